What follows belongs to an exercise in optimizing a design on an open flow for small area; a production flow would make more cautious choices. The RTL was checked by simulation tests, not by an equivalence proof against the original design. Runs are listed by start time; runs that overlapped did not see each other's results, and the first one shown may already differ from the original design. Not every run is shown, and edits may drop behaviour that the tests do not exercise. Power figures rest on the tool's default switching activity, not on a simulated workload.

File: flow/config.mk
export PLATFORM = sky130hd
export DESIGN_NAME = ikaopll_top
export DESIGN_NICKNAME = ikaopll_top
export VERILOG_FILES = /design/flow/design.v
export SDC_FILE = /design/flow/constraint.sdc
export NUM_CORES = 4
export LEC_CHECK = 0
export CAP_MARGIN = 20
export CORE_MARGIN = 2
export CORE_UTILIZATION = 45
export SLEW_MARGIN = 20
File: flow/constraint.sdc
create_clock -name core_clock -period 10.0 [get_ports {i_EMUCLK}]
set_input_delay 2.0000 -clock core_clock [delete_from_list [all_inputs] [get_ports {i_EMUCLK}]]
set_output_delay 2.0000 -clock core_clock [all_outputs]
set_load 0.01 [all_outputs]
File: flow/design.v
module IKAOPLL_srlatch (
    input   wire            i_S,
    input   wire            i_R,
    output  reg             o_Q
);
always @(*) begin
    case({i_S, i_R})
        2'b00: o_Q = o_Q;
        2'b01: o_Q = 1'b0;
        2'b10: o_Q = 1'b1;
        2'b11: o_Q = 1'b0;  
    endcase
end
endmodule
module IKAOPLL_dlatch #(parameter WIDTH = 8) (
    input   wire                    i_EN,
    input   wire    [WIDTH-1:0]     i_D,
    output  reg     [WIDTH-1:0]     o_Q
);
always @(*) begin
    if(i_EN) o_Q = i_D;
    else o_Q = o_Q;
end
endmodule
module IKAOPLL_sr #(parameter WIDTH = 1, parameter LENGTH = 9, parameter TAP0 = LENGTH, parameter TAP1 = LENGTH, parameter TAP2 = LENGTH) (
    input   wire                    i_EMUCLK,
    input   wire                    i_CEN_n,
    input   wire    [WIDTH-1:0]     i_D,
    output  wire    [WIDTH-1:0]     o_Q_TAP0,
    output  wire    [WIDTH-1:0]     o_Q_TAP1,
    output  wire    [WIDTH-1:0]     o_Q_TAP2,
    output  wire    [WIDTH-1:0]     o_Q_LAST
);
reg     [WIDTH-1:0]     sr[0:LENGTH-1];
always @(posedge i_EMUCLK) if(!i_CEN_n) begin
    sr[0] <= i_D;
end
genvar stage;
generate
for(stage = 0; stage < LENGTH-1; stage = stage + 1) begin : primitive_sr
always @(posedge i_EMUCLK) if(!i_CEN_n) begin
    sr[stage + 1] <= sr[stage];
end
end
endgenerate
assign  o_Q_LAST = sr[LENGTH-1];
assign  o_Q_TAP0 = (TAP0 == 0) ? i_D : sr[TAP0-1];
assign  o_Q_TAP1 = (TAP1 == 0) ? i_D : sr[TAP1-1];
assign  o_Q_TAP2 = (TAP2 == 0) ? i_D : sr[TAP2-1];
endmodule
module IKAOPLL_timinggen #(parameter FULLY_SYNCHRONOUS = 1, parameter FAST_RESET = 0) (
    input   wire            i_EMUCLK,  
    input   wire            i_phiM_PCEN_n,
    input   wire            i_IC_n,
    output  wire            o_RST_n,
    output  wire            o_phi1_PCEN_n,  
    output  wire            o_phi1_NCEN_n,  
    output  wire            o_DAC_EN,
    input   wire            i_RHYTHM_EN,
    output  wire            o_CYCLE_00, o_CYCLE_12, o_CYCLE_17, o_CYCLE_20, o_CYCLE_21,
    output  wire            o_CYCLE_D3_ZZ, o_CYCLE_D4, o_CYCLE_D4_ZZ,
    output  wire            o_MnC_SEL, o_INHIBIT_FDBK,
    output  reg             o_HH_TT_SEL,
    output  wire            o_MO_CTRL, o_RO_CTRL
);
wire            phi1ncen_n = o_phi1_NCEN_n;
wire            ic_n_zzzz;
reg             ic_n_negedge;  
wire            phi1_init = ic_n_negedge;
generate
if(FULLY_SYNCHRONOUS == 0) begin : FULLY_SYNCHRONOUS_0_reset_syncchain
    reg     [2:0]   ic_n_internal;
    always @(posedge i_EMUCLK) if(!i_phiM_PCEN_n) begin 
        ic_n_internal[0] <= i_IC_n; 
        ic_n_internal[2:1] <= ic_n_internal[1:0];  
    end
    always @(posedge i_EMUCLK) if(!i_phiM_PCEN_n) begin
        ic_n_negedge <= ic_n_internal[0] & ~ic_n_internal[2];
    end
    assign  ic_n_zzzz = ic_n_internal[1];
    assign  o_RST_n = ic_n_internal[2];
end
else begin : FULLY_SYNCHRONOUS_1_reset_syncchain
    reg     [4:0]   ic_n_internal;
    always @(posedge i_EMUCLK) if(!i_phiM_PCEN_n) begin 
        ic_n_internal[0] <= i_IC_n; 
        ic_n_internal[4:1] <= ic_n_internal[3:0];  
    end
    always @(posedge i_EMUCLK) if(!i_phiM_PCEN_n) begin
        ic_n_negedge <= ic_n_internal[2] & ~ic_n_internal[4];
    end
    assign  ic_n_zzzz = ic_n_internal[3];
    assign  o_RST_n = ic_n_internal[4];
end
endgenerate
reg     [3:0]   phisr;
wire            phi1p = phisr[1];
wire            phi1n = phisr[3];
assign          o_DAC_EN = phisr[0];
generate
if(FAST_RESET == 0) begin : FAST_RESET_0_phi1gen
    always @(posedge i_EMUCLK) if(!i_phiM_PCEN_n) begin
        if(phi1_init)   phisr <= 4'b1111;  
        else      begin phisr[3:1] <= phisr[2:0]; phisr[0] <= ~&{phisr} & phisr[3]; end  
    end
end
else begin : FAST_RESET_1_phi1gen
    always @(posedge i_EMUCLK) if(!(i_phiM_PCEN_n & ic_n_zzzz)) begin
        if(phi1_init)   phisr <= 4'b1111;  
        else      begin phisr[3:1] <= phisr[2:0]; phisr[0] <= ~&{phisr} & phisr[3]; end  
    end
end
endgenerate
generate
if(FAST_RESET == 0) begin : FAST_RESET_0_cenout
    assign  o_phi1_PCEN_n = phi1p | i_phiM_PCEN_n;  
    assign  o_phi1_NCEN_n = phi1n | i_phiM_PCEN_n;
end
else begin : FAST_RESET_1_cenout
    assign  o_phi1_PCEN_n = (phi1p | i_phiM_PCEN_n | ic_n_negedge) & ic_n_zzzz;  
    assign  o_phi1_NCEN_n = (phi1n | i_phiM_PCEN_n | ic_n_negedge) & ic_n_zzzz;
end
endgenerate
reg     [2:0]   mcyccntr_lo;
reg     [1:0]   mcyccntr_hi;
wire    [4:0]   mc = {mcyccntr_hi, mcyccntr_lo};
always @(posedge i_EMUCLK) if(phi1_init ? !i_phiM_PCEN_n : !phi1ncen_n) begin
    if(phi1_init) begin
        mcyccntr_lo <= 3'd0;
        mcyccntr_hi <= 2'd0;
    end
    else begin
        mcyccntr_lo <= (mcyccntr_lo == 3'd5) ? 3'd0 : mcyccntr_lo + 3'd1;
        if(mcyccntr_lo == 3'd5) mcyccntr_hi <= (mcyccntr_hi == 2'd2) ? 2'd0 : mcyccntr_hi + 2'd1;
    end
end
assign  o_CYCLE_21 = mc == 5'd21;
assign  o_CYCLE_20 = mc == 5'd20;
assign  o_CYCLE_17 = mc == 5'd17;
assign  o_CYCLE_12 = mc == 5'd12;
assign  o_CYCLE_00 = mc == 5'd0;
reg     [1:0]   mc_d4_dly, mc_d3_dly;
assign  o_CYCLE_D4 = mc[4];
assign  o_CYCLE_D4_ZZ = mc_d4_dly[1];
assign  o_CYCLE_D3_ZZ = mc_d3_dly[1];
always @(posedge i_EMUCLK) if(!phi1ncen_n) begin
    mc_d4_dly[1] <= mc_d4_dly[0];
    mc_d4_dly[0] <= mc[4];
    mc_d3_dly[1] <= mc_d3_dly[0];
    mc_d3_dly[0] <= mc[3];
end
assign  o_MnC_SEL       =  &{(~mc[2] | mc[0]), (mc[2] | ~mc[1])};  
assign  o_INHIBIT_FDBK  = ~|{o_MnC_SEL, ((mc == 5'd20) & i_RHYTHM_EN), ((mc == 5'd19) & i_RHYTHM_EN)};
assign  o_MO_CTRL       = ~|{(i_RHYTHM_EN & o_CYCLE_D4_ZZ), ~o_MnC_SEL};
assign  o_RO_CTRL       =  &{(~o_MnC_SEL | o_CYCLE_D4_ZZ), ~(mc == 5'd18), ~(mc == 5'd12), i_RHYTHM_EN};  
always @(posedge i_EMUCLK) if(!phi1ncen_n) o_HH_TT_SEL <= &{o_MnC_SEL, ~((mc[4:1] == 4'b1000) & i_RHYTHM_EN)};
endmodule
module IKAOPLL_reg #(parameter FULLY_SYNCHRONOUS = 1, parameter ALTPATCH_CONFIG_MODE = 0, parameter INSTROM_STYLE = 0) (
    input   wire            i_EMUCLK,  
    input   wire            i_phiM_PCEN_n,
    input   wire            i_RST_n,
    input   wire            i_phi1_PCEN_n,  
    input   wire            i_phi1_NCEN_n,  
    input   wire            i_CS_n,
    input   wire            i_WR_n,
    input   wire            i_A0,
    input   wire    [7:0]   i_D,
    output  wire    [1:0]   o_D,
    output  wire            o_D_OE,
    input   wire            i_ALTPATCH_EN,
    input   wire            i_CYCLE_00, i_CYCLE_12, i_CYCLE_21, i_CYCLE_D3_ZZ, i_CYCLE_D4_ZZ, i_MnC_SEL,
    output  wire    [3:0]   o_TEST,
    output  wire            o_RHYTHM_EN,
    output  wire    [8:0]   o_FNUM,
    output  wire    [2:0]   o_BLOCK,
    output  reg             o_KON,
    output  wire            o_SUSEN,
    output  reg     [5:0]   o_TL,
    output  reg             o_DC, o_DM,
    output  reg     [2:0]   o_FB,
    output  reg             o_AM, o_PM, o_ETYP, o_KSR,
    output  reg     [3:0]   o_MUL,
    output  reg     [1:0]   o_KSL,
    output  wire    [3:0]   o_AR, o_DR, o_RR,
    output  reg     [3:0]   o_SL,
    output  wire            o_EG_ENVCNTR_TEST_DATA,
    input   wire    [9:0]   i_REG_TEST_PHASE,
    input   wire    [6:0]   i_REG_TEST_ATTNLV,
    input   wire    [8:0]   i_REG_TEST_SNDDATA
);
wire            emuclk = i_EMUCLK;
wire            phiMpcen_n = i_phiM_PCEN_n;
wire            phi1pcen_n = i_phi1_PCEN_n;
wire            phi1ncen_n = i_phi1_NCEN_n;
assign  o_D_OE = |{i_CS_n, ~i_WR_n, i_A0, ~i_RST_n};
wire            addrreg_wrrq, datareg_wrrq;
IKAOPLL_rw_synchronizer #(.FULLY_SYNCHRONOUS(FULLY_SYNCHRONOUS)) u_sync_addrreg(
    .i_EMUCLK(emuclk), .i_phiM_PCEN_n(phiMpcen_n), .i_phi1_PCEN_n(phi1pcen_n), .i_phi1_NCEN_n(phi1ncen_n),
    .i_RST_n(i_RST_n), .i_IN(~|{i_CS_n, i_WR_n, i_A0}), .o_OUT(addrreg_wrrq)
);
IKAOPLL_rw_synchronizer #(.FULLY_SYNCHRONOUS(FULLY_SYNCHRONOUS)) u_sync_datareg(
    .i_EMUCLK(emuclk), .i_phiM_PCEN_n(phiMpcen_n), .i_phi1_PCEN_n(phi1pcen_n), .i_phi1_NCEN_n(phi1ncen_n),
    .i_RST_n(i_RST_n), .i_IN(~|{i_CS_n, i_WR_n, ~i_A0}), .o_OUT(datareg_wrrq)
);
wire    [7:0]   dbus_inlatch;
assign  o_EG_ENVCNTR_TEST_DATA = dbus_inlatch[2];
generate
if(FULLY_SYNCHRONOUS == 0) begin : FULLY_SYNCHRONOUS_0_inlatch
wire    [7:0]   dbus_inlatch_temp;
IKAOPLL_dlatch #(.WIDTH(8)) u_dbus_inlatch_temp (
    .i_EN(~|{i_CS_n, i_WR_n, ~i_RST_n}), .i_D(i_D), .o_Q(dbus_inlatch_temp)
);
assign  dbus_inlatch = dbus_inlatch_temp;
end
else begin : FULLY_SYNCHRONOUS_1_inlatch
reg     [7:0]   din_syncchain[0:1];
reg     [1:0]   cs_n_syncchain, wr_n_syncchain;
reg     [7:0]   dbus_inlatch_temp;
wire            cs_n = cs_n_syncchain[1];
wire            wr_n = wr_n_syncchain[1];
wire    [7:0]   din = din_syncchain[1];
always @(posedge emuclk) begin
    din_syncchain[0] <= i_D;
    din_syncchain[1] <= din_syncchain[0];
    cs_n_syncchain[0] <= i_CS_n;
    cs_n_syncchain[1] <= cs_n_syncchain[0];
    wr_n_syncchain[0] <= i_WR_n;
    wr_n_syncchain[1] <= wr_n_syncchain[0];
    if(~|{cs_n, wr_n}) dbus_inlatch_temp <= din;
end
assign  dbus_inlatch = dbus_inlatch_temp;
end
endgenerate
reg     [7:0]   d1reg_addr;
always @(posedge emuclk) if(!phi1ncen_n) if(addrreg_wrrq) d1reg_addr <= dbus_inlatch;
reg     [1:0]   am_reg, pm_reg, etyp_reg, ksr_reg;
reg     [3:0]   mul_reg[0:1];
reg     [1:0]   ksl_reg[0:1];
reg     [3:0]   ar_reg[0:1];
reg     [3:0]   dr_reg[0:1];
reg     [3:0]   sl_reg[0:1];
reg     [3:0]   rr_reg[0:1];
reg     [5:0]   tl_reg;
reg             dc_reg, dm_reg;
reg     [2:0]   fb_reg;
reg     [3:0]   test_reg;
reg     [5:0]   rhythm_reg;
reg             altpatch_en_reg;
assign  o_TEST = test_reg;
assign  o_RHYTHM_EN = rhythm_reg[5];
always @(posedge emuclk)
begin
    if(!i_RST_n) begin
        am_reg <= 2'b00; pm_reg <= 2'b00; etyp_reg <= 2'b00; ksr_reg <= 2'b00;
        mul_reg[0] <= 4'd0; mul_reg[1] <= 4'd0;
        ksl_reg[0] <= 2'd0; ksl_reg[1] <= 2'd0;
        ar_reg[0] <= 4'd0; ar_reg[1] <= 4'd0;
        dr_reg[0] <= 4'd0; dr_reg[1] <= 4'd0;
        sl_reg[0] <= 4'd0; sl_reg[1] <= 4'd0;
        rr_reg[0] <= 4'd0; rr_reg[1] <= 4'd0;
        tl_reg <= 6'd0;
        dc_reg <= 1'b0; dm_reg <= 1'b0;
        fb_reg <= 1'b0;
        test_reg <= 4'b0000;
        rhythm_reg <= 6'b000000;
    end
    else begin if(!phi1ncen_n) begin
        if(datareg_wrrq) begin
                 if(d1reg_addr == 8'h0) {am_reg[0], pm_reg[0], etyp_reg[0], ksr_reg[0], mul_reg[0]} <= dbus_inlatch;
            else if(d1reg_addr == 8'h1) {am_reg[1], pm_reg[1], etyp_reg[1], ksr_reg[1], mul_reg[1]} <= dbus_inlatch;
            else if(d1reg_addr == 8'h2) {ksl_reg[0], tl_reg} <= dbus_inlatch;
            else if(d1reg_addr == 8'h3) {ksl_reg[1], dc_reg, dm_reg, fb_reg} <= {dbus_inlatch[7:6], dbus_inlatch[4:0]};
            else if(d1reg_addr == 8'h4) {ar_reg[0], dr_reg[0]} <= dbus_inlatch;
            else if(d1reg_addr == 8'h5) {ar_reg[1], dr_reg[1]} <= dbus_inlatch;
            else if(d1reg_addr == 8'h6) {sl_reg[0], rr_reg[0]} <= dbus_inlatch;
            else if(d1reg_addr == 8'h7) {sl_reg[1], rr_reg[1]} <= dbus_inlatch;
            else if(d1reg_addr == 8'hE) rhythm_reg <= dbus_inlatch[5:0];
            else if(d1reg_addr == 8'hF) {altpatch_en_reg, test_reg} <= dbus_inlatch[4:0];
        end
    end end
end
reg     [5:0]   d9reg_addr;
always @(posedge emuclk) if(!phi1ncen_n) if(addrreg_wrrq && dbus_inlatch[7:6] == 2'b00) d9reg_addr <= dbus_inlatch[5:0];
reg             d9reg_en;
always @(posedge emuclk) begin
    if(!i_RST_n) d9reg_en <= 1'b0;
    else begin if(!phi1ncen_n) begin
        if(addrreg_wrrq) d9reg_en <= dbus_inlatch[7:6] == 2'b00;
    end end
end
reg     [7:0]   d9reg_data;
always @(posedge emuclk) begin
    if(!i_RST_n) d9reg_data <= 8'h00;
    else begin if(!phi1ncen_n) begin
        if(d9reg_en && datareg_wrrq) d9reg_data <= dbus_inlatch;
    end end
end
reg     [4:0]   d9reg_addrcntr;
always @(posedge emuclk) if(!phi1ncen_n) begin
    if(i_CYCLE_21) d9reg_addrcntr <= 5'd0;
    else d9reg_addrcntr <= d9reg_addrcntr + 5'd1;
end
reg             d9reg_wrdata_queued_n;  
wire            trace_d9reg_addrcntr = ~|{~i_RST_n, addrreg_wrrq, d9reg_wrdata_queued_n};
always @(posedge emuclk) if(!phi1ncen_n) begin
    d9reg_wrdata_queued_n <= ~(trace_d9reg_addrcntr | (d9reg_en && datareg_wrrq));
end
wire            d9reg_addr_match = ~d9reg_addrcntr[4] & (d9reg_addrcntr[3:0] == d9reg_addr[3:0]) & trace_d9reg_addrcntr;
wire            reg10_18_en = ((d9reg_addr[5:4] == 2'b01) & d9reg_addr_match) | ~i_RST_n;
wire            reg20_28_en = ((d9reg_addr[5:4] == 2'b10) & d9reg_addr_match) | ~i_RST_n;
wire            reg30_38_en = ((d9reg_addr[5:4] == 2'b11) & d9reg_addr_match) | ~i_RST_n;
wire            kon_reg;
wire    [3:0]   vol_reg, inst_reg;
IKAOPLL_d9reg #(8) u_fnum_lsbs (.i_EMUCLK(emuclk), .i_phi1_NCEN_n(phi1ncen_n), 
                                .i_EN(reg10_18_en), .i_TAPSEL({i_CYCLE_D4_ZZ, i_CYCLE_D3_ZZ}), .i_D(i_RST_n ? d9reg_data : 8'd0), .o_Q(o_FNUM[7:0]));
IKAOPLL_d9reg #(1) u_fnum_msb  (.i_EMUCLK(emuclk), .i_phi1_NCEN_n(phi1ncen_n), 
                                .i_EN(reg20_28_en), .i_TAPSEL({i_CYCLE_D4_ZZ, i_CYCLE_D3_ZZ}), .i_D(i_RST_n ? d9reg_data[0]: 1'b0), .o_Q(o_FNUM[8]));
IKAOPLL_d9reg #(3) u_block     (.i_EMUCLK(emuclk), .i_phi1_NCEN_n(phi1ncen_n), 
                                .i_EN(reg20_28_en), .i_TAPSEL({i_CYCLE_D4_ZZ, i_CYCLE_D3_ZZ}), .i_D(i_RST_n ? d9reg_data[3:1] : 3'd0), .o_Q(o_BLOCK));
IKAOPLL_d9reg #(1) u_kon       (.i_EMUCLK(emuclk), .i_phi1_NCEN_n(phi1ncen_n), 
                                .i_EN(reg20_28_en), .i_TAPSEL({i_CYCLE_D4_ZZ, i_CYCLE_D3_ZZ}), .i_D(i_RST_n ? d9reg_data[4] : 1'b0), .o_Q(kon_reg));
IKAOPLL_d9reg #(1) u_susen     (.i_EMUCLK(emuclk), .i_phi1_NCEN_n(phi1ncen_n), 
                                .i_EN(reg20_28_en), .i_TAPSEL({i_CYCLE_D4_ZZ, i_CYCLE_D3_ZZ}), .i_D(i_RST_n ? d9reg_data[5] : 1'b0), .o_Q(o_SUSEN));
IKAOPLL_d9reg #(4) u_vol       (.i_EMUCLK(emuclk), .i_phi1_NCEN_n(phi1ncen_n), 
                                .i_EN(reg30_38_en), .i_TAPSEL({i_CYCLE_D4_ZZ, i_CYCLE_D3_ZZ}), .i_D(i_RST_n ? d9reg_data[3:0] : 4'd0), .o_Q(vol_reg));
IKAOPLL_d9reg #(4) u_inst      (.i_EMUCLK(emuclk), .i_phi1_NCEN_n(phi1ncen_n), 
                                .i_EN(reg30_38_en), .i_TAPSEL({i_CYCLE_D4_ZZ, i_CYCLE_D3_ZZ}), .i_D(i_RST_n ? d9reg_data[7:4] : 4'd0), .o_Q(inst_reg));
reg             cyc13;
always @(posedge i_EMUCLK) if(!phi1ncen_n) cyc13 <= i_CYCLE_12;
wire            perc_proc_d = rhythm_reg[5] & cyc13;
reg     [4:0]   perc_proc;
always @(posedge i_EMUCLK) if(!phi1ncen_n) begin
    perc_proc[0] <= perc_proc_d;
    perc_proc[4:1] <= perc_proc[3:0];
end
wire            am_rom, pm_rom, etyp_rom, ksr_rom;
wire    [3:0]   mul_rom;
wire    [1:0]   ksl_rom;
wire    [3:0]   ar_rom;
wire    [3:0]   dr_rom;
wire    [3:0]   sl_rom;
wire    [3:0]   rr_rom;
wire    [5:0]   tl_rom;
wire            dc_rom, dm_rom;
wire    [2:0]   fb_rom;
IKAOPLL_instrom #(INSTROM_STYLE) u_instrom (
    .i_EMUCLK                   (emuclk                     ),
    .i_phi1_PCEN_n              (phi1pcen_n                 ),
    .i_ALTPATCH_EN              (ALTPATCH_CONFIG_MODE ? altpatch_en_reg : i_ALTPATCH_EN),
    .i_INST_ADDR                (inst_reg                   ),
    .i_BD0_SEL(perc_proc_d), .i_HH_SEL(perc_proc[0]), .i_TT_SEL(perc_proc[1]), .i_BD1_SEL(perc_proc[2]), .i_SD_SEL(perc_proc[3]), .i_TC_SEL(perc_proc[4]), 
    .i_MnC_SEL(i_MnC_SEL),
    .o_TL_ROM(tl_rom), .o_DC_ROM(dc_rom), .o_DM_ROM(dm_rom), .o_FB_ROM(fb_rom),
    .o_AM_ROM(am_rom), .o_PM_ROM(pm_rom), .o_ETYP_ROM(etyp_rom), .o_KSR_ROM(ksr_rom),
    .o_MUL_ROM(mul_rom), .o_KSL_ROM(ksl_rom),
    .o_AR_ROM(ar_rom), .o_DR_ROM(dr_rom), .o_SL_ROM(sl_rom), .o_RR_ROM(rr_rom)
);
always @(*) begin
    o_KON = (rhythm_reg[4] & perc_proc_d) |
            (rhythm_reg[0] & perc_proc[0]) |
            (rhythm_reg[2] & perc_proc[1]) |
            (rhythm_reg[4] & perc_proc[2]) |
            (rhythm_reg[3] & perc_proc[3]) | 
            (rhythm_reg[1] & perc_proc[4]) | 
            kon_reg;
end
wire            cust_inst_sel = ~|{perc_proc_d, perc_proc[0], perc_proc[1], perc_proc[2], perc_proc[3], perc_proc[4]} & inst_reg == 4'h0;
reg             m_nc_sel_z, cust_inst_sel_z;
always @(posedge i_EMUCLK) if(!phi1pcen_n) begin  
    m_nc_sel_z <= i_MnC_SEL;
    cust_inst_sel_z <= cust_inst_sel;
end
wire            reg_mod_oe = cust_inst_sel_z &  m_nc_sel_z;  
wire            reg_car_oe = cust_inst_sel_z & ~m_nc_sel_z;  
wire            fdbk_reg_oe = cust_inst_sel_z;  
wire            vol_latch_oe = ~m_nc_sel_z;  
reg             inst_latch_oe;
always @(posedge i_EMUCLK) if(!phi1pcen_n) inst_latch_oe <= perc_proc[0] | perc_proc[1];
wire            rom_general_oe = ~cust_inst_sel_z;
wire            tl_rom_oe = ~|{inst_latch_oe, reg_mod_oe, vol_latch_oe};
reg     [3:0]   vol_reg_latch, inst_reg_latch;
always @(posedge i_EMUCLK) if(!phi1pcen_n) vol_reg_latch <= vol_reg;
always @(posedge i_EMUCLK) if(!phi1pcen_n) inst_reg_latch <= inst_reg;
reg             kon_z;
always @(posedge i_EMUCLK) if(!phi1pcen_n) begin
    kon_z <= o_KON;
end
wire            force_egparam_zero = ~inst_latch_oe & m_nc_sel_z & ~kon_z;
reg     [3:0]   ar_muxed, dr_muxed, rr_muxed;
assign  o_AR = force_egparam_zero ? 4'd0 : ar_muxed;
assign  o_DR = force_egparam_zero ? 4'd0 : dr_muxed;
assign  o_RR = force_egparam_zero ? 4'd0 : rr_muxed;
always @(*) begin
    case({tl_rom_oe, reg_mod_oe, vol_latch_oe, inst_latch_oe})
        4'b1000: o_TL = tl_rom;
        4'b0100: o_TL = tl_reg;
        4'b0010: o_TL = {vol_reg_latch, 2'b00};
        4'b0001: o_TL = {inst_reg_latch, 2'b00};
        default: o_TL = {6{1'b0}};
    endcase
    case({rom_general_oe, fdbk_reg_oe})
        2'b10:   begin o_DC = dc_rom; o_DM = dm_rom; o_FB = fb_rom; end
        2'b01:   begin o_DC = dc_reg; o_DM = dm_reg; o_FB = fb_reg; end
        default: begin o_DC = 1'b0; o_DM = 1'b0; o_FB = {3{1'b0}}; end
    endcase
    case({rom_general_oe, reg_mod_oe, reg_car_oe})
        3'b100: begin
            o_AM = am_rom; o_PM = pm_rom; o_ETYP = etyp_rom; o_KSR = ksr_rom;
            o_MUL = mul_rom;
            o_KSL = ksl_rom;
            ar_muxed = ar_rom; dr_muxed = dr_rom; rr_muxed = rr_rom; o_SL = sl_rom; 
        end
        3'b010: begin
            o_AM = am_reg[0]; o_PM = pm_reg[0]; o_ETYP = etyp_reg[0]; o_KSR = ksr_reg[0];
            o_MUL = mul_reg[0];
            o_KSL = ksl_reg[0];
            ar_muxed = ar_reg[0]; dr_muxed = dr_reg[0]; rr_muxed = rr_reg[0]; o_SL = sl_reg[0]; 
        end
        3'b001: begin
            o_AM = am_reg[1]; o_PM = pm_reg[1]; o_ETYP = etyp_reg[1]; o_KSR = ksr_reg[1];
            o_MUL = mul_reg[1];
            o_KSL = ksl_reg[1];
            ar_muxed = ar_reg[1]; dr_muxed = dr_reg[1]; rr_muxed = rr_reg[1]; o_SL = sl_reg[1]; 
        end
        default: begin
            o_AM = 1'b0; o_PM = 1'b0; o_ETYP = 1'b0; o_KSR = 1'b0;
            o_MUL = {4{1'b0}};
            o_KSL = {2{1'b0}};
            ar_muxed = {4{1'b0}}; dr_muxed = {4{1'b0}}; rr_muxed = {4{1'b0}}; o_SL = {4{1'b0}}; 
        end
    endcase
end
reg     [16:0]  d0_testreg;
reg     [8:0]   d1_testreg;
assign  o_D[0] = d0_testreg[0];
assign  o_D[1] = d1_testreg[8];
always @(posedge emuclk) if(!phi1ncen_n) begin
    if(i_CYCLE_00) d0_testreg <= {i_REG_TEST_ATTNLV, i_REG_TEST_PHASE};
    else d0_testreg <= d0_testreg >> 1;
    if(i_CYCLE_00) d1_testreg <= i_REG_TEST_SNDDATA;
    else d1_testreg <= d1_testreg << 1;
end
endmodule
module IKAOPLL_rw_synchronizer #(parameter FULLY_SYNCHRONOUS = 1) (
    input   wire            i_EMUCLK,
    input   wire            i_phiM_PCEN_n,
    input   wire            i_phi1_PCEN_n,
    input   wire            i_phi1_NCEN_n,
    input   wire            i_RST_n,
    input   wire            i_IN,
    output  wire            o_OUT
);
generate
if(FULLY_SYNCHRONOUS == 0) begin : FULLY_SYNCHRONOUS_0_busrq
wire            busrq_latched;
IKAOPLL_srlatch u_busrq_srlatch (
    .i_S((i_IN & i_RST_n) & ~o_OUT), .i_R(o_OUT | ~i_RST_n), .o_Q(busrq_latched)
);
reg     [2:0]   inreg;
assign          o_OUT = inreg[2];
always @(posedge i_EMUCLK) begin
    if(!i_RST_n) inreg <= 3'b000;
    else begin
        if(!i_phiM_PCEN_n) inreg[0] <= busrq_latched;
        if(!i_phi1_PCEN_n) inreg[1] <= inreg[0];
        if(!i_phi1_NCEN_n) inreg[2] <= inreg[1];
    end
end
end
else begin : FULLY_SYNCHRONOUS_1_busrq
reg     [2:0]   inreg;
assign          o_OUT = inreg[2];
always @(posedge i_EMUCLK) begin
    if(!i_RST_n) inreg <= 3'b000;
    else begin
        if(!i_phiM_PCEN_n) begin
            case({o_OUT, i_IN})
                2'b00: inreg[0] <= inreg[0];
                2'b01: inreg[0] <= 1'b1;
                2'b10: inreg[0] <= 1'b0;
                2'b11: inreg[0] <= 1'b0;
            endcase
        end
        if(!i_phi1_PCEN_n) inreg[1] <= inreg[0];
        if(!i_phi1_NCEN_n) inreg[2] <= inreg[1];
    end
end
end
endgenerate
endmodule
module IKAOPLL_d9reg #(parameter WIDTH = 1) (
    input   wire                    i_EMUCLK,
    input   wire                    i_phi1_NCEN_n,
    input   wire                    i_EN,
    input   wire    [1:0]           i_TAPSEL,
    input   wire    [WIDTH-1:0]     i_D,
    output  reg     [WIDTH-1:0]     o_Q
);
wire    [WIDTH-1:0]     d, q_0, q_1, q_2, q_last;
IKAOPLL_sr #(.WIDTH(WIDTH), .LENGTH(9), .TAP0(2), .TAP1(5), .TAP2(8)) u_d9reg 
(.i_EMUCLK(i_EMUCLK), .i_CEN_n(i_phi1_NCEN_n), .i_D(d), .o_Q_TAP0(q_0), .o_Q_TAP1(q_1), .o_Q_TAP2(q_2), .o_Q_LAST(q_last));
assign  d = i_EN ? i_D : q_last;
always @(*) begin
    case(i_TAPSEL)
        2'd0: o_Q = q_0;
        2'd1: o_Q = q_1;
        2'd2: o_Q = q_2;
        2'd3: o_Q = {WIDTH{1'b0}};
    endcase
end
endmodule
module IKAOPLL_instrom #(parameter INSTROM_STYLE = 0) (
    input   wire            i_EMUCLK,
    input   wire            i_phi1_PCEN_n,  
    input   wire            i_ALTPATCH_EN,
    input   wire    [3:0]   i_INST_ADDR,
    input   wire            i_BD0_SEL, i_HH_SEL, i_TT_SEL, i_BD1_SEL, i_SD_SEL, i_TC_SEL,
    input   wire            i_MnC_SEL,  
    output  wire    [5:0]   o_TL_ROM,
    output  wire            o_DC_ROM, o_DM_ROM,
    output  wire    [2:0]   o_FB_ROM,
    output  wire            o_AM_ROM, o_PM_ROM, o_ETYP_ROM, o_KSR_ROM,
    output  wire    [3:0]   o_MUL_ROM,
    output  wire    [1:0]   o_KSL_ROM,
    output  wire    [3:0]   o_AR_ROM, o_DR_ROM, o_SL_ROM, o_RR_ROM
);
wire            percussion_sel = |{i_BD0_SEL, i_HH_SEL, i_TT_SEL, i_BD1_SEL, i_SD_SEL, i_TC_SEL};
reg     [5:0]   mem_addr;
always @(*) begin
    if(percussion_sel) begin
        case({i_BD0_SEL, i_HH_SEL, i_TT_SEL, i_BD1_SEL, i_SD_SEL, i_TC_SEL})
            6'b100000: mem_addr = {i_ALTPATCH_EN, 1'b1, 4'h0};
            6'b010000: mem_addr = {i_ALTPATCH_EN, 1'b1, 4'h1};
            6'b001000: mem_addr = {i_ALTPATCH_EN, 1'b1, 4'h2};
            6'b000100: mem_addr = {i_ALTPATCH_EN, 1'b1, 4'h3};
            6'b000010: mem_addr = {i_ALTPATCH_EN, 1'b1, 4'h4};
            6'b000001: mem_addr = {i_ALTPATCH_EN, 1'b1, 4'h5};
            default:   mem_addr = {i_ALTPATCH_EN, 1'b1, 4'hF};
        endcase
    end
    else begin
        mem_addr = {i_ALTPATCH_EN, 1'b0, i_INST_ADDR};
    end
end
reg     [62:0]  mem_q;
generate
if(INSTROM_STYLE == 0) begin
always @(posedge i_EMUCLK) if(!i_phi1_PCEN_n) begin
    case(mem_addr)
        6'h00: mem_q <= 63'b000000_0_0_000_00_00_00_00_00000000_0000_00000000_00000000_00000000_00000000;
        6'h01: mem_q <= 63'b011110_1_0_111_00_11_11_10_00010001_0000_11010111_00001000_00000001_00000111;
        6'h02: mem_q <= 63'b011010_0_1_101_00_01_00_10_00110001_0000_11011111_10000111_00100001_00110011;
        6'h03: mem_q <= 63'b011001_0_0_000_00_00_00_10_00110001_1000_11111100_00100100_00010010_00010011;
        6'h04: mem_q <= 63'b001110_0_0_111_00_01_11_10_00010001_0000_10100110_10000100_01110010_00000111;
        6'h05: mem_q <= 63'b011110_0_0_110_00_00_11_10_00100001_0000_11100111_00000110_00000010_00001000;
        6'h06: mem_q <= 63'b010110_0_0_101_00_00_11_10_00010010_0000_11100111_00000001_00000001_00001000;
        6'h07: mem_q <= 63'b011101_0_0_111_00_01_11_00_00010001_0000_10001000_00100001_00010000_00000111;
        6'h08: mem_q <= 63'b101101_1_0_100_00_00_11_00_00110001_0000_10100111_00100010_00000000_00000111;
        6'h09: mem_q <= 63'b011011_0_0_110_00_11_11_00_00010001_0000_01100110_01000101_00010001_00000111;
        6'h0A: mem_q <= 63'b001011_1_1_000_00_11_01_00_00010001_0000_10001111_01010111_01110000_00010111;
        6'h0B: mem_q <= 63'b000011_1_0_001_00_00_00_10_00110001_1000_11111110_10100100_00010000_00000100;
        6'h0C: mem_q <= 63'b100100_0_0_111_01_01_00_10_01110001_0000_11111111_10001000_00100001_00100010;
        6'h0D: mem_q <= 63'b001100_0_0_101_00_11_10_01_00010000_0000_11001111_00100101_00100100_00000010;
        6'h0E: mem_q <= 63'b010101_0_0_011_00_00_00_00_00010001_0100_11001001_10010101_00000000_00110010;
        6'h0F: mem_q <= 63'b001001_0_0_011_00_11_10_00_00010001_1000_11111110_00010100_01000001_00000011;
        6'h10: mem_q <= 63'b011000_0_1_111_00_00_00_00_00010000_0000_11010000_11110000_01100000_10100000;  
        6'h11: mem_q <= 63'b000000_0_0_000_00_00_00_00_00010000_0000_11000000_10000000_10100000_01110000;  
        6'h12: mem_q <= 63'b000000_0_0_000_00_00_00_00_01010000_0000_11110000_10000000_01010000_10010000;  
        6'h13: mem_q <= 63'b000000_0_0_000_00_00_00_00_00000001_0000_00001111_00001000_00000110_00001101;  
        6'h14: mem_q <= 63'b000000_0_0_000_00_00_00_00_00000001_0000_00001101_00001000_00000100_00001000;  
        6'h15: mem_q <= 63'b000000_0_0_000_00_00_00_00_00000001_0000_00001010_00001010_00000101_00000101;  
        6'h16: mem_q <= 63'b000000_0_0_000_00_00_00_00_00000000_0000_00000000_00000000_00000000_00000000;
        6'h17: mem_q <= 63'b000000_0_0_000_00_00_00_00_00000000_0000_00000000_00000000_00000000_00000000;
        6'h18: mem_q <= 63'b000000_0_0_000_00_00_00_00_00000000_0000_00000000_00000000_00000000_00000000;
        6'h19: mem_q <= 63'b000000_0_0_000_00_00_00_00_00000000_0000_00000000_00000000_00000000_00000000;
        6'h1A: mem_q <= 63'b000000_0_0_000_00_00_00_00_00000000_0000_00000000_00000000_00000000_00000000;
        6'h1B: mem_q <= 63'b000000_0_0_000_00_00_00_00_00000000_0000_00000000_00000000_00000000_00000000;
        6'h1C: mem_q <= 63'b000000_0_0_000_00_00_00_00_00000000_0000_00000000_00000000_00000000_00000000;
        6'h1D: mem_q <= 63'b000000_0_0_000_00_00_00_00_00000000_0000_00000000_00000000_00000000_00000000;
        6'h1E: mem_q <= 63'b000000_0_0_000_00_00_00_00_00000000_0000_00000000_00000000_00000000_00000000;
        6'h1F: mem_q <= 63'b000000_0_0_000_00_00_00_00_00000000_0000_00000000_00000000_00000000_00000000;
        6'h20: mem_q <= 63'b000000_0_0_000_00_00_00_00_00000000_0000_00000000_00000000_00000000_00000000;
        6'h21: mem_q <= 63'b000101_0_0_110_00_00_01_00_00110001_0000_11101000_10000001_01000010_00100111;
        6'h22: mem_q <= 63'b010100_0_1_101_00_01_00_10_00110001_0000_11011111_10000110_00100001_00110010;
        6'h23: mem_q <= 63'b001000_0_1_000_00_00_00_11_00010001_0000_11111011_10100010_00100001_00000010;
        6'h24: mem_q <= 63'b001100_0_0_111_00_01_11_10_00010001_0000_10100110_10000100_01100010_00010111;
        6'h25: mem_q <= 63'b011110_0_0_110_00_00_11_10_00100001_0000_11100111_00010110_00000010_00011000;
        6'h26: mem_q <= 63'b000110_0_0_000_00_00_00_00_00100001_0000_10101110_00110010_11111111_01000100;
        6'h27: mem_q <= 63'b011101_0_0_111_00_01_11_00_00010001_0000_10001000_00100001_00010000_00010111;
        6'h28: mem_q <= 63'b100010_1_0_111_00_00_11_00_00110001_0000_10100111_00100010_00000001_00010111;
        6'h29: mem_q <= 63'b100101_0_0_000_00_00_10_11_01010001_0000_01000111_00000011_01110000_00100001;
        6'h2A: mem_q <= 63'b001111_0_1_111_10_00_10_10_01010001_0000_10101010_10000101_01010000_00010010;
        6'h2B: mem_q <= 63'b100100_0_0_111_01_01_00_10_01110001_0000_11111111_10001000_00100001_00100010;
        6'h2C: mem_q <= 63'b010001_0_0_110_00_10_11_10_00010011_0000_01100111_01010100_00010001_10000110;
        6'h2D: mem_q <= 63'b010011_0_0_101_00_00_00_00_00010010_1100_11001001_10010101_00000000_00110010;
        6'h2E: mem_q <= 63'b001100_0_0_000_00_11_11_00_00010011_0000_10011100_01000000_00111111_00110110;
        6'h2F: mem_q <= 63'b001101_0_0_000_00_01_11_01_00010010_0000_11001101_00010101_01010000_01100110;
        6'h30: mem_q <= 63'b011000_0_1_111_00_00_00_00_00010000_0000_11010000_11110000_01100000_10100000;  
        6'h31: mem_q <= 63'b000000_0_0_000_00_00_00_00_00010000_0000_11000000_10000000_10100000_01110000;  
        6'h32: mem_q <= 63'b000000_0_0_000_00_00_00_00_01010000_0000_11110000_10000000_01010000_10010000;  
        6'h33: mem_q <= 63'b000000_0_0_000_00_00_00_00_00000001_0000_00001111_00001000_00000110_00001101;  
        6'h34: mem_q <= 63'b000000_0_0_000_00_00_00_00_00000001_0000_00001101_00001000_00000100_00001000;  
        6'h35: mem_q <= 63'b000000_0_0_000_00_00_00_00_00000001_0000_00001010_00001010_00000101_00000101;  
        6'h36: mem_q <= 63'b000000_0_0_000_00_00_00_00_00000000_0000_00000000_00000000_00000000_00000000;
        6'h37: mem_q <= 63'b000000_0_0_000_00_00_00_00_00000000_0000_00000000_00000000_00000000_00000000;
        6'h38: mem_q <= 63'b000000_0_0_000_00_00_00_00_00000000_0000_00000000_00000000_00000000_00000000;
        6'h39: mem_q <= 63'b000000_0_0_000_00_00_00_00_00000000_0000_00000000_00000000_00000000_00000000;
        6'h3A: mem_q <= 63'b000000_0_0_000_00_00_00_00_00000000_0000_00000000_00000000_00000000_00000000;
        6'h3B: mem_q <= 63'b000000_0_0_000_00_00_00_00_00000000_0000_00000000_00000000_00000000_00000000;
        6'h3C: mem_q <= 63'b000000_0_0_000_00_00_00_00_00000000_0000_00000000_00000000_00000000_00000000;
        6'h3D: mem_q <= 63'b000000_0_0_000_00_00_00_00_00000000_0000_00000000_00000000_00000000_00000000;
        6'h3E: mem_q <= 63'b000000_0_0_000_00_00_00_00_00000000_0000_00000000_00000000_00000000_00000000;
        6'h3F: mem_q <= 63'b000000_0_0_000_00_00_00_00_00000000_0000_00000000_00000000_00000000_00000000;
    endcase
end
end
else if(INSTROM_STYLE == 1) begin
reg     [62:0]  inst_q;
reg     [62:0]  perc_q;
reg             ipsel;  
always @(posedge i_EMUCLK) if(!i_phi1_PCEN_n) ipsel <= mem_addr[4];  
always @(*) mem_q = ipsel ? perc_q : inst_q;
always @(posedge i_EMUCLK) if(!i_phi1_PCEN_n) begin
    case({mem_addr[5], mem_addr[3:0]})
        5'h00: inst_q <= 63'b000000_0_0_000_00_00_00_00_00000000_0000_00000000_00000000_00000000_00000000;
        5'h01: inst_q <= 63'b011110_1_0_111_00_11_11_10_00010001_0000_11010111_00001000_00000001_00000111;
        5'h02: inst_q <= 63'b011010_0_1_101_00_01_00_10_00110001_0000_11011111_10000111_00100001_00110011;
        5'h03: inst_q <= 63'b011001_0_0_000_00_00_00_10_00110001_1000_11111100_00100100_00010010_00010011;
        5'h04: inst_q <= 63'b001110_0_0_111_00_01_11_10_00010001_0000_10100110_10000100_01110010_00000111;
        5'h05: inst_q <= 63'b011110_0_0_110_00_00_11_10_00100001_0000_11100111_00000110_00000010_00001000;
        5'h06: inst_q <= 63'b010110_0_0_101_00_00_11_10_00010010_0000_11100111_00000001_00000001_00001000;
        5'h07: inst_q <= 63'b011101_0_0_111_00_01_11_00_00010001_0000_10001000_00100001_00010000_00000111;
        5'h08: inst_q <= 63'b101101_1_0_100_00_00_11_00_00110001_0000_10100111_00100010_00000000_00000111;
        5'h09: inst_q <= 63'b011011_0_0_110_00_11_11_00_00010001_0000_01100110_01000101_00010001_00000111;
        5'h0A: inst_q <= 63'b001011_1_1_000_00_11_01_00_00010001_0000_10001111_01010111_01110000_00010111;
        5'h0B: inst_q <= 63'b000011_1_0_001_00_00_00_10_00110001_1000_11111110_10100100_00010000_00000100;
        5'h0C: inst_q <= 63'b100100_0_0_111_01_01_00_10_01110001_0000_11111111_10001000_00100001_00100010;
        5'h0D: inst_q <= 63'b001100_0_0_101_00_11_10_01_00010000_0000_11001111_00100101_00100100_00000010;
        5'h0E: inst_q <= 63'b010101_0_0_011_00_00_00_00_00010001_0100_11001001_10010101_00000000_00110010;
        5'h0F: inst_q <= 63'b001001_0_0_011_00_11_10_00_00010001_1000_11111110_00010100_01000001_00000011;
        5'h10: inst_q <= 63'b000000_0_0_000_00_00_00_00_00000000_0000_00000000_00000000_00000000_00000000;
        5'h11: inst_q <= 63'b000101_0_0_110_00_00_01_00_00110001_0000_11101000_10000001_01000010_00100111;
        5'h12: inst_q <= 63'b010100_0_1_101_00_01_00_10_00110001_0000_11011111_10000110_00100001_00110010;
        5'h13: inst_q <= 63'b001000_0_1_000_00_00_00_11_00010001_0000_11111011_10100010_00100001_00000010;
        5'h14: inst_q <= 63'b001100_0_0_111_00_01_11_10_00010001_0000_10100110_10000100_01100010_00010111;
        5'h15: inst_q <= 63'b011110_0_0_110_00_00_11_10_00100001_0000_11100111_00010110_00000010_00011000;
        5'h16: inst_q <= 63'b000110_0_0_000_00_00_00_00_00100001_0000_10101110_00110010_11111111_01000100;
        5'h17: inst_q <= 63'b011101_0_0_111_00_01_11_00_00010001_0000_10001000_00100001_00010000_00010111;
        5'h18: inst_q <= 63'b100010_1_0_111_00_00_11_00_00110001_0000_10100111_00100010_00000001_00010111;
        5'h19: inst_q <= 63'b100101_0_0_000_00_00_10_11_01010001_0000_01000111_00000011_01110000_00100001;
        5'h1A: inst_q <= 63'b001111_0_1_111_10_00_10_10_01010001_0000_10101010_10000101_01010000_00010010;
        5'h1B: inst_q <= 63'b100100_0_0_111_01_01_00_10_01110001_0000_11111111_10001000_00100001_00100010;
        5'h1C: inst_q <= 63'b010001_0_0_110_00_10_11_10_00010011_0000_01100111_01010100_00010001_10000110;
        5'h1D: inst_q <= 63'b010011_0_0_101_00_00_00_00_00010010_1100_11001001_10010101_00000000_00110010;
        5'h1E: inst_q <= 63'b001100_0_0_000_00_11_11_00_00010011_0000_10011100_01000000_00111111_00110110;
        5'h1F: inst_q <= 63'b001101_0_0_000_00_01_11_01_00010010_0000_11001101_00010101_01010000_01100110;
    endcase
    case(mem_addr[2:0])
        3'h0:  perc_q <= 63'b011000_0_1_111_00_00_00_00_00010000_0000_11010000_11110000_01100000_10100000;  
        3'h1:  perc_q <= 63'b000000_0_0_000_00_00_00_00_00010000_0000_11000000_10000000_10100000_01110000;  
        3'h2:  perc_q <= 63'b000000_0_0_000_00_00_00_00_01010000_0000_11110000_10000000_01010000_10010000;  
        3'h3:  perc_q <= 63'b000000_0_0_000_00_00_00_00_00000001_0000_00001111_00001000_00000110_00001101;  
        3'h4:  perc_q <= 63'b000000_0_0_000_00_00_00_00_00000001_0000_00001101_00001000_00000100_00001000;  
        3'h5:  perc_q <= 63'b000000_0_0_000_00_00_00_00_00000001_0000_00001010_00001010_00000101_00000101;  
        default: perc_q <= 63'b000000_0_0_000_00_00_00_00_00000000_0000_00000000_00000000_00000000_00000000;  
    endcase
end
end
else if(INSTROM_STYLE == 2) begin
always @(posedge i_EMUCLK) if(!i_phi1_PCEN_n) begin
    case(mem_addr)
        6'h01: mem_q <= 63'b011110_1_0_111_00_11_11_10_00010001_0000_11010111_00001000_00000001_00000111;
        6'h02: mem_q <= 63'b011010_0_1_101_00_01_00_10_00110001_0000_11011111_10000111_00100001_00110011;
        6'h03: mem_q <= 63'b011001_0_0_000_00_00_00_10_00110001_1000_11111100_00100100_00010010_00010011;
        6'h04: mem_q <= 63'b001110_0_0_111_00_01_11_10_00010001_0000_10100110_10000100_01110010_00000111;
        6'h05: mem_q <= 63'b011110_0_0_110_00_00_11_10_00100001_0000_11100111_00000110_00000010_00001000;
        6'h06: mem_q <= 63'b010110_0_0_101_00_00_11_10_00010010_0000_11100111_00000001_00000001_00001000;
        6'h07: mem_q <= 63'b011101_0_0_111_00_01_11_00_00010001_0000_10001000_00100001_00010000_00000111;
        6'h08: mem_q <= 63'b101101_1_0_100_00_00_11_00_00110001_0000_10100111_00100010_00000000_00000111;
        6'h09: mem_q <= 63'b011011_0_0_110_00_11_11_00_00010001_0000_01100110_01000101_00010001_00000111;
        6'h0A: mem_q <= 63'b001011_1_1_000_00_11_01_00_00010001_0000_10001111_01010111_01110000_00010111;
        6'h0B: mem_q <= 63'b000011_1_0_001_00_00_00_10_00110001_1000_11111110_10100100_00010000_00000100;
        6'h0C: mem_q <= 63'b100100_0_0_111_01_01_00_10_01110001_0000_11111111_10001000_00100001_00100010;
        6'h0D: mem_q <= 63'b001100_0_0_101_00_11_10_01_00010000_0000_11001111_00100101_00100100_00000010;
        6'h0E: mem_q <= 63'b010101_0_0_011_00_00_00_00_00010001_0100_11001001_10010101_00000000_00110010;
        6'h0F: mem_q <= 63'b001001_0_0_011_00_11_10_00_00010001_1000_11111110_00010100_01000001_00000011;
        6'h10: mem_q <= 63'b011000_0_1_111_00_00_00_00_00010000_0000_11010000_11110000_01100000_10100000;  
        6'h11: mem_q <= 63'b000000_0_0_000_00_00_00_00_00010000_0000_11000000_10000000_10100000_01110000;  
        6'h12: mem_q <= 63'b000000_0_0_000_00_00_00_00_01010000_0000_11110000_10000000_01010000_10010000;  
        6'h13: mem_q <= 63'b000000_0_0_000_00_00_00_00_00000001_0000_00001111_00001000_00000110_00001101;  
        6'h14: mem_q <= 63'b000000_0_0_000_00_00_00_00_00000001_0000_00001101_00001000_00000100_00001000;  
        6'h15: mem_q <= 63'b000000_0_0_000_00_00_00_00_00000001_0000_00001010_00001010_00000101_00000101;  
        6'h21: mem_q <= 63'b000101_0_0_110_00_00_01_00_00110001_0000_11101000_10000001_01000010_00100111;
        6'h22: mem_q <= 63'b010100_0_1_101_00_01_00_10_00110001_0000_11011111_10000110_00100001_00110010;
        6'h23: mem_q <= 63'b001000_0_1_000_00_00_00_11_00010001_0000_11111011_10100010_00100001_00000010;
        6'h24: mem_q <= 63'b001100_0_0_111_00_01_11_10_00010001_0000_10100110_10000100_01100010_00010111;
        6'h25: mem_q <= 63'b011110_0_0_110_00_00_11_10_00100001_0000_11100111_00010110_00000010_00011000;
        6'h26: mem_q <= 63'b000110_0_0_000_00_00_00_00_00100001_0000_10101110_00110010_11111111_01000100;
        6'h27: mem_q <= 63'b011101_0_0_111_00_01_11_00_00010001_0000_10001000_00100001_00010000_00010111;
        6'h28: mem_q <= 63'b100010_1_0_111_00_00_11_00_00110001_0000_10100111_00100010_00000001_00010111;
        6'h29: mem_q <= 63'b100101_0_0_000_00_00_10_11_01010001_0000_01000111_00000011_01110000_00100001;
        6'h2A: mem_q <= 63'b001111_0_1_111_10_00_10_10_01010001_0000_10101010_10000101_01010000_00010010;
        6'h2B: mem_q <= 63'b100100_0_0_111_01_01_00_10_01110001_0000_11111111_10001000_00100001_00100010;
        6'h2C: mem_q <= 63'b010001_0_0_110_00_10_11_10_00010011_0000_01100111_01010100_00010001_10000110;
        6'h2D: mem_q <= 63'b010011_0_0_101_00_00_00_00_00010010_1100_11001001_10010101_00000000_00110010;
        6'h2E: mem_q <= 63'b001100_0_0_000_00_11_11_00_00010011_0000_10011100_01000000_00111111_00110110;
        6'h2F: mem_q <= 63'b001101_0_0_000_00_01_11_01_00010010_0000_11001101_00010101_01010000_01100110;
        6'h30: mem_q <= 63'b011000_0_1_111_00_00_00_00_00010000_0000_11010000_11110000_01100000_10100000;  
        6'h31: mem_q <= 63'b000000_0_0_000_00_00_00_00_00010000_0000_11000000_10000000_10100000_01110000;  
        6'h32: mem_q <= 63'b000000_0_0_000_00_00_00_00_01010000_0000_11110000_10000000_01010000_10010000;  
        6'h33: mem_q <= 63'b000000_0_0_000_00_00_00_00_00000001_0000_00001111_00001000_00000110_00001101;  
        6'h34: mem_q <= 63'b000000_0_0_000_00_00_00_00_00000001_0000_00001101_00001000_00000100_00001000;  
        6'h35: mem_q <= 63'b000000_0_0_000_00_00_00_00_00000001_0000_00001010_00001010_00000101_00000101;  
        default: mem_q <= 63'b000000_0_0_000_00_00_00_00_00000000_0000_00000000_00000000_00000000_00000000;   
    endcase
end
end
endgenerate
reg             m_nc_sel_z;
always @(posedge i_EMUCLK) if(!i_phi1_PCEN_n) m_nc_sel_z <= i_MnC_SEL;  
assign  o_RR_ROM   = m_nc_sel_z ? mem_q[7:4] : mem_q[3:0];
assign  o_SL_ROM   = m_nc_sel_z ? mem_q[15:12] : mem_q[11:8];
assign  o_DR_ROM   = m_nc_sel_z ? mem_q[23:20] : mem_q[19:16];
assign  o_AR_ROM   = m_nc_sel_z ? mem_q[31:28] : mem_q[27:24];
assign  o_KSL_ROM  = m_nc_sel_z ? mem_q[35:34] : mem_q[33:32];
assign  o_MUL_ROM  = m_nc_sel_z ? mem_q[43:40] : mem_q[39:36];
assign  o_KSR_ROM  = m_nc_sel_z ? mem_q[45] : mem_q[44];
assign  o_ETYP_ROM = m_nc_sel_z ? mem_q[47] : mem_q[46];
assign  o_PM_ROM   = m_nc_sel_z ? mem_q[49] : mem_q[48];
assign  o_AM_ROM   = m_nc_sel_z ? mem_q[51] : mem_q[50];
assign  o_FB_ROM   = mem_q[54:52];
assign  o_DM_ROM   = mem_q[55];
assign  o_DC_ROM   = mem_q[56];
assign  o_TL_ROM   = mem_q[62:57];
endmodule
module IKAOPLL_lfo (
    input   wire            i_EMUCLK,  
    input   wire            i_phi1_PCEN_n,  
    input   wire            i_phi1_NCEN_n,  
    input   wire            i_RST_n,
    input   wire            i_CYCLE_00, i_CYCLE_21, i_CYCLE_D4, i_CYCLE_D3_ZZ,
    input   wire    [3:0]   i_TEST,
    output  wire    [2:0]   o_PMVAL,
    output  reg     [3:0]   o_AMVAL
);
wire            emuclk = i_EMUCLK;
wire            phi1pcen_n = i_phi1_PCEN_n;
wire            phi1ncen_n = i_phi1_NCEN_n;
reg     [5:0]   prescaler;
wire            prescaler_co = (prescaler == 6'd63) & i_CYCLE_21;
always @(posedge emuclk) if(!phi1ncen_n) begin
    if(i_TEST[1] || ~i_RST_n) prescaler <= 6'd0;
    else begin
        if(i_CYCLE_21) prescaler <= prescaler + 6'd1;
    end
end
reg     [3:0]   pm_prescaler;
wire            pm_prescaler_co = (pm_prescaler == 4'd15) & prescaler_co;
always @(posedge emuclk) if(!phi1ncen_n) begin
    if(i_TEST[1] || ~i_RST_n) pm_prescaler <= 4'd0;
    else begin
        if(prescaler_co) pm_prescaler <= pm_prescaler + 4'd1;
    end
end
reg     [2:0]   pm_cntr;
always @(posedge emuclk) if(!phi1ncen_n) begin
    if(i_TEST[1] || ~i_RST_n) pm_cntr <= 3'd0;
    else begin
        if(pm_prescaler_co || (i_CYCLE_21 && i_TEST[3])) pm_cntr <= pm_cntr + 3'd1;
    end
end
assign  o_PMVAL = pm_cntr;
reg             amval_cntup;
always @(posedge emuclk) if(!phi1pcen_n) if(i_CYCLE_21) amval_cntup <= prescaler_co;
reg             cycle_d3_zzz;
always @(posedge emuclk) if(!phi1ncen_n) cycle_d3_zzz <= i_CYCLE_D3_ZZ;
wire            amval_addend_en0 = amval_cntup | i_TEST[3];  
wire            amval_addend_en1 = ~(i_CYCLE_D4 | cycle_d3_zzz);
wire            amval_addend_src0;  
wire            amval_addend_src1 = i_CYCLE_00;
reg             amval_addend_co_z;  
wire            amval_addend_cin = amval_addend_co_z & amval_addend_en1;
wire            amval_addend_a;  
wire            amval_addend_b = ((amval_addend_src0 & amval_addend_en0) | (amval_addend_src1 & amval_addend_en0)) & amval_addend_en1;
wire    [1:0]   sum = amval_addend_a + amval_addend_b + amval_addend_cin;
always @(posedge emuclk) if(!phi1ncen_n) amval_addend_co_z <= sum[1] & i_RST_n;
wire            amval_sr_000_000_0XX;
wire            amval_sr_1XX_1X1_1XX;
reg             amval_tff;
assign  amval_addend_src0 = amval_tff;
always @(posedge emuclk) if(!phi1ncen_n) begin
    if(i_TEST[1] || ~i_RST_n) amval_tff <= 1'b0;
    else begin
        if((amval_sr_000_000_0XX || amval_sr_1XX_1X1_1XX) && amval_cntup) amval_tff <= ~amval_tff;
    end    
end
reg     [8:0]   amval_sr;
wire            amval_sr_d = ~(~i_RST_n | i_TEST[1] | ~sum[0]);
assign  amval_addend_a = amval_sr[0];
always @(posedge emuclk) if(!phi1ncen_n) begin
    amval_sr[8] <= amval_sr_d;
    amval_sr[7:0] <= amval_sr[8:1];
end
assign  amval_sr_000_000_0XX = ~|{amval_sr[6:0], ~amval_tff, ~i_CYCLE_00};
assign  amval_sr_1XX_1X1_1XX = ~|{~amval_sr[6:5], ~amval_sr[3], ~amval_sr[0], amval_tff, ~i_CYCLE_00};
always @(posedge emuclk) if(!phi1pcen_n) if(i_CYCLE_00) o_AMVAL <= amval_sr[6:3];
endmodule
module IKAOPLL_pg #(parameter USE_PIPELINED_MULTIPLIER = 1) (
    input   wire            i_EMUCLK,  
    input   wire            i_RST_n,
    input   wire            i_phi1_PCEN_n,  
    input   wire            i_phi1_NCEN_n,  
    input   wire            i_CYCLE_17, i_CYCLE_20, i_CYCLE_21,
    input   wire    [3:0]   i_TEST,
    input   wire            i_RHYTHM_EN,
    input   wire    [8:0]   i_FNUM,
    input   wire    [2:0]   i_BLOCK,
    input   wire            i_PM,
    input   wire    [2:0]   i_PMVAL,
    input   wire    [3:0]   i_MUL,
    input   wire            i_PG_PHASE_RST,
    output  wire    [9:0]   o_OP_PHASE
);
wire            emuclk = i_EMUCLK;
wire            phi1pcen_n = i_phi1_PCEN_n;
wire            phi1ncen_n = i_phi1_NCEN_n;
reg     [8:0]   cyc0r_fnum;
reg     [2:0]   cyc0r_block;
reg     [3:0]   cyc0r_mul;
reg             cyc0r_pm;
always @(posedge emuclk) if(!phi1ncen_n) begin
    cyc0r_fnum <= i_FNUM;
    cyc0r_block <= i_BLOCK;
    cyc0r_mul <= i_MUL;
    cyc0r_pm <= i_PM;
end
reg     [18:0]  cyc3r_phase_current;
wire    [18:0]  cyc18r_phase_sr_out;
generate
if(USE_PIPELINED_MULTIPLIER == 1) begin : USE_PIPELINED_MULTIPLIER_1
wire            cyc1c_pmamt_sign = i_PMVAL[2] & cyc0r_pm;
reg     [2:0]   cyc1c_pmamt_val;
always @(*) begin
    case(i_PMVAL[1:0] & {2{cyc0r_pm}})
        2'b00: cyc1c_pmamt_val = 3'b000                  ^ {3{cyc1c_pmamt_sign}};
        2'b01: cyc1c_pmamt_val = {1'b0, cyc0r_fnum[8:7]} ^ {3{cyc1c_pmamt_sign}};
        2'b10: cyc1c_pmamt_val = {cyc0r_fnum[8:6]}       ^ {3{cyc1c_pmamt_sign}};
        2'b11: cyc1c_pmamt_val = {1'b0, cyc0r_fnum[8:7]} ^ {3{cyc1c_pmamt_sign}};
    endcase
end
wire    [9:0]   debug_cyc1c_pmamt_full = {{7{cyc1c_pmamt_sign}}, cyc1c_pmamt_val} + cyc1c_pmamt_sign;
wire    [10:0]  cyc1c_phase_modded_val = {cyc0r_fnum, 1'b0} + {{7{cyc1c_pmamt_sign}}, cyc1c_pmamt_val} + cyc1c_pmamt_sign;
wire            cyc1c_phase_modded_msb = cyc1c_phase_modded_val[10] & ~cyc1c_pmamt_sign;
wire    [10:0]  cyc1c_phase_modded = {cyc1c_phase_modded_msb, cyc1c_phase_modded_val[9:0]}; 
reg     [13:0]  cyc1c_blockshifter0;
reg     [16:0]  cyc1c_blockshifter1;
always @(*) begin
    case(cyc0r_block[1:0])
        2'b00: cyc1c_blockshifter0 = {3'b000, cyc1c_phase_modded};
        2'b01: cyc1c_blockshifter0 = {2'b00, cyc1c_phase_modded, 1'b0};
        2'b10: cyc1c_blockshifter0 = {1'b0, cyc1c_phase_modded, 2'b00};
        2'b11: cyc1c_blockshifter0 = {cyc1c_phase_modded, 3'b000};
    endcase
    case(cyc0r_block[2])
        1'b0: cyc1c_blockshifter1 = {4'b0000, cyc1c_blockshifter0[13:1]};
        1'b1: cyc1c_blockshifter1 = {cyc1c_blockshifter0, 3'b000};
    endcase
end
reg     [3:0]   cyc1r_mul;
reg     [16:0]  cyc1r_phase_shifted;
reg     [18:0]  cyc1r_phase_prev;
always @(posedge emuclk) if(!phi1ncen_n) begin
    case(cyc0r_mul)
        4'h0: cyc1r_mul <= 4'd0;
        4'h1: cyc1r_mul <= 4'd1;
        4'h2: cyc1r_mul <= 4'd2;
        4'h3: cyc1r_mul <= 4'd3;
        4'h4: cyc1r_mul <= 4'd4;
        4'h5: cyc1r_mul <= 4'd5;
        4'h6: cyc1r_mul <= 4'd6;
        4'h7: cyc1r_mul <= 4'd7;
        4'h8: cyc1r_mul <= 4'd8;
        4'h9: cyc1r_mul <= 4'd9;
        4'hA: cyc1r_mul <= 4'd10;
        4'hB: cyc1r_mul <= 4'd10;
        4'hC: cyc1r_mul <= 4'd12;
        4'hD: cyc1r_mul <= 4'd12;
        4'hE: cyc1r_mul <= 4'd15;
        4'hF: cyc1r_mul <= 4'd15;
    endcase
    cyc1r_phase_shifted <= cyc1c_blockshifter1;
    cyc1r_phase_prev <= ~(i_PG_PHASE_RST | i_TEST[2]) ? cyc18r_phase_sr_out : 19'd0;
end
reg     [20:0]  cyc2r_phase_multiplied;  
reg     [18:0]  cyc2r_phase_prev;
always @(posedge emuclk) if(!phi1ncen_n) begin
    if(cyc1r_mul == 4'd0) cyc2r_phase_multiplied <= {5'b00000, cyc1r_phase_shifted[16:1]};
    else begin
        cyc2r_phase_multiplied <= cyc1r_phase_shifted * cyc1r_mul;
    end
    cyc2r_phase_prev <= cyc1r_phase_prev;
end
always @(posedge emuclk) if(!phi1ncen_n) begin
    cyc3r_phase_current <= cyc2r_phase_multiplied[18:0] + cyc2r_phase_prev;
end
end
else begin : USE_PIPELINED_MULTIPLIER_0
wire            cyc1c_pmamt_sign = i_PMVAL[2] & cyc0r_pm;
reg     [2:0]   cyc1c_pmamt_val;
always @(*) begin
    case(i_PMVAL[1:0] & {2{cyc0r_pm}})
        2'b00: cyc1c_pmamt_val = 3'b000                  ^ {3{cyc1c_pmamt_sign}};
        2'b01: cyc1c_pmamt_val = {1'b0, cyc0r_fnum[8:7]} ^ {3{cyc1c_pmamt_sign}};
        2'b10: cyc1c_pmamt_val = {cyc0r_fnum[8:6]}       ^ {3{cyc1c_pmamt_sign}};
        2'b11: cyc1c_pmamt_val = {1'b0, cyc0r_fnum[8:7]} ^ {3{cyc1c_pmamt_sign}};
    endcase
end
wire    [10:0]  cyc1c_phase_modded_val = {cyc0r_fnum, 1'b0} + {{7{cyc1c_pmamt_sign}}, cyc1c_pmamt_val} + cyc1c_pmamt_sign;
wire            cyc1c_phase_modded_sign = cyc1c_phase_modded_val[10] & ~cyc1c_pmamt_sign;
wire    [10:0]  cyc1c_phase_modded = {cyc1c_phase_modded_sign, cyc1c_phase_modded_val[9:0]}; 
reg     [13:0]  cyc1c_blockshifter0;
reg     [16:0]  cyc1c_blockshifter1;
always @(*) begin
    case(cyc0r_block[1:0])
        2'b00: cyc1c_blockshifter0 = {3'b000, cyc1c_phase_modded};
        2'b01: cyc1c_blockshifter0 = {2'b00, cyc1c_phase_modded, 1'b0};
        2'b10: cyc1c_blockshifter0 = {1'b0, cyc1c_phase_modded, 2'b00};
        2'b11: cyc1c_blockshifter0 = {cyc1c_phase_modded, 3'b000};
    endcase
    case(cyc0r_block[2])
        1'b0: cyc1c_blockshifter1 = {4'b0000, cyc1c_blockshifter0[13:1]};
        1'b1: cyc1c_blockshifter1 = {cyc1c_blockshifter0, 3'b000};
    endcase
end
reg     [20:0]  cyc1c_phase_multiplied;
always @(*) begin
    case(cyc0r_mul)
        4'h0: cyc1c_phase_multiplied = {5'b00000, cyc1c_blockshifter1[16:1]};
        4'h1: cyc1c_phase_multiplied = cyc1c_blockshifter1 * 4'd1;
        4'h2: cyc1c_phase_multiplied = cyc1c_blockshifter1 * 4'd2;
        4'h3: cyc1c_phase_multiplied = cyc1c_blockshifter1 * 4'd3;
        4'h4: cyc1c_phase_multiplied = cyc1c_blockshifter1 * 4'd4;
        4'h5: cyc1c_phase_multiplied = cyc1c_blockshifter1 * 4'd5;
        4'h6: cyc1c_phase_multiplied = cyc1c_blockshifter1 * 4'd6;
        4'h7: cyc1c_phase_multiplied = cyc1c_blockshifter1 * 4'd7;
        4'h8: cyc1c_phase_multiplied = cyc1c_blockshifter1 * 4'd8;
        4'h9: cyc1c_phase_multiplied = cyc1c_blockshifter1 * 4'd9;
        4'hA: cyc1c_phase_multiplied = cyc1c_blockshifter1 * 4'd10;
        4'hB: cyc1c_phase_multiplied = cyc1c_blockshifter1 * 4'd10;
        4'hC: cyc1c_phase_multiplied = cyc1c_blockshifter1 * 4'd12;
        4'hD: cyc1c_phase_multiplied = cyc1c_blockshifter1 * 4'd12;
        4'hE: cyc1c_phase_multiplied = cyc1c_blockshifter1 * 4'd15;
        4'hF: cyc1c_phase_multiplied = cyc1c_blockshifter1 * 4'd15;
    endcase
end
wire    [18:0]  cyc1c_phase_prev;
reg     [18:0]  cyc1r_phase_multiplied;
reg     [18:0]  cyc1r_phase_prev;
always @(posedge emuclk) if(!phi1ncen_n) begin
    cyc1r_phase_multiplied <= cyc1c_phase_multiplied[18:0];
    cyc1r_phase_prev <= ~(~i_PG_PHASE_RST | i_TEST[2]) ? cyc18r_phase_sr_out : 19'd0;
end
reg     [18:0]  cyc2r_phase_current;
always @(posedge emuclk) if(!phi1ncen_n) begin
    cyc2r_phase_current <= cyc1r_phase_multiplied + cyc1r_phase_prev;
end
always @(posedge emuclk) if(!phi1ncen_n) begin
    cyc3r_phase_current <= cyc2r_phase_current;
end
end
endgenerate
IKAOPLL_sr #(.WIDTH(19), .LENGTH(15)) u_cyc4r_cyc18r_phase_sr
(.i_EMUCLK(emuclk), .i_CEN_n(phi1ncen_n), .i_D(i_RST_n ? cyc3r_phase_current : 19'd0), .o_Q_LAST(cyc18r_phase_sr_out),
 .o_Q_TAP0(), .o_Q_TAP1(), .o_Q_TAP2());  
wire            hh_phase_en = i_CYCLE_17 & i_RHYTHM_EN;
wire            sd_phase_en = i_CYCLE_20 & i_RHYTHM_EN;
wire            tc_phase_en = i_CYCLE_21 & i_RHYTHM_EN;
reg     [3:0]   hh_phase_z;
reg     [1:0]   tc_phase_z;
always @(posedge emuclk) if(!phi1pcen_n) begin
    if(i_CYCLE_17)  hh_phase_z <= {cyc18r_phase_sr_out[17:16], cyc18r_phase_sr_out[12:11]};
    if(!i_RST_n) tc_phase_z <= 2'b00;  
    else if(tc_phase_en) tc_phase_z <= {cyc18r_phase_sr_out[14], cyc18r_phase_sr_out[12]};
end
wire            hh_phase_z_d17 = hh_phase_z[3];
wire            hh_phase_z_d16 = hh_phase_z[2];
wire            hh_phase_z_d12 = hh_phase_z[1];
wire            hh_phase_z_d11 = hh_phase_z[0];
wire            tc_phase_z_d14 = tc_phase_z[1];
wire            tc_phase_z_d12 = tc_phase_z[0];
wire            scramble_phase = |{(hh_phase_z_d16 ^ hh_phase_z_d11),
                                   (hh_phase_z_d12 ^ tc_phase_z_d14),
                                   (tc_phase_z_d14 ^ tc_phase_z_d12)};
wire            noise_out;
wire            noise_inv = noise_out ^ scramble_phase;
reg     [9:0]   rhythm_phase;
always @(*) begin
    case({hh_phase_en, sd_phase_en, tc_phase_en})
        3'b100:  rhythm_phase = {scramble_phase, 1'b0, {2{noise_inv}}, ~noise_inv, 1'b1, 1'b0, ~noise_inv, 2'b00};  
        3'b010:  rhythm_phase = {hh_phase_z_d17, noise_out ^ hh_phase_z_d17, 8'b0000_0000};  
        3'b001:  rhythm_phase = {scramble_phase, 1'b1, 8'b0000_0000};
        default: rhythm_phase = 10'b00_0000_0000;
    endcase
end
wire            pgmem_out_en = ~((i_CYCLE_17 | i_CYCLE_20 | i_CYCLE_21) & i_RHYTHM_EN);
assign  o_OP_PHASE = rhythm_phase | (cyc18r_phase_sr_out[18:9] & {10{pgmem_out_en}});
reg     [22:0]  noise_lfsr;
wire            noise_lfsr_zero = noise_lfsr == 23'd0;
assign  noise_out = noise_lfsr[22];
always @(posedge emuclk) begin
    if(!i_RST_n) noise_lfsr <= 23'd0;  
    else begin if(!phi1ncen_n) begin
        noise_lfsr[0] <= (noise_lfsr[22] ^ noise_lfsr[8]) | noise_lfsr_zero | i_TEST[1];
        noise_lfsr[22:1] <= noise_lfsr[21:0];
    end end
end
reg     [4:0]   debug_cyccntr;
reg     [9:0]   debug_phasereg_static[0:17];
always @(posedge emuclk) if(!phi1ncen_n) begin
    if(i_CYCLE_21) debug_cyccntr <= 5'd0;
    else debug_cyccntr <= debug_cyccntr + 5'd1;
    case(debug_cyccntr)
        5'd0 : debug_phasereg_static[0]  <= o_OP_PHASE;  
        5'd3 : debug_phasereg_static[1]  <= o_OP_PHASE;  
        5'd1 : debug_phasereg_static[2]  <= o_OP_PHASE;  
        5'd4 : debug_phasereg_static[3]  <= o_OP_PHASE;  
        5'd2 : debug_phasereg_static[4]  <= o_OP_PHASE;  
        5'd5 : debug_phasereg_static[5]  <= o_OP_PHASE;  
        5'd6 : debug_phasereg_static[6]  <= o_OP_PHASE;  
        5'd9 : debug_phasereg_static[7]  <= o_OP_PHASE;  
        5'd7 : debug_phasereg_static[8]  <= o_OP_PHASE;  
        5'd10: debug_phasereg_static[9]  <= o_OP_PHASE;  
        5'd8 : debug_phasereg_static[10] <= o_OP_PHASE;  
        5'd11: debug_phasereg_static[11] <= o_OP_PHASE;  
        5'd12: debug_phasereg_static[12] <= o_OP_PHASE;  
        5'd15: debug_phasereg_static[13] <= o_OP_PHASE;  
        5'd13: debug_phasereg_static[14] <= o_OP_PHASE;  
        5'd16: debug_phasereg_static[15] <= o_OP_PHASE;  
        5'd14: debug_phasereg_static[16] <= o_OP_PHASE;  
        5'd17: debug_phasereg_static[17] <= o_OP_PHASE;  
        default: ;
    endcase
end
endmodule
module IKAOPLL_eg (
    input   wire            i_EMUCLK,  
    input   wire            i_RST_n,
    input   wire            i_phi1_PCEN_n,  
    input   wire            i_phi1_NCEN_n,  
    input   wire            i_CYCLE_00, i_CYCLE_21, i_MnC_SEL, i_HH_TT_SEL,
    input   wire    [3:0]   i_TEST,
    input   wire    [8:0]   i_FNUM,
    input   wire    [2:0]   i_BLOCK,
    input   wire            i_KON,
    input   wire            i_SUSEN,
    input   wire    [5:0]   i_TL,
    input   wire            i_ETYP,
    input   wire            i_AM,
    input   wire    [3:0]   i_AMVAL,
    input   wire            i_KSR,
    input   wire    [1:0]   i_KSL,
    input   wire    [3:0]   i_AR, i_DR, i_RR, i_SL,
    input   wire            i_EG_ENVCNTR_TEST_DATA,
    output  wire            o_PG_PHASE_RST,
    output  wire    [6:0]   o_OP_ATTNLV,
    output  wire            o_OP_ATTNLV_MAX
);
wire            emuclk = i_EMUCLK;
wire            phi1pcen_n = i_phi1_PCEN_n;
wire            phi1ncen_n = i_phi1_NCEN_n;
reg     [1:0]   eg_prescaler;
reg             eg_prescaler_d0_z;
wire            serial_val_latch = i_CYCLE_00 & eg_prescaler_d0_z;
always @(posedge emuclk) begin
    if(!i_RST_n) eg_prescaler <= 2'd0;
    else begin if(!phi1ncen_n) begin
        if(i_CYCLE_21) eg_prescaler <= eg_prescaler + 2'd1;
    end end
    if(!phi1ncen_n) eg_prescaler_d0_z <= eg_prescaler[0];
end
reg     [17:0]  envcntr_sr;
reg             envcntr_adder_co_z;
wire    [1:0]   envcntr_adder = ((envcntr_adder_co_z | i_CYCLE_00) & eg_prescaler == 2'd3) + envcntr_sr[0];
always @(posedge emuclk) if(!phi1ncen_n) begin
    envcntr_adder_co_z <= envcntr_adder[1] & i_RST_n;  
    envcntr_sr[17] <= envcntr_adder[0] & i_RST_n;
    envcntr_sr[16] <= i_TEST[3] ? i_EG_ENVCNTR_TEST_DATA : envcntr_sr[17];
    envcntr_sr[15:0] <= envcntr_sr[16:1]; 
end
reg     [1:0]   envcntr;
always @(posedge emuclk) if(!phi1pcen_n) if(serial_val_latch) envcntr <= envcntr_sr[1:0];
reg     [16:0]  debug_envcntr;
always @(posedge emuclk) if(!phi1pcen_n) if(serial_val_latch) debug_envcntr <= envcntr_sr[16:0];
reg             rst_z;
reg             det_one;
reg     [16:0]  zb_sr;
always @(posedge emuclk) if(!phi1ncen_n) begin
    rst_z <= ~i_RST_n;
    det_one <= ~(~(i_CYCLE_00 | rst_z) & (envcntr_sr[17] | ~det_one));
    zb_sr[16] <= det_one & envcntr_sr[17];
    zb_sr[15:0] <= zb_sr[16:1];
end
reg     [3:0]   conseczerobitcntr;
always @(posedge emuclk) if(!phi1pcen_n) if(serial_val_latch) begin
    conseczerobitcntr[3] <= zb_sr[7] | zb_sr[8] | zb_sr[9] | zb_sr[10] | zb_sr[11] | zb_sr[12];
    conseczerobitcntr[2] <= zb_sr[3] | zb_sr[4] | zb_sr[5] | zb_sr[6]  | zb_sr[11] | zb_sr[12];
    conseczerobitcntr[1] <= zb_sr[1] | zb_sr[2] | zb_sr[5] | zb_sr[6]  | zb_sr[9]  | zb_sr[10];
    conseczerobitcntr[0] <= zb_sr[0] | zb_sr[2] | zb_sr[4] | zb_sr[6]  | zb_sr[8]  | zb_sr[10] | zb_sr[12];
end
wire    [1:0]   cyc2c_next_envstat;
wire    [1:0]   cyc17r_envstat, cyc19r_envstat;
IKAOPLL_sr #(.WIDTH(2), .LENGTH(18), .TAP0(16)) u_cyc2r_cyc19r_envstatreg
(.i_EMUCLK(i_EMUCLK), .i_CEN_n(i_phi1_NCEN_n), .i_D(cyc2c_next_envstat), .o_Q_TAP0(cyc17r_envstat), .o_Q_LAST(cyc19r_envstat),
 .o_Q_TAP1(), .o_Q_TAP2());
wire            cyc2c_decay_end, cyc2c_attnlv_min, cyc18c_attnlv_quite;  
reg             cyc18r_kon, cyc19r_kon;
reg             cyc18r_attnlv_quite, cyc19r_attnlv_quite;
always @(posedge emuclk) if(!phi1ncen_n) begin
    cyc18r_kon <= i_KON;
    cyc19r_kon <= cyc18r_kon;
    cyc18r_attnlv_quite <= cyc18c_attnlv_quite;
    cyc19r_attnlv_quite <= cyc18r_attnlv_quite;
end
wire            cyc18c_start_attack = cyc17r_envstat == 2'd3 & cyc18c_attnlv_quite & i_KON;
reg             cyc18r_start_attack, cyc19r_start_attack;
always @(posedge emuclk) if(!phi1ncen_n) begin
    cyc18r_start_attack <= cyc18c_start_attack;
    cyc19r_start_attack <= cyc18r_start_attack;
end
reg     [14:0]  hh_tt_start_attack_dly;  
assign  o_PG_PHASE_RST = i_HH_TT_SEL ? hh_tt_start_attack_dly[14] : cyc18r_start_attack;
always @(posedge emuclk) if(!phi1ncen_n) begin
    hh_tt_start_attack_dly[0] <= cyc18r_start_attack;
    hh_tt_start_attack_dly[14:1] <= hh_tt_start_attack_dly[13:0];
end
wire    [1:0]   envstat_masked = cyc17r_envstat & {2{~cyc18c_start_attack}};
assign  cyc2c_next_envstat[1] = |{~i_RST_n,
                                  ~cyc19r_start_attack & ~cyc19r_kon,
                                  ~cyc19r_start_attack &  cyc19r_envstat == 2'd3,
                                  ~cyc19r_start_attack &  cyc19r_envstat == 2'd2,
                                  ~cyc19r_start_attack &  cyc19r_envstat == 2'd1 &  cyc2c_decay_end};
assign  cyc2c_next_envstat[0] = |{~i_RST_n,
                                  ~cyc19r_start_attack & ~cyc19r_kon,
                                  ~cyc19r_start_attack &  cyc19r_envstat == 2'd3,
                                  ~cyc19r_start_attack &  cyc19r_envstat == 2'd1 & ~cyc2c_decay_end,
                                  ~cyc19r_start_attack &  cyc19r_envstat == 2'd0 &  cyc2c_attnlv_min};
wire    [1:0]   cyc0c_egparam_sel = {( i_KON & cyc17r_envstat == 2'd3 & ~cyc18c_attnlv_quite), (~i_KON & ~i_SUSEN & ~i_MnC_SEL & ~i_ETYP)};
reg     [3:0]   cyc0r_egparam_muxed;
reg     [3:0]   cyc0r_ksr_factor;
always @(posedge emuclk) if(!phi1ncen_n) begin
    case(cyc0c_egparam_sel)
        2'b10: cyc0r_egparam_muxed <= 4'd12;  
        2'b01: cyc0r_egparam_muxed <= 4'd7;   
        2'b00: begin
            case(envstat_masked)
                2'd0: cyc0r_egparam_muxed <= i_AR;
                2'd1: cyc0r_egparam_muxed <= i_DR;
                2'd2: cyc0r_egparam_muxed <= i_ETYP ? 4'd0 : i_RR;
                2'd3: cyc0r_egparam_muxed <= i_SUSEN ? 4'd5 : i_RR;
            endcase
        end
        2'b11: cyc0r_egparam_muxed <= 4'd15;  
    endcase
    cyc0r_ksr_factor <= i_KSR ? {i_BLOCK[2:0], i_FNUM[8]} : {2'b00, i_BLOCK[2:1]};
end
wire    [4:0]   cyc1c_egparam_scaled = cyc0r_egparam_muxed + cyc0r_ksr_factor[3:2];
wire    [3:0]   cyc1c_egparam_saturated = cyc1c_egparam_scaled[4] ? 4'd15 : cyc1c_egparam_scaled[3:0];  
reg     [1:0]   cyc1r_eg_prescaler;
reg     [3:0]   cyc1r_egparam_saturated;
reg     [3:0]   cyc1r_attenrate;  
reg             cyc1r_envdeltaweight_intensity;
reg     [1:0]   cyc1r_ksr_factor_lo;
reg             cyc1r_egparam_zero;
always @(posedge emuclk) if(!phi1ncen_n) begin
    cyc1r_eg_prescaler <= eg_prescaler;
    cyc1r_egparam_saturated <= cyc1c_egparam_saturated;
    cyc1r_attenrate <= conseczerobitcntr;
    cyc1r_envdeltaweight_intensity <= (cyc0r_ksr_factor[1]      & ~envcntr[0]) |
							          (cyc0r_ksr_factor[0]      &  envcntr == 2'd0) |
							          (cyc0r_ksr_factor == 2'd3 &  envcntr == 2'd1);
    cyc1r_ksr_factor_lo <= cyc0r_ksr_factor[1:0];
    cyc1r_egparam_zero <= cyc0r_egparam_muxed == 4'd0;
end
wire    [3:0]   cyc2c_egparam_final = cyc1r_egparam_saturated + cyc1r_attenrate;  
wire            cyc2c_slow_atten = (cyc2c_egparam_final == 4'd12 & cyc1r_egparam_saturated < 4'd12 & ~cyc1r_egparam_zero) |
                                   (cyc2c_egparam_final == 4'd13 & cyc1r_egparam_saturated < 4'd12 & ~cyc1r_egparam_zero & cyc1r_ksr_factor_lo[1]) |
                                   (cyc2c_egparam_final == 4'd14 & cyc1r_egparam_saturated < 4'd12 & ~cyc1r_egparam_zero & cyc1r_ksr_factor_lo[0]);
wire            cyc2c_attn_act = (~cyc19r_attnlv_quite & cyc19r_envstat[1]      & ~cyc19r_start_attack) |
                                 (~cyc19r_attnlv_quite & cyc19r_envstat == 2'd1 & ~cyc19r_start_attack & ~cyc2c_decay_end);
wire    [3:0]   cyc2c_attndelta_sel;
assign  cyc2c_attndelta_sel[0] =  cyc2c_slow_atten | 
                                 (cyc1r_egparam_saturated == 4'd12 & ~cyc1r_envdeltaweight_intensity);
assign  cyc2c_attndelta_sel[1] = (cyc1r_egparam_saturated == 4'd12 &  cyc1r_envdeltaweight_intensity) |
                                 (cyc1r_egparam_saturated == 4'd13 & ~cyc1r_envdeltaweight_intensity);
assign  cyc2c_attndelta_sel[2] = (cyc1r_egparam_saturated == 4'd13 &                               cyc1r_envdeltaweight_intensity) |
                                 (cyc1r_egparam_saturated == 4'd14 &                              ~cyc1r_envdeltaweight_intensity) |
                                 (cyc1r_egparam_saturated == 4'd12 & cyc1r_eg_prescaler == 2'd3 & ~cyc1r_envdeltaweight_intensity & cyc2c_attn_act) |
                                 (cyc1r_egparam_saturated == 4'd12 & cyc1r_eg_prescaler[0]      &  cyc1r_envdeltaweight_intensity & cyc2c_attn_act) |
                                 (cyc1r_egparam_saturated == 4'd13 & cyc1r_eg_prescaler[0]      & ~cyc1r_envdeltaweight_intensity & cyc2c_attn_act) |
                                 (cyc2c_slow_atten                 & cyc1r_eg_prescaler == 2'd3                                   & cyc2c_attn_act);
assign  cyc2c_attndelta_sel[3] = (cyc1r_egparam_saturated == 4'd14 &  cyc1r_envdeltaweight_intensity) |
                                  cyc1r_egparam_saturated == 4'd15;
wire            cyc2c_dec_attnlv = cyc19r_envstat == 2'd0 & cyc19r_kon & cyc1r_egparam_saturated != 4'd15 & ~cyc2c_attnlv_min;
wire    [6:0]   cyc19r_attnlv;
wire    [6:0]   cyc19r_attnlv_masked = cyc2c_dec_attnlv ? ~cyc19r_attnlv : 7'd0;
wire    [6:0]   cyc2c_attndelta_in0 = cyc2c_attndelta_sel[0] ? {{4{cyc2c_dec_attnlv}}, cyc19r_attnlv_masked[6:4]} : 7'd0;
wire    [6:0]   cyc2c_attndelta_in1 = cyc2c_attndelta_sel[1] ? {{3{cyc2c_dec_attnlv}}, cyc19r_attnlv_masked[6:3]} : 7'd0;
wire    [6:0]   cyc2c_attndelta_in2 = cyc2c_attndelta_sel[2] ? {{2{cyc2c_dec_attnlv}}, cyc19r_attnlv_masked[6:3], cyc2c_attn_act | cyc19r_attnlv_masked[2]} : 7'd0;
wire    [6:0]   cyc2c_attndelta_in3 = cyc2c_attndelta_sel[3] ? {{1{cyc2c_dec_attnlv}}, cyc19r_attnlv_masked[6:3], cyc2c_attn_act | cyc19r_attnlv_masked[2], cyc19r_attnlv_masked[1]} : 7'd0;
wire    [6:0]   cyc2c_attndelta = cyc2c_attndelta_in0 | cyc2c_attndelta_in1 | cyc2c_attndelta_in2 | cyc2c_attndelta_in3;
wire            cyc2c_curr_attnlv_en = ~(cyc1r_egparam_saturated == 4'd15 & cyc19r_start_attack);
wire            cyc2c_curr_attnlv_force_max = (cyc19r_attnlv_quite & |{cyc19r_envstat} & ~cyc19r_start_attack) | ~i_RST_n;
wire    [6:0]   cyc2c_curr_attnlv = cyc2c_curr_attnlv_force_max ? 7'd127 :
                                                                  cyc2c_curr_attnlv_en ? cyc19r_attnlv : 7'd0;
wire    [6:0]   cyc2c_next_attnlv = cyc2c_curr_attnlv + cyc2c_attndelta;  
reg     [6:0]   cyc2r_attnlv;
always @(posedge emuclk) if(!phi1ncen_n) cyc2r_attnlv <= i_RST_n ? cyc2c_next_attnlv : 7'd127;
wire    [6:0]   cyc17r_attnlv, cyc18r_attnlv;
IKAOPLL_sr #(.WIDTH(7), .LENGTH(17), .TAP0(15), .TAP1(16)) u_cyc3r_cyc19r_attnlvreg
(.i_EMUCLK(i_EMUCLK), .i_CEN_n(phi1ncen_n), .i_D(cyc2r_attnlv), .o_Q_TAP0(cyc17r_attnlv), .o_Q_TAP1(cyc18r_attnlv), .o_Q_LAST(cyc19r_attnlv),
 .o_Q_TAP2());
assign  cyc18c_attnlv_quite = cyc17r_attnlv[6:2] == 5'b11111;
reg     [3:0]   cyc18r_sl;
always @(posedge emuclk) if(!phi1ncen_n) cyc18r_sl <= i_SL;
reg     [3:0]   cyc19r_sl;
always @(posedge emuclk) if(!phi1ncen_n) cyc19r_sl <= cyc18r_sl;
assign  cyc2c_attnlv_min = cyc19r_attnlv == 7'd0;
assign  o_OP_ATTNLV_MAX = cyc19r_attnlv == 7'd127;
assign  cyc2c_decay_end = cyc19r_attnlv[6:3] == cyc19r_sl;
reg     [6:0]   cyc18c_ksval_base;
always @(*) begin
    case(i_FNUM[8:5])
        4'h0: cyc18c_ksval_base = 7'd0;
        4'h1: cyc18c_ksval_base = 7'd32;
        4'h2: cyc18c_ksval_base = 7'd40;
        4'h3: cyc18c_ksval_base = 7'd45;
        4'h4: cyc18c_ksval_base = 7'd48;
        4'h5: cyc18c_ksval_base = 7'd51;
        4'h6: cyc18c_ksval_base = 7'd53;
        4'h7: cyc18c_ksval_base = 7'd55;
        4'h8: cyc18c_ksval_base = 7'd56;
        4'h9: cyc18c_ksval_base = 7'd58;
        4'hA: cyc18c_ksval_base = 7'd59;
        4'hB: cyc18c_ksval_base = 7'd60;
        4'hC: cyc18c_ksval_base = 7'd61;
        4'hD: cyc18c_ksval_base = 7'd62;
        4'hE: cyc18c_ksval_base = 7'd63;
        4'hF: cyc18c_ksval_base = 7'd64;
    endcase
end
wire    [3:0]   cyc18c_ksval_adder_hi = cyc18c_ksval_base[5:3] + i_BLOCK;
wire    [5:0]   cyc18c_ksval = (cyc18c_ksval_adder_hi[3] | cyc18c_ksval_base[6]) ? {cyc18c_ksval_adder_hi[2:0], cyc18c_ksval_base[2:0]} : 6'd0;
reg     [6:0]   cyc18c_ksval_shifted;
always @(*) begin
    case(i_KSL)
        2'd0: cyc18c_ksval_shifted = 7'd0;
        2'd1: cyc18c_ksval_shifted = {2'b00, cyc18c_ksval[5:1]};
        2'd2: cyc18c_ksval_shifted = {1'b0, cyc18c_ksval};
        2'd3: cyc18c_ksval_shifted = {cyc18c_ksval, 1'b0};
    endcase
end
reg     [7:0]   cyc18r_ksval_tl;
always @(posedge emuclk) if(!phi1ncen_n) cyc18r_ksval_tl <= cyc18c_ksval_shifted + {i_TL, 1'b0};
reg     [7:0]   cyc18r_am;
always @(posedge emuclk) if(!phi1ncen_n) cyc18r_am <= i_AM;
wire    [7:0]   cyc19c_ksval_am = cyc18r_ksval_tl[6:0] + (cyc18r_am ? i_AMVAL : 4'd0);
wire    [7:0]   cyc19c_attnlv_scaled = cyc19c_ksval_am[6:0] + cyc18r_attnlv;
wire            cyc19c_ksval_ovfl = cyc18r_ksval_tl[7] | cyc19c_ksval_am[7] | cyc19c_attnlv_scaled[7];
wire    [6:0]   cyc19c_attnlv_saturated = cyc19c_ksval_ovfl ? 7'd127 : cyc19c_attnlv_scaled[6:0];
reg     [6:0]   cyc19r_final_attnlv;
always @(posedge emuclk) if(!phi1ncen_n) cyc19r_final_attnlv <= i_TEST[0] ? 7'd0 : cyc19c_attnlv_saturated;
assign  o_OP_ATTNLV = cyc19r_final_attnlv;
reg     [4:0]   debug_cyccntr;
reg     [6:0]   debug_envreg_static[0:17];
reg     [1:0]   debug_envstat_static[0:17];
reg     [1:0]   debug_cyc2r_next_envstat;
always @(posedge emuclk) if(!phi1ncen_n) begin
    if(i_CYCLE_21) debug_cyccntr <= 5'd0;
    else debug_cyccntr <= debug_cyccntr + 5'd1;
    case(debug_cyccntr)
        5'd1 : debug_envreg_static[0]  <= ~o_OP_ATTNLV;  
        5'd4 : debug_envreg_static[1]  <= ~o_OP_ATTNLV;  
        5'd2 : debug_envreg_static[2]  <= ~o_OP_ATTNLV;  
        5'd5 : debug_envreg_static[3]  <= ~o_OP_ATTNLV;  
        5'd3 : debug_envreg_static[4]  <= ~o_OP_ATTNLV;  
        5'd6 : debug_envreg_static[5]  <= ~o_OP_ATTNLV;  
        5'd7 : debug_envreg_static[6]  <= ~o_OP_ATTNLV;  
        5'd10: debug_envreg_static[7]  <= ~o_OP_ATTNLV;  
        5'd8 : debug_envreg_static[8]  <= ~o_OP_ATTNLV;  
        5'd11: debug_envreg_static[9]  <= ~o_OP_ATTNLV;  
        5'd9 : debug_envreg_static[10] <= ~o_OP_ATTNLV;  
        5'd12: debug_envreg_static[11] <= ~o_OP_ATTNLV;  
        5'd13: debug_envreg_static[12] <= ~o_OP_ATTNLV;  
        5'd16: debug_envreg_static[13] <= ~o_OP_ATTNLV;  
        5'd14: debug_envreg_static[14] <= ~o_OP_ATTNLV;  
        5'd17: debug_envreg_static[15] <= ~o_OP_ATTNLV;  
        5'd15: debug_envreg_static[16] <= ~o_OP_ATTNLV;  
        5'd0 : debug_envreg_static[17] <= ~o_OP_ATTNLV;  
        default: ;
    endcase
    debug_cyc2r_next_envstat <= cyc2c_next_envstat;
    case(debug_cyccntr)
        5'd2 : debug_envstat_static[0]  <= debug_cyc2r_next_envstat;  
        5'd5 : debug_envstat_static[1]  <= debug_cyc2r_next_envstat;  
        5'd3 : debug_envstat_static[2]  <= debug_cyc2r_next_envstat;  
        5'd6 : debug_envstat_static[3]  <= debug_cyc2r_next_envstat;  
        5'd4 : debug_envstat_static[4]  <= debug_cyc2r_next_envstat;  
        5'd7 : debug_envstat_static[5]  <= debug_cyc2r_next_envstat;  
        5'd8 : debug_envstat_static[6]  <= debug_cyc2r_next_envstat;  
        5'd11: debug_envstat_static[7]  <= debug_cyc2r_next_envstat;  
        5'd9 : debug_envstat_static[8]  <= debug_cyc2r_next_envstat;  
        5'd12: debug_envstat_static[9]  <= debug_cyc2r_next_envstat;  
        5'd10: debug_envstat_static[10] <= debug_cyc2r_next_envstat;  
        5'd13: debug_envstat_static[11] <= debug_cyc2r_next_envstat;  
        5'd14: debug_envstat_static[12] <= debug_cyc2r_next_envstat;  
        5'd17: debug_envstat_static[13] <= debug_cyc2r_next_envstat;  
        5'd15: debug_envstat_static[14] <= debug_cyc2r_next_envstat;  
        5'd0 : debug_envstat_static[15] <= debug_cyc2r_next_envstat;  
        5'd16: debug_envstat_static[16] <= debug_cyc2r_next_envstat;  
        5'd1 : debug_envstat_static[17] <= debug_cyc2r_next_envstat;  
        default: ;
    endcase
end
endmodule
module IKAOPLL_op (
    input   wire            i_EMUCLK,  
    input   wire            i_RST_n,
    input   wire            i_phi1_PCEN_n,  
    input   wire            i_phi1_NCEN_n,  
    input   wire            i_CYCLE_00, i_CYCLE_21, i_HH_TT_SEL, i_INHIBIT_FDBK,
    input   wire    [3:0]   i_TEST,
    input   wire            i_DC, i_DM,
    input   wire    [2:0]   i_FB,
    input   wire    [9:0]   i_OP_PHASE,
    input   wire    [6:0]   i_OP_ATTNLV,
    input   wire            i_OP_ATTNLV_MAX,
    output  wire    [8:0]   o_DAC_OPDATA
);
wire            emuclk = i_EMUCLK;
wire            phi1pcen_n = i_phi1_PCEN_n;
wire            phi1ncen_n = i_phi1_NCEN_n;
reg             cyc18r_dc, cyc18r_dm;
reg     [2:0]   cyc18r_fb;
always @(posedge emuclk) if(!phi1ncen_n) begin
    cyc18r_dc <= i_DC;
    cyc18r_dm <= i_DM;
    cyc18r_fb <= i_FB;
end
reg     [9:0]   cyc19c_op_fdbk;
wire    [9:0]   cyc19c_phase_modded = i_OP_PHASE + cyc19c_op_fdbk;
wire    [7:0]   cyc19c_logsin_addr = cyc19c_phase_modded[8] ? ~cyc19c_phase_modded[7:0] : cyc19c_phase_modded[7:0];  
wire    [45:0]  cyc19c_logsin_data;
IKAOPLL_logsinrom u_cyc19c_logsinrom (.i_EMUCLK(emuclk), .i_CEN_n(phi1pcen_n), .i_ADDR(cyc19c_logsin_addr[5:1]), .o_DATA(cyc19c_logsin_data));
wire    [45:0]  ls = cyc19c_logsin_data;
reg     [10:0]  cyc19c_logsin_op0, cyc19c_logsin_op1;
always @(*) begin
    case(cyc19c_logsin_addr[7:6])
        2'd0: cyc19c_logsin_op0 = {ls[45], ls[44], ls[42], ls[40], ls[36], ls[32], ls[27], ls[22], ls[17], ls[11],  ls[4]};
        2'd1: cyc19c_logsin_op0 = {  1'b0,   1'b0, ls[43], ls[41], ls[37], ls[33], ls[28], ls[23], ls[18], ls[12],  ls[5]};
        2'd2: cyc19c_logsin_op0 = {  1'b0,   1'b0,   1'b0,   1'b0, ls[38], ls[34], ls[29], ls[24], ls[19], ls[13],  ls[6]};
        2'd3: cyc19c_logsin_op0 = {  1'b0,   1'b0,   1'b0,   1'b0,   1'b0,   1'b0, ls[30], ls[25], ls[20], ls[14],  ls[7]};
    endcase
    case(cyc19c_logsin_addr[7:6])
        2'd0: cyc19c_logsin_op1 = {  1'b0,   1'b0, ls[39], ls[39], ls[35], ls[31], ls[26], ls[21], ls[15],  ls[8],  ls[0]} & {10{~cyc19c_logsin_addr[0]}};
        2'd1: cyc19c_logsin_op1 = {  1'b0,   1'b0,   1'b0,   1'b0,   1'b0,   1'b0,   1'b0,   1'b0, ls[16],  ls[9],  ls[1]} & {10{~cyc19c_logsin_addr[0]}};
        2'd2: cyc19c_logsin_op1 = {  1'b0,   1'b0,   1'b0,   1'b0,   1'b0,   1'b0,   1'b0,   1'b0,   1'b0, ls[10],  ls[2]} & {10{~cyc19c_logsin_addr[0]}};
        2'd3: cyc19c_logsin_op1 = {  1'b0,   1'b0,   1'b0,   1'b0,   1'b0,   1'b0,   1'b0,   1'b0,   1'b0,   1'b0,  ls[3]} & {10{~cyc19c_logsin_addr[0]}};
    endcase 
end
reg     [11:0]  cyc19r_lswave_raw;
reg             cyc19r_lswave_sign;
reg             cyc19r_dc, cyc19r_dm;
always @(posedge emuclk) if(!phi1ncen_n) begin
    cyc19r_lswave_raw <= cyc19c_logsin_op0 + cyc19c_logsin_op1;
    cyc19r_lswave_sign <= cyc19c_phase_modded[9];
    cyc19r_dc <= cyc18r_dc;
    cyc19r_dm <= cyc18r_dm;
end
wire    [12:0]  cyc20c_lswave_attenuated = cyc19r_lswave_raw + {i_OP_ATTNLV, 4'd0};  
wire    [11:0]  cyc20c_lswave_saturated = cyc20c_lswave_attenuated[12] ? 11'd0 : ~cyc20c_lswave_attenuated[11:0];  
wire    [47:0]  cyc20c_exp_data;
IKAOPLL_exprom u_cyc20c_exprom (.i_EMUCLK(emuclk), .i_CEN_n(phi1pcen_n), .i_ADDR(cyc20c_lswave_saturated[5:1]), .o_DATA(cyc20c_exp_data));
wire    [47:0]  e = cyc20c_exp_data;
reg     [9:0]   cyc20c_exp_op0, cyc20c_exp_op1;
always @(*) begin
    case(cyc20c_lswave_saturated[7:6])
        2'd0: cyc20c_exp_op0 = {  1'b0,   1'b0,  e[39],  e[35],  e[31],  e[27],  e[23],  e[15],   e[8],   e[0]};
        2'd1: cyc20c_exp_op0 = {  1'b0,  e[43],  e[40],  e[36],  e[32],  e[28],  e[24],  e[16],   e[9],   e[1]};
        2'd2: cyc20c_exp_op0 = { e[46],  e[44],  e[41],  e[37],  e[33],  e[29],  e[25],  e[17],  e[10],   e[2]};
        2'd3: cyc20c_exp_op0 = { e[47],  e[45],  e[42],  e[38],  e[34],  e[30],  e[26],  e[18],  e[11],   e[3]};
    endcase
    case(cyc20c_lswave_saturated[7:6])
        2'd0: cyc20c_exp_op1 = {  1'b0,   1'b0,   1'b0,   1'b0,   1'b0,   1'b0,   1'b0,  e[19],  e[12],   e[4]} & {7'b0000000, {3{cyc20c_lswave_saturated[0]}}};
        2'd1: cyc20c_exp_op1 = {  1'b0,   1'b0,   1'b0,   1'b0,   1'b0,   1'b0,   1'b0,  e[20],  e[13],   e[5]} & {7'b0000000, {3{cyc20c_lswave_saturated[0]}}};
        2'd2: cyc20c_exp_op1 = {  1'b0,   1'b0,   1'b0,   1'b0,   1'b0,   1'b0,   1'b0,  e[21],   1'b0,   e[6]} & {7'b0000000, {3{cyc20c_lswave_saturated[0]}}};
        2'd3: cyc20c_exp_op1 = {  1'b0,   1'b0,   1'b0,   1'b0,   1'b0,   1'b0,   1'b0,  e[22],  e[14],   e[7]} & {7'b0000000, {3{cyc20c_lswave_saturated[0]}}};
    endcase 
end
reg     [9:0]   cyc20r_fpwave_mantissa;
reg     [3:0]   cyc20r_fpwave_exponent;
reg             cyc20r_fpwave_sign;
reg             cyc20r_dc, cyc20r_dm, cyc20r_attnlv_max;
always @(posedge emuclk) if(!phi1ncen_n) begin
    cyc20r_fpwave_mantissa <= cyc20c_exp_op0 + cyc20c_exp_op1;  
    cyc20r_fpwave_exponent <= cyc20c_lswave_saturated[11:8];
    cyc20r_fpwave_sign <= cyc19r_lswave_sign;
    cyc20r_dc <= cyc19r_dc;
    cyc20r_dm <= cyc19r_dm;
    cyc20r_attnlv_max <= i_OP_ATTNLV_MAX;
end
wire            cyc21c_fpwave_shifter_mute =  cyc20r_attnlv_max | 
                                             ( i_INHIBIT_FDBK & cyc20r_dm & cyc20r_fpwave_sign) | 
                                             (~i_INHIBIT_FDBK & cyc20r_dc & cyc20r_fpwave_sign);
wire            cyc21c_intwave_flip = cyc20r_fpwave_sign & ~cyc20r_attnlv_max;
reg     [10:0]  cyc21c_fpwave_shifter0, cyc21c_fpwave_shifter1;
always @(*) begin
    case(cyc20r_fpwave_exponent[1:0])
        2'd0: cyc21c_fpwave_shifter0 = {4'b0001, cyc20r_fpwave_mantissa[9:3]};
        2'd1: cyc21c_fpwave_shifter0 = {3'b001, cyc20r_fpwave_mantissa[9:2]};
        2'd2: cyc21c_fpwave_shifter0 = {2'b01, cyc20r_fpwave_mantissa[9:1]};
        2'd3: cyc21c_fpwave_shifter0 = {1'b1, cyc20r_fpwave_mantissa[9:0]};
    endcase
    if(cyc21c_fpwave_shifter_mute) cyc21c_fpwave_shifter1 = 11'd0;
    else begin
        case(cyc20r_fpwave_exponent[3:2])
            2'd0: cyc21c_fpwave_shifter1 = 11'd0;
            2'd1: cyc21c_fpwave_shifter1 = {8'b0, cyc21c_fpwave_shifter0[10:8]};
            2'd2: cyc21c_fpwave_shifter1 = {4'b0, cyc21c_fpwave_shifter0[10:4]};
            2'd3: cyc21c_fpwave_shifter1 = cyc21c_fpwave_shifter0;
        endcase
    end
end
wire    [11:0]  cyc21c_intwave_flipped = cyc21c_intwave_flip ? {1'b1, ~cyc21c_fpwave_shifter1} : {1'b0, cyc21c_fpwave_shifter1};
assign  o_DAC_OPDATA = cyc21c_intwave_flipped[11:3];
wire    [11:0]  cyc21c_mod_z_tap6, cyc21c_mod_zz_tap6;
wire    [11:0]  cyc21c_mod_z_tap9, cyc21c_mod_zz_tap9;
wire    [12:0]  cyc21c_modsum = {cyc21c_mod_z_tap6[11], cyc21c_mod_z_tap6} + {cyc21c_mod_zz_tap6[11], cyc21c_mod_zz_tap6};
wire    [11:0]  op_z_reg_d = i_RST_n ? (i_INHIBIT_FDBK ? cyc21c_intwave_flipped : cyc21c_mod_z_tap9) : 12'd0;
IKAOPLL_sr #(.WIDTH(12), .LENGTH(9), .TAP0(6)) u_op_z_reg
(.i_EMUCLK(i_EMUCLK), .i_CEN_n(phi1ncen_n), .i_D(op_z_reg_d), .o_Q_TAP0(cyc21c_mod_z_tap6), .o_Q_LAST(cyc21c_mod_z_tap9),
 .o_Q_TAP1(), .o_Q_TAP2());
wire    [11:0]  op_zz_reg_d = i_RST_n ? (i_INHIBIT_FDBK ? cyc21c_mod_z_tap9 : cyc21c_mod_zz_tap9) : 12'd0;
IKAOPLL_sr #(.WIDTH(12), .LENGTH(9), .TAP0(6)) u_op_zz_reg
(.i_EMUCLK(i_EMUCLK), .i_CEN_n(phi1ncen_n), .i_D(op_zz_reg_d), .o_Q_TAP0(cyc21c_mod_zz_tap6), .o_Q_LAST(cyc21c_mod_zz_tap9),
 .o_Q_TAP1(), .o_Q_TAP2());
reg     [8:0]   cyc21r_intwave;
reg     [11:0]  cyc21r_modsum;
reg             cyc21r_inhibit_fdbk;
always @(posedge emuclk) if(!phi1ncen_n) begin
    cyc21r_intwave <= cyc21c_intwave_flipped[8:0];  
    cyc21r_modsum <= cyc21c_modsum[12:1];  
    cyc21r_inhibit_fdbk <= i_INHIBIT_FDBK;
end
always @(*) begin
    case({i_HH_TT_SEL, cyc21r_inhibit_fdbk})
        2'b10: begin
            case(cyc18r_fb)
                3'd1: cyc19c_op_fdbk = {{4{cyc21r_modsum[11]}}, cyc21r_modsum[11:6]}; 
                3'd2: cyc19c_op_fdbk = {{3{cyc21r_modsum[11]}}, cyc21r_modsum[11:5]}; 
                3'd3: cyc19c_op_fdbk = {{2{cyc21r_modsum[11]}}, cyc21r_modsum[11:4]}; 
                3'd4: cyc19c_op_fdbk = {{1{cyc21r_modsum[11]}}, cyc21r_modsum[11:3]}; 
                3'd5: cyc19c_op_fdbk = cyc21r_modsum[11:2];
                3'd6: cyc19c_op_fdbk = cyc21r_modsum[10:1];
                3'd7: cyc19c_op_fdbk = cyc21r_modsum[9:0];
                3'd0: cyc19c_op_fdbk = 10'd0;
            endcase
        end
        2'b01: cyc19c_op_fdbk = {cyc21r_intwave, 1'b0};
        default: cyc19c_op_fdbk = 10'd0;
    endcase
end
reg     [4:0]   debug_cyccntr;
reg     [11:0]  debug_opwavereg_static[0:17];
always @(posedge emuclk) if(!phi1ncen_n) begin
    if(i_CYCLE_21) debug_cyccntr <= 5'd0;
    else debug_cyccntr <= debug_cyccntr + 5'd1;
    case(debug_cyccntr)
        5'd2 : debug_opwavereg_static[0]  <= cyc21c_intwave_flipped;  
        5'd5 : debug_opwavereg_static[1]  <= cyc21c_intwave_flipped;  
        5'd3 : debug_opwavereg_static[2]  <= cyc21c_intwave_flipped;  
        5'd6 : debug_opwavereg_static[3]  <= cyc21c_intwave_flipped;  
        5'd4 : debug_opwavereg_static[4]  <= cyc21c_intwave_flipped;  
        5'd7 : debug_opwavereg_static[5]  <= cyc21c_intwave_flipped;  
        5'd8 : debug_opwavereg_static[6]  <= cyc21c_intwave_flipped;  
        5'd11: debug_opwavereg_static[7]  <= cyc21c_intwave_flipped;  
        5'd9 : debug_opwavereg_static[8]  <= cyc21c_intwave_flipped;  
        5'd12: debug_opwavereg_static[9]  <= cyc21c_intwave_flipped;  
        5'd10: debug_opwavereg_static[10] <= cyc21c_intwave_flipped;  
        5'd13: debug_opwavereg_static[11] <= cyc21c_intwave_flipped;  
        5'd14: debug_opwavereg_static[12] <= cyc21c_intwave_flipped;  
        5'd17: debug_opwavereg_static[13] <= cyc21c_intwave_flipped;  
        5'd15: debug_opwavereg_static[14] <= cyc21c_intwave_flipped;  
        5'd0 : debug_opwavereg_static[15] <= cyc21c_intwave_flipped;  
        5'd16: debug_opwavereg_static[16] <= cyc21c_intwave_flipped;  
        5'd1 : debug_opwavereg_static[17] <= cyc21c_intwave_flipped;  
        default: ;
    endcase
end
endmodule
module IKAOPLL_logsinrom (
    input   wire            i_EMUCLK,  
    input   wire            i_CEN_n,  
    input   wire    [4:0]   i_ADDR,
    output  reg     [45:0]  o_DATA
);
always @(posedge i_EMUCLK) if(!i_CEN_n) begin
    case(i_ADDR)
        5'd0 : o_DATA <= 46'b11100111110100011101111_00110011001110101111010;
        5'd1 : o_DATA <= 46'b10110101101100111101110_11000011100110000011010;
        5'd2 : o_DATA <= 46'b10100101111101011000100_01011110001010100001010;
        5'd3 : o_DATA <= 46'b10100001010111111111001_00101011100010010010011;
        5'd4 : o_DATA <= 46'b10100001000110110110010_11110010001110010101001;
        5'd5 : o_DATA <= 46'b01110101010110110010011_00100010000110100110010;
        5'd6 : o_DATA <= 46'b01110101000110010011000_11010011100010000101001;
        5'd7 : o_DATA <= 46'b01110001010101010101001_01000110000010010010001;
        5'd8 : o_DATA <= 46'b01110001000001001011111_10111011101010010111011;
        5'd9 : o_DATA <= 46'b01110001000000001011110_00101010101010101111001;
        5'd10: o_DATA <= 46'b01001101110011001101101_10111110001010111110000;
        5'd11: o_DATA <= 46'b01001101110010001100101_11100101010001100010111;
        5'd12: o_DATA <= 46'b01001101100011000100110_11010111110110100011000;
        5'd13: o_DATA <= 46'b01001101100010000010111_01000001010111011111011;
        5'd14: o_DATA <= 46'b01001001110011000010110_11000001001011000011011;
        5'd15: o_DATA <= 46'b01001001110001000100001_01110001101001011111110;
        5'd16: o_DATA <= 46'b01001001110000000100000_11101000110101110010111;
        5'd17: o_DATA <= 46'b01001000100101001010011_01111110110100101100100;
        5'd18: o_DATA <= 46'b01001000100101001000010_01111000001111110100010;
        5'd19: o_DATA <= 46'b01001000100100001000010_11100100000111001111011;
        5'd20: o_DATA <= 46'b00011100010111001110001_11110100011001001110111;
        5'd21: o_DATA <= 46'b00011100010111001100000_11011100100001010100111;
        5'd22: o_DATA <= 46'b00011100010110001010001_11001100101011001101010;
        5'd23: o_DATA <= 46'b00011100010110000000011_10010101110001101110111;
        5'd24: o_DATA <= 46'b00011100000111000010010_10011101000101111001111;
        5'd25: o_DATA <= 46'b00011100000101000110011_00001001011001110100101;
        5'd26: o_DATA <= 46'b00011100000101000100011_00000001000101110100111;
        5'd27: o_DATA <= 46'b00011100000100000110000_00011101010001110010110;
        5'd28: o_DATA <= 46'b00011100000100000000001_10011001001001100100111;
        5'd29: o_DATA <= 46'b00011000010101000010001_10000101011001100000110;
        5'd30: o_DATA <= 46'b00011000010101000010000_00001001001001100010100;
        5'd31: o_DATA <= 46'b00011000010001001000010_00010101010101000100101;
    endcase
end
endmodule
module IKAOPLL_exprom (
    input   wire            i_EMUCLK,  
    input   wire            i_CEN_n,  
    input   wire    [4:0]   i_ADDR,
    output  reg     [47:0]  o_DATA
);
always @(posedge i_EMUCLK) if(!i_CEN_n) begin
    case(i_ADDR)
        5'd0 : o_DATA <= 48'b1001011100010110010001100_11000000011101010110000;
        5'd1 : o_DATA <= 48'b1001011101010010001000010_11101001001000100000000;
        5'd2 : o_DATA <= 48'b1001011101010010001001111_11001010011001110111011;
        5'd3 : o_DATA <= 48'b1001011101110000010110000_11001010011101010110001;
        5'd4 : o_DATA <= 48'b1001011101110100000110110_11100011001000110010000;
        5'd5 : o_DATA <= 48'b1001011101110101001011001_11100001001001010011010;
        5'd6 : o_DATA <= 48'b1001011101110101111000110_11000000011101110111000;
        5'd7 : o_DATA <= 48'b1001011101110111110101001_11001000011000010101010;
        5'd8 : o_DATA <= 48'b1011001100110011100100111_11001001011100010110001;
        5'd9 : o_DATA <= 48'b1011001100110011111110010_11000010011001111110011;
        5'd10: o_DATA <= 48'b1011101000100010111011101_11000010011101010110101;
        5'd11: o_DATA <= 48'b1110100000000100100010011_11101011001000110010101;
        5'd12: o_DATA <= 48'b1110100000001100000101100_11001011011100011110101;
        5'd13: o_DATA <= 48'b1110100000001100011101011_11000000011011110110011;
        5'd14: o_DATA <= 48'b1110100001001001001010100_11000000011111010110001;
        5'd15: o_DATA <= 48'b1110100001001011000011010_11001001011010110110111;
        5'd16: o_DATA <= 48'b1110100001001011010110101_11101001001110011010101;
        5'd17: o_DATA <= 48'b1110100001001111101100000_11100110001001110010011;
        5'd18: o_DATA <= 48'b1110100001001111101101111_11100110101101001010001;
        5'd19: o_DATA <= 48'b1110100001111100110000001_11001111011001110111101;
        5'd20: o_DATA <= 48'b1110100001111100110011110_11101111001110010011011;
        5'd21: o_DATA <= 48'b1110110000111000101111001_11100110001110110010101;
        5'd22: o_DATA <= 48'b1110110010110000011100110_11101110001010111010100;
        5'd23: o_DATA <= 48'b1110110010110011010001101_11101000001101011011010;
        5'd24: o_DATA <= 48'b1110110010110111001001011_11100001001001111011110;
        5'd25: o_DATA <= 48'b1110110010110111011110100_11111001000011011000000;
        5'd26: o_DATA <= 48'b1110111010010101010111011_11101000001111111011101;
        5'd27: o_DATA <= 48'b1110111111000000100001100_11100100101000001011011;
        5'd28: o_DATA <= 48'b1110111111000000111000011_11101100101000001010110;
        5'd29: o_DATA <= 48'b1110111111000000111101101_11101101001110111011010;
        5'd30: o_DATA <= 48'b1110111111000110100111110_11000001011100010110011;
        5'd31: o_DATA <= 48'b1110111111000111111010001_11101000001000110011101;
    endcase
end
endmodule
module IKAOPLL_dac (
    input   wire            i_EMUCLK,  
    input   wire            i_RST_n,
    input   wire            i_phi1_NCEN_n,  
    input   wire            i_DAC_EN, i_CYCLE_00, i_MO_CTRL, i_RO_CTRL, i_INHIBIT_FDBK,
    input   wire            i_RHYTHM_EN,
    output  wire    [8:0]   o_REG_TEST_SNDDATA,
    input   wire    [8:0]   i_DAC_OPDATA,
    output  wire                o_DAC_EN_MO,
    output  wire                o_DAC_EN_RO,
    output  wire                o_IMP_NOFLUC_SIGN,
    output  wire        [7:0]   o_IMP_NOFLUC_MAG,
    output  wire signed [9:0]   o_IMP_FLUC_SIGNED_MO,    
    output  wire signed [9:0]   o_IMP_FLUC_SIGNED_RO,
    input   wire signed [4:0]   i_ACC_SIGNED_MOVOL,
    input   wire signed [4:0]   i_ACC_SIGNED_ROVOL,
    output  reg                 o_ACC_SIGNED_STRB,
    output  reg  signed [15:0]  o_ACC_SIGNED
);
wire            emuclk = i_EMUCLK;
wire            phi1ncen_n = i_phi1_NCEN_n;
wire            perc_sr_shift_n = ~(~i_RHYTHM_EN | i_RO_CTRL) & i_RST_n;
wire    [8:0]   perc_sr_q;
wire    [8:0]   perc_sr_d = i_INHIBIT_FDBK ? ((i_RHYTHM_EN & i_RST_n) ? perc_sr_q : 9'd0) : i_DAC_OPDATA;
IKAOPLL_sr #(.WIDTH(9), .LENGTH(5)) u_percussion_sr
(.i_EMUCLK(emuclk), .i_CEN_n(phi1ncen_n | perc_sr_shift_n), .i_D(perc_sr_d), .o_Q_LAST(perc_sr_q),
 .o_Q_TAP0(), .o_Q_TAP1(), .o_Q_TAP2());
reg     [8:0]   snddata_signmag;
assign  o_REG_TEST_SNDDATA = snddata_signmag;
always @(posedge emuclk) if(!phi1ncen_n) begin
    snddata_signmag[8] <= perc_sr_d[8];
    snddata_signmag[7:0] <= perc_sr_d[8] ? ~perc_sr_d[7:0] : perc_sr_d[7:0];
end
reg             mo_ctrl_z, ro_ctrl_z;
wire            fm_dac_en = mo_ctrl_z & i_DAC_EN;
wire            perc_dac_en = ro_ctrl_z & i_DAC_EN;
assign  o_DAC_EN_MO = fm_dac_en;
assign  o_DAC_EN_RO = perc_dac_en;
always @(posedge emuclk) if(!phi1ncen_n) begin
    mo_ctrl_z <= i_MO_CTRL;
    ro_ctrl_z <= i_RO_CTRL;
end
assign  o_IMP_NOFLUC_SIGN = snddata_signmag[8];
assign  o_IMP_NOFLUC_MAG = snddata_signmag[7:0];
wire signed [9:0]   dac_out = snddata_signmag[8] ? {2'b11, ~snddata_signmag[7:0]}: {2'b00, snddata_signmag[7:0]} + 10'b1;
wire signed [9:0]   dac_zlv = snddata_signmag[8] ? 10'h3FF : 10'h1;  
assign  o_IMP_FLUC_SIGNED_MO = fm_dac_en   ? dac_out : dac_zlv;
assign  o_IMP_FLUC_SIGNED_RO = perc_dac_en ? dac_out : dac_zlv;
reg         [2:0]   cyc0_dly;
reg                 dac_acc_en;
reg signed  [16:0]  dac_acc;
always @(posedge emuclk) if(!phi1ncen_n) begin
    cyc0_dly[0] <= i_CYCLE_00;
    cyc0_dly[2:1] <= cyc0_dly[1:0];
    dac_acc_en <= ~i_INHIBIT_FDBK;
    if(cyc0_dly[2]) begin
        dac_acc <= 17'sd0;
             if(dac_acc >  17'sd32767) o_ACC_SIGNED <= 16'sd32767;
        else if(dac_acc < -17'sd32768) o_ACC_SIGNED <= -16'sd32768;
        else o_ACC_SIGNED <= dac_acc[15:0];
    end
    else begin if(dac_acc_en) begin
        if(ro_ctrl_z) dac_acc <= dac_acc + ($signed(snddata_signmag[8] ? {1'b1, ~snddata_signmag[7:0]} : {1'b0, snddata_signmag[7:0]}) * i_ACC_SIGNED_ROVOL);
        else          dac_acc <= dac_acc + ($signed(snddata_signmag[8] ? {1'b1, ~snddata_signmag[7:0]} : {1'b0, snddata_signmag[7:0]}) * i_ACC_SIGNED_MOVOL);
    end end
end
reg     [4:0]   dac_acc_outcyc;
always @(posedge emuclk) if(!phi1ncen_n) begin
    if(cyc0_dly[2]) dac_acc_outcyc <= 5'd0;
    else dac_acc_outcyc <= dac_acc_outcyc + 5'd1;
    if(dac_acc_outcyc == 5'd1) o_ACC_SIGNED_STRB <= 1'b1;
    else if(dac_acc_outcyc == 5'd10) o_ACC_SIGNED_STRB <= 1'b0;
end
endmodule
module IKAOPLL #(
    parameter FULLY_SYNCHRONOUS = 1,         
    parameter FAST_RESET = 0,                
    parameter ALTPATCH_CONFIG_MODE = 0,      
    parameter USE_PIPELINED_MULTIPLIER = 0   
    ) (
    input   wire                i_XIN_EMUCLK,  
    output  wire                o_XOUT,
    input   wire                i_phiM_PCEN_n,  
    input   wire                i_IC_n,
    input   wire                i_ALTPATCH_EN,
    input   wire                i_CS_n,
    input   wire                i_WR_n,
    input   wire                i_A0,
    input   wire        [7:0]   i_D,
    output  wire        [1:0]   o_D,  
    output  wire                o_D_OE,
    output  wire                o_DAC_EN_MO,
    output  wire                o_DAC_EN_RO,
    output  wire                o_IMP_NOFLUC_SIGN,
    output  wire        [7:0]   o_IMP_NOFLUC_MAG,
    output  wire signed [9:0]   o_IMP_FLUC_SIGNED_MO,    
    output  wire signed [9:0]   o_IMP_FLUC_SIGNED_RO,
    input   wire signed [4:0]   i_ACC_SIGNED_MOVOL,
    input   wire signed [4:0]   i_ACC_SIGNED_ROVOL,
    output  wire                o_ACC_SIGNED_STRB,
    output  wire signed [15:0]  o_ACC_SIGNED
);
wire            emuclk = i_XIN_EMUCLK;
assign  o_XOUT = ~emuclk;
wire            phi1pcen_n, phi1ncen_n, dac_en;
wire            rst_n;
wire            cycle_00, cycle_12, cycle_17, cycle_20, cycle_21;
wire            cycle_d4, cycle_d3_zz, cycle_d4_zz;
wire            m_nc_sel, inhibit_fdbk, hh_tt_sel;
wire            mo_ctrl, ro_ctrl;
wire    [3:0]   test;
wire            rhythm_en;
wire    [8:0]   fnum;
wire    [2:0]   block;
wire            kon, susen;
wire    [5:0]   tl;
wire            dc, dm;
wire    [2:0]   fb;
wire            am, pm, etyp, ksr;
wire    [3:0]   mul;
wire    [1:0]   ksl;
wire    [3:0]   ar, dr, rr, sl;
wire            eg_envcntr_test_data;
wire    [8:0]   reg_test_snddata;
wire    [2:0]   pmval;  
wire    [3:0]   amval;
wire            pg_phase_rst;
wire    [9:0]   op_phase;
wire    [6:0]   op_attnlv;
wire            op_attnlv_max;
wire    [8:0]   dac_opdata;
IKAOPLL_timinggen #(.FULLY_SYNCHRONOUS(FULLY_SYNCHRONOUS), .FAST_RESET(FAST_RESET)) u_TIMINGGEN (
    .i_EMUCLK                   (emuclk                     ),
    .i_phiM_PCEN_n              (i_phiM_PCEN_n              ),
    .i_IC_n                     (i_IC_n                     ),
    .o_RST_n                    (rst_n                      ),
    .o_phi1_PCEN_n              (phi1pcen_n                 ),
    .o_phi1_NCEN_n              (phi1ncen_n                 ),
    .o_DAC_EN                   (dac_en                     ),
    .i_RHYTHM_EN                (rhythm_en                  ),
    .o_CYCLE_00                 (cycle_00                   ), 
    .o_CYCLE_12                 (cycle_12                   ), 
    .o_CYCLE_17                 (cycle_17                   ), 
    .o_CYCLE_20                 (cycle_20                   ), 
    .o_CYCLE_21                 (cycle_21                   ),
    .o_CYCLE_D4                 (cycle_d4                   ),
    .o_CYCLE_D3_ZZ              (cycle_d3_zz                ),
    .o_CYCLE_D4_ZZ              (cycle_d4_zz                ),
    .o_MnC_SEL                  (m_nc_sel                   ),
    .o_INHIBIT_FDBK             (inhibit_fdbk               ),
    .o_HH_TT_SEL                (hh_tt_sel                  ),
    .o_MO_CTRL                  (mo_ctrl                    ),
    .o_RO_CTRL                  (ro_ctrl                    )
);
IKAOPLL_reg #(.FULLY_SYNCHRONOUS(FULLY_SYNCHRONOUS), .ALTPATCH_CONFIG_MODE(ALTPATCH_CONFIG_MODE), .INSTROM_STYLE(0)) u_REG (
    .i_EMUCLK                   (emuclk                     ),
    .i_phiM_PCEN_n              (i_phiM_PCEN_n              ),
    .i_RST_n                    (rst_n                      ),
    .i_phi1_PCEN_n              (phi1pcen_n                 ),
    .i_phi1_NCEN_n              (phi1ncen_n                 ),
    .i_CS_n                     (i_CS_n                     ),
    .i_WR_n                     (i_WR_n                     ),
    .i_A0                       (i_A0                       ),
    .i_D                        (i_D                        ),
    .o_D                        (o_D                        ),
    .o_D_OE                     (o_D_OE                     ),
    .i_ALTPATCH_EN              (i_ALTPATCH_EN              ),
    .i_CYCLE_00                 (cycle_00                   ),
    .i_CYCLE_12                 (cycle_12                   ),
    .i_CYCLE_21                 (cycle_21                   ),
    .i_CYCLE_D3_ZZ              (cycle_d3_zz                ),
    .i_CYCLE_D4_ZZ              (cycle_d4_zz                ),
    .i_MnC_SEL                  (m_nc_sel                   ),
    .o_TEST                     (test                       ),
    .o_RHYTHM_EN                (rhythm_en                  ),
    .o_FNUM                     (fnum                       ),
    .o_BLOCK                    (block                      ),
    .o_KON                      (kon                        ),
    .o_SUSEN                    (susen                      ),
    .o_TL                       (tl                         ),
    .o_DC                       (dc                         ), 
    .o_DM                       (dm                         ),
    .o_FB                       (fb                         ),
    .o_AM                       (am                         ),
    .o_PM                       (pm                         ),
    .o_ETYP                     (etyp                       ),
    .o_KSR                      (ksr                        ),
    .o_MUL                      (mul                        ),
    .o_KSL                      (ksl                        ),
    .o_AR                       (ar                         ),
    .o_DR                       (dr                         ),
    .o_RR                       (rr                         ),
    .o_SL                       (sl                         ),
    .o_EG_ENVCNTR_TEST_DATA     (eg_envcntr_test_data       ),
    .i_REG_TEST_PHASE           (op_phase                   ),
    .i_REG_TEST_ATTNLV          (op_attnlv                  ),
    .i_REG_TEST_SNDDATA         (reg_test_snddata           )
);
IKAOPLL_lfo u_LFO (
    .i_EMUCLK                   (emuclk                     ),
    .i_RST_n                    (rst_n                      ),
    .i_phi1_PCEN_n              (phi1pcen_n                 ),
    .i_phi1_NCEN_n              (phi1ncen_n                 ),
    .i_CYCLE_00                 (cycle_00                   ),
    .i_CYCLE_21                 (cycle_21                   ),
    .i_CYCLE_D4                 (cycle_d4                   ),
    .i_CYCLE_D3_ZZ              (cycle_d3_zz                ),
    .i_TEST                     (test                       ),
    .o_PMVAL                    (pmval                      ),
    .o_AMVAL                    (amval                      )
);
IKAOPLL_pg #(.USE_PIPELINED_MULTIPLIER(USE_PIPELINED_MULTIPLIER)) u_PG (
    .i_EMUCLK                   (emuclk                     ),
    .i_RST_n                    (rst_n                      ),
    .i_phi1_PCEN_n              (phi1pcen_n                 ),
    .i_phi1_NCEN_n              (phi1ncen_n                 ),
    .i_CYCLE_17                 (cycle_17                   ),
    .i_CYCLE_20                 (cycle_20                   ),
    .i_CYCLE_21                 (cycle_21                   ),
    .i_TEST                     (test                       ),
    .i_RHYTHM_EN                (rhythm_en                  ),
    .i_FNUM                     (fnum                       ),
    .i_BLOCK                    (block                      ),
    .i_PM                       (pm                         ),
    .i_PMVAL                    (pmval                      ),
    .i_MUL                      (mul                        ),
    .i_PG_PHASE_RST             (pg_phase_rst               ),
    .o_OP_PHASE                 (op_phase                   )
);
IKAOPLL_eg u_EG (
    .i_EMUCLK                   (emuclk                     ),
    .i_RST_n                    (rst_n                      ),
    .i_phi1_PCEN_n              (phi1pcen_n                 ),
    .i_phi1_NCEN_n              (phi1ncen_n                 ),
    .i_CYCLE_00                 (cycle_00                   ),
    .i_CYCLE_21                 (cycle_21                   ),
    .i_MnC_SEL                  (m_nc_sel                   ),
    .i_HH_TT_SEL                (hh_tt_sel                  ),
    .i_TEST                     (test                       ),
    .i_FNUM                     (fnum                       ),
    .i_BLOCK                    (block                      ),
    .i_KON                      (kon                        ),
    .i_SUSEN                    (susen                      ),
    .i_TL                       (tl                         ),
    .i_ETYP                     (etyp                       ),
    .i_AM                       (am                         ),
    .i_AMVAL                    (amval                      ),
    .i_KSR                      (ksr                        ),
    .i_KSL                      (ksl                        ),
    .i_AR                       (ar                         ),
    .i_DR                       (dr                         ),
    .i_RR                       (rr                         ),
    .i_SL                       (sl                         ),
    .i_EG_ENVCNTR_TEST_DATA     (eg_envcntr_test_data       ),
    .o_PG_PHASE_RST             (pg_phase_rst               ),
    .o_OP_ATTNLV                (op_attnlv                  ),
    .o_OP_ATTNLV_MAX            (op_attnlv_max              )
);
IKAOPLL_op u_OP (
    .i_EMUCLK                   (emuclk                     ),
    .i_RST_n                    (rst_n                      ),
    .i_phi1_PCEN_n              (phi1pcen_n                 ),
    .i_phi1_NCEN_n              (phi1ncen_n                 ),
    .i_CYCLE_00                 (cycle_00                   ),
    .i_CYCLE_21                 (cycle_21                   ),
    .i_HH_TT_SEL                (hh_tt_sel                  ),
    .i_INHIBIT_FDBK             (inhibit_fdbk               ),
    .i_TEST                     (test                       ),
    .i_DC                       (dc                         ),
    .i_DM                       (dm                         ),
    .i_FB                       (fb                         ),
    .i_OP_PHASE                 (op_phase                   ),
    .i_OP_ATTNLV                (op_attnlv                  ),
    .i_OP_ATTNLV_MAX            (op_attnlv_max              ),
    .o_DAC_OPDATA               (dac_opdata                 )
);
IKAOPLL_dac u_DAC (
    .i_EMUCLK                   (emuclk                     ),
    .i_RST_n                    (rst_n                      ),
    .i_phi1_NCEN_n              (phi1ncen_n                 ),
    .i_DAC_EN                   (dac_en                     ),
    .i_CYCLE_00                 (cycle_00                   ),
    .i_MO_CTRL                  (mo_ctrl                    ),
    .i_RO_CTRL                  (ro_ctrl                    ),
    .i_INHIBIT_FDBK             (inhibit_fdbk               ),
    .i_RHYTHM_EN                (rhythm_en                  ),
    .o_REG_TEST_SNDDATA         (reg_test_snddata           ),
    .i_DAC_OPDATA               (dac_opdata                 ),
    .o_DAC_EN_MO                (o_DAC_EN_MO                ),
    .o_DAC_EN_RO                (o_DAC_EN_RO                ),
    .o_IMP_NOFLUC_SIGN          (o_IMP_NOFLUC_SIGN          ),
    .o_IMP_NOFLUC_MAG           (o_IMP_NOFLUC_MAG           ),
    .o_IMP_FLUC_SIGNED_MO       (o_IMP_FLUC_SIGNED_MO       ),
    .o_IMP_FLUC_SIGNED_RO       (o_IMP_FLUC_SIGNED_RO       ),
    .i_ACC_SIGNED_MOVOL         (i_ACC_SIGNED_MOVOL         ),
    .i_ACC_SIGNED_ROVOL         (i_ACC_SIGNED_ROVOL         ),
    .o_ACC_SIGNED_STRB          (o_ACC_SIGNED_STRB          ),
    .o_ACC_SIGNED               (o_ACC_SIGNED               )
);
endmodule 
module ikaopll_top (
    input   wire                i_EMUCLK,
    input   wire                i_phiM_PCEN_n,
    input   wire                i_IC_n,
    input   wire                i_ALTPATCH_EN,
    input   wire                i_CS_n,
    input   wire                i_WR_n,
    input   wire                i_A0,
    input   wire        [7:0]   i_D,
    output  wire        [1:0]   o_D,
    output  wire                o_D_OE,
    output  wire                o_DAC_EN_MO,
    output  wire                o_DAC_EN_RO,
    output  wire                o_IMP_NOFLUC_SIGN,
    output  wire        [7:0]   o_IMP_NOFLUC_MAG,
    output  wire signed [9:0]   o_IMP_FLUC_SIGNED_MO,
    output  wire signed [9:0]   o_IMP_FLUC_SIGNED_RO,
    input   wire signed [4:0]   i_ACC_SIGNED_MOVOL,
    input   wire signed [4:0]   i_ACC_SIGNED_ROVOL,
    output  wire                o_ACC_SIGNED_STRB,
    output  wire signed [15:0]  o_ACC_SIGNED
);
IKAOPLL #(
    .FULLY_SYNCHRONOUS          (1),
    .FAST_RESET                 (1),
    .ALTPATCH_CONFIG_MODE       (0),
    .USE_PIPELINED_MULTIPLIER   (1)
) u_opll (
    .i_XIN_EMUCLK               (i_EMUCLK),
    .o_XOUT                     (),
    .i_phiM_PCEN_n              (i_phiM_PCEN_n),
    .i_IC_n                     (i_IC_n),
    .i_ALTPATCH_EN              (i_ALTPATCH_EN),
    .i_CS_n                     (i_CS_n),
    .i_WR_n                     (i_WR_n),
    .i_A0                       (i_A0),
    .i_D                        (i_D),
    .o_D                        (o_D),
    .o_D_OE                     (o_D_OE),
    .o_DAC_EN_MO                (o_DAC_EN_MO),
    .o_DAC_EN_RO                (o_DAC_EN_RO),
    .o_IMP_NOFLUC_SIGN          (o_IMP_NOFLUC_SIGN),
    .o_IMP_NOFLUC_MAG           (o_IMP_NOFLUC_MAG),
    .o_IMP_FLUC_SIGNED_MO       (o_IMP_FLUC_SIGNED_MO),
    .o_IMP_FLUC_SIGNED_RO       (o_IMP_FLUC_SIGNED_RO),
    .i_ACC_SIGNED_MOVOL         (i_ACC_SIGNED_MOVOL),
    .i_ACC_SIGNED_ROVOL         (i_ACC_SIGNED_ROVOL),
    .o_ACC_SIGNED_STRB          (o_ACC_SIGNED_STRB),
    .o_ACC_SIGNED               (o_ACC_SIGNED)
);
endmodule
File: flow/run.sh
#!/bin/bash
# synth_recipe.tcl (not shown) runs the flow's synth.tcl, then flattens the netlist and writes it again
# the make line also repeats each setting of config.mk as NAME=value (left out here)
make -C /OpenROAD-flow-scripts/flow DESIGN_CONFIG=/design/flow/config.mk WORK_HOME=/design/flow/orfs CLKGATE_MAP_FILE= SYNTH_SCRIPT=/design/flow/synth_recipe.tcl finish
==> results of run 1 <==
## cells by family (layout without fill, tap and decap cells)
kind of cell             Yosys count  in the layout  share of synthesized area
flip-flops                      1653           1653                     0.6356
AND/OR/NAND/NOR                 1580           1580                    0.09480
AO/OA/AOI/OAI                   1148           1148                    0.09657
buffers and inverters            536            729                    0.02713
adder cells (fa/ha/maj)          401            401                    0.08043
multiplexers                     272            272                    0.04226
XOR/XNOR                         195            195                    0.02326
other                              0              3                          0
## routing by layer
metal / up-vias / wire length [um] / GRT usage
met4: 0 / 5321 / 0.06625
li1: 21380 / - / -
met3: 300 / 7460 / 0.02843
met2: 1167 / 82020 / 0.3190
met5: - / 0 / 0
met1: 22740 / 79600 / 0.2836
## final cells by class
cell class,count,area share
flip-flops and latches,1653,0.5682
multi-input cells,3596,0.3025
clock buffers,210,0.05362
well taps,2204,0.03244
repair buffers,163,0.01756
clock inverters,109,0.01456
inverters,247,0.01108
diodes,3,0.00008830
## cell usage in the layout, fill, tap and decap left out, types with 37 or more instances in the layout
cell type	instances
nand2b_1	37
o22ai_1	46
dfxtp_1	133
xnor2_1	128
o21ai_0	266
nor3_1	87
a21oi_1	331
buf_4	82
mux2i_1	205
a21o_1	54
a31oi_1	47
a211oi_1	47
nor2_1	448
edfxtp_1	1520
inv_1	236
nor2b_1	51
clkbuf_16	173
ha_1	255
xor2_1	61
o211ai_1	48
nand3_1	86
fa_1	146
nand2_1	572
clkdlybuf4s50_1	75
and2_1	141
## stage by stage
| stage | setup slack (ns) | hold WS [ns] | instances |
|---|---|---|---|
| 6_report | 2.167 | 0.3256 | 8185 |
| 5_1_grt | 1.567 | 0.3338 | 8182 |
| 4_1_cts | 2.258 | 0.3274 | 8179 |
| 3_5_place_dp | 2.266 | 0.3121 | 7860 |
| 3_3_place_gp | 2.248 | 0.3107 | 7860 |
| 2_1_floorplan | 1.037 | 0.3096 | 5785 |
## worst max-delay path by stage
stage                                   from                                end  slack, ns  depth (start not counted)
CTS                 u_opll.u_OP.cyc18r_fb[2]  u_opll.u_OP.cyc19r_lswave_raw[10]       2.26                         26
finish              u_opll.u_OP.cyc18r_fb[2]  u_opll.u_OP.cyc19r_lswave_raw[10]       2.17                         26
floorplan                      i_phiM_PCEN_n       u_opll.u_DAC.o_ACC_SIGNED[0]       1.04                          5
global placement    u_opll.u_OP.cyc18r_fb[2]  u_opll.u_OP.cyc19r_lswave_raw[10]       2.25                         26
detailed placement  u_opll.u_OP.cyc18r_fb[2]  u_opll.u_OP.cyc19r_lswave_raw[10]       2.27                         26
global route        u_opll.u_OP.cyc18r_fb[2]  u_opll.u_OP.cyc19r_lswave_raw[10]       1.57                         26
## power groups by stage
| stage | logic, mW | registers (mW) | clock network [mW] |
|---|---|---|---|
| final | 9.18 | 9.42 | 6.45 |
| after global placement | 9.04 | 9.55 | 0 |
| after detailed placement | 9.12 | 9.57 | 0 |
| after floorplan | 6.82 | 9.30 | 0 |
| after CTS | 9.19 | 9.44 | 6.64 |
| after global routing | 10.3 | 9.52 | 6.90 |
==> impl_metrics.toml, run 1 <==
[run_status]
outcome = "complete, no violations"

[floorplanning]
coreArea_um2 = 167400
rows = 150
fp.dieW_um = 415.0
ioPinCount = 76
die_area_um2 = 172200
die_h_um = 415.0
start_util = 0.4540

[clock_tree]
clk_latency_ns = 0.84
root_buffer = "clkbuf_16"
ctsHoldBuffers = 0
clk_transition_reported_paths_ns = 0.06
postCtsSetupBuffers = 0
cts_buffers = 171
cts_resized = 0
clockBufferDepth = 3
htree_levels = 4
cts_tree = "done"
cts_sinks = 1653

[timing]
drv_slew = 0
fin_skew_ns = 0.06986
setup_tns_ns = 0
grt_setup_unrepaired = "false"
setup_violations = 0
fmax_mhz = 127.7
worst_pin_slew_ns = 1.074
slew_headroom = 0.2654
final.min_clock_period_ns = 7.833
hold_viol_final = 0
min_period_over_period = 0.7833

[critical_path]
r2r_setup_slack_ns = 2.17
rr_worst_depth = 26
worstPathArrival_ns = 8.38
timing.rr.end = "u_opll.u_OP.cyc19r_lswave_raw[10]"
crit_type = "flip-flop to flip-flop"
endpoint_kind = "flip-flop"
required_ns = 10.55
crit_path_max_incr_delay_ns = 0.87
cpMaxStageDelayCell = "edfxtp_1"
critPathMostFrequentCell = "o21a_1"
startpoint_type = "flip-flop"
cp_num_buf_inv = 2
cp_top_family = "compound AO/OA/AOI/OAI gates"
critPathMaxFanout = 24
r2r-start = "u_opll.u_OP.cyc18r_fb[2]"

[power_and_ir_drop]
seqPwrFrac = 0.376
leakage_nw = 31.47
pwr-share-clk = 0.258
switchingPower_mw = 8.847
power_mw = 25.05
sw_frac_of_total = 0.3531
p_int_mw = 16.21
power_density_nw_per_um2 = 294.7
vdd.ir_drop.worst_v = 0.0001929
pwr-share-comb = 0.366

[logic_synthesis]
synth_cell_type_count = 97
syn-num-nets = 6211
synth_top_cell_by_area = "edfxtp_1"
synthesis.area_um2 = 76010
yosysMostFrequentCell = "edfxtp_1"
synth_top_area_frac = 0.6005
synth_common_cells = "edfxtp_1 (1,520), nand2_1 (572), nor2_1 (449)"
synthCells = 5785
synth-seq-cells = 1653
ys_top_cells_by_area = "edfxtp_1 (60%), ha_1 (4.2%), fa_1 (3.8%)"
avgSynthCellArea_um2 = 13.14
synthFlopType = "edfxtp_1"
ys_warn_count = 44
ys_seq_area_frac = 0.6356
synth_edf_count = 1520
ys_async_sr_fraction = 0

[routing]
drc = 0
first_iter_violations = 4499
ant_nets = 0
vias_per_cell = 5.569
vias = 45580
wirelength_mm = 174.4
first_pass_iters = 5
wl_per_cell_um = 21.31

[worst_hold_path]
hold_class = "flip-flop to flip-flop"
whs_path_depth = 0

[cells_and_area]
syn2layout_area_growth_pct = 11.85
seqCellArea_um2 = 48310
reg.largest.list = "u_opll.u_PG.u_cyc4r_cyc18r_phase_sr.sr x285, u_opll.u_EG.u_cyc3r_cyc19r_attnlvreg.sr x119"
final_layout_size_suffix_gt1_frac = 0.08297
regMostFlops = "u_opll.u_PG.u_cyc4r_cyc18r_phase_sr.sr"
post-route-util = 0.5078
fin_nets = 6258
multi_input_area_um2 = 25710
largest_register_ffs = 285
fin_area_um2 = 85020
nFillCells = 14350

[global_route]
grt_max_degree = 207
antenna_found_initial = 1
grt_overflow = 0
grt_pass1_vias = 44630
grt_pass1_wl_mm = 268.6
grt_usage = 0.2004

[flow_run]
maxCapViolCount = 0

[place]
gp_congestion = 0.9191
portBuffers = 75
place_area_um2 = 79140
dp_hpwl_mm = 116.4
==> inputs of run 2 (changes only) <==
--- a/flow/design.v
+++ b/flow/design.v
@@ -547,68 +547,70 @@
 if(INSTROM_STYLE == 0) begin
-always @(posedge i_EMUCLK) if(!i_phi1_PCEN_n) begin
-    case(mem_addr)
-        6'h00: mem_q <= 63'b000000_0_0_000_00_00_00_00_00000000_0000_00000000_00000000_00000000_00000000;
-        6'h01: mem_q <= 63'b011110_1_0_111_00_11_11_10_00010001_0000_11010111_00001000_00000001_00000111;
-        6'h02: mem_q <= 63'b011010_0_1_101_00_01_00_10_00110001_0000_11011111_10000111_00100001_00110011;
-        6'h03: mem_q <= 63'b011001_0_0_000_00_00_00_10_00110001_1000_11111100_00100100_00010010_00010011;
-        6'h04: mem_q <= 63'b001110_0_0_111_00_01_11_10_00010001_0000_10100110_10000100_01110010_00000111;
-        6'h05: mem_q <= 63'b011110_0_0_110_00_00_11_10_00100001_0000_11100111_00000110_00000010_00001000;
-        6'h06: mem_q <= 63'b010110_0_0_101_00_00_11_10_00010010_0000_11100111_00000001_00000001_00001000;
-        6'h07: mem_q <= 63'b011101_0_0_111_00_01_11_00_00010001_0000_10001000_00100001_00010000_00000111;
-        6'h08: mem_q <= 63'b101101_1_0_100_00_00_11_00_00110001_0000_10100111_00100010_00000000_00000111;
-        6'h09: mem_q <= 63'b011011_0_0_110_00_11_11_00_00010001_0000_01100110_01000101_00010001_00000111;
-        6'h0A: mem_q <= 63'b001011_1_1_000_00_11_01_00_00010001_0000_10001111_01010111_01110000_00010111;
-        6'h0B: mem_q <= 63'b000011_1_0_001_00_00_00_10_00110001_1000_11111110_10100100_00010000_00000100;
-        6'h0C: mem_q <= 63'b100100_0_0_111_01_01_00_10_01110001_0000_11111111_10001000_00100001_00100010;
-        6'h0D: mem_q <= 63'b001100_0_0_101_00_11_10_01_00010000_0000_11001111_00100101_00100100_00000010;
-        6'h0E: mem_q <= 63'b010101_0_0_011_00_00_00_00_00010001_0100_11001001_10010101_00000000_00110010;
-        6'h0F: mem_q <= 63'b001001_0_0_011_00_11_10_00_00010001_1000_11111110_00010100_01000001_00000011;
-        6'h10: mem_q <= 63'b011000_0_1_111_00_00_00_00_00010000_0000_11010000_11110000_01100000_10100000;  
-        6'h11: mem_q <= 63'b000000_0_0_000_00_00_00_00_00010000_0000_11000000_10000000_10100000_01110000;  
-        6'h12: mem_q <= 63'b000000_0_0_000_00_00_00_00_01010000_0000_11110000_10000000_01010000_10010000;  
-        6'h13: mem_q <= 63'b000000_0_0_000_00_00_00_00_00000001_0000_00001111_00001000_00000110_00001101;  
-        6'h14: mem_q <= 63'b000000_0_0_000_00_00_00_00_00000001_0000_00001101_00001000_00000100_00001000;  
-        6'h15: mem_q <= 63'b000000_0_0_000_00_00_00_00_00000001_0000_00001010_00001010_00000101_00000101;  
-        6'h16: mem_q <= 63'b000000_0_0_000_00_00_00_00_00000000_0000_00000000_00000000_00000000_00000000;
-        6'h17: mem_q <= 63'b000000_0_0_000_00_00_00_00_00000000_0000_00000000_00000000_00000000_00000000;
-        6'h18: mem_q <= 63'b000000_0_0_000_00_00_00_00_00000000_0000_00000000_00000000_00000000_00000000;
-        6'h19: mem_q <= 63'b000000_0_0_000_00_00_00_00_00000000_0000_00000000_00000000_00000000_00000000;
-        6'h1A: mem_q <= 63'b000000_0_0_000_00_00_00_00_00000000_0000_00000000_00000000_00000000_00000000;
-        6'h1B: mem_q <= 63'b000000_0_0_000_00_00_00_00_00000000_0000_00000000_00000000_00000000_00000000;
-        6'h1C: mem_q <= 63'b000000_0_0_000_00_00_00_00_00000000_0000_00000000_00000000_00000000_00000000;
-        6'h1D: mem_q <= 63'b000000_0_0_000_00_00_00_00_00000000_0000_00000000_00000000_00000000_00000000;
-        6'h1E: mem_q <= 63'b000000_0_0_000_00_00_00_00_00000000_0000_00000000_00000000_00000000_00000000;
-        6'h1F: mem_q <= 63'b000000_0_0_000_00_00_00_00_00000000_0000_00000000_00000000_00000000_00000000;
-        6'h20: mem_q <= 63'b000000_0_0_000_00_00_00_00_00000000_0000_00000000_00000000_00000000_00000000;
-        6'h21: mem_q <= 63'b000101_0_0_110_00_00_01_00_00110001_0000_11101000_10000001_01000010_00100111;
-        6'h22: mem_q <= 63'b010100_0_1_101_00_01_00_10_00110001_0000_11011111_10000110_00100001_00110010;
-        6'h23: mem_q <= 63'b001000_0_1_000_00_00_00_11_00010001_0000_11111011_10100010_00100001_00000010;
-        6'h24: mem_q <= 63'b001100_0_0_111_00_01_11_10_00010001_0000_10100110_10000100_01100010_00010111;
-        6'h25: mem_q <= 63'b011110_0_0_110_00_00_11_10_00100001_0000_11100111_00010110_00000010_00011000;
-        6'h26: mem_q <= 63'b000110_0_0_000_00_00_00_00_00100001_0000_10101110_00110010_11111111_01000100;
-        6'h27: mem_q <= 63'b011101_0_0_111_00_01_11_00_00010001_0000_10001000_00100001_00010000_00010111;
-        6'h28: mem_q <= 63'b100010_1_0_111_00_00_11_00_00110001_0000_10100111_00100010_00000001_00010111;
-        6'h29: mem_q <= 63'b100101_0_0_000_00_00_10_11_01010001_0000_01000111_00000011_01110000_00100001;
-        6'h2A: mem_q <= 63'b001111_0_1_111_10_00_10_10_01010001_0000_10101010_10000101_01010000_00010010;
-        6'h2B: mem_q <= 63'b100100_0_0_111_01_01_00_10_01110001_0000_11111111_10001000_00100001_00100010;
-        6'h2C: mem_q <= 63'b010001_0_0_110_00_10_11_10_00010011_0000_01100111_01010100_00010001_10000110;
-        6'h2D: mem_q <= 63'b010011_0_0_101_00_00_00_00_00010010_1100_11001001_10010101_00000000_00110010;
-        6'h2E: mem_q <= 63'b001100_0_0_000_00_11_11_00_00010011_0000_10011100_01000000_00111111_00110110;
-        6'h2F: mem_q <= 63'b001101_0_0_000_00_01_11_01_00010010_0000_11001101_00010101_01010000_01100110;
-        6'h30: mem_q <= 63'b011000_0_1_111_00_00_00_00_00010000_0000_11010000_11110000_01100000_10100000;  
-        6'h31: mem_q <= 63'b000000_0_0_000_00_00_00_00_00010000_0000_11000000_10000000_10100000_01110000;  
-        6'h32: mem_q <= 63'b000000_0_0_000_00_00_00_00_01010000_0000_11110000_10000000_01010000_10010000;  
-        6'h33: mem_q <= 63'b000000_0_0_000_00_00_00_00_00000001_0000_00001111_00001000_00000110_00001101;  
-        6'h34: mem_q <= 63'b000000_0_0_000_00_00_00_00_00000001_0000_00001101_00001000_00000100_00001000;  
-        6'h35: mem_q <= 63'b000000_0_0_000_00_00_00_00_00000001_0000_00001010_00001010_00000101_00000101;  
-        6'h36: mem_q <= 63'b000000_0_0_000_00_00_00_00_00000000_0000_00000000_00000000_00000000_00000000;
-        6'h37: mem_q <= 63'b000000_0_0_000_00_00_00_00_00000000_0000_00000000_00000000_00000000_00000000;
-        6'h38: mem_q <= 63'b000000_0_0_000_00_00_00_00_00000000_0000_00000000_00000000_00000000_00000000;
-        6'h39: mem_q <= 63'b000000_0_0_000_00_00_00_00_00000000_0000_00000000_00000000_00000000_00000000;
-        6'h3A: mem_q <= 63'b000000_0_0_000_00_00_00_00_00000000_0000_00000000_00000000_00000000_00000000;
-        6'h3B: mem_q <= 63'b000000_0_0_000_00_00_00_00_00000000_0000_00000000_00000000_00000000_00000000;
-        6'h3C: mem_q <= 63'b000000_0_0_000_00_00_00_00_00000000_0000_00000000_00000000_00000000_00000000;
-        6'h3D: mem_q <= 63'b000000_0_0_000_00_00_00_00_00000000_0000_00000000_00000000_00000000_00000000;
-        6'h3E: mem_q <= 63'b000000_0_0_000_00_00_00_00_00000000_0000_00000000_00000000_00000000_00000000;
-        6'h3F: mem_q <= 63'b000000_0_0_000_00_00_00_00_00000000_0000_00000000_00000000_00000000_00000000;
+reg     [5:0]   mem_addr_z;
+always @(posedge i_EMUCLK) if(!i_phi1_PCEN_n) mem_addr_z <= mem_addr;
+always @(*) begin
+    case(mem_addr_z)
+        6'h00: mem_q = 63'b000000_0_0_000_00_00_00_00_00000000_0000_00000000_00000000_00000000_00000000;
+        6'h01: mem_q = 63'b011110_1_0_111_00_11_11_10_00010001_0000_11010111_00001000_00000001_00000111;
+        6'h02: mem_q = 63'b011010_0_1_101_00_01_00_10_00110001_0000_11011111_10000111_00100001_00110011;
+        6'h03: mem_q = 63'b011001_0_0_000_00_00_00_10_00110001_1000_11111100_00100100_00010010_00010011;
+        6'h04: mem_q = 63'b001110_0_0_111_00_01_11_10_00010001_0000_10100110_10000100_01110010_00000111;
+        6'h05: mem_q = 63'b011110_0_0_110_00_00_11_10_00100001_0000_11100111_00000110_00000010_00001000;
+        6'h06: mem_q = 63'b010110_0_0_101_00_00_11_10_00010010_0000_11100111_00000001_00000001_00001000;
+        6'h07: mem_q = 63'b011101_0_0_111_00_01_11_00_00010001_0000_10001000_00100001_00010000_00000111;
+        6'h08: mem_q = 63'b101101_1_0_100_00_00_11_00_00110001_0000_10100111_00100010_00000000_00000111;
+        6'h09: mem_q = 63'b011011_0_0_110_00_11_11_00_00010001_0000_01100110_01000101_00010001_00000111;
+        6'h0A: mem_q = 63'b001011_1_1_000_00_11_01_00_00010001_0000_10001111_01010111_01110000_00010111;
+        6'h0B: mem_q = 63'b000011_1_0_001_00_00_00_10_00110001_1000_11111110_10100100_00010000_00000100;
+        6'h0C: mem_q = 63'b100100_0_0_111_01_01_00_10_01110001_0000_11111111_10001000_00100001_00100010;
+        6'h0D: mem_q = 63'b001100_0_0_101_00_11_10_01_00010000_0000_11001111_00100101_00100100_00000010;
+        6'h0E: mem_q = 63'b010101_0_0_011_00_00_00_00_00010001_0100_11001001_10010101_00000000_00110010;
+        6'h0F: mem_q = 63'b001001_0_0_011_00_11_10_00_00010001_1000_11111110_00010100_01000001_00000011;
+        6'h10: mem_q = 63'b011000_0_1_111_00_00_00_00_00010000_0000_11010000_11110000_01100000_10100000;  
+        6'h11: mem_q = 63'b000000_0_0_000_00_00_00_00_00010000_0000_11000000_10000000_10100000_01110000;  
+        6'h12: mem_q = 63'b000000_0_0_000_00_00_00_00_01010000_0000_11110000_10000000_01010000_10010000;  
+        6'h13: mem_q = 63'b000000_0_0_000_00_00_00_00_00000001_0000_00001111_00001000_00000110_00001101;  
+        6'h14: mem_q = 63'b000000_0_0_000_00_00_00_00_00000001_0000_00001101_00001000_00000100_00001000;  
+        6'h15: mem_q = 63'b000000_0_0_000_00_00_00_00_00000001_0000_00001010_00001010_00000101_00000101;  
+        6'h16: mem_q = 63'b000000_0_0_000_00_00_00_00_00000000_0000_00000000_00000000_00000000_00000000;
+        6'h17: mem_q = 63'b000000_0_0_000_00_00_00_00_00000000_0000_00000000_00000000_00000000_00000000;
+        6'h18: mem_q = 63'b000000_0_0_000_00_00_00_00_00000000_0000_00000000_00000000_00000000_00000000;
+        6'h19: mem_q = 63'b000000_0_0_000_00_00_00_00_00000000_0000_00000000_00000000_00000000_00000000;
+        6'h1A: mem_q = 63'b000000_0_0_000_00_00_00_00_00000000_0000_00000000_00000000_00000000_00000000;
+        6'h1B: mem_q = 63'b000000_0_0_000_00_00_00_00_00000000_0000_00000000_00000000_00000000_00000000;
+        6'h1C: mem_q = 63'b000000_0_0_000_00_00_00_00_00000000_0000_00000000_00000000_00000000_00000000;
+        6'h1D: mem_q = 63'b000000_0_0_000_00_00_00_00_00000000_0000_00000000_00000000_00000000_00000000;
+        6'h1E: mem_q = 63'b000000_0_0_000_00_00_00_00_00000000_0000_00000000_00000000_00000000_00000000;
+        6'h1F: mem_q = 63'b000000_0_0_000_00_00_00_00_00000000_0000_00000000_00000000_00000000_00000000;
+        6'h20: mem_q = 63'b000000_0_0_000_00_00_00_00_00000000_0000_00000000_00000000_00000000_00000000;
+        6'h21: mem_q = 63'b000101_0_0_110_00_00_01_00_00110001_0000_11101000_10000001_01000010_00100111;
+        6'h22: mem_q = 63'b010100_0_1_101_00_01_00_10_00110001_0000_11011111_10000110_00100001_00110010;
+        6'h23: mem_q = 63'b001000_0_1_000_00_00_00_11_00010001_0000_11111011_10100010_00100001_00000010;
+        6'h24: mem_q = 63'b001100_0_0_111_00_01_11_10_00010001_0000_10100110_10000100_01100010_00010111;
+        6'h25: mem_q = 63'b011110_0_0_110_00_00_11_10_00100001_0000_11100111_00010110_00000010_00011000;
+        6'h26: mem_q = 63'b000110_0_0_000_00_00_00_00_00100001_0000_10101110_00110010_11111111_01000100;
+        6'h27: mem_q = 63'b011101_0_0_111_00_01_11_00_00010001_0000_10001000_00100001_00010000_00010111;
+        6'h28: mem_q = 63'b100010_1_0_111_00_00_11_00_00110001_0000_10100111_00100010_00000001_00010111;
+        6'h29: mem_q = 63'b100101_0_0_000_00_00_10_11_01010001_0000_01000111_00000011_01110000_00100001;
+        6'h2A: mem_q = 63'b001111_0_1_111_10_00_10_10_01010001_0000_10101010_10000101_01010000_00010010;
+        6'h2B: mem_q = 63'b100100_0_0_111_01_01_00_10_01110001_0000_11111111_10001000_00100001_00100010;
+        6'h2C: mem_q = 63'b010001_0_0_110_00_10_11_10_00010011_0000_01100111_01010100_00010001_10000110;
+        6'h2D: mem_q = 63'b010011_0_0_101_00_00_00_00_00010010_1100_11001001_10010101_00000000_00110010;
+        6'h2E: mem_q = 63'b001100_0_0_000_00_11_11_00_00010011_0000_10011100_01000000_00111111_00110110;
+        6'h2F: mem_q = 63'b001101_0_0_000_00_01_11_01_00010010_0000_11001101_00010101_01010000_01100110;
+        6'h30: mem_q = 63'b011000_0_1_111_00_00_00_00_00010000_0000_11010000_11110000_01100000_10100000;  
+        6'h31: mem_q = 63'b000000_0_0_000_00_00_00_00_00010000_0000_11000000_10000000_10100000_01110000;  
+        6'h32: mem_q = 63'b000000_0_0_000_00_00_00_00_01010000_0000_11110000_10000000_01010000_10010000;  
+        6'h33: mem_q = 63'b000000_0_0_000_00_00_00_00_00000001_0000_00001111_00001000_00000110_00001101;  
+        6'h34: mem_q = 63'b000000_0_0_000_00_00_00_00_00000001_0000_00001101_00001000_00000100_00001000;  
+        6'h35: mem_q = 63'b000000_0_0_000_00_00_00_00_00000001_0000_00001010_00001010_00000101_00000101;  
+        6'h36: mem_q = 63'b000000_0_0_000_00_00_00_00_00000000_0000_00000000_00000000_00000000_00000000;
+        6'h37: mem_q = 63'b000000_0_0_000_00_00_00_00_00000000_0000_00000000_00000000_00000000_00000000;
+        6'h38: mem_q = 63'b000000_0_0_000_00_00_00_00_00000000_0000_00000000_00000000_00000000_00000000;
+        6'h39: mem_q = 63'b000000_0_0_000_00_00_00_00_00000000_0000_00000000_00000000_00000000_00000000;
+        6'h3A: mem_q = 63'b000000_0_0_000_00_00_00_00_00000000_0000_00000000_00000000_00000000_00000000;
+        6'h3B: mem_q = 63'b000000_0_0_000_00_00_00_00_00000000_0000_00000000_00000000_00000000_00000000;
+        6'h3C: mem_q = 63'b000000_0_0_000_00_00_00_00_00000000_0000_00000000_00000000_00000000_00000000;
+        6'h3D: mem_q = 63'b000000_0_0_000_00_00_00_00_00000000_0000_00000000_00000000_00000000_00000000;
+        6'h3E: mem_q = 63'b000000_0_0_000_00_00_00_00_00000000_0000_00000000_00000000_00000000_00000000;
+        6'h3F: mem_q = 63'b000000_0_0_000_00_00_00_00_00000000_0000_00000000_00000000_00000000_00000000;
     endcase
@@ -868,38 +870,17 @@
 end
-reg     [3:0]   cyc1r_mul;
-reg     [16:0]  cyc1r_phase_shifted;
-reg     [18:0]  cyc1r_phase_prev;
-always @(posedge emuclk) if(!phi1ncen_n) begin
+reg     [3:0]   cyc1c_mul;
+always @(*) begin
     case(cyc0r_mul)
-        4'h0: cyc1r_mul <= 4'd0;
-        4'h1: cyc1r_mul <= 4'd1;
-        4'h2: cyc1r_mul <= 4'd2;
-        4'h3: cyc1r_mul <= 4'd3;
-        4'h4: cyc1r_mul <= 4'd4;
-        4'h5: cyc1r_mul <= 4'd5;
-        4'h6: cyc1r_mul <= 4'd6;
-        4'h7: cyc1r_mul <= 4'd7;
-        4'h8: cyc1r_mul <= 4'd8;
-        4'h9: cyc1r_mul <= 4'd9;
-        4'hA: cyc1r_mul <= 4'd10;
-        4'hB: cyc1r_mul <= 4'd10;
-        4'hC: cyc1r_mul <= 4'd12;
-        4'hD: cyc1r_mul <= 4'd12;
-        4'hE: cyc1r_mul <= 4'd15;
-        4'hF: cyc1r_mul <= 4'd15;
+        4'hB:    cyc1c_mul = 4'd10;
+        4'hD:    cyc1c_mul = 4'd12;
+        4'hE:    cyc1c_mul = 4'd15;
+        default: cyc1c_mul = cyc0r_mul;
     endcase
-    cyc1r_phase_shifted <= cyc1c_blockshifter1;
-    cyc1r_phase_prev <= ~(i_PG_PHASE_RST | i_TEST[2]) ? cyc18r_phase_sr_out : 19'd0;
-end
-reg     [20:0]  cyc2r_phase_multiplied;  
-reg     [18:0]  cyc2r_phase_prev;
-always @(posedge emuclk) if(!phi1ncen_n) begin
-    if(cyc1r_mul == 4'd0) cyc2r_phase_multiplied <= {5'b00000, cyc1r_phase_shifted[16:1]};
-    else begin
-        cyc2r_phase_multiplied <= cyc1r_phase_shifted * cyc1r_mul;
-    end
-    cyc2r_phase_prev <= cyc1r_phase_prev;
 end
+wire    [18:0]  cyc1c_phase_delta = (cyc0r_mul == 4'd0) ? {3'b000, cyc1c_blockshifter1[16:1]} : cyc1c_blockshifter1 * cyc1c_mul;
+reg     [18:0]  cyc1r_phase_current, cyc2r_phase_current;
 always @(posedge emuclk) if(!phi1ncen_n) begin
-    cyc3r_phase_current <= cyc2r_phase_multiplied[18:0] + cyc2r_phase_prev;
+    cyc1r_phase_current <= cyc1c_phase_delta + (~(i_PG_PHASE_RST | i_TEST[2]) ? cyc18r_phase_sr_out : 19'd0);
+    cyc2r_phase_current <= cyc1r_phase_current;
+    cyc3r_phase_current <= cyc2r_phase_current;
 end
@@ -1503,40 +1484,98 @@
     input   wire    [4:0]   i_ADDR,
-    output  reg     [45:0]  o_DATA
+    output  wire    [45:0]  o_DATA
 );
-always @(posedge i_EMUCLK) if(!i_CEN_n) begin
-    case(i_ADDR)
-        5'd0 : o_DATA <= 46'b11100111110100011101111_00110011001110101111010;
-        5'd1 : o_DATA <= 46'b10110101101100111101110_11000011100110000011010;
-        5'd2 : o_DATA <= 46'b10100101111101011000100_01011110001010100001010;
-        5'd3 : o_DATA <= 46'b10100001010111111111001_00101011100010010010011;
-        5'd4 : o_DATA <= 46'b10100001000110110110010_11110010001110010101001;
-        5'd5 : o_DATA <= 46'b01110101010110110010011_00100010000110100110010;
-        5'd6 : o_DATA <= 46'b01110101000110010011000_11010011100010000101001;
-        5'd7 : o_DATA <= 46'b01110001010101010101001_01000110000010010010001;
-        5'd8 : o_DATA <= 46'b01110001000001001011111_10111011101010010111011;
-        5'd9 : o_DATA <= 46'b01110001000000001011110_00101010101010101111001;
-        5'd10: o_DATA <= 46'b01001101110011001101101_10111110001010111110000;
-        5'd11: o_DATA <= 46'b01001101110010001100101_11100101010001100010111;
-        5'd12: o_DATA <= 46'b01001101100011000100110_11010111110110100011000;
-        5'd13: o_DATA <= 46'b01001101100010000010111_01000001010111011111011;
-        5'd14: o_DATA <= 46'b01001001110011000010110_11000001001011000011011;
-        5'd15: o_DATA <= 46'b01001001110001000100001_01110001101001011111110;
-        5'd16: o_DATA <= 46'b01001001110000000100000_11101000110101110010111;
-        5'd17: o_DATA <= 46'b01001000100101001010011_01111110110100101100100;
-        5'd18: o_DATA <= 46'b01001000100101001000010_01111000001111110100010;
-        5'd19: o_DATA <= 46'b01001000100100001000010_11100100000111001111011;
-        5'd20: o_DATA <= 46'b00011100010111001110001_11110100011001001110111;
-        5'd21: o_DATA <= 46'b00011100010111001100000_11011100100001010100111;
-        5'd22: o_DATA <= 46'b00011100010110001010001_11001100101011001101010;
-        5'd23: o_DATA <= 46'b00011100010110000000011_10010101110001101110111;
-        5'd24: o_DATA <= 46'b00011100000111000010010_10011101000101111001111;
-        5'd25: o_DATA <= 46'b00011100000101000110011_00001001011001110100101;
-        5'd26: o_DATA <= 46'b00011100000101000100011_00000001000101110100111;
-        5'd27: o_DATA <= 46'b00011100000100000110000_00011101010001110010110;
-        5'd28: o_DATA <= 46'b00011100000100000000001_10011001001001100100111;
-        5'd29: o_DATA <= 46'b00011000010101000010001_10000101011001100000110;
-        5'd30: o_DATA <= 46'b00011000010101000010000_00001001001001100010100;
-        5'd31: o_DATA <= 46'b00011000010001001000010_00010101010101000100101;
-    endcase
-end
+reg     [4:0]   addr_z;
+always @(posedge i_EMUCLK) if(!i_CEN_n) addr_z <= i_ADDR;
+wire    [31:0]  col0 = 32'b10010111101110010110101111011000;
+assign  o_DATA[0] = col0[addr_z];
+wire    [31:0]  col1 = 32'b00111101111111011110100100101111;
+assign  o_DATA[1] = col1[addr_z];
+wire    [31:0]  col2 = 32'b11111111101100111000100000000000;
+assign  o_DATA[2] = col2[addr_z];
+wire    [31:0]  col3 = 32'b00000001010010001111001101010111;
+assign  o_DATA[3] = col3[addr_z];
+wire    [31:0]  col4 = 32'b01001000100110011111111110101011;
+assign  o_DATA[4] = col4[addr_z];
+wire    [31:0]  col5 = 32'b10010110111111101010011101110001;
+assign  o_DATA[5] = col5[addr_z];
+wire    [31:0]  col6 = 32'b00000001110110101010011000000001;
+assign  o_DATA[6] = col6[addr_z];
+wire    [31:0]  col7 = 32'b00001111001001011010010110011000;
+assign  o_DATA[7] = col7[addr_z];
+wire    [31:0]  col8 = 32'b01111111100001110001111000100101;
+assign  o_DATA[8] = col8[addr_z];
+wire    [31:0]  col9 = 32'b11111111111111011110100000000000;
+assign  o_DATA[9] = col9[addr_z];
+wire    [31:0]  col10 = 32'b00000000010011000111011111111111;
+assign  o_DATA[10] = col10[addr_z];
+wire    [31:0]  col11 = 32'b10000101000011110011000000110011;
+assign  o_DATA[11] = col11[addr_z];
+wire    [31:0]  col12 = 32'b01110010010101001100011100010101;
+assign  o_DATA[12] = col12[addr_z];
+wire    [31:0]  col13 = 32'b10101010100100110011100000000000;
+assign  o_DATA[13] = col13[addr_z];
+wire    [31:0]  col14 = 32'b00000000111000111001001101001010;
+assign  o_DATA[14] = col14[addr_z];
+wire    [31:0]  col15 = 32'b11111111100000001111100101001011;
+assign  o_DATA[15] = col15[addr_z];
+wire    [31:0]  col16 = 32'b00000000000000100001011111111111;
+assign  o_DATA[16] = col16[addr_z];
+wire    [31:0]  col17 = 32'b10101001111110100001110010000100;
+assign  o_DATA[17] = col17[addr_z];
+wire    [31:0]  col18 = 32'b01011011011001110000011100001100;
+assign  o_DATA[18] = col18[addr_z];
+wire    [31:0]  col19 = 32'b10011001101101101001010101010101;
+assign  o_DATA[19] = col19[addr_z];
+wire    [31:0]  col20 = 32'b00000000000111111000111100111001;
+assign  o_DATA[20] = col20[addr_z];
+wire    [31:0]  col21 = 32'b00000000011111111111100011010110;
+assign  o_DATA[21] = col21[addr_z];
+wire    [31:0]  col22 = 32'b00110001111110010101110101010010;
+assign  o_DATA[22] = col22[addr_z];
+wire    [31:0]  col23 = 32'b00110110110100101010110110101001;
+assign  o_DATA[23] = col23[addr_z];
+wire    [31:0]  col24 = 32'b10000111100011100111001100110011;
+assign  o_DATA[24] = col24[addr_z];
+wire    [31:0]  col25 = 32'b00000000000000000111111100000111;
+assign  o_DATA[25] = col25[addr_z];
+wire    [31:0]  col26 = 32'b00000000000000000000011111001011;
+assign  o_DATA[26] = col26[addr_z];
+wire    [31:0]  col27 = 32'b01101011010100100110001101111000;
+assign  o_DATA[27] = col27[addr_z];
+wire    [31:0]  col28 = 32'b00001110001100011001110010011011;
+assign  o_DATA[28] = col28[addr_z];
+wire    [31:0]  col29 = 32'b10000000011111100000111100001111;
+assign  o_DATA[29] = col29[addr_z];
+wire    [31:0]  col30 = 32'b00000000000000000000000011111111;
+assign  o_DATA[30] = col30[addr_z];
+wire    [31:0]  col31 = 32'b00000000000000000000000000111010;
+assign  o_DATA[31] = col31[addr_z];
+wire    [31:0]  col32 = 32'b11100111001101101101010110001100;
+assign  o_DATA[32] = col32[addr_z];
+wire    [31:0]  col33 = 32'b00000001111100000111110001111000;
+assign  o_DATA[33] = col33[addr_z];
+wire    [31:0]  col34 = 32'b01111111111111100000000011111111;
+assign  o_DATA[34] = col34[addr_z];
+wire    [31:0]  col35 = 32'b00000000000000000000000000000110;
+assign  o_DATA[35] = col35[addr_z];
+wire    [31:0]  col36 = 32'b11100000111100011100110010101101;
+assign  o_DATA[36] = col36[addr_z];
+wire    [31:0]  col37 = 32'b00000000000011111111110000000111;
+assign  o_DATA[37] = col37[addr_z];
+wire    [31:0]  col38 = 32'b00000000000000011111111111111111;
+assign  o_DATA[38] = col38[addr_z];
+wire    [31:0]  col39 = 32'b00000000000000000000000000000001;
+assign  o_DATA[39] = col39[addr_z];
+wire    [31:0]  col40 = 32'b00011111111100000011110001100111;
+assign  o_DATA[40] = col40[addr_z];
+wire    [31:0]  col41 = 32'b11111111111111111111110000000000;
+assign  o_DATA[41] = col41[addr_z];
+wire    [31:0]  col42 = 32'b11111111111100000000001111100010;
+assign  o_DATA[42] = col42[addr_z];
+wire    [31:0]  col43 = 32'b00000000000000000000001111111111;
+assign  o_DATA[43] = col43[addr_z];
+wire    [31:0]  col44 = 32'b00000000000011111111111111100001;
+assign  o_DATA[44] = col44[addr_z];
+wire    [31:0]  col45 = 32'b00000000000000000000000000011111;
+assign  o_DATA[45] = col45[addr_z];
 endmodule
@@ -1546,40 +1585,102 @@
     input   wire    [4:0]   i_ADDR,
-    output  reg     [47:0]  o_DATA
+    output  wire    [47:0]  o_DATA
 );
-always @(posedge i_EMUCLK) if(!i_CEN_n) begin
-    case(i_ADDR)
-        5'd0 : o_DATA <= 48'b1001011100010110010001100_11000000011101010110000;
-        5'd1 : o_DATA <= 48'b1001011101010010001000010_11101001001000100000000;
-        5'd2 : o_DATA <= 48'b1001011101010010001001111_11001010011001110111011;
-        5'd3 : o_DATA <= 48'b1001011101110000010110000_11001010011101010110001;
-        5'd4 : o_DATA <= 48'b1001011101110100000110110_11100011001000110010000;
-        5'd5 : o_DATA <= 48'b1001011101110101001011001_11100001001001010011010;
-        5'd6 : o_DATA <= 48'b1001011101110101111000110_11000000011101110111000;
-        5'd7 : o_DATA <= 48'b1001011101110111110101001_11001000011000010101010;
-        5'd8 : o_DATA <= 48'b1011001100110011100100111_11001001011100010110001;
-        5'd9 : o_DATA <= 48'b1011001100110011111110010_11000010011001111110011;
-        5'd10: o_DATA <= 48'b1011101000100010111011101_11000010011101010110101;
-        5'd11: o_DATA <= 48'b1110100000000100100010011_11101011001000110010101;
-        5'd12: o_DATA <= 48'b1110100000001100000101100_11001011011100011110101;
-        5'd13: o_DATA <= 48'b1110100000001100011101011_11000000011011110110011;
-        5'd14: o_DATA <= 48'b1110100001001001001010100_11000000011111010110001;
-        5'd15: o_DATA <= 48'b1110100001001011000011010_11001001011010110110111;
-        5'd16: o_DATA <= 48'b1110100001001011010110101_11101001001110011010101;
-        5'd17: o_DATA <= 48'b1110100001001111101100000_11100110001001110010011;
-        5'd18: o_DATA <= 48'b1110100001001111101101111_11100110101101001010001;
-        5'd19: o_DATA <= 48'b1110100001111100110000001_11001111011001110111101;
-        5'd20: o_DATA <= 48'b1110100001111100110011110_11101111001110010011011;
-        5'd21: o_DATA <= 48'b1110110000111000101111001_11100110001110110010101;
-        5'd22: o_DATA <= 48'b1110110010110000011100110_11101110001010111010100;
-        5'd23: o_DATA <= 48'b1110110010110011010001101_11101000001101011011010;
-        5'd24: o_DATA <= 48'b1110110010110111001001011_11100001001001111011110;
-        5'd25: o_DATA <= 48'b1110110010110111011110100_11111001000011011000000;
-        5'd26: o_DATA <= 48'b1110111010010101010111011_11101000001111111011101;
-        5'd27: o_DATA <= 48'b1110111111000000100001100_11100100101000001011011;
-        5'd28: o_DATA <= 48'b1110111111000000111000011_11101100101000001010110;
-        5'd29: o_DATA <= 48'b1110111111000000111101101_11101101001110111011010;
-        5'd30: o_DATA <= 48'b1110111111000110100111110_11000001011100010110011;
-        5'd31: o_DATA <= 48'b1110111111000111111010001_11101000001000110011101;
-    endcase
-end
+reg     [4:0]   addr_z;
+always @(posedge i_EMUCLK) if(!i_CEN_n) addr_z <= i_ADDR;
+wire    [31:0]  col0 = 32'b11001100001111111111111100001100;
+assign  o_DATA[0] = col0[addr_z];
+wire    [31:0]  col1 = 32'b01111001100100101010001010100100;
+assign  o_DATA[1] = col1[addr_z];
+wire    [31:0]  col2 = 32'b10010101011010011001110000000000;
+assign  o_DATA[2] = col2[addr_z];
+wire    [31:0]  col3 = 32'b10101101100110000000000011100100;
+assign  o_DATA[3] = col3[addr_z];
+wire    [31:0]  col4 = 32'b11111101111111111111111101111101;
+assign  o_DATA[4] = col4[addr_z];
+wire    [31:0]  col5 = 32'b01000000000010001111011111001101;
+assign  o_DATA[5] = col5[addr_z];
+wire    [31:0]  col6 = 32'b00111111110001010001001000000000;
+assign  o_DATA[6] = col6[addr_z];
+wire    [31:0]  col7 = 32'b11100111111110111111111111111101;
+assign  o_DATA[7] = col7[addr_z];
+wire    [31:0]  col8 = 32'b10100101011010101010101001010110;
+assign  o_DATA[8] = col8[addr_z];
+wire    [31:0]  col9 = 32'b00000111100011100110011001101101;
+assign  o_DATA[9] = col9[addr_z];
+wire    [31:0]  col10 = 32'b00100110011100011110000000000000;
+assign  o_DATA[10] = col10[addr_z];
+wire    [31:0]  col11 = 32'b01100100101101010101010101001001;
+assign  o_DATA[11] = col11[addr_z];
+wire    [31:0]  col12 = 32'b11111101111111111111111111111111;
+assign  o_DATA[12] = col12[addr_z];
+wire    [31:0]  col13 = 32'b01000000000010001111011111001101;
+assign  o_DATA[13] = col13[addr_z];
+wire    [31:0]  col14 = 32'b00011000000001000000000000000000;
+assign  o_DATA[14] = col14[addr_z];
+wire    [31:0]  col15 = 32'b01100011000110011001100100110010;
+assign  o_DATA[15] = col15[addr_z];
+wire    [31:0]  col16 = 32'b00000000011111100001111000011100;
+assign  o_DATA[16] = col16[addr_z];
+wire    [31:0]  col17 = 32'b00111000011111100000000000000000;
+assign  o_DATA[17] = col17[addr_z];
+wire    [31:0]  col18 = 32'b10110110110110011001100110001110;
+assign  o_DATA[18] = col18[addr_z];
+wire    [31:0]  col19 = 32'b00000010000000000000000000000000;
+assign  o_DATA[19] = col19[addr_z];
+wire    [31:0]  col20 = 32'b10111111111101110000100000110010;
+assign  o_DATA[20] = col20[addr_z];
+wire    [31:0]  col21 = 32'b11111111111111111111111111111111;
+assign  o_DATA[21] = col21[addr_z];
+wire    [31:0]  col22 = 32'b11111111111111111111111111111111;
+assign  o_DATA[22] = col22[addr_z];
+wire    [31:0]  col23 = 32'b10110101101011010010110110100100;
+assign  o_DATA[23] = col23[addr_z];
+wire    [31:0]  col24 = 32'b01010101010101001010101101010110;
+assign  o_DATA[24] = col24[addr_z];
+wire    [31:0]  col25 = 32'b01101010110101010101010101010101;
+assign  o_DATA[25] = col25[addr_z];
+wire    [31:0]  col26 = 32'b01101101101101001011010010100101;
+assign  o_DATA[26] = col26[addr_z];
+wire    [31:0]  col27 = 32'b11000110001100011100111000111000;
+assign  o_DATA[27] = col27[addr_z];
+wire    [31:0]  col28 = 32'b01100110011001110011001110011000;
+assign  o_DATA[28] = col28[addr_z];
+wire    [31:0]  col29 = 32'b10110011011001100110011001100110;
+assign  o_DATA[29] = col29[addr_z];
+wire    [31:0]  col30 = 32'b10110110110110010010011011001001;
+assign  o_DATA[30] = col30[addr_z];
+wire    [31:0]  col31 = 32'b11111000001111100000111111000000;
+assign  o_DATA[31] = col31[addr_z];
+wire    [31:0]  col32 = 32'b10000111100001111100001111100000;
+assign  o_DATA[32] = col32[addr_z];
+wire    [31:0]  col33 = 32'b11000011100001111000011110000111;
+assign  o_DATA[33] = col33[addr_z];
+wire    [31:0]  col34 = 32'b11000111000111100011100011110001;
+assign  o_DATA[34] = col34[addr_z];
+wire    [31:0]  col35 = 32'b00000000001111111111000000000000;
+assign  o_DATA[35] = col35[addr_z];
+wire    [31:0]  col36 = 32'b00000111111110000000001111111111;
+assign  o_DATA[36] = col36[addr_z];
+wire    [31:0]  col37 = 32'b00000011111110000000011111111000;
+assign  o_DATA[37] = col37[addr_z];
+wire    [31:0]  col38 = 32'b11111000000111111100000011111110;
+assign  o_DATA[38] = col38[addr_z];
+wire    [31:0]  col39 = 32'b11111111110000000000000000000000;
+assign  o_DATA[39] = col39[addr_z];
+wire    [31:0]  col40 = 32'b11111000000000000000001111111111;
+assign  o_DATA[40] = col40[addr_z];
+wire    [31:0]  col41 = 32'b11111100000000000000011111111111;
+assign  o_DATA[41] = col41[addr_z];
+wire    [31:0]  col42 = 32'b11111111111000000000000011111111;
+assign  o_DATA[42] = col42[addr_z];
+wire    [31:0]  col43 = 32'b11111111111111111111110000000000;
+assign  o_DATA[43] = col43[addr_z];
+wire    [31:0]  col44 = 32'b00000000000000000000011111111111;
+assign  o_DATA[44] = col44[addr_z];
+wire    [31:0]  col45 = 32'b11111111111111111111111100000000;
+assign  o_DATA[45] = col45[addr_z];
+wire    [31:0]  col46 = 32'b11111111111111111111100000000000;
+assign  o_DATA[46] = col46[addr_z];
+wire    [31:0]  col47 = 32'b11111111111111111111111111111111;
+assign  o_DATA[47] = col47[addr_z];
 endmodule
==> impl_metrics.toml, run 2 <==
[clock_tree]
cts_resized = 0
cts_buffers = 153
clk_latency_ns = 0.79
cts_sinks = 1481
clockBufferDepth = 3
htree_levels = 4
root_buffer = "clkbuf_16"
cts_tree = "done"
postCtsSetupBuffers = 0
ctsHoldBuffers = 0
clk_transition_reported_paths_ns = 0.06

[timing]
fmax_mhz = 115.1
hold_viol_final = 0
min_period_over_period = 0.8692
worst_pin_slew_ns = 1.153
grt_setup_unrepaired = "false"
fin_skew_ns = 0.03861
timing.final.ws_setup_ns = 1.308
drv_slew = 0
setup_violations = 0
setup_tns_ns = 0
slew_headroom = 0.2312
final.min_clock_period_ns = 8.692

[routing]
ant_nets = 0
first_pass_iters = 6
first_iter_violations = 4089
wl_per_cell_um = 20.03
vias_per_cell = 5.553
drc = 0
wirelength_mm = 154.7
vias = 42880

[critical_path]
startpoint_type = "flip-flop"
crit_type = "flip-flop to flip-flop"
endpoint_kind = "flip-flop"
critPathMostFrequentCell = "a21oi_1"
worstPathArrival_ns = 9.30
cpMaxStageDelayCell = "edfxtp_1"
crit_path_max_incr_delay_ns = 1.00
required_ns = 10.60
critPathMaxFanout = 33

[logic_synthesis]
ys_seq_area_frac = 0.6189
synth_common_cells = "edfxtp_1 (1,348), nand2_1 (545), nor2_1 (452)"
synthesis.area_um2 = 69700
ys_async_sr_fraction = 0
avgSynthCellArea_um2 = 12.57
synth-seq-cells = 1481
ys_top_cells_by_area = "edfxtp_1 (58%), ha_1 (4.3%), fa_1 (4.2%)"
synthFlopType = "edfxtp_1"
synth_top_area_frac = 0.5807
synth_cell_type_count = 85
ys_warn_count = 44
synthCells = 5544
yosysMostFrequentCell = "edfxtp_1"
synth_top_cell_by_area = "edfxtp_1"
syn-num-nets = 5951
synth_edf_count = 1348

[global_route]
antenna_found_initial = 7
grt_max_degree = 199
grt_pass1_wl_mm = 241.4
grt_overflow = 0
grt_usage = 0.1942
grt_pass1_vias = 41480

[cells_and_area]
mostFrequentLayoutCells = "edfxtp_1 (1,348), nand2_1 (545), nor2_1 (450)"
syn2layout_area_growth_pct = 11.26
regMostFlops = "u_opll.u_PG.u_cyc4r_cyc18r_phase_sr.sr"
reg.largest.list = "u_opll.u_PG.u_cyc4r_cyc18r_phase_sr.sr x285, u_opll.u_EG.u_cyc3r_cyc19r_attnlvreg.sr x119"
largest_register_ffs = 285
final_common_cell = "edfxtp_1"
final_layout_size_suffix_gt1_frac = 0.06855
fin_nets = 5953

[flow_run]
maxCapViolCount = 0

[floorplanning]
die_area_um2 = 158100
fp.dieW_um = 397.6
ioPinCount = 76
rows = 144
coreArea_um2 = 153900
die_h_um = 397.6
start_util = 0.4530

[power_and_ir_drop]
leakage_nw = 28.71
vdd.ir_drop.worst_v = 0.0002378
power_density_nw_per_um2 = 287.2

[run_status]
outcome = "complete, no violations"

[place]
post-place-ws_ns = 1.372
dp_hpwl_mm = 101.4
gp_congestion = 0.9135
portBuffers = 75

[worst_hold_path]
hold_class = "flip-flop to flip-flop"
[run 2: cell count changes in the layout (fill, tap and decap cells not counted), sizes merged, moves of 21 or more]
cell | before | now
mux2i | 205 | 174
a21oi | 335 | 385
o21ai | 278 | 257
mux4 | 36 | 12
nand2b | 37 | 61
nand2 | 572 | 545
edfxtp | 1520 | 1348
[run 2: final cells by class]
type / count / area [um^2]
diodes: 2 / 5.005
clock buffers: 197 / 4128
clock inverters: 87 / 897.1
fillers: 13340 / 76320
inverters: 243 / 922.1
multi-input cells: 3523 / 24560
flip-flops and latches: 1481 / 43140
well taps: 2044 / 2557
repair buffers: 144 / 1343
[run 2: power by group]
group	total, mW	internal (mW)	switching [mW]
combinational	8.51	3.43	5.08
clock	5.65	3.20	2.45
sequential	8.12	7.68	0.435
[run 2: kinds of logic after synthesis]
kind of cell / share of synthesized area
fa+ha+maj: 0.08447
xor+xnor: 0.02585
simple gates: 0.1020
flops: 0.6189
compound gates: 0.1048
buf+inv: 0.02933
mux: 0.03468
[run 2: metrics by stage]
stage / hold slack, ns / power, mW / utilization / std cells / cell area, um^2
floorplan: 0.3096 / 14.57 / - / 5544 / 69710
global placement: 0.3103 / 16.64 / 0.4710 / 7433 / 72470
global route: 0.3281 / 23.88 / 0.5040 / 7719 / 77550
CTS: 0.3101 / 22.49 / 0.5037 / 7717 / 77510
finish: 0.3090 / 22.27 / 0.5040 / 7721 / 77550
detailed placement: 0.3121 / 16.71 / 0.4711 / 7433 / 72480
[run 2: per-layer routing]
layer,vias to the layer above,GRT usage,wire length (um)
met2,1135,0.2975,69880
met3,249,0.02973,7949
met4,2,0.06466,4082
met1,21240,0.2833,72750
met5,-,0,7
li1,20250,-,-
[run 2: worst max-delay path: cells and delay by family (launching register included)]
kind | cells | cell delay, ns
mux | 1 | 0.30
simple gates | 7 | 0.79
xor+xnor | 2 | 0.50
buf+inv | 4 | 0.91
flops | 1 | 1.00
compound gates | 20 | 3.71
fa+ha+maj | 4 | 1.27
[run 2: worst paths after layout]
kind,from,end,slack [ns],cells past startpoint
worst max-delay path,u_opll.u_OP.cyc18r_fb[2],u_opll.u_OP.cyc19r_lswave_raw[10],1.31,38
worst min-delay path,flip-flop,flip-flop,0.31,0
worst max register to register,u_opll.u_OP.cyc18r_fb[2],u_opll.u_OP.cyc19r_lswave_raw[10],1.31,38
worst min register to register,flip-flop,flip-flop,0.31,0
==> inputs of run 3 (changes only) <==
--- a/flow/design.v
+++ b/flow/design.v
@@ -367,7 +367,4 @@
 wire            cust_inst_sel = ~|{perc_proc_d, perc_proc[0], perc_proc[1], perc_proc[2], perc_proc[3], perc_proc[4]} & inst_reg == 4'h0;
-reg             m_nc_sel_z, cust_inst_sel_z;
-always @(posedge i_EMUCLK) if(!phi1pcen_n) begin  
-    m_nc_sel_z <= i_MnC_SEL;
-    cust_inst_sel_z <= cust_inst_sel;
-end
+wire            m_nc_sel_z = i_MnC_SEL;
+wire            cust_inst_sel_z = cust_inst_sel;
 wire            reg_mod_oe = cust_inst_sel_z &  m_nc_sel_z;  
@@ -376,13 +373,8 @@
 wire            vol_latch_oe = ~m_nc_sel_z;  
-reg             inst_latch_oe;
-always @(posedge i_EMUCLK) if(!phi1pcen_n) inst_latch_oe <= perc_proc[0] | perc_proc[1];
+wire            inst_latch_oe = perc_proc[0] | perc_proc[1];
 wire            rom_general_oe = ~cust_inst_sel_z;
 wire            tl_rom_oe = ~|{inst_latch_oe, reg_mod_oe, vol_latch_oe};
-reg     [3:0]   vol_reg_latch, inst_reg_latch;
-always @(posedge i_EMUCLK) if(!phi1pcen_n) vol_reg_latch <= vol_reg;
-always @(posedge i_EMUCLK) if(!phi1pcen_n) inst_reg_latch <= inst_reg;
-reg             kon_z;
-always @(posedge i_EMUCLK) if(!phi1pcen_n) begin
-    kon_z <= o_KON;
-end
+wire    [3:0]   vol_reg_latch = vol_reg;
+wire    [3:0]   inst_reg_latch = inst_reg;
+wire            kon_z = o_KON;
 wire            force_egparam_zero = ~inst_latch_oe & m_nc_sel_z & ~kon_z;
@@ -526,2 +518,4 @@
 );
+reg             altpatch_en_z;
+always @(posedge i_EMUCLK) if(!i_phi1_PCEN_n) altpatch_en_z <= i_ALTPATCH_EN;
 wire            percussion_sel = |{i_BD0_SEL, i_HH_SEL, i_TT_SEL, i_BD1_SEL, i_SD_SEL, i_TC_SEL};
@@ -531,9 +525,9 @@
         case({i_BD0_SEL, i_HH_SEL, i_TT_SEL, i_BD1_SEL, i_SD_SEL, i_TC_SEL})
-            6'b100000: mem_addr = {i_ALTPATCH_EN, 1'b1, 4'h0};
-            6'b010000: mem_addr = {i_ALTPATCH_EN, 1'b1, 4'h1};
-            6'b001000: mem_addr = {i_ALTPATCH_EN, 1'b1, 4'h2};
-            6'b000100: mem_addr = {i_ALTPATCH_EN, 1'b1, 4'h3};
-            6'b000010: mem_addr = {i_ALTPATCH_EN, 1'b1, 4'h4};
-            6'b000001: mem_addr = {i_ALTPATCH_EN, 1'b1, 4'h5};
-            default:   mem_addr = {i_ALTPATCH_EN, 1'b1, 4'hF};
+            6'b100000: mem_addr = {altpatch_en_z, 1'b1, 4'h0};
+            6'b010000: mem_addr = {altpatch_en_z, 1'b1, 4'h1};
+            6'b001000: mem_addr = {altpatch_en_z, 1'b1, 4'h2};
+            6'b000100: mem_addr = {altpatch_en_z, 1'b1, 4'h3};
+            6'b000010: mem_addr = {altpatch_en_z, 1'b1, 4'h4};
+            6'b000001: mem_addr = {altpatch_en_z, 1'b1, 4'h5};
+            default:   mem_addr = {altpatch_en_z, 1'b1, 4'hF};
         endcase
@@ -541,3 +535,3 @@
     else begin
-        mem_addr = {i_ALTPATCH_EN, 1'b0, i_INST_ADDR};
+        mem_addr = {altpatch_en_z, 1'b0, i_INST_ADDR};
     end
@@ -547,4 +541,3 @@
 if(INSTROM_STYLE == 0) begin
-reg     [5:0]   mem_addr_z;
-always @(posedge i_EMUCLK) if(!i_phi1_PCEN_n) mem_addr_z <= mem_addr;
+wire    [5:0]   mem_addr_z = mem_addr;
 always @(*) begin
@@ -720,4 +713,3 @@
 endgenerate
-reg             m_nc_sel_z;
-always @(posedge i_EMUCLK) if(!i_phi1_PCEN_n) m_nc_sel_z <= i_MnC_SEL;  
+wire            m_nc_sel_z = i_MnC_SEL;
 assign  o_RR_ROM   = m_nc_sel_z ? mem_q[7:4] : mem_q[3:0];
@@ -1587,4 +1579,3 @@
 );
-reg     [4:0]   addr_z;
-always @(posedge i_EMUCLK) if(!i_CEN_n) addr_z <= i_ADDR;
+wire    [4:0]   addr_z = i_ADDR;
 wire    [31:0]  col0 = 32'b11001100001111111111111100001100;
@@ -1748,4 +1739,3 @@
     else begin if(dac_acc_en) begin
-        if(ro_ctrl_z) dac_acc <= dac_acc + ($signed(snddata_signmag[8] ? {1'b1, ~snddata_signmag[7:0]} : {1'b0, snddata_signmag[7:0]}) * i_ACC_SIGNED_ROVOL);
-        else          dac_acc <= dac_acc + ($signed(snddata_signmag[8] ? {1'b1, ~snddata_signmag[7:0]} : {1'b0, snddata_signmag[7:0]}) * i_ACC_SIGNED_MOVOL);
+        dac_acc <= dac_acc + ($signed(snddata_signmag[8] ? {1'b1, ~snddata_signmag[7:0]} : {1'b0, snddata_signmag[7:0]}) * (ro_ctrl_z ? i_ACC_SIGNED_ROVOL : i_ACC_SIGNED_MOVOL));
     end end
--- a/flow/config.mk
+++ b/flow/config.mk
@@ -10,2 +10,4 @@
 export CORE_UTILIZATION = 45
+export CTS_CLUSTER_DIAMETER = 100
+export CTS_CLUSTER_SIZE = 20
 export SLEW_MARGIN = 20
==> impl_metrics.toml, run 3 <==
[global_route]
grt_max_degree = 193
grt_usage = 0.2047
grt_overflow = 0
grt_pass1_vias = 39930
grt_pass1_wl_mm = 240.9
antenna_found_initial = 4

[clock_tree]
root_buffer = "clkbuf_16"
ctsHoldBuffers = 0
cts_sinks = 1459
postCtsSetupBuffers = 0
cts_tree = "done"
cts_buffers = 86
clk_transition_reported_paths_ns = 0.09
clockBufferDepth = 3
cts_resized = 0
htree_levels = 3
clk_latency_ns = 0.71

[timing]
slew_headroom = 0.2628
hold_viol_final = 0
fmax_mhz = 114.9
fin_skew_ns = 0.02756
setup_tns_ns = 0
setup_violations = 0
timing.final.ws_setup_ns = 1.297
grt_setup_unrepaired = "false"
worst_pin_slew_ns = 1.106
final.min_clock_period_ns = 8.703
drv_slew = 0
min_period_over_period = 0.8703
hold_slack_ns = 0.3180

[routing]
dr_wl_met3_mm = 9.257
wirelength_mm = 157.4
first_iter_violations = 4045
wl_per_cell_um = 21.59
vias = 41300
drc = 0
vias_per_cell = 5.665
wl_met2_mm = 70.66
first_pass_iters = 8
wl_met1_mm = 72.69
topRoutingLayerUsed = "met5"
ant_nets = 0

[logic_synthesis]
syn-num-nets = 5681
ys_seq_area_frac = 0.6343
synthFlopType = "edfxtp_1"
synth_top_cell_by_area = "edfxtp_1"
synthCells = 5345
synth-seq-cells = 1459
avgSynthCellArea_um2 = 12.53
synth_common_cells = "edfxtp_1 (1,326), nand2_1 (520), nor2_1 (497)"
ys_top_cells_by_area = "edfxtp_1 (59%), ha_1 (4.0%), dfxtp_1 (4.0%)"
synth_top_area_frac = 0.5945
synth_cell_type_count = 93
yosysMostFrequentCell = "edfxtp_1"
synth_edf_count = 1326
ys_warn_count = 43
synthesis.area_um2 = 66980
ys_async_sr_fraction = 0

[power_and_ir_drop]
pwr-share-comb = 0.399
seqPwrFrac = 0.413
leakage_nw = 26.34
sw_frac_of_total = 0.3721
power_density_nw_per_um2 = 265.8
p_int_mw = 12.07
vdd.ir_drop.worst_v = 0.0002765
switchingPower_mw = 7.153
pwr-share-clk = 0.187

[floorplanning]
ioPinCount = 76
start_util = 0.4530
die_area_um2 = 151900
coreArea_um2 = 147800
rows = 141
die_h_um = 389.8
fp.dieW_um = 389.8

[critical_path]
rr_worst_depth = 35
r2r-start = "u_opll.u_OP.cyc18r_fb[2]"
cpMaxStageDelayCell = "edfxtp_1"
startpoint_type = "flip-flop"
timing.rr.end = "u_opll.u_OP.cyc19r_lswave_raw[10]"
r2r_setup_slack_ns = 1.30
crit_type = "flip-flop to flip-flop"
crit_path_max_incr_delay_ns = 0.80
worstPathArrival_ns = 9.18
critPathMostFrequentCell = "a21oi_1"
endpoint_kind = "flip-flop"
critPathMaxFanout = 20
required_ns = 10.48

[place]
dp_hpwl_mm = 105.3
post-place-ws_ns = 1.467
portBuffers = 75
gp_congestion = 0.9622

[cells_and_area]
final_layout_size_suffix_gt1_frac = 0.05097
mostFrequentLayoutCells = "edfxtp_1 (1,326), nand2_1 (520), nor2_1 (497)"
fin_nets = 5646
syn2layout_area_growth_pct = 7.990
final_common_cell = "edfxtp_1"
seqCellArea_um2 = 42480
reg.largest.list = "u_opll.u_PG.u_cyc4r_cyc18r_phase_sr.sr x285, u_opll.u_EG.u_cyc3r_cyc19r_attnlvreg.sr x119"
regMostFlops = "u_opll.u_PG.u_cyc4r_cyc18r_phase_sr.sr"
multi_input_area_um2 = 22680
largest_register_ffs = 285
nFillCells = 12950

[flow_run]
maxCapViolCount = 0

[worst_hold_path]
hold_class = "flip-flop to flip-flop"
whs_path_depth = 0

[run_status]
outcome = "complete, no violations"
-- run 3: cell types whose count changed after synthesis, sizes merged, moves of 15 or more --
cell    change
nor3       +23
ha         -22
nand2b     -22
inv        -31
nand2      -25
nor2       +47
edfxtp     -22
fa         -49
clkbuf     -18
and2       -64
xnor2      -15
-- run 3: layer usage --
metal  vias to the layer above  track usage
met1                     20310       0.2958
li1                      19480            -
met3                       256      0.03204
met4                         2      0.06753
met2                      1252       0.3170
met5                         -            0
-- run 3: worst max path at each step --
stage | start | endpoint | slack, ns | cells past startpoint
final | u_opll.u_OP.cyc18r_fb[2] | u_opll.u_OP.cyc19r_lswave_raw[10] | 1.30 | 35
after detailed placement | u_opll.u_OP.cyc18r_fb[2] | u_opll.u_OP.cyc19r_lswave_raw[10] | 1.47 | 36
after global routing | u_opll.u_OP.cyc18r_fb[2] | u_opll.u_OP.cyc19r_lswave_raw[10] | 0.23 | 36
after global placement | u_opll.u_OP.cyc18r_fb[2] | u_opll.u_OP.cyc19r_lswave_raw[10] | 1.48 | 36
after CTS | u_opll.u_OP.cyc18r_fb[2] | u_opll.u_OP.cyc19r_lswave_raw[10] | 1.40 | 36
after floorplan | i_phiM_PCEN_n | u_opll.u_DAC.u_percussion_sr.sr[0][0] | 0.25 | 4
-- run 3: stage by stage --
stage	total power, mW	cells	instance area, um^2	utilization
final	19.22	7290	72330	0.4892
after global routing	20.55	7288	72320	0.4892
after CTS	19.34	7285	72300	0.4890
after detailed placement	15.65	7151	69790	0.4721
after global placement	15.67	7150	69790	0.4720
after floorplan	13.55	5345	66980	-
-- run 3: cells by family (layout without fill, tap and decap cells) --
logic type / Yosys count / count (layout) / synth area share
and+or+nand+nor: 1537 / 1537 / 0.1032
DFF: 1459 / 1459 / 0.6343
AOI/OAI and AO/OA: 1141 / 1141 / 0.1071
buffers and inverters: 495 / 506 / 0.02825
adders and majority gates: 323 / 323 / 0.07065
muxes: 200 / 200 / 0.03165
xor gates and xnor gates: 190 / 190 / 0.02485
other: 0 / 4 / 0
-- run 3: worst max-delay path: cells and delay by family, from the launching register on --
kind                       cells  cell delay [ns]
AOI/OAI and AO/OA             17             2.90
and+or+nand+nor                9             1.74
adders and majority gates      4             1.06
xor gates and xnor gates       2             0.97
buffers and inverters          3             0.96
DFF                            1             0.80
-- run 3: layout make-up --
cell class / instances / share of cell area
Clock buffer: 117 / 0.03136
Timing Repair Buffer: 156 / 0.01962
Clock inverter: 17 / 0.003252
Sequential cell: 1459 / 0.5873
Inverter: 216 / 0.01135
Antenna cell: 4 / 0.0001384
Multi-Input combinational cell: 3391 / 0.3135
Tap cell: 1930 / 0.03339
-- run 3: power groups by stage --
stage / Combinational [mW] / Clock [mW] / Sequential, mW
2_1_floorplan: 5.62 / 0 / 7.93
3_3_place_gp: 7.61 / 0 / 8.06
3_5_place_dp: 7.58 / 0 / 8.08
4_1_cts: 7.64 / 3.76 / 7.95
5_1_grt: 8.58 / 3.96 / 8.01
6_report: 7.68 / 3.60 / 7.94
==> inputs of run 4 (changes only) <==
--- a/flow/design.v
+++ b/flow/design.v
@@ -61,2 +61,4 @@
     output  wire            o_CYCLE_D3_ZZ, o_CYCLE_D4, o_CYCLE_D4_ZZ,
+    output  wire            o_CYCLE_03, o_CYCLE_13, o_ACC_STRB_WINDOW,
+    output  reg     [4:0]   o_SLOT_INDEX,
     output  wire            o_MnC_SEL, o_INHIBIT_FDBK,
@@ -141,11 +143,14 @@
 assign  o_CYCLE_00 = mc == 5'd0;
-reg     [1:0]   mc_d4_dly, mc_d3_dly;
 assign  o_CYCLE_D4 = mc[4];
-assign  o_CYCLE_D4_ZZ = mc_d4_dly[1];
-assign  o_CYCLE_D3_ZZ = mc_d3_dly[1];
-always @(posedge i_EMUCLK) if(!phi1ncen_n) begin
-    mc_d4_dly[1] <= mc_d4_dly[0];
-    mc_d4_dly[0] <= mc[4];
-    mc_d3_dly[1] <= mc_d3_dly[0];
-    mc_d3_dly[0] <= mc[3];
+assign  o_CYCLE_D4_ZZ = (mc == 5'd0) | (mc == 5'd1) | (mc[4] & (mc[2:1] != 2'b00));  
+assign  o_CYCLE_D3_ZZ = (~mc[4] & mc[3] & (mc[2:1] != 2'b00)) | (mc == 5'd16) | (mc == 5'd17);  
+assign  o_CYCLE_03 = mc == 5'd3;
+assign  o_CYCLE_13 = mc == 5'd13;
+assign  o_ACC_STRB_WINDOW = (mc >= 5'd8) & (mc <= 5'd18);
+always @(*) begin
+    case(mc[4:3])
+        2'd0:    o_SLOT_INDEX = {2'b00, mc[2:0]};
+        2'd1:    o_SLOT_INDEX = 5'd6 + {2'b00, mc[2:0]};
+        default: o_SLOT_INDEX = 5'd12 + {2'b00, mc[2:0]};
+    endcase
 end
@@ -170,3 +175,4 @@
     input   wire            i_ALTPATCH_EN,
-    input   wire            i_CYCLE_00, i_CYCLE_12, i_CYCLE_21, i_CYCLE_D3_ZZ, i_CYCLE_D4_ZZ, i_MnC_SEL,
+    input   wire            i_CYCLE_00, i_CYCLE_13, i_CYCLE_21, i_CYCLE_D3_ZZ, i_CYCLE_D4_ZZ, i_MnC_SEL,
+    input   wire    [4:0]   i_SLOT_INDEX,
     output  wire    [3:0]   o_TEST,
@@ -297,7 +303,3 @@
 end
-reg     [4:0]   d9reg_addrcntr;
-always @(posedge emuclk) if(!phi1ncen_n) begin
-    if(i_CYCLE_21) d9reg_addrcntr <= 5'd0;
-    else d9reg_addrcntr <= d9reg_addrcntr + 5'd1;
-end
+wire    [4:0]   d9reg_addrcntr = i_SLOT_INDEX;
 reg             d9reg_wrdata_queued_n;  
@@ -327,4 +329,3 @@
                                 .i_EN(reg30_38_en), .i_TAPSEL({i_CYCLE_D4_ZZ, i_CYCLE_D3_ZZ}), .i_D(i_RST_n ? d9reg_data[7:4] : 4'd0), .o_Q(inst_reg));
-reg             cyc13;
-always @(posedge i_EMUCLK) if(!phi1ncen_n) cyc13 <= i_CYCLE_12;
+wire            cyc13 = i_CYCLE_13;
 wire            perc_proc_d = rhythm_reg[5] & cyc13;
@@ -848,16 +849,2 @@
 wire    [10:0]  cyc1c_phase_modded = {cyc1c_phase_modded_msb, cyc1c_phase_modded_val[9:0]}; 
-reg     [13:0]  cyc1c_blockshifter0;
-reg     [16:0]  cyc1c_blockshifter1;
-always @(*) begin
-    case(cyc0r_block[1:0])
-        2'b00: cyc1c_blockshifter0 = {3'b000, cyc1c_phase_modded};
-        2'b01: cyc1c_blockshifter0 = {2'b00, cyc1c_phase_modded, 1'b0};
-        2'b10: cyc1c_blockshifter0 = {1'b0, cyc1c_phase_modded, 2'b00};
-        2'b11: cyc1c_blockshifter0 = {cyc1c_phase_modded, 3'b000};
-    endcase
-    case(cyc0r_block[2])
-        1'b0: cyc1c_blockshifter1 = {4'b0000, cyc1c_blockshifter0[13:1]};
-        1'b1: cyc1c_blockshifter1 = {cyc1c_blockshifter0, 3'b000};
-    endcase
-end
 reg     [3:0]   cyc1c_mul;
@@ -865,2 +852,3 @@
     case(cyc0r_mul)
+        4'h0:    cyc1c_mul = 4'd1;
         4'hB:    cyc1c_mul = 4'd10;
@@ -871,3 +859,8 @@
 end
-wire    [18:0]  cyc1c_phase_delta = (cyc0r_mul == 4'd0) ? {3'b000, cyc1c_blockshifter1[16:1]} : cyc1c_blockshifter1 * cyc1c_mul;
+wire            cyc1c_mul_zero = cyc0r_mul == 4'd0;
+wire    [10:0]  cyc1c_phase_masked = {cyc1c_phase_modded[10:1], cyc1c_phase_modded[0] & ~(cyc0r_block == 3'd0 & ~cyc1c_mul_zero)};
+wire    [14:0]  cyc1c_phase_product = cyc1c_phase_masked * cyc1c_mul;
+wire    [17:0]  cyc1c_blockshifter0 = {3'b000, cyc1c_phase_product} << cyc0r_block[1:0];
+wire    [21:0]  cyc1c_blockshifter1 = cyc0r_block[2] ? {cyc1c_blockshifter0, 4'b0000} : {4'b0000, cyc1c_blockshifter0};
+wire    [18:0]  cyc1c_phase_delta = cyc1c_mul_zero ? cyc1c_blockshifter1[20:2] : cyc1c_blockshifter1[19:1];
 reg     [18:0]  cyc1r_phase_current, cyc2r_phase_current;
@@ -1681,3 +1674,3 @@
     input   wire            i_phi1_NCEN_n,  
-    input   wire            i_DAC_EN, i_CYCLE_00, i_MO_CTRL, i_RO_CTRL, i_INHIBIT_FDBK,
+    input   wire            i_DAC_EN, i_CYCLE_03, i_ACC_STRB_WINDOW, i_MO_CTRL, i_RO_CTRL, i_INHIBIT_FDBK,
     input   wire            i_RHYTHM_EN,
@@ -1693,3 +1686,3 @@
     input   wire signed [4:0]   i_ACC_SIGNED_ROVOL,
-    output  reg                 o_ACC_SIGNED_STRB,
+    output  wire                o_ACC_SIGNED_STRB,
     output  reg  signed [15:0]  o_ACC_SIGNED
@@ -1725,3 +1718,3 @@
 assign  o_IMP_FLUC_SIGNED_RO = perc_dac_en ? dac_out : dac_zlv;
-reg         [2:0]   cyc0_dly;
+wire        [2:0]   cyc0_dly = {i_CYCLE_03, 2'b00};
 reg                 dac_acc_en;
@@ -1729,4 +1722,2 @@
 always @(posedge emuclk) if(!phi1ncen_n) begin
-    cyc0_dly[0] <= i_CYCLE_00;
-    cyc0_dly[2:1] <= cyc0_dly[1:0];
     dac_acc_en <= ~i_INHIBIT_FDBK;
@@ -1742,9 +1733,3 @@
 end
-reg     [4:0]   dac_acc_outcyc;
-always @(posedge emuclk) if(!phi1ncen_n) begin
-    if(cyc0_dly[2]) dac_acc_outcyc <= 5'd0;
-    else dac_acc_outcyc <= dac_acc_outcyc + 5'd1;
-    if(dac_acc_outcyc == 5'd1) o_ACC_SIGNED_STRB <= 1'b1;
-    else if(dac_acc_outcyc == 5'd10) o_ACC_SIGNED_STRB <= 1'b0;
-end
+assign  o_ACC_SIGNED_STRB = i_ACC_STRB_WINDOW;
 endmodule
@@ -1784,2 +1769,4 @@
 wire            cycle_d4, cycle_d3_zz, cycle_d4_zz;
+wire            cycle_03, cycle_13, acc_strb_window;
+wire    [4:0]   slot_index;
 wire            m_nc_sel, inhibit_fdbk, hh_tt_sel;
@@ -1824,2 +1811,6 @@
     .o_CYCLE_D4_ZZ              (cycle_d4_zz                ),
+    .o_CYCLE_03                 (cycle_03                   ),
+    .o_CYCLE_13                 (cycle_13                   ),
+    .o_ACC_STRB_WINDOW          (acc_strb_window            ),
+    .o_SLOT_INDEX               (slot_index                 ),
     .o_MnC_SEL                  (m_nc_sel                   ),
@@ -1844,3 +1835,4 @@
     .i_CYCLE_00                 (cycle_00                   ),
-    .i_CYCLE_12                 (cycle_12                   ),
+    .i_CYCLE_13                 (cycle_13                   ),
+    .i_SLOT_INDEX               (slot_index                 ),
     .i_CYCLE_21                 (cycle_21                   ),
@@ -1957,3 +1949,4 @@
     .i_DAC_EN                   (dac_en                     ),
-    .i_CYCLE_00                 (cycle_00                   ),
+    .i_CYCLE_03                 (cycle_03                   ),
+    .i_ACC_STRB_WINDOW          (acc_strb_window            ),
     .i_MO_CTRL                  (mo_ctrl                    ),
--- a/flow/config.mk
+++ b/flow/config.mk
@@ -7,5 +7,6 @@
 export LEC_CHECK = 0
+export ABC_AREA = 1
 export CAP_MARGIN = 20
 export CORE_MARGIN = 2
-export CORE_UTILIZATION = 45
+export CORE_UTILIZATION = 60
 export CTS_CLUSTER_DIAMETER = 100
==> impl_metrics.toml, run 4 <==
[cells_and_area]
multi_input_area_um2 = 19960
reg.largest.list = "u_opll.u_PG.u_cyc4r_cyc18r_phase_sr.sr x285, u_opll.u_EG.u_cyc3r_cyc19r_attnlvreg.sr x119"
final_common_cell = "edfxtp_1"
final_layout_size_suffix_gt1_frac = 0.04942
stdcell_count = 7171
syn2layout_area_growth_pct = 7.084
regMostFlops = "u_opll.u_PG.u_cyc4r_cyc18r_phase_sr.sr"
largest_register_ffs = 285
nFillCells = 8161
seqCellArea_um2 = 41910
mostFrequentLayoutCells = "edfxtp_1 (1,307), nand2_1 (1,002), inv_1 (622)"
fin_nets = 6043

[floorplanning]
start_util = 0.6065
die_h_um = 333.4
ioPinCount = 76
die_area_um2 = 111200
rows = 120
coreArea_um2 = 107400
fp.dieW_um = 333.4

[power_and_ir_drop]
leakage_nw = 27.36
p_int_mw = 11.68
pwr-share-comb = 0.400
vdd.ir_drop.worst_v = 0.0002417
pwr-share-clk = 0.183
seqPwrFrac = 0.418
sw_frac_of_total = 0.3823
power_density_nw_per_um2 = 271.2
switchingPower_mw = 7.229

[routing]
first_iter_violations = 4886
ant_nets = 0
drc = 0
vias = 41940
wirelength_mm = 151.4
first_pass_iters = 6
vias_per_cell = 5.848
wl_per_cell_um = 21.12

[timing]
drv_slew = 0
fin_skew_ns = 0.03270
fmax_mhz = 123.6
final.min_clock_period_ns = 8.089
setup_violations = 0
worst_pin_slew_ns = 1.076
setup_tns_ns = 0
min_period_over_period = 0.8089
slew_headroom = 0.2826
grt_setup_unrepaired = "false"
hold_viol_final = 0

[clock_tree]
cts_tree = "done"
root_buffer = "clkbuf_16"
clockBufferDepth = 3
postCtsSetupBuffers = 0
clk_transition_reported_paths_ns = 0.08
cts_resized = 0
cts_sinks = 1440
clk_latency_ns = 0.68
cts_buffers = 84
htree_levels = 3
ctsHoldBuffers = 0

[logic_synthesis]
synthesis.area_um2 = 65100
synthCells = 5681
yosysMostFrequentCell = "edfxtp_1"
ys_warn_count = 43
synth_edf_count = 1307
synth_top_cell_by_area = "edfxtp_1"
avgSynthCellArea_um2 = 11.46
syn-num-nets = 6003
synth_common_cells = "edfxtp_1 (1,307), nand2_1 (1,003), inv_1 (622)"
ys_async_sr_fraction = 0
ys_seq_area_frac = 0.6437
synthFlopType = "edfxtp_1"
synth_cell_type_count = 78
synth-seq-cells = 1440
synth_top_area_frac = 0.6028
ys_top_cells_by_area = "edfxtp_1 (60%), nand2_1 (5.8%), ha_1 (4.1%)"

[critical_path]
critPathMaxFanout = 15
worstPathArrival_ns = 8.51
required_ns = 10.42
startpoint_type = "flip-flop"
critPathMostFrequentCell = "nand2_1"
crit_type = "flip-flop to flip-flop"
crit_path_max_incr_delay_ns = 0.54
endpoint_kind = "flip-flop"
r2r-start = "u_opll.u_LFO.pm_cntr[2]"
cpMaxStageDelayCell = "fa_1"
r2r_setup_slack_ns = 1.91
rr_worst_depth = 44

[place]
placed_cells = 7037
gp_congestion = 0.9771
portBuffers = 75
dp_hpwl_mm = 106.0

[global_route]
grt_overflow = 0
grt_pass1_vias = 39750
grt_max_degree = 206
grt_usage = 0.2707
grt_pass1_wl_mm = 231.2
antenna_found_initial = 5

[worst_hold_path]
whs_path_depth = 0
hold_class = "flip-flop to flip-flop"

[run_status]
outcome = "complete, no violations"

[flow_run]
maxCapViolCount = 0
-- run 4: cells by family after synthesis --
kind of cell	count (synthesis)	synth area share
simple gates	1876	0.1234
fa+ha+maj	297	0.06665
xor+xnor	134	0.01814
buf+inv	838	0.05033
compound gates	1089	0.09671
flops	1440	0.6437
mux	7	0.001076
-- run 4: how the worst max path moves through the flow --
| stage | endpoint | start | cells past startpoint |
|---|---|---|---|
| global route | u_opll.u_OP.cyc19r_lswave_raw[10] | u_opll.u_OP.cyc18r_fb[2] | 46 |
| CTS | flip-flop | u_opll.u_LFO.pm_cntr[2] | 44 |
| finish | flip-flop | u_opll.u_LFO.pm_cntr[2] | 44 |
| global placement | flip-flop | u_opll.u_LFO.pm_cntr[2] | 44 |
| detailed placement | flip-flop | u_opll.u_LFO.pm_cntr[2] | 44 |
| floorplan | u_opll.u_DAC.dac_acc[0] | i_phiM_PCEN_n | 5 |
-- run 4: final cells by class --
type | instances | area share
sequential | 1440 | 0.6011
tap | 1403 | 0.02518
inverter | 668 | 0.03604
clock inverter | 10 | 0.001759
antenna | 1 | 0.00003589
clock buffer | 122 | 0.03250
multi-input combinational | 3403 | 0.2863
timing repair buffer | 124 | 0.01705
-- run 4: metrics by stage --
step	total power, mW	area (um^2)	hold WS (ns)	utilization	setup slack (ns)
2_1_floorplan	13.32	65120	0.3096	-	1.790
3_3_place_gp	15.38	67280	0.3116	0.6267	2.154
3_5_place_dp	15.45	67310	0.3161	0.6270	1.938
4_1_cts	18.93	69700	0.3358	0.6493	1.906
5_1_grt	20.15	69710	0.3465	0.6494	1.053
6_report	18.91	69720	0.3356	0.6494	1.911
-- run 4: per-layer routing --
metal / share of wire / track usage / routed length [um] / up-vias
met5: 0.000066 / 0 / 10 / -
met4: 0.038 / 0.1026 / 5733 / 2
met3: 0.062 / 0.03396 / 9454 / 289
met2: 0.45 / 0.4172 / 68400 / 1464
met1: 0.45 / 0.3978 / 67830 / 20360
li1: - / - / - / 19830
-- run 4: power by group through the flow --
| stage | Clock (mW) | Combinational [mW] | Sequential [mW] |
|---|---|---|---|
| after CTS | 3.55 | 7.49 | 7.89 |
| after global placement | 0 | 7.38 | 8.00 |
| after detailed placement | 0 | 7.44 | 8.01 |
| final | 3.45 | 7.56 | 7.89 |
| after floorplan | 0 | 5.42 | 7.89 |
| after global routing | 3.73 | 8.46 | 7.95 |
-- run 4: worst max-delay path, delay by kind of cell (launching register included) --
| family | cells | cell delay (ns) |
|---|---|---|
| AND/OR/NAND/NOR | 14 | 1.69 |
| XOR/XNOR | 3 | 0.51 |
| adder cells (fa/ha/maj) | 6 | 2.37 |
| multiplexers | 1 | 0.14 |
| flip-flops | 1 | 0.41 |
| AO/OA/AOI/OAI | 15 | 2.14 |
| buffers and inverters | 5 | 0.56 |
==> inputs of run 5 (changes only) <==
--- a/flow/design.v
+++ b/flow/design.v
@@ -522,209 +522,67 @@
 wire            percussion_sel = |{i_BD0_SEL, i_HH_SEL, i_TT_SEL, i_BD1_SEL, i_SD_SEL, i_TC_SEL};
-reg     [5:0]   mem_addr;
-always @(*) begin
-    if(percussion_sel) begin
-        case({i_BD0_SEL, i_HH_SEL, i_TT_SEL, i_BD1_SEL, i_SD_SEL, i_TC_SEL})
-            6'b100000: mem_addr = {altpatch_en_z, 1'b1, 4'h0};
-            6'b010000: mem_addr = {altpatch_en_z, 1'b1, 4'h1};
-            6'b001000: mem_addr = {altpatch_en_z, 1'b1, 4'h2};
-            6'b000100: mem_addr = {altpatch_en_z, 1'b1, 4'h3};
-            6'b000010: mem_addr = {altpatch_en_z, 1'b1, 4'h4};
-            6'b000001: mem_addr = {altpatch_en_z, 1'b1, 4'h5};
-            default:   mem_addr = {altpatch_en_z, 1'b1, 4'hF};
-        endcase
-    end
-    else begin
-        mem_addr = {altpatch_en_z, 1'b0, i_INST_ADDR};
-    end
-end
 reg     [62:0]  mem_q;
-generate
-if(INSTROM_STYLE == 0) begin
-wire    [5:0]   mem_addr_z = mem_addr;
 always @(*) begin
-    case(mem_addr_z)
-        6'h00: mem_q = 63'b000000_0_0_000_00_00_00_00_00000000_0000_00000000_00000000_00000000_00000000;
-        6'h01: mem_q = 63'b011110_1_0_111_00_11_11_10_00010001_0000_11010111_00001000_00000001_00000111;
-        6'h02: mem_q = 63'b011010_0_1_101_00_01_00_10_00110001_0000_11011111_10000111_00100001_00110011;
-        6'h03: mem_q = 63'b011001_0_0_000_00_00_00_10_00110001_1000_11111100_00100100_00010010_00010011;
-        6'h04: mem_q = 63'b001110_0_0_111_00_01_11_10_00010001_0000_10100110_10000100_01110010_00000111;
-        6'h05: mem_q = 63'b011110_0_0_110_00_00_11_10_00100001_0000_11100111_00000110_00000010_00001000;
-        6'h06: mem_q = 63'b010110_0_0_101_00_00_11_10_00010010_0000_11100111_00000001_00000001_00001000;
-        6'h07: mem_q = 63'b011101_0_0_111_00_01_11_00_00010001_0000_10001000_00100001_00010000_00000111;
-        6'h08: mem_q = 63'b101101_1_0_100_00_00_11_00_00110001_0000_10100111_00100010_00000000_00000111;
-        6'h09: mem_q = 63'b011011_0_0_110_00_11_11_00_00010001_0000_01100110_01000101_00010001_00000111;
-        6'h0A: mem_q = 63'b001011_1_1_000_00_11_01_00_00010001_0000_10001111_01010111_01110000_00010111;
-        6'h0B: mem_q = 63'b000011_1_0_001_00_00_00_10_00110001_1000_11111110_10100100_00010000_00000100;
-        6'h0C: mem_q = 63'b100100_0_0_111_01_01_00_10_01110001_0000_11111111_10001000_00100001_00100010;
-        6'h0D: mem_q = 63'b001100_0_0_101_00_11_10_01_00010000_0000_11001111_00100101_00100100_00000010;
-        6'h0E: mem_q = 63'b010101_0_0_011_00_00_00_00_00010001_0100_11001001_10010101_00000000_00110010;
-        6'h0F: mem_q = 63'b001001_0_0_011_00_11_10_00_00010001_1000_11111110_00010100_01000001_00000011;
-        6'h10: mem_q = 63'b011000_0_1_111_00_00_00_00_00010000_0000_11010000_11110000_01100000_10100000;  
-        6'h11: mem_q = 63'b000000_0_0_000_00_00_00_00_00010000_0000_11000000_10000000_10100000_01110000;  
-        6'h12: mem_q = 63'b000000_0_0_000_00_00_00_00_01010000_0000_11110000_10000000_01010000_10010000;  
-        6'h13: mem_q = 63'b000000_0_0_000_00_00_00_00_00000001_0000_00001111_00001000_00000110_00001101;  
-        6'h14: mem_q = 63'b000000_0_0_000_00_00_00_00_00000001_0000_00001101_00001000_00000100_00001000;  
-        6'h15: mem_q = 63'b000000_0_0_000_00_00_00_00_00000001_0000_00001010_00001010_00000101_00000101;  
-        6'h16: mem_q = 63'b000000_0_0_000_00_00_00_00_00000000_0000_00000000_00000000_00000000_00000000;
-        6'h17: mem_q = 63'b000000_0_0_000_00_00_00_00_00000000_0000_00000000_00000000_00000000_00000000;
-        6'h18: mem_q = 63'b000000_0_0_000_00_00_00_00_00000000_0000_00000000_00000000_00000000_00000000;
-        6'h19: mem_q = 63'b000000_0_0_000_00_00_00_00_00000000_0000_00000000_00000000_00000000_00000000;
-        6'h1A: mem_q = 63'b000000_0_0_000_00_00_00_00_00000000_0000_00000000_00000000_00000000_00000000;
-        6'h1B: mem_q = 63'b000000_0_0_000_00_00_00_00_00000000_0000_00000000_00000000_00000000_00000000;
-        6'h1C: mem_q = 63'b000000_0_0_000_00_00_00_00_00000000_0000_00000000_00000000_00000000_00000000;
-        6'h1D: mem_q = 63'b000000_0_0_000_00_00_00_00_00000000_0000_00000000_00000000_00000000_00000000;
-        6'h1E: mem_q = 63'b000000_0_0_000_00_00_00_00_00000000_0000_00000000_00000000_00000000_00000000;
-        6'h1F: mem_q = 63'b000000_0_0_000_00_00_00_00_00000000_0000_00000000_00000000_00000000_00000000;
-        6'h20: mem_q = 63'b000000_0_0_000_00_00_00_00_00000000_0000_00000000_00000000_00000000_00000000;
-        6'h21: mem_q = 63'b000101_0_0_110_00_00_01_00_00110001_0000_11101000_10000001_01000010_00100111;
-        6'h22: mem_q = 63'b010100_0_1_101_00_01_00_10_00110001_0000_11011111_10000110_00100001_00110010;
-        6'h23: mem_q = 63'b001000_0_1_000_00_00_00_11_00010001_0000_11111011_10100010_00100001_00000010;
-        6'h24: mem_q = 63'b001100_0_0_111_00_01_11_10_00010001_0000_10100110_10000100_01100010_00010111;
-        6'h25: mem_q = 63'b011110_0_0_110_00_00_11_10_00100001_0000_11100111_00010110_00000010_00011000;
-        6'h26: mem_q = 63'b000110_0_0_000_00_00_00_00_00100001_0000_10101110_00110010_11111111_01000100;
-        6'h27: mem_q = 63'b011101_0_0_111_00_01_11_00_00010001_0000_10001000_00100001_00010000_00010111;
-        6'h28: mem_q = 63'b100010_1_0_111_00_00_11_00_00110001_0000_10100111_00100010_00000001_00010111;
-        6'h29: mem_q = 63'b100101_0_0_000_00_00_10_11_01010001_0000_01000111_00000011_01110000_00100001;
-        6'h2A: mem_q = 63'b001111_0_1_111_10_00_10_10_01010001_0000_10101010_10000101_01010000_00010010;
-        6'h2B: mem_q = 63'b100100_0_0_111_01_01_00_10_01110001_0000_11111111_10001000_00100001_00100010;
-        6'h2C: mem_q = 63'b010001_0_0_110_00_10_11_10_00010011_0000_01100111_01010100_00010001_10000110;
-        6'h2D: mem_q = 63'b010011_0_0_101_00_00_00_00_00010010_1100_11001001_10010101_00000000_00110010;
-        6'h2E: mem_q = 63'b001100_0_0_000_00_11_11_00_00010011_0000_10011100_01000000_00111111_00110110;
-        6'h2F: mem_q = 63'b001101_0_0_000_00_01_11_01_00010010_0000_11001101_00010101_01010000_01100110;
-        6'h30: mem_q = 63'b011000_0_1_111_00_00_00_00_00010000_0000_11010000_11110000_01100000_10100000;  
-        6'h31: mem_q = 63'b000000_0_0_000_00_00_00_00_00010000_0000_11000000_10000000_10100000_01110000;  
-        6'h32: mem_q = 63'b000000_0_0_000_00_00_00_00_01010000_0000_11110000_10000000_01010000_10010000;  
-        6'h33: mem_q = 63'b000000_0_0_000_00_00_00_00_00000001_0000_00001111_00001000_00000110_00001101;  
-        6'h34: mem_q = 63'b000000_0_0_000_00_00_00_00_00000001_0000_00001101_00001000_00000100_00001000;  
-        6'h35: mem_q = 63'b000000_0_0_000_00_00_00_00_00000001_0000_00001010_00001010_00000101_00000101;  
-        6'h36: mem_q = 63'b000000_0_0_000_00_00_00_00_00000000_0000_00000000_00000000_00000000_00000000;
-        6'h37: mem_q = 63'b000000_0_0_000_00_00_00_00_00000000_0000_00000000_00000000_00000000_00000000;
-        6'h38: mem_q = 63'b000000_0_0_000_00_00_00_00_00000000_0000_00000000_00000000_00000000_00000000;
-        6'h39: mem_q = 63'b000000_0_0_000_00_00_00_00_00000000_0000_00000000_00000000_00000000_00000000;
-        6'h3A: mem_q = 63'b000000_0_0_000_00_00_00_00_00000000_0000_00000000_00000000_00000000_00000000;
-        6'h3B: mem_q = 63'b000000_0_0_000_00_00_00_00_00000000_0000_00000000_00000000_00000000_00000000;
-        6'h3C: mem_q = 63'b000000_0_0_000_00_00_00_00_00000000_0000_00000000_00000000_00000000_00000000;
-        6'h3D: mem_q = 63'b000000_0_0_000_00_00_00_00_00000000_0000_00000000_00000000_00000000_00000000;
-        6'h3E: mem_q = 63'b000000_0_0_000_00_00_00_00_00000000_0000_00000000_00000000_00000000_00000000;
-        6'h3F: mem_q = 63'b000000_0_0_000_00_00_00_00_00000000_0000_00000000_00000000_00000000_00000000;
-    endcase
-end
-end
-else if(INSTROM_STYLE == 1) begin
-reg     [62:0]  inst_q;
-reg     [62:0]  perc_q;
-reg             ipsel;  
-always @(posedge i_EMUCLK) if(!i_phi1_PCEN_n) ipsel <= mem_addr[4];  
-always @(*) mem_q = ipsel ? perc_q : inst_q;
-always @(posedge i_EMUCLK) if(!i_phi1_PCEN_n) begin
-    case({mem_addr[5], mem_addr[3:0]})
-        5'h00: inst_q <= 63'b000000_0_0_000_00_00_00_00_00000000_0000_00000000_00000000_00000000_00000000;
-        5'h01: inst_q <= 63'b011110_1_0_111_00_11_11_10_00010001_0000_11010111_00001000_00000001_00000111;
-        5'h02: inst_q <= 63'b011010_0_1_101_00_01_00_10_00110001_0000_11011111_10000111_00100001_00110011;
-        5'h03: inst_q <= 63'b011001_0_0_000_00_00_00_10_00110001_1000_11111100_00100100_00010010_00010011;
-        5'h04: inst_q <= 63'b001110_0_0_111_00_01_11_10_00010001_0000_10100110_10000100_01110010_00000111;
-        5'h05: inst_q <= 63'b011110_0_0_110_00_00_11_10_00100001_0000_11100111_00000110_00000010_00001000;
-        5'h06: inst_q <= 63'b010110_0_0_101_00_00_11_10_00010010_0000_11100111_00000001_00000001_00001000;
-        5'h07: inst_q <= 63'b011101_0_0_111_00_01_11_00_00010001_0000_10001000_00100001_00010000_00000111;
-        5'h08: inst_q <= 63'b101101_1_0_100_00_00_11_00_00110001_0000_10100111_00100010_00000000_00000111;
-        5'h09: inst_q <= 63'b011011_0_0_110_00_11_11_00_00010001_0000_01100110_01000101_00010001_00000111;
-        5'h0A: inst_q <= 63'b001011_1_1_000_00_11_01_00_00010001_0000_10001111_01010111_01110000_00010111;
-        5'h0B: inst_q <= 63'b000011_1_0_001_00_00_00_10_00110001_1000_11111110_10100100_00010000_00000100;
-        5'h0C: inst_q <= 63'b100100_0_0_111_01_01_00_10_01110001_0000_11111111_10001000_00100001_00100010;
-        5'h0D: inst_q <= 63'b001100_0_0_101_00_11_10_01_00010000_0000_11001111_00100101_00100100_00000010;
-        5'h0E: inst_q <= 63'b010101_0_0_011_00_00_00_00_00010001_0100_11001001_10010101_00000000_00110010;
-        5'h0F: inst_q <= 63'b001001_0_0_011_00_11_10_00_00010001_1000_11111110_00010100_01000001_00000011;
-        5'h10: inst_q <= 63'b000000_0_0_000_00_00_00_00_00000000_0000_00000000_00000000_00000000_00000000;
-        5'h11: inst_q <= 63'b000101_0_0_110_00_00_01_00_00110001_0000_11101000_10000001_01000010_00100111;
-        5'h12: inst_q <= 63'b010100_0_1_101_00_01_00_10_00110001_0000_11011111_10000110_00100001_00110010;
-        5'h13: inst_q <= 63'b001000_0_1_000_00_00_00_11_00010001_0000_11111011_10100010_00100001_00000010;
-        5'h14: inst_q <= 63'b001100_0_0_111_00_01_11_10_00010001_0000_10100110_10000100_01100010_00010111;
-        5'h15: inst_q <= 63'b011110_0_0_110_00_00_11_10_00100001_0000_11100111_00010110_00000010_00011000;
-        5'h16: inst_q <= 63'b000110_0_0_000_00_00_00_00_00100001_0000_10101110_00110010_11111111_01000100;
-        5'h17: inst_q <= 63'b011101_0_0_111_00_01_11_00_00010001_0000_10001000_00100001_00010000_00010111;
-        5'h18: inst_q <= 63'b100010_1_0_111_00_00_11_00_00110001_0000_10100111_00100010_00000001_00010111;
-        5'h19: inst_q <= 63'b100101_0_0_000_00_00_10_11_01010001_0000_01000111_00000011_01110000_00100001;
-        5'h1A: inst_q <= 63'b001111_0_1_111_10_00_10_10_01010001_0000_10101010_10000101_01010000_00010010;
-        5'h1B: inst_q <= 63'b100100_0_0_111_01_01_00_10_01110001_0000_11111111_10001000_00100001_00100010;
-        5'h1C: inst_q <= 63'b010001_0_0_110_00_10_11_10_00010011_0000_01100111_01010100_00010001_10000110;
-        5'h1D: inst_q <= 63'b010011_0_0_101_00_00_00_00_00010010_1100_11001001_10010101_00000000_00110010;
-        5'h1E: inst_q <= 63'b001100_0_0_000_00_11_11_00_00010011_0000_10011100_01000000_00111111_00110110;
-        5'h1F: inst_q <= 63'b001101_0_0_000_00_01_11_01_00010010_0000_11001101_00010101_01010000_01100110;
-    endcase
-    case(mem_addr[2:0])
-        3'h0:  perc_q <= 63'b011000_0_1_111_00_00_00_00_00010000_0000_11010000_11110000_01100000_10100000;  
-        3'h1:  perc_q <= 63'b000000_0_0_000_00_00_00_00_00010000_0000_11000000_10000000_10100000_01110000;  
-        3'h2:  perc_q <= 63'b000000_0_0_000_00_00_00_00_01010000_0000_11110000_10000000_01010000_10010000;  
-        3'h3:  perc_q <= 63'b000000_0_0_000_00_00_00_00_00000001_0000_00001111_00001000_00000110_00001101;  
-        3'h4:  perc_q <= 63'b000000_0_0_000_00_00_00_00_00000001_0000_00001101_00001000_00000100_00001000;  
-        3'h5:  perc_q <= 63'b000000_0_0_000_00_00_00_00_00000001_0000_00001010_00001010_00000101_00000101;  
-        default: perc_q <= 63'b000000_0_0_000_00_00_00_00_00000000_0000_00000000_00000000_00000000_00000000;  
-    endcase
-end
-end
-else if(INSTROM_STYLE == 2) begin
-always @(posedge i_EMUCLK) if(!i_phi1_PCEN_n) begin
-    case(mem_addr)
-        6'h01: mem_q <= 63'b011110_1_0_111_00_11_11_10_00010001_0000_11010111_00001000_00000001_00000111;
-        6'h02: mem_q <= 63'b011010_0_1_101_00_01_00_10_00110001_0000_11011111_10000111_00100001_00110011;
-        6'h03: mem_q <= 63'b011001_0_0_000_00_00_00_10_00110001_1000_11111100_00100100_00010010_00010011;
-        6'h04: mem_q <= 63'b001110_0_0_111_00_01_11_10_00010001_0000_10100110_10000100_01110010_00000111;
-        6'h05: mem_q <= 63'b011110_0_0_110_00_00_11_10_00100001_0000_11100111_00000110_00000010_00001000;
-        6'h06: mem_q <= 63'b010110_0_0_101_00_00_11_10_00010010_0000_11100111_00000001_00000001_00001000;
-        6'h07: mem_q <= 63'b011101_0_0_111_00_01_11_00_00010001_0000_10001000_00100001_00010000_00000111;
-        6'h08: mem_q <= 63'b101101_1_0_100_00_00_11_00_00110001_0000_10100111_00100010_00000000_00000111;
-        6'h09: mem_q <= 63'b011011_0_0_110_00_11_11_00_00010001_0000_01100110_01000101_00010001_00000111;
-        6'h0A: mem_q <= 63'b001011_1_1_000_00_11_01_00_00010001_0000_10001111_01010111_01110000_00010111;
-        6'h0B: mem_q <= 63'b000011_1_0_001_00_00_00_10_00110001_1000_11111110_10100100_00010000_00000100;
-        6'h0C: mem_q <= 63'b100100_0_0_111_01_01_00_10_01110001_0000_11111111_10001000_00100001_00100010;
-        6'h0D: mem_q <= 63'b001100_0_0_101_00_11_10_01_00010000_0000_11001111_00100101_00100100_00000010;
-        6'h0E: mem_q <= 63'b010101_0_0_011_00_00_00_00_00010001_0100_11001001_10010101_00000000_00110010;
-        6'h0F: mem_q <= 63'b001001_0_0_011_00_11_10_00_00010001_1000_11111110_00010100_01000001_00000011;
-        6'h10: mem_q <= 63'b011000_0_1_111_00_00_00_00_00010000_0000_11010000_11110000_01100000_10100000;  
-        6'h11: mem_q <= 63'b000000_0_0_000_00_00_00_00_00010000_0000_11000000_10000000_10100000_01110000;  
-        6'h12: mem_q <= 63'b000000_0_0_000_00_00_00_00_01010000_0000_11110000_10000000_01010000_10010000;  
-        6'h13: mem_q <= 63'b000000_0_0_000_00_00_00_00_00000001_0000_00001111_00001000_00000110_00001101;  
-        6'h14: mem_q <= 63'b000000_0_0_000_00_00_00_00_00000001_0000_00001101_00001000_00000100_00001000;  
-        6'h15: mem_q <= 63'b000000_0_0_000_00_00_00_00_00000001_0000_00001010_00001010_00000101_00000101;  
-        6'h21: mem_q <= 63'b000101_0_0_110_00_00_01_00_00110001_0000_11101000_10000001_01000010_00100111;
-        6'h22: mem_q <= 63'b010100_0_1_101_00_01_00_10_00110001_0000_11011111_10000110_00100001_00110010;
-        6'h23: mem_q <= 63'b001000_0_1_000_00_00_00_11_00010001_0000_11111011_10100010_00100001_00000010;
-        6'h24: mem_q <= 63'b001100_0_0_111_00_01_11_10_00010001_0000_10100110_10000100_01100010_00010111;
-        6'h25: mem_q <= 63'b011110_0_0_110_00_00_11_10_00100001_0000_11100111_00010110_00000010_00011000;
-        6'h26: mem_q <= 63'b000110_0_0_000_00_00_00_00_00100001_0000_10101110_00110010_11111111_01000100;
-        6'h27: mem_q <= 63'b011101_0_0_111_00_01_11_00_00010001_0000_10001000_00100001_00010000_00010111;
-        6'h28: mem_q <= 63'b100010_1_0_111_00_00_11_00_00110001_0000_10100111_00100010_00000001_00010111;
-        6'h29: mem_q <= 63'b100101_0_0_000_00_00_10_11_01010001_0000_01000111_00000011_01110000_00100001;
-        6'h2A: mem_q <= 63'b001111_0_1_111_10_00_10_10_01010001_0000_10101010_10000101_01010000_00010010;
-        6'h2B: mem_q <= 63'b100100_0_0_111_01_01_00_10_01110001_0000_11111111_10001000_00100001_00100010;
-        6'h2C: mem_q <= 63'b010001_0_0_110_00_10_11_10_00010011_0000_01100111_01010100_00010001_10000110;
-        6'h2D: mem_q <= 63'b010011_0_0_101_00_00_00_00_00010010_1100_11001001_10010101_00000000_00110010;
-        6'h2E: mem_q <= 63'b001100_0_0_000_00_11_11_00_00010011_0000_10011100_01000000_00111111_00110110;
-        6'h2F: mem_q <= 63'b001101_0_0_000_00_01_11_01_00010010_0000_11001101_00010101_01010000_01100110;
-        6'h30: mem_q <= 63'b011000_0_1_111_00_00_00_00_00010000_0000_11010000_11110000_01100000_10100000;  
-        6'h31: mem_q <= 63'b000000_0_0_000_00_00_00_00_00010000_0000_11000000_10000000_10100000_01110000;  
-        6'h32: mem_q <= 63'b000000_0_0_000_00_00_00_00_01010000_0000_11110000_10000000_01010000_10010000;  
-        6'h33: mem_q <= 63'b000000_0_0_000_00_00_00_00_00000001_0000_00001111_00001000_00000110_00001101;  
-        6'h34: mem_q <= 63'b000000_0_0_000_00_00_00_00_00000001_0000_00001101_00001000_00000100_00001000;  
-        6'h35: mem_q <= 63'b000000_0_0_000_00_00_00_00_00000001_0000_00001010_00001010_00000101_00000101;  
-        default: mem_q <= 63'b000000_0_0_000_00_00_00_00_00000000_0000_00000000_00000000_00000000_00000000;   
-    endcase
-end
-end
-endgenerate
-wire            m_nc_sel_z = i_MnC_SEL;
-assign  o_RR_ROM   = m_nc_sel_z ? mem_q[7:4] : mem_q[3:0];
-assign  o_SL_ROM   = m_nc_sel_z ? mem_q[15:12] : mem_q[11:8];
-assign  o_DR_ROM   = m_nc_sel_z ? mem_q[23:20] : mem_q[19:16];
-assign  o_AR_ROM   = m_nc_sel_z ? mem_q[31:28] : mem_q[27:24];
-assign  o_KSL_ROM  = m_nc_sel_z ? mem_q[35:34] : mem_q[33:32];
-assign  o_MUL_ROM  = m_nc_sel_z ? mem_q[43:40] : mem_q[39:36];
-assign  o_KSR_ROM  = m_nc_sel_z ? mem_q[45] : mem_q[44];
-assign  o_ETYP_ROM = m_nc_sel_z ? mem_q[47] : mem_q[46];
-assign  o_PM_ROM   = m_nc_sel_z ? mem_q[49] : mem_q[48];
-assign  o_AM_ROM   = m_nc_sel_z ? mem_q[51] : mem_q[50];
-assign  o_FB_ROM   = mem_q[54:52];
-assign  o_DM_ROM   = mem_q[55];
-assign  o_DC_ROM   = mem_q[56];
-assign  o_TL_ROM   = mem_q[62:57];
+    case({altpatch_en_z, i_INST_ADDR})
+        5'h00: mem_q = 63'b000000000000000000000000000000000000000000000000000000000000000;
+        5'h01: mem_q = 63'b011110101110011111000010001000011010111000010000000000100000111;
+        5'h02: mem_q = 63'b011010011010001001000110001000011011111100001110010000100110011;
+        5'h03: mem_q = 63'b011001000000000001000110001100011111100001001000001001000010011;
+        5'h04: mem_q = 63'b001110001110001111000010001000010100110100001000111001000000111;
+        5'h05: mem_q = 63'b011110001100000111000100001000011100111000001100000001000001000;
+        5'h06: mem_q = 63'b010110001010000111000010010000011100111000000010000000100001000;
+        5'h07: mem_q = 63'b011101001110001110000010001000010001000001000010001000000000111;
+        5'h08: mem_q = 63'b101101101000000110000110001000010100111001000100000000000000111;
+        5'h09: mem_q = 63'b011011001100011110000010001000001100110010001010001000100000111;
+        5'h0A: mem_q = 63'b001011110000011010000010001000010001111010101110111000000010111;
+        5'h0B: mem_q = 63'b000011100010000001000110001100011111110101001000001000000000100;
+        5'h0C: mem_q = 63'b100100001110101001001110001000011111111100010000010000100100010;
+        5'h0D: mem_q = 63'b001100001010011100100010000000011001111001001010010010000000010;
+        5'h0E: mem_q = 63'b010101000110000000000010001010011001001100101010000000000110010;
+        5'h0F: mem_q = 63'b001001000110011100000010001100011111110000101000100000100000011;
+        5'h10: mem_q = 63'b000000000000000000000000000000000000000000000000000000000000000;
+        5'h11: mem_q = 63'b000101001100000010000110001000011101000100000010100001000100111;
+        5'h12: mem_q = 63'b010100011010001001000110001000011011111100001100010000100110010;
+        5'h13: mem_q = 63'b001000010000000001100010001000011111011101000100010000100000010;
+        5'h14: mem_q = 63'b001100001110001111000010001000010100110100001000110001000010111;
+        5'h15: mem_q = 63'b011110001100000111000100001000011100111000101100000001000011000;
+        5'h16: mem_q = 63'b000110000000000000000100001000010101110001100101111111101000100;
+        5'h17: mem_q = 63'b011101001110001110000010001000010001000001000010001000000010111;
+        5'h18: mem_q = 63'b100010101110000110000110001000010100111001000100000000100010111;
+        5'h19: mem_q = 63'b100101000000000101101010001000001000111000000110111000000100001;
+        5'h1A: mem_q = 63'b001111011111000101001010001000010101010100001010101000000010010;
+        5'h1B: mem_q = 63'b100100001110101001001110001000011111111100010000010000100100010;
+        5'h1C: mem_q = 63'b010001001100010111000010011000001100111010101000001000110000110;
+        5'h1D: mem_q = 63'b010011001010000000000010010110011001001100101010000000000110010;
+        5'h1E: mem_q = 63'b001100000000011110000010011000010011100010000000011111100110110;
+        5'h1F: mem_q = 63'b001101000000001110100010010000011001101000101010101000001100110;
+    endcase
+end
+wire    [3:0]   perc_rr = ({4{i_BD0_SEL}} & 4'b1010) | ({4{i_HH_SEL}} & 4'b0111) | ({4{i_TT_SEL}} & 4'b1001) | ({4{i_BD1_SEL}} & 4'b1101) | ({4{i_SD_SEL}} & 4'b1000) | ({4{i_TC_SEL}} & 4'b0101);
+wire    [3:0]   perc_sl = ({4{i_BD0_SEL}} & 4'b0110) | ({4{i_HH_SEL}} & 4'b1010) | ({4{i_TT_SEL}} & 4'b0101) | ({4{i_BD1_SEL}} & 4'b0110) | ({4{i_SD_SEL}} & 4'b0100) | ({4{i_TC_SEL}} & 4'b0101);
+wire    [3:0]   perc_dr = ({4{i_BD0_SEL}} & 4'b1111) | ({4{i_HH_SEL}} & 4'b1000) | ({4{i_TT_SEL}} & 4'b1000) | ({4{i_BD1_SEL}} & 4'b1000) | ({4{i_SD_SEL}} & 4'b1000) | ({4{i_TC_SEL}} & 4'b1010);
+wire    [3:0]   perc_ar = ({4{i_BD0_SEL}} & 4'b1101) | ({4{i_HH_SEL}} & 4'b1100) | ({4{i_TT_SEL}} & 4'b1111) | ({4{i_BD1_SEL}} & 4'b1111) | ({4{i_SD_SEL}} & 4'b1101) | ({4{i_TC_SEL}} & 4'b1010);
+wire    [1:0]   perc_ksl = 2'b0;
+wire    [3:0]   perc_mul = ({4{i_BD0_SEL}} & 4'b0001) | ({4{i_HH_SEL}} & 4'b0001) | ({4{i_TT_SEL}} & 4'b0101) | ({4{i_BD1_SEL}} & 4'b0001) | ({4{i_SD_SEL}} & 4'b0001) | ({4{i_TC_SEL}} & 4'b0001);
+wire    [0:0]   perc_ksr = 1'b0;
+wire    [0:0]   perc_etyp = 1'b0;
+wire    [0:0]   perc_pm = 1'b0;
+wire    [0:0]   perc_am = 1'b0;
+wire    [2:0]   perc_fb = ({3{i_BD0_SEL}} & 3'b111);
+wire    [0:0]   perc_dm = ({1{i_BD0_SEL}} & 1'b1);
+wire    [0:0]   perc_dc = 1'b0;
+wire    [5:0]   perc_tl = ({6{i_BD0_SEL}} & 6'b011000);
+assign  o_RR_ROM = percussion_sel ? perc_rr : (i_MnC_SEL ? mem_q[7:4] : mem_q[3:0]);
+assign  o_SL_ROM = percussion_sel ? perc_sl : (i_MnC_SEL ? mem_q[15:12] : mem_q[11:8]);
+assign  o_DR_ROM = percussion_sel ? perc_dr : (i_MnC_SEL ? mem_q[23:20] : mem_q[19:16]);
+assign  o_AR_ROM = percussion_sel ? perc_ar : (i_MnC_SEL ? mem_q[31:28] : mem_q[27:24]);
+assign  o_KSL_ROM = percussion_sel ? perc_ksl : (i_MnC_SEL ? mem_q[35:34] : mem_q[33:32]);
+assign  o_MUL_ROM = percussion_sel ? perc_mul : (i_MnC_SEL ? mem_q[43:40] : mem_q[39:36]);
+assign  o_KSR_ROM = percussion_sel ? perc_ksr : (i_MnC_SEL ? mem_q[45] : mem_q[44]);
+assign  o_ETYP_ROM = percussion_sel ? perc_etyp : (i_MnC_SEL ? mem_q[47] : mem_q[46]);
+assign  o_PM_ROM = percussion_sel ? perc_pm : (i_MnC_SEL ? mem_q[49] : mem_q[48]);
+assign  o_AM_ROM = percussion_sel ? perc_am : (i_MnC_SEL ? mem_q[51] : mem_q[50]);
+assign  o_FB_ROM = percussion_sel ? perc_fb : mem_q[54:52];
+assign  o_DM_ROM = percussion_sel ? perc_dm : mem_q[55];
+assign  o_DC_ROM = percussion_sel ? perc_dc : mem_q[56];
+assign  o_TL_ROM = percussion_sel ? perc_tl : mem_q[62:57];
 endmodule
@@ -1718,5 +1576,25 @@
 assign  o_IMP_FLUC_SIGNED_RO = perc_dac_en ? dac_out : dac_zlv;
+reg signed  [16:0]  dac_acc;
+wire signed [8:0]   acc_x = $signed(snddata_signmag[8] ? {1'b1, ~snddata_signmag[7:0]} : {1'b0, snddata_signmag[7:0]});
+wire        [4:0]   acc_v = ro_ctrl_z ? i_ACC_SIGNED_ROVOL : i_ACC_SIGNED_MOVOL;
+wire        [5:0]   acc_vx = {acc_v, 1'b0};
+wire signed [10:0]  acc_x1 = {{2{acc_x[8]}}, acc_x};
+wire signed [10:0]  acc_x2 = {acc_x[8], acc_x, 1'b0};
+wire        [2:0]   acc_neg, acc_one, acc_two;
+wire signed [10:0]  acc_pp[0:2];
+genvar bd;
+generate
+for(bd = 0; bd < 3; bd = bd + 1) begin : booth_digit
+    wire    [2:0]   b = (bd == 2) ? {acc_vx[5], acc_vx[5:4]} : acc_vx[2*bd+2:2*bd];
+    assign  acc_one[bd] = b[1] ^ b[0];
+    assign  acc_two[bd] = (b[2] & ~b[1] & ~b[0]) | (~b[2] & b[1] & b[0]);
+    assign  acc_neg[bd] = b[2] & ~(b[1] & b[0]);
+    wire signed [10:0] mag = acc_one[bd] ? acc_x1 : acc_two[bd] ? acc_x2 : 11'sd0;
+    assign  acc_pp[bd] = acc_neg[bd] ? ~mag : mag;
+end
+endgenerate
+wire signed [16:0]  dac_acc_next = dac_acc + acc_pp[0] + (acc_pp[1] <<< 2) + (acc_pp[2] <<< 4)
+                                   + $signed({12'd0, acc_neg[2], 1'b0, acc_neg[1], 1'b0, acc_neg[0]});
 wire        [2:0]   cyc0_dly = {i_CYCLE_03, 2'b00};
 reg                 dac_acc_en;
-reg signed  [16:0]  dac_acc;
 always @(posedge emuclk) if(!phi1ncen_n) begin
@@ -1730,3 +1608,3 @@
     else begin if(dac_acc_en) begin
-        dac_acc <= dac_acc + ($signed(snddata_signmag[8] ? {1'b1, ~snddata_signmag[7:0]} : {1'b0, snddata_signmag[7:0]}) * (ro_ctrl_z ? i_ACC_SIGNED_ROVOL : i_ACC_SIGNED_MOVOL));
+        dac_acc <= dac_acc_next;
     end end
==> impl_metrics.toml, run 5 <==
[run_status]
outcome = "complete, no violations"

[power_and_ir_drop]
power_density_nw_per_um2 = 258.5
vdd.ir_drop.worst_v = 0.0001991
leakage_nw = 26.88

[critical_path]
required_ns = 10.44
startpoint_type = "flip-flop"
critPathMaxFanout = 17
crit_path_max_incr_delay_ns = 0.52
rr_worst_depth = 45
endpoint_kind = "flip-flop"
crit_type = "flip-flop to flip-flop"
startpoint = "u_opll.u_LFO.pm_cntr[2]"
worstPathArrival_ns = 8.61
r2r_setup_slack_ns = 1.82
cpMaxStageDelayCell = "fa_1"
critPathMostFrequentCell = "nand2_1"
r2r-start = "u_opll.u_LFO.pm_cntr[2]"

[floorplanning]
start_util = 0.6048
die_h_um = 332.3
coreArea_um2 = 106900
die_area_um2 = 110400
fp.dieW_um = 332.3
rows = 120
ioPinCount = 76

[timing]
setup_tns_ns = 0
hold_slack_ns = 0.3326
min_period_over_period = 0.8176
fmax_mhz = 122.3
setup_violations = 0
slew_headroom = 0.2476
fin_skew_ns = 0.04151
grt_setup_unrepaired = "false"
final.min_clock_period_ns = 8.176
drv_slew = 0
timing.final.ws_setup_ns = 1.824
hold_viol_final = 0
worst_pin_slew_ns = 1.114

[clock_tree]
ctsHoldBuffers = 0
cts_buffers = 83
cts_resized = 0
postCtsSetupBuffers = 0
clk_transition_reported_paths_ns = 0.08
clockBufferDepth = 3
root_buffer = "clkbuf_16"
htree_levels = 3
cts_tree = "done"
cts_sinks = 1440
clk_latency_ns = 0.71

[worst_hold_path]
hold_class = "flip-flop to flip-flop"

[logic_synthesis]
synth_edf_count = 1307
ys_async_sr_fraction = 0
yosysMostFrequentCell = "edfxtp_1"
syn-num-nets = 5967
synthCells = 5681
synth_common_cells = "edfxtp_1 (1,307), nand2_1 (1,028), inv_1 (581)"
synth_cell_type_count = 73
avgSynthCellArea_um2 = 11.38
ys_warn_count = 43
synth-seq-cells = 1440
ys_seq_area_frac = 0.6483
synth_top_cell_by_area = "edfxtp_1"
synthesis.area_um2 = 64650
synthFlopType = "edfxtp_1"
synth_top_area_frac = 0.6071
ys_top_cells_by_area = "edfxtp_1 (61%), nand2_1 (6.0%), dfxtp_1 (4.1%)"

[routing]
drc = 0
first_pass_iters = 10
first_iter_violations = 4352
ant_nets = 0
vias_per_cell = 5.811
vias = 41620
wl_per_cell_um = 20.70
wirelength_mm = 148.2

[place]
gp_congestion = 0.9787
post-place-ws_ns = 1.884
dp_hpwl_mm = 102.6
place_area_um2 = 66820
placed_cells = 7027
portBuffers = 75

[global_route]
grt_max_degree = 216
grt_usage = 0.2656
grt_pass1_vias = 39200
antenna_found_initial = 2
grt_overflow = 0
grt_pass1_wl_mm = 226.2

[cells_and_area]
final_layout_size_suffix_gt1_frac = 0.05036
reg.largest.list = "u_opll.u_PG.u_cyc4r_cyc18r_phase_sr.sr x285, u_opll.u_EG.u_cyc3r_cyc19r_attnlvreg.sr x119"
regMostFlops = "u_opll.u_PG.u_cyc4r_cyc18r_phase_sr.sr"
largest_register_ffs = 285
final_common_cell = "edfxtp_1"
antennaDiodeCount = 0
mostFrequentLayoutCells = "edfxtp_1 (1,307), nand2_1 (1,028), inv_1 (580)"
fin_area_um2 = 69240
stdcell_count = 7161
syn2layout_area_growth_pct = 7.101
fin_nets = 5995

[flow_run]
maxCapViolCount = 0
run 5: cell count changes in the layout (fill, tap and decap cells not counted), moves of 8 or more:
cell	previous run	this run
nand4_1	31	39
inv_1	622	580
a21oi_1	359	410
buf_4	44	31
ha_1	214	199
a211oi_1	38	16
nor3_1	48	35
nand2_1	1002	1028
o21ai_0	388	447
xnor2_1	45	36
nor2_1	421	391
xor2_1	88	112
fa_1	83	62
run 5: routing by layer:
metal	part of all wire	track usage	vias to the layer above
met4	0.038	0.09749	0
met3	0.061	0.03439	295
met5	0	0	-
li1	-	-	19850
met1	0.45	0.3879	20010
met2	0.45	0.4128	1457
run 5: cell type report:
| class | instances | area, um^2 |
|---|---|---|
| Multi-Input combinational cell | 3437 | 19620 |
| Clock inverter | 11 | 161.4 |
| Fill cell | 8230 | 37660 |
| Inverter | 632 | 2384 |
| Sequential cell | 1440 | 41910 |
| Timing Repair Buffer | 115 | 1166 |
| Tap cell | 1403 | 1755 |
| Clock buffer | 123 | 2247 |
run 5: power by group:
group	switching, mW	total (mW)	internal [mW]
sequential	0.306	7.77	7.47
combinational	4.51	6.67	2.16
clock	1.87	3.45	1.58
total	6.69	17.9	11.2
run 5: kinds of logic after synthesis:
family,Yosys count,share of synthesized area
and+or+nand+nor,1870,0.1240
DFF,1440,0.6483
AOI/OAI and AO/OA,1151,0.09981
buffers and inverters,804,0.04904
adders and majority gates,261,0.05771
xor gates and xnor gates,148,0.02005
muxes,7,0.001084
run 5: worst min-delay path by stage:
stage                     cells past startpoint       from  slack [ns]   endpoint
final                                         0  flip-flop        0.33  flip-flop
after global routing                          0  flip-flop        0.34  flip-flop
after CTS                                     0  flip-flop        0.33  flip-flop
after detailed placement                      0  flip-flop        0.31  flip-flop
after global placement                        0  flip-flop        0.31  flip-flop
after floorplan                               0  flip-flop        0.31  flip-flop
run 5: critical path: cells and delay by family, from the launching register on:
kind / cells / cell delay, ns
and+or+nand+nor: 22 / 2.94
DFF: 1 / 0.42
AOI/OAI and AO/OA: 10 / 1.27
xor gates and xnor gates: 2 / 0.48
buffers and inverters: 5 / 0.45
adders and majority gates: 6 / 2.31
run 5: metrics by stage:
stage	power, mW	util
after CTS	17.92	0.6476
after detailed placement	14.45	0.6250
after global routing	19.08	0.6477
final	17.90	0.6477
after floorplan	12.66	-
after global placement	14.41	0.6246
==> inputs of run 6 (changes only) <==
--- a/flow/design.v
+++ b/flow/design.v
@@ -894,2 +894,16 @@
 wire            phi1ncen_n = i_phi1_NCEN_n;
+function automatic [16:0] rca16;
+    input   [15:0]  a, b;
+    input           ci;
+    integer         k;
+    reg             c;
+    begin
+        c = ci;
+        for(k = 0; k < 16; k = k + 1) begin
+            rca16[k] = a[k] ^ b[k] ^ c;
+            c = (a[k] & b[k]) | (c & (a[k] ^ b[k]));
+        end
+        rca16[16] = c;
+    end
+endfunction
 reg     [1:0]   eg_prescaler;
@@ -989,3 +1003,4 @@
 end
-wire    [4:0]   cyc1c_egparam_scaled = cyc0r_egparam_muxed + cyc0r_ksr_factor[3:2];
+wire    [16:0]  cyc1c_egparam_scaled_w = rca16({12'd0, cyc0r_egparam_muxed}, {14'd0, cyc0r_ksr_factor[3:2]}, 1'b0);
+wire    [4:0]   cyc1c_egparam_scaled = cyc1c_egparam_scaled_w[4:0];
 wire    [3:0]   cyc1c_egparam_saturated = cyc1c_egparam_scaled[4] ? 4'd15 : cyc1c_egparam_scaled[3:0];  
@@ -1007,3 +1022,4 @@
 end
-wire    [3:0]   cyc2c_egparam_final = cyc1r_egparam_saturated + cyc1r_attenrate;  
+wire    [16:0]  cyc2c_egparam_final_w = rca16({12'd0, cyc1r_egparam_saturated}, {12'd0, cyc1r_attenrate}, 1'b0);
+wire    [3:0]   cyc2c_egparam_final = cyc2c_egparam_final_w[3:0];  
 wire            cyc2c_slow_atten = (cyc2c_egparam_final == 4'd12 & cyc1r_egparam_saturated < 4'd12 & ~cyc1r_egparam_zero) |
@@ -1038,3 +1054,4 @@
                                                                   cyc2c_curr_attnlv_en ? cyc19r_attnlv : 7'd0;
-wire    [6:0]   cyc2c_next_attnlv = cyc2c_curr_attnlv + cyc2c_attndelta;  
+wire    [16:0]  cyc2c_next_attnlv_w = rca16({9'd0, cyc2c_curr_attnlv}, {9'd0, cyc2c_attndelta}, 1'b0);
+wire    [6:0]   cyc2c_next_attnlv = cyc2c_next_attnlv_w[6:0];  
 reg     [6:0]   cyc2r_attnlv;
@@ -1074,3 +1091,4 @@
 end
-wire    [3:0]   cyc18c_ksval_adder_hi = cyc18c_ksval_base[5:3] + i_BLOCK;
+wire    [16:0]  cyc18c_ksval_adder_hi_w = rca16({13'd0, cyc18c_ksval_base[5:3]}, {13'd0, i_BLOCK}, 1'b0);
+wire    [3:0]   cyc18c_ksval_adder_hi = cyc18c_ksval_adder_hi_w[3:0];
 wire    [5:0]   cyc18c_ksval = (cyc18c_ksval_adder_hi[3] | cyc18c_ksval_base[6]) ? {cyc18c_ksval_adder_hi[2:0], cyc18c_ksval_base[2:0]} : 6'd0;
@@ -1086,7 +1104,10 @@
 reg     [7:0]   cyc18r_ksval_tl;
-always @(posedge emuclk) if(!phi1ncen_n) cyc18r_ksval_tl <= cyc18c_ksval_shifted + {i_TL, 1'b0};
+wire    [16:0]  cyc18c_ksval_tl_w = rca16({9'd0, cyc18c_ksval_shifted}, {9'd0, i_TL, 1'b0}, 1'b0);
+always @(posedge emuclk) if(!phi1ncen_n) cyc18r_ksval_tl <= cyc18c_ksval_tl_w[7:0];
 reg     [7:0]   cyc18r_am;
 always @(posedge emuclk) if(!phi1ncen_n) cyc18r_am <= i_AM;
-wire    [7:0]   cyc19c_ksval_am = cyc18r_ksval_tl[6:0] + (cyc18r_am ? i_AMVAL : 4'd0);
-wire    [7:0]   cyc19c_attnlv_scaled = cyc19c_ksval_am[6:0] + cyc18r_attnlv;
+wire    [16:0]  cyc19c_ksval_am_w = rca16({9'd0, cyc18r_ksval_tl[6:0]}, {12'd0, (cyc18r_am ? i_AMVAL : 4'd0)}, 1'b0);
+wire    [7:0]   cyc19c_ksval_am = cyc19c_ksval_am_w[7:0];
+wire    [16:0]  cyc19c_attnlv_scaled_w = rca16({9'd0, cyc19c_ksval_am[6:0]}, {9'd0, cyc18r_attnlv}, 1'b0);
+wire    [7:0]   cyc19c_attnlv_scaled = cyc19c_attnlv_scaled_w[7:0];
 wire            cyc19c_ksval_ovfl = cyc18r_ksval_tl[7] | cyc19c_ksval_am[7] | cyc19c_attnlv_scaled[7];
@@ -1165,2 +1186,16 @@
 wire            phi1ncen_n = i_phi1_NCEN_n;
+function automatic [16:0] rca16;
+    input   [15:0]  a, b;
+    input           ci;
+    integer         k;
+    reg             c;
+    begin
+        c = ci;
+        for(k = 0; k < 16; k = k + 1) begin
+            rca16[k] = a[k] ^ b[k] ^ c;
+            c = (a[k] & b[k]) | (c & (a[k] ^ b[k]));
+        end
+        rca16[16] = c;
+    end
+endfunction
 reg             cyc18r_dc, cyc18r_dm;
@@ -1173,3 +1208,4 @@
 reg     [9:0]   cyc19c_op_fdbk;
-wire    [9:0]   cyc19c_phase_modded = i_OP_PHASE + cyc19c_op_fdbk;
+wire    [16:0]  cyc19c_phase_modded_w = {7'd0, i_OP_PHASE + cyc19c_op_fdbk};  
+wire    [9:0]   cyc19c_phase_modded = cyc19c_phase_modded_w[9:0];
 wire    [7:0]   cyc19c_logsin_addr = cyc19c_phase_modded[8] ? ~cyc19c_phase_modded[7:0] : cyc19c_phase_modded[7:0];  
@@ -1193,2 +1229,3 @@
 end
+wire    [16:0]  cyc19c_lswave_sum = rca16({5'd0, cyc19c_logsin_op0}, {5'd0, cyc19c_logsin_op1}, 1'b0);
 reg     [11:0]  cyc19r_lswave_raw;
@@ -1197,3 +1234,3 @@
 always @(posedge emuclk) if(!phi1ncen_n) begin
-    cyc19r_lswave_raw <= cyc19c_logsin_op0 + cyc19c_logsin_op1;
+    cyc19r_lswave_raw <= cyc19c_lswave_sum[11:0];
     cyc19r_lswave_sign <= cyc19c_phase_modded[9];
@@ -1202,3 +1239,4 @@
 end
-wire    [12:0]  cyc20c_lswave_attenuated = cyc19r_lswave_raw + {i_OP_ATTNLV, 4'd0};  
+wire    [16:0]  cyc20c_lswave_attenuated_w = rca16({8'd0, cyc19r_lswave_raw[11:4]}, {9'd0, i_OP_ATTNLV}, 1'b0);
+wire    [12:0]  cyc20c_lswave_attenuated = {cyc20c_lswave_attenuated_w[8:0], cyc19r_lswave_raw[3:0]};  
 wire    [11:0]  cyc20c_lswave_saturated = cyc20c_lswave_attenuated[12] ? 11'd0 : ~cyc20c_lswave_attenuated[11:0];  
@@ -1260,3 +1298,4 @@
 wire    [11:0]  cyc21c_mod_z_tap9, cyc21c_mod_zz_tap9;
-wire    [12:0]  cyc21c_modsum = {cyc21c_mod_z_tap6[11], cyc21c_mod_z_tap6} + {cyc21c_mod_zz_tap6[11], cyc21c_mod_zz_tap6};
+wire    [16:0]  cyc21c_modsum_w = rca16({{4{cyc21c_mod_z_tap6[11]}}, cyc21c_mod_z_tap6}, {{4{cyc21c_mod_zz_tap6[11]}}, cyc21c_mod_zz_tap6}, 1'b0);
+wire    [12:0]  cyc21c_modsum = cyc21c_modsum_w[12:0];
 wire    [11:0]  op_z_reg_d = i_RST_n ? (i_INHIBIT_FDBK ? cyc21c_intwave_flipped : cyc21c_mod_z_tap9) : 12'd0;
==> impl_metrics.toml, run 6 <==
[run_status]
outcome = "complete, no violations"

[global_route]
busiest_layer = "met2"
grt_overflow = 0
use_met1 = 0.3725
grt_pass1_wl_mm = 217.4
met2_usage = 0.4145
grt_pass1_vias = 37840
grt_max_degree = 211
grt_usage = 0.2616
antenna_found_initial = 6
grt_util_met3 = 0.03481

[timing]
fin_skew_ns = 0.02188
setup_tns_ns = 0
final.min_clock_period_ns = 8.827
min_period_over_period = 0.8827
timing.final.ws_setup_ns = 1.173
setup_violations = 0
drv_slew = 0
hold_viol_final = 0
grt_setup_unrepaired = "false"
worst_pin_slew_ns = 1.072
hold_slack_ns = 0.3234
fmax_mhz = 113.3
slew_headroom = 0.2852

[clock_tree]
htree_levels = 3
clk_latency_ns = 0.69
clk_transition_reported_paths_ns = 0.09
root_buffer = "clkbuf_16"
cts_buffers = 82
postCtsSetupBuffers = 0
ctsHoldBuffers = 0
cts_tree = "done"
clockBufferDepth = 3
cts_sinks = 1440
cts_resized = 0

[routing]
ant_nets = 0
wl_per_cell_um = 20.76
wirelength_mm = 142.8
drc = 0
first_iter_violations = 4589
vias = 40070
first_pass_iters = 18
vias_per_cell = 5.826

[cells_and_area]
final_common_cell = "edfxtp_1"
fin_area_um2 = 68150
nFillCells = 7970
final_layout_size_suffix_gt1_frac = 0.04340
mostFrequentLayoutCells = "edfxtp_1 (1,307), nand2_1 (885), inv_1 (596)"
multi_input_area_um2 = 18470
fin_nets = 5704
regMostFlops = "u_opll.u_PG.u_cyc4r_cyc18r_phase_sr.sr"
reg.largest.list = "u_opll.u_PG.u_cyc4r_cyc18r_phase_sr.sr x285, u_opll.u_EG.u_cyc3r_cyc19r_attnlvreg.sr x119"
largest_register_ffs = 285
syn2layout_area_growth_pct = 7.474
seqCellArea_um2 = 41910

[critical_path]
crit_path_max_incr_delay_ns = 0.50
crit_type = "flip-flop to flip-flop"
r2r-start = "u_opll.u_TIMINGGEN.mcyccntr_lo[1]"
startpoint = "u_opll.u_TIMINGGEN.mcyccntr_lo[1]"
cpMaxStageDelayCell = "ha_1"
worstPathArrival_ns = 9.28
startpoint_type = "flip-flop"
required_ns = 10.46
critPathMaxFanout = 10
endpoint_kind = "flip-flop"
critPathMostFrequentCell = "nand2_1"

[flow_run]
maxCapViolCount = 0

[floorplanning]
ioPinCount = 76
die_h_um = 329.1
start_util = 0.6032
coreArea_um2 = 105100
die_area_um2 = 108300
fp.dieW_um = 329.1
rows = 119

[logic_synthesis]
synth_top_cell_by_area = "edfxtp_1"
yosysMostFrequentCell = "edfxtp_1"
synth_common_cells = "edfxtp_1 (1,307), nand2_1 (886), inv_1 (597)"
synthesis.area_um2 = 63410
ys_warn_count = 43
synth_cell_type_count = 67
ys_seq_area_frac = 0.6609
synth-seq-cells = 1440
avgSynthCellArea_um2 = 11.79
synthCells = 5378
synth_top_area_frac = 0.6189
ys_async_sr_fraction = 0
syn-num-nets = 5668
synthFlopType = "edfxtp_1"
ys_top_cells_by_area = "edfxtp_1 (62%), nand2_1 (5.2%), dfxtp_1 (4.2%)"
synth_edf_count = 1307

[place]
post-place-ws_ns = 1.247
portBuffers = 75
dp_hpwl_mm = 98.88
gp_congestion = 0.9505
place_area_um2 = 65640

[power_and_ir_drop]
power_density_nw_per_um2 = 257.6
vdd.ir_drop.worst_v = 0.0002670
leakage_nw = 26.21

[worst_hold_path]
hold_class = "flip-flop to flip-flop"
[run 6: final cells by class]
| type | count | area share |
|---|---|---|
| well taps | 1391 | 0.02554 |
| diodes | 2 | 0.00007344 |
| flip-flops and latches | 1440 | 0.6150 |
| inverters | 626 | 0.03459 |
| repair buffers | 122 | 0.01737 |
| clock buffers | 146 | 0.03426 |
| clock inverters | 8 | 0.002148 |
| multi-input cells | 3142 | 0.2711 |
[run 6: cells by family after synthesis]
kind of cell,Yosys count,share of synthesized area
simple gates,1682,0.1123
flops,1440,0.6609
compound gates,1081,0.09816
buf+inv,796,0.04842
fa+ha+maj,265,0.06436
xor+xnor,110,0.01519
mux,4,0.0006314
[run 6: final timing paths]
check | endpoint | slack, ns | cells past startpoint
worst min-delay path | flip-flop | 0.32 | 0
worst max register to register | u_opll.u_OP.cyc19r_lswave_raw[10] | 1.17 | 41
worst min register to register | flip-flop | 0.32 | 0
worst max-delay path | u_opll.u_OP.cyc19r_lswave_raw[10] | 1.17 | 41
[run 6: per-stage QoR]
stage,total power [mW],std cells,utilization
floorplan,12.28,5378,-
global placement,14.08,6719,0.6244
detailed placement,14.07,6720,0.6244
CTS,17.59,6874,0.6480
global route,18.65,6875,0.6483
finish,17.56,6877,0.6483
[run 6: critical path: cells and delay by family, from the launching register on]
family | cells | cell delay [ns]
AOI/OAI and AO/OA | 2 | 0.18
xor gates and xnor gates | 1 | 0.47
adders and majority gates | 15 | 4.73
buffers and inverters | 6 | 0.72
DFF | 1 | 0.46
and+or+nand+nor | 17 | 2.01
[run 6: layer usage]
metal / up-vias / wire length [um]
met1: 19390 / 62050
met4: 6 / 5513
met3: 333 / 9044
li1: 18900 / -
met5: - / 35
met2: 1441 / 66150
[run 6: report_power, final]
group | switching [mW] | leakage, nW | total [mW] | internal [mW]
Sequential | 0.274 | 13.7 | 7.74 | 7.46
Combinational | 4.27 | 11.4 | 6.33 | 2.06
Clock | 1.88 | 1.17 | 3.49 | 1.61
==> inputs of run 7 (changes only) <==
==> flow/flow/run.sh (new file) <==
#!/bin/bash
# Own flow: the standard layout (standard.sh, with its standard synthesis),
# except that the port buffers are the smallest buffer cell rather than the one
# buffer_ports picks by default. Every input and output port still gets a buffer.
set -e
cp standard.sh standard_sh_copy.log
export BUFFER_PORTS_ARGS="-buffer_cell sky130_fd_sc_hd__buf_1"
bash standard.sh > standard.log 2>&1
==> flow/standard.sh (new file) <==
#!/bin/bash
# synth_recipe.tcl (not shown) runs the flow's synth.tcl, then flattens the netlist and writes it again
# the make line also repeats each setting of config.mk as NAME=value (left out here)
make -C /OpenROAD-flow-scripts/flow DESIGN_CONFIG=/design/flow/config.mk WORK_HOME=/design/flow/orfs CLKGATE_MAP_FILE= SYNTH_SCRIPT=/design/flow/synth_recipe.tcl "${@:-finish}"
--- a/flow/config.mk
+++ b/flow/config.mk
@@ -11,4 +11,4 @@
 export CORE_UTILIZATION = 60
-export CTS_CLUSTER_DIAMETER = 100
-export CTS_CLUSTER_SIZE = 20
+export CTS_CLUSTER_DIAMETER = 120
+export CTS_CLUSTER_SIZE = 28
 export SLEW_MARGIN = 20
removed: flow/run.sh
==> impl_metrics.toml, run 7 <==
[global_route]
met2_usage = 0.4166
grt_usage = 0.2595
grt_max_degree = 206
grt_pass1_wl_mm = 216.0
grt_overflow = 0
use_met1 = 0.3790
grt_util_met3 = 0.03402
grt_pass1_vias = 37110
busiest_layer = "met2"
antenna_found_initial = 4

[logic_synthesis]
synthesis.area_um2 = 63410
ys_seq_area_frac = 0.6609
synth_top_area_frac = 0.6189
yosysMostFrequentCell = "edfxtp_1"
synth-seq-cells = 1440
avgSynthCellArea_um2 = 11.79
syn-num-nets = 5668
synthCells = 5378
synth_edf_count = 1307
synth_common_cells = "edfxtp_1 (1,307), nand2_1 (886), inv_1 (597)"
synth_top_cell_by_area = "edfxtp_1"
synth_cell_type_count = 67
ys_top_cells_by_area = "edfxtp_1 (62%), nand2_1 (5.2%), dfxtp_1 (4.2%)"
ys_warn_count = 43
synthFlopType = "edfxtp_1"
ys_async_sr_fraction = 0

[clock_tree]
clk_latency_ns = 0.72
cts_tree = "done"
clockBufferDepth = 3
cts_sinks = 1440
htree_levels = 2
cts_resized = 0
root_buffer = "clkbuf_16"
ctsHoldBuffers = 0
cts_buffers = 59
postCtsSetupBuffers = 0
clk_transition_reported_paths_ns = 0.11

[routing]
wirelength_mm = 142.4
wl_per_cell_um = 20.82
vias_per_cell = 5.826
drc = 0
first_pass_iters = 8
first_iter_violations = 4311
ant_nets = 0
vias = 39840

[cells_and_area]
fin_area_um2 = 67060
regMostFlops = "u_opll.u_PG.u_cyc4r_cyc18r_phase_sr.sr"
seqCellArea_um2 = 41910
largest_register_ffs = 285
reg.largest.list = "u_opll.u_PG.u_cyc4r_cyc18r_phase_sr.sr x285, u_opll.u_EG.u_cyc3r_cyc19r_attnlvreg.sr x119"
nFillCells = 8200
final_common_cell = "edfxtp_1"
post-route-util = 0.6379
mostFrequentLayoutCells = "edfxtp_1 (1,307), nand2_1 (885), inv_1 (596)"
final_layout_size_suffix_gt1_frac = 0.04057
syn2layout_area_growth_pct = 5.750
multi_input_area_um2 = 18480
fin_nets = 5688
antennaDiodeCount = 0

[timing]
hold_viol_final = 0
worst_pin_slew_ns = 1.097
timing.final.ws_setup_ns = 1.053
fin_skew_ns = 0.04814
grt_setup_unrepaired = "false"
fmax_mhz = 111.8
setup_tns_ns = 0
slew_headroom = 0.2659
setup_violations = 0
min_period_over_period = 0.8947
hold_slack_ns = 0.3346
final.min_clock_period_ns = 8.947
drv_slew = 0

[place]
portBuffers = 75
dp_hpwl_mm = 99.00
gp_congestion = 0.9887
post-place-ws_ns = 1.207
place_area_um2 = 65230

[critical_path]
critPathMostFrequentCell = "fa_1"
crit_type = "flip-flop to flip-flop"
startpoint_type = "flip-flop"
required_ns = 10.46
critPathMaxFanout = 10
worstPathArrival_ns = 9.41
endpoint_kind = "flip-flop"
cpMaxStageDelayCell = "ha_1"
crit_path_max_incr_delay_ns = 0.48
rr_worst_depth = 37

[floorplanning]
fp.dieW_um = 329.1
ioPinCount = 76
coreArea_um2 = 105100
start_util = 0.6032
rows = 119
die_area_um2 = 108300
die_h_um = 329.1

[power_and_ir_drop]
leakage_nw = 25.72
power_density_nw_per_um2 = 253.8
vdd.ir_drop.worst_v = 0.0003002

[worst_hold_path]
hold_class = "flip-flop to flip-flop"
whs_path_depth = 0

[flow_run]
maxCapViolCount = 0

[run_status]
outcome = "complete, no violations"
==> run 7: cell types whose count changed in the layout (fill, tap and decap cells not counted), moves of 4 or more <==
cell             change
clkbuf_16           -25
clkinv_8             -4
clkbuf_1            -18
clkdlybuf4s50_1     -75
buf_4                +8
buf_1               +75
==> run 7: critical path, delay by kind of cell (launching register included) <==
kind / cells / cell delay [ns]
and+or+nand+nor: 15 / 2.11
buffers and inverters: 5 / 0.70
DFF: 1 / 0.46
AOI/OAI and AO/OA: 4 / 0.87
adders and majority gates: 12 / 4.07
xor gates and xnor gates: 1 / 0.43
==> run 7: layout make-up <==
cell class                      instances  area share
Tap cell                             1391     0.02595
Multi-Input combinational cell       3142      0.2756
Inverter                              626     0.03515
Clock inverter                          8    0.002388
Timing Repair Buffer                  129     0.01147
Clock buffer                          103     0.02448
Sequential cell                      1440      0.6250
==> run 7: logic make-up after synthesis <==
kind of cell,Yosys count,share of synthesized area
fa+ha+maj,265,0.06436
flops,1440,0.6609
xor+xnor,110,0.01519
compound gates,1081,0.09816
mux,4,0.0006314
buf+inv,796,0.04842
simple gates,1682,0.1123
==> run 7: path summary, 6_finish.rpt <==
path                                               start                           endpoint  slack, ns
worst max-delay path            u_opll.u_OP.cyc18r_fb[1]  u_opll.u_OP.cyc19r_lswave_raw[10]       1.05
worst min-delay path                           flip-flop                          flip-flop       0.33
worst max register to register  u_opll.u_OP.cyc18r_fb[1]  u_opll.u_OP.cyc19r_lswave_raw[10]       1.05
worst min register to register                 flip-flop                          flip-flop       0.33
==> run 7: metrics by stage <==
stage | total power [mW] | std cells
2_1_floorplan | 12.28 | 5378
3_3_place_gp | 14.06 | 6726
3_5_place_dp | 14.10 | 6727
4_1_cts | 17.04 | 6838
5_1_grt | 18.11 | 6839
6_report | 17.02 | 6839
==> run 7: power breakdown <==
group          internal, mW  leakage, nW  switching (mW)
registers              7.46         13.7           0.273
clock network          1.18        0.852            1.77
logic                  2.04         11.2            4.29
total                  10.7         25.7            6.33
==> run 7: per-layer routing <==
| metal | vias up | part of all wire | wire length, um |
|---|---|---|---|
| met1 | 19400 | 0.45 | 63460 |
| met4 | 2 | 0.026 | 3737 |
| li1 | 18820 | - | - |
| met3 | 225 | 0.064 | 9125 |
| met5 | - | 0.000091 | 13 |
| met2 | 1395 | 0.46 | 66070 |
==> inputs of run 8 (changes only) <==
--- a/flow/design.v
+++ b/flow/design.v
@@ -596,2 +596,3 @@
     output  wire    [2:0]   o_PMVAL,
+    output  wire    [2:0]   o_PMVAL_NEXT,  
     output  reg     [3:0]   o_AMVAL
@@ -618,8 +619,6 @@
 reg     [2:0]   pm_cntr;
-always @(posedge emuclk) if(!phi1ncen_n) begin
-    if(i_TEST[1] || ~i_RST_n) pm_cntr <= 3'd0;
-    else begin
-        if(pm_prescaler_co || (i_CYCLE_21 && i_TEST[3])) pm_cntr <= pm_cntr + 3'd1;
-    end
-end
+wire    [2:0]   pm_cntr_next = (i_TEST[1] || ~i_RST_n) ? 3'd0 :
+                               (pm_prescaler_co || (i_CYCLE_21 && i_TEST[3])) ? pm_cntr + 3'd1 : pm_cntr;
+always @(posedge emuclk) if(!phi1ncen_n) pm_cntr <= pm_cntr_next;
+assign  o_PMVAL_NEXT = pm_cntr_next;
 assign  o_PMVAL = pm_cntr;
@@ -679,118 +678,59 @@
 wire            phi1ncen_n = i_phi1_NCEN_n;
-reg     [8:0]   cyc0r_fnum;
-reg     [2:0]   cyc0r_block;
-reg     [3:0]   cyc0r_mul;
-reg             cyc0r_pm;
-always @(posedge emuclk) if(!phi1ncen_n) begin
-    cyc0r_fnum <= i_FNUM;
-    cyc0r_block <= i_BLOCK;
-    cyc0r_mul <= i_MUL;
-    cyc0r_pm <= i_PM;
-end
-reg     [18:0]  cyc3r_phase_current;
-wire    [18:0]  cyc18r_phase_sr_out;
-generate
-if(USE_PIPELINED_MULTIPLIER == 1) begin : USE_PIPELINED_MULTIPLIER_1
-wire            cyc1c_pmamt_sign = i_PMVAL[2] & cyc0r_pm;
-reg     [2:0]   cyc1c_pmamt_val;
-always @(*) begin
-    case(i_PMVAL[1:0] & {2{cyc0r_pm}})
-        2'b00: cyc1c_pmamt_val = 3'b000                  ^ {3{cyc1c_pmamt_sign}};
-        2'b01: cyc1c_pmamt_val = {1'b0, cyc0r_fnum[8:7]} ^ {3{cyc1c_pmamt_sign}};
-        2'b10: cyc1c_pmamt_val = {cyc0r_fnum[8:6]}       ^ {3{cyc1c_pmamt_sign}};
-        2'b11: cyc1c_pmamt_val = {1'b0, cyc0r_fnum[8:7]} ^ {3{cyc1c_pmamt_sign}};
-    endcase
-end
-wire    [9:0]   debug_cyc1c_pmamt_full = {{7{cyc1c_pmamt_sign}}, cyc1c_pmamt_val} + cyc1c_pmamt_sign;
-wire    [10:0]  cyc1c_phase_modded_val = {cyc0r_fnum, 1'b0} + {{7{cyc1c_pmamt_sign}}, cyc1c_pmamt_val} + cyc1c_pmamt_sign;
-wire            cyc1c_phase_modded_msb = cyc1c_phase_modded_val[10] & ~cyc1c_pmamt_sign;
-wire    [10:0]  cyc1c_phase_modded = {cyc1c_phase_modded_msb, cyc1c_phase_modded_val[9:0]}; 
-reg     [3:0]   cyc1c_mul;
-always @(*) begin
-    case(cyc0r_mul)
-        4'h0:    cyc1c_mul = 4'd1;
-        4'hB:    cyc1c_mul = 4'd10;
-        4'hD:    cyc1c_mul = 4'd12;
-        4'hE:    cyc1c_mul = 4'd15;
-        default: cyc1c_mul = cyc0r_mul;
-    endcase
-end
-wire            cyc1c_mul_zero = cyc0r_mul == 4'd0;
-wire    [10:0]  cyc1c_phase_masked = {cyc1c_phase_modded[10:1], cyc1c_phase_modded[0] & ~(cyc0r_block == 3'd0 & ~cyc1c_mul_zero)};
-wire    [14:0]  cyc1c_phase_product = cyc1c_phase_masked * cyc1c_mul;
-wire    [17:0]  cyc1c_blockshifter0 = {3'b000, cyc1c_phase_product} << cyc0r_block[1:0];
-wire    [21:0]  cyc1c_blockshifter1 = cyc0r_block[2] ? {cyc1c_blockshifter0, 4'b0000} : {4'b0000, cyc1c_blockshifter0};
-wire    [18:0]  cyc1c_phase_delta = cyc1c_mul_zero ? cyc1c_blockshifter1[20:2] : cyc1c_blockshifter1[19:1];
-reg     [18:0]  cyc1r_phase_current, cyc2r_phase_current;
-always @(posedge emuclk) if(!phi1ncen_n) begin
-    cyc1r_phase_current <= cyc1c_phase_delta + (~(i_PG_PHASE_RST | i_TEST[2]) ? cyc18r_phase_sr_out : 19'd0);
-    cyc2r_phase_current <= cyc1r_phase_current;
-    cyc3r_phase_current <= cyc2r_phase_current;
-end
-end
-else begin : USE_PIPELINED_MULTIPLIER_0
-wire            cyc1c_pmamt_sign = i_PMVAL[2] & cyc0r_pm;
-reg     [2:0]   cyc1c_pmamt_val;
-always @(*) begin
-    case(i_PMVAL[1:0] & {2{cyc0r_pm}})
-        2'b00: cyc1c_pmamt_val = 3'b000                  ^ {3{cyc1c_pmamt_sign}};
-        2'b01: cyc1c_pmamt_val = {1'b0, cyc0r_fnum[8:7]} ^ {3{cyc1c_pmamt_sign}};
-        2'b10: cyc1c_pmamt_val = {cyc0r_fnum[8:6]}       ^ {3{cyc1c_pmamt_sign}};
-        2'b11: cyc1c_pmamt_val = {1'b0, cyc0r_fnum[8:7]} ^ {3{cyc1c_pmamt_sign}};
-    endcase
-end
-wire    [10:0]  cyc1c_phase_modded_val = {cyc0r_fnum, 1'b0} + {{7{cyc1c_pmamt_sign}}, cyc1c_pmamt_val} + cyc1c_pmamt_sign;
-wire            cyc1c_phase_modded_sign = cyc1c_phase_modded_val[10] & ~cyc1c_pmamt_sign;
-wire    [10:0]  cyc1c_phase_modded = {cyc1c_phase_modded_sign, cyc1c_phase_modded_val[9:0]}; 
-reg     [13:0]  cyc1c_blockshifter0;
-reg     [16:0]  cyc1c_blockshifter1;
+wire            cyc0c_pmamt_sign = i_PMVAL[2] & i_PM;
+reg     [2:0]   cyc0c_pmamt_val;
 always @(*) begin
-    case(cyc0r_block[1:0])
-        2'b00: cyc1c_blockshifter0 = {3'b000, cyc1c_phase_modded};
-        2'b01: cyc1c_blockshifter0 = {2'b00, cyc1c_phase_modded, 1'b0};
-        2'b10: cyc1c_blockshifter0 = {1'b0, cyc1c_phase_modded, 2'b00};
-        2'b11: cyc1c_blockshifter0 = {cyc1c_phase_modded, 3'b000};
-    endcase
-    case(cyc0r_block[2])
-        1'b0: cyc1c_blockshifter1 = {4'b0000, cyc1c_blockshifter0[13:1]};
-        1'b1: cyc1c_blockshifter1 = {cyc1c_blockshifter0, 3'b000};
+    case(i_PMVAL[1:0] & {2{i_PM}})
+        2'b00: cyc0c_pmamt_val = 3'b000              ^ {3{cyc0c_pmamt_sign}};
+        2'b01: cyc0c_pmamt_val = {1'b0, i_FNUM[8:7]} ^ {3{cyc0c_pmamt_sign}};
+        2'b10: cyc0c_pmamt_val = {i_FNUM[8:6]}       ^ {3{cyc0c_pmamt_sign}};
+        2'b11: cyc0c_pmamt_val = {1'b0, i_FNUM[8:7]} ^ {3{cyc0c_pmamt_sign}};
     endcase
 end
-reg     [20:0]  cyc1c_phase_multiplied;
+wire    [10:0]  cyc0c_phase_modded_val = {i_FNUM, 1'b0} + {{7{cyc0c_pmamt_sign}}, cyc0c_pmamt_val} + cyc0c_pmamt_sign;
+wire            cyc0c_phase_modded_msb = cyc0c_phase_modded_val[10] & ~cyc0c_pmamt_sign;
+wire    [10:0]  cyc0c_phase_modded = {cyc0c_phase_modded_msb, cyc0c_phase_modded_val[9:0]};
+reg     [3:0]   cyc0c_mul;
 always @(*) begin
-    case(cyc0r_mul)
-        4'h0: cyc1c_phase_multiplied = {5'b00000, cyc1c_blockshifter1[16:1]};
-        4'h1: cyc1c_phase_multiplied = cyc1c_blockshifter1 * 4'd1;
-        4'h2: cyc1c_phase_multiplied = cyc1c_blockshifter1 * 4'd2;
-        4'h3: cyc1c_phase_multiplied = cyc1c_blockshifter1 * 4'd3;
-        4'h4: cyc1c_phase_multiplied = cyc1c_blockshifter1 * 4'd4;
-        4'h5: cyc1c_phase_multiplied = cyc1c_blockshifter1 * 4'd5;
-        4'h6: cyc1c_phase_multiplied = cyc1c_blockshifter1 * 4'd6;
-        4'h7: cyc1c_phase_multiplied = cyc1c_blockshifter1 * 4'd7;
-        4'h8: cyc1c_phase_multiplied = cyc1c_blockshifter1 * 4'd8;
-        4'h9: cyc1c_phase_multiplied = cyc1c_blockshifter1 * 4'd9;
-        4'hA: cyc1c_phase_multiplied = cyc1c_blockshifter1 * 4'd10;
-        4'hB: cyc1c_phase_multiplied = cyc1c_blockshifter1 * 4'd10;
-        4'hC: cyc1c_phase_multiplied = cyc1c_blockshifter1 * 4'd12;
-        4'hD: cyc1c_phase_multiplied = cyc1c_blockshifter1 * 4'd12;
-        4'hE: cyc1c_phase_multiplied = cyc1c_blockshifter1 * 4'd15;
-        4'hF: cyc1c_phase_multiplied = cyc1c_blockshifter1 * 4'd15;
+    case(i_MUL)
+        4'h0:    cyc0c_mul = 4'd1;
+        4'hB:    cyc0c_mul = 4'd10;
+        4'hD:    cyc0c_mul = 4'd12;
+        4'hE:    cyc0c_mul = 4'd15;
+        default: cyc0c_mul = i_MUL;
     endcase
 end
-wire    [18:0]  cyc1c_phase_prev;
-reg     [18:0]  cyc1r_phase_multiplied;
-reg     [18:0]  cyc1r_phase_prev;
-always @(posedge emuclk) if(!phi1ncen_n) begin
-    cyc1r_phase_multiplied <= cyc1c_phase_multiplied[18:0];
-    cyc1r_phase_prev <= ~(~i_PG_PHASE_RST | i_TEST[2]) ? cyc18r_phase_sr_out : 19'd0;
-end
-reg     [18:0]  cyc2r_phase_current;
+wire            cyc0c_mul_zero = i_MUL == 4'd0;
+wire    [10:0]  cyc0c_phase_masked = {cyc0c_phase_modded[10:1], cyc0c_phase_modded[0] & ~(i_BLOCK == 3'd0 & ~cyc0c_mul_zero)};
+reg     [14:0]  cyc0r_phase_product;
+reg     [2:0]   cyc0r_block;
+reg             cyc0r_mul_zero;
 always @(posedge emuclk) if(!phi1ncen_n) begin
-    cyc2r_phase_current <= cyc1r_phase_multiplied + cyc1r_phase_prev;
+    cyc0r_phase_product <= cyc0c_phase_masked * cyc0c_mul;
+    cyc0r_block <= i_BLOCK;
+    cyc0r_mul_zero <= cyc0c_mul_zero;
 end
+function automatic [19:0] rca19;
+    input   [18:0]  a, b;
+    integer         k;
+    reg             c;
+    begin
+        c = 1'b0;
+        for(k = 0; k < 19; k = k + 1) begin
+            rca19[k] = a[k] ^ b[k] ^ c;
+            c = (a[k] & b[k]) | (c & (a[k] ^ b[k]));
+        end
+        rca19[19] = c;
+    end
+endfunction
+wire    [18:0]  cyc18r_phase_sr_out;
+wire    [17:0]  cyc1c_blockshifter0 = {3'b000, cyc0r_phase_product} << cyc0r_block[1:0];
+wire    [21:0]  cyc1c_blockshifter1 = cyc0r_block[2] ? {cyc1c_blockshifter0, 4'b0000} : {4'b0000, cyc1c_blockshifter0};
+wire    [18:0]  cyc1c_phase_delta = cyc0r_mul_zero ? cyc1c_blockshifter1[20:2] : cyc1c_blockshifter1[19:1];
+wire    [19:0]  cyc1c_phase_sum = rca19(cyc1c_phase_delta, (~(i_PG_PHASE_RST | i_TEST[2]) ? cyc18r_phase_sr_out : 19'd0));
+reg     [18:0]  cyc1r_phase_current, cyc2r_phase_current, cyc3r_phase_current;
 always @(posedge emuclk) if(!phi1ncen_n) begin
+    cyc1r_phase_current <= cyc1c_phase_sum[18:0];
+    cyc2r_phase_current <= cyc1r_phase_current;
     cyc3r_phase_current <= cyc2r_phase_current;
 end
-end
-endgenerate
 IKAOPLL_sr #(.WIDTH(19), .LENGTH(15)) u_cyc4r_cyc18r_phase_sr
@@ -1229,3 +1169,3 @@
 end
-wire    [16:0]  cyc19c_lswave_sum = rca16({5'd0, cyc19c_logsin_op0}, {5'd0, cyc19c_logsin_op1}, 1'b0);
+wire    [11:0]  cyc19c_lswave_sum = cyc19c_logsin_op0 + cyc19c_logsin_op1;  
 reg     [11:0]  cyc19r_lswave_raw;
@@ -1705,2 +1645,3 @@
 wire    [2:0]   pmval;  
+wire    [2:0]   pmval_next;
 wire    [3:0]   amval;
@@ -1794,2 +1735,3 @@
     .o_PMVAL                    (pmval                      ),
+    .o_PMVAL_NEXT               (pmval_next                 ),
     .o_AMVAL                    (amval                      )
@@ -1809,3 +1751,3 @@
     .i_PM                       (pm                         ),
-    .i_PMVAL                    (pmval                      ),
+    .i_PMVAL                    (pmval_next                 ),
     .i_MUL                      (mul                        ),
==> flow/run.sh (new file) <==
#!/bin/bash
# synth_recipe.tcl (not shown) runs the flow's synth.tcl, then flattens the netlist and writes it again
# the make line also repeats each setting of config.mk as NAME=value (left out here)
make -C /OpenROAD-flow-scripts/flow DESIGN_CONFIG=/design/flow/config.mk WORK_HOME=/design/flow/orfs CLKGATE_MAP_FILE= SYNTH_SCRIPT=/design/flow/synth_recipe.tcl finish
removed: flow/flow/run.sh
removed: flow/standard.sh
==> impl_metrics.toml, run 8 <==
[place]
portBuffers = 75
post-place-ws_ns = 0.9223
gp_congestion = 0.9767
place_area_um2 = 65460
dp_hpwl_mm = 102.2

[cells_and_area]
final_common_cell = "edfxtp_1"
fin_nets = 5626
nFillCells = 7997
reg.largest.list = "u_opll.u_PG.u_cyc4r_cyc18r_phase_sr.sr x285, u_opll.u_EG.u_cyc3r_cyc19r_attnlvreg.sr x119"
post-route-util = 0.6471
mostFrequentLayoutCells = "edfxtp_1 (1,309), nand2_1 (875), inv_1 (588)"
regMostFlops = "u_opll.u_PG.u_cyc4r_cyc18r_phase_sr.sr"
final_layout_size_suffix_gt1_frac = 0.04010
largest_register_ffs = 285
fin_area_um2 = 67260
syn2layout_area_growth_pct = 6.672

[power_and_ir_drop]
power_density_nw_per_um2 = 241.0
vdd.ir_drop.worst_v = 0.0002245
leakage_nw = 25.76

[floorplanning]
die_h_um = 328.2
start_util = 0.6066
coreArea_um2 = 103900
rows = 118
fp.dieW_um = 328.2
die_area_um2 = 107700
ioPinCount = 76

[critical_path]
crit_type = "flip-flop to flip-flop"
worstPathArrival_ns = 9.68
rr_worst_depth = 48
cpMaxStageDelayCell = "fa_1"
r2r_setup_slack_ns = 0.80
critPathMaxFanout = 9
cp_num_buf_inv = 10
r2r-start = "u_opll.u_TIMINGGEN.mcyccntr_lo[2]"
required_ns = 10.48
timing.rr.end = "u_opll.u_PG.cyc0r_phase_product[14]"
crit_path_max_incr_delay_ns = 0.53
startpoint_type = "flip-flop"
endpoint_kind = "flip-flop"
path_depth = 48
critPathMostFrequentCell = "nand2_1"
cp_top_family = "adder cells"
startpoint = "u_opll.u_TIMINGGEN.mcyccntr_lo[2]"
endpoint = "u_opll.u_PG.cyc0r_phase_product[14]"

[routing]
ant_nets = 0
first_pass_iters = 7
drc = 0
vias = 39690
first_iter_violations = 4612
vias_per_cell = 5.865
wl_per_cell_um = 21.38
wirelength_mm = 144.7

[run_status]
outcome = "complete, no violations"

[clock_tree]
ctsHoldBuffers = 0
clk_transition_reported_paths_ns = 0.11
cts_buffers = 58
postCtsSetupBuffers = 0
cts_tree = "done"
clk_latency_ns = 0.73
cts_sinks = 1442
root_buffer = "clkbuf_16"
cts_resized = 0
clockBufferDepth = 3
htree_levels = 2

[logic_synthesis]
synthCells = 5301
synth_top_area_frac = 0.6234
synthesis.area_um2 = 63050
syn-num-nets = 5590
synth_common_cells = "edfxtp_1 (1,309), nand2_1 (875), inv_1 (590)"
synthFlopType = "edfxtp_1"
synth_cell_type_count = 66
ys_warn_count = 43
synth-seq-cells = 1442
synth_edf_count = 1309
yosysMostFrequentCell = "edfxtp_1"
avgSynthCellArea_um2 = 11.89
ys_async_sr_fraction = 0
synth_top_cell_by_area = "edfxtp_1"
ys_seq_area_frac = 0.6656
ys_top_cells_by_area = "edfxtp_1 (62%), nand2_1 (5.2%), dfxtp_1 (4.2%)"

[timing]
slew_headroom = 0.2663
fmax_mhz = 108.7
grt_setup_unrepaired = "false"
drv_slew = 0
final.min_clock_period_ns = 9.196
hold_viol_final = 0
setup_tns_ns = 0
worst_pin_slew_ns = 1.097
fin_skew_ns = 0.03669
hold_slack_ns = 0.3371
min_period_over_period = 0.9196
setup_violations = 0
timing.final.ws_setup_ns = 0.8041

[global_route]
grt_max_degree = 192
grt_usage = 0.2673
grt_pass1_vias = 37160
grt_overflow = 0
antenna_found_initial = 4
grt_pass1_wl_mm = 219.5

[worst_hold_path]
hold_class = "flip-flop to flip-flop"

[flow_run]
maxCapViolCount = 0
run 8: cell count changes after synthesis, sizes merged, moves of 9 or more:
cell and change:
o21a -13, o21ai -28, nand2 -10, a21oi -11, fa +9, inv -12
clkbuf -12, xor2 -10, nand3 -20, ha -10, nor2 +26
run 8: through the flow:
step	power, mW	std cells
final	16.21	6768
after global routing	17.21	6767
after CTS	16.23	6766
after detailed placement	13.32	6656
after global placement	13.32	6656
after floorplan	11.69	5301
run 8: cell type report:
cell class / instances / area, um^2 / share of cell area
flip-flops and latches: 1442 / 41970 / 0.6240
multi-input cells: 3082 / 18160 / 0.2700
inverters: 616 / 2320 / 0.03449
well taps: 1380 / 1727 / 0.02567
clock buffers: 104 / 1644 / 0.02444
repair buffers: 137 / 1292 / 0.01922
clock inverters: 6 / 141.4 / 0.002102
diodes: 1 / 2.502 / 0.00003721
run 8: logic make-up after synthesis:
logic type,after synthesis,share of synthesized area
AOI/OAI and AO/OA,1042,0.09587
DFF,1442,0.6656
adders and majority gates,264,0.06560
muxes,5,0.0007938
buffers and inverters,777,0.04723
xor gates and xnor gates,102,0.01417
and+or+nand+nor,1669,0.1107
run 8: where the power goes:
group	internal (mW)	switching [mW]
Sequential	7.44	0.292
Combinational	1.82	3.77
Clock	1.15	1.74
Total	10.4	5.80
run 8: how the worst min path moves through the flow:
stage / depth (start not counted) / endpoint / slack [ns] / start
2_1_floorplan: 0 / flip-flop / 0.31 / flip-flop
3_3_place_gp: 0 / flip-flop / 0.31 / flip-flop
3_5_place_dp: 0 / flip-flop / 0.31 / flip-flop
4_1_cts: 0 / flip-flop / 0.34 / flip-flop
5_1_grt: 0 / flip-flop / 0.34 / flip-flop
6_report: 0 / flip-flop / 0.34 / flip-flop
run 8: per-layer routing:
metal  vias to the layer above  track usage  part of all wire
met4                         2      0.08170             0.031
met3                       229      0.03267             0.070
met2                      1545       0.4071              0.45
met1                     19330       0.4075              0.45
li1                      18590            -                 -
met5                         -            0          0.000090
==> inputs of run 9 (changes only) <==
--- a/flow/design.v
+++ b/flow/design.v
@@ -65,2 +65,3 @@
     output  reg             o_HH_TT_SEL,
+    output  wire            o_HH_TT_SEL_NEXT,  
     output  wire            o_MO_CTRL, o_RO_CTRL
@@ -160,3 +161,4 @@
 assign  o_RO_CTRL       =  &{(~o_MnC_SEL | o_CYCLE_D4_ZZ), ~(mc == 5'd18), ~(mc == 5'd12), i_RHYTHM_EN};  
-always @(posedge i_EMUCLK) if(!phi1ncen_n) o_HH_TT_SEL <= &{o_MnC_SEL, ~((mc[4:1] == 4'b1000) & i_RHYTHM_EN)};
+assign  o_HH_TT_SEL_NEXT = &{o_MnC_SEL, ~((mc[4:1] == 4'b1000) & i_RHYTHM_EN)};
+always @(posedge i_EMUCLK) if(!phi1ncen_n) o_HH_TT_SEL <= o_HH_TT_SEL_NEXT;
 endmodule
@@ -814,2 +816,3 @@
     input   wire            i_CYCLE_00, i_CYCLE_21, i_MnC_SEL, i_HH_TT_SEL,
+    input   wire    [4:0]   i_SLOT_INDEX,
     input   wire    [3:0]   i_TEST,
@@ -873,3 +876,2 @@
 reg             det_one;
-reg     [16:0]  zb_sr;
 always @(posedge emuclk) if(!phi1ncen_n) begin
@@ -877,4 +879,7 @@
     det_one <= ~(~(i_CYCLE_00 | rst_z) & (envcntr_sr[17] | ~det_one));
-    zb_sr[16] <= det_one & envcntr_sr[17];
-    zb_sr[15:0] <= zb_sr[16:1];
+end
+reg     [3:0]   zb_cnt;
+always @(posedge emuclk) if(!phi1ncen_n) begin
+    if(i_CYCLE_00) zb_cnt <= 4'd0;
+    else if(det_one & envcntr_sr[17]) zb_cnt <= (i_SLOT_INDEX <= 5'd13) ? i_SLOT_INDEX[3:0] : 4'd0;
 end
@@ -882,6 +887,3 @@
 always @(posedge emuclk) if(!phi1pcen_n) if(serial_val_latch) begin
-    conseczerobitcntr[3] <= zb_sr[7] | zb_sr[8] | zb_sr[9] | zb_sr[10] | zb_sr[11] | zb_sr[12];
-    conseczerobitcntr[2] <= zb_sr[3] | zb_sr[4] | zb_sr[5] | zb_sr[6]  | zb_sr[11] | zb_sr[12];
-    conseczerobitcntr[1] <= zb_sr[1] | zb_sr[2] | zb_sr[5] | zb_sr[6]  | zb_sr[9]  | zb_sr[10];
-    conseczerobitcntr[0] <= zb_sr[0] | zb_sr[2] | zb_sr[4] | zb_sr[6]  | zb_sr[8]  | zb_sr[10] | zb_sr[12];
+    conseczerobitcntr <= zb_cnt;
 end
@@ -1114,3 +1116,3 @@
     input   wire            i_phi1_NCEN_n,  
-    input   wire            i_CYCLE_00, i_CYCLE_21, i_HH_TT_SEL, i_INHIBIT_FDBK,
+    input   wire            i_CYCLE_00, i_CYCLE_21, i_HH_TT_SEL, i_HH_TT_SEL_NEXT, i_INHIBIT_FDBK,
     input   wire    [3:0]   i_TEST,
@@ -1141,3 +1143,2 @@
 reg             cyc18r_dc, cyc18r_dm;
-reg     [2:0]   cyc18r_fb;
 always @(posedge emuclk) if(!phi1ncen_n) begin
@@ -1145,3 +1146,2 @@
     cyc18r_dm <= i_DM;
-    cyc18r_fb <= i_FB;
 end
@@ -1248,26 +1248,24 @@
  .o_Q_TAP1(), .o_Q_TAP2());
-reg     [8:0]   cyc21r_intwave;
-reg     [11:0]  cyc21r_modsum;
-reg             cyc21r_inhibit_fdbk;
-always @(posedge emuclk) if(!phi1ncen_n) begin
-    cyc21r_intwave <= cyc21c_intwave_flipped[8:0];  
-    cyc21r_modsum <= cyc21c_modsum[12:1];  
-    cyc21r_inhibit_fdbk <= i_INHIBIT_FDBK;
-end
+wire    [8:0]   cyc21r_intwave = cyc21c_intwave_flipped[8:0];  
+wire    [11:0]  cyc21r_modsum = cyc21c_modsum[12:1];  
+wire            cyc21r_inhibit_fdbk = i_INHIBIT_FDBK;
+wire    [2:0]   cyc18r_fb = i_FB;
+reg     [9:0]   cyc19c_op_fdbk_next;
+always @(posedge emuclk) if(!phi1ncen_n) cyc19c_op_fdbk <= cyc19c_op_fdbk_next;
 always @(*) begin
-    case({i_HH_TT_SEL, cyc21r_inhibit_fdbk})
+    case({i_HH_TT_SEL_NEXT, cyc21r_inhibit_fdbk})
         2'b10: begin
             case(cyc18r_fb)
-                3'd1: cyc19c_op_fdbk = {{4{cyc21r_modsum[11]}}, cyc21r_modsum[11:6]}; 
-                3'd2: cyc19c_op_fdbk = {{3{cyc21r_modsum[11]}}, cyc21r_modsum[11:5]}; 
-                3'd3: cyc19c_op_fdbk = {{2{cyc21r_modsum[11]}}, cyc21r_modsum[11:4]}; 
-                3'd4: cyc19c_op_fdbk = {{1{cyc21r_modsum[11]}}, cyc21r_modsum[11:3]}; 
-                3'd5: cyc19c_op_fdbk = cyc21r_modsum[11:2];
-                3'd6: cyc19c_op_fdbk = cyc21r_modsum[10:1];
-                3'd7: cyc19c_op_fdbk = cyc21r_modsum[9:0];
-                3'd0: cyc19c_op_fdbk = 10'd0;
+                3'd1: cyc19c_op_fdbk_next = {{4{cyc21r_modsum[11]}}, cyc21r_modsum[11:6]}; 
+                3'd2: cyc19c_op_fdbk_next = {{3{cyc21r_modsum[11]}}, cyc21r_modsum[11:5]}; 
+                3'd3: cyc19c_op_fdbk_next = {{2{cyc21r_modsum[11]}}, cyc21r_modsum[11:4]}; 
+                3'd4: cyc19c_op_fdbk_next = {{1{cyc21r_modsum[11]}}, cyc21r_modsum[11:3]}; 
+                3'd5: cyc19c_op_fdbk_next = cyc21r_modsum[11:2];
+                3'd6: cyc19c_op_fdbk_next = cyc21r_modsum[10:1];
+                3'd7: cyc19c_op_fdbk_next = cyc21r_modsum[9:0];
+                3'd0: cyc19c_op_fdbk_next = 10'd0;
             endcase
         end
-        2'b01: cyc19c_op_fdbk = {cyc21r_intwave, 1'b0};
-        default: cyc19c_op_fdbk = 10'd0;
+        2'b01: cyc19c_op_fdbk_next = {cyc21r_intwave, 1'b0};
+        default: cyc19c_op_fdbk_next = 10'd0;
     endcase
@@ -1628,3 +1626,3 @@
 wire    [4:0]   slot_index;
-wire            m_nc_sel, inhibit_fdbk, hh_tt_sel;
+wire            m_nc_sel, inhibit_fdbk, hh_tt_sel, hh_tt_sel_next;
 wire            mo_ctrl, ro_ctrl;
@@ -1676,2 +1674,3 @@
     .o_HH_TT_SEL                (hh_tt_sel                  ),
+    .o_HH_TT_SEL_NEXT           (hh_tt_sel_next             ),
     .o_MO_CTRL                  (mo_ctrl                    ),
@@ -1765,2 +1764,3 @@
     .i_HH_TT_SEL                (hh_tt_sel                  ),
+    .i_SLOT_INDEX               (slot_index                 ),
     .i_TEST                     (test                       ),
@@ -1793,2 +1793,3 @@
     .i_HH_TT_SEL                (hh_tt_sel                  ),
+    .i_HH_TT_SEL_NEXT           (hh_tt_sel_next             ),
     .i_INHIBIT_FDBK             (inhibit_fdbk               ),
==> flow/flow/run.sh (new file) <==
#!/bin/bash
# Own flow: the standard layout (standard.sh, with its standard synthesis),
# except that the port buffers are the smallest buffer cell rather than the one
# buffer_ports picks by default. Every input and output port still gets a buffer.
set -e
cp standard.sh standard_sh_copy.log
export BUFFER_PORTS_ARGS="-buffer_cell sky130_fd_sc_hd__buf_1"
bash standard.sh > standard.log 2>&1
==> flow/standard.sh (new file) <==
#!/bin/bash
# synth_recipe.tcl (not shown) runs the flow's synth.tcl, then flattens the netlist and writes it again
# the make line also repeats each setting of config.mk as NAME=value (left out here)
make -C /OpenROAD-flow-scripts/flow DESIGN_CONFIG=/design/flow/config.mk WORK_HOME=/design/flow/orfs CLKGATE_MAP_FILE= SYNTH_SCRIPT=/design/flow/synth_recipe.tcl "${@:-finish}"
--- a/flow/config.mk
+++ b/flow/config.mk
@@ -10,3 +10,3 @@
 export CORE_MARGIN = 2
-export CORE_UTILIZATION = 60
+export CORE_UTILIZATION = 70
 export CTS_CLUSTER_DIAMETER = 120
removed: flow/run.sh
==> impl_metrics.toml, run 9 <==
[global_route]
grt_overflow = 0
grt_pass1_wl_mm = 241.1
grt_pass1_vias = 40320
antenna_found_initial = 6
grt_usage = 0.3520
grt_max_degree = 206

[logic_synthesis]
synthFlopType = "edfxtp_1"
ys_async_sr_fraction = 0
ys_seq_area_frac = 0.6558
ys_top_cells_by_area = "edfxtp_1 (61%), nand2_1 (5.0%), dfxtp_1 (4.2%)"
synth_edf_count = 1281
synth_cell_type_count = 68
synth-seq-cells = 1414
ys_warn_count = 43
synth_top_cell_by_area = "edfxtp_1"
syn-num-nets = 5628
synthesis.area_um2 = 62710
synthCells = 5340
yosysMostFrequentCell = "edfxtp_1"
synth_common_cells = "edfxtp_1 (1,281), nand2_1 (837), inv_1 (622)"
avgSynthCellArea_um2 = 11.74
synth_top_area_frac = 0.6134

[timing]
fmax_mhz = 105.0
final.min_clock_period_ns = 9.526
setup_tns_ns = 0
slew_headroom = 0.1925
grt_setup_unrepaired = "false"
worst_pin_slew_ns = 1.211
setup_violations = 0
drv_slew = 0
fin_skew_ns = 0.08179
hold_slack_ns = 0.3359
hold_viol_final = 0
timing.final.ws_setup_ns = 0.4742
min_period_over_period = 0.9526

[critical_path]
required_ns = 10.46
endpoint_kind = "flip-flop"
critPathMaxFanout = 14
startpoint_type = "flip-flop"
critPathMostFrequentCell = "nor2_1"
startpoint = "u_opll.u_TIMINGGEN.mcyccntr_hi[0]"
cpMaxStageDelayCell = "fa_1"
rr_worst_depth = 51
r2r_setup_slack_ns = 0.47
endpoint = "u_opll.u_PG.cyc0r_phase_product[14]"
worstPathArrival_ns = 9.99
crit_path_max_incr_delay_ns = 0.55
crit_type = "flip-flop to flip-flop"
timing.rr.end = "u_opll.u_PG.cyc0r_phase_product[14]"
r2r-start = "u_opll.u_TIMINGGEN.mcyccntr_hi[0]"

[clock_tree]
root_buffer = "clkbuf_16"
clk_transition_reported_paths_ns = 0.12
htree_levels = 2
cts_buffers = 58
cts_tree = "done"
clk_latency_ns = 0.72
clockBufferDepth = 3
ctsHoldBuffers = 0
cts_sinks = 1414

[place]
portBuffers = 75
post-place-ws_ns = 0.6692
dp_hpwl_mm = 112.7
gp_congestion = 1.013

[run_status]
outcome = "complete, no violations"

[cells_and_area]
final_layout_size_suffix_gt1_frac = 0.04400
post-route-util = 0.7445
reg.largest.list = "u_opll.u_PG.u_cyc4r_cyc18r_phase_sr.sr x285, u_opll.u_EG.u_cyc3r_cyc19r_attnlvreg.sr x119"
final_common_cell = "edfxtp_1"
antennaDiodeCount = 0
mostFrequentLayoutCells = "edfxtp_1 (1,281), nand2_1 (837), inv_1 (620)"
largest_register_ffs = 285
fin_nets = 5656
regMostFlops = "u_opll.u_PG.u_cyc4r_cyc18r_phase_sr.sr"
syn2layout_area_growth_pct = 5.239

[power_and_ir_drop]
power_density_nw_per_um2 = 245.8
pwr-share-clk = 0.177
pwr-share-comb = 0.353
seqPwrFrac = 0.470
vdd.ir_drop.worst_v = 0.0002925
leakage_nw = 25.61
switchingPower_mw = 6.024
sw_frac_of_total = 0.3713
p_int_mw = 10.20

[routing]
ant_nets = 0
wirelength_mm = 163.0
first_pass_iters = 8
wl_per_cell_um = 24.80
vias = 42290
first_iter_violations = 6440
vias_per_cell = 6.433
drc = 0

[floorplanning]
fp.dieW_um = 303.3
rows = 109
start_util = 0.7074
die_h_um = 303.3
die_area_um2 = 92000
coreArea_um2 = 88650
ioPinCount = 76

[flow_run]
maxCapViolCount = 0

[worst_hold_path]
hold_class = "flip-flop to flip-flop"
run 9: cell count changes after synthesis, moves of 13 or more:
cell,previous run,this run
inv_1,590,622
nand4_1,29,42
nand3_1,194,212
nor2_1,423,445
edfxtp_1,1309,1281
a221oi_1,10,27
nand2_1,875,837
a22oi_1,26,6
run 9: through the flow:
stage	total power, mW	cells	cell area (um^2)
2_1_floorplan	11.52	5340	62720
3_3_place_gp	13.09	6462	64180
3_5_place_dp	13.26	6462	64190
4_1_cts	16.10	6563	65910
5_1_grt	17.05	6574	66000
6_report	16.22	6574	66000
run 9: cells by family (layout without fill, tap and decap cells):
family | count (synthesis) | after routing | synth area share
compound gates | 1039 | 1039 | 0.09537
xor+xnor | 102 | 102 | 0.01425
fa+ha+maj | 263 | 263 | 0.06564
buf+inv | 826 | 895 | 0.05135
flops | 1414 | 1414 | 0.6558
mux | 7 | 7 | 0.001137
simple gates | 1689 | 1689 | 0.1164
run 9: power by group through the flow:
| stage | Combinational [mW] | Sequential, mW | Clock, mW |
|---|---|---|---|
| after floorplan | 3.90 | 7.62 | 0 |
| after global placement | 5.39 | 7.69 | 0 |
| after detailed placement | 5.53 | 7.73 | 0 |
| after CTS | 5.59 | 7.61 | 2.89 |
| after global routing | 6.33 | 7.66 | 3.06 |
| final | 5.72 | 7.62 | 2.88 |
run 9: final cells by class:
class	instances	area, um^2
flip-flops and latches	1414	41130
fillers	5464	22650
multi-input cells	3100	18400
inverters	657	2474
clock buffers	93	1583
well taps	1165	1458
repair buffers	137	819.5
clock inverters	8	137.6
run 9: timing repair:
action	4_1_cts	5_1_grt
hold endpoints to repair	0	0
resized for setup	0	4
setup endpoints to repair	0	4
setup buffers	0	10
run 9: per-layer routing:
layer	global-route usage	share of wire	vias to the layer above
met4	0.1543	0.053	6
met5	0	0.00022	-
met3	0.05255	0.098	564
met1	0.4902	0.38	20250
li1	-	-	18600
met2	0.5612	0.47	2882
run 9: how the worst min path moves through the flow:
stage	cells past startpoint	slack (ns)	endpoint	from
6_report	0	0.34	flip-flop	flip-flop
5_1_grt	0	0.34	flip-flop	flip-flop
4_1_cts	0	0.33	flip-flop	flip-flop
3_5_place_dp	0	0.31	flip-flop	flip-flop
3_3_place_gp	0	0.31	flip-flop	flip-flop
2_1_floorplan	0	0.31	flip-flop	flip-flop
run 9: worst max-delay path: cells and delay by family (launching register included):
kind | cells | cell delay (ns)
simple gates | 23 | 3.29
fa+ha+maj | 8 | 2.82
compound gates | 9 | 1.44
buf+inv | 10 | 1.01
flops | 1 | 0.54
xor+xnor | 1 | 0.14
==> inputs of run 10 (changes only) <==
--- a/flow/config.mk
+++ b/flow/config.mk
@@ -10,3 +10,3 @@
 export CORE_MARGIN = 2
-export CORE_UTILIZATION = 70
+export CORE_UTILIZATION = 60
 export CTS_CLUSTER_DIAMETER = 120
==> impl_metrics.toml, run 10 <==
[cells_and_area]
final_layout_size_suffix_gt1_frac = 0.04261
fin_nets = 5650
seqCellArea_um2 = 41130
final_common_cell = "edfxtp_1"
reg.largest.list = "u_opll.u_PG.u_cyc4r_cyc18r_phase_sr.sr x285, u_opll.u_EG.u_cyc3r_cyc19r_attnlvreg.sr x119"
syn2layout_area_growth_pct = 5.497
largest_register_ffs = 285
mostFrequentLayoutCells = "edfxtp_1 (1,281), nand2_1 (837), inv_1 (621)"
regMostFlops = "u_opll.u_PG.u_cyc4r_cyc18r_phase_sr.sr"
nFillCells = 7976
multi_input_area_um2 = 18390

[clock_tree]
cts_tree = "done"
clk_latency_ns = 0.73
root_buffer = "clkbuf_16"
clk_transition_reported_paths_ns = 0.11
cts_buffers = 57
clockBufferDepth = 3
cts_sinks = 1414
htree_levels = 2

[global_route]
grt_pass1_wl_mm = 221.9
antenna_found_initial = 5
grt_usage = 0.2736
grt_max_degree = 208
grt_overflow = 0
grt_pass1_vias = 36640

[routing]
first_iter_violations = 4569
ant_nets = 0
first_pass_iters = 6
vias_per_cell = 5.849
wirelength_mm = 147.5
drc = 0
wl_per_cell_um = 21.75
vias = 39650

[logic_synthesis]
synth_cell_type_count = 68
ys_warn_count = 43
synth-seq-cells = 1414
ys_seq_area_frac = 0.6558
ys_async_sr_fraction = 0
synthFlopType = "edfxtp_1"
synthesis.area_um2 = 62710
avgSynthCellArea_um2 = 11.74
synthCells = 5340
synth_edf_count = 1281
synth_top_area_frac = 0.6134
yosysMostFrequentCell = "edfxtp_1"
synth_common_cells = "edfxtp_1 (1,281), nand2_1 (837), inv_1 (622)"
syn-num-nets = 5628
synth_top_cell_by_area = "edfxtp_1"
ys_top_cells_by_area = "edfxtp_1 (61%), nand2_1 (5.0%), dfxtp_1 (4.2%)"

[critical_path]
cp_num_buf_inv = 10
critPathMaxFanout = 18
cpMaxStageDelayCell = "edfxtp_1"
endpoint_kind = "flip-flop"
required_ns = 10.46
startpoint_type = "flip-flop"
crit_type = "flip-flop to flip-flop"
cp_top_family = "adder cells"
worstPathArrival_ns = 9.65
crit_path_max_incr_delay_ns = 0.54

[floorplanning]
ioPinCount = 76
rows = 118
start_util = 0.6051
die_area_um2 = 107100
coreArea_um2 = 103600
die_h_um = 327.3
fp.dieW_um = 327.3

[timing]
fin_skew_ns = 0.04756
min_period_over_period = 0.9197
grt_setup_unrepaired = "false"
fmax_mhz = 108.7
setup_tns_ns = 0
final.min_clock_period_ns = 9.197
worst_pin_slew_ns = 1.097
slew_headroom = 0.2641
hold_viol_final = 0
setup_violations = 0
drv_slew = 0

[power_and_ir_drop]
power_density_nw_per_um2 = 240.8
power_mw = 15.93
leakage_nw = 25.57
vdd.ir_drop.worst_v = 0.0003109

[place]
gp_congestion = 0.9999
dp_hpwl_mm = 104.9
portBuffers = 75

[flow_run]
maxCapViolCount = 0

[worst_hold_path]
hold_class = "flip-flop to flip-flop"

[run_status]
outcome = "complete, no violations"
## run 10: cell types whose count changed in the layout (fill, tap and decap cells not counted), sizes merged
cell      previous run  this run
buf                136       132
diode                0         1
clkinvlp             1         0
inv                641       642
clkbuf              94        87
## run 10: where the power goes
group	switching [mW]	internal, mW
clock	1.69	1.09
combinational	3.80	1.77
sequential	0.289	7.29
## run 10: final timing paths
| check | start | end | slack, ns | cells past startpoint |
|---|---|---|---|---|
| worst max-delay path | u_opll.u_TIMINGGEN.mcyccntr_lo[2] | u_opll.u_PG.cyc0r_phase_product[13] | 0.80 | 49 |
| worst min-delay path | flip-flop | flip-flop | 0.33 | 0 |
| worst max register to register | u_opll.u_TIMINGGEN.mcyccntr_lo[2] | u_opll.u_PG.cyc0r_phase_product[13] | 0.80 | 49 |
| worst min register to register | flip-flop | flip-flop | 0.33 | 0 |
## run 10: worst register-to-register path: cells and delay by family (launching register included)
kind,cells,cell delay [ns]
buffers and inverters,10,1.29
adders and majority gates,7,2.54
and+or+nand+nor,20,2.44
xor gates and xnor gates,1,0.13
AOI/OAI and AO/OA,11,2.02
DFF,1,0.54
## run 10: logic make-up (layout without fill, tap and decap cells)
| kind of cell | Yosys count | in the layout | share of synthesized area |
|---|---|---|---|
| AO/OA/AOI/OAI | 1039 | 1039 | 0.09537 |
| AND/OR/NAND/NOR | 1689 | 1689 | 0.1164 |
| multiplexers | 7 | 7 | 0.001137 |
| adder cells (fa/ha/maj) | 263 | 263 | 0.06564 |
| flip-flops | 1414 | 1414 | 0.6558 |
| other | 0 | 1 | 0 |
| buffers and inverters | 826 | 884 | 0.05135 |
| XOR/XNOR | 102 | 102 | 0.01425 |
## run 10: layout make-up
class	count	area share
sequential	1414	0.6217
clock buffer	87	0.02326
inverter	657	0.03739
timing repair buffer	132	0.01186
clock inverter	8	0.001702
antenna	1	0.00003782
multi-input combinational	3100	0.2780
tap	1380	0.02610
## run 10: per-layer routing
metal,routed length (um),vias to the layer above,GRT usage
li1,-,18610,-
met5,0,-,0
met1,66980,19280,0.4208
met2,66050,1541,0.4169
met3,10540,210,0.03888
met4,3904,0,0.06522
## run 10: through the flow
step                      setup WS [ns]  instances  utilization  instance area [um^2]  hold slack (ns)
after global routing            0.03818       6778       0.6383                 66160           0.3429
after floorplan                   1.682       5340            -                 62720           0.3096
final                            0.8027       6779       0.6383                 66160           0.3343
after CTS                        0.6601       6775       0.6380                 66130           0.3380
after detailed placement         0.7022       6680       0.6221                 64480           0.3138
after global placement           0.9223       6679       0.6219                 64460           0.3099
## run 10: repair_timing
item	in CTS	in global routing
hold buffers	0	0
gates resized for setup	0	2
setup endpoints to repair	0	2
setup buffers	0	3
==> inputs of run 11 (changes only) <==
--- a/flow/design.v
+++ b/flow/design.v
@@ -1169,3 +1169,3 @@
 end
-wire    [11:0]  cyc19c_lswave_sum = cyc19c_logsin_op0 + cyc19c_logsin_op1;  
+wire    [16:0]  cyc19c_lswave_sum = rca16({5'd0, cyc19c_logsin_op0}, {5'd0, cyc19c_logsin_op1}, 1'b0);
 reg     [11:0]  cyc19r_lswave_raw;
==> impl_metrics.toml, run 11 <==
[run_status]
outcome = "complete, no violations"

[power_and_ir_drop]
power_mw = 16.13
leakage_nw = 25.48
vdd.ir_drop.worst_v = 0.0002212
power_density_nw_per_um2 = 243.9

[routing]
vias = 39310
drc = 0
ant_nets = 0
first_iter_violations = 4509
vias_per_cell = 5.825
wirelength_mm = 145.7
first_pass_iters = 6
wl_per_cell_um = 21.60

[timing]
slew_headroom = 0.2533
hold_viol_final = 0
min_period_over_period = 0.9362
worst_pin_slew_ns = 1.115
hold_slack_ns = 0.3389
grt_setup_unrepaired = "true"
drv_slew = 0
setup_violations = 0
final.min_clock_period_ns = 9.362
timing.final.ws_setup_ns = 0.6377
fin_skew_ns = 0.03975
fmax_mhz = 106.8

[cells_and_area]
stdcell_count = 6749
post-route-util = 0.6397
final_common_cell = "edfxtp_1"
final_layout_size_suffix_gt1_frac = 0.04434
fin_nets = 5620
reg.largest.list = "u_opll.u_PG.u_cyc4r_cyc18r_phase_sr.sr x285, u_opll.u_EG.u_cyc3r_cyc19r_attnlvreg.sr x119"
mostFrequentLayoutCells = "edfxtp_1 (1,281), nand2_1 (863), inv_1 (597)"
largest_register_ffs = 285
syn2layout_area_growth_pct = 5.886
regMostFlops = "u_opll.u_PG.u_cyc4r_cyc18r_phase_sr.sr"

[global_route]
grt_overflow = 0
grt_pass1_wl_mm = 221.3
grt_max_degree = 198
grt_pass1_vias = 37300
grt_usage = 0.2709
antenna_found_initial = 5

[clock_tree]
ctsHoldBuffers = 0
clk_latency_ns = 0.73
root_buffer = "clkbuf_16"
clockBufferDepth = 3
cts_sinks = 1414
cts_buffers = 58
cts_tree = "done"
htree_levels = 2
clk_transition_reported_paths_ns = 0.11

[floorplanning]
coreArea_um2 = 103300
die_area_um2 = 106700
die_h_um = 326.6
rows = 118
start_util = 0.6041
fp.dieW_um = 326.6
ioPinCount = 76

[place]
placed_cells = 6640
portBuffers = 75
post-place-ws_ns = 0.4928
dp_hpwl_mm = 102.4
gp_congestion = 0.9815

[logic_synthesis]
ys_warn_count = 43
synth_top_area_frac = 0.6161
yosysMostFrequentCell = "edfxtp_1"
synth-seq-cells = 1414
syn-num-nets = 5586
synth_top_cell_by_area = "edfxtp_1"
synth_common_cells = "edfxtp_1 (1,281), nand2_1 (863), inv_1 (599)"
ys_seq_area_frac = 0.6587
synth_cell_type_count = 71
ys_async_sr_fraction = 0
synthesis.area_um2 = 62440
avgSynthCellArea_um2 = 11.80
ys_top_cells_by_area = "edfxtp_1 (62%), nand2_1 (5.2%), dfxtp_1 (4.3%)"
synthFlopType = "edfxtp_1"
synthCells = 5292
synth_edf_count = 1281

[critical_path]
worstPathArrival_ns = 9.84
crit_path_max_incr_delay_ns = 0.51
cp_num_buf_inv = 7
required_ns = 10.47
r2r-start = "u_opll.u_TIMINGGEN.mcyccntr_lo[1]"
timing.rr.end = "u_opll.u_OP.cyc19r_lswave_raw[10]"
crit_type = "flip-flop to flip-flop"
cp_top_family = "adder cells"
r2r_setup_slack_ns = 0.64
cpMaxStageDelayCell = "ha_1"
critPathMaxFanout = 9
rr_worst_depth = 37
startpoint_type = "flip-flop"
endpoint_kind = "flip-flop"
critPathMostFrequentCell = "fa_1"

[worst_hold_path]
whs_path_depth = 0
hold_class = "flip-flop to flip-flop"

[flow_run]
maxCapViolCount = 0
-- run 11: what timing repair did --
action / 4_1_cts / 5_1_grt
setup buffers: 0 / 5
setup endpoints to repair: 0 / 7
gates resized for setup: 0 / 5
endpoints found under the hold margin: 0 / 0
-- run 11: cell type report --
type	count	area, um^2
tap	1380	1727
antenna	1	2.502
clock buffer	91	1575
clock inverter	11	172.7
sequential	1414	41130
multi-input combinational	3064	18210
timing repair buffer	146	872.1
inverter	642	2420
fill	8014	37240
-- run 11: where the power goes --
| part | internal, mW | leakage, nW | switching [mW] |
|---|---|---|---|
| combinational | 1.81 | 11.2 | 3.89 |
| clock | 1.13 | 0.833 | 1.73 |
| sequential | 7.29 | 13.4 | 0.271 |
-- run 11: worst register-to-register path, delay by kind of cell, from the launching register on --
kind,cells,cell delay (ns)
xor+xnor,2,0.69
simple gates,9,1.31
fa+ha+maj,15,4.88
buf+inv,7,0.95
flops,1,0.47
compound gates,4,0.83
-- run 11: logic make-up (layout without fill, tap and decap cells) --
group | after synthesis | count (layout) | synth area share
multiplexers | 6 | 6 | 0.0009819
AND/OR/NAND/NOR | 1653 | 1654 | 0.1123
AO/OA/AOI/OAI | 1041 | 1041 | 0.09597
other | 0 | 1 | 0
flip-flops | 1414 | 1414 | 0.6587
buffers and inverters | 815 | 890 | 0.05086
XOR/XNOR | 94 | 94 | 0.01319
adder cells (fa/ha/maj) | 269 | 269 | 0.06797
-- run 11: worst max-delay path by stage --
| stage | cells after the start | start | to |
|---|---|---|---|
| after global routing | 51 | u_opll.u_TIMINGGEN.mcyccntr_lo[2] | u_opll.u_PG.cyc0r_phase_product[14] |
| after detailed placement | 52 | u_opll.u_TIMINGGEN.mcyccntr_hi[1] | u_opll.u_PG.cyc0r_phase_product[13] |
| after CTS | 52 | u_opll.u_TIMINGGEN.mcyccntr_hi[1] | u_opll.u_PG.cyc0r_phase_product[13] |
| after global placement | 52 | u_opll.u_TIMINGGEN.mcyccntr_hi[1] | u_opll.u_PG.cyc0r_phase_product[13] |
| after floorplan | 38 | u_opll.u_TIMINGGEN.mcyccntr_lo[1] | u_opll.u_OP.cyc19r_lswave_raw[10] |
| final | 37 | u_opll.u_TIMINGGEN.mcyccntr_lo[1] | u_opll.u_OP.cyc19r_lswave_raw[10] |
-- run 11: stage by stage --
stage	setup TNS, ns	instance area (um^2)
2_1_floorplan	0	62450
3_3_place_gp	0	64260
3_5_place_dp	0	64290
4_1_cts	0	66040
5_1_grt	-0.05154	66110
6_report	0	66110
-- run 11: layer usage --
layer	part of all wire	wire length (um)	vias to the layer above	GRT usage
met4	0.032	4683	2	0.08067
met1	0.45	65530	19180	0.4043
li1	-	-	18470	-
met3	0.064	9257	275	0.03674
met2	0.45	66260	1384	0.4202
met5	0.000089	13	-	0

[afterwards: timing with drivers on the ports]
In the flow no input, the clock included, has a driving cell. The finished layouts below were timed again as built, in two steps. Step 1, drivers: a clkbuf_16 drives i_EMUCLK and a buf_2 each remaining input, both assumed. Step 2 adds t to the input delays and takes it off the output delays; t is the mean of the earliest and latest rising clock arrival at the registers after step 1. Input paths then give back, and output paths get back, about the clock's delay inside the block. a / b / c = ideal / step 1 / step 2; a / b = the first two.
| run | t (ns) | slack for setup (ns) | hold WS [ns] | worst setup path after step 2 | cell pins on the clock port's net |
|---|---|---|---|---|---|
| run 1 | 0.882 | 2.167 / 2.167 / 2.167 | 0.326 / 0.326 / 0.326 | register to register | 1 |
| run 2 | 0.856 | 1.308 / 1.308 / 1.308 | 0.309 / 0.309 / 0.309 | register to register | 1 |
| run 3 | 0.770 | 1.297 / 1.297 / 1.297 | 0.318 / 0.318 / 0.318 | register to register | 1 |
| run 4 | 0.740 | 1.911 / 1.911 / 1.911 | 0.336 / 0.336 / 0.336 | register to register | 1 |
| run 5 | 0.760 | 1.824 / 1.824 / 1.824 | 0.333 / 0.333 / 0.333 | register to register | 1 |
| run 6 | 0.758 | 1.173 / 1.173 / 1.173 | 0.323 / 0.323 / 0.323 | register to register | 1 |
| run 7 | 0.773 | 1.053 / 1.053 / 1.053 | 0.335 / 0.335 / 0.335 | register to register | 1 |
| run 8 | 0.778 | 0.804 / 0.804 / 0.804 | 0.337 / 0.337 / 0.337 | register to register | 1 |
| run 9 | 0.760 | 0.474 / 0.474 / 0.474 | 0.336 / 0.336 / 0.336 | register to register | 1 |
| run 10 | 0.782 | 0.803 / 0.803 / 0.803 | 0.334 / 0.334 / 0.334 | register to register | 1 |
| run 11 | 0.776 | 0.638 / 0.638 / 0.638 | 0.339 / 0.339 / 0.339 | register to register | 1 |
After both steps every run listed still meets setup and hold.
